Context: an optimization exercise on an open-source flow, tuned for small area and a short achievable clock period. The choices shown serve that exercise and are no tape-out recipe.
RTL that was checked went through simulation tests only; none was proved equivalent to the original.
Order is by start time. A run may have started before the one above it ended, and the first run may already hold edits.
Some runs may be left out. An edit can pass the tests and still lose a function that they never use.
Only the layout flow was run in runs 2 to 10, 16, 24, 30, 31, 34, 35 and 43 to 49; the RTL was not checked for function there.

### design/flow/run.sh
#!/bin/bash
# synth_recipe.tcl (not shown) runs the flow's synth.tcl, then flattens the netlist and writes it again
# the make line also repeats each setting of config.mk as NAME=value (left out here)
make -C /OpenROAD-flow-scripts/flow DESIGN_CONFIG=/design/flow/config.mk WORK_HOME=/design/flow/orfs CLKGATE_MAP_FILE= SYNTH_SCRIPT=/design/flow/synth_recipe.tcl finish
### design/flow/config.mk
export PLATFORM = sky130hd
export DESIGN_NAME = iir
export DESIGN_NICKNAME = iir
export VERILOG_FILES = /design/flow/design.v
export SDC_FILE = /design/flow/constraint.sdc
export NUM_CORES = 4
export LEC_CHECK = 0
export CAP_MARGIN = 20
export CORE_MARGIN = 2
export CORE_UTILIZATION = 40
export SETUP_SLACK_MARGIN = 0.5
export SLEW_MARGIN = 20
### design/flow/constraint.sdc
create_clock -name core_clock -period 11.0 [get_ports {clk}]
set_input_delay 2.2000 -clock core_clock [delete_from_list [all_inputs] [get_ports {clk}]]
set_output_delay 2.2000 -clock core_clock [all_outputs]
set_load 0.01 [all_outputs]
### design/flow/design.v
`timescale 1ns / 1ps
module iir(
    input signed [31:0] x,
    input clk,
    input reset,
    output reg signed [31:0] y
    );
    reg signed [31:0] x1;
    reg signed [31:0] x2;
    reg signed [31:0] y1;
    reg signed [31:0] y2;
    always@* begin
        y = 32'sd6*x+32'sd1*x1+32'sd2*x2-32'sd4*y1-32'sd3*y2;
    end 
    always@(posedge clk or posedge reset)
        if(reset)
            x1 <= 32'sd0;
        else
            x1 <= x;
    always@(posedge clk or posedge reset)
        if(reset)
            x2 <= 32'sd0;
        else
            x2 <= x1;
    always@(posedge clk or posedge reset)
        if(reset)
            y1 <= 32'sd0;
        else
            y1 <= y;
    always@(posedge clk or posedge reset)
        if(reset)
            y2 <= 32'sd0;
        else
            y2 <= y1;
endmodule
==> results of run 1 <==
## registers in the layout, indices dropped and copies added, names as in the netlist
| signal | count |
|---|---|
| x1 | 32 |
| x2 | 31 |
| y2 | 32 |
| y1 | 32 |
## repair_timing
item	CTS	global route
setup endpoints to repair	16	15
buffers inserted	4	10
pin swaps	24	51
resized for setup	66	95
## placed cells by master, fill, tap and decap left out, types with 10 or more instances in the layout
master	n
clkbuf_2	11
a21oi_2	15
ha_4	16
o21a_1	13
o21ai_0	19
fa_1	116
ha_1	98
xor2_1	15
dfrtp_1	127
a21oi_1	33
clkbuf_16	17
nand2_1	26
dlygate4sd2_1	10
clkdlybuf4s50_1	34
inv_1	198
a21o_1	14
nor2_1	25
buf_4	81
xnor2_1	44
## worst min-delay path by stage
stage            from     end  slack [ps]  cells past startpoint
6_report       y1[31]  y2[31]         350                      0
5_1_grt        y1[31]  y2[31]         350                      0
4_1_cts        y1[31]  y2[31]         350                      0
3_5_place_dp   y1[30]  y2[30]         340                      0
3_3_place_gp   y1[30]  y2[30]         330                      0
2_1_floorplan  y1[30]  y2[30]         330                      0
## layout make-up
type,count,area (sq um),share of cell area
Timing Repair Buffer,148,1232,0.09761
Sequential cell,127,3178,0.2517
Clock inverter,10,112.6,0.008919
Multi-Input combinational cell,556,6470,0.5124
Clock buffer,22,464.2,0.03677
Tap cell,324,405.4,0.03211
Inverter,202,763.2,0.06045
## per-stage QoR
stage          cell area [sq um]  hold slack (ps)
2_1_floorplan               9913            331.2
3_3_place_gp               11480            333.6
3_5_place_dp               11480            336.2
4_1_cts                    12230            348.5
5_1_grt                    12630            352.5
6_report                   12630            345.5
## synthesized netlist by cell type (2+ instances only)
cell / count / share of area
inv_1: 202 / 0.076
dfrtp_1: 127 / 0.32
ha_1: 122 / 0.15
fa_1: 119 / 0.24
a21oi_1: 49 / 0.025
xnor2_1: 48 / 0.042
o21ai_0: 30 / 0.015
nand2_1: 27 / 0.010
nor2_1: 26 / 0.0098
xor2_1: 16 / 0.014
a21o_1: 14 / 0.011
o21a_1: 13 / 0.0098
nand2b_1: 8 / 0.0050
nor2b_1: 7 / 0.0044
nor3_1: 7 / 0.0035
o21bai_1: 6 / 0.0045
nand3_1: 5 / 0.0025
nand4_1: 5 / 0.0032
or3_1: 5 / 0.0032
a211oi_1: 4 / 0.0030
o31a_1: 4 / 0.0035
a31oi_1: 3 / 0.0019
o22a_1: 3 / 0.0027
and2_1: 2 / 0.0013
and3_1: 2 / 0.0013
clkbuf_1: 2 / 0.00076
o2111ai_1: 2 / 0.0018
o21ba_2: 2 / 0.0020
o22ai_1: 2 / 0.0013
or2_2: 2 / 0.0013
## critical path, stage by stage
cell and delay [ps]:
dlygate4sd2_1 290, ha_1 300, ha_2 280, o41ai_2 380
a21oi_2 90, o22ai_4 210, buf_6 140, o31ai_4 80
a211oi_2 180, buf_4 160, nor3_1 60, or3_4 380
a31oi_2 190, xor2_1 220, fa_1 470, fa_1 470
fa_1 550, inv_1 40, ha_1 310, buf_4 170
nor2b_1 140, a311oi_2 260, o21bai_1 100, xor2_1 210
buf_2 170
## kinds of logic after synthesis
family                     after synthesis
AOI/OAI and AO/OA                      147
xor gates and xnor gates                65
adders and majority gates              241
buffers and inverters                  204
DFF                                    127
muxes                                    1
and+or+nand+nor                        102
## routing by layer
| metal | wire length, um | global-route usage | share of wire | up-vias |
|---|---|---|---|---|
| met5 | 0 | 0 | 0 | - |
| met4 | 423 | 0.05885 | 0.021 | 0 |
| met3 | 593 | 0.03082 | 0.029 | 30 |
| met2 | 9698 | 0.2778 | 0.48 | 92 |
| met1 | 9606 | 0.2355 | 0.47 | 3256 |
| li1 | - | - | - | 3188 |
==> summary.txt, run 1 <==
Final HPWL DP 16.26 mm; fmax between 90 and 100 MHz; vias in the first global route around 7000; fillers about 2200; Synth Net Count 1162; CTS tree built; Critical Path End Type output port; remaining global-route overflow 0; cell count of the worst reg-to-reg path 18; top_reg_cell synth dfrtp_1; Synth Area in Adders 0.3943; IO Pins 66; Post-Route WL between 20 and 25 mm; CP startpoint kind primary input; flop and latch count out of synthesis about 130; Placer Congestion between 0.8 and 0.9; Arr. time, crit path 8070 ps; Vias/cell ~4.7; clk root buf clkbuf_16; total die area 26060 sq um; period utilization 0.9334; largest family of logic cells by synthesized area adder cells; Initial Utilization 0.4076; FF-to-FF setup slack approximately 6000 ps; area grow syn2layout 27.36%; post-synthesis compound-gate area fraction 0.09693; first-pass GRT wire length approximately 35 mm; R2R Path Start y2[2]; setup violators final 0; Worst Setup EP y[30]; initial antenna violation count 0; Post-synth ARST share 1.000; sequential area share after synthesis 0.3206; Slew headroom 0.6727; Inst Count DP roughly 1300; largest net degree at the start of global routing between 70 and 80; EDFF count, synth 0; CP max FO 5; Final Util 0.5192; Final Skew between 8 and 9 ps; fin. max-slew vios 0; worst-skew pair later-pin latency around 430 ps; Clock Tree Buf Depth 2; worst slack, placed -270.3 ps; Post-Syn Instances 887; critical path class in -> out; cell row count between 50 and 60; DRT iter0 DRCs ~200; Syn Area/Cell roughly 11 sq um; Worst Tran Pin Value around 500 ps; worst path required time a little under 9000 ps; core area about 24000 sq um; status finished clean; RSZ-0062 raised after global routing yes; Finished Layout Cells around 1400; Hold Vio Cnt, Final 0; die height between 150 and 200 um; Worst-path clk slew around 60 ps; share of cells above drive strength 1 0.2000; mapped cell area between 9000 and 10000 sq um; CTS buffer count 17; chip width 161.4 um; H-tree lvl count 4; cts hold-fix bufs 0; Reg-to-Reg End y1[22]; DR pass1 iterations 4; fin worst setup slack around 730 ps; crit path launch x[7]; Total Routing Usage GR 0.1722; min Tclk post-route 10270 ps; post-synthesis simple-gate area fraction 0.05112; vias 6566; Inserted Diodes 0; mux cell area share after synthesis 0.001010; Distinct cells, synth between 50 and 60; yosys warns 1; Max-cap violations 0; Detail Route Antenna Nets 0; clk sink count 127; layout net count around 1300; Synth Area in XOR/XNOR 0.05882; wire length per cell about 15 um; PortBufs 65; setup TNS 0 ps; drc violations 0; Worst Hold Class reg -> reg
Power of run 1 is left out: the tool's default activity adds up to more than one toggle a clock period on the data nets, which glitch-free logic cannot reach.
==> run 2: changes to the inputs <==
==> design/flow/design.v (replaced) <==
module iir(
    input signed [31:0] x,
    input clk,
    input reset,
    output reg signed [31:0] y
    );
    reg [31:0] s1;
    reg [31:0] s2;
    always @* begin
        y = (x << 2) + (x << 1) + s1;
    end
    always @(posedge clk or posedge reset)
        if (reset) begin
            s1 <= 32'd0;
            s2 <= 32'd0;
        end else begin
            s1 <= x - (y << 2) + s2;
            s2 <= (x << 1) - y - (y << 1);
        end
endmodule
==> run 2 against run 1 <==
Compared with the run above: still clean on timing, DRC and antenna; final cell count is 12% lower; area after synthesis is 15% lower; critical path depth is 4 lower; synthesized cell count is 0.23% lower; critical path type is now in -> reg; largest cell class unchanged; highest routed layer unchanged.
==> summary.txt, run 2 <==
Post-synth ARST share 1.000; min Tclk post-route ~9000 ps; Post-Syn Instances between 800 and 900; CTS buffer count 9; Final HPWL DP roughly 17 mm; setup TNS 0 ps; EDFF count, synth 0; Total Routing Usage GR 0.1932; commonest non-fill, non-tap cells in the layout ha_1 (119), a21oi_1 (76), xnor2_1 (75), inv_1 (74), clkdlybuf4s50_1 (65); hold depth 1; Resize count post-CTS 0; Vias/cell around 5.3; DR pass1 iterations 4; Post-CTS Setup Repair Bufs 0; die height 148.8 um; hold wc startpoint s2[0]; Post-Route WL between 20 and 25 mm; Initial Utilization 0.4105; cell count of the worst reg-to-reg path 20; worst-skew pair later-pin latency roughly 350 ps; Worst-path clk slew approximately 60 ps; chip width 148.8 um; synth top area cells dfrtp_1 (19%), ha_1 (18%), fa_1 (15%); cts hold-fix bufs 0; Slew headroom 0.3610; Syn Area/Cell roughly 9.5 sq um; top_reg_cell synth dfrtp_1; drc violations 0; total die area 22140 sq um; worst-path cell chain clkdlybuf4s50_1 > fa_1 > ha_1 > fa_1 > a211oi_1 > o21ai_1 > a21oi_2 > o211a_1 > o21ai_1 > xor2_1 > xnor2_1 > ha_1 > ha_1 > and3_1 > and3_1 > and3_1 > a32o_1 > a2111oi_1 > o21ai_0 > a31oi_1 > xnor2_1; clk sink count between 60 and 70; WP depth 21; CP max stage delay 860 ps; share of cells above drive strength 1 0.04289; delay-heaviest family, CP compound AO/OA/AOI/OAI gates; CP startpoint kind primary input; clk root buf clkbuf_16; fin. max-slew vios 0; Arr. time, crit path approximately 9200 ps; remaining global-route overflow 0; Synth Net Count 1100; worst path required time 11270 ps; largest net degree at the start of global routing 65; status finished clean; setup violators final 0; CTS tree built; Max-cap violations 0; mapped cell area around 8400 sq um; area grow syn2layout 14.73%; cell row count 52; cell taking the most area after synthesis dfrtp_1; Inserted Diodes 0; yosys warns 1; DRT iter0 DRCs 307; Distinct cells, synth 71; Final Skew 9.459 ps; IO Pins between 60 and 70; CP max stage cell a2111oi_1; flop and latch count out of synthesis 64; end of the worst hold path s1[0]; most common cell in the netlist ha_1; initial antenna violation count 0; period utilization 0.8157; H-tree lvl count 3; first-pass GRT wire length 33.51 mm; Worst Hold Class reg -> reg; Clock Tree Buf Depth 2; wire length per cell between 15 and 20 um; fmax 111.4 MHz; layout net count around 1200; critical path class in -> reg; Worst Path Buf+Inv 1; vias between 6000 and 7000; most common cell after layout, fill and taps aside ha_1; Detail Route Antenna Nets 0; Critical Path End Type flop; RSZ-0062 raised after global routing no; Placer Congestion approximately 0.89; sequential area share after synthesis 0.1910; PortBufs 65; Reg-to-Reg End s2[31]; Worst Tran Pin Value between 900 and 1000 ps; Hold Vio Cnt, Final 0; R2R Path Start s1[2]; CP max FO 8; Regs by FF count s1 x32, s2 x32; Yosys top cell area share 0.1910; FF-to-FF setup slack roughly 4200 ps; core area about 20000 sq um; vias in the first global route around 6600; most frequent cells after synthesis ha_1 (119), a21oi_1 (76), inv_1 (75), xnor2_1 (75), dfrtp_1 (64)
[run 2: cell types whose count changed after synthesis, moves of 12 or more]
cell      change
inv_1       -127
dfrtp_1      -63
fa_1         -57
a21oi_1      +27
xnor2_1      +27
o21bai_1     +26
a21o_1       +22
xor2_1       +16
nand3_1      +15
nor2_1       +13
nand2_1      +12
[run 2: worst max path at each step]
stage          from      to
6_report       x[0]  s2[31]
5_1_grt        x[0]  s2[31]
4_1_cts        x[0]  s2[31]
3_5_place_dp   x[0]  s2[31]
3_3_place_gp   x[0]  s2[31]
2_1_floorplan  x[0]  s2[31]
[run 2: kinds of logic (layout without fill, tap and decap cells)]
| group | Yosys count | in the layout | synth area share |
|---|---|---|---|
| adder cells (fa/ha/maj) | 181 | 181 | 0.3256 |
| flip-flops | 64 | 64 | 0.1910 |
| multiplexers | 1 | 1 | 0.001194 |
| AND/OR/NAND/NOR | 173 | 173 | 0.1046 |
| AO/OA/AOI/OAI | 267 | 267 | 0.2171 |
| buffers and inverters | 88 | 159 | 0.04029 |
| XOR/XNOR | 111 | 111 | 0.1203 |
[run 2: final cells by class]
| cell class | count | area, sq um |
|---|---|---|
| clock buffers | 13 | 240.2 |
| well taps | 270 | 337.8 |
| flip-flops and latches | 64 | 1602 |
| multi-input cells | 733 | 6447 |
| repair buffers | 67 | 665.6 |
| inverters | 76 | 285.3 |
| clock inverters | 3 | 42.54 |
| fillers | 2000 | 10810 |
[run 2: worst reg2reg max path, cell delays in order, from the launching register on]
cell and delay, ps:
dfrtp_1 380, fa_1 450, ha_1 260, fa_1 490, a211oi_1 360, o21ai_1 160
a21oi_2 300, o211a_1 240, o21ai_1 110, xor2_1 650, xnor2_1 170, ha_1 300
ha_1 400, and3_1 280, and3_1 230, and3_1 210, a32o_1 220, a2111oi_1 860
o21ai_0 280, a31oi_1 250, xnor2_1 130
[run 2: stage by stage]
stage	instance area [sq um]	instances	setup slack (ps)	hold slack, ps	utilization
floorplan	8386	885	3476	443.0	-
global placement	9336	1210	1649	471.9	0.4570
detailed placement	9338	1210	1746	481.2	0.4571
CTS	9620	1226	2061	492.8	0.4709
global route	9620	1226	1608	518.6	0.4709
finish	9620	1226	2027	494.4	0.4709
[run 2: layer usage]
layer,GRT usage,part of all wire,vias to the layer above
li1,-,-,3297
met1,0.2694,0.50,3125
met2,0.3204,0.46,104
met3,0.02141,0.030,15
met4,0.05238,0.013,0
met5,0,0,-
Power of run 2 is left out for the same reason.
==> run 3: changes to the inputs <==
--- a/design/flow/config.mk
+++ b/design/flow/config.mk
@@ -9,4 +9,4 @@
 export CORE_MARGIN = 2
 export CORE_UTILIZATION = 40
-export SETUP_SLACK_MARGIN = 0.5
+export SETUP_SLACK_MARGIN = 5
 export SLEW_MARGIN = 20
==> run 3 against run 2 <==
Compared with the run above: still clean; die area is the same; sequential cell count unchanged; area after synthesis unchanged; final cell count up 11%; critical path type is now in -> out; largest cell class unchanged.
==> summary.txt, run 3 <==
Final HPWL DP 17.05 mm; hold depth 1; IO Pins 66; Final Skew 9.412 ps; most common cell in the netlist ha_1; Worst Hold Class reg -> reg; Vias/cell 5.449; flop and latch count out of synthesis 64; Yosys top cell area share 0.1910; Critical Path End Type output port; Placer Congestion 0.8679; Worst-path clk slew about 60 ps; crit path launch x[1]; Clock Tree Buf Depth 2; top_reg_cell synth dfrtp_1; CP max FO 4; clk sink count between 60 and 70; Hold Vio Cnt, Final 0; CTS buffer count 9; initial antenna violation count 0; Syn Area/Cell ~9.5 sq um; critical path class in -> out; hold wc startpoint s2[0]; status finished clean; CTS tree built; Synth Net Count between 1000 and 1500; setup TNS 0 ps; drc violations 0; Worst Tran Pin Value slightly above 900 ps; Post-synth ARST share 1.000; sequential area share after synthesis 0.1910; area grow syn2layout 48.42%; fin. max-slew vios 0; die height 148.8 um; min Tclk post-route about 7500 ps; DRT iter0 DRCs roughly 260; Initial Utilization 0.4105; RSZ-0062 raised after global routing yes; worst-skew pair later-pin latency approximately 350 ps; cell count of the worst reg-to-reg path 25; mapped cell area around 8400 sq um; H-tree lvl count 3; cell taking the most area after synthesis dfrtp_1; most frequent cells after synthesis ha_1 (119), a21oi_1 (76), inv_1 (75), xnor2_1 (75), dfrtp_1 (64); Regs by FF count s1 x32, s2 x32; fillers approximately 1700; layout net count approximately 1300; R2R Path Start s1[3]; yosys warns 1; wire length per cell around 18 um; Inserted Diodes 0; first-pass GRT wire length 38.43 mm; core area 20430 sq um; most common cell after layout, fill and taps aside buf_4; Total Routing Usage GR 0.2213; setup violators final 0; share of cells above drive strength 1 0.3991; Post-Syn Instances around 900; EDFF count, synth 0; Detail Route Antenna Nets 0; Max-cap violations 0; largest net degree at the start of global routing 65; commonest non-fill, non-tap cells in the layout buf_4 (98), ha_1 (75), inv_1 (68), dfrtp_1 (64), xnor2_1 (59); CP startpoint kind primary input; remaining global-route overflow 0; period utilization 0.6824; total die area around 22000 sq um; chip width 148.8 um; worst path required time about 8800 ps; synth top area cells dfrtp_1 (19%), ha_1 (18%), fa_1 (15%); PortBufs between 60 and 70; vias around 7400; Distinct cells, synth just over 70; clk root buf clkbuf_16; vias in the first global route 7377; Slew headroom 0.3941; cell row count 52; fmax roughly 130 MHz; DR pass1 iterations 5; Arr. time, crit path around 5300 ps; Post-Route WL ~24 mm
==> run 3: logic make-up after synthesis <==
logic type               share of synthesized area
AO/OA/AOI/OAI                               0.2171
AND/OR/NAND/NOR                             0.1046
multiplexers                              0.001194
buffers and inverters                      0.04029
flip-flops                                  0.1910
XOR/XNOR                                    0.1203
adder cells (fa/ha/maj)                     0.3256
==> run 3: area by class of cell <==
cell class	count	area, sq um	share of cell area
Clock buffer	14	274.0	0.02202
Sequential cell	64	1602	0.1287
Timing Repair Buffer	198	1729	0.1389
Multi-Input combinational cell	733	8213	0.6599
Inverter	76	290.3	0.02332
Tap cell	270	337.8	0.02714
==> run 3: timing repair <==
item | 4_1_cts | 5_1_grt
pin swaps | 82 | 100
hold buffers | 0 | 0
setup endpoints to repair | 76 | 69
buffers inserted | 80 | 52
resized for setup | 421 | 111
==> run 3: worst paths after layout <==
kind,to,slack [ps]
setup reg to reg,s2[28],5110
max in group asynchronous,s2[23],7950
hold / removal,s1[0],490
min in group asynchronous,s1[31],2450
hold reg to reg,s1[0],490
setup / recovery,y[17],3490
==> run 3: worst max-delay path: stages <==
cell,delay (ps)
buf_12,110
fa_2,580
ha_4,210
a211oi_2,270
o211ai_2,180
a221oi_4,320
and2b_2,270
o21a_1,190
o21a_1,210
o21a_1,200
nor2_4,130
buf_4,130
xnor2_2,130
buf_2,170
==> run 3: per-layer routing <==
layer / vias up / wire length (um) / GRT usage
li1: 3551 / - / -
met1: 3685 / 11200 / 0.3065
met2: 125 / 12220 / 0.3701
met3: 23 / 714 / 0.02385
met4: 0 / 316 / 0.06095
met5: - / 0 / 0
==> run 3: metrics by stage <==
step                      cell area (sq um)  worst slack, ps  hold slack (ps)  cells  utilization
final                                 12450             3494            487.9   1355       0.6092
after global routing                  12450             3385            496.0   1355       0.6092
after CTS                             11560             3594            490.3   1303       0.5658
after detailed placement               9714             2511            477.7   1209       0.4755
after global placement                 9714             2521            471.6   1209       0.4755
after floorplan                        8803             3905            443.0    885            -
Power of run 3 is left out for the same reason.
==> run 4: changes to the inputs <==
--- a/design/flow/config.mk
+++ b/design/flow/config.mk
@@ -9,4 +9,4 @@
 export CORE_MARGIN = 2
 export CORE_UTILIZATION = 40
-export SETUP_SLACK_MARGIN = 5
+export SETUP_SLACK_MARGIN = 3
 export SLEW_MARGIN = 20
==> run 4 against run 3 <==
Compared with the run above: synthesized cell count did not move; area after synthesis unchanged; worst setup slack got worse by 350 ps; via count down 9.5%; clock skew is 0.52 ps lower; wire length shrank 15%; fmax fell by 4.5%; global-route usage decreased by 2.4 points.
==> summary.txt, run 4 <==
Distinct cells, synth a little over 70; worst path required time ~8800 ps; Worst Hold Class reg -> reg; most frequent cells after synthesis ha_1 (119), a21oi_1 (76), inv_1 (75), xnor2_1 (75), dfrtp_1 (64); Total Routing Usage GR 0.1973; Post-Route WL slightly above 20 mm; EDFF count, synth 0; fillers about 2000; Final HPWL DP 16.61 mm; wire length per cell 16.57 um; sequential area share after synthesis 0.1910; setup violators final 0; min Tclk post-route a little under 8000 ps; worst-skew pair later-pin latency roughly 350 ps; yosys warns 1; fmax 127.2 MHz; Clock Tree Buf Depth 2; initial antenna violation count 0; first-pass GRT wire length about 34 mm; cell row count between 50 and 60; Critical Path End Type output port; share of cells above drive strength 1 0.1009; Worst Tran Pin Value about 900 ps; remaining global-route overflow 0; Post-Syn Instances a little under 900; hold depth 1; Regs by FF count s1 x32, s2 x32; area of the multi-input gates between 6000 and 7000 sq um; H-tree lvl count 3; top_reg_cell synth dfrtp_1; largest family of logic cells by synthesized area adder cells; clk root buf clkbuf_16; chip width approximately 150 um; CTS tree built; setup TNS 0 ps; DRT iter0 DRCs approximately 340; post-synthesis compound-gate area fraction 0.2171; mux cell area share after synthesis 0.001194; Detail Route Antenna Nets 0; PortBufs 65; clk sink count 64; period utilization 0.7146; commonest non-fill, non-tap cells in the layout ha_1 (118), a21oi_1 (76), inv_1 (74), xnor2_1 (70), dfrtp_1 (64); total die area 22140 sq um; flop and latch count out of synthesis 64; vias between 6000 and 7000; vias in the first global route 6766; layout net count 1191; Hold Vio Cnt, Final 0; Initial Utilization 0.4105; Worst-path clk slew around 50 ps; Vias/cell approximately 5.3; Inserted Diodes 0; core area ~20000 sq um; Synth Area in XOR/XNOR 0.1203; Slew headroom 0.4126; cell taking the most area after synthesis dfrtp_1; synth top area cells dfrtp_1 (19%), ha_1 (18%), fa_1 (15%); Arr. time, crit path around 5700 ps; Max-cap violations 0; largest net degree at the start of global routing 65; RSZ-0062 raised after global routing yes; sequential cell area between 1500 and 2000 sq um; most common cell in the netlist ha_1; design area 9966 sq um; post-synthesis simple-gate area fraction 0.1046; CP startpoint kind primary input; DP Area 9338 sq um; Synth Net Count 1100; CTS buffer count 9; critical path class in -> out; most common cell after layout, fill and taps aside ha_1; cts hold-fix bufs 0; Final Skew 8.896 ps; Syn Area/Cell roughly 9.5 sq um; area grow syn2layout 18.85%; status finished clean; Placer Congestion approximately 0.9; cell count of the worst reg-to-reg path 22; DR pass1 iterations 5; fin. max-slew vios 0; Yosys top cell area share 0.1910; IO Pins 66; CP max FO 7; Synth Area in Adders 0.3256; drc violations 0; Post-synth ARST share 1.000; die height approximately 150 um; mapped cell area about 8400 sq um
run 4: cell counts after synthesis:
Identical to the previous run, type by type.
run 4: layout make-up:
| type | instances | area share |
|---|---|---|
| sequential | 64 | 0.1607 |
| inverter | 76 | 0.02863 |
| clock inverter | 3 | 0.004269 |
| timing repair buffer | 92 | 0.08098 |
| tap | 270 | 0.03390 |
| clock buffer | 13 | 0.02411 |
| multi-input combinational | 733 | 0.6674 |
run 4: per-stage QoR:
stage,worst slack [ps],hold slack [ps],utilization,instances
CTS,2932,492.8,0.4812,1241
finish,3139,488.2,0.4878,1251
detailed placement,1746,481.2,0.4571,1210
global route,2976,518.6,0.4878,1251
global placement,1649,471.9,0.4570,1210
floorplan,3476,443.0,-,885
run 4: cell families after synthesis:
group / Yosys count
AOI/OAI and AO/OA: 267
adders and majority gates: 181
and+or+nand+nor: 173
xor gates and xnor gates: 111
buffers and inverters: 88
DFF: 64
muxes: 1
run 4: path summary, 6_finish.rpt:
kind                       start      to  slack, ps
max reg2reg                s1[3]  s2[30]       5040
min in group asynchronous  reset  s1[31]       2440
min                        s2[0]   s1[0]        490
max in group asynchronous  reset  s2[14]       7980
max                         x[0]   y[26]       3140
min reg2reg                s2[0]   s1[0]        490
run 4: what timing repair did:
action	in CTS	in global routing
endpoints found under the hold margin	0	0
gates resized for setup	48	30
pin swaps	6	12
endpoints found under the setup margin	28	20
setup buffers	15	10
run 4: critical path, stage by stage:
cell,delay [ps]
clkdlybuf4s15_2,270
fa_2,490
ha_1,260
fa_2,440
a211oi_2,270
o21ai_1,140
a21oi_2,220
buf_4,140
nand3_1,70
a31oi_1,190
o21bai_1,150
a2111oi_2,420
nor2_2,90
dlygate4sd2_1,310
run 4: per-layer routing:
layer / vias to the layer above / track usage / wire length, um
met4: 0 / 0.05381 / 260
met3: 18 / 0.02171 / 621
met2: 120 / 0.3306 / 9803
met1: 3205 / 0.2724 / 10050
met5: - / 0 / 0
li1: 3338 / - / -
Power of run 4 is left out for the same reason.
## Run 5: large edit since run 4, in outline
design/flow/design.v: 20 -> 833 lines; modules unchanged: 0
  iir: edited, 20 -> 833 lines, not shown
--- a/design/flow/config.mk
+++ b/design/flow/config.mk
@@ -6,4 +6,5 @@
 export NUM_CORES = 4
 export LEC_CHECK = 0
+export ABC_AREA = 1
 export CAP_MARGIN = 20
 export CORE_MARGIN = 2
==> run 5 against run 4 <==
Compared with the run above: sequential share of layout area up 2.3 points; critical path type unchanged; clock-buffer cell count unchanged; die area down 10%; highest routed layer is now met5; utilization down 1.6 points; largest cell class unchanged; sequential cell count unchanged; critical path depth down 1; wire length down 29%; area after synthesis down 11%; clock skew down 2.1 ps; first-iteration DRC count down 68%.
==> summary.txt, run 5 <==
flop and latch count out of synthesis 64; layout net count around 1100; wire length per cell around 14 um; Post-Route WL 14.74 mm; Post-Syn Instances 730; Yosys top cell area share 0.3422; FF-to-FF setup slack approximately 5400 ps; setup violators final 0; core area 18520 sq um; clk sink count 64; cts hold-fix bufs 0; worst-skew pair later-pin latency around 340 ps; sequential area share after synthesis 0.2139; top_reg_cell synth dfrtp_1; Post-synth ARST share 1.000; Worst Path Buf+Inv 3; fin. max-slew vios 0; setup TNS 0 ps; Clock Tree Buf Depth 2; Critical Path End Type output port; synth top area cells fa_1 (34%), dfrtp_1 (21%), ha_1 (15%); fillers 1774; post-synthesis simple-gate area fraction 0.09442; commonest non-fill, non-tap cells in the layout inv_1 (165), fa_1 (126), nand2_1 (92), ha_1 (88), dfrtp_1 (64); Hold Vio Cnt, Final 0; CP max stage delay about 640 ps; mux cell area share after synthesis 0; Vias/cell ~4.6; yosys warns 1; Detail Route Antenna Nets 0; period utilization 0.7037; Placer Congestion 0.7922; cell taking the most area after synthesis fa_1; area grow syn2layout 16.66%; largest family of logic cells by synthesized area adder cells; DR pass1 iterations 4; Initial Utilization 0.4043; most frequent cells after synthesis inv_1 (167), fa_1 (128), nand2_1 (92); IO Pins 66; Synth Area in Adders 0.4893; Final HPWL DP 12.54 mm; total die area roughly 20000 sq um; Slew headroom 0.3924; mapped cell area 7487 sq um; Max-cap violations 0; sequential cell area approximately 1600 sq um; Synth Area in XOR/XNOR 0.06668; EDFF count, synth 0; post-synthesis compound-gate area fraction 0.04796; Regs by FF count s1 x32, s2 x32; Worst-path clk slew roughly 60 ps; status finished clean; Worst Hold Class reg -> reg; CTS buffer count 9; fmax 129.2 MHz; share of cells above drive strength 1 0.08015; CP startpoint kind primary input; Inserted Diodes 0; chip width about 140 um; first-pass GRT wire length roughly 26 mm; cell row count 50; H-tree lvl count 3; Final Skew ~6.8 ps; CP max stage cell clkdlybuf4s50_1; Synth Net Count 980; Total Routing Usage GR 0.1684; CTS tree built; Distinct cells, synth 30; critical path class in -> out; Syn Area/Cell a little over 10 sq um; min Tclk post-route between 7000 and 8000 ps; vias ~4800; worst path required time 8800 ps; worst-path cell chain dlygate4sd2_1 > fa_1 > ha_1 > nand2_1 > nor2_1 > inv_1 > nor2_1 > nand2_1 > nand2_2 > a31oi_1 > fa_1 > xnor2_1 > clkdlybuf4s50_1; Worst Tran Pin Value between 900 and 1000 ps; largest net degree at the start of global routing 65; DRT iter0 DRCs approximately 110; RSZ-0062 raised after global routing yes; CP max FO 4; most common cell after layout, fill and taps aside inv_1; PortBufs 65; Arr. time, crit path around 5500 ps; die height around 140 um; clk root buf clkbuf_16; remaining global-route overflow 0; delay-heaviest family, CP adder cells; area of the multi-input gates around 5300 sq um; most common cell in the netlist inv_1; drc violations 0; initial antenna violation count 1; vias in the first global route around 5300
-- run 5: changes by cell type after synthesis, moves of 29 or more --
cell / previous run / this run
a21o_1: 36 / 7
ha_1: 119 / 88
fa_1: 62 / 128
nand2_1: 39 / 92
a21oi_1: 76 / 31
xnor2_1: 75 / 19
inv_1: 75 / 167
-- run 5: layout make-up --
class	instances	area share
clock buffers	13	0.03209
clock inverters	2	0.001432
inverters	171	0.07349
multi-input cells	493	0.6051
flip-flops and latches	64	0.1834
well taps	234	0.03352
repair buffers	68	0.07105
-- run 5: logic make-up after synthesis --
kind of cell,after synthesis
buf+inv,173
flops,64
fa+ha+maj,216
xor+xnor,57
compound gates,58
simple gates,162
-- run 5: timing repair --
| action | 4_1_cts | 5_1_grt |
|---|---|---|
| gates resized for setup | 33 | 24 |
| pin swaps | 1 | 4 |
| setup endpoints to repair | 18 | 11 |
| buffers inserted | 1 | 1 |
| hold endpoints to repair | 0 | 0 |
-- run 5: path summary, 6_finish.rpt --
| check | from | to | cells after the start |
|---|---|---|---|
| worst max-delay path | x[12] | y[19] | 13 |
| worst max register to register | s1[3] | s2[31] | 29 |
| max in group asynchronous | reset | s2[6] | 3 |
| worst min register to register | s2[0] | s1[0] | 1 |
| worst min-delay path | s2[0] | s1[0] | 1 |
| min in group asynchronous | reset | s2[31] | 3 |
-- run 5: worst reg2reg max path, delay by kind of cell, from the launching register on --
family / cells / cell delay (ps)
buf+inv: 2 / 240
simple gates: 14 / 1150
compound gates: 3 / 420
fa+ha+maj: 6 / 2380
flops: 1 / 380
xor+xnor: 4 / 950
-- run 5: through the flow --
step | setup slack (ps) | hold WS (ps) | utilization | instance area (sq um) | std cells
final | 3259 | 466.3 | 0.4717 | 8735 | 1045
after global routing | 2997 | 499.5 | 0.4717 | 8735 | 1045
after CTS | 3002 | 470.6 | 0.4702 | 8707 | 1044
after detailed placement | 2599 | 457.4 | 0.4549 | 8423 | 1028
after global placement | 2632 | 445.8 | 0.4549 | 8423 | 1028
after floorplan | 3945 | 443.0 | - | 7487 | 730
-- run 5: routing by layer --
layer	global-route usage	wire length, um
met4	0.03789	151
met3	0.03397	418
met2	0.2942	7601
met1	0.2174	6558
met5	0	13
Power of run 5 is left out for the same reason.
## Run 6: large edit since run 5, in outline
design/flow/design.v: 833 -> 971 lines; modules unchanged: 0
  iir: edited, 833 -> 971 lines, not shown
==> run 6 against run 5 <==
Compared with the run above: non-clock buffer count up 1; clock-buffer cell count shrank 3; utilization down 0.11 points; final cell count up 33%; still clean; critical path type unchanged; synthesized cell count grew 42%; area after synthesis rose by 13%.
==> summary.txt, run 6 <==
setup TNS 0 ps; Post-Syn Instances ~1000; worst-skew pair later-pin latency between 300 and 400 ps; met3 WL 507 um; DR pass1 iterations 4; RSZ-0062 raised after global routing yes; area grow syn2layout 16.52%; total die area about 22000 sq um; die height between 100 and 150 um; Critical Path End Type output port; PortBufs between 60 and 70; worst-path cell chain clkdlybuf4s50_1 > fa_1 > ha_1 > inv_1 > nor3_2 > a21oi_4 > nand2_8 > inv_1 > fa_1 > xor2_4 > inv_1 > clkdlybuf4s50_1; cell taking the most area after synthesis fa_1; DRT iter0 DRCs roughly 220; mapped cell area between 8000 and 9000 sq um; Syn Area/Cell a little over 8 sq um; top_reg_cell synth dfrtp_1; IO Pins 66; vias in the first global route around 6800; share of cells above drive strength 1 0.08625; clk root buf clkbuf_16; Hold Vio Cnt, Final 0; commonest non-fill, non-tap cells in the layout nand2_1 (207), inv_1 (201), ha_1 (98), fa_1 (81); CTS tree built; Worst Tran Pin Value 917.8 ps; cts hold-fix bufs 0; initial antenna violation count 0; critical path class in -> out; wire length per cell approximately 13 um; Total Routing Usage GR 0.1773; CP max FO 14; Regs by FF count s1 x32, s2 x32; status finished clean; CP max stage delay between 500 and 600 ps; Slew headroom 0.3881; fillers roughly 2100; Initial Utilization 0.4039; yosys warns 1; Clock Tree Buf Depth 2; worst slack, placed about 2800 ps; period utilization 0.7134; Final Skew roughly 8.6 ps; setup violators final 0; core area about 21000 sq um; delay-heaviest family, CP adder cells; CTS buffer count 9; met2 WL ~8.6 mm; clk sink count 64; EDFF count, synth 0; remaining global-route overflow 0; Inserted Diodes 0; Max-cap violations 0; Post-Route WL about 18 mm; Vias/cell between 4 and 5; H-tree lvl count 3; flop and latch count out of synthesis between 60 and 70; fin. max-slew vios 0; Yosys top cell area share 0.1922; cell row count 53; Final HPWL DP between 10 and 15 mm; Worst Path Buf+Inv 5; drc violations 0; max layer used met4; most common cell after layout, fill and taps aside nand2_1; largest net degree at the start of global routing 65; most common cell in the netlist nand2_1; CP max stage cell clkdlybuf4s50_1; fin worst setup slack 3153 ps; most frequent cells after synthesis nand2_1 (209), inv_1 (202), ha_1 (98); Synth Net Count ~1200; sequential area share after synthesis 0.1898; Worst path most repeated cell inv_1; Detail Route Antenna Nets 0; Distinct cells, synth 37; Arr. time, crit path between 5000 and 6000 ps; vias 6488; fmax approximately 130 MHz; Worst Hold Class reg -> reg; synth top area cells fa_1 (19%), dfrtp_1 (19%), ha_1 (15%); worst path required time about 8800 ps; first-pass GRT wire length 31.50 mm; Met1 Routed Length 8.415 mm; layout net count about 1300; chip width between 100 and 150 um; min Tclk post-route a little under 8000 ps; Worst-path clk slew roughly 60 ps; Placer Congestion between 0.8 and 0.9; Post-synth ARST share 1.000; CP startpoint kind primary input
-- run 6: repair_timing --
action	in CTS	in global routing
endpoints found under the setup margin	5	9
gates resized for setup	8	18
cloned	0	0
setup buffers	0	3
pin swaps	0	1
-- run 6: final cells by class --
class	instances	area [sq um]	share of cell area
Clock buffer	10	239.0	0.02431
Sequential cell	64	1602	0.1629
Clock inverter	6	82.58	0.008400
Inverter	215	807.0	0.08209
Multi-Input combinational cell	749	6041	0.6145
Tap cell	275	344.1	0.03500
Timing Repair Buffer	69	715.7	0.07280
-- run 6: kinds of logic after synthesis --
group	after synthesis	synth area share
AO/OA/AOI/OAI	117	0.08572
XOR/XNOR	80	0.08394
adder cells (fa/ha/maj)	179	0.3375
buffers and inverters	220	0.1016
flip-flops	64	0.1898
AND/OR/NAND/NOR	373	0.2014
-- run 6: per-layer routing --
metal / track usage / vias to the layer above
met2: 0.3051 / 83
met1: 0.2318 / 3025
met4: 0.05190 / 0
met5: 0 / -
li1: - / 3357
met3: 0.02599 / 23
-- run 6: stage by stage --
stage | utilization | std cells | cell area [sq um] | hold WS [ps]
after floorplan | - | 1033 | 8437 | 443.0
after global placement | 0.4495 | 1369 | 9389 | 446.7
after detailed placement | 0.4495 | 1369 | 9389 | 457.4
after CTS | 0.4670 | 1385 | 9754 | 471.6
after global routing | 0.4706 | 1388 | 9831 | 482.9
final | 0.4706 | 1388 | 9831 | 463.4
-- run 6: worst paths after layout --
| path | start | cells after the start | slack, ps | to |
|---|---|---|---|---|
| worst max-delay path | x[11] | 12 | 3150 | y[17] |
| worst min-delay path | s2[0] | 1 | 460 | s1[0] |
| worst max register to register | s1[3] | 23 | 6020 | s2[16] |
| worst min register to register | s2[0] | 1 | 460 | s1[0] |
| max in group asynchronous | reset | 3 | 7930 | s2[28] |
| min in group asynchronous | reset | 3 | 2420 | s2[31] |
Power of run 6 is left out for the same reason.
==> run 7: changes to the inputs <==
==> design/flow/design.v: back to that of run 5 <==
==> design/flow/flow/run.sh (new file) <==
#!/bin/bash
# The standard ORFS layout with extra make settings:
#   BUFFER_PORTS_ARGS="-buffer_cell sky130_fd_sc_hd__buf_2"
# Each ORFS step keeps its full log under orfs/logs; make's own output goes to flow.log.
set -o pipefail
bash standard.sh BUFFER_PORTS_ARGS="-buffer_cell sky130_fd_sc_hd__buf_2" finish > flow.log 2>&1
==> design/flow/standard.sh (new file) <==
#!/bin/bash
# synth_recipe.tcl (not shown) runs the flow's synth.tcl, then flattens the netlist and writes it again
# the make line also repeats each setting of config.mk as NAME=value (left out here)
make -C /OpenROAD-flow-scripts/flow DESIGN_CONFIG=/design/flow/config.mk WORK_HOME=/design/flow/orfs CLKGATE_MAP_FILE= SYNTH_SCRIPT=/design/flow/synth_recipe.tcl "${@:-finish}"
removed: design/flow/run.sh
==> run 7 against run 6 <==
Compared with the run above: still clean; worst hold slack improved by 5.0 ps; final area fell by 15%; synthesized cell count down 29%; sequential cell count is the same; via count shrank 25%; worst setup slack improved by 330 ps; largest cell class unchanged.
==> summary.txt, run 7 <==
status finished clean; RSZ-0062 raised after global routing no; Synth Net Count 980; CTS buffer count 9; area of the multi-input gates 5229 sq um; setup TNS 0 ps; largest net degree at the start of global routing 65; GR Layer Usage met3 0.03668; worst-skew pair later-pin latency 340 ps; Post-Route WL ~15 mm; synth top area cells fa_1 (34%), dfrtp_1 (21%), ha_1 (15%); Critical Path End Type output port; yosys warns 1; met2 Track Usage GR 0.2896; chip width 140.8 um; clk sink count 64; Yosys top cell area share 0.3422; Max-cap violations 0; mux cell area share after synthesis 0; first-pass GRT wire length between 20 and 30 mm; Inserted Diodes 0; initial antenna violation count 1; Hold Vio Cnt, Final 0; met1 Use GR 0.2123; EDFF count, synth 0; CP max FO 4; Post-CTS Setup Repair Bufs 0; die height roughly 140 um; DR pass1 iterations 4; Final Util 0.4529; wire length per cell 14.13 um; Post-synth ARST share 1.000; post-synthesis compound-gate area fraction 0.04796; CP startpoint kind primary input; area grow syn2layout 12.02%; Worst Tran Pin Value approximately 880 ps; vias in the first global route around 5300; IO Pins 66; worst path required time 8800 ps; mapped cell area about 7500 sq um; fin. max-slew vios 0; min Tclk post-route roughly 7500 ps; critical path class in -> out; flop and latch count out of synthesis 64; Worst-path clk slew 60 ps; period utilization 0.6836; remaining global-route overflow 0; sequential cell area between 1500 and 2000 sq um; Vias/cell between 4 and 5; Synth Area in XOR/XNOR 0.06668; cts hold-fix bufs 0; Slew headroom 0.4103; most frequent cells after synthesis inv_1 (167), fa_1 (128), nand2_1 (92); Distinct cells, synth 30; vias 4842; PortBufs 65; Post-Syn Instances 730; core area about 19000 sq um; cell row count 50; share of cells above drive strength 1 0.1358; Clock Tree Buf Depth 2; clk root buf clkbuf_16; sequential area share after synthesis 0.2139; most common cell in the netlist inv_1; Final Skew approximately 6.6 ps; Worst Hold Class reg -> reg; drc violations 0; CTS tree built; setup violators final 0; GRT Max-Usage Layer met2; Regs by FF count s1 x32, s2 x32; Initial Utilization 0.4043; Synth Area in Adders 0.4893; post-synthesis simple-gate area fraction 0.09442; cell taking the most area after synthesis fa_1; Syn Area/Cell between 10 and 15 sq um; Total Routing Usage GR 0.1673; DRT iter0 DRCs between 150 and 200; top_reg_cell synth dfrtp_1; largest family of logic cells by synthesized area adder cells; fillers 1781; Placer Congestion around 0.8; Detail Route Antenna Nets 0; total die area 19830 sq um; most common cell after layout, fill and taps aside inv_1; fmax approximately 130 MHz; Resize count post-CTS 0; layout net count roughly 1100; H-tree lvl count 3; commonest non-fill, non-tap cells in the layout inv_1 (166), fa_1 (128), nand2_1 (92), ha_1 (88), buf_2 (65); Final HPWL DP ~13 mm; Arr. time, crit path around 5300 ps
[run 7: changes by cell type after synthesis, moves of 7 or more]
cell,change
nand2_2,-20
nor3_1,-7
nor2_1,-13
a21oi_1,-30
a21o_1,-8
fa_1,+47
ha_1,-10
nand3_1,-44
inv_1,-35
xor2_1,-18
nand2_1,-117
o21bai_1,-11
inv_2,-9
[run 7: metal layers]
metal / up-vias / wire [um]
li1: 2385 / -
met1: 2369 / 6484
met2: 66 / 7462
met3: 20 / 524
met4: 2 / 265
met5: - / 13
[run 7: worst paths after layout]
path	from	endpoint	slack [ps]	cells after the start
min	s2[0]	s1[0]	470	1
max in group asynchronous	reset	s2[7]	8310	3
min reg2reg	s2[0]	s1[0]	470	1
max	x[3]	y[31]	3480	22
min in group asynchronous	reset	s2[12]	2130	3
max reg2reg	s1[5]	s1[31]	5430	29
[run 7: per-stage QoR]
step                      instance area (sq um)  hold WS (ps)  instances  setup slack [ps]
after floorplan                            7487         443.0        730              3945
after global placement                     8098         446.4       1028              3305
after detailed placement                   8098         452.9       1028              3269
after CTS                                  8387         467.2       1044              3428
after global routing                       8387         502.9       1044              3172
final                                      8387         468.4       1044              3480
[run 7: critical path: stages]
cell and delay, ps:
buf_2 150, inv_1 80, fa_1 530, inv_1 40, ha_1 320, nand2_1 90, nor2_1 90, nand2_1 70
nand3_2 110, nand2_1 80, nand2_2 100, nand2_2 60, nand2_2 70, nand2_1 50, nand2_1 90, a21oi_2 70
fa_1 370, xnor2_1 150, xnor2_1 250, xor2_1 170, inv_1 50, buf_2 130
[run 7: kinds of logic (layout without fill, tap and decap cells)]
logic type,after synthesis,in the layout
AO/OA/AOI/OAI,58,58
adder cells (fa/ha/maj),216,216
flip-flops,64,64
buffers and inverters,173,253
XOR/XNOR,57,57
AND/OR/NAND/NOR,162,162
[run 7: final cells by class]
cell class / count / share of cell area
clock inverters: 6 / 0.007161
well taps: 234 / 0.03491
flip-flops and latches: 64 / 0.1910
inverters: 171 / 0.07653
multi-input cells: 493 / 0.6235
clock buffers: 10 / 0.02730
repair buffers: 66 / 0.03968
Power of run 7 is left out for the same reason.
==> run 8: changes to the inputs <==
==> design/flow/design.v: back to that of run 6 <==
==> run 8 against run 7 <==
Compared with the run above: critical path type unchanged; area after synthesis up 13%; synthesized cell count up 42%; non-clock buffer count unchanged; utilization down 0.62 points; via count up 33%; wire length up 17%; sequential cell count unchanged; highest routed layer is now met4; clock-buffer cell count up 5; register-to-register slack better by 590 ps; critical endpoint is now y[17].
==> summary.txt, run 8 <==
total die area roughly 22000 sq um; Distinct cells, synth 37; mapped cell area about 8400 sq um; Slew headroom 0.4039; initial antenna violation count 0; Placer Congestion 0.8271; DR pass1 iterations 4; Worst Hold Class reg -> reg; Post-synth ARST share 1.000; die height around 150 um; core area approximately 21000 sq um; RSZ-0062 raised after global routing no; most frequent cells after synthesis nand2_1 (209), inv_1 (202), ha_1 (98); DRT iter0 DRCs 194; Total Routing Usage GR 0.1708; IO Pins 66; drc violations 0; Synth Area in XOR/XNOR 0.08394; share of cells above drive strength 1 0.1326; largest family of logic cells by synthesized area adder cells; fin. max-slew vios 0; most common cell in the netlist nand2_1; synth top area cells fa_1 (19%), dfrtp_1 (19%), ha_1 (15%); PortBufs 65; Synth Area in Adders 0.3375; vias 6440; Worst Tran Pin Value around 900 ps; cell taking the most area after synthesis fa_1; cell row count 53; CP max FO 14; Final Skew around 8.3 ps; CTS buffer count 9; Initial Utilization 0.4039; sequential area share after synthesis 0.1898; Synth Net Count about 1200; fmax roughly 140 MHz; wire length per cell approximately 12 um; Critical Path End Type output port; cts hold-fix bufs 0; CP startpoint kind primary input; Vias/cell about 4.7; EDFF count, synth 0; min Tclk post-route about 7400 ps; H-tree lvl count 3; commonest non-fill, non-tap cells in the layout nand2_1 (209), inv_1 (201), ha_1 (98), fa_1 (81), buf_2 (65); critical path class in -> out; mux cell area share after synthesis 0; Hold Vio Cnt, Final 0; status finished clean; yosys warns 1; worst path required time slightly below 9000 ps; post-synthesis compound-gate area fraction 0.08572; worst-skew pair later-pin latency between 300 and 400 ps; Yosys top cell area share 0.1922; most common cell after layout, fill and taps aside nand2_1; remaining global-route overflow 0; Regs by FF count s1 x32, s2 x32; period utilization 0.6691; chip width between 100 and 150 um; vias in the first global route 6541; CTS tree built; Max-cap violations 0; clk root buf clkbuf_16; Inserted Diodes 0; Arr. time, crit path slightly above 5000 ps; Syn Area/Cell slightly above 8 sq um; Clock Tree Buf Depth 2; post-synthesis simple-gate area fraction 0.2014; setup violators final 0; largest net degree at the start of global routing between 60 and 70; flop and latch count out of synthesis 64; area grow syn2layout 10.60%; Post-CTS Setup Repair Bufs 0; Detail Route Antenna Nets 0; Min Hold Slack 459.0 ps; first-pass GRT wire length ~30 mm; Worst-path clk slew around 50 ps; setup TNS 0 ps; fillers 2119; top_reg_cell synth dfrtp_1; Post-Route WL 17.29 mm; Final HPWL DP roughly 15 mm; Resize count post-CTS 0; clk sink count between 60 and 70; layout net count roughly 1300; Post-Syn Instances between 1000 and 1500
==> run 8: cell types whose count changed after synthesis, sizes merged, moves of 19 or more <==
cell / change
fa: -47
nand3: +48
nand2: +141
a21oi: +34
inv: +44
xor2: +19
==> run 8: layout make-up <==
class,count,area (sq um),area share
clock buffers,15,267.8,0.02869
repair buffers,66,332.8,0.03567
multi-input cells,749,5978,0.6407
inverters,215,807.0,0.08648
well taps,275,344.1,0.03687
flip-flops and latches,64,1602,0.1716
==> run 8: path summary, 6_finish.rpt <==
kind | from | endpoint | slack (ps) | depth (start not counted)
max | x[1] | y[17] | 3640 | 16
min | s2[0] | s1[0] | 460 | 1
max reg2reg | s1[3] | s2[16] | 6020 | 23
min reg2reg | s2[0] | s1[0] | 460 | 1
max in group asynchronous | reset | s1[14] | 8300 | 3
min in group asynchronous | reset | s2[31] | 2140 | 3
==> run 8: per-stage QoR <==
stage                 util  setup WS [ps]  instance area, sq um  cells
finish              0.4467           3640                  9331   1384
CTS                 0.4467           3586                  9331   1384
global route        0.4467           3411                  9331   1384
global placement    0.4339           3633                  9064   1369
floorplan                -           4185                  8437   1033
detailed placement  0.4339           3587                  9064   1369
==> run 8: routing by layer <==
layer | GRT usage | share of wire | vias up
met3 | 0.02171 | 0.032 | 13
met2 | 0.2959 | 0.48 | 73
met4 | 0.05810 | 0.015 | 0
met1 | 0.2204 | 0.47 | 2994
li1 | - | - | 3360
met5 | 0 | 0 | -
==> run 8: worst max-delay path, stage by stage <==
cell and delay [ps]:
buf_2 130, inv_1 100, fa_1 540, inv_1 40, ha_1 300, nand3_1 80, nand2_1 120, nand2_1 80
nand3_2 130, nand2_2 80, nand2_4 190, inv_1 80, fa_1 370, xor2_1 400, inv_1 150, buf_2 170
==> run 8: logic make-up after synthesis <==
kind of cell	count (synthesis)
AO/OA/AOI/OAI	117
adder cells (fa/ha/maj)	179
buffers and inverters	220
XOR/XNOR	80
AND/OR/NAND/NOR	373
flip-flops	64
Power of run 8 is left out for the same reason.
==> run 9: too many edits to list; what changed since run 8 <==
design/flow/design.v: 971 -> 1547 lines; modules unchanged: 0
  iir: edited, 971 -> 807 lines, shown in part
  iir_fa: new, 4 lines
  iir_ha: new, 4 lines
  iir_pfx_y: new, 266 lines, not shown
  iir_pfx_r: new, 197 lines, not shown
  iir_pfx_s: new, 269 lines, not shown
==> module iir as of run 9, first 38 of 807 lines <==
module iir(
    input signed [31:0] x,
    input clk,
    input reset,
    output signed [31:0] y
    );
    reg [31:0] s1;
    reg [31:0] r2;
    wire [31:0] yv;
    wire [31:0] s1n;
    wire [31:0] r2n;
    wire ys_1;
    wire yc_2;
    wire ys_3;
    wire yc_4;
    wire ys_5;
    wire yc_6;
    wire ys_7;
    wire yc_8;
    wire ys_9;
    wire yc_10;
    wire ys_11;
    wire yc_12;
    wire ys_13;
    wire yc_14;
    wire ys_15;
    wire yc_16;
    wire ys_17;
    wire yc_18;
    wire ys_19;
    wire yc_20;
    wire ys_21;
    wire yc_22;
    wire ys_23;
    wire yc_24;
    wire ys_25;
    wire yc_26;
    wire ys_27;
==> module iir_fa as of run 9 <==
module iir_fa(input a, input b, input c, output s, output co);
    assign s = a ^ b ^ c;
    assign co = (a & b) | (a & c) | (b & c);
endmodule
==> module iir_ha as of run 9 <==
module iir_ha(input a, input b, output s, output co);
    assign s = a ^ b;
    assign co = a & b;
endmodule
--- a/design/flow/config.mk
+++ b/design/flow/config.mk
@@ -6,5 +6,4 @@
 export NUM_CORES = 4
 export LEC_CHECK = 0
-export ABC_AREA = 1
 export CAP_MARGIN = 20
 export CORE_MARGIN = 2
@@ -12,2 +11,3 @@
 export SETUP_SLACK_MARGIN = 3
 export SLEW_MARGIN = 20
+export SYNTH_HIERARCHICAL = 1
==> run 9 against run 8 <==
Compared with the run above: critical path depth down 5; utilization up 1.6 points; still clean on timing, DRC and antenna; clock skew down 3.6 ps; worst setup slack worse by 44 ps; sequential share of layout area up 2.8 points; area after synthesis down 15%; register-to-register slack worse by 400 ps.
==> summary.txt, run 9 <==
status finished clean; cell taking the most area after synthesis fa_1; drc violations 0; sequential area share after synthesis 0.2243; Worst Tran Pin Value 865.0 ps; Final HPWL DP between 10 and 15 mm; Distinct cells, synth just under 60; CP startpoint kind primary input; Post-Route WL approximately 16 mm; cts hold-fix bufs 0; synth top area cells fa_1 (25%), dfrtp_1 (22%), ha_1 (16%); critical path class in -> out; Final Skew ~4.7 ps; Vias/cell approximately 5.4; total die area about 19000 sq um; period utilization 0.6731; Detail Route Antenna Nets 0; CP max FO 5; Max-cap violations 0; min Tclk post-route roughly 7400 ps; commonest non-fill, non-tap cells in the layout ha_1 (91), fa_1 (88), buf_2 (65), dfrtp_1 (64), xor2_1 (60); vias 5058; worst slack, placed 3584 ps; Inserted Diodes 0; fillers ~1600; mapped cell area roughly 7100 sq um; Resize count post-CTS 0; RSZ-0062 raised after global routing no; CTS tree built; most common cell in the netlist ha_1; most common cell after layout, fill and taps aside ha_1; wire length per cell 17.34 um; cell row count 48; Slew headroom 0.4234; Worst Hold Class reg -> reg; Yosys top cell area share 0.2467; Worst-path clk slew about 60 ps; DR pass1 iterations 4; layout net count 926; remaining global-route overflow 0; first-pass GRT wire length about 27 mm; Post-CTS Setup Repair Bufs 0; vias in the first global route roughly 5400; EDFF count, synth 0; Regs by FF count r2 x32, s1 x32; Initial Utilization 0.4114; Post-Syn Instances 638; share of cells above drive strength 1 0.1518; most frequent cells after synthesis ha_1 (91), fa_1 (88), dfrtp_1 (64); clk sink count 64; fin. max-slew vios 0; core area around 17000 sq um; Hold Vio Cnt, Final 0; worst-skew pair later-pin latency ~340 ps; chip width around 140 um; PortBufs 65; Post-synth ARST share 1.000; fin worst setup slack 3596 ps; yosys warns 7; Clock Tree Buf Depth 2; IO Pins 66; initial antenna violation count 0; Synth Net Count about 850; clk root buf clkbuf_16; top_reg_cell synth dfrtp_1; Arr. time, crit path 5200 ps; area grow syn2layout 12.37%; worst path required time about 8800 ps; Total Routing Usage GR 0.1869; H-tree lvl count 3; Placer Congestion a little under 0.9; flop and latch count out of synthesis 64; setup TNS 0 ps; Syn Area/Cell roughly 11 sq um; Critical Path End Type output port; setup violators final 0; die height 137.6 um; DRT iter0 DRCs roughly 210; CTS buffer count 9; Final Util 0.4623; fmax 135.1 MHz; largest net degree at the start of global routing 65
[run 9: Yosys stat by module (local to each module, per instance)]
module	cell area [sq um]	flip-flops and latches	times used
iir_ha	12.51	0	89
iir	2566	64	1
iir_fa	20.02	0	88
iir_pfx_s	679.4	0	1
iir_pfx_r	481.7	0	1
iir_pfx_y	538.0	0	1
[run 9: logic make-up (layout without fill, tap and decap cells)]
group           count (synthesis)  count (layout)  synth area share
buf+inv                        52             132           0.02839
flops                          64              64            0.2243
fa+ha+maj                     179             179            0.4062
simple gates                  107             107           0.08148
xor+xnor                       91              91            0.1116
compound gates                145             145            0.1481
[run 9: worst paths after layout]
kind,end,slack (ps),start,depth (start not counted)
min,r2[0],470,s1[0],0
min in group asynchronous,r2[2],2120,reset,3
max,y[28],3600,x[12],11
max in group asynchronous,r2[18],8320,reset,3
max reg2reg,s1[31],5620,s1[9],17
min reg2reg,r2[0],470,s1[0],0
[run 9: through the flow]
step | instances | hold WS (ps) | area, sq um
detailed placement | 927 | 453.5 | 7740
global placement | 927 | 442.7 | 7740
floorplan | 638 | 417.6 | 7141
finish | 943 | 469.0 | 8024
global route | 943 | 493.0 | 8024
CTS | 943 | 468.4 | 8024
[run 9: final cells by class]
class | instances | area [sq um] | area share
Timing Repair Buffer | 66 | 332.8 | 0.04148
Tap cell | 225 | 281.5 | 0.03508
Clock inverter | 6 | 45.04 | 0.005614
Sequential cell | 64 | 1602 | 0.1996
Inverter | 50 | 187.7 | 0.02339
Clock buffer | 10 | 239.0 | 0.02978
Multi-Input combinational cell | 522 | 5336 | 0.6651
[run 9: worst max-delay path, stage by stage]
cell and delay [ps]:
buf_2 140, fa_1 470, ha_1 380, and4_1 280, nand4_1 110, o21bai_2 220
a211oi_1 560, o2111ai_1 220, a21oi_1 210, xor2_1 240, buf_2 180
[run 9: metal layers]
metal  vias to the layer above  GRT usage  wire length, um
met5                         -          0                0
met4                         0    0.05498              287
met3                        23    0.03458              518
met2                        85     0.3170             7986
met1                      2553     0.2435             7558
li1                       2397          -                -
Power of run 9 is left out for the same reason.
==> run 10: changes to the inputs <==
--- a/design/flow/config.mk
+++ b/design/flow/config.mk
@@ -9,5 +9,5 @@
 export CORE_MARGIN = 2
 export CORE_UTILIZATION = 40
-export SETUP_SLACK_MARGIN = 3
+export SETUP_SLACK_MARGIN = 2
 export SLEW_MARGIN = 20
 export SYNTH_HIERARCHICAL = 1
==> run 10 against run 9 <==
Compared with the run above: fmax is the same; non-clock buffer count is the same; sequential share of layout area is the same; die area is the same; worst setup slack is the same; critical path depth is the same; register-to-register slack is essentially flat; area after synthesis is the same; critical path type unchanged; critical endpoint unchanged; largest cell class unchanged; highest routed layer unchanged.
==> summary.txt, run 10 <==
status finished clean; Post-CTS Setup Repair Bufs 0; Detail Route Antenna Nets 0; H-tree lvl count 3; Initial Utilization 0.4114; vias 5058; yosys warns 7; Arr. time, crit path about 5200 ps; Final Util 0.4623; Regs by FF count r2 x32, s1 x32; clk root buf clkbuf_16; core area about 17000 sq um; CP max FO 5; chip width roughly 140 um; Resize count post-CTS 0; CP startpoint kind primary input; synth top area cells fa_1 (25%), dfrtp_1 (22%), ha_1 (16%); worst path required time around 9000 ps; PortBufs 65; Yosys top cell area share 0.2467; cell row count 48; GRT Max-Usage Layer met2; mapped cell area roughly 7100 sq um; CP max stage cell a211oi_1; drc violations 0; DR pass1 iterations 4; Total Routing Usage GR 0.1869; EDFF count, synth 0; met1 Use GR 0.2435; worst-path cell chain buf_2 > fa_1 > ha_1 > and4_1 > nand4_1 > o21bai_2 > a211oi_1 > o2111ai_1 > a21oi_1 > xor2_1 > buf_2; Post-synth ARST share 1.000; Post-Route WL 16.35 mm; setup TNS 0 ps; min Tclk post-route approximately 7400 ps; die height around 140 um; Slew headroom 0.4234; Worst Hold Class reg -> reg; met2 Track Usage GR 0.3170; Vias/cell 5.364; Critical Path End Type output port; worst-skew pair later-pin latency 340 ps; RSZ-0062 raised after global routing no; period utilization 0.6731; commonest non-fill, non-tap cells in the layout ha_1 (91), fa_1 (88), buf_2 (65), dfrtp_1 (64), xor2_1 (60); most frequent cells after synthesis ha_1 (91), fa_1 (88), dfrtp_1 (64); area grow syn2layout 12.37%; top_reg_cell synth dfrtp_1; Distinct cells, synth between 50 and 60; fmax ~140 MHz; vias in the first global route 5415; CTS tree built; largest net degree at the start of global routing between 60 and 70; Syn Area/Cell about 11 sq um; initial antenna violation count 0; IO Pins between 60 and 70; cell taking the most area after synthesis fa_1; Placer Congestion around 0.87; sequential area share after synthesis 0.2243; cts hold-fix bufs 0; Post-Syn Instances between 600 and 700; CTS buffer count 9; Clock Tree Buf Depth 2; Synth Net Count roughly 850; Worst path most repeated cell buf_2; flop and latch count out of synthesis 64; layout net count around 900; first-pass GRT wire length about 27 mm; Max-cap violations 0; Worst-path clk slew ~60 ps; Final HPWL DP approximately 14 mm; most common cell after layout, fill and taps aside ha_1; remaining global-route overflow 0; Final Skew ~4.7 ps; total die area about 19000 sq um; critical path class in -> out; fin. max-slew vios 0; most common cell in the netlist ha_1; setup violators final 0; share of cells above drive strength 1 0.1518; Inserted Diodes 0; CP max stage delay roughly 560 ps; Worst Tran Pin Value about 860 ps; DRT iter0 DRCs roughly 200; wire length per cell roughly 17 um; Hold Vio Cnt, Final 0; GR Layer Usage met3 0.03458; clk sink count 64
-- run 10: cell counts in the layout (fill, tap and decap cells not counted) --
No cell type changed its count.
-- run 10: worst paths after layout --
kind | cells after the start | slack (ps) | start | end
max | 11 | 3600 | x[12] | y[28]
min | 0 | 470 | s1[0] | r2[0]
max reg2reg | 17 | 5620 | s1[9] | s1[31]
min reg2reg | 0 | 470 | s1[0] | r2[0]
max in group asynchronous | 3 | 8320 | reset | r2[18]
min in group asynchronous | 3 | 2120 | reset | r2[2]
-- run 10: per-module statistics from Yosys, one instance, submodules excluded --
module	copies in the design	cell area (sq um)	cells	flip-flops and latches
iir	1	2566	193	64
iir_fa	88	20.02	1	0
iir_ha	89	12.51	1	0
iir_pfx_r	1	481.7	71	0
iir_pfx_s	1	679.4	111	0
iir_pfx_y	1	538.0	86	0
-- run 10: final cells by class --
type | count | area, sq um
clock inverter | 6 | 45.04
clock buffer | 10 | 239.0
tap | 225 | 281.5
timing repair buffer | 66 | 332.8
multi-input combinational | 522 | 5336
fill | 1627 | 9333
sequential | 64 | 1602
inverter | 50 | 187.7
-- run 10: metrics by stage --
step,hold slack (ps),worst slack (ps),cells,area (sq um)
floorplan,417.6,4279,638,7141
global placement,442.7,3592,927,7740
detailed placement,453.5,3584,927,7740
CTS,468.4,3578,943,8024
global route,493.0,3388,943,8024
finish,469.0,3596,943,8024
-- run 10: cells by family (layout without fill, tap and decap cells) --
kind of cell               after synthesis  in the layout  share of synthesized area
AOI/OAI and AO/OA                      145            145                     0.1481
xor gates and xnor gates                91             91                     0.1116
adders and majority gates              179            179                     0.4062
buffers and inverters                   52            132                    0.02839
DFF                                     64             64                     0.2243
and+or+nand+nor                        107            107                    0.08148
-- run 10: critical path: cells and delay by family --
family | cells | cell delay, ps
compound gates | 4 | 1210
simple gates | 2 | 390
buf+inv | 2 | 320
fa+ha+maj | 2 | 850
xor+xnor | 1 | 240
-- run 10: metal layers --
metal	up-vias	part of all wire
li1	2397	-
met1	2553	0.46
met2	85	0.49
met3	23	0.032
met4	0	0.018
met5	-	0
Power of run 10 is left out for the same reason.
==> run 11: changes to the inputs <==
--- a/design/flow/design.v
+++ b/design/flow/design.v
@@ -1324,224 +1324,155 @@
     wire n45 = i30 | n44;
     wire n46 = i62 & i61;
-    wire n47 = i33 & n2;
-    wire n48 = i33 & n3;
-    wire n49 = n4 & n2;
-    wire n50 = i2 | n49;
-    wire n51 = n4 & n3;
-    wire n52 = i37 & n6;
-    wire n53 = i5 | n52;
-    wire n54 = i37 & n7;
-    wire n55 = n10 & n6;
-    wire n56 = n9 | n55;
-    wire n57 = n10 & n7;
-    wire n58 = i41 & n12;
-    wire n59 = i9 | n58;
-    wire n60 = i41 & n13;
-    wire n61 = n16 & n12;
-    wire n62 = n15 | n61;
-    wire n63 = n16 & n13;
-    wire n64 = i45 & n18;
-    wire n65 = i13 | n64;
-    wire n66 = i45 & n19;
-    wire n67 = n22 & n18;
-    wire n68 = n21 | n67;
-    wire n69 = n22 & n19;
-    wire n70 = i49 & n24;
-    wire n71 = i17 | n70;
-    wire n72 = i49 & n25;
-    wire n73 = n28 & n24;
-    wire n74 = n27 | n73;
-    wire n75 = n28 & n25;
-    wire n76 = i53 & n30;
-    wire n77 = i21 | n76;
-    wire n78 = i53 & n31;
-    wire n79 = n34 & n30;
-    wire n80 = n33 | n79;
-    wire n81 = n34 & n31;
-    wire n82 = i57 & n36;
-    wire n83 = i25 | n82;
-    wire n84 = i57 & n37;
-    wire n85 = n40 & n36;
-    wire n86 = n39 | n85;
-    wire n87 = n40 & n37;
-    wire n88 = i61 & n42;
-    wire n89 = i29 | n88;
-    wire n90 = i61 & n43;
-    wire n91 = n46 & n42;
-    wire n92 = n45 | n91;
-    wire n93 = n46 & n43;
-    wire n94 = i35 & n50;
-    wire n95 = i3 | n94;
-    wire n96 = i35 & n51;
-    wire n97 = n7 & n50;
-    wire n98 = n6 | n97;
-    wire n99 = n7 & n51;
-    wire n100 = n54 & n50;
-    wire n101 = n53 | n100;
-    wire n102 = n54 & n51;
-    wire n103 = n57 & n50;
-    wire n104 = n56 | n103;
-    wire n105 = n57 & n51;
-    wire n106 = i43 & n62;
-    wire n107 = i11 | n106;
-    wire n108 = i43 & n63;
-    wire n109 = n19 & n62;
-    wire n110 = n18 | n109;
-    wire n111 = n19 & n63;
-    wire n112 = n66 & n62;
-    wire n113 = n65 | n112;
-    wire n114 = n66 & n63;
-    wire n115 = n69 & n62;
-    wire n116 = n68 | n115;
-    wire n117 = n69 & n63;
-    wire n118 = i51 & n74;
-    wire n119 = i19 | n118;
-    wire n120 = i51 & n75;
-    wire n121 = n31 & n74;
-    wire n122 = n30 | n121;
-    wire n123 = n31 & n75;
-    wire n124 = n78 & n74;
-    wire n125 = n77 | n124;
-    wire n126 = n78 & n75;
-    wire n127 = n81 & n74;
-    wire n128 = n80 | n127;
-    wire n129 = n81 & n75;
-    wire n130 = i59 & n86;
-    wire n131 = i27 | n130;
-    wire n132 = i59 & n87;
-    wire n133 = n43 & n86;
-    wire n134 = n42 | n133;
-    wire n135 = n43 & n87;
-    wire n136 = n90 & n86;
-    wire n137 = n89 | n136;
-    wire n138 = n90 & n87;
-    wire n139 = n93 & n86;
-    wire n140 = n92 | n139;
-    wire n141 = n93 & n87;
-    wire n142 = i39 & n104;
-    wire n143 = i7 | n142;
-    wire n144 = i39 & n105;
-    wire n145 = n13 & n104;
-    wire n146 = n12 | n145;
-    wire n147 = n13 & n105;
-    wire n148 = n60 & n104;
-    wire n149 = n59 | n148;
-    wire n150 = n60 & n105;
-    wire n151 = n63 & n104;
-    wire n152 = n62 | n151;
-    wire n153 = n63 & n105;
-    wire n154 = n108 & n104;
-    wire n155 = n107 | n154;
-    wire n156 = n108 & n105;
-    wire n157 = n111 & n104;
-    wire n158 = n110 | n157;
-    wire n159 = n111 & n105;
-    wire n160 = n114 & n104;
-    wire n161 = n113 | n160;
-    wire n162 = n114 & n105;
-    wire n163 = n117 & n104;
-    wire n164 = n116 | n163;
-    wire n165 = n117 & n105;
-    wire n166 = i55 & n128;
-    wire n167 = i23 | n166;
-    wire n168 = i55 & n129;
-    wire n169 = n37 & n128;
-    wire n170 = n36 | n169;
-    wire n171 = n37 & n129;
-    wire n172 = n84 & n128;
-    wire n173 = n83 | n172;
-    wire n174 = n84 & n129;
-    wire n175 = n87 & n128;
-    wire n176 = n86 | n175;
-    wire n177 = n87 & n129;
-    wire n178 = n132 & n128;
-    wire n179 = n131 | n178;
-    wire n180 = n132 & n129;
-    wire n181 = n135 & n128;
-    wire n182 = n134 | n181;
-    wire n183 = n135 & n129;
-    wire n184 = n138 & n128;
-    wire n185 = n137 | n184;
-    wire n186 = n138 & n129;
-    wire n187 = n141 & n128;
-    wire n188 = n140 | n187;
-    wire n189 = n141 & n129;
-    wire n190 = i47 & n164;
-    wire n191 = i15 | n190;
-    wire n192 = i47 & n165;
-    wire n193 = n25 & n164;
-    wire n194 = n24 | n193;
-    wire n195 = n25 & n165;
-    wire n196 = n72 & n164;
-    wire n197 = n71 | n196;
-    wire n198 = n72 & n165;
-    wire n199 = n75 & n164;
-    wire n200 = n74 | n199;
-    wire n201 = n75 & n165;
-    wire n202 = n120 & n164;
-    wire n203 = n119 | n202;
-    wire n204 = n120 & n165;
-    wire n205 = n123 & n164;
-    wire n206 = n122 | n205;
-    wire n207 = n123 & n165;
-    wire n208 = n126 & n164;
-    wire n209 = n125 | n208;
-    wire n210 = n126 & n165;
-    wire n211 = n129 & n164;
-    wire n212 = n128 | n211;
-    wire n213 = n129 & n165;
-    wire n214 = n168 & n164;
-    wire n215 = n167 | n214;
-    wire n216 = n168 & n165;
-    wire n217 = n171 & n164;
-    wire n218 = n170 | n217;
-    wire n219 = n171 & n165;
-    wire n220 = n174 & n164;
-    wire n221 = n173 | n220;
-    wire n222 = n174 & n165;
-    wire n223 = n177 & n164;
-    wire n224 = n176 | n223;
-    wire n225 = n177 & n165;
-    wire n226 = n180 & n164;
-    wire n227 = n179 | n226;
-    wire n228 = n180 & n165;
-    wire n229 = n183 & n164;
-    wire n230 = n182 | n229;
-    wire n231 = n183 & n165;
-    wire n232 = n186 & n164;
-    wire n233 = n185 | n232;
-    wire n234 = n186 & n165;
-    wire n235 = n189 & n164;
-    wire n236 = n188 | n235;
-    wire n237 = n189 & n165;
+    wire n47 = n4 & n2;
+    wire n48 = i2 | n47;
+    wire n49 = n4 & n3;
+    wire n50 = n10 & n6;
+    wire n51 = n9 | n50;
+    wire n52 = n10 & n7;
+    wire n53 = n16 & n12;
+    wire n54 = n15 | n53;
+    wire n55 = n16 & n13;
+    wire n56 = n22 & n18;
+    wire n57 = n21 | n56;
+    wire n58 = n22 & n19;
+    wire n59 = n28 & n24;
+    wire n60 = n27 | n59;
+    wire n61 = n28 & n25;
+    wire n62 = n34 & n30;
+    wire n63 = n33 | n62;
+    wire n64 = n34 & n31;
+    wire n65 = n40 & n36;
+    wire n66 = n39 | n65;
+    wire n67 = n40 & n37;
+    wire n68 = n46 & n42;
+    wire n69 = n45 | n68;
+    wire n70 = n46 & n43;
+    wire n71 = n52 & n48;
+    wire n72 = n51 | n71;
+    wire n73 = n52 & n49;
+    wire n74 = n58 & n54;
+    wire n75 = n57 | n74;
+    wire n76 = n58 & n55;
+    wire n77 = n64 & n60;
+    wire n78 = n63 | n77;
+    wire n79 = n64 & n61;
+    wire n80 = n70 & n66;
+    wire n81 = n69 | n80;
+    wire n82 = n70 & n67;
+    wire n83 = n76 & n72;
+    wire n84 = n75 | n83;
+    wire n85 = n76 & n73;
+    wire n86 = n82 & n78;
+    wire n87 = n81 | n86;
+    wire n88 = n82 & n79;
+    wire n89 = n88 & n84;
+    wire n90 = n87 | n89;
+    wire n91 = n88 & n85;
+    wire n92 = n79 & n84;
+    wire n93 = n78 | n92;
+    wire n94 = n79 & n85;
+    wire n95 = n55 & n72;
+    wire n96 = n54 | n95;
+    wire n97 = n55 & n73;
+    wire n98 = n61 & n84;
+    wire n99 = n60 | n98;
+    wire n100 = n61 & n85;
+    wire n101 = n67 & n93;
+    wire n102 = n66 | n101;
+    wire n103 = n67 & n94;
+    wire n104 = n7 & n48;
+    wire n105 = n6 | n104;
+    wire n106 = n7 & n49;
+    wire n107 = n13 & n72;
+    wire n108 = n12 | n107;
+    wire n109 = n13 & n73;
+    wire n110 = n19 & n96;
+    wire n111 = n18 | n110;
+    wire n112 = n19 & n97;
+    wire n113 = n25 & n84;
+    wire n114 = n24 | n113;
+    wire n115 = n25 & n85;
+    wire n116 = n31 & n99;
+    wire n117 = n30 | n116;
+    wire n118 = n31 & n100;
+    wire n119 = n37 & n93;
+    wire n120 = n36 | n119;
+    wire n121 = n37 & n94;
+    wire n122 = n43 & n102;
+    wire n123 = n42 | n122;
+    wire n124 = n43 & n103;
+    wire n125 = i33 & n2;
+    wire n126 = i33 & n3;
+    wire n127 = i35 & n48;
+    wire n128 = i3 | n127;
+    wire n129 = i35 & n49;
+    wire n130 = i37 & n105;
+    wire n131 = i5 | n130;
+    wire n132 = i37 & n106;
+    wire n133 = i39 & n72;
+    wire n134 = i7 | n133;
+    wire n135 = i39 & n73;
+    wire n136 = i41 & n108;
+    wire n137 = i9 | n136;
+    wire n138 = i41 & n109;
+    wire n139 = i43 & n96;
+    wire n140 = i11 | n139;
+    wire n141 = i43 & n97;
+    wire n142 = i45 & n111;
+    wire n143 = i13 | n142;
+    wire n144 = i45 & n112;
+    wire n145 = i47 & n84;
+    wire n146 = i15 | n145;
+    wire n147 = i47 & n85;
+    wire n148 = i49 & n114;
+    wire n149 = i17 | n148;
+    wire n150 = i49 & n115;
+    wire n151 = i51 & n99;
+    wire n152 = i19 | n151;
+    wire n153 = i51 & n100;
+    wire n154 = i53 & n117;
+    wire n155 = i21 | n154;
+    wire n156 = i53 & n118;
+    wire n157 = i55 & n93;
+    wire n158 = i23 | n157;
+    wire n159 = i55 & n94;
+    wire n160 = i57 & n120;
+    wire n161 = i25 | n160;
+    wire n162 = i57 & n121;
+    wire n163 = i59 & n102;
+    wire n164 = i27 | n163;
+    wire n165 = i59 & n103;
+    wire n166 = i61 & n123;
+    wire n167 = i29 | n166;
+    wire n168 = i61 & n124;
     assign o0 = n2;
-    assign o1 = n47;
-    assign o2 = n50;
-    assign o3 = n95;
-    assign o4 = n98;
-    assign o5 = n101;
-    assign o6 = n104;
-    assign o7 = n143;
-    assign o8 = n146;
-    assign o9 = n149;
-    assign o10 = n152;
-    assign o11 = n155;
-    assign o12 = n158;
-    assign o13 = n161;
-    assign o14 = n164;
-    assign o15 = n191;
-    assign o16 = n194;
-    assign o17 = n197;
-    assign o18 = n200;
-    assign o19 = n203;
-    assign o20 = n206;
-    assign o21 = n209;
-    assign o22 = n212;
-    assign o23 = n215;
-    assign o24 = n218;
-    assign o25 = n221;
-    assign o26 = n224;
-    assign o27 = n227;
-    assign o28 = n230;
-    assign o29 = n233;
+    assign o1 = n125;
+    assign o2 = n48;
+    assign o3 = n128;
+    assign o4 = n105;
+    assign o5 = n131;
+    assign o6 = n72;
+    assign o7 = n134;
+    assign o8 = n108;
+    assign o9 = n137;
+    assign o10 = n96;
+    assign o11 = n140;
+    assign o12 = n111;
+    assign o13 = n143;
+    assign o14 = n84;
+    assign o15 = n146;
+    assign o16 = n114;
+    assign o17 = n149;
+    assign o18 = n99;
+    assign o19 = n152;
+    assign o20 = n117;
+    assign o21 = n155;
+    assign o22 = n93;
+    assign o23 = n158;
+    assign o24 = n120;
+    assign o25 = n161;
+    assign o26 = n102;
+    assign o27 = n164;
+    assign o28 = n123;
+    assign o29 = n167;
 endmodule
--- a/design/flow/config.mk
+++ b/design/flow/config.mk
@@ -9,5 +9,5 @@
 export CORE_MARGIN = 2
 export CORE_UTILIZATION = 40
-export SETUP_SLACK_MARGIN = 2
+export SETUP_SLACK_MARGIN = 4
 export SLEW_MARGIN = 20
 export SYNTH_HIERARCHICAL = 1
==> run 11 against run 10 <==
Compared with the run above: still clean on timing, DRC and antenna; fmax up 4.5%; wire length is 0.23% higher; utilization is 3.1 points higher; first-iteration DRC count shrank 22%; critical path depth stayed put; die area shrank 2.6%; worst hold slack worse by 12 ps; clock skew is 1.5 ps higher; final cell count fell by 0.85%; register-to-register slack barely moved; area after synthesis fell by 2.6%; critical endpoint is now y[23]; largest cell class unchanged.
==> summary.txt, run 11 <==
CP max stage cell fa_1; Worst path most repeated cell buf_2; CTS tree built; fin. max-slew vios 0; largest family of logic cells by synthesized area adder cells; post-synthesis compound-gate area fraction 0.1474; area of the multi-input gates 5487 sq um; cell row count between 40 and 50; fmax 141.2 MHz; min Tclk post-route ~7100 ps; die height 135.8 um; sequential cell area 1602 sq um; Final Util 0.4930; cell taking the most area after synthesis fa_1; share of cells above drive strength 1 0.2380; worst path required time between 8000 and 9000 ps; H-tree lvl count 3; Post-synth ARST share 1.000; worst slack, placed around 3600 ps; Inst Count DP between 800 and 900; DR pass1 iterations 4; Arr. time, crit path about 5000 ps; CTS buffer count 9; top_reg_cell synth dfrtp_1; Synth Area in Adders 0.4172; initial antenna violation count 0; drc violations 0; worst-path cell chain buf_2 > fa_1 > ha_4 > a21oi_1 > o22ai_2 > o21bai_4 > nand2_4 > a221o_2 > a31o_1 > xor2_2 > buf_2; Worst Hold Class reg -> reg; most common cell after layout, fill and taps aside fa_1; most frequent cells after synthesis ha_1 (91), fa_1 (88), dfrtp_1 (64); setup violators final 0; IO Pins 66; synth top area cells fa_1 (25%), dfrtp_1 (23%), ha_1 (16%); Worst-path clk slew about 50 ps; setup TNS 0 ps; layout net count approximately 920; DRT iter0 DRCs 159; total die area about 18000 sq um; vias in the first global route ~5400; cts hold-fix bufs 0; CP max FO 4; delay-heaviest family, CP compound AO/OA/AOI/OAI gates; fillers between 1500 and 2000; Vias/cell roughly 5.2; Slew headroom 0.4113; commonest non-fill, non-tap cells in the layout fa_1 (88), ha_1 (78), dfrtp_1 (64), buf_2 (56), xor2_1 (50); yosys warns 7; Initial Utilization 0.4061; Final HPWL DP ~13 mm; sequential area share after synthesis 0.2304; Clock Tree Buf Depth 2; most common cell in the netlist ha_1; Syn Area/Cell between 10 and 15 sq um; largest net degree at the start of global routing 65; CP startpoint kind primary input; Worst Path Buf+Inv 2; Max-cap violations 0; vias between 4000 and 5000; fin worst setup slack 3917 ps; Total Routing Usage GR 0.1926; wire length per cell ~18 um; chip width 135.8 um; Synth Net Count 819; area grow syn2layout 21.38%; Critical Path End Type output port; Post-Route WL about 16 mm; status finished clean; Synth Area in XOR/XNOR 0.1147; EDFF count, synth 0; post-synthesis simple-gate area fraction 0.06281; Inserted Diodes 0; CP max stage delay about 570 ps; period utilization 0.6439; Detail Route Antenna Nets 0; RSZ-0062 raised after global routing yes; Hold Vio Cnt, Final 0; worst-skew pair later-pin latency ~340 ps; Post-Syn Instances roughly 600; mux cell area share after synthesis 0; PortBufs between 60 and 70; Yosys top cell area share 0.2534; FF-to-FF setup slack 5630 ps; Finished Layout Cells just over 900; Worst Tran Pin Value roughly 880 ps; critical path class in -> out; Final Skew slightly above 6 ps; mapped cell area 6952 sq um; clk root buf clkbuf_16; flop and latch count out of synthesis between 60 and 70; first-pass GRT wire length around 27 mm; Distinct cells, synth 50; remaining global-route overflow 0; Placer Congestion a little under 0.9; core area ~17000 sq um; Regs by FF count r2 x32, s1 x32; clk sink count 64
-- run 11: cell count changes after synthesis, moves of 3 or more --
cell	delta
a21o_2	+3
a21o_1	+8
o21ai_0	-5
inv_1	-3
and3_1	-3
nor2_1	-8
nand2_1	+6
and4_1	-3
nor3_1	-6
-- run 11: modules after synthesis (local to each module, per instance) --
module     cell area (sq um)  cells  times used  flops+latches
iir_fa                 20.02      1          88              0
iir_pfx_r              481.7     71           1              0
iir_ha                 12.51      1          89              0
iir                     2566    193           1             64
iir_pfx_s              490.5     79           1              0
iir_pfx_y              538.0     86           1              0
-- run 11: stage by stage --
stage | cell area [sq um] | hold WS, ps
after global placement | 7551 | 458.1
after global routing | 8438 | 495.4
after floorplan | 6952 | 417.6
final | 8438 | 457.0
after detailed placement | 7551 | 458.7
after CTS | 8155 | 466.8
-- run 11: kinds of logic after synthesis --
kind of cell,count (synthesis)
AOI/OAI and AO/OA,140
xor gates and xnor gates,91
adders and majority gates,179
buffers and inverters,49
DFF,64
and+or+nand+nor,83
-- run 11: per-layer routing --
| metal | track usage | part of all wire |
|---|---|---|
| met2 | 0.3272 | 0.50 |
| met5 | 0 | 0 |
| met4 | 0.05556 | 0.018 |
| met1 | 0.2499 | 0.45 |
| met3 | 0.03878 | 0.032 |
-- run 11: cell type report --
cell class,count,share of cell area
Clock buffer,12,0.03158
Clock inverter,3,0.004745
Inverter,47,0.02091
Multi-Input combinational cell,493,0.6502
Sequential cell,64,0.1898
Tap cell,225,0.03336
Timing Repair Buffer,91,0.06940
-- run 11: timing repair --
item / 4_1_cts / 5_1_grt
setup buffers: 11 / 14
gates resized for setup: 31 / 42
pin swaps: 18 / 38
setup endpoints to repair: 18 / 19
-- run 11: final timing paths --
kind,end,start,depth (start not counted)
setup / recovery,y[23],x[3],11
hold / removal,r2[0],s1[0],0
setup reg to reg,s1[31],s1[9],21
hold reg to reg,r2[0],s1[0],0
max in group asynchronous,r2[10],reset,3
min in group asynchronous,s1[0],reset,3
Power of run 11 is left out for the same reason.
==> run 12: changes to the inputs <==
--- a/design/flow/config.mk
+++ b/design/flow/config.mk
@@ -9,5 +9,5 @@
 export CORE_MARGIN = 2
 export CORE_UTILIZATION = 40
-export SETUP_SLACK_MARGIN = 4
+export SETUP_SLACK_MARGIN = 4.5
 export SLEW_MARGIN = 20
 export SYNTH_HIERARCHICAL = 1
==> run 12 against run 11 <==
Compared with the run above: still clean; area after synthesis is the same; die area is the same; sequential cell count is the same; fmax grew 0.55%; critical path depth grew 1.
==> summary.txt, run 12 <==
flop and latch count out of synthesis between 60 and 70; critical path class in -> out; mapped cell area between 6000 and 7000 sq um; Worst Hold Class reg -> reg; Post-synth ARST share 1.000; fmax 142.0 MHz; FF-to-FF setup slack a little under 6000 ps; Final HPWL DP 13.10 mm; drc violations 0; worst path required time ~9000 ps; wire length per cell ~17 um; status finished clean; CP startpoint kind primary input; hold wc startpoint s1[0]; Final Skew roughly 8.0 ps; EDFF count, synth 0; first-pass GRT wire length around 28 mm; setup violators final 0; share of cells above drive strength 1 0.3289; min Tclk post-route about 7000 ps; remaining global-route overflow 0; cell taking the most area after synthesis fa_1; worst-path cell chain buf_12 > fa_2 > ha_4 > a21oi_4 > o21ai_4 > a221oi_2 > buf_4 > nand2_4 > a221o_2 > a31o_1 > xor2_2 > buf_2; vias about 5000; Inserted Diodes 0; initial antenna violation count 0; Critical Path End Type output port; Hold Vio Cnt, Final 0; fin. max-slew vios 0; delay-heaviest family, CP compound AO/OA/AOI/OAI gates; CP max FO 4; CP max stage cell fa_2; Clock Tree Buf Depth 2; Vias/cell just over 5; most common cell after layout, fill and taps aside fa_1; cell row count 48; worst-skew pair later-pin latency approximately 340 ps; area grow syn2layout 34.29%; sequential area share after synthesis 0.2304; Worst Tran Pin Value around 870 ps; Distinct cells, synth 50; clk root buf clkbuf_16; cts hold-fix bufs 0; Syn Area/Cell about 11 sq um; layout net count 963; Yosys top cell area share 0.2534; met3 WL 613 um; Initial Utilization 0.4061; hold depth 0; Detail Route Antenna Nets 0; die height 135.8 um; Synth Net Count between 800 and 900; Regs by FF count r2 x32, s1 x32; yosys warns 7; Met1 Routed Length about 7.6 mm; most frequent cells after synthesis ha_1 (91), fa_1 (88), dfrtp_1 (64); Placer Congestion just under 0.9; DR pass1 iterations 4; cell count of the worst reg-to-reg path 20; most common cell in the netlist ha_1; synth top area cells fa_1 (25%), dfrtp_1 (23%), ha_1 (16%); Reg-to-Reg End s1[27]; chip width 135.8 um; RSZ-0062 raised after global routing yes; clk sink count 64; Max-cap violations 0; top_reg_cell synth dfrtp_1; CTS tree built; DRT iter0 DRCs between 150 and 200; IO Pins 66; Post-Route WL around 17 mm; Worst-path clk slew approximately 50 ps; CTS buffer count 9; Post-Syn Instances 606; R2R Path Start s1[3]; largest net degree at the start of global routing 65; H-tree lvl count 3; vias in the first global route 5495; fillers approximately 1400; Arr. time, crit path roughly 4800 ps; setup TNS 0 ps; PortBufs 65; core area 17120 sq um; Worst Path Buf+Inv 3; Total Routing Usage GR 0.1984; period utilization 0.6404; Slew headroom 0.4217; CP max stage delay between 500 and 600 ps; total die area 18450 sq um; end of the worst hold path r2[0]; commonest non-fill, non-tap cells in the layout fa_1 (85), ha_1 (73), dfrtp_1 (64), buf_4 (56), a21o_1 (46); max layer used met4; met2 WL approximately 8.6 mm
run 12: changes by cell type in the layout (fill, tap and decap cells not counted), sizes merged:
cell    change
buf        +44
clkbuf      +1
bufinv      +1
clkinv      -2
run 12: area by class of cell:
class,instances,area (sq um),area share
multi-input combinational,493,5863,0.6281
inverter,47,178.9,0.01917
tap,225,281.5,0.03016
sequential,64,1602,0.1716
clock buffer,13,280.3,0.03002
timing repair buffer,135,1070,0.1146
clock inverter,2,60.06,0.006433
run 12: worst max-delay path by stage:
stage	depth (start not counted)	end	slack (ps)	start
2_1_floorplan	9	y[22]	4420	x[12]
3_3_place_gp	11	y[22]	3720	x[10]
3_5_place_dp	11	y[22]	3720	x[10]
4_1_cts	12	y[23]	3950	x[13]
5_1_grt	12	y[23]	3870	x[10]
6_report	12	y[23]	3960	x[10]
run 12: logic make-up (layout without fill, tap and decap cells):
logic type                 Yosys count  in the layout  share of synthesized area
AOI/OAI and AO/OA                  140            140                     0.1474
DFF                                 64             64                     0.2304
buffers and inverters               49            197                    0.02754
adders and majority gates          179            179                     0.4172
xor gates and xnor gates            91             91                     0.1147
and+or+nand+nor                     83             83                    0.06281
run 12: metrics by stage:
stage	util	worst slack [ps]	cells	instance area, sq um	hold slack (ps)
after floorplan	-	4424	606	7122	417.6
after global placement	0.4511	3717	895	7721	443.1
after detailed placement	0.4511	3715	895	7721	445.7
after CTS	0.5221	3955	961	8937	468.5
after global routing	0.5454	3867	979	9335	476.7
final	0.5454	3956	979	9335	452.9
run 12: what timing repair did:
| action | CTS | global route |
|---|---|---|
| setup buffers | 51 | 18 |
| setup endpoints to repair | 35 | 38 |
| resized for setup | 92 | 50 |
| pin swaps | 66 | 49 |
run 12: routing by layer:
metal  vias to the layer above  GRT usage
met5                         -          0
met4                         0    0.05150
met3                        23    0.04027
met2                        94     0.3361
met1                      2524     0.2607
li1                       2371          -
run 12: worst reg2reg max path, stage by stage, from the launching register on:
cell and delay (ps):
dfrtp_1 450, fa_2 630, ha_4 210, a31o_4 240, and3_4 190, or3_4 400
a21o_4 230, a21o_1 200, xor2_2 150, buf_4 130, fa_1 510, ha_4 220
nand4_1 130, nor3_2 80, a31oi_2 200, nand3_2 140, a21oi_4 220, inv_2 80
a21o_4 220, a41o_1 220, xnor2_1 120
run 12: modules after synthesis, one instance, submodules excluded:
| module | cells | flip-flops and latches | area (sq um) | times used |
|---|---|---|---|---|
| iir_pfx_s | 79 | 0 | 490.5 | 1 |
| iir_fa | 1 | 0 | 20.02 | 88 |
| iir_pfx_r | 71 | 0 | 481.7 | 1 |
| iir_pfx_y | 86 | 0 | 538.0 | 1 |
| iir_ha | 1 | 0 | 12.51 | 89 |
| iir | 193 | 64 | 2566 | 1 |
Power of run 12 is left out for the same reason.
==> run 13: changes to the inputs <==
==> design/flow/flow/run.sh (replaced) <==
#!/bin/bash
# The standard ORFS layout, with the port buffers made from buf_2 cells
# instead of the delay cells buffer_ports picks by default.  Each ORFS step
# keeps its full log under orfs/logs; make's own output goes to flow.log.
set -o pipefail
bash standard.sh BUFFER_PORTS_ARGS="-buffer_cell sky130_fd_sc_hd__buf_2" finish > flow.log 2>&1
--- a/design/flow/config.mk
+++ b/design/flow/config.mk
@@ -9,5 +9,5 @@
 export CORE_MARGIN = 2
 export CORE_UTILIZATION = 40
-export SETUP_SLACK_MARGIN = 4.5
+export SETUP_SLACK_MARGIN = 3
 export SLEW_MARGIN = 20
 export SYNTH_HIERARCHICAL = 1
==> run 13 against run 12 <==
Compared with the run above: final area decreased by 16%; register-to-register slack got worse by 450 ps; non-clock buffer count decreased by 69; critical path type unchanged.
==> summary.txt, run 13 <==
die height between 100 and 150 um; Initial Utilization 0.4061; Arr. time, crit path 5200 ps; mux cell area share after synthesis 0; chip width roughly 140 um; Worst Path Buf+Inv 2; Post-synth ARST share 1.000; critical path class in -> out; CTS buffer count 9; Synth Area in Adders 0.4172; RSZ-0062 raised after global routing no; flop and latch count out of synthesis between 60 and 70; largest net degree at the start of global routing 65; Placer Congestion about 0.87; most common cell after layout, fill and taps aside ha_1; total die area 18450 sq um; Critical Path End Type output port; vias in the first global route between 5000 and 6000; CP max FO 5; Yosys top cell area share 0.2534; initial antenna violation count 0; DP Area 7551 sq um; Worst Hold Class reg -> reg; min Tclk post-route about 7400 ps; Min Hold Slack 457.4 ps; DRT iter0 DRCs approximately 160; Final Util 0.4591; yosys warns 7; Vias/cell around 5.2; design area ~8000 sq um; area grow syn2layout 13.03%; setup TNS 0 ps; cell row count 48; wire length per cell between 15 and 20 um; EDFF count, synth 0; Synth Area in XOR/XNOR 0.1147; first-pass GRT wire length about 27 mm; drc violations 0; DR pass1 iterations 4; Post-Route WL between 15 and 20 mm; clk sink count 64; sequential area share after synthesis 0.2304; largest family of logic cells by synthesized area adder cells; cell taking the most area after synthesis fa_1; Worst path most repeated cell buf_2; layout net count between 800 and 900; Total Routing Usage GR 0.1891; H-tree lvl count 3; Inserted Diodes 0; post-synthesis simple-gate area fraction 0.06281; clk root buf clkbuf_16; worst path required time about 8800 ps; Final Skew approximately 6.8 ps; most common cell in the netlist ha_1; Final HPWL DP ~13 mm; period utilization 0.6729; synth top area cells fa_1 (25%), dfrtp_1 (23%), ha_1 (16%); Worst Tran Pin Value 867.2 ps; Post-Syn Instances around 610; fillers ~1600; Clock Tree Buf Depth 2; Resize count post-CTS 0; Detail Route Antenna Nets 0; Syn Area/Cell about 11 sq um; setup violators final 0; IO Pins 66; CP max stage delay approximately 460 ps; CTS tree built; commonest non-fill, non-tap cells in the layout ha_1 (91), fa_1 (88), buf_2 (65), dfrtp_1 (64), xor2_1 (60); worst-skew pair later-pin latency 350 ps; remaining global-route overflow 0; Worst-path clk slew roughly 50 ps; post-synthesis compound-gate area fraction 0.1474; CP startpoint kind primary input; top_reg_cell synth dfrtp_1; PortBufs 65; Synth Net Count around 800; CP max stage cell fa_1; status finished clean; fmax around 140 MHz; share of cells above drive strength 1 0.1577; core area between 15000 and 20000 sq um; delay-heaviest family, CP compound AO/OA/AOI/OAI gates; fin. max-slew vios 0; Post-CTS Setup Repair Bufs 0; Max-cap violations 0; vias 4743; most frequent cells after synthesis ha_1 (91), fa_1 (88), dfrtp_1 (64); mapped cell area 6952 sq um; cts hold-fix bufs 0; Hold Vio Cnt, Final 0; Slew headroom 0.4218; worst-path cell chain buf_2 > fa_1 > ha_1 > a21oi_1 > o21ai_1 > a221oi_2 > nand2_2 > a221o_2 > a31o_1 > xor2_1 > buf_2; Regs by FF count r2 x32, s1 x32; Distinct cells, synth 50
==> run 13: worst paths after layout <==
path,slack (ps),endpoint,cells past startpoint,start
max,3600,y[23],11,x[8]
min,460,r2[0],0,s1[0]
max reg2reg,5460,s1[31],19,s1[9]
min reg2reg,460,r2[0],0,s1[0]
max in group asynchronous,8310,r2[10],3,reset
min in group asynchronous,2090,s1[0],3,reset
==> run 13: metal layers <==
metal / global-route usage / part of all wire / wire length [um] / vias to the layer above
li1: - / - / - / 2253
met1: 0.2459 / 0.46 / 7282 / 2386
met2: 0.3201 / 0.49 / 7796 / 86
met3: 0.03915 / 0.030 / 478 / 18
met4: 0.05382 / 0.018 / 291 / 0
met5: 0 / 0 / 0 / -
==> run 13: final cells by class <==
| class | count | area [sq um] | area share |
|---|---|---|---|
| Inverter | 47 | 176.4 | 0.02245 |
| Multi-Input combinational cell | 493 | 5159 | 0.6565 |
| Clock buffer | 12 | 266.5 | 0.03392 |
| Clock inverter | 3 | 40.04 | 0.005096 |
| Timing Repair Buffer | 66 | 332.8 | 0.04236 |
| Sequential cell | 64 | 1602 | 0.2038 |
| Tap cell | 225 | 281.5 | 0.03583 |
==> run 13: stage by stage <==
step	setup WS (ps)	instances
after floorplan	4279	606
after global placement	3560	895
after detailed placement	3584	895
after CTS	3569	910
after global routing	3464	910
final	3598	910
==> run 13: kinds of logic (layout without fill, tap and decap cells) <==
family          Yosys count  in the layout
buf+inv                  49            128
flops                    64             64
xor+xnor                 91             91
compound gates          140            140
simple gates             83             83
fa+ha+maj               179            179
==> run 13: per-module statistics from Yosys (local to each module, per instance) <==
module | flops+latches | cell area [sq um]
iir | 64 | 2566
iir_pfx_y | 0 | 538.0
iir_pfx_s | 0 | 490.5
iir_pfx_r | 0 | 481.7
iir_fa | 0 | 20.02
iir_ha | 0 | 12.51
Power of run 13 is left out for the same reason.
==> run 14: changes to the inputs <==
==> design/flow/flow/run.sh (replaced) <==
#!/bin/bash
# The standard ORFS layout with extra make settings:
#   BUFFER_PORTS_ARGS="-buffer_cell sky130_fd_sc_hd__buf_2"
# Each ORFS step keeps its full log under orfs/logs; make's own output goes to flow.log.
set -o pipefail
bash standard.sh BUFFER_PORTS_ARGS="-buffer_cell sky130_fd_sc_hd__buf_2" finish > flow.log 2>&1
--- a/design/flow/config.mk
+++ b/design/flow/config.mk
@@ -8,5 +8,5 @@
 export CAP_MARGIN = 20
 export CORE_MARGIN = 2
-export CORE_UTILIZATION = 40
+export CORE_UTILIZATION = 65
 export SETUP_SLACK_MARGIN = 3
 export SLEW_MARGIN = 20
==> run 14 against run 13 <==
Compared with the run above: still clean on timing, DRC and antenna; non-clock buffer count is the same; area after synthesis unchanged; final cell count fell by 9.7%; utilization up 28 points; wire length down 2.3%; sequential cell count stayed put; critical path depth unchanged; worst hold slack got worse by 4.1 ps; synthesized cell count did not move; worst setup slack improved by 100 ps; critical endpoint is now y[25]; highest routed layer unchanged.
==> summary.txt, run 14 <==
status finished clean; Placer Congestion roughly 0.89; Arr. time, crit path around 5100 ps; Detail Route Antenna Nets 0; CP max FO 5; Slew headroom 0.4422; sequential cell area 1602 sq um; clk sink count 64; Resize count post-CTS 0; Post-Route WL 15.48 mm; Total Routing Usage GR 0.2992; Post-synth ARST share 1.000; most frequent cells after synthesis ha_1 (91), fa_1 (88), dfrtp_1 (64); Synth Net Count ~800; setup TNS 0 ps; Post-Syn Instances between 600 and 700; EDFF count, synth 0; mapped cell area between 6000 and 7000 sq um; RSZ-0062 raised after global routing no; min Tclk post-route between 7000 and 8000 ps; PortBufs 65; area grow syn2layout 10.48%; cell row count 37; R2R Path Start s1[6]; area of the multi-input gates between 5000 and 6000 sq um; top_reg_cell synth dfrtp_1; drc violations 0; H-tree lvl count 3; Worst-path clk slew 70 ps; vias in the first global route approximately 5300; Inserted Diodes 0; fillers 749; fin. max-slew vios 0; total die area 11540 sq um; wire length per cell around 19 um; initial antenna violation count 0; Worst Tran Pin Value roughly 840 ps; Yosys top cell area share 0.2534; CP startpoint kind primary input; CTS tree built; period utilization 0.6635; share of cells above drive strength 1 0.1589; cell count of the worst reg-to-reg path 19; Distinct cells, synth 50; core area ~10000 sq um; critical path class in -> out; Critical Path End Type output port; Final HPWL DP 12.99 mm; largest net degree at the start of global routing 65; clk root buf clkbuf_8; cell taking the most area after synthesis fa_1; Clock Tree Buf Depth 2; Max-cap violations 0; hold wc startpoint s1[0]; DR pass1 iterations 4; remaining global-route overflow 0; worst path required time just under 9000 ps; end of the worst hold path r2[0]; Finished Layout Cells 822; chip width between 100 and 150 um; fin worst setup slack between 3000 and 4000 ps; Initial Utilization 0.6704; worst-skew pair later-pin latency 370 ps; die height around 110 um; Vias/cell 5.915; Hold Vio Cnt, Final 0; Reg-to-Reg End s1[28]; flop and latch count out of synthesis 64; most common cell in the netlist ha_1; Syn Area/Cell about 11 sq um; Final Skew between 7 and 8 ps; CTS buffer count 9; worst slack, placed ~3700 ps; hold depth 0; fmax about 140 MHz; Worst Hold Class reg -> reg; layout net count a little under 900; first-pass GRT wire length about 26 mm; most common cell after layout, fill and taps aside ha_1; yosys warns 7; DRT iter0 DRCs around 250; Inst Count DP 806; synth top area cells fa_1 (25%), dfrtp_1 (23%), ha_1 (16%); IO Pins 66; Post-CTS Setup Repair Bufs 0; vias 4862; setup violators final 0; commonest non-fill, non-tap cells in the layout ha_1 (91), fa_1 (88), buf_2 (65), dfrtp_1 (64), xor2_1 (60); FF-to-FF setup slack between 5000 and 6000 ps; sequential area share after synthesis 0.2304; cts hold-fix bufs 0; crit path launch x[12]; Regs by FF count r2 x32, s1 x32
[run 14: cell counts after synthesis]
Identical to the previous run, type by type.
[run 14: final cells by class]
| type | count | area share |
|---|---|---|
| flip-flops and latches | 64 | 0.2085 |
| clock inverters | 4 | 0.009775 |
| multi-input cells | 493 | 0.6717 |
| inverters | 47 | 0.02297 |
| repair buffers | 66 | 0.04334 |
| well taps | 136 | 0.02216 |
| clock buffers | 12 | 0.02151 |
[run 14: metal layers]
metal  share of wire  wire (um)  vias up  GRT usage
met3           0.039        599       38    0.05751
met1            0.41       6341     2451     0.3616
met4           0.025        385        0    0.09615
met5               0          0        -          0
met2            0.53       8157      119     0.5389
li1                -          -     2254          -
[run 14: kinds of logic after synthesis]
group                      count (synthesis)  synth area share
AOI/OAI and AO/OA                        140            0.1474
xor gates and xnor gates                  91            0.1147
adders and majority gates                179            0.4172
buffers and inverters                     49           0.02754
DFF                                       64            0.2304
and+or+nand+nor                           83           0.06281
[run 14: modules after synthesis (local to each module, per instance)]
module | copies in the design | cells inside | cell area [sq um] | flops+latches
iir | 1 | 193 | 2566 | 64
iir_fa | 88 | 1 | 20.02 | 0
iir_pfx_y | 1 | 86 | 538.0 | 0
iir_pfx_s | 1 | 79 | 490.5 | 0
iir_pfx_r | 1 | 71 | 481.7 | 0
iir_ha | 89 | 1 | 12.51 | 0
[run 14: worst max-delay path, cell delays in order]
cell,delay (ps)
buf_2,150
fa_1,480
ha_1,390
and4_1,270
nand4_1,100
o21bai_2,230
a211oi_1,410
nor2_1,140
o21bai_1,210
xor2_1,330
buf_2,200
[run 14: worst max path at each step]
stage | endpoint | slack, ps
2_1_floorplan | y[23] | 4280
3_3_place_gp | y[23] | 3750
3_5_place_dp | y[25] | 3720
4_1_cts | y[25] | 3730
5_1_grt | y[26] | 3500
6_report | y[25] | 3700
[run 14: metrics by stage]
step                utilization  cell area, sq um  hold slack (ps)
finish                   0.7406              7680            453.4
global route             0.7406              7680            491.7
CTS                      0.7406              7680            457.0
detailed placement       0.7174              7440            434.6
global placement         0.7174              7440            436.8
floorplan                     -              6952            417.6
Power of run 14 is left out for the same reason.
==> run 15: changes to the inputs <==
--- a/design/flow/config.mk
+++ b/design/flow/config.mk
@@ -8,5 +8,5 @@
 export CAP_MARGIN = 20
 export CORE_MARGIN = 2
-export CORE_UTILIZATION = 65
+export CORE_UTILIZATION = 80
 export SETUP_SLACK_MARGIN = 3
 export SLEW_MARGIN = 20
==> run 15 against run 14 <==
Compared with the run above: still clean on timing, DRC and antenna; final cell count down 3.4%; area after synthesis is the same; global-route usage is 8.4 points higher; worst setup slack got worse by 21 ps; clock-buffer cell count fell by 2; final area decreased by 0.91%; worst hold slack improved by 10 ps; non-clock buffer count is the same; sequential cell count unchanged; largest cell class unchanged; highest routed layer unchanged.
==> summary.txt, run 15 <==
Final HPWL DP 13.22 mm; post-synthesis simple-gate area fraction 0.06281; Inst Count DP 778; met2 WL 8.870 mm; yosys warns 7; cell taking the most area after synthesis fa_1; CP max FO 5; first-pass GRT wire length 28.15 mm; cts hold-fix bufs 0; hold wc startpoint s1[0]; Post-Route WL 17.01 mm; Inserted Diodes 0; Arr. time, crit path 5120 ps; setup TNS 0 ps; Post-Syn Instances 606; mux cell area share after synthesis 0; most frequent cells after synthesis ha_1 (91), fa_1 (88), dfrtp_1 (64); H-tree lvl count 3; Max-cap violations 0; mapped cell area approximately 7000 sq um; Worst path most repeated cell buf_2; share of cells above drive strength 1 0.1589; Placer Congestion about 0.91; CP max stage delay around 470 ps; Worst Hold Class reg -> reg; worst slack, placed 3758 ps; CP startpoint kind primary input; clk root buf clkbuf_8; max layer used met4; die height a little under 100 um; initial antenna violation count 0; worst-path cell chain buf_2 > fa_1 > ha_1 > a21oi_1 > o21ai_1 > a221oi_2 > nand2_2 > a221o_2 > a31o_1 > xor2_1 > buf_2; Critical Path End Type output port; Detail Route Antenna Nets 0; delay-heaviest family, CP compound AO/OA/AOI/OAI gates; sequential cell area ~1600 sq um; critical path class in -> out; vias in the first global route around 5700; fmax roughly 140 MHz; top_reg_cell synth dfrtp_1; remaining global-route overflow 0; DP Area 7405 sq um; largest net degree at the start of global routing 65; wire length per cell 21.42 um; RSZ-0062 raised after global routing no; status finished clean; largest family of logic cells by synthesized area adder cells; worst path required time roughly 8800 ps; Vias/cell ~6.5; post-synthesis compound-gate area fraction 0.1474; cell row count 34; sequential area share after synthesis 0.2304; Post-CTS Setup Repair Bufs 0; cell count of the worst reg-to-reg path 19; vias between 5000 and 6000; min Tclk post-route approximately 7300 ps; Resize count post-CTS 0; Worst Tran Pin Value around 860 ps; design area ~7600 sq um; met3 WL ~930 um; Synth Area in XOR/XNOR 0.1147; area grow syn2layout 9.467%; FF-to-FF setup slack about 5500 ps; DRT iter0 DRCs 257; hold depth 0; Yosys top cell area share 0.2534; total die area about 9500 sq um; R2R Path Start s1[3]; chip width about 100 um; Distinct cells, synth 50; layout net count 894; period utilization 0.6653; Final Skew roughly 14 ps; Worst Path Buf+Inv 2; WP depth 11; commonest non-fill, non-tap cells in the layout ha_1 (91), fa_1 (88), buf_2 (65), dfrtp_1 (64), xor2_1 (60); Syn Area/Cell about 11 sq um; fin. max-slew vios 0; Met1 Routed Length 6.532 mm; most common cell after layout, fill and taps aside ha_1; clk sink count between 60 and 70; DR pass1 iterations 7; setup violators final 0; Worst-path clk slew 80 ps; Synth Net Count 819; synth top area cells fa_1 (25%), dfrtp_1 (23%), ha_1 (16%); end of the worst hold path r2[0]; Reg-to-Reg End s1[27]; Initial Utilization 0.8130; Regs by FF count r2 x32, s1 x32; fillers around 400; area of the multi-input gates a little over 5000 sq um; CP max stage cell fa_1; Synth Area in Adders 0.4172; Hold Vio Cnt, Final 0; Post-synth ARST share 1.000; drc violations 0; CTS buffer count 9; Clock Tree Buf Depth 2; Total Routing Usage GR 0.3829; flop and latch count out of synthesis 64; most common cell in the netlist ha_1; EDFF count, synth 0; core area roughly 8600 sq um; fin worst setup slack between 3000 and 4000 ps; worst-skew pair later-pin latency between 300 and 400 ps; Finished Layout Cells 794; IO Pins 66; Slew headroom 0.4256; CTS tree built; PortBufs 65
==> run 15: metrics by stage <==
step | util | hold WS [ps]
after global routing | 0.8900 | 485.0
after detailed placement | 0.8660 | 450.9
after floorplan | - | 417.6
final | 0.8900 | 463.5
after CTS | 0.8900 | 468.6
after global placement | 0.8660 | 439.6
==> run 15: routing by layer <==
layer | track usage | vias up
met5 | 0 | -
met4 | 0.1624 | 0
met3 | 0.06259 | 64
met2 | 0.6811 | 225
met1 | 0.4648 | 2612
li1 | - | 2263
==> run 15: cell families (layout without fill, tap and decap cells) <==
kind of cell / count (synthesis) / count (layout)
adders and majority gates: 179 / 179
AOI/OAI and AO/OA: 140 / 140
DFF: 64 / 64
buffers and inverters: 49 / 129
and+or+nand+nor: 83 / 83
xor gates and xnor gates: 91 / 91
==> run 15: worst max path at each step <==
| stage | start | slack [ps] | end |
|---|---|---|---|
| finish | x[8] | 3680 | y[23] |
| global route | x[13] | 3490 | y[28] |
| CTS | x[8] | 3720 | y[23] |
| detailed placement | x[13] | 3760 | y[28] |
| global placement | x[8] | 3780 | y[23] |
| floorplan | x[8] | 4280 | y[23] |
==> run 15: modules after synthesis (local to each module, per instance) <==
module,area (sq um),flip-flops and latches
iir_ha,12.51,0
iir,2566,64
iir_pfx_r,481.7,0
iir_pfx_y,538.0,0
iir_pfx_s,490.5,0
iir_fa,20.02,0
==> run 15: cell type report <==
class | count | area share
Clock buffer | 10 | 0.01809
Inverter | 47 | 0.02318
Timing Repair Buffer | 66 | 0.04374
Multi-Input combinational cell | 493 | 0.6779
Clock inverter | 6 | 0.008879
Tap cell | 108 | 0.01776
Sequential cell | 64 | 0.2105
==> run 15: worst reg2reg max path: cells and delay by family (launching register included) <==
kind                     cells  cell delay (ps)
flip-flops                   1              460
adder cells (fa/ha/maj)      4             1680
AO/OA/AOI/OAI                9             2040
AND/OR/NAND/NOR              3              770
XOR/XNOR                     2              350
buffers and inverters        1               90
Power of run 15 is left out for the same reason.
==> run 16: too many edits to list; what changed since run 15 <==
design/flow/design.v: 1478 -> 1697 lines; modules unchanged: 4
  iir: edited, 807 -> 1277 lines, shown in part
  iir_aoi21: new, 3 lines
  iir_oai21: new, 3 lines
  iir_nand2: new, 3 lines
  iir_nor2: new, 3 lines
  iir_inv: new, 3 lines
  removed: iir_pfx_y
==> module iir as of run 16, first 29 of 1277 lines <==
module iir(
    input signed [31:0] x,
    input clk,
    input reset,
    output signed [31:0] y
    );
    reg [31:0] s1;
    reg [31:0] r2;
    wire [31:0] yv;
    wire [31:0] s1n;
    wire [31:0] r2n;
    wire ys_1;
    wire yc_2;
    wire ys_3;
    wire yc_4;
    wire ys_5;
    wire yc_6;
    wire ys_7;
    wire yc_8;
    wire ys_9;
    wire yc_10;
    wire ys_11;
    wire yc_12;
    wire ys_13;
    wire yc_14;
    wire ys_15;
    wire yc_16;
    wire ys_17;
    wire yc_18;
==> module iir_aoi21 as of run 16 <==
module iir_aoi21(input a, input b, input c, output y);
    assign y = ~((a & b) | c);
endmodule
==> module iir_oai21 as of run 16 <==
module iir_oai21(input a, input b, input c, output y);
    assign y = ~((a | b) & c);
endmodule
==> module iir_nand2 as of run 16 <==
module iir_nand2(input a, input b, output y);
    assign y = ~(a & b);
endmodule
==> module iir_nor2 as of run 16 <==
module iir_nor2(input a, input b, output y);
    assign y = ~(a | b);
endmodule
==> module iir_inv as of run 16 <==
module iir_inv(input a, output y);
    assign y = ~a;
endmodule
--- a/design/flow/config.mk
+++ b/design/flow/config.mk
@@ -8,5 +8,5 @@
 export CAP_MARGIN = 20
 export CORE_MARGIN = 2
-export CORE_UTILIZATION = 80
+export CORE_UTILIZATION = 65
 export SETUP_SLACK_MARGIN = 3
 export SLEW_MARGIN = 20
==> run 16 against run 15 <==
Compared with the run above: final area rose by 11%; still clean on timing, DRC and antenna; fmax rose by 5.4%; critical path depth fell by 1; final cell count rose by 21%; wire length rose by 9.0%; utilization fell by 15 points; synthesized cell count rose by 22%; worst hold slack improved by 17 ps; via count rose by 12%; die area rose by 34%.
==> summary.txt, run 16 <==
status finished clean; H-tree lvl count 3; CP startpoint kind primary input; Slew headroom 0.4255; fin. max-slew vios 0; layout net count around 1000; setup TNS 0 ps; CTS buffer count 9; Finished Layout Cells about 960; sequential cell area 1602 sq um; clk root buf clkbuf_16; Resize count post-CTS 0; Worst-path clk slew 60 ps; Yosys top cell area share 0.2308; Detail Route Antenna Nets 0; Post-Route WL roughly 19 mm; chip width approximately 110 um; cell taking the most area after synthesis fa_1; Hold Vio Cnt, Final 0; DRT iter0 DRCs 381; cts hold-fix bufs 0; CTS tree built; hold wc startpoint s1[0]; Final HPWL DP approximately 15 mm; yosys warns 7; worst path required time about 8800 ps; Min Hold Slack 480.7 ps; drc violations 0; Syn Area/Cell between 10 and 15 sq um; share of cells above drive strength 1 0.2017; die height between 100 and 150 um; Synth Net Count between 900 and 1000; initial antenna violation count 0; Worst Hold Class reg -> reg; mapped cell area 7634 sq um; Distinct cells, synth 43; synth top area cells fa_1 (23%), dfrtp_1 (21%), ha_1 (15%); Clock Tree Buf Depth 2; IO Pins 66; Regs by FF count r2 x32, s1 x32; largest net degree at the start of global routing between 60 and 70; critical path class in -> out; Worst Tran Pin Value about 860 ps; clk sink count 64; Inst Count DP roughly 950; most frequent cells after synthesis ha_1 (91), fa_1 (88), nand2_1 (72); Total Routing Usage GR 0.3166; sequential area share after synthesis 0.2098; top_reg_cell synth dfrtp_1; min Tclk post-route ~6900 ps; crit path launch x[3]; Vias/cell between 6 and 7; fmax 144.0 MHz; area grow syn2layout 10.29%; vias in the first global route 6086; fillers around 900; core area 11420 sq um; RSZ-0062 raised after global routing no; DR pass1 iterations 6; Max-cap violations 0; Inserted Diodes 0; total die area roughly 13000 sq um; wire length per cell slightly below 20 um; most common cell in the netlist ha_1; CP max FO 4; vias around 5800; worst-skew pair later-pin latency approximately 350 ps; remaining global-route overflow 0; cell row count 39; flop and latch count out of synthesis between 60 and 70; Arr. time, crit path between 4000 and 5000 ps; Post-CTS Setup Repair Bufs 0; setup violators final 0; first-pass GRT wire length 31.08 mm; most common cell after layout, fill and taps aside ha_1; Final Skew slightly below 5 ps; Post-Syn Instances ~740; commonest non-fill, non-tap cells in the layout ha_1 (91), fa_1 (88), nand2_1 (72), a21oi_2 (68), buf_2 (65); EDFF count, synth 0; Initial Utilization 0.6685; Critical Path End Type output port; R2R Path Start s1[4]; period utilization 0.6313; Post-synth ARST share 1.000; Placer Congestion a little under 1; area of the multi-input gates about 6000 sq um; PortBufs 65
## run 16: cell count changes after synthesis, sizes merged, moves of 11 or more
cell,previous run,this run
nand2,30,72
xnor2,31,51
a21oi,32,89
o21ai,15,60
xor2,60,40
a21o,53,42
nor2,9,42
## run 16: stage by stage
stage               cell area (sq um)  worst slack (ps)    util
finish                           8419              4056  0.7373
global route                     8419              3913  0.7373
CTS                              8419              4058  0.7373
detailed placement               8130              3983  0.7120
global placement                 8130              4020  0.7120
floorplan                        7634              4754       -
## run 16: worst paths after layout
kind,to,slack [ps],depth (start not counted)
max in group asynchronous,r2[17],8330,3
worst max-delay path,y[29],4060,10
worst max register to register,s1[27],5730,18
min in group asynchronous,r2[31],2120,3
worst min register to register,r2[0],480,0
worst min-delay path,r2[0],480,0
## run 16: area by class of cell
type / instances / share of cell area
multi-input combinational: 621 / 0.6919
clock inverter: 6 / 0.007133
inverter: 51 / 0.02274
clock buffer: 10 / 0.02720
tap: 143 / 0.02125
timing repair buffer: 66 / 0.03953
sequential: 64 / 0.1902
## run 16: cells by family (layout without fill, tap and decap cells)
logic type | count (synthesis) | in the layout | synth area share
adders and majority gates | 179 | 179 | 0.3799
and+or+nand+nor | 138 | 138 | 0.07638
DFF | 64 | 64 | 0.2098
xor gates and xnor gates | 91 | 91 | 0.1044
AOI/OAI and AO/OA | 213 | 213 | 0.2024
buffers and inverters | 53 | 133 | 0.02704
## run 16: layer usage
layer / up-vias / part of all wire / track usage
li1: 2695 / - / -
met1: 2881 / 0.46 / 0.4479
met2: 172 / 0.47 / 0.5124
met3: 31 / 0.045 / 0.04320
met4: 0 / 0.022 / 0.1016
met5: - / 0 / 0
## run 16: critical path, cell delays in order
cell     delay, ps
buf_2          140
fa_1           470
ha_1           380
nand2_1        110
o21ai_1        360
inv_1           70
o21ai_1        400
a21oi_2        110
xnor2_1        310
buf_2          190
## run 16: per-module statistics from Yosys, one instance, submodules excluded
module,times used,flip-flops and latches,cells inside,area (sq um)
iir_nor2,40,0,1,3.754
iir_fa,88,0,1,20.02
iir_oai21,49,0,1,5.005
iir_aoi21,68,0,1,8.758
iir_nand2,51,0,1,3.754
iir_pfx_r,1,0,71,481.7
iir,1,64,193,2566
iir_pfx_s,1,0,79,490.5
iir_ha,89,0,1,12.51
iir_inv,10,0,1,3.754
Power of run 16 is left out for the same reason.
==> run 17: changes to the inputs <==
==> design/flow/design.v: back to that of run 11 <==
--- a/design/flow/config.mk
+++ b/design/flow/config.mk
@@ -9,5 +9,5 @@
 export CORE_MARGIN = 2
 export CORE_UTILIZATION = 65
-export SETUP_SLACK_MARGIN = 3
+export SETUP_SLACK_MARGIN = 3.8
 export SLEW_MARGIN = 20
 export SYNTH_HIERARCHICAL = 1
==> run 17 against run 16 <==
Compared with the run above: die area decreased by 8.6%; fmax decreased by 2.6%; register-to-register slack got worse by 90 ps; area after synthesis decreased by 8.9%; clock skew increased by 1.8 ps; largest cell class unchanged.
==> summary.txt, run 17 <==
IO Pins 66; CP max FO 5; post-synthesis compound-gate area fraction 0.1474; min Tclk post-route just over 7000 ps; Critical Path End Type output port; DR pass1 iterations 4; yosys warns 7; fin. max-slew vios 0; Worst Hold Class reg -> reg; Synth Net Count between 800 and 900; Reg-to-Reg End s1[23]; CP startpoint kind primary input; largest net degree at the start of global routing 65; most common cell after layout, fill and taps aside fa_1; Synth Area in Adders 0.4172; end of the worst hold path r2[0]; first-pass GRT wire length around 26 mm; flop and latch count out of synthesis between 60 and 70; synth top area cells fa_1 (25%), dfrtp_1 (23%), ha_1 (16%); cell taking the most area after synthesis fa_1; Arr. time, crit path between 4000 and 5000 ps; vias in the first global route 5333; layout net count 901; clk sink count between 60 and 70; Regs by FF count r2 x32, s1 x32; initial antenna violation count 0; mux cell area share after synthesis 0; share of cells above drive strength 1 0.1847; RSZ-0062 raised after global routing yes; most common cell in the netlist ha_1; hold wc startpoint s1[0]; DRT iter0 DRCs around 260; clk root buf clkbuf_8; drc violations 0; fmax between 100 and 150 MHz; Distinct cells, synth 50; R2R Path Start s1[5]; Final Skew slightly below 7 ps; remaining global-route overflow 0; FF-to-FF setup slack about 5600 ps; PortBufs 65; die height about 110 um; mapped cell area between 6000 and 7000 sq um; post-synthesis simple-gate area fraction 0.06281; Inserted Diodes 0; wire length per cell 19.02 um; Worst Tran Pin Value around 840 ps; CTS tree built; Synth Area in XOR/XNOR 0.1147; total die area roughly 12000 sq um; worst-skew pair later-pin latency 370 ps; chip width 107.4 um; Hold Vio Cnt, Final 0; Slew headroom 0.4392; setup violators final 0; most frequent cells after synthesis ha_1 (91), fa_1 (88), dfrtp_1 (64); H-tree lvl count 3; area grow syn2layout 12.65%; critical path class in -> out; sequential area share after synthesis 0.2304; CTS buffer count 9; largest family of logic cells by synthesized area adder cells; status finished clean; Clock Tree Buf Depth 2; vias approximately 5000; Max-cap violations 0; Post-Route WL ~16 mm; commonest non-fill, non-tap cells in the layout fa_1 (88), ha_1 (86), buf_2 (65), dfrtp_1 (64), xor2_1 (57); hold depth 0; cell count of the worst reg-to-reg path 19; top_reg_cell synth dfrtp_1; core area approximately 10000 sq um; Vias/cell 5.891; Placer Congestion between 0.8 and 0.9; Final HPWL DP ~13 mm; Worst-path clk slew approximately 70 ps; cts hold-fix bufs 0; Syn Area/Cell between 10 and 15 sq um; EDFF count, synth 0; period utilization 0.6482; Post-Syn Instances 606; Post-synth ARST share 1.000; Yosys top cell area share 0.2534; worst path required time 8800 ps; cell row count 37; setup TNS 0 ps; Total Routing Usage GR 0.2998; Detail Route Antenna Nets 0; Initial Utilization 0.6704
run 17: changes by cell type after synthesis, moves of 20 or more:
cell,previous run,this run
xor2_1,40,60
nand2_1,72,29
nor2_1,42,9
xnor2_1,51,31
a21oi_2,68,0
o21ai_1,51,3
run 17: kinds of logic after synthesis:
kind of cell,Yosys count
adder cells (fa/ha/maj),179
flip-flops,64
AND/OR/NAND/NOR,83
buffers and inverters,49
XOR/XNOR,91
AO/OA/AOI/OAI,140
run 17: cell type report:
type,instances,area [sq um]
multi-input cells,493,5258
inverters,47,176.4
fillers,727,2539
repair buffers,73,385.4
flip-flops and latches,64,1602
well taps,136,170.2
clock buffers,12,165.2
clock inverters,4,75.07
run 17: how the worst max path moves through the flow:
stage | from | end | slack (ps) | depth (start not counted)
floorplan | x[8] | y[23] | 4280 | 9
global placement | x[8] | y[23] | 3750 | 11
detailed placement | x[12] | y[25] | 3720 | 11
CTS | x[8] | y[29] | 3800 | 12
global route | x[12] | y[25] | 3780 | 11
finish | x[4] | y[22] | 3870 | 11
run 17: Yosys stat by module, one instance, submodules excluded:
module	copies in the design	flip-flops and latches	area, sq um	cells inside
iir	1	64	2566	193
iir_pfx_s	1	0	490.5	79
iir_pfx_r	1	0	481.7	71
iir_ha	89	0	12.51	1
iir_fa	88	0	20.02	1
iir_pfx_y	1	0	538.0	86
run 17: routing by layer:
metal / vias up / routed length (um) / GRT usage
met5: - / 0 / 0
li1: 2266 / - / -
met2: 106 / 8282 / 0.5402
met3: 37 / 582 / 0.05024
met1: 2475 / 6534 / 0.3637
met4: 0 / 371 / 0.1044
run 17: through the flow:
| step | instance area [sq um] | hold WS, ps | worst slack [ps] | std cells | utilization |
|---|---|---|---|---|---|
| 4_1_cts | 7707 | 457.0 | 3802 | 823 | 0.7432 |
| 5_1_grt | 7831 | 491.7 | 3780 | 829 | 0.7552 |
| 6_report | 7831 | 455.6 | 3870 | 829 | 0.7552 |
| 3_3_place_gp | 7440 | 436.8 | 3751 | 806 | 0.7174 |
| 3_5_place_dp | 7440 | 434.6 | 3725 | 806 | 0.7174 |
| 2_1_floorplan | 6952 | 417.6 | 4279 | 606 | - |
run 17: what timing repair did:
action,CTS,global route
endpoints found under the hold margin,0,0
pin swaps,0,7
setup buffers,1,6
setup endpoints to repair,7,13
gates resized for setup,3,13
run 17: worst max-delay path: stages:
cell and delay (ps):
buf_2 140, fa_1 460, ha_1 400, and4_1 260, and3_4 200, o21bai_4 170
nand2_2 100, a221o_2 410, a21o_2 240, xor2_2 200, buf_2 170
Power of run 17 is left out for the same reason.
## Run 18: large edit since run 17, in outline
design/flow/design.v: 1478 -> 1515 lines; modules unchanged: 4
  iir: edited, 807 -> 1095 lines, shown in part
  iir_aoi21: new, 3 lines
  iir_oai21: new, 3 lines
  iir_nand2: new, 3 lines
  iir_nor2: new, 3 lines
  iir_inv: new, 3 lines
  removed: iir_pfx_y
==> module iir as of run 18, first 25 of 1095 lines <==
module iir(
    input signed [31:0] x,
    input clk,
    input reset,
    output signed [31:0] y
    );
    reg [31:0] s1;
    reg [31:0] r2;
    wire [31:0] yv;
    wire [31:0] s1n;
    wire [31:0] r2n;
    wire ys_1;
    wire yc_2;
    wire ys_3;
    wire yc_4;
    wire ys_5;
    wire yc_6;
    wire ys_7;
    wire yc_8;
    wire ys_9;
    wire yc_10;
    wire ys_11;
    wire yc_12;
    wire ys_13;
    wire yc_14;
==> module iir_aoi21 as of run 18 <==
module iir_aoi21(input a, input b, input c, output y);
    assign y = ~((a & b) | c);
endmodule
==> module iir_oai21 as of run 18 <==
module iir_oai21(input a, input b, input c, output y);
    assign y = ~((a | b) & c);
endmodule
==> module iir_nand2 as of run 18 <==
module iir_nand2(input a, input b, output y);
    assign y = ~(a & b);
endmodule
==> module iir_nor2 as of run 18 <==
module iir_nor2(input a, input b, output y);
    assign y = ~(a | b);
endmodule
==> module iir_inv as of run 18 <==
module iir_inv(input a, output y);
    assign y = ~a;
endmodule
--- a/design/flow/config.mk
+++ b/design/flow/config.mk
@@ -8,6 +8,6 @@
 export CAP_MARGIN = 20
 export CORE_MARGIN = 2
-export CORE_UTILIZATION = 65
-export SETUP_SLACK_MARGIN = 3.8
+export CORE_UTILIZATION = 80
+export SETUP_SLACK_MARGIN = 3
 export SLEW_MARGIN = 20
 export SYNTH_HIERARCHICAL = 1
==> run 18 against run 17 <==
Compared with the run above: clock skew is 2.2 ps higher; wire length is 9.1% higher; largest cell class unchanged; final area is 0.24% higher; still clean on timing, DRC and antenna; worst setup slack better by 140 ps; critical path depth is 1 higher; sequential share of layout area hardly changed.
==> summary.txt, run 18 <==
drc violations 0; status finished clean; fmax 143.0 MHz; CP max stage cell fa_1; Inserted Diodes 0; vias between 5000 and 6000; delay-heaviest family, CP adder cells; flop and latch count out of synthesis 64; CTS tree built; most common cell in the netlist ha_1; Arr. time, crit path roughly 4800 ps; CP max stage delay about 480 ps; EDFF count, synth 0; PortBufs 65; most common cell after layout, fill and taps aside ha_1; share of cells above drive strength 1 0.1984; area of the multi-input gates about 5400 sq um; largest net degree at the start of global routing 65; vias in the first global route roughly 5900; remaining global-route overflow 0; IO Pins 66; DRT iter0 DRCs ~200; critical path class in -> out; RSZ-0062 raised after global routing no; most frequent cells after synthesis ha_1 (91), fa_1 (88), dfrtp_1 (64); fin. max-slew vios 0; top_reg_cell synth dfrtp_1; sequential cell area approximately 1600 sq um; worst-skew pair later-pin latency 350 ps; Vias/cell 6.356; H-tree lvl count 3; setup TNS 0 ps; die height ~99 um; clk sink count 64; Placer Congestion between 0.9 and 1; Initial Utilization 0.8228; cts hold-fix bufs 0; Post-Route WL ~17 mm; clk root buf clkbuf_8; Max-cap violations 0; DR pass1 iterations 4; Final Skew between 8 and 9 ps; Final HPWL DP roughly 14 mm; Regs by FF count r2 x32, s1 x32; Critical Path End Type output port; Worst Hold Class reg -> reg; fillers between 400 and 500; Post-CTS Setup Repair Bufs 0; yosys warns 7; synth top area cells fa_1 (25%), dfrtp_1 (22%), ha_1 (16%); CP startpoint kind primary input; layout net count between 900 and 1000; CP max FO 4; setup violators final 0; Yosys top cell area share 0.2455; Worst Tran Pin Value about 840 ps; Hold Vio Cnt, Final 0; Detail Route Antenna Nets 0; Syn Area/Cell 11.02 sq um; worst-path cell chain buf_2 > fa_1 > ha_1 > nand2_1 > nor2_1 > nand2_1 > o21ai_1 > a21oi_2 > inv_1 > a21oi_2 > xnor2_1 > buf_2; cell row count 34; Worst Path Buf+Inv 3; first-pass GRT wire length roughly 29 mm; Synth Net Count roughly 860; sequential area share after synthesis 0.2232; chip width a little under 100 um; Worst-path clk slew about 80 ps; total die area 9743 sq um; worst path required time approximately 9000 ps; Post-synth ARST share 1.000; Distinct cells, synth 43; wire length per cell around 20 um; Slew headroom 0.4373; area grow syn2layout 9.398%; core area a little under 9000 sq um; min Tclk post-route roughly 7000 ps; Clock Tree Buf Depth 2; Post-Syn Instances approximately 650; Resize count post-CTS 0; initial antenna violation count 0; mapped cell area roughly 7200 sq um; cell taking the most area after synthesis fa_1; CTS buffer count 9; commonest non-fill, non-tap cells in the layout ha_1 (91), fa_1 (88), buf_2 (65), dfrtp_1 (64), xnor2_1 (56); Total Routing Usage GR 0.3788; period utilization 0.6358
==> run 18: final cells by class <==
cell class | count | area share
flip-flops and latches | 64 | 0.2040
repair buffers | 66 | 0.04240
clock inverters | 5 | 0.01020
clock buffers | 11 | 0.01801
multi-input cells | 531 | 0.6823
inverters | 54 | 0.02582
well taps | 108 | 0.01721
==> run 18: worst paths after layout <==
kind | startpoint | endpoint | slack (ps) | cells past startpoint
max reg2reg | s1[3] | s1[27] | 5740 | 21
max | x[7] | y[27] | 4010 | 12
min in group asynchronous | reset | s1[21] | 2100 | 3
max in group asynchronous | reset | s1[11] | 8340 | 3
min reg2reg | s1[0] | r2[0] | 480 | 0
min | s1[0] | r2[0] | 480 | 0
==> run 18: modules after synthesis (local to each module, per instance), excerpt <==
| module | times used | flip-flops and latches | cells inside |
|---|---|---|---|
| iir | 1 | 64 | 193 |
| iir_aoi21 | 48 | 0 | 1 |
| iir_fa | 88 | 0 | 1 |
| iir_ha | 89 | 0 | 1 |
| iir_inv | 13 | 0 | 1 |
| iir_nand2 | 26 | 0 | 1 |
| iir_oai21 | 24 | 0 | 1 |
| iir_pfx_s | 1 | 0 | 79 |
==> run 18: worst register-to-register path, cell delays in order, from the launching register on <==
cell,delay [ps]
dfrtp_1,460
fa_1,500
ha_1,310
nand2_1,110
inv_1,60
a21oi_2,200
inv_1,120
a21oi_2,210
inv_1,120
a21oi_2,150
xnor2_1,200
fa_1,480
ha_1,360
a21oi_1,280
o21ai_0,170
a21oi_1,190
nand3_1,160
a21oi_1,330
inv_2,90
a21o_1,240
a41o_1,280
xnor2_1,120
==> run 18: logic make-up (layout without fill, tap and decap cells) <==
logic type               after synthesis  count (layout)  share of synthesized area
XOR/XNOR                              91              91                     0.1111
AO/OA/AOI/OAI                        168             168                     0.1735
flip-flops                            64              64                     0.2232
adder cells (fa/ha/maj)              179             179                     0.4042
buffers and inverters                 56             136                    0.03034
AND/OR/NAND/NOR                       93              93                    0.05772
==> run 18: through the flow <==
stage	util	cell area, sq um	setup slack, ps	hold WS, ps	instances
global placement	0.8747	7629	4164	450.7	823
floorplan	-	7176	4648	417.6	651
global route	0.9001	7850	3818	491.6	839
finish	0.9001	7850	4006	476.2	839
detailed placement	0.8747	7629	4062	456.8	823
CTS	0.9001	7850	4043	479.7	839
==> run 18: metal layers <==
| layer | wire length (um) | vias up | GRT usage |
|---|---|---|---|
| met5 | 0 | - | 0 |
| met4 | 427 | 0 | 0.1233 |
| met3 | 1011 | 41 | 0.07305 |
| met2 | 8745 | 196 | 0.6536 |
| met1 | 7013 | 2708 | 0.4875 |
| li1 | - | 2388 | - |
Power of run 18 is left out for the same reason.
==> run 19: changes to the inputs <==
--- a/design/flow/config.mk
+++ b/design/flow/config.mk
@@ -9,5 +9,5 @@
 export CORE_MARGIN = 2
 export CORE_UTILIZATION = 80
-export SETUP_SLACK_MARGIN = 3
+export SETUP_SLACK_MARGIN = 4.3
 export SLEW_MARGIN = 20
 export SYNTH_HIERARCHICAL = 1
==> run 19 against run 18 <==
Compared with the run above: the flow now stops in 5_1_grt; area after synthesis is the same; synthesized cell count is the same.
==> summary.txt, run 19 <==
worst slack, placed ~4000 ps; Fail Step 5_1_grt; die height 98.71 um; cell taking the most area after synthesis fa_1; PortBufs 65; yosys warns 7; top_reg_cell synth dfrtp_1; synth top area cells fa_1 (25%), dfrtp_1 (22%), ha_1 (16%); Distinct cells, synth 43; Final HPWL DP roughly 14 mm; Post-Syn Instances roughly 650; Worst endpoint type primary output; Clock Tree Buf Depth 2; Placer Congestion 0.9885; clk root buf clkbuf_8; sequential area share after synthesis 0.2232; cell row count 34; Log Error [ERROR DPL-0038] Utilization greater than 100%, impossible to legalize; status aborted with a tool error; most common cell in the netlist ha_1; worst_ep grt y[23]; chip width just under 100 um; cts hold-fix bufs 0; most frequent cells after synthesis ha_1 (91), fa_1 (88), dfrtp_1 (64); flop and latch count out of synthesis 64; H-tree lvl count 3; Synth Net Count 864; Syn Area/Cell 11.02 sq um; mapped cell area ~7200 sq um; Initial Utilization 0.8228; clk sink count between 60 and 70; IO Pins 66; EDFF count, synth 0; CTS buffer count 9; Post-synth ARST share 1.000; Yosys top cell area share 0.2455; largest net degree at the start of global routing between 60 and 70
==> run 19: cell counts after synthesis <==
No cell type changed its count.
==> run 19: logic make-up after synthesis <==
logic type / after synthesis / share of synthesized area
buf+inv: 56 / 0.03034
flops: 64 / 0.2232
simple gates: 93 / 0.05772
compound gates: 168 / 0.1735
xor+xnor: 91 / 0.1111
fa+ha+maj: 179 / 0.4042
==> run 19: per-stage QoR <==
step / std cells / area (sq um)
floorplan: 651 / 7176
global placement: 823 / 7629
detailed placement: 823 / 7629
CTS: 843 / 8045
==> run 19: modules after synthesis (local to each module, per instance) <==
module | area (sq um) | cells
iir_oai21 | 5.005 | 1
iir_nor2 | 3.754 | 1
iir_ha | 12.51 | 1
iir_pfx_r | 481.7 | 71
iir_pfx_s | 490.5 | 79
iir_fa | 20.02 | 1
iir_aoi21 | 8.758 | 1
iir | 2566 | 193
iir_inv | 3.754 | 1
iir_nand2 | 3.754 | 1
==> run 19: how the worst min path moves through the flow <==
stage / endpoint / start / cells past startpoint / slack (ps)
after detailed placement: r2[0] / s1[0] / 0 / 460
after global placement: r2[0] / s1[0] / 0 / 450
after floorplan: r2[0] / s1[0] / 0 / 420
after CTS: r2[0] / s1[0] / 0 / 480
==> run 19: what timing repair did <==
item,in CTS
buffers inserted,4
setup endpoints to repair,16
cloned,0
gates resized for setup,23
pin swaps,7
==> run 20: changes to the inputs <==
--- a/design/flow/config.mk
+++ b/design/flow/config.mk
@@ -9,5 +9,5 @@
 export CORE_MARGIN = 2
 export CORE_UTILIZATION = 80
-export SETUP_SLACK_MARGIN = 4.3
+export SETUP_SLACK_MARGIN = 4
 export SLEW_MARGIN = 20
 export SYNTH_HIERARCHICAL = 1
==> run 20 against run 19 <==
Compared with the run above: the run now finishes clean; area after synthesis unchanged; synthesized cell count is the same.
==> summary.txt, run 20 <==
cell row count 34; min Tclk post-route 6903 ps; status finished clean; worst-skew pair later-pin latency about 350 ps; vias in the first global route around 5900; Post-CTS Setup Repair Bufs 0; vias around 5300; IO Pins 66; core area between 8000 and 9000 sq um; Arr. time, crit path roughly 4700 ps; remaining global-route overflow 0; worst path required time 8800 ps; total die area between 9000 and 10000 sq um; PortBufs 65; RSZ-0062 raised after global routing yes; Syn Area/Cell 11.02 sq um; commonest non-fill, non-tap cells in the layout ha_1 (91), fa_1 (88), buf_2 (65), dfrtp_1 (64), xnor2_1 (54); layout net count around 940; Inserted Diodes 0; top_reg_cell synth dfrtp_1; clk sink count between 60 and 70; fin. max-slew vios 0; Critical Path End Type output port; Initial Utilization 0.8228; cts hold-fix bufs 0; Worst Setup EP y[29]; Hold Vio Cnt, Final 0; CP startpoint kind primary input; Synth Net Count approximately 860; share of cells above drive strength 1 0.2066; synth top area cells fa_1 (25%), dfrtp_1 (22%), ha_1 (16%); R2R Path Start s1[3]; Post-Syn Instances ~650; most frequent cells after synthesis ha_1 (91), fa_1 (88), dfrtp_1 (64); cell taking the most area after synthesis fa_1; most common cell after layout, fill and taps aside ha_1; fmax around 140 MHz; flop and latch count out of synthesis 64; wire length per cell roughly 20 um; H-tree lvl count 3; first-pass GRT wire length roughly 29 mm; period utilization 0.6275; Distinct cells, synth between 40 and 50; initial antenna violation count 0; yosys warns 7; DR pass1 iterations 6; Max-cap violations 0; Final Skew between 8 and 9 ps; crit path launch x[3]; largest net degree at the start of global routing 65; CP max FO 4; Regs by FF count r2 x32, s1 x32; fillers ~400; most common cell in the netlist ha_1; Placer Congestion between 0.9 and 1; Worst Tran Pin Value approximately 850 ps; Worst Hold Class reg -> reg; Vias/cell 6.372; critical path class in -> out; area grow syn2layout 9.974%; cell count of the worst reg-to-reg path 21; die height roughly 99 um; EDFF count, synth 0; Yosys top cell area share 0.2455; Final HPWL DP 13.88 mm; Post-Route WL around 17 mm; drc violations 0; CTS tree built; mapped cell area ~7200 sq um; Slew headroom 0.4332; DRT iter0 DRCs about 230; Detail Route Antenna Nets 0; Reg-to-Reg End s1[22]; CTS buffer count 9; sequential area share after synthesis 0.2232; setup violators final 0; FF-to-FF setup slack roughly 5900 ps; Total Routing Usage GR 0.3788; chip width ~100 um; Worst-path clk slew around 80 ps; setup TNS 0 ps; Clock Tree Buf Depth 2; Post-synth ARST share 1.000; clk root buf clkbuf_8
run 20: cell counts after synthesis:
Identical to the previous run, type by type.
run 20: cell families (layout without fill, tap and decap cells):
kind of cell	after synthesis	count (layout)	synth area share
adders and majority gates	179	179	0.4042
DFF	64	64	0.2232
xor gates and xnor gates	91	91	0.1111
and+or+nand+nor	93	93	0.05772
AOI/OAI and AO/OA	168	168	0.1735
buffers and inverters	56	136	0.03034
run 20: cell type report:
type | count | area, sq um | share of cell area
inverters | 54 | 202.7 | 0.02569
well taps | 108 | 135.1 | 0.01712
multi-input cells | 531 | 5398 | 0.6840
clock inverters | 5 | 80.08 | 0.01015
clock buffers | 11 | 141.4 | 0.01792
repair buffers | 66 | 332.8 | 0.04218
flip-flops and latches | 64 | 1602 | 0.2029
run 20: worst max-delay path, stage by stage:
cell and delay [ps]:
buf_2 140, fa_1 460, ha_1 360, nand2_1 120
nor2_1 260, nand2_1 110, o21ai_1 310, a21oi_2 130
inv_1 90, a21oi_2 50, xnor2_1 270, buf_2 190
run 20: worst min-delay path by stage:
stage,endpoint,start,slack [ps],cells after the start
after floorplan,r2[0],s1[0],420,0
after global placement,r2[0],s1[0],450,0
after detailed placement,r2[0],s1[0],460,0
after CTS,r2[0],s1[0],480,0
after global routing,r2[0],s1[0],490,0
final,r2[0],s1[0],470,0
run 20: per-stage QoR:
stage | hold WS, ps | instances | worst slack, ps | instance area, sq um | util
2_1_floorplan | 417.6 | 651 | 4648 | 7176 | -
3_3_place_gp | 450.7 | 823 | 4164 | 7629 | 0.8747
3_5_place_dp | 456.8 | 823 | 4062 | 7629 | 0.8747
4_1_cts | 479.7 | 839 | 4043 | 7850 | 0.9001
5_1_grt | 491.6 | 839 | 3932 | 7891 | 0.9049
6_report | 474.7 | 839 | 4097 | 7891 | 0.9049
run 20: per-module statistics from Yosys, one instance, submodules excluded, a selection:
module	copies in the design	area (sq um)	flops+latches	cells
iir_oai21	24	5.005	0	1
iir	1	2566	64	193
iir_nor2	20	3.754	0	1
iir_pfx_r	1	481.7	0	71
iir_fa	88	20.02	0	1
iir_ha	89	12.51	0	1
iir_pfx_s	1	490.5	0	79
run 20: what timing repair did:
item                                   4_1_cts  5_1_grt
endpoints found under the hold margin        0        0
gates resized for setup                      0        8
setup endpoints to repair                    0       14
run 20: routing by layer:
metal	vias to the layer above	part of all wire	GRT usage
li1	2383	-	-
met1	2689	0.40	0.4875
met2	225	0.51	0.6536
met3	49	0.063	0.07305
met4	0	0.027	0.1233
met5	-	0	0
Power of run 20 is left out for the same reason.
==> run 21: changes to the inputs <==
==> design/flow/flow/run.sh (replaced) <==
#!/bin/bash
# The standard ORFS layout with extra make settings:
#   BUFFER_PORTS_ARGS="-buffer_cell sky130_fd_sc_hd__buf_2" ABC_LOAD_IN_FF=1
# Each ORFS step keeps its full log under orfs/logs; make's own output goes to flow.log.
set -o pipefail
bash standard.sh BUFFER_PORTS_ARGS="-buffer_cell sky130_fd_sc_hd__buf_2" ABC_LOAD_IN_FF=1 finish > flow.log 2>&1
--- a/design/flow/config.mk
+++ b/design/flow/config.mk
@@ -8,6 +8,6 @@
 export CAP_MARGIN = 20
 export CORE_MARGIN = 2
-export CORE_UTILIZATION = 80
-export SETUP_SLACK_MARGIN = 4
+export CORE_UTILIZATION = 70
+export SETUP_SLACK_MARGIN = 3.5
 export SLEW_MARGIN = 20
 export SYNTH_HIERARCHICAL = 1
==> run 21 against run 20 <==
Compared with the run above: critical path depth rose by 2; worst hold slack got worse by 13 ps; highest routed layer unchanged; sequential share of layout area rose by 0.56 points.
==> summary.txt, run 21 <==
initial antenna violation count 0; die height between 100 and 150 um; fillers between 600 and 700; Detail Route Antenna Nets 0; Syn Area/Cell between 10 and 15 sq um; Yosys top cell area share 0.2524; cell row count 36; worst-skew pair later-pin latency 370 ps; top_reg_cell synth dfrtp_1; Post-synth ARST share 1.000; area grow syn2layout 10.00%; first-pass GRT wire length ~28 mm; Resize count post-CTS 0; total die area 10790 sq um; Inserted Diodes 0; share of cells above drive strength 1 0.1231; CP max stage delay ~470 ps; clk root buf clkbuf_8; fmax around 140 MHz; vias in the first global route 5561; Post-CTS Setup Repair Bufs 0; period utilization 0.6544; layout net count about 940; Placer Congestion ~0.95; CP startpoint kind primary input; fin. max-slew vios 0; Worst-path clk slew ~70 ps; most common cell in the netlist ha_1; Vias/cell 5.903; most frequent cells after synthesis ha_1 (91), fa_1 (88), a21oi_1 (69); critical path class in -> out; clk sink count 64; Post-Route WL around 17 mm; Clock Tree Buf Depth 2; PortBufs 65; DRT iter0 DRCs approximately 230; most common cell after layout, fill and taps aside ha_1; synth top area cells fa_1 (25%), dfrtp_1 (23%), ha_1 (16%); Regs by FF count r2 x32, s1 x32; wire length per cell approximately 19 um; Worst Tran Pin Value 873.6 ps; yosys warns 7; core area 9729 sq um; Synth Net Count 864; Final HPWL DP roughly 14 mm; Final Skew roughly 7.8 ps; setup TNS 0 ps; DR pass1 iterations 4; CP max stage cell fa_1; Worst Path Buf+Inv 6; CP max FO 4; Post-Syn Instances between 600 and 700; sequential area share after synthesis 0.2294; EDFF count, synth 0; RSZ-0062 raised after global routing no; remaining global-route overflow 0; mapped cell area 6980 sq um; largest net degree at the start of global routing 65; status finished clean; Initial Utilization 0.7175; chip width between 100 and 150 um; CTS buffer count 9; setup violators final 0; drc violations 0; commonest non-fill, non-tap cells in the layout ha_1 (91), fa_1 (88), a21oi_1 (69), buf_2 (65), dfrtp_1 (64); Critical Path End Type output port; Distinct cells, synth 37; Worst Hold Class reg -> reg; worst path required time approximately 9000 ps; worst-path cell chain buf_2 > fa_1 > ha_1 > nand2_1 > inv_1 > a21oi_1 > inv_1 > a21oi_1 > inv_1 > a21oi_1 > inv_1 > a21oi_1 > xnor2_1 > buf_2; min Tclk post-route between 7000 and 8000 ps; delay-heaviest family, CP compound AO/OA/AOI/OAI gates; IO Pins 66; Total Routing Usage GR 0.3295; Slew headroom 0.4176; cell taking the most area after synthesis fa_1; Max-cap violations 0; vias just over 5000; H-tree lvl count 3; Arr. time, crit path ~5000 ps; Hold Vio Cnt, Final 0; CTS tree built; flop and latch count out of synthesis 64; cts hold-fix bufs 0
[run 21: cell families after synthesis]
| kind of cell | count (synthesis) | share of synthesized area |
|---|---|---|
| fa+ha+maj | 179 | 0.4155 |
| compound gates | 168 | 0.1515 |
| simple gates | 93 | 0.05826 |
| xor+xnor | 91 | 0.1142 |
| flops | 64 | 0.2294 |
| buf+inv | 56 | 0.03119 |
[run 21: modules after synthesis (local to each module, per instance)]
module     flops+latches  times used  cells
iir_nand2              0          26      1
iir_ha                 0          89      1
iir_pfx_s              0           1     79
iir_pfx_r              0           1     71
iir_nor2               0          20      1
iir_inv                0          13      1
iir_oai21              0          24      1
iir_fa                 0          88      1
iir                   64           1    193
iir_aoi21              0          48      1
[run 21: path summary, 6_finish.rpt]
path                            start     end  slack (ps)  cells past startpoint
worst max-delay path             x[2]   y[25]        3800                     14
worst max register to register  s1[3]  s1[27]        5350                     21
max in group asynchronous       reset  s1[31]        8350                      3
min in group asynchronous       reset   s1[0]        2090                      3
worst min register to register  s1[0]   r2[0]         460                      0
worst min-delay path            s1[0]   r2[0]         460                      0
[run 21: worst register-to-register path, cell delays in order (launching register included)]
cell and delay, ps:
dfrtp_1 440, fa_1 500, ha_1 330, nand2_1 100
inv_1 40, a21oi_1 280, inv_1 120, a21oi_1 310
inv_1 150, a21oi_1 180, xnor2_1 220, fa_1 480
ha_1 370, a21oi_1 300, o21ai_0 150, a21oi_1 240
nand3_1 180, a21oi_1 290, inv_1 140, a21o_1 250
a41o_1 270, xnor2_1 200
[run 21: per-layer routing]
layer  GRT usage  vias up  wire (um)
li1            -     2375          -
met1      0.4126     2559       6952
met2      0.5851      143       8620
met3     0.06579       23        644
met4     0.08977        0        302
met5           0        -          0
[run 21: cell type report]
cell class	count	area [sq um]	share of cell area
timing repair buffer	66	332.8	0.04334
clock inverter	3	65.06	0.008473
tap	133	166.4	0.02167
clock buffer	13	148.9	0.01939
sequential	64	1602	0.2086
inverter	54	202.7	0.02640
multi-input combinational	531	5161	0.6722
[run 21: through the flow]
step	cells	hold WS, ps	util	cell area, sq um	setup WS (ps)
after floorplan	651	417.6	-	6980	4514
after global placement	848	436.4	0.7672	7465	3675
after detailed placement	848	447.4	0.7672	7465	3604
after CTS	864	464.3	0.7892	7679	3852
after global routing	864	473.8	0.7892	7679	3602
final	864	461.9	0.7892	7679	3802
Power of run 21 is left out for the same reason.
==> run 22: changes to the inputs <==
--- a/design/flow/config.mk
+++ b/design/flow/config.mk
@@ -9,5 +9,5 @@
 export CORE_MARGIN = 2
 export CORE_UTILIZATION = 70
-export SETUP_SLACK_MARGIN = 3.5
+export SETUP_SLACK_MARGIN = 4
 export SLEW_MARGIN = 20
 export SYNTH_HIERARCHICAL = 1
==> run 22 against run 21 <==
Compared with the run above: via count decreased by 0.24%; global-route usage unchanged; utilization increased by 1.1 points; highest routed layer unchanged; critical endpoint is now y[15]; clock skew decreased by 0.86 ps; area after synthesis unchanged.
==> summary.txt, run 22 <==
status finished clean; cell taking the most area after synthesis fa_1; initial antenna violation count 0; Yosys top cell area share 0.2524; Final Skew around 6.9 ps; largest net degree at the start of global routing between 60 and 70; Worst Path Buf+Inv 2; Inserted Diodes 0; fin. max-slew vios 0; Synth Area in Adders 0.4155; DRT iter0 DRCs around 250; EDFF count, synth 0; post-synthesis simple-gate area fraction 0.05825; Post-Route WL 16.69 mm; Critical Path End Type output port; Arr. time, crit path about 4700 ps; yosys warns 7; Final HPWL DP between 10 and 15 mm; fmax 144.5 MHz; period utilization 0.6293; CP startpoint kind primary input; area grow syn2layout 11.51%; Placer Congestion 0.9482; Worst Hold Class reg -> reg; Total Routing Usage GR 0.3295; mapped cell area ~7000 sq um; worst-path cell chain buf_2 > fa_1 > ha_1 > nand2_1 > o21ai_1 > a21oi_2 > o21ai_1 > a21oi_1 > xnor2_1 > buf_2; DR pass1 iterations 4; Worst Tran Pin Value 873.6 ps; most frequent cells after synthesis ha_1 (91), fa_1 (88), a21oi_1 (69); area of the multi-input gates between 5000 and 6000 sq um; Vias/cell around 6; CP max stage delay 510 ps; IO Pins 66; largest family of logic cells by synthesized area adder cells; cell row count 36; layout net count 940; Clock Tree Buf Depth 2; PortBufs between 60 and 70; flop and latch count out of synthesis 64; drc violations 0; min Tclk post-route 6922 ps; post-synthesis compound-gate area fraction 0.1515; vias in the first global route between 5000 and 6000; Max-cap violations 0; Worst-path clk slew about 70 ps; die height approximately 100 um; CP max FO 4; synth top area cells fa_1 (25%), dfrtp_1 (23%), ha_1 (16%); worst-skew pair later-pin latency around 370 ps; setup TNS 0 ps; Distinct cells, synth 37; sequential cell area around 1600 sq um; clk sink count 64; worst path required time around 8800 ps; most common cell in the netlist ha_1; CTS buffer count 9; vias a little over 5000; wire length per cell slightly below 20 um; Slew headroom 0.4176; Syn Area/Cell 10.72 sq um; delay-heaviest family, CP compound AO/OA/AOI/OAI gates; critical path class in -> out; Initial Utilization 0.7175; Post-Syn Instances between 600 and 700; CP max stage cell fa_1; total die area roughly 11000 sq um; sequential area share after synthesis 0.2294; Regs by FF count r2 x32, s1 x32; CTS tree built; core area 9729 sq um; clk root buf clkbuf_8; commonest non-fill, non-tap cells in the layout ha_1 (91), fa_1 (88), buf_2 (65), dfrtp_1 (64), xnor2_1 (54); most common cell after layout, fill and taps aside ha_1; top_reg_cell synth dfrtp_1; share of cells above drive strength 1 0.1516; Post-synth ARST share 1.000; remaining global-route overflow 0; Synth Area in XOR/XNOR 0.1142; Synth Net Count between 800 and 900; setup violators final 0; RSZ-0062 raised after global routing yes; fillers around 660; Detail Route Antenna Nets 0; H-tree lvl count 3; mux cell area share after synthesis 0; Hold Vio Cnt, Final 0; first-pass GRT wire length 27.51 mm; chip width 103.9 um
[run 22: cell counts after synthesis]
No cell type changed its count.
[run 22: kinds of logic after synthesis]
family          count (synthesis)
compound gates                168
xor+xnor                       91
fa+ha+maj                     179
buf+inv                        56
flops                          64
simple gates                   93
[run 22: final cells by class]
| cell class | instances | share of cell area |
|---|---|---|
| Sequential cell | 64 | 0.2058 |
| Clock buffer | 13 | 0.01913 |
| Multi-Input combinational cell | 531 | 0.6756 |
| Inverter | 54 | 0.02604 |
| Timing Repair Buffer | 67 | 0.04372 |
| Clock inverter | 3 | 0.008359 |
| Tap cell | 133 | 0.02138 |
[run 22: final timing paths]
kind,from,endpoint,slack (ps),depth (start not counted)
setup / recovery,x[3],y[15],4080,10
hold / removal,s1[0],r2[0],460,0
setup reg to reg,s1[3],s1[26],5660,21
hold reg to reg,s1[0],r2[0],460,0
max in group asynchronous,reset,r2[29],8350,3
min in group asynchronous,reset,s1[0],2090,3
[run 22: routing by layer]
layer	vias to the layer above	global-route usage	part of all wire
li1	2385	-	-
met1	2546	0.4126	0.42
met2	134	0.5851	0.52
met3	23	0.06579	0.037
met4	0	0.08977	0.017
met5	-	0	0
[run 22: repair_timing]
| action | 4_1_cts | 5_1_grt |
|---|---|---|
| pin swaps | 0 | 1 |
| resized for setup | 3 | 19 |
| hold buffers | 0 | 0 |
| endpoints found under the setup margin | 5 | 18 |
| buffers inserted | 0 | 1 |
[run 22: worst register-to-register path, stage by stage, from the launching register on]
cell     delay, ps
dfrtp_1        440
fa_1           500
ha_1           330
nand2_1        110
inv_1           80
a21oi_4        190
inv_1          120
a21oi_4        180
inv_1          110
a21oi_1        170
xnor2_1        220
fa_1           480
ha_1           370
a21oi_1        280
o21ai_0        150
a21oi_1        240
nand3_1        200
a21oi_2        240
inv_1          120
a21o_1         240
a31o_2         270
xnor2_1        200
[run 22: metrics by stage]
| stage | hold slack (ps) | area, sq um | std cells | worst slack (ps) | util |
|---|---|---|---|---|---|
| 6_report | 461.7 | 7784 | 865 | 4078 | 0.8000 |
| 2_1_floorplan | 417.6 | 6980 | 651 | 4514 | - |
| 5_1_grt | 473.8 | 7784 | 865 | 3936 | 0.8000 |
| 4_1_cts | 464.3 | 7690 | 864 | 3935 | 0.7904 |
| 3_3_place_gp | 436.4 | 7465 | 848 | 3675 | 0.7672 |
| 3_5_place_dp | 447.4 | 7465 | 848 | 3604 | 0.7672 |
[run 22: Yosys stat by module (local to each module, per instance)]
module | cells | times used
iir_fa | 1 | 88
iir_ha | 1 | 89
iir_aoi21 | 1 | 48
iir | 193 | 1
iir_oai21 | 1 | 24
iir_inv | 1 | 13
iir_nand2 | 1 | 26
iir_nor2 | 1 | 20
iir_pfx_r | 71 | 1
iir_pfx_s | 79 | 1
Power of run 22 is left out for the same reason.
==> run 23: changes to the inputs <==
==> design/flow/flow/run.sh (replaced) <==
#!/bin/bash
# The standard ORFS layout with extra make settings:
#   BUFFER_PORTS_ARGS="-buffer_cell sky130_fd_sc_hd__buf_2" CTS_ARGS="-sink_clustering_enable -repair_clock_nets -dont_use_dummy_load"
# Each ORFS step keeps its full log under orfs/logs; make's own output goes to flow.log.
set -o pipefail
bash standard.sh BUFFER_PORTS_ARGS="-buffer_cell sky130_fd_sc_hd__buf_2" CTS_ARGS="-sink_clustering_enable -repair_clock_nets -dont_use_dummy_load" finish > flow.log 2>&1
--- a/design/flow/config.mk
+++ b/design/flow/config.mk
@@ -8,5 +8,5 @@
 export CAP_MARGIN = 20
 export CORE_MARGIN = 2
-export CORE_UTILIZATION = 70
+export CORE_UTILIZATION = 75
 export SETUP_SLACK_MARGIN = 4
 export SLEW_MARGIN = 20
==> run 23 against run 22 <==
Compared with the run above: area after synthesis is 2.8% higher; largest cell class unchanged; worst setup slack better by 16 ps; fmax grew 0.23%; utilization up 4.7 points; final area is 0.51% higher.
==> summary.txt, run 23 <==
status finished clean; RSZ-0062 raised after global routing no; commonest non-fill, non-tap cells in the layout ha_1 (91), fa_1 (88), buf_2 (65), dfrtp_1 (64), xnor2_1 (55); drc violations 0; wire length per cell roughly 20 um; Clock Tree Buf Depth 2; Distinct cells, synth 43; flop and latch count out of synthesis 64; setup violators final 0; post-synthesis compound-gate area fraction 0.1735; sequential cell area between 1500 and 2000 sq um; Syn Area/Cell around 11 sq um; largest net degree at the start of global routing 65; clk sink count 64; vias about 5300; area grow syn2layout 9.032%; layout net count 940; PortBufs 65; worst path required time 8800 ps; fin. max-slew vios 0; most frequent cells after synthesis ha_1 (91), fa_1 (88), dfrtp_1 (64); Slew headroom 0.4272; worst-skew pair later-pin latency between 300 and 400 ps; most common cell in the netlist ha_1; yosys warns 7; Worst-path clk slew 70 ps; Vias/cell 6.184; share of cells above drive strength 1 0.2041; CTS buffer count 9; EDFF count, synth 0; Regs by FF count r2 x32, s1 x32; cell taking the most area after synthesis fa_1; Initial Utilization 0.7766; Critical Path End Type output port; Worst Tran Pin Value ~860 ps; Post-synth ARST share 1.000; Max-cap violations 0; Total Routing Usage GR 0.3519; Arr. time, crit path 4710 ps; min Tclk post-route approximately 6900 ps; R2R Path Start s1[3]; chip width just over 100 um; Synth Area in Adders 0.4042; fillers ~560; DRT iter0 DRCs 320; CTS tree built; most common cell after layout, fill and taps aside ha_1; hold wc startpoint s1[0]; Final Skew a little under 20 ps; die height approximately 100 um; cts hold-fix bufs 0; remaining global-route overflow 0; initial antenna violation count 0; top_reg_cell synth dfrtp_1; Reg-to-Reg End s1[28]; first-pass GRT wire length ~27 mm; Post-Syn Instances 651; clk root buf clkbuf_8; fmax 144.8 MHz; IO Pins 66; vias in the first global route 5530; FF-to-FF setup slack roughly 5800 ps; cell row count 35; Detail Route Antenna Nets 0; mux cell area share after synthesis 0; Synth Area in XOR/XNOR 0.1111; Final HPWL DP between 10 and 15 mm; Inserted Diodes 0; post-synthesis simple-gate area fraction 0.05772; mapped cell area approximately 7000 sq um; cell count of the worst reg-to-reg path 21; sequential area share after synthesis 0.2232; critical path class in -> out; synth top area cells fa_1 (25%), dfrtp_1 (22%), ha_1 (16%); Hold Vio Cnt, Final 0; CP startpoint kind primary input; Worst Hold Class reg -> reg; Yosys top cell area share 0.2455; total die area slightly above 10000 sq um; end of the worst hold path r2[0]; hold depth 0; largest family of logic cells by synthesized area adder cells; DR pass1 iterations 5; Synth Net Count ~860; H-tree lvl count 3; period utilization 0.6278; CP max FO 4; area of the multi-input gates ~5400 sq um; setup TNS 0 ps; Post-Route WL between 15 and 20 mm; core area 9240 sq um; Placer Congestion just over 0.9
==> run 23: cell count changes after synthesis, moves of 2 or more <==
cell	delta
a21oi_2	+48
and3_1	-2
a21o_1	-3
a21o_2	+3
a21oi_1	-48
==> run 23: modules after synthesis, one instance, submodules excluded <==
module	cell area, sq um	cells inside	flops+latches
iir	2566	193	64
iir_pfx_s	490.5	79	0
iir_pfx_r	481.7	71	0
iir_fa	20.02	1	0
iir_ha	12.51	1	0
iir_aoi21	8.758	1	0
iir_oai21	5.005	1	0
iir_inv	3.754	1	0
iir_nand2	3.754	1	0
iir_nor2	3.754	1	0
==> run 23: per-stage QoR <==
stage | cell area (sq um) | setup slack (ps) | instances | util | hold WS [ps]
finish | 7824 | 4094 | 854 | 0.8467 | 464.9
global route | 7824 | 3998 | 854 | 0.8467 | 490.8
CTS | 7779 | 4067 | 853 | 0.8418 | 465.0
detailed placement | 7655 | 3811 | 844 | 0.8284 | 455.1
global placement | 7655 | 3903 | 844 | 0.8284 | 446.3
floorplan | 7176 | 4648 | 651 | - | 417.6
==> run 23: cells by family (layout without fill, tap and decap cells) <==
family,Yosys count,after routing
compound gates,168,168
xor+xnor,91,91
fa+ha+maj,179,179
buf+inv,56,130
flops,64,64
simple gates,93,93
==> run 23: cell type report <==
| class | instances | share of cell area |
|---|---|---|
| Clock buffer | 9 | 0.01583 |
| Inverter | 54 | 0.02591 |
| Multi-Input combinational cell | 531 | 0.6894 |
| Sequential cell | 64 | 0.2047 |
| Tap cell | 129 | 0.02063 |
| Timing Repair Buffer | 67 | 0.04350 |
==> run 23: how the worst max path moves through the flow <==
stage / start / slack, ps / cells after the start / endpoint
4_1_cts: x[8] / 4070 / 12 / y[27]
2_1_floorplan: x[6] / 4650 / 10 / y[27]
3_3_place_gp: x[2] / 3900 / 22 / s1[27]
5_1_grt: x[6] / 4000 / 12 / y[27]
6_report: x[11] / 4090 / 10 / y[17]
3_5_place_dp: x[2] / 3810 / 22 / s1[28]
==> run 23: worst max-delay path, stage by stage <==
cell,delay [ps]
buf_2,150
fa_1,520
ha_1,380
nand2_1,110
nor2_1,250
nand2_1,130
o21ai_1,320
a21oi_2,100
xnor2_1,350
buf_2,200
==> run 23: repair_timing <==
action / CTS / global route
setup buffers: 0 / 1
endpoints found under the hold margin: 0 / 0
resized for setup: 0 / 9
endpoints found under the setup margin: 0 / 16
==> run 23: layer usage <==
metal | GRT usage | share of wire | vias to the layer above
met4 | 0.09949 | 0.021 | 0
li1 | - | - | 2373
met1 | 0.4998 | 0.43 | 2643
met5 | 0 | 0 | -
met3 | 0.06361 | 0.065 | 47
met2 | 0.5643 | 0.48 | 218
Power of run 23 is left out for the same reason.
==> run 24: changes to the inputs <==
--- a/design/flow/design.v
+++ b/design/flow/design.v
@@ -586,34 +586,164 @@
     wire sp_575;
     wire sg_576;
-    wire scy_577;
-    wire scy_578;
-    wire scy_579;
-    wire scy_580;
-    wire scy_581;
-    wire scy_582;
-    wire scy_583;
-    wire scy_584;
-    wire scy_585;
-    wire scy_586;
-    wire scy_587;
-    wire scy_588;
-    wire scy_589;
-    wire scy_590;
-    wire scy_591;
-    wire scy_592;
-    wire scy_593;
-    wire scy_594;
-    wire scy_595;
-    wire scy_596;
-    wire scy_597;
-    wire scy_598;
-    wire scy_599;
-    wire scy_600;
-    wire scy_601;
-    wire scy_602;
-    wire scy_603;
-    wire scy_604;
-    wire scy_605;
-    wire scy_606;
+    wire saoi21_577;
+    wire snand2_578;
+    wire snand2_579;
+    wire saoi21_580;
+    wire snand2_581;
+    wire saoi21_582;
+    wire snand2_583;
+    wire saoi21_584;
+    wire snand2_585;
+    wire saoi21_586;
+    wire snand2_587;
+    wire saoi21_588;
+    wire snand2_589;
+    wire saoi21_590;
+    wire snand2_591;
+    wire saoi21_592;
+    wire snand2_593;
+    wire saoi21_594;
+    wire snand2_595;
+    wire saoi21_596;
+    wire snand2_597;
+    wire saoi21_598;
+    wire snand2_599;
+    wire saoi21_600;
+    wire snand2_601;
+    wire saoi21_602;
+    wire snand2_603;
+    wire saoi21_604;
+    wire snand2_605;
+    wire saoi21_606;
+    wire snand2_607;
+    wire sinv_608;
+    wire sinv_609;
+    wire sinv_610;
+    wire saoi21_611;
+    wire snand2_612;
+    wire sinv_613;
+    wire soai21_614;
+    wire snor2_615;
+    wire soai21_616;
+    wire snor2_617;
+    wire soai21_618;
+    wire snor2_619;
+    wire soai21_620;
+    wire snor2_621;
+    wire soai21_622;
+    wire snor2_623;
+    wire soai21_624;
+    wire snor2_625;
+    wire soai21_626;
+    wire snor2_627;
+    wire soai21_628;
+    wire snor2_629;
+    wire soai21_630;
+    wire snor2_631;
+    wire soai21_632;
+    wire snor2_633;
+    wire soai21_634;
+    wire snor2_635;
+    wire soai21_636;
+    wire snor2_637;
+    wire soai21_638;
+    wire snor2_639;
+    wire soai21_640;
+    wire snor2_641;
+    wire saoi21_642;
+    wire snand2_643;
+    wire sinv_644;
+    wire sinv_645;
+    wire saoi21_646;
+    wire snand2_647;
+    wire saoi21_648;
+    wire snand2_649;
+    wire saoi21_650;
+    wire snand2_651;
+    wire saoi21_652;
+    wire snand2_653;
+    wire saoi21_654;
+    wire snand2_655;
+    wire saoi21_656;
+    wire snand2_657;
+    wire saoi21_658;
+    wire snand2_659;
+    wire saoi21_660;
+    wire snand2_661;
+    wire saoi21_662;
+    wire snand2_663;
+    wire saoi21_664;
+    wire snand2_665;
+    wire saoi21_666;
+    wire snand2_667;
+    wire saoi21_668;
+    wire snand2_669;
+    wire saoi21_670;
+    wire snand2_671;
+    wire soai21_672;
+    wire snor2_673;
+    wire soai21_674;
+    wire snor2_675;
+    wire soai21_676;
+    wire snor2_677;
+    wire soai21_678;
+    wire snor2_679;
+    wire soai21_680;
+    wire snor2_681;
+    wire soai21_682;
+    wire snor2_683;
+    wire soai21_684;
+    wire snor2_685;
+    wire soai21_686;
+    wire snor2_687;
+    wire soai21_688;
+    wire snor2_689;
+    wire soai21_690;
+    wire snor2_691;
+    wire soai21_692;
+    wire snor2_693;
+    wire soai21_694;
+    wire snor2_695;
+    wire saoi21_696;
+    wire snand2_697;
+    wire saoi21_698;
+    wire snand2_699;
+    wire sinv_700;
+    wire sinv_701;
+    wire saoi21_702;
+    wire snand2_703;
+    wire sinv_704;
+    wire sinv_705;
+    wire saoi21_706;
+    wire snand2_707;
+    wire saoi21_708;
+    wire snand2_709;
+    wire saoi21_710;
+    wire snand2_711;
+    wire saoi21_712;
+    wire snand2_713;
+    wire saoi21_714;
+    wire snand2_715;
+    wire saoi21_716;
+    wire saoi21_717;
+    wire saoi21_718;
+    wire saoi21_719;
+    wire saoi21_720;
+    wire saoi21_721;
+    wire saoi21_722;
+    wire sinv_723;
+    wire saoi21_724;
+    wire sinv_725;
+    wire saoi21_726;
+    wire sinv_727;
+    wire saoi21_728;
+    wire sinv_729;
+    wire saoi21_730;
+    wire sinv_731;
+    wire saoi21_732;
+    wire sinv_733;
+    wire saoi21_734;
+    wire sinv_735;
+    wire saoi21_736;
     iir_fa yfa_2 (.a(s1[2]), .b(x[1]), .c(x[0]), .s(ys_1), .co(yc_2));
     iir_fa yfa_4 (.a(s1[3]), .b(x[2]), .c(x[1]), .s(ys_3), .co(yc_4));
@@ -1051,37 +1181,196 @@
     iir_ha spg_574 (.a(sc_508), .b(ss_510), .s(sp_573), .co(sg_574));
     iir_ha spg_576 (.a(sc_511), .b(ss_513), .s(sp_575), .co(sg_576));
-    iir_pfx_s s_pfx (.i0(sg_515), .i1(sg_517), .i2(sg_520), .i3(sg_522), .i4(sg_524), .i5(sg_526), .i6(sg_528), .i7(sg_530), .i8(sg_532), .i9(sg_534), .i10(sg_536), .i11(sg_538), .i12(sg_540), .i13(sg_542), .i14(sg_544), .i15(sg_546), .i16(sg_548), .i17(sg_550), .i18(sg_552), .i19(sg_554), .i20(sg_556), .i21(sg_558), .i22(sg_560), .i23(sg_562), .i24(sg_564), .i25(sg_566), .i26(sg_568), .i27(sg_570), .i28(sg_572), .i29(sg_574), .i30(sg_576), .i31(sp_516), .i32(sp_518), .i33(ss_426), .i34(sp_519), .i35(sp_521), .i36(sp_523), .i37(sp_525), .i38(sp_527), .i39(sp_529), .i40(sp_531), .i41(sp_533), .i42(sp_535), .i43(sp_537), .i44(sp_539), .i45(sp_541), .i46(sp_543), .i47(sp_545), .i48(sp_547), .i49(sp_549), .i50(sp_551), .i51(sp_553), .i52(sp_555), .i53(sp_557), .i54(sp_559), .i55(sp_561), .i56(sp_563), .i57(sp_565), .i58(sp_567), .i59(sp_569), .i60(sp_571), .i61(sp_573), .i62(sp_575), .o0(scy_577), .o1(scy_578), .o2(scy_579), .o3(scy_580), .o4(scy_581), .o5(scy_582), .o6(scy_583), .o7(scy_584), .o8(scy_585), .o9(scy_586), .o10(scy_587), .o11(scy_588), .o12(scy_589), .o13(scy_590), .o14(scy_591), .o15(scy_592), .o16(scy_593), .o17(scy_594), .o18(scy_595), .o19(scy_596), .o20(scy_597), .o21(scy_598), .o22(scy_599), .o23(scy_600), .o24(scy_601), .o25(scy_602), .o26(scy_603), .o27(scy_604), .o28(scy_605), .o29(scy_606));
+    iir_aoi21 saoi21_577_i (.a(sp_518), .b(sg_515), .c(sg_517), .y(saoi21_577));
+    iir_nand2 snand2_578_i (.a(sp_518), .b(sp_516), .y(snand2_578));
+    iir_nand2 snand2_579_i (.a(sp_519), .b(ss_426), .y(snand2_579));
+    iir_aoi21 saoi21_580_i (.a(sp_523), .b(sg_522), .c(sg_524), .y(saoi21_580));
+    iir_nand2 snand2_581_i (.a(sp_523), .b(sp_521), .y(snand2_581));
+    iir_aoi21 saoi21_582_i (.a(sp_527), .b(sg_526), .c(sg_528), .y(saoi21_582));
+    iir_nand2 snand2_583_i (.a(sp_527), .b(sp_525), .y(snand2_583));
+    iir_aoi21 saoi21_584_i (.a(sp_531), .b(sg_530), .c(sg_532), .y(saoi21_584));
+    iir_nand2 snand2_585_i (.a(sp_531), .b(sp_529), .y(snand2_585));
+    iir_aoi21 saoi21_586_i (.a(sp_535), .b(sg_534), .c(sg_536), .y(saoi21_586));
+    iir_nand2 snand2_587_i (.a(sp_535), .b(sp_533), .y(snand2_587));
+    iir_aoi21 saoi21_588_i (.a(sp_539), .b(sg_538), .c(sg_540), .y(saoi21_588));
+    iir_nand2 snand2_589_i (.a(sp_539), .b(sp_537), .y(snand2_589));
+    iir_aoi21 saoi21_590_i (.a(sp_543), .b(sg_542), .c(sg_544), .y(saoi21_590));
+    iir_nand2 snand2_591_i (.a(sp_543), .b(sp_541), .y(snand2_591));
+    iir_aoi21 saoi21_592_i (.a(sp_547), .b(sg_546), .c(sg_548), .y(saoi21_592));
+    iir_nand2 snand2_593_i (.a(sp_547), .b(sp_545), .y(snand2_593));
+    iir_aoi21 saoi21_594_i (.a(sp_551), .b(sg_550), .c(sg_552), .y(saoi21_594));
+    iir_nand2 snand2_595_i (.a(sp_551), .b(sp_549), .y(snand2_595));
+    iir_aoi21 saoi21_596_i (.a(sp_555), .b(sg_554), .c(sg_556), .y(saoi21_596));
+    iir_nand2 snand2_597_i (.a(sp_555), .b(sp_553), .y(snand2_597));
+    iir_aoi21 saoi21_598_i (.a(sp_559), .b(sg_558), .c(sg_560), .y(saoi21_598));
+    iir_nand2 snand2_599_i (.a(sp_559), .b(sp_557), .y(snand2_599));
+    iir_aoi21 saoi21_600_i (.a(sp_563), .b(sg_562), .c(sg_564), .y(saoi21_600));
+    iir_nand2 snand2_601_i (.a(sp_563), .b(sp_561), .y(snand2_601));
+    iir_aoi21 saoi21_602_i (.a(sp_567), .b(sg_566), .c(sg_568), .y(saoi21_602));
+    iir_nand2 snand2_603_i (.a(sp_567), .b(sp_565), .y(snand2_603));
+    iir_aoi21 saoi21_604_i (.a(sp_571), .b(sg_570), .c(sg_572), .y(saoi21_604));
+    iir_nand2 snand2_605_i (.a(sp_571), .b(sp_569), .y(snand2_605));
+    iir_aoi21 saoi21_606_i (.a(sp_575), .b(sg_574), .c(sg_576), .y(saoi21_606));
+    iir_nand2 snand2_607_i (.a(sp_575), .b(sp_573), .y(snand2_607));
+    iir_inv sinv_608_i (.a(snand2_579), .y(sinv_608));
+    iir_inv sinv_609_i (.a(saoi21_577), .y(sinv_609));
+    iir_inv sinv_610_i (.a(snand2_578), .y(sinv_610));
+    iir_aoi21 saoi21_611_i (.a(sinv_608), .b(sinv_609), .c(sg_520), .y(saoi21_611));
+    iir_nand2 snand2_612_i (.a(sinv_608), .b(sinv_610), .y(snand2_612));
+    iir_inv sinv_613_i (.a(sg_520), .y(sinv_613));
+    iir_oai21 soai21_614_i (.a(snand2_581), .b(sinv_613), .c(saoi21_580), .y(soai21_614));
+    iir_nor2 snor2_615_i (.a(snand2_581), .b(snand2_579), .y(snor2_615));
+    iir_oai21 soai21_616_i (.a(snand2_583), .b(saoi21_580), .c(saoi21_582), .y(soai21_616));
+    iir_nor2 snor2_617_i (.a(snand2_583), .b(snand2_581), .y(snor2_617));
+    iir_oai21 soai21_618_i (.a(snand2_585), .b(saoi21_582), .c(saoi21_584), .y(soai21_618));
+    iir_nor2 snor2_619_i (.a(snand2_585), .b(snand2_583), .y(snor2_619));
+    iir_oai21 soai21_620_i (.a(snand2_587), .b(saoi21_584), .c(saoi21_586), .y(soai21_620));
+    iir_nor2 snor2_621_i (.a(snand2_587), .b(snand2_585), .y(snor2_621));
+    iir_oai21 soai21_622_i (.a(snand2_589), .b(saoi21_586), .c(saoi21_588), .y(soai21_622));
+    iir_nor2 snor2_623_i (.a(snand2_589), .b(snand2_587), .y(snor2_623));
+    iir_oai21 soai21_624_i (.a(snand2_591), .b(saoi21_588), .c(saoi21_590), .y(soai21_624));
+    iir_nor2 snor2_625_i (.a(snand2_591), .b(snand2_589), .y(snor2_625));
+    iir_oai21 soai21_626_i (.a(snand2_593), .b(saoi21_590), .c(saoi21_592), .y(soai21_626));
+    iir_nor2 snor2_627_i (.a(snand2_593), .b(snand2_591), .y(snor2_627));
+    iir_oai21 soai21_628_i (.a(snand2_595), .b(saoi21_592), .c(saoi21_594), .y(soai21_628));
+    iir_nor2 snor2_629_i (.a(snand2_595), .b(snand2_593), .y(snor2_629));
+    iir_oai21 soai21_630_i (.a(snand2_597), .b(saoi21_594), .c(saoi21_596), .y(soai21_630));
+    iir_nor2 snor2_631_i (.a(snand2_597), .b(snand2_595), .y(snor2_631));
+    iir_oai21 soai21_632_i (.a(snand2_599), .b(saoi21_596), .c(saoi21_598), .y(soai21_632));
+    iir_nor2 snor2_633_i (.a(snand2_599), .b(snand2_597), .y(snor2_633));
+    iir_oai21 soai21_634_i (.a(snand2_601), .b(saoi21_598), .c(saoi21_600), .y(soai21_634));
+    iir_nor2 snor2_635_i (.a(snand2_601), .b(snand2_599), .y(snor2_635));
+    iir_oai21 soai21_636_i (.a(snand2_603), .b(saoi21_600), .c(saoi21_602), .y(soai21_636));
+    iir_nor2 snor2_637_i (.a(snand2_603), .b(snand2_601), .y(snor2_637));
+    iir_oai21 soai21_638_i (.a(snand2_605), .b(saoi21_602), .c(saoi21_604), .y(soai21_638));
+    iir_nor2 snor2_639_i (.a(snand2_605), .b(snand2_603), .y(snor2_639));
+    iir_oai21 soai21_640_i (.a(snand2_607), .b(saoi21_604), .c(saoi21_606), .y(soai21_640));
+    iir_nor2 snor2_641_i (.a(snand2_607), .b(snand2_605), .y(snor2_641));
+    iir_aoi21 saoi21_642_i (.a(snor2_615), .b(sinv_609), .c(soai21_614), .y(saoi21_642));
+    iir_nand2 snand2_643_i (.a(snor2_615), .b(sinv_610), .y(snand2_643));
+    iir_inv sinv_644_i (.a(saoi21_611), .y(sinv_644));
+    iir_inv sinv_645_i (.a(snand2_612), .y(sinv_645));
+    iir_aoi21 saoi21_646_i (.a(snor2_617), .b(sinv_644), .c(soai21_616), .y(saoi21_646));
+    iir_nand2 snand2_647_i (.a(snor2_617), .b(sinv_645), .y(snand2_647));
+    iir_aoi21 saoi21_648_i (.a(snor2_619), .b(soai21_614), .c(soai21_618), .y(saoi21_648));
+    iir_nand2 snand2_649_i (.a(snor2_619), .b(snor2_615), .y(snand2_649));
+    iir_aoi21 saoi21_650_i (.a(snor2_621), .b(soai21_616), .c(soai21_620), .y(saoi21_650));
+    iir_nand2 snand2_651_i (.a(snor2_621), .b(snor2_617), .y(snand2_651));
+    iir_aoi21 saoi21_652_i (.a(snor2_623), .b(soai21_618), .c(soai21_622), .y(saoi21_652));
+    iir_nand2 snand2_653_i (.a(snor2_623), .b(snor2_619), .y(snand2_653));
+    iir_aoi21 saoi21_654_i (.a(snor2_625), .b(soai21_620), .c(soai21_624), .y(saoi21_654));
+    iir_nand2 snand2_655_i (.a(snor2_625), .b(snor2_621), .y(snand2_655));
+    iir_aoi21 saoi21_656_i (.a(snor2_627), .b(soai21_622), .c(soai21_626), .y(saoi21_656));
+    iir_nand2 snand2_657_i (.a(snor2_627), .b(snor2_623), .y(snand2_657));
+    iir_aoi21 saoi21_658_i (.a(snor2_629), .b(soai21_624), .c(soai21_628), .y(saoi21_658));
+    iir_nand2 snand2_659_i (.a(snor2_629), .b(snor2_625), .y(snand2_659));
+    iir_aoi21 saoi21_660_i (.a(snor2_631), .b(soai21_626), .c(soai21_630), .y(saoi21_660));
+    iir_nand2 snand2_661_i (.a(snor2_631), .b(snor2_627), .y(snand2_661));
+    iir_aoi21 saoi21_662_i (.a(snor2_633), .b(soai21_628), .c(soai21_632), .y(saoi21_662));
+    iir_nand2 snand2_663_i (.a(snor2_633), .b(snor2_629), .y(snand2_663));
+    iir_aoi21 saoi21_664_i (.a(snor2_635), .b(soai21_630), .c(soai21_634), .y(saoi21_664));
+    iir_nand2 snand2_665_i (.a(snor2_635), .b(snor2_631), .y(snand2_665));
+    iir_aoi21 saoi21_666_i (.a(snor2_637), .b(soai21_632), .c(soai21_636), .y(saoi21_666));
+    iir_nand2 snand2_667_i (.a(snor2_637), .b(snor2_633), .y(snand2_667));
+    iir_aoi21 saoi21_668_i (.a(snor2_639), .b(soai21_634), .c(soai21_638), .y(saoi21_668));
+    iir_nand2 snand2_669_i (.a(snor2_639), .b(snor2_635), .y(snand2_669));
+    iir_aoi21 saoi21_670_i (.a(snor2_641), .b(soai21_636), .c(soai21_640), .y(saoi21_670));
+    iir_nand2 snand2_671_i (.a(snor2_641), .b(snor2_637), .y(snand2_671));
+    iir_oai21 soai21_672_i (.a(snand2_649), .b(saoi21_577), .c(saoi21_648), .y(soai21_672));
+    iir_nor2 snor2_673_i (.a(snand2_649), .b(snand2_578), .y(snor2_673));
+    iir_oai21 soai21_674_i (.a(snand2_651), .b(saoi21_611), .c(saoi21_650), .y(soai21_674));
+    iir_nor2 snor2_675_i (.a(snand2_651), .b(snand2_612), .y(snor2_675));
+    iir_oai21 soai21_676_i (.a(snand2_653), .b(saoi21_642), .c(saoi21_652), .y(soai21_676));
+    iir_nor2 snor2_677_i (.a(snand2_653), .b(snand2_643), .y(snor2_677));
+    iir_oai21 soai21_678_i (.a(snand2_655), .b(saoi21_646), .c(saoi21_654), .y(soai21_678));
+    iir_nor2 snor2_679_i (.a(snand2_655), .b(snand2_647), .y(snor2_679));
+    iir_oai21 soai21_680_i (.a(snand2_657), .b(saoi21_648), .c(saoi21_656), .y(soai21_680));
+    iir_nor2 snor2_681_i (.a(snand2_657), .b(snand2_649), .y(snor2_681));
+    iir_oai21 soai21_682_i (.a(snand2_659), .b(saoi21_650), .c(saoi21_658), .y(soai21_682));
+    iir_nor2 snor2_683_i (.a(snand2_659), .b(snand2_651), .y(snor2_683));
+    iir_oai21 soai21_684_i (.a(snand2_661), .b(saoi21_652), .c(saoi21_660), .y(soai21_684));
+    iir_nor2 snor2_685_i (.a(snand2_661), .b(snand2_653), .y(snor2_685));
+    iir_oai21 soai21_686_i (.a(snand2_663), .b(saoi21_654), .c(saoi21_662), .y(soai21_686));
+    iir_nor2 snor2_687_i (.a(snand2_663), .b(snand2_655), .y(snor2_687));
+    iir_oai21 soai21_688_i (.a(snand2_665), .b(saoi21_656), .c(saoi21_664), .y(soai21_688));
+    iir_nor2 snor2_689_i (.a(snand2_665), .b(snand2_657), .y(snor2_689));
+    iir_oai21 soai21_690_i (.a(snand2_667), .b(saoi21_658), .c(saoi21_666), .y(soai21_690));
+    iir_nor2 snor2_691_i (.a(snand2_667), .b(snand2_659), .y(snor2_691));
+    iir_oai21 soai21_692_i (.a(snand2_669), .b(saoi21_660), .c(saoi21_668), .y(soai21_692));
+    iir_nor2 snor2_693_i (.a(snand2_669), .b(snand2_661), .y(snor2_693));
+    iir_oai21 soai21_694_i (.a(snand2_671), .b(saoi21_662), .c(saoi21_670), .y(soai21_694));
+    iir_nor2 snor2_695_i (.a(snand2_671), .b(snand2_663), .y(snor2_695));
+    iir_aoi21 saoi21_696_i (.a(snor2_681), .b(sinv_609), .c(soai21_680), .y(saoi21_696));
+    iir_nand2 snand2_697_i (.a(snor2_681), .b(sinv_610), .y(snand2_697));
+    iir_aoi21 saoi21_698_i (.a(snor2_683), .b(sinv_644), .c(soai21_682), .y(saoi21_698));
+    iir_nand2 snand2_699_i (.a(snor2_683), .b(sinv_645), .y(snand2_699));
+    iir_inv sinv_700_i (.a(saoi21_642), .y(sinv_700));
+    iir_inv sinv_701_i (.a(snand2_643), .y(sinv_701));
+    iir_aoi21 saoi21_702_i (.a(snor2_685), .b(sinv_700), .c(soai21_684), .y(saoi21_702));
+    iir_nand2 snand2_703_i (.a(snor2_685), .b(sinv_701), .y(snand2_703));
+    iir_inv sinv_704_i (.a(saoi21_646), .y(sinv_704));
+    iir_inv sinv_705_i (.a(snand2_647), .y(sinv_705));
+    iir_aoi21 saoi21_706_i (.a(snor2_687), .b(sinv_704), .c(soai21_686), .y(saoi21_706));
+    iir_nand2 snand2_707_i (.a(snor2_687), .b(sinv_705), .y(snand2_707));
+    iir_aoi21 saoi21_708_i (.a(snor2_689), .b(soai21_672), .c(soai21_688), .y(saoi21_708));
+    iir_nand2 snand2_709_i (.a(snor2_689), .b(snor2_673), .y(snand2_709));
+    iir_aoi21 saoi21_710_i (.a(snor2_691), .b(soai21_674), .c(soai21_690), .y(saoi21_710));
+    iir_nand2 snand2_711_i (.a(snor2_691), .b(snor2_675), .y(snand2_711));
+    iir_aoi21 saoi21_712_i (.a(snor2_693), .b(soai21_676), .c(soai21_692), .y(saoi21_712));
+    iir_nand2 snand2_713_i (.a(snor2_693), .b(snor2_677), .y(snand2_713));
+    iir_aoi21 saoi21_714_i (.a(snor2_695), .b(soai21_678), .c(soai21_694), .y(saoi21_714));
+    iir_nand2 snand2_715_i (.a(ss_426), .b(sinv_609), .y(snand2_715));
+    iir_aoi21 saoi21_716_i (.a(sp_521), .b(sinv_644), .c(sg_522), .y(saoi21_716));
+    iir_aoi21 saoi21_717_i (.a(sp_525), .b(sinv_700), .c(sg_526), .y(saoi21_717));
+    iir_aoi21 saoi21_718_i (.a(sp_529), .b(sinv_704), .c(sg_530), .y(saoi21_718));
+    iir_aoi21 saoi21_719_i (.a(sp_533), .b(soai21_672), .c(sg_534), .y(saoi21_719));
+    iir_aoi21 saoi21_720_i (.a(sp_537), .b(soai21_674), .c(sg_538), .y(saoi21_720));
+    iir_aoi21 saoi21_721_i (.a(sp_541), .b(soai21_676), .c(sg_542), .y(saoi21_721));
+    iir_aoi21 saoi21_722_i (.a(sp_545), .b(soai21_678), .c(sg_546), .y(saoi21_722));
+    iir_inv sinv_723_i (.a(saoi21_696), .y(sinv_723));
+    iir_aoi21 saoi21_724_i (.a(sp_549), .b(sinv_723), .c(sg_550), .y(saoi21_724));
+    iir_inv sinv_725_i (.a(saoi21_698), .y(sinv_725));
+    iir_aoi21 saoi21_726_i (.a(sp_553), .b(sinv_725), .c(sg_554), .y(saoi21_726));
+    iir_inv sinv_727_i (.a(saoi21_702), .y(sinv_727));
+    iir_aoi21 saoi21_728_i (.a(sp_557), .b(sinv_727), .c(sg_558), .y(saoi21_728));
+    iir_inv sinv_729_i (.a(saoi21_706), .y(sinv_729));
+    iir_aoi21 saoi21_730_i (.a(sp_561), .b(sinv_729), .c(sg_562), .y(saoi21_730));
+    iir_inv sinv_731_i (.a(saoi21_708), .y(sinv_731));
+    iir_aoi21 saoi21_732_i (.a(sp_565), .b(sinv_731), .c(sg_566), .y(saoi21_732));
+    iir_inv sinv_733_i (.a(saoi21_710), .y(sinv_733));
+    iir_aoi21 saoi21_734_i (.a(sp_569), .b(sinv_733), .c(sg_570), .y(saoi21_734));
+    iir_inv sinv_735_i (.a(saoi21_712), .y(sinv_735));
+    iir_aoi21 saoi21_736_i (.a(sp_573), .b(sinv_735), .c(sg_574), .y(saoi21_736));
     assign s1n[0] = ~sp_516;
     assign s1n[1] = ~(sp_518 ^ sg_515);
-    assign s1n[2] = ~(ss_426 ^ scy_577);
-    assign s1n[3] = ~(sp_519 ^ scy_578);
-    assign s1n[4] = ~(sp_521 ^ scy_579);
-    assign s1n[5] = ~(sp_523 ^ scy_580);
-    assign s1n[6] = ~(sp_525 ^ scy_581);
-    assign s1n[7] = ~(sp_527 ^ scy_582);
-    assign s1n[8] = ~(sp_529 ^ scy_583);
-    assign s1n[9] = ~(sp_531 ^ scy_584);
-    assign s1n[10] = ~(sp_533 ^ scy_585);
-    assign s1n[11] = ~(sp_535 ^ scy_586);
-    assign s1n[12] = ~(sp_537 ^ scy_587);
-    assign s1n[13] = ~(sp_539 ^ scy_588);
-    assign s1n[14] = ~(sp_541 ^ scy_589);
-    assign s1n[15] = ~(sp_543 ^ scy_590);
-    assign s1n[16] = ~(sp_545 ^ scy_591);
-    assign s1n[17] = ~(sp_547 ^ scy_592);
-    assign s1n[18] = ~(sp_549 ^ scy_593);
-    assign s1n[19] = ~(sp_551 ^ scy_594);
-    assign s1n[20] = ~(sp_553 ^ scy_595);
-    assign s1n[21] = ~(sp_555 ^ scy_596);
-    assign s1n[22] = ~(sp_557 ^ scy_597);
-    assign s1n[23] = ~(sp_559 ^ scy_598);
-    assign s1n[24] = ~(sp_561 ^ scy_599);
-    assign s1n[25] = ~(sp_563 ^ scy_600);
-    assign s1n[26] = ~(sp_565 ^ scy_601);
-    assign s1n[27] = ~(sp_567 ^ scy_602);
-    assign s1n[28] = ~(sp_569 ^ scy_603);
-    assign s1n[29] = ~(sp_571 ^ scy_604);
-    assign s1n[30] = ~(sp_573 ^ scy_605);
-    assign s1n[31] = ~(sp_575 ^ scy_606);
+    assign s1n[2] = ss_426 ^ saoi21_577;
+    assign s1n[3] = sp_519 ^ snand2_715;
+    assign s1n[4] = sp_521 ^ saoi21_611;
+    assign s1n[5] = sp_523 ^ saoi21_716;
+    assign s1n[6] = sp_525 ^ saoi21_642;
+    assign s1n[7] = sp_527 ^ saoi21_717;
+    assign s1n[8] = sp_529 ^ saoi21_646;
+    assign s1n[9] = sp_531 ^ saoi21_718;
+    assign s1n[10] = ~(sp_533 ^ soai21_672);
+    assign s1n[11] = sp_535 ^ saoi21_719;
+    assign s1n[12] = ~(sp_537 ^ soai21_674);
+    assign s1n[13] = sp_539 ^ saoi21_720;
+    assign s1n[14] = ~(sp_541 ^ soai21_676);
+    assign s1n[15] = sp_543 ^ saoi21_721;
+    assign s1n[16] = ~(sp_545 ^ soai21_678);
+    assign s1n[17] = sp_547 ^ saoi21_722;
+    assign s1n[18] = sp_549 ^ saoi21_696;
+    assign s1n[19] = sp_551 ^ saoi21_724;
+    assign s1n[20] = sp_553 ^ saoi21_698;
+    assign s1n[21] = sp_555 ^ saoi21_726;
+    assign s1n[22] = sp_557 ^ saoi21_702;
+    assign s1n[23] = sp_559 ^ saoi21_728;
+    assign s1n[24] = sp_561 ^ saoi21_706;
+    assign s1n[25] = sp_563 ^ saoi21_730;
+    assign s1n[26] = sp_565 ^ saoi21_708;
+    assign s1n[27] = sp_567 ^ saoi21_732;
+    assign s1n[28] = sp_569 ^ saoi21_710;
+    assign s1n[29] = sp_571 ^ saoi21_734;
+    assign s1n[30] = sp_573 ^ saoi21_712;
+    assign s1n[31] = sp_575 ^ saoi21_736;
     assign y = yv;
     always @(posedge clk or posedge reset)
@@ -1314,202 +1603,2 @@
     assign o28 = n165;
 endmodule
-module iir_pfx_s(input i0, input i1, input i2, input i3, input i4, input i5, input i6, input i7, input i8, input i9, input i10, input i11, input i12, input i13, input i14, input i15, input i16, input i17, input i18, input i19, input i20, input i21, input i22, input i23, input i24, input i25, input i26, input i27, input i28, input i29, input i30, input i31, input i32, input i33, input i34, input i35, input i36, input i37, input i38, input i39, input i40, input i41, input i42, input i43, input i44, input i45, input i46, input i47, input i48, input i49, input i50, input i51, input i52, input i53, input i54, input i55, input i56, input i57, input i58, input i59, input i60, input i61, input i62, output o0, output o1, output o2, output o3, output o4, output o5, output o6, output o7, output o8, output o9, output o10, output o11, output o12, output o13, output o14, output o15, output o16, output o17, output o18, output o19, output o20, output o21, output o22, output o23, output o24, output o25, output o26, output o27, output o28, output o29);
-    wire n1 = i32 & i0;
-    wire n2 = i1 | n1;
-    wire n3 = i32 & i31;
-    wire n4 = i34 & i33;
-    wire n5 = i36 & i3;
-    wire n6 = i4 | n5;
-    wire n7 = i36 & i35;
-    wire n8 = i38 & i5;
-    wire n9 = i6 | n8;
-    wire n10 = i38 & i37;
-    wire n11 = i40 & i7;
-    wire n12 = i8 | n11;
-    wire n13 = i40 & i39;
-    wire n14 = i42 & i9;
-    wire n15 = i10 | n14;
-    wire n16 = i42 & i41;
-    wire n17 = i44 & i11;
-    wire n18 = i12 | n17;
-    wire n19 = i44 & i43;
-    wire n20 = i46 & i13;
-    wire n21 = i14 | n20;
-    wire n22 = i46 & i45;
-    wire n23 = i48 & i15;
-    wire n24 = i16 | n23;
-    wire n25 = i48 & i47;
-    wire n26 = i50 & i17;
-    wire n27 = i18 | n26;
-    wire n28 = i50 & i49;
-    wire n29 = i52 & i19;
-    wire n30 = i20 | n29;
-    wire n31 = i52 & i51;
-    wire n32 = i54 & i21;
-    wire n33 = i22 | n32;
-    wire n34 = i54 & i53;
-    wire n35 = i56 & i23;
-    wire n36 = i24 | n35;
-    wire n37 = i56 & i55;
-    wire n38 = i58 & i25;
-    wire n39 = i26 | n38;
-    wire n40 = i58 & i57;
-    wire n41 = i60 & i27;
-    wire n42 = i28 | n41;
-    wire n43 = i60 & i59;
-    wire n44 = i62 & i29;
-    wire n45 = i30 | n44;
-    wire n46 = i62 & i61;
-    wire n47 = n4 & n2;
-    wire n48 = i2 | n47;
-    wire n49 = n4 & n3;
-    wire n50 = n10 & n6;
-    wire n51 = n9 | n50;
-    wire n52 = n10 & n7;
-    wire n53 = n16 & n12;
-    wire n54 = n15 | n53;
-    wire n55 = n16 & n13;
-    wire n56 = n22 & n18;
-    wire n57 = n21 | n56;
-    wire n58 = n22 & n19;
-    wire n59 = n28 & n24;
-    wire n60 = n27 | n59;
-    wire n61 = n28 & n25;
-    wire n62 = n34 & n30;
-    wire n63 = n33 | n62;
-    wire n64 = n34 & n31;
-    wire n65 = n40 & n36;
-    wire n66 = n39 | n65;
-    wire n67 = n40 & n37;
-    wire n68 = n46 & n42;
-    wire n69 = n45 | n68;
-    wire n70 = n46 & n43;
-    wire n71 = n52 & n48;
-    wire n72 = n51 | n71;
-    wire n73 = n52 & n49;
-    wire n74 = n58 & n54;
-    wire n75 = n57 | n74;
-    wire n76 = n58 & n55;
-    wire n77 = n64 & n60;
-    wire n78 = n63 | n77;
-    wire n79 = n64 & n61;
-    wire n80 = n70 & n66;
-    wire n81 = n69 | n80;
-    wire n82 = n70 & n67;
-    wire n83 = n76 & n72;
-    wire n84 = n75 | n83;
-    wire n85 = n76 & n73;
-    wire n86 = n82 & n78;
-    wire n87 = n81 | n86;
-    wire n88 = n82 & n79;
-    wire n89 = n88 & n84;
-    wire n90 = n87 | n89;
-    wire n91 = n88 & n85;
-    wire n92 = n79 & n84;
-    wire n93 = n78 | n92;
-    wire n94 = n79 & n85;
-    wire n95 = n55 & n72;
-    wire n96 = n54 | n95;
-    wire n97 = n55 & n73;
-    wire n98 = n61 & n84;
-    wire n99 = n60 | n98;
-    wire n100 = n61 & n85;
-    wire n101 = n67 & n93;
-    wire n102 = n66 | n101;
-    wire n103 = n67 & n94;
-    wire n104 = n7 & n48;
-    wire n105 = n6 | n104;
-    wire n106 = n7 & n49;
-    wire n107 = n13 & n72;
-    wire n108 = n12 | n107;
-    wire n109 = n13 & n73;
-    wire n110 = n19 & n96;
-    wire n111 = n18 | n110;
-    wire n112 = n19 & n97;
-    wire n113 = n25 & n84;
-    wire n114 = n24 | n113;
-    wire n115 = n25 & n85;
-    wire n116 = n31 & n99;
-    wire n117 = n30 | n116;
-    wire n118 = n31 & n100;
-    wire n119 = n37 & n93;
-    wire n120 = n36 | n119;
-    wire n121 = n37 & n94;
-    wire n122 = n43 & n102;
-    wire n123 = n42 | n122;
-    wire n124 = n43 & n103;
-    wire n125 = i33 & n2;
-    wire n126 = i33 & n3;
-    wire n127 = i35 & n48;
-    wire n128 = i3 | n127;
-    wire n129 = i35 & n49;
-    wire n130 = i37 & n105;
-    wire n131 = i5 | n130;
-    wire n132 = i37 & n106;
-    wire n133 = i39 & n72;
-    wire n134 = i7 | n133;
-    wire n135 = i39 & n73;
-    wire n136 = i41 & n108;
-    wire n137 = i9 | n136;
-    wire n138 = i41 & n109;
-    wire n139 = i43 & n96;
-    wire n140 = i11 | n139;
-    wire n141 = i43 & n97;
-    wire n142 = i45 & n111;
-    wire n143 = i13 | n142;
-    wire n144 = i45 & n112;
-    wire n145 = i47 & n84;
-    wire n146 = i15 | n145;
-    wire n147 = i47 & n85;
-    wire n148 = i49 & n114;
-    wire n149 = i17 | n148;
-    wire n150 = i49 & n115;
-    wire n151 = i51 & n99;
-    wire n152 = i19 | n151;
-    wire n153 = i51 & n100;
-    wire n154 = i53 & n117;
-    wire n155 = i21 | n154;
-    wire n156 = i53 & n118;
-    wire n157 = i55 & n93;
-    wire n158 = i23 | n157;
-    wire n159 = i55 & n94;
-    wire n160 = i57 & n120;
-    wire n161 = i25 | n160;
-    wire n162 = i57 & n121;
-    wire n163 = i59 & n102;
-    wire n164 = i27 | n163;
-    wire n165 = i59 & n103;
-    wire n166 = i61 & n123;
-    wire n167 = i29 | n166;
-    wire n168 = i61 & n124;
-    assign o0 = n2;
-    assign o1 = n125;
-    assign o2 = n48;
-    assign o3 = n128;
-    assign o4 = n105;
-    assign o5 = n131;
-    assign o6 = n72;
-    assign o7 = n134;
-    assign o8 = n108;
-    assign o9 = n137;
-    assign o10 = n96;
-    assign o11 = n140;
-    assign o12 = n111;
-    assign o13 = n143;
-    assign o14 = n84;
-    assign o15 = n146;
-    assign o16 = n114;
-    assign o17 = n149;
-    assign o18 = n99;
-    assign o19 = n152;
-    assign o20 = n117;
-    assign o21 = n155;
-    assign o22 = n93;
-    assign o23 = n158;
-    assign o24 = n120;
-    assign o25 = n161;
-    assign o26 = n102;
-    assign o27 = n164;
-    assign o28 = n123;
-    assign o29 = n167;
-endmodule
==> design/flow/flow/run.sh (replaced) <==
#!/bin/bash
# The standard ORFS layout with extra make settings:
#   BUFFER_PORTS_ARGS="-buffer_cell sky130_fd_sc_hd__buf_2" ABC_LOAD_IN_FF=1
# Each ORFS step keeps its full log under orfs/logs; make's own output goes to flow.log.
set -o pipefail
bash standard.sh BUFFER_PORTS_ARGS="-buffer_cell sky130_fd_sc_hd__buf_2" ABC_LOAD_IN_FF=1 finish > flow.log 2>&1
--- a/design/flow/config.mk
+++ b/design/flow/config.mk
@@ -8,6 +8,6 @@
 export CAP_MARGIN = 20
 export CORE_MARGIN = 2
-export CORE_UTILIZATION = 75
-export SETUP_SLACK_MARGIN = 4
+export CORE_UTILIZATION = 70
+export SETUP_SLACK_MARGIN = 4.3
 export SLEW_MARGIN = 20
 export SYNTH_HIERARCHICAL = 1
==> run 24 against run 23 <==
Compared with the run above: worst hold slack better by 15 ps; area after synthesis is 1.1% lower; final area is 13% higher; register-to-register slack better by 30 ps.
==> summary.txt, run 24 <==
most frequent cells after synthesis a21oi_1 (105), ha_1 (91), fa_1 (88); clk sink count 64; hold depth 0; vias in the first global route ~6000; initial antenna violation count 0; Synth Area in XOR/XNOR 0.1123; largest family of logic cells by synthesized area adder cells; Reg-to-Reg End s1[25]; Yosys top cell area share 0.2482; CTS buffer count 9; DRT iter0 DRCs ~600; core area slightly below 10000 sq um; cell row count 36; post-synthesis simple-gate area fraction 0.06435; setup violators final 0; worst path required time slightly below 9000 ps; wire length per cell ~23 um; fin worst setup slack roughly 4200 ps; mux cell area share after synthesis 0; Final Skew between 10 and 15 ps; Syn Area/Cell between 10 and 15 sq um; Vias/cell ~6.4; fillers 440; H-tree lvl count 3; Max-cap violations 0; vias 6027; Post-Route WL 21.52 mm; PortBufs 65; setup TNS 0 ps; status finished clean; Post-Syn Instances ~700; chip width about 100 um; Hold Vio Cnt, Final 0; period utilization 0.6169; DR pass1 iterations 6; cts hold-fix bufs 0; area grow syn2layout 24.26%; layout net count 1015; Worst Hold Class reg -> reg; end of the worst hold path r2[0]; cell count of the worst reg-to-reg path 23; CTS tree built; CP max FO 4; Detail Route Antenna Nets 0; clk root buf clkbuf_8; largest net degree at the start of global routing 65; Worst-path clk slew ~70 ps; Initial Utilization 0.7227; Slew headroom 0.4125; Synth Net Count between 900 and 1000; first-pass GRT wire length around 31 mm; Critical Path End Type output port; Regs by FF count r2 x32, s1 x32; Synth Area in Adders 0.4087; Min Hold Slack around 480 ps; Distinct cells, synth 31; synth top area cells fa_1 (25%), dfrtp_1 (23%), ha_1 (16%); drc violations 0; Worst Tran Pin Value about 900 ps; Post-synth ARST share 1.000; critical path class in -> out; most common cell after layout, fill and taps aside fa_1; share of cells above drive strength 1 0.2776; die height approximately 100 um; Placer Congestion ~0.98; yosys warns 7; worst-skew pair later-pin latency approximately 380 ps; cell taking the most area after synthesis fa_1; Arr. time, crit path 4590 ps; RSZ-0062 raised after global routing yes; Final HPWL DP ~15 mm; most common cell in the netlist a21oi_1; Total Routing Usage GR 0.3722; top_reg_cell synth dfrtp_1; IO Pins 66; R2R Path Start s1[7]; CP startpoint kind primary input; FF-to-FF setup slack between 5000 and 6000 ps; worst slack, placed slightly below 4000 ps; total die area ~11000 sq um; remaining global-route overflow 0; hold wc startpoint s1[0]; Clock Tree Buf Depth 2; Final Util 0.8981; post-synthesis compound-gate area fraction 0.1536; EDFF count, synth 0; min Tclk post-route between 6000 and 7000 ps; flop and latch count out of synthesis 64; commonest non-fill, non-tap cells in the layout fa_1 (85), ha_1 (75), a21oi_1 (68), dfrtp_1 (64), xor2_1 (60); fin. max-slew vios 0; fmax between 100 and 150 MHz; Inserted Diodes 0; sequential area share after synthesis 0.2257; mapped cell area between 7000 and 8000 sq um
run 24: changes by cell type in the layout (fill, tap and decap cells not counted), moves of 18 or more:
| cell | previous run | this run |
|---|---|---|
| a21oi_1 | 18 | 68 |
| xnor2_1 | 55 | 19 |
| a21oi_2 | 50 | 19 |
| xor2_1 | 35 | 60 |
| buf_4 | 2 | 25 |
| a21o_1 | 39 | 21 |
run 24: critical path: stages:
cell     delay, ps
buf_2          140
fa_1           520
ha_1           380
nand2_2        130
nor2_4         180
nand2_1        160
nor2_1         180
a21oi_2        110
buf_4          140
xnor2_1        250
buf_2          190
run 24: worst max-delay path by stage:
| stage | from | endpoint | depth (start not counted) |
|---|---|---|---|
| 5_1_grt | x[15] | y[19] | 12 |
| 3_5_place_dp | x[2] | y[25] | 14 |
| 4_1_cts | x[6] | y[17] | 10 |
| 6_report | x[15] | y[20] | 11 |
| 2_1_floorplan | x[2] | y[25] | 12 |
| 3_3_place_gp | x[6] | y[27] | 12 |
run 24: area by class of cell:
class / count / area, sq um / share of cell area
Clock buffer: 13 / 168.9 / 0.01915
Clock inverter: 3 / 15.01 / 0.001703
Inverter: 63 / 236.5 / 0.02682
Multi-Input combinational cell: 575 / 6053 / 0.6864
Sequential cell: 64 / 1602 / 0.1816
Tap cell: 133 / 166.4 / 0.01887
Timing Repair Buffer: 89 / 576.8 / 0.06541
run 24: metrics by stage:
stage	instance area, sq um	std cells
2_1_floorplan	7097	704
3_3_place_gp	7581	901
3_5_place_dp	7581	901
4_1_cts	8105	928
5_1_grt	8818	940
6_report	8818	940
run 24: modules after synthesis, one instance, submodules excluded:
| module | times used | cells inside | area, sq um |
|---|---|---|---|
| iir_inv | 26 | 1 | 3.754 |
| iir_fa | 88 | 1 | 20.02 |
| iir | 1 | 193 | 2566 |
| iir_aoi21 | 97 | 1 | 5.005 |
| iir_nor2 | 40 | 1 | 3.754 |
| iir_oai21 | 48 | 1 | 5.005 |
| iir_pfx_r | 1 | 71 | 486.7 |
| iir_nand2 | 52 | 1 | 3.754 |
| iir_ha | 89 | 1 | 12.51 |
run 24: metal layers:
layer | wire length (um) | part of all wire | vias to the layer above | GRT usage
li1 | - | - | 2577 | -
met1 | 8183 | 0.38 | 2966 | 0.4859
met2 | 10790 | 0.50 | 365 | 0.6349
met3 | 1518 | 0.071 | 119 | 0.07985
met4 | 1023 | 0.048 | 0 | 0.09905
met5 | 0 | 0 | - | 0
run 24: timing repair:
action	4_1_cts	5_1_grt
pin swaps	14	58
endpoints found under the setup margin	21	25
setup buffers	11	12
gates resized for setup	48	138
Power of run 24 is left out for the same reason.
==> run 25: changes to the inputs <==
==> design/flow/design.v: back to that of run 18 <==
==> design/flow/flow/run.sh (replaced) <==
#!/bin/bash
# The standard ORFS layout with two extra make settings:
#  - the port buffers are buf_2 cells instead of the delay cells that
#    buffer_ports picks by default;
#  - ABC maps the small leaf modules for a 1 fF load, so they start at the
#    smallest drive strength and the resizer upsizes only what timing needs.
# Each ORFS step keeps its full log under orfs/logs; make's own output goes
# to flow.log.
set -o pipefail
bash standard.sh BUFFER_PORTS_ARGS="-buffer_cell sky130_fd_sc_hd__buf_2" ABC_LOAD_IN_FF=1 finish > flow.log 2>&1
--- a/design/flow/config.mk
+++ b/design/flow/config.mk
@@ -9,5 +9,5 @@
 export CORE_MARGIN = 2
 export CORE_UTILIZATION = 70
-export SETUP_SLACK_MARGIN = 4.3
+export SETUP_SLACK_MARGIN = 4
 export SLEW_MARGIN = 20
 export SYNTH_HIERARCHICAL = 1
==> run 25 against run 24 <==
Compared with the run above: synthesized cell count shrank 7.5%; worst setup slack lost 140 ps; clock-buffer cell count is the same; clock skew shrank 7.1 ps; first-iteration DRC count shrank 60%; non-clock buffer count shrank 22; still clean on timing, DRC and antenna; final cell count shrank 8.0%; fmax shrank 2.0%; via count shrank 16%; die area shrank 1.6%; largest cell class unchanged; sequential share of layout area grew 2.4 points.
==> summary.txt, run 25 <==
Final HPWL DP ~14 mm; Post-Route WL about 17 mm; Hold Vio Cnt, Final 0; flop and latch count out of synthesis 64; H-tree lvl count 3; Syn Area/Cell between 10 and 15 sq um; Synth Net Count between 800 and 900; share of cells above drive strength 1 0.1516; IO Pins 66; Arr. time, crit path 4720 ps; Worst-path clk slew about 70 ps; commonest non-fill, non-tap cells in the layout ha_1 (91), fa_1 (88), buf_2 (65), dfrtp_1 (64), xnor2_1 (54); Critical Path End Type output port; Clock Tree Buf Depth 2; remaining global-route overflow 0; PortBufs 65; RSZ-0062 raised after global routing yes; Initial Utilization 0.7175; vias in the first global route about 5600; largest net degree at the start of global routing 65; most common cell after layout, fill and taps aside ha_1; top_reg_cell synth dfrtp_1; fin. max-slew vios 0; CP max stage cell fa_1; Worst Path Buf+Inv 2; Post-synth ARST share 1.000; chip width slightly above 100 um; WP depth 10; CP max stage delay about 510 ps; CP max FO 4; worst-path cell chain buf_2 > fa_1 > ha_1 > nand2_1 > o21ai_1 > a21oi_2 > o21ai_1 > a21oi_1 > xnor2_1 > buf_2; Worst Tran Pin Value about 870 ps; Final Skew approximately 6.9 ps; most common cell in the netlist ha_1; Detail Route Antenna Nets 0; initial antenna violation count 0; first-pass GRT wire length between 20 and 30 mm; Placer Congestion about 0.95; Slew headroom 0.4176; Distinct cells, synth 37; cts hold-fix bufs 0; Worst Hold Class reg -> reg; min Tclk post-route approximately 7000 ps; Yosys top cell area share 0.2524; most frequent cells after synthesis ha_1 (91), fa_1 (88), a21oi_1 (69); Worst Setup EP y[15]; worst slack, placed around 3600 ps; mapped cell area between 6000 and 7000 sq um; fmax between 100 and 150 MHz; DR pass1 iterations 4; crit path launch x[3]; DRT iter0 DRCs 245; Vias/cell just under 6; drc violations 0; clk root buf clkbuf_8; cell taking the most area after synthesis fa_1; wire length per cell 19.29 um; area grow syn2layout 11.51%; total die area around 11000 sq um; core area a little under 10000 sq um; die height 103.9 um; worst-skew pair later-pin latency ~370 ps; worst path required time between 8000 and 9000 ps; fin worst setup slack a little over 4000 ps; synth top area cells fa_1 (25%), dfrtp_1 (23%), ha_1 (16%); cell count of the worst reg-to-reg path 21; R2R Path Start s1[3]; period utilization 0.6293; CTS buffer count 9; Post-Syn Instances between 600 and 700; Inserted Diodes 0; EDFF count, synth 0; yosys warns 7; clk sink count between 60 and 70; cell row count 36; sequential area share after synthesis 0.2294; Total Routing Usage GR 0.3295; delay-heaviest family, CP compound AO/OA/AOI/OAI gates; layout net count 940; Regs by FF count r2 x32, s1 x32; setup TNS 0 ps; vias 5088; setup violators final 0; Max-cap violations 0; CP startpoint kind primary input; Reg-to-Reg End s1[26]; status finished clean; FF-to-FF setup slack ~5700 ps; CTS tree built; critical path class in -> out
## run 25: cells by family (layout without fill, tap and decap cells)
logic type / count (synthesis) / after routing / share of synthesized area
AO/OA/AOI/OAI: 168 / 168 / 0.1515
flip-flops: 64 / 64 / 0.2294
buffers and inverters: 56 / 137 / 0.03119
XOR/XNOR: 91 / 91 / 0.1142
adder cells (fa/ha/maj): 179 / 179 / 0.4155
AND/OR/NAND/NOR: 93 / 93 / 0.05826
## run 25: timing repair
item / in CTS / in global routing
endpoints found under the setup margin: 5 / 18
pin swaps: 0 / 1
resized for setup: 3 / 19
setup buffers: 0 / 1
## run 25: area by class of cell
| cell class | instances | area (sq um) |
|---|---|---|
| Tap cell | 133 | 166.4 |
| Clock buffer | 13 | 148.9 |
| Multi-Input combinational cell | 531 | 5259 |
| Fill cell | 655 | 1946 |
| Clock inverter | 3 | 65.06 |
| Timing Repair Buffer | 67 | 340.3 |
| Inverter | 54 | 202.7 |
| Sequential cell | 64 | 1602 |
## run 25: modules after synthesis (local to each module, per instance)
module | cells | area [sq um] | copies in the design | flip-flops and latches
iir_nand2 | 1 | 3.754 | 26 | 0
iir_pfx_r | 71 | 486.7 | 1 | 0
iir_nor2 | 1 | 3.754 | 20 | 0
iir_inv | 1 | 3.754 | 13 | 0
iir_pfx_s | 79 | 470.5 | 1 | 0
iir_aoi21 | 1 | 5.005 | 48 | 0
iir_oai21 | 1 | 5.005 | 24 | 0
iir_fa | 1 | 20.02 | 88 | 0
iir | 193 | 2566 | 1 | 64
iir_ha | 1 | 12.51 | 89 | 0
## run 25: through the flow
| stage | util | hold WS, ps | cell area (sq um) | instances |
|---|---|---|---|---|
| 2_1_floorplan | - | 417.6 | 6980 | 651 |
| 3_3_place_gp | 0.7672 | 436.4 | 7465 | 848 |
| 3_5_place_dp | 0.7672 | 447.4 | 7465 | 848 |
| 4_1_cts | 0.7904 | 464.3 | 7690 | 864 |
| 5_1_grt | 0.8000 | 473.8 | 7784 | 865 |
| 6_report | 0.8000 | 461.7 | 7784 | 865 |
## run 25: worst min path at each step
stage / startpoint / to / slack [ps] / cells after the start
CTS: s1[0] / r2[0] / 460 / 0
global route: s1[0] / r2[0] / 470 / 0
global placement: s1[0] / r2[0] / 440 / 0
detailed placement: s1[0] / r2[0] / 450 / 0
floorplan: s1[0] / r2[0] / 420 / 0
finish: s1[0] / r2[0] / 460 / 0
## run 25: per-layer routing
metal	vias up	wire [um]	track usage
met3	23	612	0.06579
met5	-	0	0
li1	2385	-	-
met1	2546	7037	0.4126
met2	134	8757	0.5851
met4	0	279	0.08977
Power of run 25 is left out for the same reason.
==> run 26: changes to the inputs <==
==> design/flow/flow/run.sh (replaced) <==
#!/bin/bash
# The standard ORFS layout with extra make settings:
#   BUFFER_PORTS_ARGS="-buffer_cell sky130_fd_sc_hd__buf_2" ABC_LOAD_IN_FF=1 CTS_ARGS="-sink_clustering_enable -repair_clock_nets -dont_use_dummy_load"
# Each ORFS step keeps its full log under orfs/logs; make's own output goes to flow.log.
set -o pipefail
bash standard.sh BUFFER_PORTS_ARGS="-buffer_cell sky130_fd_sc_hd__buf_2" ABC_LOAD_IN_FF=1 CTS_ARGS="-sink_clustering_enable -repair_clock_nets -dont_use_dummy_load" finish > flow.log 2>&1
==> run 26 against run 25 <==
Compared with the run above: first-iteration DRC count decreased by 7.3%; sequential share of layout area increased by 0.29 points; clock skew increased by 11 ps; die area unchanged; synthesized cell count unchanged; wire length decreased by 1.3%; global-route usage decreased by 0.096 points; clock-buffer cell count decreased by 4; critical path depth increased by 2; fmax decreased by 0.18%.
==> summary.txt, run 26 <==
Max-cap violations 0; Post-Syn Instances roughly 650; Initial Utilization 0.7175; Final HPWL DP 13.60 mm; CTS buffer count 9; synth top area cells fa_1 (25%), dfrtp_1 (23%), ha_1 (16%); top_reg_cell synth dfrtp_1; Post-Route WL approximately 16 mm; Synth Area in Adders 0.4155; total die area about 11000 sq um; area grow syn2layout 9.948%; H-tree lvl count 3; most common cell in the netlist ha_1; clk root buf clkbuf_8; fin. max-slew vios 0; mux cell area share after synthesis 0; setup TNS 0 ps; design area 7675 sq um; PortBufs 65; hold wc startpoint s1[0]; cts hold-fix bufs 0; worst path required time slightly below 9000 ps; min Tclk post-route ~6900 ps; first-pass GRT wire length ~27 mm; most common cell after layout, fill and taps aside ha_1; Hold Vio Cnt, Final 0; RSZ-0062 raised after global routing yes; CTS tree built; CP max stage delay around 480 ps; crit path launch x[4]; Worst Hold Class reg -> reg; mapped cell area between 6000 and 7000 sq um; Detail Route Antenna Nets 0; IO Pins 66; post-synthesis simple-gate area fraction 0.05825; sequential area share after synthesis 0.2294; status finished clean; period utilization 0.6304; CP max stage cell fa_1; Regs by FF count r2 x32, s1 x32; die height slightly above 100 um; CP startpoint kind primary input; critical path class in -> out; flop and latch count out of synthesis between 60 and 70; cell row count 36; largest family of logic cells by synthesized area adder cells; DR pass1 iterations 4; layout net count 939; Placer Congestion between 0.9 and 1; most frequent cells after synthesis ha_1 (91), fa_1 (88), a21oi_1 (69); drc violations 0; Inserted Diodes 0; clk sink count 64; chip width ~100 um; core area around 10000 sq um; yosys warns 7; cell taking the most area after synthesis fa_1; share of cells above drive strength 1 0.1450; DRT iter0 DRCs around 230; setup violators final 0; worst-skew pair later-pin latency 370 ps; Yosys top cell area share 0.2524; post-synthesis compound-gate area fraction 0.1515; vias in the first global route between 5000 and 6000; remaining global-route overflow 0; Final Skew between 15 and 20 ps; largest net degree at the start of global routing 65; Slew headroom 0.4014; Post-synth ARST share 1.000; Distinct cells, synth 37; Worst Tran Pin Value 897.9 ps; Worst-path clk slew around 70 ps; CP max FO 4; EDFF count, synth 0; initial antenna violation count 0; Total Routing Usage GR 0.3285; Arr. time, crit path 4730 ps; Clock Tree Buf Depth 2; wire length per cell 19.21 um; fmax around 140 MHz; Critical Path End Type output port; vias ~5000; worst-path cell chain buf_2 > fa_1 > ha_1 > a21oi_1 > o21ai_1 > a21oi_2 > inv_1 > a21oi_2 > inv_1 > a21oi_1 > xnor2_1 > buf_2; Synth Area in XOR/XNOR 0.1142; DP Area 7465 sq um; commonest non-fill, non-tap cells in the layout ha_1 (91), fa_1 (88), buf_2 (65), dfrtp_1 (64), xnor2_1 (55); Synth Net Count 864; R2R Path Start s1[3]; Vias/cell 5.874; Syn Area/Cell between 10 and 15 sq um
run 26: path summary, 6_finish.rpt:
path                               end  slack [ps]  cells after the start
worst min-delay path             r2[0]         460                      0
worst max register to register  s1[27]        5710                     21
worst max-delay path             y[23]        4070                     12
worst min register to register   r2[0]         460                      0
min in group asynchronous       r2[17]        2050                      3
max in group asynchronous       s1[10]        8300                      3
run 26: cell type report:
class	instances	area (sq um)
flip-flops and latches	64	1602
clock buffers	9	123.9
inverters	54	202.7
fillers	678	2054
multi-input cells	531	5248
well taps	133	166.4
repair buffers	66	332.8
run 26: repair_timing:
action / CTS / global route
gates resized for setup: 2 / 19
setup buffers: 0 / 0
pin swaps: 0 / 2
setup endpoints to repair: 3 / 15
run 26: logic make-up after synthesis:
group | count (synthesis)
buffers and inverters | 56
DFF | 64
adders and majority gates | 179
and+or+nand+nor | 93
xor gates and xnor gates | 91
AOI/OAI and AO/OA | 168
run 26: layer usage:
| metal | up-vias | GRT usage | part of all wire | wire length, um |
|---|---|---|---|---|
| li1 | 2368 | - | - | - |
| met1 | 2497 | 0.4173 | 0.42 | 6932 |
| met2 | 137 | 0.5724 | 0.52 | 8518 |
| met3 | 32 | 0.06328 | 0.039 | 645 |
| met4 | 0 | 0.1023 | 0.022 | 369 |
| met5 | - | 0 | 0 | 0 |
run 26: Yosys stat by module (local to each module, per instance):
module     cells inside  cell area (sq um)  flops+latches  copies in the design
iir_oai21             1              5.005              0                    24
iir_pfx_r            71              486.7              0                     1
iir_inv               1              3.754              0                    13
iir_pfx_s            79              470.5              0                     1
iir_ha                1              12.51              0                    89
iir                 193               2566             64                     1
iir_fa                1              20.02              0                    88
iir_nand2             1              3.754              0                    26
iir_aoi21             1              5.005              0                    48
iir_nor2              1              3.754              0                    20
run 26: critical path: cells and delay by family:
| kind | cells | cell delay [ps] |
|---|---|---|
| AO/OA/AOI/OAI | 5 | 970 |
| adder cells (fa/ha/maj) | 2 | 810 |
| buffers and inverters | 4 | 550 |
| XOR/XNOR | 1 | 210 |
run 26: metrics by stage:
| stage | setup WS [ps] | util | hold WS [ps] | cells |
|---|---|---|---|---|
| 3_5_place_dp | 3604 | 0.7672 | 447.4 | 848 |
| 4_1_cts | 4002 | 0.7807 | 464.3 | 857 |
| 6_report | 4065 | 0.7888 | 462.3 | 857 |
| 2_1_floorplan | 4514 | - | 417.6 | 651 |
| 5_1_grt | 3965 | 0.7888 | 473.8 | 857 |
| 3_3_place_gp | 3675 | 0.7672 | 436.4 | 848 |
Power of run 26 is left out for the same reason.
==> run 27: changes to the inputs <==
--- a/design/flow/config.mk
+++ b/design/flow/config.mk
@@ -6,4 +6,5 @@
 export NUM_CORES = 4
 export LEC_CHECK = 0
+export ABC_AREA = 1
 export CAP_MARGIN = 20
 export CORE_MARGIN = 2
==> run 27 against run 26 <==
Compared with the run above: via count grew 30%; sequential share of layout area is 2.8 points lower; clock-buffer cell count unchanged; worst setup slack improved by 52 ps; final area grew 15%; critical path depth up 2; critical path type unchanged; critical endpoint is now y[21]; highest routed layer unchanged.
==> summary.txt, run 27 <==
status finished clean; clk root buf clkbuf_16; initial antenna violation count 0; fmax approximately 150 MHz; WP depth 14; Arr. time, crit path 4680 ps; CP max FO 4; vias between 6000 and 7000; period utilization 0.6257; min Tclk post-route 6883 ps; first-pass GRT wire length roughly 30 mm; chip width approximately 110 um; Regs by FF count r2 x32, s1 x32; worst path required time about 9000 ps; setup TNS 0 ps; mux cell area share after synthesis 0; area grow syn2layout 9.949%; Worst-path clk slew roughly 50 ps; flop and latch count out of synthesis 64; die height approximately 110 um; vias in the first global route 6739; Min Hold Slack 465.5 ps; Final Util 0.7817; synth top area cells fa_1 (22%), dfrtp_1 (20%), nand2_1 (17%); Post-synth ARST share 1.000; post-synthesis simple-gate area fraction 0.2209; CP max stage cell fa_1; core area between 10000 and 15000 sq um; hold depth 0; share of cells above drive strength 1 0.1139; Post-CTS Setup Repair Bufs 0; commonest non-fill, non-tap cells in the layout nand2_1 (368), inv_1 (258), ha_1 (91), fa_1 (88), buf_2 (65); Slew headroom 0.4480; Hold Vio Cnt, Final 0; Syn Area/Cell approximately 7.5 sq um; cell taking the most area after synthesis fa_1; Final HPWL DP approximately 14 mm; PortBufs 65; Synth Area in XOR/XNOR 0; Worst Hold Class reg -> reg; Post-Syn Instances about 1100; RSZ-0062 raised after global routing yes; worst-path cell chain buf_2 > fa_1 > ha_1 > a21oi_1 > o21ai_1 > a21oi_2 > o21ai_1 > a21oi_1 > inv_1 > a21oi_1 > inv_1 > nand2_1 > nand2_1 > buf_2; delay-heaviest family, CP compound AO/OA/AOI/OAI gates; CP startpoint kind primary input; drc violations 0; Final Skew 9.227 ps; largest net degree at the start of global routing 65; top_reg_cell synth dfrtp_1; worst-skew pair later-pin latency approximately 340 ps; Max-cap violations 0; CP max stage delay ~460 ps; cts hold-fix bufs 0; Synth Net Count approximately 1300; layout net count approximately 1400; yosys warns 7; setup violators final 0; most frequent cells after synthesis nand2_1 (368), inv_1 (259), ha_1 (91); Yosys top cell area share 0.2189; critical path class in -> out; Worst Tran Pin Value roughly 830 ps; DRT iter0 DRCs 373; wire length per cell ~13 um; IO Pins 66; cell row count 39; sequential area share after synthesis 0.1990; Vias/cell ~5; Inserted Diodes 0; Synth Area in Adders 0.3603; Worst Path Buf+Inv 4; clk sink count 64; post-synthesis compound-gate area fraction 0.09529; total die area between 10000 and 15000 sq um; most common cell after layout, fill and taps aside nand2_1; EDFF count, synth 0; Post-Route WL 17.18 mm; most common cell in the netlist nand2_1; largest family of logic cells by synthesized area adder cells; Initial Utilization 0.7110; fin. max-slew vios 0; Total Routing Usage GR 0.3054; Placer Congestion ~0.87; Clock Tree Buf Depth 2; DR pass1 iterations 5; cell count of the worst reg-to-reg path 26; Distinct cells, synth 26; CTS tree built; mapped cell area between 8000 and 9000 sq um; CTS buffer count 9; Critical Path End Type output port; Detail Route Antenna Nets 0; remaining global-route overflow 0; H-tree lvl count 3; Worst path most repeated cell a21oi_1
run 27: changes by cell type after synthesis, sizes merged, moves of 3 or more:
cell   delta
and4      -3
o21ai    -10
a21oi     -5
and3      -4
xnor2    -56
nand3     +6
a21o     -16
nor2     +16
nand2   +339
xor2     -35
inv     +209
run 27: final timing paths:
path	endpoint	from	slack, ps
min in group asynchronous	s1[27]	reset	2100
hold reg to reg	r2[0]	s1[0]	470
hold / removal	r2[0]	s1[0]	470
max in group asynchronous	s1[9]	reset	8360
setup reg to reg	s1[31]	s1[5]	6220
setup / recovery	y[21]	x[4]	4120
run 27: through the flow:
step | cell area, sq um | cells | setup slack (ps)
after floorplan | 8049 | 1077 | 4527
after global placement | 8546 | 1284 | 3949
after detailed placement | 8546 | 1284 | 3858
after CTS | 8778 | 1293 | 4017
after global routing | 8850 | 1293 | 3901
final | 8850 | 1293 | 4117
run 27: modules after synthesis (local to each module, per instance), excerpt:
module	cells	copies in the design
iir_pfx_s	105	1
iir	557	1
iir_inv	1	13
iir_oai21	1	24
iir_aoi21	1	48
iir_ha	1	89
iir_fa	1	88
iir_nor2	1	20
run 27: cells by family (layout without fill, tap and decap cells):
kind of cell,after synthesis,after routing
simple gates,442,442
buf+inv,265,338
fa+ha+maj,179,179
compound gates,127,127
flops,64,64
run 27: worst register-to-register path, stage by stage, from the launching register on:
cell and delay (ps):
dfrtp_1 470, fa_1 510, ha_1 330, a21oi_1 220
o21ai_1 170, a21oi_2 200, o21ai_1 90, a21oi_1 250
inv_1 70, a21oi_1 180, inv_1 70, nand2_1 60
nand2_1 90, fa_1 460, ha_1 370, a21oi_1 200
nand2_1 70, nor2_1 180, nand2_4 110, nand2_2 70
nand2_2 60, nand2_1 80, nand2_1 80, nand2_1 70
nand2_1 80, nand2_1 70, nand2_1 50
run 27: what timing repair did:
action	4_1_cts	5_1_grt
endpoints found under the setup margin	1	9
resized for setup	2	16
endpoints found under the hold margin	0	0
run 27: area by class of cell:
cell class / instances / area, sq um
Tap cell: 143 / 178.9
Sequential cell: 64 / 1602
Timing Repair Buffer: 66 / 332.8
Multi-Input combinational cell: 748 / 5524
Inverter: 263 / 987.2
Fill cell: 858 / 2471
Clock buffer: 9 / 225.2
run 27: per-layer routing:
metal,GRT usage,share of wire,up-vias
met5,0,0,-
met4,0.1012,0.021,0
met3,0.05194,0.038,30
met2,0.5187,0.48,135
met1,0.4002,0.46,3013
li1,-,-,3379
Power of run 27 is left out for the same reason.
## Run 28: large edit since run 27, in outline
design/flow/design.v: 1515 -> 1497 lines; modules unchanged: 7
  iir: edited, 1095 -> 1474 lines, shown in part
  removed: iir_pfx_r, iir_pfx_s
==> module iir as of run 28, first 70 of 1474 lines <==
module iir(
    input signed [31:0] x,
    input clk,
    input reset,
    output signed [31:0] y
    );
    reg [31:0] s1;
    reg [31:0] r2;
    wire [31:0] yv;
    wire [31:0] s1n;
    wire [31:0] r2n;
    wire ys_1;
    wire yc_2;
    wire ys_3;
    wire yc_4;
    wire ys_5;
    wire yc_6;
    wire ys_7;
    wire yc_8;
    wire ys_9;
    wire yc_10;
    wire ys_11;
    wire yc_12;
    wire ys_13;
    wire yc_14;
    wire ys_15;
    wire yc_16;
    wire ys_17;
    wire yc_18;
    wire ys_19;
    wire yc_20;
    wire ys_21;
    wire yc_22;
    wire ys_23;
    wire yc_24;
    wire ys_25;
    wire yc_26;
    wire ys_27;
    wire yc_28;
    wire ys_29;
    wire yc_30;
    wire ys_31;
    wire yc_32;
    wire ys_33;
    wire yc_34;
    wire ys_35;
    wire yc_36;
    wire ys_37;
    wire yc_38;
    wire ys_39;
    wire yc_40;
    wire ys_41;
    wire yc_42;
    wire ys_43;
    wire yc_44;
    wire ys_45;
    wire yc_46;
    wire ys_47;
    wire yc_48;
    wire ys_49;
    wire yc_50;
    wire ys_51;
    wire yc_52;
    wire ys_53;
    wire yc_54;
    wire ys_55;
    wire yc_56;
    wire ys_57;
    wire yc_58;
    wire ys_59;
--- a/design/flow/config.mk
+++ b/design/flow/config.mk
@@ -6,5 +6,4 @@
 export NUM_CORES = 4
 export LEC_CHECK = 0
-export ABC_AREA = 1
 export CAP_MARGIN = 20
 export CORE_MARGIN = 2
==> run 28 against run 27 <==
Compared with the run above: worst hold slack improved by 5.4 ps; non-clock buffer count grew 4; still clean on timing, DRC and antenna; highest routed layer unchanged; fmax decreased by 0.33%; critical endpoint is now y[25].
==> summary.txt, run 28 <==
status finished clean; Total Routing Usage GR 0.3293; Hold Vio Cnt, Final 0; IO Pins 66; Post-Route WL ~16 mm; worst-path cell chain buf_2 > fa_1 > ha_1 > nand2_1 > inv_1 > a21oi_4 > inv_1 > a21oi_4 > inv_1 > a21oi_2 > inv_1 > a21oi_1 > xnor2_1 > buf_2; CP max FO 4; vias just over 5000; period utilization 0.6278; most frequent cells after synthesis a21oi_1 (117), ha_1 (91), fa_1 (88); synth top area cells fa_1 (26%), dfrtp_1 (24%), ha_1 (17%); Distinct cells, synth 11; delay-heaviest family, CP adder cells; Yosys top cell area share 0.2605; clk root buf clkbuf_8; Worst Path Buf+Inv 6; cell row count 35; wire length per cell 18.36 um; Worst-path clk slew 60 ps; area grow syn2layout 10.97%; Regs by FF count r2 x32, s1 x32; Final HPWL DP 13.12 mm; Final Skew 9.067 ps; Synth Net Count 878; Worst Hold Class reg -> reg; mapped cell area ~6800 sq um; Worst Tran Pin Value 854.5 ps; chip width around 100 um; CP max stage cell fa_1; layout net count between 900 and 1000; Critical Path End Type output port; Placer Congestion 0.9476; CTS buffer count 9; Post-Syn Instances approximately 670; fmax roughly 140 MHz; yosys warns 7; Vias/cell about 5.8; vias in the first global route 5339; flop and latch count out of synthesis between 60 and 70; cts hold-fix bufs 0; RSZ-0062 raised after global routing yes; Clock Tree Buf Depth 2; DR pass1 iterations 5; Detail Route Antenna Nets 0; die height ~100 um; Inserted Diodes 0; worst path required time a little under 9000 ps; setup TNS 0 ps; Arr. time, crit path between 4000 and 5000 ps; min Tclk post-route around 6900 ps; CTS tree built; CP max stage delay around 460 ps; initial antenna violation count 0; Slew headroom 0.4303; DRT iter0 DRCs around 180; Initial Utilization 0.7250; PortBufs 65; Max-cap violations 0; fin. max-slew vios 0; core area a little over 9000 sq um; critical path class in -> out; top_reg_cell synth dfrtp_1; total die area 10460 sq um; drc violations 0; remaining global-route overflow 0; most common cell after layout, fill and taps aside a21oi_1; first-pass GRT wire length 25.79 mm; commonest non-fill, non-tap cells in the layout a21oi_1 (100), ha_1 (91), fa_1 (88), inv_1 (65), buf_2 (65); H-tree lvl count 3; EDFF count, synth 0; clk sink count between 60 and 70; CP startpoint kind primary input; largest net degree at the start of global routing 65; Post-synth ARST share 1.000; cell taking the most area after synthesis fa_1; share of cells above drive strength 1 0.1388; Worst path most repeated cell inv_1; Syn Area/Cell roughly 10 sq um; setup violators final 0; sequential area share after synthesis 0.2368; worst-skew pair later-pin latency 350 ps; most common cell in the netlist a21oi_1
## run 28: cell count changes in the layout (fill, tap and decap cells not counted), sizes merged, moves of 4 or more
cell,previous run,this run
nand2,386,60
inv,263,66
xnor2,0,55
a21oi,64,117
xor2,0,36
o21ai,25,54
a21o,26,0
nand3,13,0
a31o,7,0
nor2,38,32
buf,66,70
## run 28: area by class of cell
| cell class | instances | area [sq um] |
|---|---|---|
| Clock buffer | 9 | 123.9 |
| Tap cell | 129 | 161.4 |
| Multi-Input combinational cell | 533 | 5007 |
| Inverter | 66 | 247.7 |
| Timing Repair Buffer | 70 | 362.8 |
| Fill cell | 620 | 1823 |
| Sequential cell | 64 | 1602 |
## run 28: timing repair
item	in CTS	in global routing
endpoints found under the setup margin	3	10
gates resized for setup	5	20
pin swaps	0	5
buffers inserted	0	4
## run 28: kinds of logic after synthesis
group                    count (synthesis)  synth area share
AND/OR/NAND/NOR                         92           0.05107
adder cells (fa/ha/maj)                179            0.4289
buffers and inverters                   68           0.03885
AO/OA/AOI/OAI                          171            0.1265
flip-flops                              64            0.2368
XOR/XNOR                                91            0.1179
## run 28: path summary, 6_finish.rpt
| kind | depth (start not counted) | to | slack [ps] | start |
|---|---|---|---|---|
| setup reg to reg | 20 | s1[31] | 5820 | s1[5] |
| min in group asynchronous | 3 | s1[17] | 2110 | reset |
| max in group asynchronous | 3 | s1[12] | 8330 | reset |
| hold / removal | 0 | r2[0] | 470 | s1[0] |
| hold reg to reg | 0 | r2[0] | 470 | s1[0] |
| setup / recovery | 14 | y[25] | 4090 | x[2] |
## run 28: Yosys stat by module (local to each module, per instance)
module | flops+latches | copies in the design
iir_aoi21 | 0 | 117
iir_nor2 | 0 | 32
iir_oai21 | 0 | 54
iir_nand2 | 0 | 60
iir_ha | 0 | 89
iir_inv | 0 | 32
iir_fa | 0 | 88
iir | 64 | 1
## run 28: per-layer routing
| layer | track usage | vias to the layer above | wire length, um | part of all wire |
|---|---|---|---|---|
| li1 | - | 2364 | - | - |
| met1 | 0.4111 | 2511 | 6569 | 0.41 |
| met2 | 0.5774 | 169 | 8289 | 0.52 |
| met3 | 0.05609 | 31 | 693 | 0.043 |
| met4 | 0.1221 | 0 | 434 | 0.027 |
| met5 | 0 | - | 0 | 0 |
## run 28: through the flow
stage / cell area (sq um) / utilization / hold WS [ps] / cells / setup slack (ps)
floorplan: 6763 / - / 417.6 / 665 / 4514
global placement: 7242 / 0.7764 / 453.2 / 858 / 3857
detailed placement: 7242 / 0.7764 / 456.0 / 858 / 3708
CTS: 7385 / 0.7917 / 477.9 / 867 / 4024
global route: 7505 / 0.8046 / 486.5 / 871 / 3912
finish: 7505 / 0.8046 / 470.9 / 871 / 4094
Power of run 28 is left out for the same reason.
==> run 29: changes to the inputs <==
==> design/flow/design.v: back to that of run 18 <==
--- a/design/flow/config.mk
+++ b/design/flow/config.mk
@@ -9,5 +9,5 @@
 export CORE_MARGIN = 2
 export CORE_UTILIZATION = 70
-export SETUP_SLACK_MARGIN = 4
+export SETUP_SLACK_MARGIN = 4.2
 export SLEW_MARGIN = 20
 export SYNTH_HIERARCHICAL = 1
==> run 29 against run 28 <==
Compared with the run above: still clean; sequential cell count unchanged; first-iteration DRC count increased by 31%; global-route usage increased by 0.069 points; register-to-register slack improved by 20 ps; sequential share of layout area decreased by 1.3 points; wire length increased by 5.9%; clock skew increased by 8.9 ps; critical endpoint is now y[17].
==> summary.txt, run 29 <==
status finished clean; clk root buf clkbuf_8; mapped cell area 6980 sq um; Vias/cell 5.943; Max-cap violations 0; IO Pins 66; Synth Area in XOR/XNOR 0.1142; Yosys top cell area share 0.2524; die height 103.9 um; min Tclk post-route 6773 ps; core area 9729 sq um; DR pass1 iterations 5; post-synthesis simple-gate area fraction 0.05825; most frequent cells after synthesis ha_1 (91), fa_1 (88), a21oi_1 (69); Worst Tran Pin Value a little over 900 ps; clk sink count 64; worst-path cell chain buf_2 > fa_1 > ha_1 > nand2_1 > o21ai_1 > a21oi_2 > buf_4 > o21ai_1 > a21oi_2 > xnor2_2 > buf_2; largest family of logic cells by synthesized area adder cells; Clock Tree Buf Depth 2; Regs by FF count r2 x32, s1 x32; sequential area share after synthesis 0.2294; Final HPWL DP between 10 and 15 mm; Arr. time, crit path 4570 ps; Placer Congestion about 0.95; chip width between 100 and 150 um; first-pass GRT wire length between 20 and 30 mm; Final Skew 17.93 ps; share of cells above drive strength 1 0.2169; fin. max-slew vios 0; Post-synth ARST share 1.000; vias 5147; post-synthesis compound-gate area fraction 0.1515; critical path class in -> out; RSZ-0062 raised after global routing yes; flop and latch count out of synthesis 64; layout net count about 950; Distinct cells, synth 37; worst path required time approximately 8800 ps; yosys warns 7; Worst Path Buf+Inv 3; fmax ~150 MHz; CTS tree built; top_reg_cell synth dfrtp_1; Synth Area in Adders 0.4155; synth top area cells fa_1 (25%), dfrtp_1 (23%), ha_1 (16%); CP max stage delay between 400 and 500 ps; Worst-path clk slew roughly 70 ps; Worst Hold Class reg -> reg; CTS buffer count 9; EDFF count, synth 0; setup violators final 0; Critical Path End Type output port; cell row count 36; H-tree lvl count 3; CP max stage cell fa_1; most common cell after layout, fill and taps aside fa_1; Post-Route WL about 17 mm; worst-skew pair later-pin latency 380 ps; Post-Syn Instances 651; cell taking the most area after synthesis fa_1; CP startpoint kind primary input; initial antenna violation count 1; remaining global-route overflow 0; CP max FO 4; vias in the first global route approximately 5600; area grow syn2layout 14.70%; period utilization 0.6157; Initial Utilization 0.7175; PortBufs 65; wire length per cell ~20 um; Inserted Diodes 0; Syn Area/Cell between 10 and 15 sq um; most common cell in the netlist ha_1; cts hold-fix bufs 0; Detail Route Antenna Nets 0; delay-heaviest family, CP adder cells; mux cell area share after synthesis 0; drc violations 0; largest net degree at the start of global routing 65; Hold Vio Cnt, Final 0; setup TNS 0 ps; total die area roughly 11000 sq um; DRT iter0 DRCs 230; commonest non-fill, non-tap cells in the layout fa_1 (88), ha_1 (82), buf_2 (65), dfrtp_1 (64); Synth Net Count between 800 and 900; Slew headroom 0.3956; Total Routing Usage GR 0.3300
[run 29: changes by cell type after synthesis, sizes merged, moves of 4 or more]
cell | previous run | this run
nand3 | 0 | 7
o21ai | 54 | 35
and3 | 0 | 4
nand2 | 60 | 47
a21o | 0 | 42
a21oi | 117 | 69
a31o | 0 | 7
inv | 66 | 54
nor2 | 32 | 22
[run 29: worst reg2reg max path, stage by stage, from the launching register on]
cell and delay, ps:
dfrtp_1 440, fa_1 600, ha_4 220, nand2_1 110, inv_1 90, a21oi_4 160, inv_2 80, a21oi_2 180
inv_2 80, a21oi_1 160, xnor2_1 230, fa_1 480, ha_1 380, a21oi_2 230, o21ai_0 120, a21oi_1 240
nand3_1 200, a21oi_2 240, inv_1 110, a21o_1 240, a41o_1 280, xnor2_1 210
[run 29: metrics by stage]
step / worst slack [ps] / instance area, sq um / hold slack, ps / instances / utilization
after floorplan: 4514 / 6980 / 417.6 / 651 / -
after global placement: 3675 / 7465 / 436.4 / 848 / 0.7672
after detailed placement: 3604 / 7465 / 447.4 / 848 / 0.7672
after CTS: 4152 / 7679 / 464.3 / 859 / 0.7892
after global routing: 4089 / 8006 / 472.9 / 866 / 0.8229
final: 4227 / 8006 / 461.3 / 866 / 0.8229
[run 29: cell type report]
type,count,area [sq um]
Clock buffer,9,123.9
Fill cell,619,1723
Inverter,54,202.7
Multi-Input combinational cell,531,5512
Sequential cell,64,1602
Tap cell,133,166.4
Timing Repair Buffer,75,400.4
[run 29: routing by layer]
metal	track usage	vias to the layer above	wire length, um
met1	0.4073	2544	6938
met4	0.1100	2	483
met3	0.07080	46	781
met2	0.5789	163	8710
met5	0	-	13
li1	-	2392	-
[run 29: repair_timing]
item                       in CTS  in global routing
pin swaps                       4                 16
setup endpoints to repair      19                 29
gates resized for setup        18                 50
setup buffers                   2                  7
cloned                          0                  0
[run 29: worst paths after layout]
path	startpoint	end	slack, ps	cells after the start
setup / recovery	x[5]	y[17]	4230	11
hold / removal	s1[0]	r2[0]	460	0
setup reg to reg	s1[3]	s1[27]	5840	21
hold reg to reg	s1[0]	r2[0]	460	0
max in group asynchronous	reset	s1[10]	8300	3
min in group asynchronous	reset	r2[17]	2040	3
[run 29: cell families (layout without fill, tap and decap cells)]
kind of cell,after synthesis,after routing
compound gates,168,168
simple gates,93,93
fa+ha+maj,179,179
flops,64,64
xor+xnor,91,91
buf+inv,56,138
Power of run 29 is left out for the same reason.
==> run 30: too many edits to list; what changed since run 29 <==
design/flow/design.v: 1515 -> 1531 lines; modules unchanged: 7
  iir: edited, 1095 -> 1508 lines, shown in part
  removed: iir_pfx_r, iir_pfx_s
==> module iir, changes in run 30, first 50 of 1761 lines <==
@@ -197,6 +197,6 @@
     wire yinv_186;
     wire yinv_187;
-    wire yaoi21_188;
-    wire ynand2_189;
+    wire yoai21_188;
+    wire ynor2_189;
     wire yaoi21_190;
     wire ynand2_191;
@@ -230,8 +230,8 @@
     wire yoai21_219;
     wire ynor2_220;
-    wire yoai21_221;
-    wire ynor2_222;
-    wire yoai21_223;
-    wire ynor2_224;
+    wire yinv_221;
+    wire yinv_222;
+    wire yaoi21_223;
+    wire ynand2_224;
     wire yoai21_225;
     wire ynor2_226;
@@ -248,6 +248,6 @@
     wire yoai21_237;
     wire ynor2_238;
-    wire yaoi21_239;
-    wire ynand2_240;
+    wire yoai21_239;
+    wire ynor2_240;
     wire yaoi21_241;
     wire ynand2_242;
@@ -268,352 +268,530 @@
     wire yaoi21_257;
     wire ynand2_258;
-    wire yaoi21_259;
-    wire yaoi21_260;
-    wire yaoi21_261;
-    wire yaoi21_262;
-    wire yaoi21_263;
-    wire yaoi21_264;
-    wire yaoi21_265;
+    wire yinv_259;
+    wire yinv_260;
+    wire yoai21_261;
+    wire ynand2_262;
+    wire yinv_263;
+    wire yinv_264;
+    wire yoai21_265;
     wire yinv_266;
-    wire yaoi21_267;
--- a/design/flow/config.mk
+++ b/design/flow/config.mk
@@ -9,5 +9,5 @@
 export CORE_MARGIN = 2
 export CORE_UTILIZATION = 70
-export SETUP_SLACK_MARGIN = 4.2
+export SETUP_SLACK_MARGIN = 3.8
 export SLEW_MARGIN = 20
 export SYNTH_HIERARCHICAL = 1
==> run 30 against run 29 <==
Compared with the run above: area after synthesis is 2.3% lower; still clean; critical endpoint is now y[23]; synthesized cell count is 4.6% higher; clock-buffer cell count stayed put; utilization is 4.8 points lower; highest routed layer is now met4; sequential share of layout area is 1.5 points higher; wire length is 9.0% lower; first-iteration DRC count is 22% higher; worst hold slack better by 8.6 ps; worst setup slack worse by 250 ps; clock skew is 6.7 ps lower.
==> summary.txt, run 30 <==
CTS buffer count 9; IO Pins between 60 and 70; status finished clean; most common cell in the netlist a21oi_1; vias in the first global route 5391; DR pass1 iterations 6; Clock Tree Buf Depth 2; PortBufs 65; Detail Route Antenna Nets 0; synth top area cells fa_1 (26%), dfrtp_1 (23%), ha_1 (17%); most common cell after layout, fill and taps aside a21oi_1; total die area approximately 11000 sq um; Total Routing Usage GR 0.3247; DRT iter0 DRCs 280; setup violators final 0; fmax 142.3 MHz; first-pass GRT wire length about 26 mm; Worst Hold Class reg -> reg; CP max stage delay around 470 ps; Worst Tran Pin Value slightly below 900 ps; Distinct cells, synth 11; design area 7438 sq um; CP max FO 4; worst path required time just under 9000 ps; worst-path cell chain buf_2 > fa_1 > ha_1 > a21oi_1 > o21ai_1 > a21oi_1 > inv_1 > a21oi_1 > o21ai_1 > xor2_1 > buf_2; Regs by FF count r2 x32, s1 x32; commonest non-fill, non-tap cells in the layout a21oi_1 (106), ha_1 (91), fa_1 (88), inv_1 (81), buf_2 (65); Vias/cell ~5.7; Slew headroom 0.4237; most frequent cells after synthesis a21oi_1 (107), ha_1 (91), fa_1 (88); CTS tree built; share of cells above drive strength 1 0.1034; vias about 5000; core area 9594 sq um; clk root buf clkbuf_8; Final HPWL DP roughly 13 mm; DP Area between 7000 and 8000 sq um; period utilization 0.6388; Arr. time, crit path a little under 5000 ps; worst slack, placed between 3000 and 4000 ps; min Tclk post-route between 7000 and 8000 ps; worst-skew pair later-pin latency roughly 350 ps; clk sink count 64; top_reg_cell synth dfrtp_1; layout net count between 900 and 1000; flop and latch count out of synthesis 64; Hold Vio Cnt, Final 0; remaining global-route overflow 0; drc violations 0; Worst-path clk slew approximately 60 ps; Initial Utilization 0.7111; H-tree lvl count 3; mapped cell area about 6800 sq um; sequential area share after synthesis 0.2347; Placer Congestion roughly 1.1; Critical Path End Type output port; cts hold-fix bufs 0; cell taking the most area after synthesis fa_1; delay-heaviest family, CP compound AO/OA/AOI/OAI gates; Post-Syn Instances between 600 and 700; Yosys top cell area share 0.2582; wire length per cell roughly 17 um; RSZ-0062 raised after global routing no; Inserted Diodes 0; chip width 102.7 um; EDFF count, synth 0; Worst path most repeated cell a21oi_1; setup TNS 0 ps; Max-cap violations 0; Post-Route WL 15.40 mm; area grow syn2layout 9.022%; critical path class in -> out; Worst Path Buf+Inv 3; largest net degree at the start of global routing 65; fin. max-slew vios 0; Synth Net Count just under 900; Syn Area/Cell around 10 sq um; fin worst setup slack between 3000 and 4000 ps; yosys warns 7; initial antenna violation count 0; CP max stage cell fa_1; CP startpoint kind primary input; Final Skew 11.28 ps; die height around 100 um; Post-synth ARST share 1.000; cell row count 36
-- run 30: cell types whose count changed in the layout (fill, tap and decap cells not counted), sizes merged, moves of 10 or more --
cell and change:
a21o -42, a21oi +38, inv +28, nand2 +13
nor2 +10, o21ai +29, xnor2 -11, xor2 +11
-- run 30: path summary, 6_finish.rpt --
check / start / endpoint / slack [ps] / cells after the start
min in group asynchronous: reset / r2[4] / 2080 / 3
max: x[4] / y[23] / 3970 / 11
max reg2reg: s1[5] / s1[31] / 5740 / 20
max in group asynchronous: reset / s1[25] / 8310 / 3
min: s1[0] / r2[0] / 470 / 0
min reg2reg: s1[0] / r2[0] / 470 / 0
-- run 30: what timing repair did --
action | in CTS | in global routing
endpoints found under the setup margin | 0 | 2
buffers inserted | 0 | 0
resized for setup | 0 | 2
-- run 30: cell families (layout without fill, tap and decap cells) --
kind of cell,Yosys count,count (layout),synth area share
compound gates,171,171,0.1254
xor+xnor,91,91,0.1168
fa+ha+maj,179,179,0.4251
buf+inv,84,157,0.04731
flops,64,64,0.2347
simple gates,92,92,0.05062
-- run 30: layer usage --
metal / part of all wire / routed length [um] / track usage
met2: 0.52 / 7991 / 0.5641
met5: 0 / 0 / 0
met3: 0.039 / 599 / 0.04339
met4: 0.033 / 513 / 0.1436
met1: 0.41 / 6297 / 0.4077
-- run 30: stage by stage --
| stage | util | hold WS [ps] | std cells |
|---|---|---|---|
| finish | 0.7753 | 469.9 | 887 |
| global route | 0.7753 | 491.6 | 887 |
| CTS | 0.7745 | 472.9 | 887 |
| detailed placement | 0.7616 | 457.1 | 878 |
| global placement | 0.7616 | 456.1 | 878 |
| floorplan | - | 417.6 | 681 |
-- run 30: area by class of cell --
class,count,area (sq um)
Tap cell,133,166.4
Timing Repair Buffer,66,332.8
Fill cell,660,2156
Sequential cell,64,1602
Multi-Input combinational cell,533,4906
Inverter,82,307.8
Clock buffer,9,123.9
-- run 30: Yosys stat by module, one instance, submodules excluded --
module,cells,flip-flops and latches,copies in the design
iir_nor2,1,0,32
iir_fa,1,0,88
iir_oai21,1,0,64
iir_ha,1,0,89
iir,193,64,1
iir_inv,1,0,48
iir_nand2,1,0,60
iir_aoi21,1,0,107
Power of run 30 is left out for the same reason.
==> run 31: changes to the inputs <==
--- a/design/flow/config.mk
+++ b/design/flow/config.mk
@@ -9,5 +9,5 @@
 export CORE_MARGIN = 2
 export CORE_UTILIZATION = 70
-export SETUP_SLACK_MARGIN = 3.8
+export SETUP_SLACK_MARGIN = 4
 export SLEW_MARGIN = 20
 export SYNTH_HIERARCHICAL = 1
==> run 31 against run 30 <==
Compared with the run above: final cell count grew 0.11%; die area unchanged; global-route usage stayed put; sequential cell count is the same; wire length is 1.1% higher; register-to-register slack improved by 160 ps.
==> summary.txt, run 31 <==
most frequent cells after synthesis a21oi_1 (107), ha_1 (91), fa_1 (88); Met1 Routed Length ~6.3 mm; Worst Tran Pin Value approximately 860 ps; remaining global-route overflow 0; met2 WL approximately 8.1 mm; status finished clean; clk sink count 64; max layer used met4; Clock Tree Buf Depth 2; cell taking the most area after synthesis fa_1; Synth Net Count 894; wire length per cell 17.53 um; Yosys top cell area share 0.2582; chip width ~100 um; Vias/cell between 5 and 6; Detail Route Antenna Nets 0; hold depth 0; initial antenna violation count 0; largest net degree at the start of global routing 65; Post-Route WL ~16 mm; Worst Hold Class reg -> reg; Hold Vio Cnt, Final 0; most common cell in the netlist a21oi_1; DR pass1 iterations 4; met3 WL between 600 and 700 um; layout net count between 900 and 1000; cell count of the worst reg-to-reg path 20; area grow syn2layout 10.01%; Arr. time, crit path 4790 ps; Final HPWL DP 13.11 mm; DRT iter0 DRCs 287; worst path required time between 8000 and 9000 ps; setup violators final 0; Critical Path End Type output port; die height just over 100 um; Placer Congestion about 1.1; Initial Utilization 0.7111; synth top area cells fa_1 (26%), dfrtp_1 (23%), ha_1 (17%); EDFF count, synth 0; Final Util 0.7823; Finished Layout Cells approximately 900; first-pass GRT wire length between 20 and 30 mm; period utilization 0.6350; Distinct cells, synth 11; Post-Syn Instances between 600 and 700; Slew headroom 0.4248; Final Skew about 13 ps; Regs by FF count r2 x32, s1 x32; share of cells above drive strength 1 0.1205; drc violations 0; CTS tree built; RSZ-0062 raised after global routing yes; most common cell after layout, fill and taps aside a21oi_1; yosys warns 7; Total Routing Usage GR 0.3247; worst-skew pair later-pin latency between 300 and 400 ps; vias approximately 5100; sequential area share after synthesis 0.2347; vias in the first global route 5397; flop and latch count out of synthesis 64; cts hold-fix bufs 0; setup TNS 0 ps; Worst-path clk slew approximately 70 ps; min Tclk post-route 6985 ps; H-tree lvl count 3; fin. max-slew vios 0; cell row count 36; Inst Count DP ~880; core area 9594 sq um; Syn Area/Cell between 10 and 15 sq um; mapped cell area between 6000 and 7000 sq um; commonest non-fill, non-tap cells in the layout a21oi_1 (100), ha_1 (91), fa_1 (88), inv_1 (81), buf_2 (65); Max-cap violations 0; clk root buf clkbuf_8; CP max FO 4; fmax approximately 140 MHz; critical path class in -> out; PortBufs 65; Post-synth ARST share 1.000; worst slack, placed 3843 ps; CTS buffer count 9; total die area 10550 sq um; CP startpoint kind primary input; top_reg_cell synth dfrtp_1; fin worst setup slack 4015 ps; IO Pins 66; Inserted Diodes 0
-- run 31: cell count changes in the layout (fill, tap and decap cells not counted) --
cell,change
xor2_1,-3
xnor2_2,+1
buf_4,+1
o21ai_1,-2
xor2_2,+3
a21oi_1,-6
a21oi_2,+6
xnor2_1,-1
o21ai_2,+2
-- run 31: cell families (layout without fill, tap and decap cells) --
group | count (synthesis) | after routing | synth area share
flops | 64 | 64 | 0.2347
simple gates | 92 | 92 | 0.05062
compound gates | 171 | 171 | 0.1254
buf+inv | 84 | 158 | 0.04731
xor+xnor | 91 | 91 | 0.1168
fa+ha+maj | 179 | 179 | 0.4251
-- run 31: path summary, 6_finish.rpt --
check / from / slack (ps) / end
max: x[12] / 4010 / y[21]
max reg2reg: s1[11] / 5900 / s1[31]
min in group asynchronous: reset / 2070 / r2[4]
max in group asynchronous: reset / 8320 / s1[25]
min reg2reg: s1[0] / 470 / r2[0]
min: s1[0] / 470 / r2[0]
-- run 31: per-layer routing --
| metal | track usage | vias up |
|---|---|---|
| li1 | - | 2391 |
| met1 | 0.4073 | 2467 |
| met2 | 0.5646 | 162 |
| met3 | 0.04339 | 43 |
| met4 | 0.1436 | 0 |
| met5 | 0 | - |
-- run 31: what timing repair did --
item | CTS | global route
setup endpoints to repair | 1 | 13
cloned | 0 | 0
gates resized for setup | 1 | 13
setup buffers | 0 | 1
pin swaps | 0 | 5
-- run 31: area by class of cell --
cell class / instances / area, sq um
multi-input cells: 533 / 4966
fillers: 656 / 2088
flip-flops and latches: 64 / 1602
repair buffers: 67 / 340.3
inverters: 82 / 307.8
well taps: 133 / 166.4
clock buffers: 9 / 123.9
-- run 31: metrics by stage --
step                      hold WS [ps]  cell area, sq um
after floorplan                  417.6              6823
after CTS                        472.9              7435
after detailed placement         457.1              7307
final                            471.0              7506
after global routing             491.6              7506
after global placement           456.1              7307
-- run 31: worst max-delay path, stage by stage --
cell and delay, ps:
buf_2 140, fa_1 460, ha_1 350, a21oi_1 230, o21ai_1 140, a21oi_1 280, o21ai_1 150, a21oi_2 240
o21ai_1 130, xor2_1 280, buf_2 190
-- run 31: Yosys stat by module, one instance, submodules excluded --
module / cells inside / cell area (sq um)
iir_nand2: 1 / 3.754
iir_inv: 1 / 3.754
iir_nor2: 1 / 3.754
iir_ha: 1 / 12.51
iir_oai21: 1 / 5.005
iir_fa: 1 / 20.02
iir: 193 / 2566
iir_aoi21: 1 / 5.005
Power of run 31 is left out for the same reason.
==> run 32: changes to the inputs <==
==> design/flow/design.v: back to that of run 28 <==
==> design/flow/flow/run.sh (replaced) <==
#!/bin/bash
# The standard ORFS layout with three extra make settings:
#  - the port buffers are buf_2 cells instead of the delay cells that
#    buffer_ports picks by default;
#  - ABC maps the small leaf modules for a 1 fF load, so they start at the
#    smallest drive strength and the resizer upsizes only what timing needs;
#  - clock tree synthesis adds no dummy loads (its default arguments
#    otherwise).
# Each ORFS step keeps its full log under orfs/logs; make's own output goes
# to flow.log.
set -o pipefail
bash standard.sh BUFFER_PORTS_ARGS="-buffer_cell sky130_fd_sc_hd__buf_2" ABC_LOAD_IN_FF=1 \
  CTS_ARGS="-sink_clustering_enable -repair_clock_nets -dont_use_dummy_load" finish > flow.log 2>&1
==> run 32 against run 31 <==
Compared with the run above: final area barely moved; area after synthesis fell by 0.88%; first-iteration DRC count fell by 39%; synthesized cell count fell by 2.3%; worst setup slack improved by 80 ps; global-route usage rose by 0.46 points; final cell count fell by 1.9%; utilization rose by 2.2 points; fmax rose by 1.2%; die area fell by 0.85%; critical path type unchanged.
==> summary.txt, run 32 <==
status finished clean; CTS tree built; Clock Tree Buf Depth 2; vias 5075; largest net degree at the start of global routing 65; Hold Vio Cnt, Final 0; layout net count around 960; clk root buf clkbuf_8; Yosys top cell area share 0.2605; initial antenna violation count 0; Post-synth ARST share 1.000; FF-to-FF setup slack slightly below 6000 ps; cell taking the most area after synthesis fa_1; share of cells above drive strength 1 0.1388; worst-skew pair later-pin latency between 300 and 400 ps; period utilization 0.6278; fmax about 140 MHz; flop and latch count out of synthesis 64; CTS buffer count 9; setup TNS 0 ps; fin. max-slew vios 0; Max-cap violations 0; critical path class in -> out; clk sink count between 60 and 70; cell row count 35; remaining global-route overflow 0; Regs by FF count r2 x32, s1 x32; Worst Setup EP y[25]; Placer Congestion around 0.95; Final Skew about 9 ps; H-tree lvl count 3; crit path launch x[2]; die height between 100 and 150 um; wire length per cell 18.36 um; chip width ~100 um; DRT iter0 DRCs ~180; core area around 9300 sq um; top_reg_cell synth dfrtp_1; Detail Route Antenna Nets 0; Inserted Diodes 0; Distinct cells, synth 11; min Tclk post-route between 6000 and 7000 ps; RSZ-0062 raised after global routing yes; EDFF count, synth 0; PortBufs 65; Total Routing Usage GR 0.3293; synth top area cells fa_1 (26%), dfrtp_1 (24%), ha_1 (17%); Post-Route WL 15.99 mm; Reg-to-Reg End s1[31]; most common cell after layout, fill and taps aside a21oi_1; Final HPWL DP 13.12 mm; mapped cell area approximately 6800 sq um; IO Pins 66; total die area about 10000 sq um; Post-Syn Instances approximately 670; CP max FO 4; most frequent cells after synthesis a21oi_1 (117), ha_1 (91), fa_1 (88); R2R Path Start s1[5]; yosys warns 7; CP startpoint kind primary input; sequential area share after synthesis 0.2368; cell count of the worst reg-to-reg path 20; Syn Area/Cell around 10 sq um; Worst-path clk slew 60 ps; Slew headroom 0.4303; Vias/cell around 6; Synth Net Count between 800 and 900; Critical Path End Type output port; worst path required time just under 9000 ps; DR pass1 iterations 5; drc violations 0; commonest non-fill, non-tap cells in the layout a21oi_1 (100), ha_1 (91), fa_1 (88), inv_1 (65), buf_2 (65); area grow syn2layout 10.97%; most common cell in the netlist a21oi_1; Initial Utilization 0.7250; Worst Tran Pin Value 854.5 ps; first-pass GRT wire length between 20 and 30 mm; Arr. time, crit path ~4700 ps; vias in the first global route about 5300; Worst Hold Class reg -> reg; setup violators final 0
run 32: repair_timing:
item                                   CTS  global route
setup endpoints to repair                3            10
setup buffers                            0             4
endpoints found under the hold margin    0             0
gates resized for setup                  5            20
pin swaps                                0             5
hold buffers                             0             0
run 32: worst min-delay path by stage:
stage | from | end | depth (start not counted)
floorplan | s1[0] | r2[0] | 0
global placement | s1[0] | r2[0] | 0
detailed placement | s1[0] | r2[0] | 0
CTS | s1[0] | r2[0] | 0
global route | s1[0] | r2[0] | 0
finish | s1[0] | r2[0] | 0
run 32: area by class of cell:
cell class | instances | area [sq um]
Sequential cell | 64 | 1602
Fill cell | 620 | 1823
Multi-Input combinational cell | 533 | 5007
Clock buffer | 9 | 123.9
Timing Repair Buffer | 70 | 362.8
Inverter | 66 | 247.7
Tap cell | 129 | 161.4
run 32: metrics by stage:
step	util	cells	setup slack [ps]	hold slack (ps)	cell area, sq um
3_5_place_dp	0.7764	858	3708	456.0	7242
5_1_grt	0.8046	871	3912	486.5	7505
4_1_cts	0.7917	867	4024	477.9	7385
3_3_place_gp	0.7764	858	3857	453.2	7242
2_1_floorplan	-	665	4514	417.6	6763
6_report	0.8046	871	4094	470.9	7505
run 32: critical path, stage by stage:
cell and delay (ps):
buf_2 150, fa_1 460, ha_1 310, nand2_1 110
inv_1 80, a21oi_4 190, inv_1 130, a21oi_4 180
inv_1 110, a21oi_2 210, inv_1 70, a21oi_1 150
xnor2_1 180, buf_2 180
run 32: logic make-up (layout without fill, tap and decap cells):
group | Yosys count | after routing | synth area share
adder cells (fa/ha/maj) | 179 | 179 | 0.4289
AO/OA/AOI/OAI | 171 | 171 | 0.1265
AND/OR/NAND/NOR | 92 | 92 | 0.05107
XOR/XNOR | 91 | 91 | 0.1179
buffers and inverters | 68 | 145 | 0.03885
flip-flops | 64 | 64 | 0.2368
run 32: layer usage:
metal / wire length (um) / vias up / global-route usage
li1: - / 2364 / -
met2: 8289 / 169 / 0.5774
met4: 434 / 0 / 0.1221
met1: 6569 / 2511 / 0.4111
met5: 0 / - / 0
met3: 693 / 31 / 0.05609
run 32: modules after synthesis, one instance, submodules excluded:
module	copies in the design	flops+latches	area, sq um
iir_ha	89	0	12.51
iir_nand2	60	0	3.754
iir_oai21	54	0	5.005
iir_nor2	32	0	3.754
iir_inv	32	0	3.754
iir	1	64	2566
iir_fa	88	0	20.02
iir_aoi21	117	0	5.005
Power of run 32 is left out for the same reason.
==> run 33: changes to the inputs <==
==> design/flow/flow/run.sh (replaced) <==
#!/bin/bash
# The standard ORFS layout with extra make settings:
#   BUFFER_PORTS_ARGS="-buffer_cell sky130_fd_sc_hd__buf_2" ABC_LOAD_IN_FF=1 CTS_ARGS="-sink_clustering_enable -repair_clock_nets -dont_use_dummy_load -buf_list sky130_fd_sc_hd__clkbuf_4"
# Each ORFS step keeps its full log under orfs/logs; make's own output goes to flow.log.
set -o pipefail
bash standard.sh BUFFER_PORTS_ARGS="-buffer_cell sky130_fd_sc_hd__buf_2" ABC_LOAD_IN_FF=1 CTS_ARGS="-sink_clustering_enable -repair_clock_nets -dont_use_dummy_load -buf_list sky130_fd_sc_hd__clkbuf_4" finish > flow.log 2>&1
==> run 33 against run 32 <==
Compared with the run above: global-route usage shrank 0.26 points; fmax shrank 0.76%; wire length shrank 1.9%; synthesized cell count is the same; critical endpoint is now y[17]; final area shrank 1.0%; area after synthesis is the same; via count shrank 1.3%; clock skew grew 8.1 ps; die area is the same; worst hold slack gained 6.2 ps; critical path depth shrank 1.
==> summary.txt, run 33 <==
DRT iter0 DRCs roughly 170; top_reg_cell synth dfrtp_1; Regs by FF count r2 x32, s1 x32; wire length per cell ~18 um; Clock Tree Buf Depth 2; worst path required time between 8000 and 9000 ps; Initial Utilization 0.7250; Worst Tran Pin Value ~860 ps; most common cell in the netlist a21oi_1; GRT Max-Usage Layer met2; Post-synth ARST share 1.000; Inserted Diodes 0; flop and latch count out of synthesis 64; total die area roughly 10000 sq um; vias between 5000 and 6000; area grow syn2layout 9.861%; core area about 9300 sq um; most frequent cells after synthesis a21oi_1 (117), ha_1 (91), fa_1 (88); yosys warns 7; CTS tree built; Placer Congestion roughly 0.95; critical path class in -> out; min Tclk post-route roughly 7000 ps; first-pass GRT wire length 25.53 mm; setup TNS 0 ps; Max-cap violations 0; met2 Track Usage GR 0.5693; met1 Use GR 0.4025; largest net degree at the start of global routing 65; clk root buf clkbuf_4; Post-Syn Instances about 670; Syn Area/Cell between 10 and 15 sq um; status finished clean; Arr. time, crit path approximately 4800 ps; fin. max-slew vios 0; vias in the first global route around 5300; clk sink count between 60 and 70; drc violations 0; CTS buffer count 9; Worst Hold Class reg -> reg; Distinct cells, synth 11; most common cell after layout, fill and taps aside a21oi_1; mapped cell area approximately 6800 sq um; remaining global-route overflow 0; CP startpoint kind primary input; Post-Route WL 15.68 mm; GR Layer Usage met3 0.06361; layout net count 956; R2R Path Start s1[3]; Detail Route Antenna Nets 0; setup violators final 0; sequential area share after synthesis 0.2368; die height 102.3 um; cell row count 35; Final Skew about 17 ps; Total Routing Usage GR 0.3266; initial antenna violation count 0; IO Pins 66; CP max FO 4; cell taking the most area after synthesis fa_1; period utilization 0.6326; Worst-path clk slew 90 ps; DR pass1 iterations 5; hold wc startpoint s1[0]; H-tree lvl count 3; fmax about 140 MHz; Hold Vio Cnt, Final 0; RSZ-0062 raised after global routing yes; synth top area cells fa_1 (26%), dfrtp_1 (24%), ha_1 (17%); Critical Path End Type output port; Slew headroom 0.4295; worst-skew pair later-pin latency 430 ps; commonest non-fill, non-tap cells in the layout a21oi_1 (100), ha_1 (91), fa_1 (88), inv_1 (65), buf_2 (65); EDFF count, synth 0; share of cells above drive strength 1 0.1363; Yosys top cell area share 0.2605; Vias/cell 5.760; chip width between 100 and 150 um; Synth Net Count just under 900; Final HPWL DP about 13 mm; PortBufs 65; crit path launch x[2]
[run 33: cell counts after synthesis]
Identical to the previous run, type by type.
[run 33: modules after synthesis (local to each module, per instance)]
module | flip-flops and latches | area [sq um] | cells | times used
iir | 64 | 2566 | 193 | 1
iir_aoi21 | 0 | 5.005 | 1 | 117
iir_fa | 0 | 20.02 | 1 | 88
iir_ha | 0 | 12.51 | 1 | 89
iir_inv | 0 | 3.754 | 1 | 32
iir_nand2 | 0 | 3.754 | 1 | 60
iir_nor2 | 0 | 3.754 | 1 | 32
iir_oai21 | 0 | 5.005 | 1 | 54
[run 33: layout make-up]
class | count | area (sq um)
clock buffer | 9 | 67.56
inverter | 66 | 247.7
sequential | 64 | 1602
tap | 129 | 161.4
multi-input combinational | 533 | 4996
timing repair buffer | 69 | 355.3
fill | 636 | 1898
[run 33: repair_timing]
item,4_1_cts,5_1_grt
cloned,0,0
resized for setup,5,18
pin swaps,0,5
setup buffers,0,3
hold buffers,0,0
setup endpoints to repair,3,8
[run 33: cells by family after synthesis]
kind of cell               after synthesis  synth area share
AOI/OAI and AO/OA                      171            0.1265
xor gates and xnor gates                91            0.1179
adders and majority gates              179            0.4289
buffers and inverters                   68           0.03885
DFF                                     64            0.2368
and+or+nand+nor                         92           0.05107
[run 33: path summary, 6_finish.rpt]
check | end | slack (ps) | cells past startpoint
setup / recovery | y[17] | 4040 | 13
hold / removal | r2[0] | 480 | 0
setup reg to reg | s1[31] | 5810 | 20
hold reg to reg | r2[0] | 480 | 0
max in group asynchronous | s1[12] | 8420 | 3
min in group asynchronous | s1[17] | 2010 | 3
[run 33: per-stage QoR]
step / cell area (sq um) / util / hold WS, ps / worst slack, ps / instances
global route: 7430 / 0.7965 / 495.9 / 3901 / 870
CTS: 7328 / 0.7856 / 485.8 / 4024 / 867
global placement: 7242 / 0.7764 / 453.2 / 3857 / 858
detailed placement: 7242 / 0.7764 / 456.0 / 3708 / 858
finish: 7430 / 0.7965 / 477.1 / 4041 / 870
floorplan: 6763 / - / 417.6 / 4514 / 665
[run 33: worst max-delay path, cell delays in order]
cell,delay (ps)
buf_2,140
fa_1,460
ha_1,320
nand2_1,80
inv_1,110
a21oi_4,80
inv_1,140
a21oi_2,90
buf_4,140
o21ai_1,280
a21oi_1,150
xnor2_1,350
buf_2,200
[run 33: per-layer routing]
layer / part of all wire / wire length, um
met4: 0.029 / 459
met3: 0.045 / 704
met5: 0 / 0
met2: 0.51 / 8072
met1: 0.41 / 6448
Power of run 33 is left out for the same reason.
==> run 34: changes to the inputs <==
==> design/flow/design.v: back to that of run 30 <==
==> run 34 against run 33 <==
Compared with the run above: critical path depth shrank 2; final cell count grew 2.1%; clock-buffer cell count is the same; sequential share of layout area is essentially flat; first-iteration DRC count grew 68%; clock skew grew 5.2 ps; die area grew 0.85%; still clean on timing, DRC and antenna.
==> summary.txt, run 34 <==
Total Routing Usage GR 0.3208; Clock Tree Buf Depth 2; Placer Congestion 1.110; Syn Area/Cell around 10 sq um; drc violations 0; min Tclk post-route 6962 ps; RSZ-0062 raised after global routing yes; Initial Utilization 0.7111; setup TNS 0 ps; Regs by FF count r2 x32, s1 x32; WP depth 11; Worst Hold Class reg -> reg; top_reg_cell synth dfrtp_1; mapped cell area 6823 sq um; flop and latch count out of synthesis 64; DR pass1 iterations 5; cell taking the most area after synthesis fa_1; Post-synth ARST share 1.000; sequential area share after synthesis 0.2347; cell row count 36; hold depth 0; critical path class in -> out; area grow syn2layout 9.022%; PortBufs between 60 and 70; chip width between 100 and 150 um; Vias/cell between 5 and 6; share of cells above drive strength 1 0.1179; most common cell in the netlist a21oi_1; DP Area between 7000 and 8000 sq um; IO Pins 66; initial antenna violation count 0; Post-Syn Instances 681; commonest non-fill, non-tap cells in the layout a21oi_1 (101), ha_1 (91), fa_1 (88), inv_1 (81), buf_2 (65); Final Util 0.7753; most common cell after layout, fill and taps aside a21oi_1; first-pass GRT wire length between 20 and 30 mm; CP max stage delay 460 ps; status finished clean; synth top area cells fa_1 (26%), dfrtp_1 (23%), ha_1 (17%); DRT iter0 DRCs 278; CP max stage cell fa_1; Yosys top cell area share 0.2582; Hold Vio Cnt, Final 0; Max-cap violations 0; remaining global-route overflow 0; vias in the first global route ~5300; vias between 5000 and 6000; Reg-to-Reg End s1[31]; Critical Path End Type output port; EDFF count, synth 0; Distinct cells, synth 11; largest net degree at the start of global routing 65; fin. max-slew vios 0; most frequent cells after synthesis a21oi_1 (107), ha_1 (91), fa_1 (88); CTS buffer count 9; cell count of the worst reg-to-reg path 20; setup violators final 0; delay-heaviest family, CP compound AO/OA/AOI/OAI gates; Inserted Diodes 0; Worst-path clk slew 100 ps; fmax roughly 140 MHz; worst-path cell chain buf_2 > fa_1 > ha_1 > a21oi_1 > o21ai_1 > a21oi_1 > o21ai_1 > a21oi_1 > o21ai_1 > xor2_1 > buf_2; clk sink count 64; Synth Net Count around 890; period utilization 0.6329; Final HPWL DP 13.11 mm; Final Skew about 22 ps; crit path launch x[15]; Worst Setup EP y[23]; core area 9594 sq um; Detail Route Antenna Nets 0; die height slightly above 100 um; worst-skew pair later-pin latency around 420 ps; Worst Path Buf+Inv 2; Arr. time, crit path 4760 ps; Worst Tran Pin Value 860.1 ps; Slew headroom 0.4266; R2R Path Start s1[10]; total die area around 11000 sq um; CP max FO 4; yosys warns 7; H-tree lvl count 3; CP startpoint kind primary input; worst path required time 8800 ps; fillers 665; clk root buf clkbuf_4; wire length per cell around 17 um; FF-to-FF setup slack ~6000 ps; CTS tree built; layout net count 970; Post-Route WL roughly 15 mm; design area ~7400 sq um
## run 34: cell count changes after synthesis
cell / before / now
o21ai_1: 54 / 64
a21oi_1: 117 / 107
xor2_1: 36 / 46
xnor2_1: 55 / 45
inv_1: 66 / 82
## run 34: area by class of cell
cell class	instances	area, sq um	share of cell area
Multi-Input combinational cell	533	4955	0.6661
Sequential cell	64	1602	0.2153
Timing Repair Buffer	67	340.3	0.04575
Inverter	82	307.8	0.04138
Tap cell	133	166.4	0.02237
Clock buffer	9	67.56	0.009083
## run 34: per-stage QoR
stage	hold slack, ps	std cells	setup slack (ps)
2_1_floorplan	417.6	681	4619
3_3_place_gp	456.1	878	3972
3_5_place_dp	457.1	878	3843
4_1_cts	481.6	887	4007
5_1_grt	501.4	888	3943
6_report	482.3	888	4038
## run 34: layer usage
metal,vias to the layer above,GRT usage,routed length (um)
met5,-,0,0
met3,37,0.04068,631
met2,155,0.5566,7919
met1,2471,0.4075,6260
li1,2395,-,-
met4,0,0.1364,548
## run 34: cells by family (layout without fill, tap and decap cells)
family / count (synthesis) / in the layout / synth area share
flops: 64 / 64 / 0.2347
buf+inv: 84 / 158 / 0.04731
fa+ha+maj: 179 / 179 / 0.4251
xor+xnor: 91 / 91 / 0.1168
simple gates: 92 / 92 / 0.05062
compound gates: 171 / 171 / 0.1254
## run 34: Yosys stat by module, one instance, submodules excluded, excerpt
module,area [sq um],flip-flops and latches,cells inside
iir,2566,64,193
iir_fa,20.02,0,1
iir_ha,12.51,0,1
iir_oai21,5.005,0,1
iir_aoi21,5.005,0,1
iir_nand2,3.754,0,1
iir_inv,3.754,0,1
## run 34: worst min path at each step
| stage | to | from | slack, ps |
|---|---|---|---|
| 2_1_floorplan | r2[0] | s1[0] | 420 |
| 3_3_place_gp | r2[0] | s1[0] | 460 |
| 3_5_place_dp | r2[0] | s1[0] | 460 |
| 4_1_cts | r2[0] | s1[0] | 480 |
| 5_1_grt | r2[0] | s1[0] | 500 |
| 6_report | r2[0] | s1[0] | 480 |
## run 34: timing repair
action                                  in CTS  in global routing
hold buffers                                 0                  0
buffers inserted                             0                  1
endpoints found under the setup margin       1                 11
cloned                                       0                  0
gates resized for setup                      1                 11
pin swaps                                    0                  6
Power of run 34 is left out for the same reason.
--- run 35: outline of the changes from run 34 ---
design/flow/design.v: 1531 -> 1534 lines; modules unchanged: 7
  iir: edited, 1508 -> 1508 lines, shown in part
  iir_xnor2: new, 3 lines
==> module iir as of run 35, first 73 of 1508 lines <==
module iir(
    input signed [31:0] x,
    input clk,
    input reset,
    output signed [31:0] y
    );
    reg [31:0] s1;
    reg [31:0] r2;
    wire [31:0] yv;
    wire [31:0] s1n;
    wire [31:0] r2n;
    wire ys_1;
    wire yc_2;
    wire ys_3;
    wire yc_4;
    wire ys_5;
    wire yc_6;
    wire ys_7;
    wire yc_8;
    wire ys_9;
    wire yc_10;
    wire ys_11;
    wire yc_12;
    wire ys_13;
    wire yc_14;
    wire ys_15;
    wire yc_16;
    wire ys_17;
    wire yc_18;
    wire ys_19;
    wire yc_20;
    wire ys_21;
    wire yc_22;
    wire ys_23;
    wire yc_24;
    wire ys_25;
    wire yc_26;
    wire ys_27;
    wire yc_28;
    wire ys_29;
    wire yc_30;
    wire ys_31;
    wire yc_32;
    wire ys_33;
    wire yc_34;
    wire ys_35;
    wire yc_36;
    wire ys_37;
    wire yc_38;
    wire ys_39;
    wire yc_40;
    wire ys_41;
    wire yc_42;
    wire ys_43;
    wire yc_44;
    wire ys_45;
    wire yc_46;
    wire ys_47;
    wire yc_48;
    wire ys_49;
    wire yc_50;
    wire ys_51;
    wire yc_52;
    wire ys_53;
    wire yc_54;
    wire ys_55;
    wire yc_56;
    wire ys_57;
    wire yc_58;
    wire ys_59;
    wire yc_60;
    wire ygn_61;
    wire ypn_62;
==> module iir_xnor2 as of run 35 <==
module iir_xnor2(input a, input b, output y);
    assign y = ~(a ^ b);
endmodule
==> run 35 against run 34 <==
Compared with the run above: highest routed layer unchanged; worst setup slack better by 13 ps; first-iteration DRC count is 56% higher; clock-buffer cell count stayed put; clock skew is 17 ps higher; non-clock buffer count is 1 higher; global-route usage is 1.6 points higher; final cell count is 1.4% higher; fmax is 0.19% higher.
==> summary.txt, run 35 <==
status finished clean; Syn Area/Cell a little under 10 sq um; DRT iter0 DRCs 434; CTS tree built; clk sink count between 60 and 70; fillers 650; period utilization 0.6317; mapped cell area around 6800 sq um; cts hold-fix bufs 0; FF-to-FF setup slack 5680 ps; commonest non-fill, non-tap cells in the layout a21oi_1 (91), fa_1 (88), nand2_1 (84), xnor2_1 (76), o21ai_1 (73); setup TNS 0 ps; die height ~100 um; min Tclk post-route between 6000 and 7000 ps; Post-synth ARST share 1.000; clk root buf clkbuf_4; Worst Tran Pin Value between 800 and 900 ps; largest net degree at the start of global routing between 60 and 70; sequential area share after synthesis 0.2369; EDFF count, synth 0; Final HPWL DP between 10 and 15 mm; worst path required time between 8000 and 9000 ps; area grow syn2layout 9.848%; Initial Utilization 0.7280; Clock Tree Buf Depth 2; chip width 102.3 um; H-tree lvl count 3; layout net count 956; flop and latch count out of synthesis 64; CP max FO 4; Vias/cell approximately 5.8; Total Routing Usage GR 0.3364; met1 Use GR 0.4629; yosys warns 7; CTS buffer count 9; Arr. time, crit path approximately 4800 ps; most common cell in the netlist a21oi_1; GR Layer Usage met3 0.07524; top_reg_cell synth dfrtp_1; Max-cap violations 0; Worst-path clk slew 120 ps; first-pass GRT wire length 26.22 mm; remaining global-route overflow 0; RSZ-0062 raised after global routing yes; Synth Net Count a little under 900; fmax between 100 and 150 MHz; synth top area cells fa_1 (26%), dfrtp_1 (24%), ha_1 (11%); fin. max-slew vios 0; worst-skew pair later-pin latency 440 ps; CP startpoint kind primary input; Worst Hold Class reg -> reg; DR pass1 iterations 7; setup violators final 0; cell row count 35; Inserted Diodes 0; cell taking the most area after synthesis fa_1; wire length per cell around 18 um; Placer Congestion roughly 0.95; GRT Max-Usage Layer met2; Slew headroom 0.4343; share of cells above drive strength 1 0.1232; Critical Path End Type output port; PortBufs 65; Distinct cells, synth 11; total die area between 10000 and 15000 sq um; Regs by FF count r2 x32, s1 x32; vias about 5200; most common cell after layout, fill and taps aside a21oi_1; IO Pins 66; most frequent cells after synthesis a21oi_1 (93), fa_1 (88), xnor2_1 (85); Post-Route WL 16.13 mm; Final Skew 39.49 ps; critical path class in -> out; vias in the first global route roughly 5400; core area around 9300 sq um; Yosys top cell area share 0.2606; drc violations 0; met2 Track Usage GR 0.5461; initial antenna violation count 0; Hold Vio Cnt, Final 0; Detail Route Antenna Nets 0; Post-Syn Instances 695
[run 35: worst paths after layout]
kind                            cells past startpoint  startpoint     end
worst min register to register                      0       s1[0]   r2[0]
worst max-delay path                               12       x[15]   y[19]
worst max register to register                     20       s1[5]  s1[31]
max in group asynchronous                           3       reset  s1[31]
min in group asynchronous                           3       reset   r2[0]
worst min-delay path                                0       s1[0]   r2[0]
[run 35: cell families after synthesis]
group,after synthesis,share of synthesized area
buffers and inverters,69,0.03887
DFF,64,0.2369
AOI/OAI and AO/OA,171,0.1266
adders and majority gates,149,0.3736
and+or+nand+nor,121,0.06720
xor gates and xnor gates,121,0.1568
[run 35: per-module statistics from Yosys (local to each module, per instance), a selection]
module	area [sq um]	flops+latches
iir	2562	64
iir_ha	12.51	0
iir_xnor2	8.758	0
iir_aoi21	5.005	0
iir_oai21	5.005	0
iir_nor2	3.754	0
[run 35: final cells by class]
cell class	instances	area, sq um	area share
Timing Repair Buffer	68	347.8	0.04685
Multi-Input combinational cell	562	4991	0.6722
Tap cell	129	161.4	0.02174
Inverter	68	255.2	0.03438
Sequential cell	64	1602	0.2157
Clock buffer	9	67.56	0.009100
[run 35: worst max-delay path: stages]
cell and delay, ps:
buf_2 180, fa_1 470, xnor2_1 370, nor2_1 140, a21oi_1 250, o21ai_1 140, a21oi_1 190, o21ai_2 120
inv_1 70, o21ai_1 90, xnor2_1 310, buf_2 200
[run 35: repair_timing]
item,4_1_cts,5_1_grt
setup buffers,0,2
endpoints found under the setup margin,1,14
gates resized for setup,1,16
pin swaps,0,1
gates cloned,0,0
[run 35: per-stage QoR]
| stage | instances | cell area (sq um) | setup WS, ps | hold slack [ps] | utilization |
|---|---|---|---|---|---|
| detailed placement | 889 | 7246 | 3816 | 471.4 | 0.7805 |
| floorplan | 695 | 6759 | 4617 | 417.6 | - |
| global placement | 889 | 7246 | 3922 | 458.7 | 0.7805 |
| finish | 900 | 7425 | 4051 | 497.5 | 0.7997 |
| global route | 900 | 7425 | 3966 | 523.8 | 0.7997 |
| CTS | 898 | 7317 | 4006 | 498.0 | 0.7881 |
[run 35: layer usage]
| layer | part of all wire | up-vias |
|---|---|---|
| li1 | - | 2424 |
| met1 | 0.43 | 2549 |
| met2 | 0.48 | 205 |
| met3 | 0.070 | 29 |
| met4 | 0.018 | 0 |
| met5 | 0 | - |
Power of run 35 is left out for the same reason.
--- run 36: outline of the changes from run 35 ---
design/flow/design.v: 1534 -> 1568 lines; modules unchanged: 8
  iir: edited, 1508 -> 1542 lines, shown in part
==> module iir, changes in run 36, first 61 of 2100 lines <==
@@ -199,6 +199,6 @@
     wire yinv_188;
     wire yinv_189;
-    wire yoai21_190;
-    wire ynor2_191;
+    wire yaoi21_190;
+    wire ynand2_191;
     wire yoai21_192;
     wire ynor2_193;
@@ -232,8 +232,8 @@
     wire yaoi21_221;
     wire ynand2_222;
-    wire yaoi21_223;
-    wire ynand2_224;
-    wire yaoi21_225;
-    wire ynand2_226;
+    wire yinv_223;
+    wire yinv_224;
+    wire yoai21_225;
+    wire ynor2_226;
     wire yaoi21_227;
     wire ynand2_228;
@@ -250,6 +250,6 @@
     wire yaoi21_239;
     wire ynand2_240;
-    wire yoai21_241;
-    wire ynor2_242;
+    wire yaoi21_241;
+    wire ynand2_242;
     wire yoai21_243;
     wire ynor2_244;
@@ -269,209 +269,209 @@
     wire ynor2_258;
     wire yoai21_259;
-    wire ynand2_260;
-    wire yoai21_261;
-    wire yoai21_262;
-    wire yoai21_263;
-    wire yoai21_264;
-    wire yoai21_265;
-    wire yoai21_266;
-    wire yoai21_267;
+    wire ynor2_260;
+    wire yinv_261;
+    wire yinv_262;
+    wire yaoi21_263;
+    wire ynand2_264;
+    wire yinv_265;
+    wire yinv_266;
+    wire yaoi21_267;
     wire yinv_268;
-    wire yoai21_269;
-    wire yinv_270;
+    wire yinv_269;
+    wire yaoi21_270;
     wire yoai21_271;
-    wire yinv_272;
+    wire yoai21_272;
     wire yoai21_273;
-    wire yinv_274;
-    wire yoai21_275;
==> run 36 against run 35 <==
Compared with the run above: still clean on timing, DRC and antenna; sequential cell count did not move; final cell count rose by 2.1%; worst setup slack improved by 97 ps; sequential share of layout area fell by 0.17 points; critical endpoint is now y[23]; largest cell class unchanged.
==> summary.txt, run 36 <==
remaining global-route overflow 0; cell row count 36; flop and latch count out of synthesis 64; setup TNS 0 ps; IO Pins 66; R2R Path Start s1[4]; Post-synth ARST share 1.000; Regs by FF count r2 x32, s1 x32; vias in the first global route 5565; drc violations 0; area grow syn2layout 9.743%; Clock Tree Buf Depth 2; Inserted Diodes 0; Worst Hold Class reg -> reg; worst-skew pair later-pin latency between 400 and 500 ps; FF-to-FF setup slack 5880 ps; Hold Vio Cnt, Final 0; Total Routing Usage GR 0.3305; worst slack, placed 3833 ps; Slew headroom 0.4216; RSZ-0062 raised after global routing no; Placer Congestion 0.9724; vias about 5200; clk sink count 64; Worst Setup EP y[23]; initial antenna violation count 0; Worst-path clk slew approximately 110 ps; DRT iter0 DRCs 267; Arr. time, crit path about 4700 ps; top_reg_cell synth dfrtp_1; wire length per cell 17.22 um; Vias/cell approximately 5.7; critical path class in -> out; Post-Route WL about 16 mm; Final Skew 20.14 ps; DP Area around 7300 sq um; most common cell in the netlist a21oi_1; cell taking the most area after synthesis fa_1; Distinct cells, synth 11; Detail Route Antenna Nets 0; fin. max-slew vios 0; die height slightly above 100 um; Critical Path End Type output port; Worst Tran Pin Value about 870 ps; Final HPWL DP approximately 13 mm; DR pass1 iterations 5; CTS tree built; mapped cell area 6819 sq um; PortBufs 65; min Tclk post-route approximately 6900 ps; Syn Area/Cell between 9 and 10 sq um; share of cells above drive strength 1 0.1183; Post-Syn Instances 711; largest net degree at the start of global routing 65; yosys warns 7; cell count of the worst reg-to-reg path 20; cts hold-fix bufs 0; Synth Net Count about 890; chip width 102.7 um; Yosys top cell area share 0.2583; sequential area share after synthesis 0.2349; Reg-to-Reg End s1[31]; commonest non-fill, non-tap cells in the layout a21oi_1 (100), fa_1 (88), nand2_1 (84), inv_1 (83); Max-cap violations 0; CP startpoint kind primary input; most common cell after layout, fill and taps aside a21oi_1; crit path launch x[15]; status finished clean; clk root buf clkbuf_4; layout net count between 900 and 1000; total die area approximately 11000 sq um; synth top area cells fa_1 (26%), dfrtp_1 (23%), ha_1 (11%); fmax ~150 MHz; H-tree lvl count 3; setup violators final 0; CP max FO 4; design area 7483 sq um; worst path required time ~8800 ps; CTS buffer count 9; period utilization 0.6229; EDFF count, synth 0; Initial Utilization 0.7107; fin worst setup slack ~4100 ps; most frequent cells after synthesis a21oi_1 (103), fa_1 (88), inv_1 (84), nand2_1 (84), xnor2_1 (75); first-pass GRT wire length ~26 mm; core area between 9000 and 10000 sq um; Final Util 0.7800
## run 36: area by class of cell
cell class,count,area [sq um]
well taps,133,166.4
repair buffers,67,340.3
clock buffers,9,67.56
multi-input cells,562,4992
inverters,84,315.3
flip-flops and latches,64,1602
fillers,693,2111
## run 36: layer usage
| metal | track usage | vias to the layer above | part of all wire |
|---|---|---|---|
| met5 | 0 | - | 0 |
| met3 | 0.08068 | 50 | 0.049 |
| met2 | 0.5812 | 152 | 0.52 |
| met1 | 0.3973 | 2575 | 0.40 |
| met4 | 0.1169 | 0 | 0.033 |
| li1 | - | 2454 | - |
## run 36: Yosys stat by module (local to each module, per instance)
module	area, sq um	times used
iir_nor2	3.754	37
iir_xnor2	8.758	30
iir_oai21	5.005	68
iir	2562	1
iir_aoi21	5.005	103
iir_ha	12.51	59
iir_nand2	3.754	84
iir_fa	20.02	88
iir_inv	3.754	49
## run 36: worst min-delay path by stage
stage               startpoint    end  slack, ps  cells after the start
global route             s1[0]  r2[0]        520                      0
floorplan                s1[0]  r2[0]        420                      0
CTS                      s1[0]  r2[0]        500                      0
finish                   s1[0]  r2[0]        510                      0
detailed placement       s1[0]  r2[0]        470                      0
global placement         s1[0]  r2[0]        460                      0
## run 36: cell families (layout without fill, tap and decap cells)
group                    count (synthesis)  after routing  share of synthesized area
AO/OA/AOI/OAI                          171            171                     0.1255
buffers and inverters                   85            160                    0.04734
AND/OR/NAND/NOR                        121            121                    0.06660
XOR/XNOR                               121            121                     0.1554
adder cells (fa/ha/maj)                149            149                     0.3703
flip-flops                              64             64                     0.2349
## run 36: timing repair
item | in CTS | in global routing
pin swaps | 0 | 1
setup buffers | 0 | 1
resized for setup | 3 | 13
endpoints found under the setup margin | 4 | 10
## run 36: through the flow
step                      hold slack, ps  cells
after global routing               515.8    919
final                              506.8    919
after CTS                          498.4    918
after floorplan                    417.6    711
after global placement             462.2    909
after detailed placement           469.8    909
## run 36: critical path: stages
cell     delay (ps)
buf_2           150
fa_1            510
xnor2_1         330
nor2_1          140
a21oi_1         230
o21ai_1         120
a21oi_1         130
o21ai_1         150
a21oi_1         200
xor2_1          290
buf_2           190
Power of run 36 is left out for the same reason.
==> run 37: changes to the inputs <==
--- a/design/flow/config.mk
+++ b/design/flow/config.mk
@@ -9,5 +9,5 @@
 export CORE_MARGIN = 2
 export CORE_UTILIZATION = 70
-export SETUP_SLACK_MARGIN = 4
+export SETUP_SLACK_MARGIN = 4.2
 export SLEW_MARGIN = 20
 export SYNTH_HIERARCHICAL = 1
==> run 37 against run 36 <==
Compared with the run above: still clean; critical path type unchanged; clock skew shrank 3.0 ps; final cell count grew 1.6%; via count increased by 2.7%; critical path depth did not move; clock-buffer cell count did not move; non-clock buffer count grew 15; register-to-register slack improved by 100 ps; critical endpoint is now y[19].
==> summary.txt, run 37 <==
CP max stage delay between 500 and 600 ps; Critical Path End Type output port; share of cells above drive strength 1 0.1798; CP max stage cell fa_1; DR pass1 iterations 6; Placer Congestion between 0.9 and 1; remaining global-route overflow 0; cell row count 36; Final HPWL DP between 10 and 15 mm; Post-Route WL roughly 16 mm; worst path required time roughly 9000 ps; Initial Utilization 0.7107; most frequent cells after synthesis a21oi_1 (103), fa_1 (88), inv_1 (84), nand2_1 (84), xnor2_1 (75); IO Pins 66; Final Util 0.8108; CTS buffer count 9; setup TNS 0 ps; area grow syn2layout 14.07%; Final Skew around 17 ps; Syn Area/Cell roughly 9.6 sq um; Worst Tran Pin Value ~860 ps; initial antenna violation count 0; delay-heaviest family, CP compound AO/OA/AOI/OAI gates; clk root buf clkbuf_4; most common cell after layout, fill and taps aside a21oi_1; worst-skew pair later-pin latency 460 ps; layout net count 986; period utilization 0.6173; Worst path most repeated cell a21oi_1; Yosys top cell area share 0.2583; clk sink count 64; yosys warns 7; vias between 5000 and 6000; Slew headroom 0.4277; Worst Hold Class reg -> reg; cts hold-fix bufs 0; RSZ-0062 raised after global routing yes; mapped cell area slightly below 7000 sq um; GR Layer Usage met3 0.08068; worst-path cell chain buf_2 > fa_1 > xnor2_2 > o21ai_1 > a21oi_1 > o21ai_1 > a21oi_1 > o21ai_2 > a21oi_1 > xor2_1 > buf_2; setup violators final 0; Synth Net Count around 890; CTS tree built; Regs by FF count r2 x32, s1 x32; Worst-path clk slew 110 ps; EDFF count, synth 0; vias in the first global route roughly 5600; Arr. time, crit path about 4600 ps; Inserted Diodes 0; chip width about 100 um; Distinct cells, synth 11; DRT iter0 DRCs 289; commonest non-fill, non-tap cells in the layout a21oi_1 (92), fa_1 (86), nand2_1 (84), inv_1 (83), buf_2 (65); flop and latch count out of synthesis 64; fillers 630; total die area ~11000 sq um; PortBufs 65; Post-synth ARST share 1.000; met1 Use GR 0.4015; synth top area cells fa_1 (26%), dfrtp_1 (23%), ha_1 (11%); Clock Tree Buf Depth 2; sequential area share after synthesis 0.2349; core area around 9600 sq um; fin. max-slew vios 0; top_reg_cell synth dfrtp_1; Hold Vio Cnt, Final 0; Max-cap violations 0; first-pass GRT wire length between 20 and 30 mm; Post-Syn Instances a little over 700; CP startpoint kind primary input; critical path class in -> out; Vias/cell about 5.8; Min Hold Slack 501.4 ps; Inst Count DP 909; status finished clean; drc violations 0; CP max FO 4; wire length per cell 17.59 um; met2 Track Usage GR 0.5852; H-tree lvl count 3; largest net degree at the start of global routing 65; cell taking the most area after synthesis fa_1; fmax 147.3 MHz; GRT Max-Usage Layer met2; min Tclk post-route between 6000 and 7000 ps; Total Routing Usage GR 0.3330; Detail Route Antenna Nets 0; Finished Layout Cells 934; die height just over 100 um; Worst Path Buf+Inv 2; most common cell in the netlist a21oi_1
-- run 37: modules after synthesis (local to each module, per instance) --
module,cells,copies in the design,cell area (sq um)
iir,193,1,2562
iir_fa,1,88,20.02
iir_ha,1,59,12.51
iir_xnor2,1,30,8.758
iir_aoi21,1,103,5.005
iir_oai21,1,68,5.005
iir_inv,1,49,3.754
iir_nand2,1,84,3.754
iir_nor2,1,37,3.754
-- run 37: worst paths after layout --
path | depth (start not counted) | end | start | slack [ps]
max in group asynchronous | 3 | s1[13] | reset | 8440
min | 0 | r2[0] | s1[0] | 500
max | 11 | y[19] | x[14] | 4210
min reg2reg | 0 | r2[0] | s1[0] | 500
max reg2reg | 20 | s1[31] | s1[4] | 5980
min in group asynchronous | 3 | r2[17] | reset | 1970
-- run 37: metal layers --
| metal | up-vias | routed length [um] | share of wire |
|---|---|---|---|
| li1 | 2490 | - | - |
| met2 | 174 | 8668 | 0.53 |
| met3 | 45 | 910 | 0.055 |
| met4 | 0 | 479 | 0.029 |
| met1 | 2662 | 6372 | 0.39 |
| met5 | - | 0 | 0 |
-- run 37: through the flow --
stage	area [sq um]	setup slack [ps]
2_1_floorplan	6819	4665
3_3_place_gp	7311	3825
3_5_place_dp	7311	3833
4_1_cts	7472	4159
5_1_grt	7779	4142
6_report	7779	4210
-- run 37: cell families (layout without fill, tap and decap cells) --
| kind of cell | after synthesis | after routing | synth area share |
|---|---|---|---|
| compound gates | 171 | 171 | 0.1255 |
| fa+ha+maj | 149 | 149 | 0.3703 |
| xor+xnor | 121 | 121 | 0.1554 |
| simple gates | 121 | 121 | 0.06660 |
| buf+inv | 85 | 175 | 0.04734 |
| flops | 64 | 64 | 0.2349 |
-- run 37: area by class of cell --
class,instances,area [sq um],share of cell area
Tap cell,133,166.4,0.02139
Multi-Input combinational cell,562,5175,0.6653
Timing Repair Buffer,82,452.9,0.05823
Sequential cell,64,1602,0.2059
Inverter,84,315.3,0.04053
Clock buffer,9,67.56,0.008686
-- run 37: repair_timing --
action                                  4_1_cts  5_1_grt
endpoints found under the setup margin       13       21
pin swaps                                     0       17
hold endpoints to repair                      0        0
gates resized for setup                      12       42
setup buffers                                 3       13
-- run 37: worst register-to-register path: cells and delay by family, from the launching register on --
family,cells,cell delay (ps)
AOI/OAI and AO/OA,9,1750
adders and majority gates,3,1480
xor gates and xnor gates,3,630
DFF,1,490
and+or+nand+nor,4,430
buffers and inverters,1,100
Power of run 37 is left out for the same reason.
==> run 38: changes to the inputs <==
--- a/design/flow/config.mk
+++ b/design/flow/config.mk
@@ -8,6 +8,6 @@
 export CAP_MARGIN = 20
 export CORE_MARGIN = 2
-export CORE_UTILIZATION = 70
-export SETUP_SLACK_MARGIN = 4.2
+export CORE_UTILIZATION = 60
+export SETUP_SLACK_MARGIN = 4
 export SLEW_MARGIN = 20
 export SYNTH_HIERARCHICAL = 1
==> run 38 against run 37 <==
Compared with the run above: wire length is 4.2% lower; die area rose by 16%; global-route usage shrank 5.9 points; synthesized cell count did not move; first-iteration DRC count down 17%; area after synthesis stayed put; final area shrank 3.3%; critical endpoint is now y[27]; via count decreased by 4.4%; clock-buffer cell count unchanged; highest routed layer unchanged.
==> summary.txt, run 38 <==
Arr. time, crit path between 4000 and 5000 ps; yosys warns 7; drc violations 0; setup TNS 0 ps; flop and latch count out of synthesis 64; remaining global-route overflow 0; vias between 5000 and 6000; CTS buffer count 9; cell taking the most area after synthesis fa_1; worst-path cell chain buf_2 > fa_1 > xnor2_2 > nor2_1 > a21oi_1 > o21ai_1 > a21oi_2 > o21ai_1 > a21oi_1 > xor2_1 > buf_2; Worst Hold Class reg -> reg; period utilization 0.6278; Post-Route WL ~16 mm; Total Routing Usage GR 0.2740; Regs by FF count r2 x32, s1 x32; Max-cap violations 0; most frequent cells after synthesis a21oi_1 (103), fa_1 (88), inv_1 (84), nand2_1 (84), xnor2_1 (75); commonest non-fill, non-tap cells in the layout a21oi_1 (99), fa_1 (88), nand2_1 (84), inv_1 (83), buf_2 (65); Clock Tree Buf Depth 2; clk sink count 64; Critical Path End Type output port; chip width 110.6 um; layout net count ~1000; area grow syn2layout 10.31%; fin. max-slew vios 0; Yosys top cell area share 0.2583; core area roughly 11000 sq um; CTS tree built; PortBufs between 60 and 70; Worst Path Buf+Inv 2; critical path class in -> out; die height approximately 110 um; cell count of the worst reg-to-reg path 20; fmax 144.8 MHz; IO Pins 66; Initial Utilization 0.6209; Placer Congestion 0.9724; Inserted Diodes 0; status finished clean; DR pass1 iterations 4; cell row count 38; Post-synth ARST share 1.000; clk root buf clkbuf_4; EDFF count, synth 0; Final Skew around 32 ps; vias in the first global route around 5500; Hold Vio Cnt, Final 0; Distinct cells, synth 11; first-pass GRT wire length roughly 27 mm; initial antenna violation count 0; setup violators final 0; hold depth 0; most common cell in the netlist a21oi_1; Final HPWL DP 13.23 mm; largest net degree at the start of global routing 65; top_reg_cell synth dfrtp_1; share of cells above drive strength 1 0.1244; Worst-path clk slew between 100 and 150 ps; synth top area cells fa_1 (26%), dfrtp_1 (23%), ha_1 (11%); Syn Area/Cell 9.591 sq um; CP max stage cell fa_1; worst-skew pair later-pin latency about 440 ps; most common cell after layout, fill and taps aside a21oi_1; total die area approximately 12000 sq um; sequential area share after synthesis 0.2349; CP max stage delay about 550 ps; Detail Route Antenna Nets 0; Slew headroom 0.4115; DRT iter0 DRCs between 200 and 250; wire length per cell 16.96 um; Synth Net Count between 800 and 900; RSZ-0062 raised after global routing yes; Worst Tran Pin Value around 900 ps; worst path required time 8800 ps; min Tclk post-route between 6000 and 7000 ps; WP depth 11; delay-heaviest family, CP compound AO/OA/AOI/OAI gates; mapped cell area 6819 sq um; CP max FO 4; Vias/cell 5.532; CP startpoint kind primary input; Post-Syn Instances 711; H-tree lvl count 3
## run 38: metal layers
layer / GRT usage / share of wire
met5: 0 / 0
met1: 0.3541 / 0.43
met2: 0.4703 / 0.51
met3: 0.03897 / 0.035
met4: 0.1025 / 0.021
## run 38: logic make-up (layout without fill, tap and decap cells)
group | after synthesis | in the layout | share of synthesized area
xor+xnor | 121 | 121 | 0.1554
compound gates | 171 | 171 | 0.1255
simple gates | 121 | 121 | 0.06660
fa+ha+maj | 149 | 149 | 0.3703
buf+inv | 85 | 162 | 0.04734
flops | 64 | 64 | 0.2349
## run 38: path summary, 6_finish.rpt
| kind | start | end | slack, ps |
|---|---|---|---|
| setup / recovery | x[3] | y[27] | 4090 |
| hold / removal | s1[0] | r2[0] | 490 |
| setup reg to reg | s1[4] | s1[31] | 5830 |
| hold reg to reg | s1[0] | r2[0] | 490 |
| max in group asynchronous | reset | r2[24] | 8380 |
| min in group asynchronous | reset | r2[21] | 1970 |
## run 38: metrics by stage
| stage | utilization | std cells | setup slack [ps] | hold WS [ps] | cell area (sq um) |
|---|---|---|---|---|---|
| after floorplan | - | 711 | 4665 | 417.6 | 6819 |
| after global placement | 0.6664 | 916 | 3707 | 456.0 | 7320 |
| after detailed placement | 0.6664 | 916 | 3627 | 473.9 | 7320 |
| after CTS | 0.6729 | 925 | 4001 | 502.1 | 7391 |
| after global routing | 0.6849 | 928 | 3938 | 522.6 | 7522 |
| final | 0.6849 | 928 | 4094 | 491.0 | 7522 |
## run 38: layout make-up
cell class,count,area (sq um)
clock buffers,9,67.56
fillers,879,3461
inverters,84,315.3
multi-input cells,562,5007
flip-flops and latches,64,1602
well taps,140,175.2
repair buffers,69,355.3
## run 38: what timing repair did
| item | 4_1_cts | 5_1_grt |
|---|---|---|
| setup endpoints to repair | 1 | 18 |
| gates resized for setup | 1 | 18 |
| buffers inserted | 0 | 3 |
| hold buffers | 0 | 0 |
| gates cloned | 0 | 0 |
## run 38: worst reg2reg max path: stages (launching register included)
cell and delay (ps):
dfrtp_1 470, fa_1 580, xnor2_2 250, nor2_1 110, a21oi_1 260, o21ai_1 150
a21oi_2 220, o21ai_1 120, xnor2_1 310, fa_1 490, ha_1 340, nand2_1 80
nor2_1 150, nand2_1 80, o21ai_2 310, inv_1 130, o21ai_2 300, a21oi_1 170
o21ai_1 240, a21oi_1 110, xor2_1 160
Power of run 38 is left out for the same reason.
==> run 39: changes to the inputs <==
--- a/design/flow/config.mk
+++ b/design/flow/config.mk
@@ -8,6 +8,7 @@
 export CAP_MARGIN = 20
 export CORE_MARGIN = 2
-export CORE_UTILIZATION = 60
-export SETUP_SLACK_MARGIN = 4
+export CORE_UTILIZATION = 70
+export SETUP_SLACK_MARGIN = 4.3
 export SLEW_MARGIN = 20
 export SYNTH_HIERARCHICAL = 1
+export TNS_END_PERCENT = 0
==> run 39 against run 38 <==
Compared with the run above: register-to-register slack improved by 40 ps; sequential cell count unchanged; non-clock buffer count increased by 20; still clean on timing, DRC and antenna; final cell count increased by 1.4%; utilization increased by 15 points; clock skew decreased by 17 ps; critical path depth increased by 1; worst setup slack improved by 200 ps.
==> summary.txt, run 39 <==
Placer Congestion between 0.9 and 1; most frequent cells after synthesis a21oi_1 (103), fa_1 (88), inv_1 (84), nand2_1 (84), xnor2_1 (75); vias in the first global route around 5700; Post-synth ARST share 1.000; Arr. time, crit path 4500 ps; flop and latch count out of synthesis 64; Yosys top cell area share 0.2583; setup TNS 0 ps; clk root buf clkbuf_4; worst path required time just under 9000 ps; total die area 10550 sq um; Post-Route WL between 15 and 20 mm; Synth Net Count 894; Final Skew ~15 ps; commonest non-fill, non-tap cells in the layout inv_1 (83), a21oi_1 (83), nand2_1 (83), fa_1 (82), buf_2 (65); Clock Tree Buf Depth 2; setup violators final 0; Regs by FF count r2 x32, s1 x32; critical path class in -> out; vias 5502; Worst Path Buf+Inv 3; synth top area cells fa_1 (26%), dfrtp_1 (23%), ha_1 (11%); Distinct cells, synth 11; mapped cell area 6819 sq um; area grow syn2layout 17.14%; Final Util 0.8326; Post-Syn Instances between 700 and 800; Syn Area/Cell ~9.6 sq um; Hold Vio Cnt, Final 0; CP max stage delay between 500 and 600 ps; drc violations 0; CP startpoint kind primary input; IO Pins between 60 and 70; H-tree lvl count 3; Initial Utilization 0.7107; die height roughly 100 um; remaining global-route overflow 0; Slew headroom 0.4306; CTS tree built; Max-cap violations 0; Worst Tran Pin Value approximately 850 ps; yosys warns 7; delay-heaviest family, CP compound AO/OA/AOI/OAI gates; Detail Route Antenna Nets 0; worst-path cell chain buf_2 > fa_1 > xnor2_2 > buf_4 > nor2_4 > a21oi_2 > o21ai_1 > a21oi_2 > o21ai_2 > a21oi_1 > xor2_1 > buf_2; Finished Layout Cells approximately 940; RSZ-0062 raised after global routing yes; chip width slightly above 100 um; fmax between 100 and 150 MHz; most common cell in the netlist a21oi_1; fin worst setup slack between 4000 and 5000 ps; core area between 9000 and 10000 sq um; share of cells above drive strength 1 0.2252; Worst Hold Class reg -> reg; min Tclk post-route between 6000 and 7000 ps; largest net degree at the start of global routing 65; Worst-path clk slew 100 ps; CTS buffer count 9; layout net count 993; DRT iter0 DRCs 325; Inst Count DP around 910; status finished clean; top_reg_cell synth dfrtp_1; wire length per cell roughly 18 um; cts hold-fix bufs 0; initial antenna violation count 0; Critical Path End Type output port; cell taking the most area after synthesis fa_1; fin. max-slew vios 0; worst slack, placed between 3000 and 4000 ps; CP max stage cell fa_1; worst-skew pair later-pin latency between 400 and 500 ps; Total Routing Usage GR 0.3393; Inserted Diodes 0; CP max FO 4; period utilization 0.6094; PortBufs 65; Final HPWL DP between 10 and 15 mm; clk sink count 64; DR pass1 iterations 5; EDFF count, synth 0; Vias/cell 5.847; first-pass GRT wire length 26.84 mm; fillers between 500 and 600; cell row count 36; sequential area share after synthesis 0.2349
run 39: cell counts after synthesis:
Identical to the previous run, type by type.
run 39: kinds of logic after synthesis:
kind of cell | synth area share
buf+inv | 0.04734
flops | 0.2349
simple gates | 0.06660
xor+xnor | 0.1554
fa+ha+maj | 0.3703
compound gates | 0.1255
run 39: final timing paths:
path	from	endpoint	slack, ps	depth (start not counted)
max	x[14]	y[21]	4300	12
min	s1[0]	r2[0]	500	0
max reg2reg	s1[4]	s1[31]	5870	20
min reg2reg	s1[0]	r2[0]	500	0
max in group asynchronous	reset	s1[30]	8440	3
min in group asynchronous	reset	r2[16]	1980	3
run 39: what timing repair did:
action | 4_1_cts | 5_1_grt
endpoints found under the hold margin | 0 | 0
gates resized for setup | 29 | 62
pin swaps | 6 | 27
buffers inserted | 9 | 14
endpoints found under the setup margin | 19 | 21
run 39: final cells by class:
| type | instances | area (sq um) | share of cell area |
|---|---|---|---|
| timing repair buffer | 89 | 505.5 | 0.06328 |
| inverter | 84 | 315.3 | 0.03947 |
| clock buffer | 9 | 67.56 | 0.008459 |
| multi-input combinational | 562 | 5331 | 0.6674 |
| sequential | 64 | 1602 | 0.2005 |
| tap | 133 | 166.4 | 0.02083 |
run 39: modules after synthesis, one instance, submodules excluded, excerpt:
module	cells	cell area, sq um	flops+latches	copies in the design
iir	193	2562	64	1
iir_ha	1	12.51	0	59
iir_oai21	1	5.005	0	68
iir_nor2	1	3.754	0	37
iir_nand2	1	3.754	0	84
iir_inv	1	3.754	0	49
iir_xnor2	1	8.758	0	30
iir_fa	1	20.02	0	88
run 39: worst register-to-register path, cell delays in order (launching register included):
cell and delay [ps]:
dfrtp_1 480, fa_2 690, xnor2_4 160, nor2_2 90, a21oi_2 230, o21ai_4 110
buf_4 160, a21oi_1 200, xor2_1 300, fa_1 470, ha_1 330, nand2_1 90
nor2_1 180, nand2_1 100, o21ai_2 250, inv_1 100, o21ai_1 340, a21oi_1 200
o21ai_1 240, a21oi_1 110, xor2_1 170
run 39: per-stage QoR:
step	hold WS, ps	cell area [sq um]
2_1_floorplan	417.6	6819
3_3_place_gp	462.2	7311
3_5_place_dp	469.8	7311
4_1_cts	498.4	7629
5_1_grt	514.6	7988
6_report	503.0	7988
run 39: routing by layer:
metal  GRT usage  wire length (um)  vias up  share of wire
li1            -                 -     2495              -
met1      0.4129              6574     2707           0.38
met2      0.5892              8875      229           0.52
met3     0.06576               959       71          0.056
met4      0.1497               803        0          0.047
met5           0                 0        -              0
Power of run 39 is left out for the same reason.
==> run 40: changes to the inputs <==
--- a/design/flow/config.mk
+++ b/design/flow/config.mk
@@ -9,6 +9,6 @@
 export CORE_MARGIN = 2
 export CORE_UTILIZATION = 70
-export SETUP_SLACK_MARGIN = 4.3
+export GPL_ROUTABILITY_DRIVEN = 0
+export SETUP_SLACK_MARGIN = 4
 export SLEW_MARGIN = 20
 export SYNTH_HIERARCHICAL = 1
-export TNS_END_PERCENT = 0
==> run 40 against run 39 <==
Compared with the run above: largest cell class unchanged; non-clock buffer count fell by 21; still clean; via count fell by 6.5%; die area stayed put; first-iteration DRC count fell by 31%; sequential cell count stayed put; area after synthesis is the same; global-route usage down 2.6 points; critical path depth fell by 1; critical endpoint is now y[29]; final cell count down 2.2%; critical path type unchanged; utilization shrank 5.1 points; register-to-register slack worse by 220 ps; final area down 6.2%.
==> summary.txt, run 40 <==
core area ~9600 sq um; Detail Route Antenna Nets 0; vias 5143; Synth Net Count approximately 890; Distinct cells, synth 11; Clock Tree Buf Depth 2; DRT iter0 DRCs ~220; CTS tree built; Initial Utilization 0.7107; DP Area ~7300 sq um; Worst Hold Class reg -> reg; fillers slightly below 700; hold wc startpoint s1[0]; Regs by FF count r2 x32, s1 x32; DR pass1 iterations 4; cell count of the worst reg-to-reg path 20; first-pass GRT wire length roughly 25 mm; Syn Area/Cell between 9 and 10 sq um; drc violations 0; H-tree lvl count 3; CTS buffer count 9; design area 7495 sq um; Slew headroom 0.4403; layout net count just under 1000; Arr. time, crit path 4690 ps; setup TNS 0 ps; yosys warns 7; clk sink count 64; mapped cell area a little under 7000 sq um; share of cells above drive strength 1 0.1194; largest net degree at the start of global routing 65; Hold Vio Cnt, Final 0; die height slightly above 100 um; most frequent cells after synthesis a21oi_1 (103), fa_1 (88), inv_1 (84), nand2_1 (84), xnor2_1 (75); fmax approximately 150 MHz; setup violators final 0; initial antenna violation count 0; worst path required time a little under 9000 ps; FF-to-FF setup slack ~5700 ps; total die area approximately 11000 sq um; Yosys top cell area share 0.2583; IO Pins 66; Post-Route WL between 15 and 20 mm; Total Routing Usage GR 0.3137; Worst Tran Pin Value ~840 ps; cts hold-fix bufs 0; commonest non-fill, non-tap cells in the layout a21oi_1 (100), fa_1 (88), nand2_1 (84), inv_1 (83), o21ai_1 (66); Worst-path clk slew 110 ps; clk root buf clkbuf_4; status finished clean; top_reg_cell synth dfrtp_1; Max-cap violations 0; sequential area share after synthesis 0.2349; Post-synth ARST share 1.000; hold depth 0; Post-Syn Instances approximately 700; remaining global-route overflow 0; Inst Count DP between 900 and 1000; critical path class in -> out; period utilization 0.6262; vias in the first global route 5347; chip width between 100 and 150 um; Reg-to-Reg End s1[31]; Finished Layout Cells 920; synth top area cells fa_1 (26%), dfrtp_1 (23%), ha_1 (11%); cell taking the most area after synthesis fa_1; CP startpoint kind primary input; Vias/cell approximately 5.6; CP max FO 4; PortBufs 65; Final Skew between 20 and 25 ps; worst-skew pair later-pin latency roughly 440 ps; min Tclk post-route 6888 ps; cell row count 36; flop and latch count out of synthesis 64; wire length per cell approximately 17 um; most common cell after layout, fill and taps aside a21oi_1; RSZ-0062 raised after global routing no; fin. max-slew vios 0; Final HPWL DP ~13 mm; EDFF count, synth 0; area grow syn2layout 9.908%; Critical Path End Type output port; Inserted Diodes 0; R2R Path Start s1[5]; most common cell in the netlist a21oi_1; end of the worst hold path r2[0]
-- run 40: worst max-delay path, cell delays in order --
cell	delay, ps
buf_2	140
fa_1	530
xnor2_2	260
nor2_1	120
a21oi_1	250
o21ai_1	140
a21oi_2	240
o21ai_1	180
a21oi_1	180
xor2_1	260
buf_2	180
-- run 40: stage by stage --
| stage | util | hold WS (ps) | setup slack [ps] |
|---|---|---|---|
| 6_report | 0.7812 | 478.8 | 4112 |
| 2_1_floorplan | - | 417.6 | 4665 |
| 4_1_cts | 0.7698 | 481.2 | 4040 |
| 5_1_grt | 0.7812 | 504.3 | 3931 |
| 3_5_place_dp | 0.7620 | 448.9 | 3835 |
| 3_3_place_gp | 0.7620 | 454.8 | 3880 |
-- run 40: cell families (layout without fill, tap and decap cells) --
kind of cell / after synthesis / after routing / synth area share
and+or+nand+nor: 121 / 121 / 0.06660
buffers and inverters: 85 / 161 / 0.04734
adders and majority gates: 149 / 149 / 0.3703
AOI/OAI and AO/OA: 171 / 171 / 0.1255
DFF: 64 / 64 / 0.2349
xor gates and xnor gates: 121 / 121 / 0.1554
-- run 40: how the worst max path moves through the flow --
stage                     startpoint  endpoint  slack, ps  cells after the start
after floorplan                 x[5]     y[29]       4660                      9
after global placement          x[9]    s1[31]       3880                     21
after detailed placement        x[7]    s1[31]       3840                     21
after CTS                       x[7]     y[27]       4040                     11
after global routing            x[4]     y[27]       3930                     12
final                           x[9]     y[29]       4110                     11
-- run 40: per-module statistics from Yosys, one instance, submodules excluded --
module	copies in the design	cells	flip-flops and latches	area (sq um)
iir_oai21	68	1	0	5.005
iir_inv	49	1	0	3.754
iir_aoi21	103	1	0	5.005
iir_nor2	37	1	0	3.754
iir	1	193	64	2562
iir_ha	59	1	0	12.51
iir_xnor2	30	1	0	8.758
iir_nand2	84	1	0	3.754
iir_fa	88	1	0	20.02
-- run 40: per-layer routing --
metal  part of all wire  up-vias  GRT usage
li1                   -     2456          -
met1               0.41     2498     0.3826
met2               0.50      142     0.5289
met3              0.046       47    0.08000
met4              0.040        0     0.1395
met5                  0        -          0
-- run 40: what timing repair did --
action / in CTS / in global routing
pin swaps: 0 / 0
setup endpoints to repair: 2 / 10
resized for setup: 2 / 14
buffers inserted: 0 / 2
-- run 40: final cells by class --
cell class	count	area [sq um]	area share
multi-input cells	562	4996	0.6666
well taps	133	166.4	0.02220
clock buffers	9	67.56	0.009015
repair buffers	68	347.8	0.04641
flip-flops and latches	64	1602	0.2137
inverters	84	315.3	0.04207
Power of run 40 is left out for the same reason.
==> run 41: changes to the inputs <==
==> design/flow/flow/run.sh (replaced) <==
#!/bin/bash
# The standard ORFS layout with three extra make settings:
#  - the port buffers are buf_2 cells instead of the delay cells that
#    buffer_ports picks by default;
#  - ABC maps the small leaf modules for a 1 fF load, so they start at the
#    smallest drive strength and the resizer upsizes only what timing needs;
#  - clock tree synthesis uses clkbuf_4 buffers and adds no dummy loads
#    (its default arguments otherwise).
# Each ORFS step keeps its full log under orfs/logs; make's own output goes
# to flow.log.
set -o pipefail
bash standard.sh BUFFER_PORTS_ARGS="-buffer_cell sky130_fd_sc_hd__buf_2" ABC_LOAD_IN_FF=1 \
  CTS_ARGS="-sink_clustering_enable -repair_clock_nets -dont_use_dummy_load -buf_list sky130_fd_sc_hd__clkbuf_4" \
  finish > flow.log 2>&1
--- a/design/flow/config.mk
+++ b/design/flow/config.mk
@@ -9,5 +9,4 @@
 export CORE_MARGIN = 2
 export CORE_UTILIZATION = 70
-export GPL_ROUTABILITY_DRIVEN = 0
 export SETUP_SLACK_MARGIN = 4
 export SLEW_MARGIN = 20
==> run 41 against run 40 <==
Compared with the run above: still clean on timing, DRC and antenna; non-clock buffer count fell by 1; final area is 0.15% lower; critical path depth stayed put; wire length grew 3.8%; clock skew is 2.2 ps lower; sequential cell count is the same; sequential share of layout area barely moved; utilization shrank 0.12 points; worst setup slack better by 36 ps; clock-buffer cell count did not move; critical path type unchanged.
==> summary.txt, run 41 <==
status finished clean; most common cell after layout, fill and taps aside a21oi_1; core area ~9600 sq um; Total Routing Usage GR 0.3305; Synth Net Count between 800 and 900; IO Pins 66; CP startpoint kind primary input; setup violators final 0; DR pass1 iterations 5; remaining global-route overflow 0; critical path class in -> out; PortBufs 65; setup TNS 0 ps; Hold Vio Cnt, Final 0; die height slightly above 100 um; vias in the first global route between 5000 and 6000; Post-Route WL about 16 mm; Detail Route Antenna Nets 0; flop and latch count out of synthesis 64; fmax 145.9 MHz; Critical Path End Type output port; H-tree lvl count 3; vias 5231; clk sink count 64; CP max FO 4; Final HPWL DP approximately 13 mm; Worst Hold Class reg -> reg; most common cell in the netlist a21oi_1; clk root buf clkbuf_4; fin. max-slew vios 0; area grow syn2layout 9.743%; period utilization 0.6229; most frequent cells after synthesis a21oi_1 (103), fa_1 (88), inv_1 (84), nand2_1 (84), xnor2_1 (75); Post-Syn Instances ~710; synth top area cells fa_1 (26%), dfrtp_1 (23%), ha_1 (11%); cell taking the most area after synthesis fa_1; Arr. time, crit path 4650 ps; Max-cap violations 0; Placer Congestion 0.9724; drc violations 0; layout net count 971; Syn Area/Cell between 9 and 10 sq um; Final Skew just over 20 ps; Vias/cell about 5.7; first-pass GRT wire length around 26 mm; chip width between 100 and 150 um; Clock Tree Buf Depth 2; Regs by FF count r2 x32, s1 x32; DRT iter0 DRCs about 270; CTS buffer count 9; cell row count 36; Slew headroom 0.4216; min Tclk post-route between 6000 and 7000 ps; RSZ-0062 raised after global routing no; hold depth 0; worst-skew pair later-pin latency 460 ps; wire length per cell 17.22 um; worst path required time ~8800 ps; share of cells above drive strength 1 0.1183; top_reg_cell synth dfrtp_1; total die area approximately 11000 sq um; CTS tree built; Inserted Diodes 0; cell count of the worst reg-to-reg path 20; Worst-path clk slew 110 ps; EDFF count, synth 0; Distinct cells, synth 11; Min Hold Slack 506.8 ps; Yosys top cell area share 0.2583; Post-synth ARST share 1.000; yosys warns 7; cts hold-fix bufs 0; sequential area share after synthesis 0.2349; largest net degree at the start of global routing 65; mapped cell area between 6000 and 7000 sq um; initial antenna violation count 0; commonest non-fill, non-tap cells in the layout a21oi_1 (100), fa_1 (88), nand2_1 (84), inv_1 (83); Initial Utilization 0.7107; Worst Tran Pin Value just under 900 ps
[run 41: path summary, 6_finish.rpt]
| path | from | endpoint | slack, ps |
|---|---|---|---|
| min in group asynchronous | reset | r2[16] | 1960 |
| hold / removal | s1[0] | r2[0] | 510 |
| setup reg to reg | s1[4] | s1[31] | 5880 |
| hold reg to reg | s1[0] | r2[0] | 510 |
| setup / recovery | x[15] | y[23] | 4150 |
| max in group asynchronous | reset | s1[20] | 8420 |
[run 41: critical path, cell delays in order]
cell,delay (ps)
buf_2,150
fa_1,510
xnor2_1,330
nor2_1,140
a21oi_1,230
o21ai_1,120
a21oi_1,130
o21ai_1,150
a21oi_1,200
xor2_1,290
buf_2,190
[run 41: kinds of logic (layout without fill, tap and decap cells)]
| kind of cell | after synthesis | after routing | synth area share |
|---|---|---|---|
| buffers and inverters | 85 | 160 | 0.04734 |
| and+or+nand+nor | 121 | 121 | 0.06660 |
| DFF | 64 | 64 | 0.2349 |
| adders and majority gates | 149 | 149 | 0.3703 |
| AOI/OAI and AO/OA | 171 | 171 | 0.1255 |
| xor gates and xnor gates | 121 | 121 | 0.1554 |
[run 41: timing repair]
item / in CTS / in global routing
pin swaps: 0 / 1
buffers inserted: 0 / 1
resized for setup: 3 / 13
setup endpoints to repair: 4 / 10
[run 41: Yosys stat by module, one instance, submodules excluded]
module	cells	flip-flops and latches	area, sq um	times used
iir	193	64	2562	1
iir_aoi21	1	0	5.005	103
iir_fa	1	0	20.02	88
iir_ha	1	0	12.51	59
iir_inv	1	0	3.754	49
iir_nand2	1	0	3.754	84
iir_nor2	1	0	3.754	37
iir_oai21	1	0	5.005	68
iir_xnor2	1	0	8.758	30
[run 41: per-layer routing]
layer	global-route usage	wire length [um]
met1	0.3973	6276
met3	0.08068	768
met4	0.1169	524
met2	0.5812	8252
met5	0	0
[run 41: layout make-up]
cell class | count | area, sq um
multi-input cells | 562 | 4992
fillers | 693 | 2111
flip-flops and latches | 64 | 1602
repair buffers | 67 | 340.3
inverters | 84 | 315.3
well taps | 133 | 166.4
clock buffers | 9 | 67.56
[run 41: metrics by stage]
stage | cells | utilization | area [sq um] | worst slack [ps]
after floorplan | 711 | - | 6819 | 4665
after global placement | 909 | 0.7620 | 7311 | 3825
after detailed placement | 909 | 0.7620 | 7311 | 3833
after CTS | 918 | 0.7706 | 7393 | 4010
after global routing | 919 | 0.7800 | 7483 | 3991
final | 919 | 0.7800 | 7483 | 4148
Power of run 41 is left out for the same reason.
==> run 42: changes to the inputs <==
==> design/flow/flow/run.sh (replaced) <==
#!/bin/bash
# The standard ORFS layout with extra make settings:
#   BUFFER_PORTS_ARGS="-buffer_cell sky130_fd_sc_hd__buf_2" ABC_LOAD_IN_FF=1 RECOVER_POWER=100 CTS_ARGS="-sink_clustering_enable -repair_clock_nets -dont_use_dummy_load -buf_list sky130_fd_sc_hd__clkbuf_4"
# Each ORFS step keeps its full log under orfs/logs; make's own output goes to flow.log.
set -o pipefail
bash standard.sh BUFFER_PORTS_ARGS="-buffer_cell sky130_fd_sc_hd__buf_2" ABC_LOAD_IN_FF=1 RECOVER_POWER=100 CTS_ARGS="-sink_clustering_enable -repair_clock_nets -dont_use_dummy_load -buf_list sky130_fd_sc_hd__clkbuf_4" finish > flow.log 2>&1
==> run 42 against run 41 <==
Compared with the run above: the layout now fails its checks (capacitance limit, slew limit); wire length up 0.33%; register-to-register slack worse by 850 ps; fmax down 8.1%; global-route usage unchanged; sequential cell count unchanged; area after synthesis unchanged; via count down 0.38%; die area unchanged; critical endpoint is now s1[31]; largest cell class unchanged.
==> summary.txt, run 42 <==
IO Pins 66; Placer Congestion a little under 1; commonest non-fill, non-tap cells in the layout a21oi_1 (103), fa_1 (88), inv_1 (84), nand2_1 (84), xnor2_1 (66); DRT iter0 DRCs approximately 270; FF-to-FF setup slack just over 5000 ps; wire length per cell approximately 17 um; Layout Check Failures capacitance limit, slew limit; CP startpoint kind primary input; critical path class in -> reg; hold depth 0; design area roughly 7400 sq um; sequential area share after synthesis 0.2349; fin. max-slew vios 65; CP max FO 5; remaining global-route overflow 0; Distinct cells, synth 11; setup violators final 0; Total Routing Usage GR 0.3305; Vias/cell about 5.7; Reg-to-Reg End s1[31]; Syn Area/Cell around 9.6 sq um; core area about 9600 sq um; CTS tree built; Final HPWL DP 13.28 mm; synth top area cells fa_1 (26%), dfrtp_1 (23%), ha_1 (11%); mapped cell area 6819 sq um; clk sink count 64; Synth Net Count approximately 890; Final Skew approximately 18 ps; cell row count 36; setup TNS 0 ps; Clock Tree Buf Depth 2; Post-Route WL around 16 mm; Worst Tran Pin Value about 3600 ps; min Tclk post-route approximately 7500 ps; end of the worst hold path r2[0]; area grow syn2layout 8.826%; layout net count around 970; status failed layout checks; first-pass GRT wire length 26.18 mm; area of the multi-input gates about 5000 sq um; fmax ~130 MHz; clk root buf clkbuf_4; RSZ-0062 raised after global routing no; CTS buffer count 9; largest net degree at the start of global routing 65; most common cell after layout, fill and taps aside a21oi_1; Detail Route Antenna Nets 0; Worst Hold Class reg -> reg; worst path required time roughly 11000 ps; Post-synth ARST share 1.000; vias in the first global route roughly 5600; vias around 5200; sequential cell area about 1600 sq um; chip width 102.7 um; Arr. time, crit path approximately 7800 ps; Inserted Diodes 0; total die area 10550 sq um; Hold Vio Cnt, Final 0; yosys warns 7; Regs by FF count r2 x32, s1 x32; H-tree lvl count 3; most frequent cells after synthesis a21oi_1 (103), fa_1 (88), inv_1 (84), nand2_1 (84), xnor2_1 (75); Initial Utilization 0.7107; Critical Path End Type flop; DP Area roughly 7300 sq um; Max-cap violations 1; die height 102.7 um; period utilization 0.6778; fillers around 720; PortBufs between 60 and 70; most common cell in the netlist a21oi_1; DR pass1 iterations 6; EDFF count, synth 0; drc violations 0; Worst-path clk slew roughly 100 ps; cell taking the most area after synthesis fa_1; Yosys top cell area share 0.2583; initial antenna violation count 0; top_reg_cell synth dfrtp_1; Post-Syn Instances 711; cell count of the worst reg-to-reg path 20; worst-skew pair later-pin latency between 400 and 500 ps; hold wc startpoint s1[0]; share of cells above drive strength 1 0.07761; flop and latch count out of synthesis 64; R2R Path Start s1[3]; Min Hold Slack roughly 500 ps; Slew headroom -1.395
==> run 42: worst max-delay path, stage by stage <==
cell and delay, ps:
clkbuf_1 240, fa_1 500, xnor2_1 190, nor2_1 140, inv_1 50, o21ai_0 530
a21oi_1 310, o21ai_0 290, xnor2_1 210, fa_1 490, ha_1 350, nand2_1 90
nor2_1 130, nand2_1 60, o21ai_0 550, inv_1 130, o21ai_0 490, a21oi_1 230
o21ai_0 320, a21oi_1 130, xor2_1 170
==> run 42: cell families after synthesis <==
kind of cell	share of synthesized area
compound gates	0.1255
xor+xnor	0.1554
buf+inv	0.04734
fa+ha+maj	0.3703
simple gates	0.06660
flops	0.2349
==> run 42: metrics by stage <==
stage | util | worst slack [ps] | cells
after floorplan | - | 4665 | 711
after global placement | 0.7620 | 3825 | 909
after detailed placement | 0.7620 | 3833 | 909
after CTS | 0.7706 | 4010 | 918
after global routing | 0.7735 | 3119 | 919
final | 0.7735 | 3544 | 919
==> run 42: Yosys stat by module (local to each module, per instance) <==
module | copies in the design | area (sq um) | flops+latches | cells inside
iir_inv | 49 | 3.754 | 0 | 1
iir_ha | 59 | 12.51 | 0 | 1
iir_nand2 | 84 | 3.754 | 0 | 1
iir | 1 | 2562 | 64 | 193
iir_nor2 | 37 | 3.754 | 0 | 1
iir_fa | 88 | 20.02 | 0 | 1
iir_aoi21 | 103 | 5.005 | 0 | 1
iir_xnor2 | 30 | 8.758 | 0 | 1
iir_oai21 | 68 | 5.005 | 0 | 1
==> run 42: what timing repair did <==
| item | CTS | global route |
|---|---|---|
| setup endpoints to repair | 4 | 10 |
| resized for setup | 3 | 13 |
| buffers inserted | 0 | 1 |
| hold buffers | 0 | 0 |
| pin swaps | 0 | 1 |
==> run 42: layout make-up <==
type                            count  share of cell area
Multi-Input combinational cell    562              0.6687
Sequential cell                    64              0.2158
Inverter                           84             0.04249
Timing Repair Buffer               67             0.04148
Tap cell                          133             0.02242
Clock buffer                        9            0.009105
==> run 42: how the worst max path moves through the flow <==
stage,from,cells past startpoint,endpoint,slack [ps]
6_report,x[2],21,s1[31],3540
3_5_place_dp,x[5],21,s1[31],3830
3_3_place_gp,x[10],21,s1[31],3830
4_1_cts,x[8],11,y[27],4010
5_1_grt,x[2],21,s1[31],3120
2_1_floorplan,x[5],9,y[29],4660
==> run 42: routing by layer <==
layer / track usage / up-vias / wire (um)
li1: - / 2447 / -
met1: 0.3973 / 2560 / 6241
met2: 0.5812 / 163 / 8311
met3: 0.08068 / 41 / 838
met4: 0.1169 / 0 / 483
met5: 0 / - / 0
Power of run 42 is left out for the same reason.
==> run 43: too many edits to list; what changed since run 42 <==
design/flow/design.v: 1568 -> 1562 lines; modules unchanged: 8
  iir: edited, 1542 -> 1536 lines, shown in part
==> module iir as of run 43, first 47 of 1536 lines <==
module iir(
    input signed [31:0] x,
    input clk,
    input reset,
    output signed [31:0] y
    );
    reg [31:0] s1;
    reg [31:0] r2;
    wire [31:0] yv;
    wire [31:0] s1n;
    wire [31:0] r2n;
    wire ys_1;
    wire yc_2;
    wire ys_3;
    wire yc_4;
    wire ys_5;
    wire yc_6;
    wire ys_7;
    wire yc_8;
    wire ys_9;
    wire yc_10;
    wire ys_11;
    wire yc_12;
    wire ys_13;
    wire yc_14;
    wire ys_15;
    wire yc_16;
    wire ys_17;
    wire yc_18;
    wire ys_19;
    wire yc_20;
    wire ys_21;
    wire yc_22;
    wire ys_23;
    wire yc_24;
    wire ys_25;
    wire yc_26;
    wire ys_27;
    wire yc_28;
    wire ys_29;
    wire yc_30;
    wire ys_31;
    wire yc_32;
    wire ys_33;
    wire yc_34;
    wire ys_35;
    wire yc_36;
==> design/flow/flow/run.sh (replaced) <==
#!/bin/bash
# The standard ORFS layout with extra make settings:
#   BUFFER_PORTS_ARGS="-buffer_cell sky130_fd_sc_hd__buf_2" ABC_LOAD_IN_FF=1 CTS_ARGS="-sink_clustering_enable -repair_clock_nets -dont_use_dummy_load -buf_list sky130_fd_sc_hd__clkbuf_4"
# Each ORFS step keeps its full log under orfs/logs; make's own output goes to flow.log.
set -o pipefail
bash standard.sh BUFFER_PORTS_ARGS="-buffer_cell sky130_fd_sc_hd__buf_2" ABC_LOAD_IN_FF=1 CTS_ARGS="-sink_clustering_enable -repair_clock_nets -dont_use_dummy_load -buf_list sky130_fd_sc_hd__clkbuf_4" finish > flow.log 2>&1
==> run 43 against run 42 <==
Compared with the run above: the run now finishes clean; via count shrank 0.73%; fmax grew 8.1%; critical path type is now in -> out; die area is the same; clock-buffer cell count is the same; clock skew up 6.0 ps; critical path depth shrank 10; sequential share of layout area shrank 0.080 points; worst setup slack gained 560 ps.
==> summary.txt, run 43 <==
min Tclk post-route slightly below 7000 ps; cell row count 36; fin. max-slew vios 0; Clock Tree Buf Depth 2; worst path required time about 8800 ps; fillers around 700; CTS buffer count 9; period utilization 0.6270; layout net count roughly 970; top_reg_cell synth dfrtp_1; total die area around 11000 sq um; Final Skew between 20 and 25 ps; Post-Route WL 15.98 mm; commonest non-fill, non-tap cells in the layout fa_1 (88), inv_1 (81), o21ai_1 (80), a21oi_1 (79), nand2_1 (78); design area about 7400 sq um; initial antenna violation count 0; CTS tree built; yosys warns 7; status finished clean; Arr. time, crit path 4700 ps; Vias/cell between 5 and 6; clk sink count 64; flop and latch count out of synthesis 64; most frequent cells after synthesis a21oi_1 (89), fa_1 (88), inv_1 (82), o21ai_1 (82), nand2_1 (78); Worst Tran Pin Value between 800 and 900 ps; synth top area cells fa_1 (26%), dfrtp_1 (23%), ha_1 (12%); area grow syn2layout 9.229%; Synth Net Count roughly 890; Distinct cells, synth 11; remaining global-route overflow 0; most common cell in the netlist a21oi_1; DR pass1 iterations 5; setup violators final 0; Hold Vio Cnt, Final 0; Final HPWL DP about 14 mm; IO Pins 66; Max-cap violations 0; first-pass GRT wire length 25.94 mm; PortBufs 65; fmax ~140 MHz; Total Routing Usage GR 0.3311; core area roughly 9600 sq um; cts hold-fix bufs 0; Detail Route Antenna Nets 0; Post-CTS Setup Repair Bufs 0; CP max FO 4; Worst Hold Class reg -> reg; Critical Path End Type output port; wire length per cell 17.46 um; drc violations 0; most common cell after layout, fill and taps aside fa_1; Min Hold Slack around 490 ps; Slew headroom 0.4312; vias in the first global route about 5500; chip width between 100 and 150 um; Inserted Diodes 0; Resize count post-CTS 2; Placer Congestion slightly below 1; Regs by FF count r2 x32, s1 x32; vias 5173; worst-skew pair later-pin latency just over 400 ps; mapped cell area slightly below 7000 sq um; DP Area around 7300 sq um; share of cells above drive strength 1 0.1176; Initial Utilization 0.7107; RSZ-0062 raised after global routing yes; Post-Syn Instances 708; H-tree lvl count 3; setup TNS 0 ps; clk root buf clkbuf_4; critical path class in -> out; cell taking the most area after synthesis fa_1; DRT iter0 DRCs between 200 and 300; CP startpoint kind primary input; Worst-path clk slew 100 ps; Yosys top cell area share 0.2583; sequential area share after synthesis 0.2349; Syn Area/Cell 9.631 sq um; hold depth 0; EDFF count, synth 0; largest net degree at the start of global routing between 60 and 70; Post-synth ARST share 1.000; die height approximately 100 um; cell count of the worst reg-to-reg path 20
-- run 43: changes by cell type after synthesis --
| cell | previous run | this run |
|---|---|---|
| ha_1 | 61 | 63 |
| buf_4 | 1 | 2 |
| o21ai_1 | 68 | 82 |
| inv_1 | 84 | 82 |
| xnor2_1 | 75 | 74 |
| nand2_1 | 84 | 78 |
| nor2_1 | 37 | 41 |
| xor2_1 | 46 | 45 |
| a21oi_1 | 103 | 89 |
-- run 43: final timing paths --
| path | slack [ps] | from | to |
|---|---|---|---|
| min reg2reg | 490 | s1[0] | r2[0] |
| max in group asynchronous | 8380 | reset | r2[26] |
| min in group asynchronous | 2030 | reset | s1[2] |
| max reg2reg | 5690 | s1[4] | s1[31] |
| min | 490 | s1[0] | r2[0] |
| max | 4100 | x[14] | y[19] |
-- run 43: through the flow --
step,utilization,worst slack [ps],std cells
after floorplan,-,4619,708
after global placement,0.7612,3730,905
after detailed placement,0.7612,3669,905
after CTS,0.7690,4021,914
after global routing,0.7763,3967,915
final,0.7763,4103,915
-- run 43: layer usage --
layer	routed length (um)	part of all wire	vias to the layer above	track usage
li1	-	-	2453	-
met1	6540	0.41	2546	0.4099
met2	8214	0.51	140	0.5797
met3	677	0.042	34	0.04678
met4	546	0.034	0	0.1467
met5	0	0	-	0
-- run 43: cell type report --
cell class / count / area (sq um) / share of cell area
timing repair buffer: 67 / 340.3 / 0.04569
inverter: 82 / 307.8 / 0.04132
tap: 133 / 166.4 / 0.02234
multi-input combinational: 560 / 4965 / 0.6666
clock buffer: 9 / 67.56 / 0.009071
sequential: 64 / 1602 / 0.2150
-- run 43: modules after synthesis, one instance, submodules excluded --
module / cell area, sq um / times used / flops+latches / cells inside
iir_fa: 20.02 / 88 / 0 / 1
iir_aoi21: 5.005 / 89 / 0 / 1
iir_nand2: 3.754 / 78 / 0 / 1
iir_oai21: 5.005 / 82 / 0 / 1
iir_inv: 3.754 / 48 / 0 / 1
iir_nor2: 3.754 / 41 / 0 / 1
iir_ha: 12.51 / 61 / 0 / 1
iir_xnor2: 8.758 / 28 / 0 / 1
iir: 2566 / 1 / 64 / 193
-- run 43: critical path, cell delays in order --
cell and delay [ps]:
buf_2 160, fa_1 530, ha_1 350, a21oi_1 210
o21ai_1 140, a21oi_1 210, o21ai_1 110, a21oi_2 200
o21ai_1 130, xor2_1 260, buf_2 190
-- run 43: logic make-up after synthesis --
family / count (synthesis) / share of synthesized area
compound gates: 171 / 0.1255
buf+inv: 84 / 0.04734
fa+ha+maj: 151 / 0.3739
flops: 64 / 0.2349
xor+xnor: 119 / 0.1528
simple gates: 119 / 0.06550
Power of run 43 is left out for the same reason.
==> run 44: changes to the inputs <==
--- a/design/flow/config.mk
+++ b/design/flow/config.mk
@@ -9,5 +9,6 @@
 export CORE_MARGIN = 2
 export CORE_UTILIZATION = 70
-export SETUP_SLACK_MARGIN = 4
+export SETUP_SLACK_MARGIN = 4.1
 export SLEW_MARGIN = 20
 export SYNTH_HIERARCHICAL = 1
+export TNS_END_PERCENT = 0
==> run 44 against run 43 <==
Compared with the run above: final cell count is 0.33% higher; via count decreased by 0.19%; sequential cell count did not move; worst setup slack improved by 9.9 ps; clock skew rose by 1.6 ps; worst hold slack about the same; highest routed layer unchanged.
==> summary.txt, run 44 <==
core area roughly 9600 sq um; fillers approximately 710; min Tclk post-route about 6900 ps; critical path class in -> out; largest net degree at the start of global routing 65; Worst Tran Pin Value roughly 850 ps; commonest non-fill, non-tap cells in the layout fa_1 (88), inv_1 (81), o21ai_1 (80), a21oi_1 (78), nand2_1 (78); vias 5163; Worst Hold Class reg -> reg; Worst Path Buf+Inv 2; period utilization 0.6261; wire length per cell between 15 and 20 um; most frequent cells after synthesis a21oi_1 (89), fa_1 (88), inv_1 (82), o21ai_1 (82), nand2_1 (78); Post-Syn Instances approximately 710; area grow syn2layout 9.541%; Yosys top cell area share 0.2583; Reg-to-Reg End s1[31]; Final Skew approximately 26 ps; worst path required time 8800 ps; IO Pins 66; setup TNS 0 ps; cell taking the most area after synthesis fa_1; largest family of logic cells by synthesized area adder cells; Clock Tree Buf Depth 2; chip width about 100 um; drc violations 0; EDFF count, synth 0; delay-heaviest family, CP compound AO/OA/AOI/OAI gates; R2R Path Start s1[4]; CP max FO 4; end of the worst hold path r2[0]; CP max stage delay 470 ps; Synth Area in XOR/XNOR 0.1528; worst-skew pair later-pin latency ~420 ps; Distinct cells, synth 11; fmax between 100 and 150 MHz; Slew headroom 0.4366; H-tree lvl count 3; worst-path cell chain buf_2 > fa_1 > ha_1 > a21oi_1 > o21ai_1 > a21oi_2 > o21ai_1 > a21oi_1 > o21ai_1 > xor2_1 > buf_2; initial antenna violation count 0; Worst path most repeated cell o21ai_1; fin. max-slew vios 0; Hold Vio Cnt, Final 0; remaining global-route overflow 0; post-synthesis simple-gate area fraction 0.06550; cell count of the worst reg-to-reg path 20; Post-Route WL around 16 mm; CTS tree built; layout net count between 900 and 1000; clk root buf clkbuf_4; total die area 10550 sq um; Vias/cell between 5 and 6; share of cells above drive strength 1 0.1236; Worst-path clk slew around 100 ps; vias in the first global route 5479; post-synthesis compound-gate area fraction 0.1255; sequential area share after synthesis 0.2349; Total Routing Usage GR 0.3312; Regs by FF count r2 x32, s1 x32; CTS buffer count 9; Placer Congestion slightly below 1; cell row count 36; Final HPWL DP around 14 mm; CP startpoint kind primary input; hold depth 0; PortBufs 65; Critical Path End Type output port; mux cell area share after synthesis 0; Arr. time, crit path around 4700 ps; Inserted Diodes 0; status finished clean; hold wc startpoint s1[0]; top_reg_cell synth dfrtp_1; die height between 100 and 150 um; RSZ-0062 raised after global routing yes; DR pass1 iterations 5; setup violators final 0; yosys warns 7; FF-to-FF setup slack 5680 ps; Synth Net Count a little under 900; most common cell in the netlist a21oi_1; first-pass GRT wire length ~26 mm; Max-cap violations 0; mapped cell area approximately 7000 sq um; Syn Area/Cell slightly below 10 sq um; Synth Area in Adders 0.3739; most common cell after layout, fill and taps aside fa_1; CP max stage cell fa_1; clk sink count 64; DRT iter0 DRCs 217; cts hold-fix bufs 0; Post-synth ARST share 1.000; Initial Utilization 0.7107; Detail Route Antenna Nets 0; synth top area cells fa_1 (26%), dfrtp_1 (23%), ha_1 (12%); flop and latch count out of synthesis 64
-- run 44: kinds of logic after synthesis --
family          count (synthesis)
compound gates                171
xor+xnor                      119
fa+ha+maj                     151
buf+inv                        84
flops                          64
simple gates                  119
-- run 44: worst max path at each step --
stage,from,to,slack [ps],cells past startpoint
after floorplan,x[4],y[31],4620,9
after global placement,x[2],s1[31],3730,21
after detailed placement,x[2],s1[31],3670,21
after CTS,x[14],y[27],4020,11
after global routing,x[12],y[31],4020,11
final,x[4],y[31],4110,11
-- run 44: cell type report --
| class | instances | area, sq um | area share |
|---|---|---|---|
| sequential | 64 | 1602 | 0.2144 |
| timing repair buffer | 70 | 362.8 | 0.04858 |
| inverter | 82 | 307.8 | 0.04121 |
| clock buffer | 9 | 67.56 | 0.009045 |
| multi-input combinational | 560 | 4964 | 0.6645 |
| tap | 133 | 166.4 | 0.02228 |
-- run 44: repair_timing --
item,in CTS,in global routing
pin swaps,1,5
setup endpoints to repair,9,19
endpoints found under the hold margin,0,0
gates resized for setup,3,14
setup buffers,0,4
-- run 44: stage by stage --
step / util / instance area, sq um / worst slack, ps / hold WS [ps] / cells
5_1_grt: 0.7786 / 7470 / 4019 / 514.4 / 918
3_3_place_gp: 0.7612 / 7303 / 3730 / 458.7 / 905
2_1_floorplan: - / 6819 / 4619 / 417.6 / 708
3_5_place_dp: 0.7612 / 7303 / 3669 / 487.3 / 905
6_report: 0.7786 / 7470 / 4113 / 493.0 / 918
4_1_cts: 0.7694 / 7382 / 4024 / 502.5 / 914
-- run 44: routing by layer --
layer / wire length, um / GRT usage / up-vias
li1: - / - / 2460
met1: 6579 / 0.4099 / 2517
met2: 8220 / 0.5802 / 147
met3: 632 / 0.04678 / 39
met4: 601 / 0.1467 / 0
met5: 0 / 0 / -
-- run 44: Yosys stat by module, one instance, submodules excluded --
module / cell area [sq um] / cells / times used / flops+latches
iir: 2566 / 193 / 1 / 64
iir_aoi21: 5.005 / 1 / 89 / 0
iir_fa: 20.02 / 1 / 88 / 0
iir_ha: 12.51 / 1 / 61 / 0
iir_inv: 3.754 / 1 / 48 / 0
iir_nand2: 3.754 / 1 / 78 / 0
iir_nor2: 3.754 / 1 / 41 / 0
iir_oai21: 5.005 / 1 / 82 / 0
iir_xnor2: 8.758 / 1 / 28 / 0
Power of run 44 is left out for the same reason.
==> run 45: changes to the inputs <==
--- a/design/flow/config.mk
+++ b/design/flow/config.mk
@@ -9,5 +9,5 @@
 export CORE_MARGIN = 2
 export CORE_UTILIZATION = 70
-export SETUP_SLACK_MARGIN = 4.1
+export SETUP_SLACK_MARGIN = 4.0
 export SLEW_MARGIN = 20
 export SYNTH_HIERARCHICAL = 1
==> run 45 against run 44 <==
Compared with the run above: via count about the same; clock-buffer cell count unchanged; non-clock buffer count is 4 lower; first-iteration DRC count is 1.4% higher; wire length fell by 0.49%; fmax decreased by 0.67%; synthesized cell count is the same; critical path depth unchanged; global-route usage decreased by 0.058 points; sequential cell count stayed put; worst hold slack better by 4.9 ps; area after synthesis unchanged; highest routed layer unchanged.
==> summary.txt, run 45 <==
wire length per cell between 15 and 20 um; Placer Congestion slightly below 1; end of the worst hold path r2[0]; Vias/cell ~5.6; hold wc startpoint s1[0]; Initial Utilization 0.7107; sequential area share after synthesis 0.2349; core area 9594 sq um; Hold Vio Cnt, Final 0; Synth Net Count 893; Regs by FF count r2 x32, s1 x32; status finished clean; Final HPWL DP ~14 mm; CP max stage delay 460 ps; period utilization 0.6303; Clock Tree Buf Depth 2; fmax about 140 MHz; Slew headroom 0.4307; cell row count 36; Worst-path clk slew 100 ps; commonest non-fill, non-tap cells in the layout fa_1 (88), a21oi_1 (82), inv_1 (81), o21ai_1 (81), nand2_1 (78); Yosys top cell area share 0.2583; IO Pins 66; Worst Path Buf+Inv 2; Inserted Diodes 0; GRT Max-Usage Layer met2; most common cell after layout, fill and taps aside fa_1; RSZ-0062 raised after global routing yes; Post-Route WL 15.95 mm; worst path required time a little under 9000 ps; top_reg_cell synth dfrtp_1; Reg-to-Reg End s1[31]; GR Layer Usage met3 0.04678; design area approximately 7400 sq um; H-tree lvl count 3; vias in the first global route between 5000 and 6000; critical path class in -> out; Worst Hold Class reg -> reg; yosys warns 7; worst-skew pair later-pin latency 420 ps; Max-cap violations 0; clk sink count 64; initial antenna violation count 0; clk root buf clkbuf_4; cts hold-fix bufs 0; hold depth 0; PortBufs between 60 and 70; largest net degree at the start of global routing 65; layout net count between 900 and 1000; remaining global-route overflow 0; first-pass GRT wire length between 20 and 30 mm; Min Hold Slack approximately 500 ps; Detail Route Antenna Nets 0; Critical Path End Type output port; FF-to-FF setup slack 5700 ps; min Tclk post-route roughly 7000 ps; Total Routing Usage GR 0.3307; met1 Use GR 0.4099; Worst Tran Pin Value roughly 850 ps; share of cells above drive strength 1 0.1101; CTS tree built; most common cell in the netlist a21oi_1; cell taking the most area after synthesis fa_1; chip width between 100 and 150 um; drc violations 0; DR pass1 iterations 4; setup violators final 0; Post-CTS Setup Repair Bufs 0; R2R Path Start s1[4]; CP startpoint kind primary input; EDFF count, synth 0; area grow syn2layout 8.752%; setup TNS 0 ps; CP max FO 4; DRT iter0 DRCs 220; DP Area between 7000 and 8000 sq um; mapped cell area between 6000 and 7000 sq um; fin. max-slew vios 0; synth top area cells fa_1 (26%), dfrtp_1 (23%), ha_1 (12%); cell count of the worst reg-to-reg path 20; Final Skew 23.64 ps; worst-path cell chain buf_2 > fa_1 > ha_1 > a21oi_1 > o21ai_1 > a21oi_1 > o21ai_1 > a21oi_1 > o21ai_1 > xor2_1 > buf_2; vias slightly above 5000; Distinct cells, synth 11; CTS buffer count 9; CP max stage cell fa_1; Post-Syn Instances between 700 and 800; most frequent cells after synthesis a21oi_1 (89), fa_1 (88), inv_1 (82), o21ai_1 (82), nand2_1 (78); delay-heaviest family, CP compound AO/OA/AOI/OAI gates; Syn Area/Cell 9.631 sq um; total die area between 10000 and 15000 sq um; Arr. time, crit path 4730 ps; met2 Track Usage GR 0.5782; Post-synth ARST share 1.000; flop and latch count out of synthesis 64; die height about 100 um
==> run 45: changes by cell type in the layout (fill, tap and decap cells not counted), moves of 2 or more <==
| cell | before | now |
|---|---|---|
| a21oi_2 | 11 | 7 |
| buf_4 | 5 | 1 |
| a21oi_1 | 78 | 82 |
| nor2_1 | 39 | 41 |
| nor2_2 | 2 | 0 |
==> run 45: metrics by stage <==
| step | util | cells | setup slack [ps] |
|---|---|---|---|
| final | 0.7730 | 914 | 4066 |
| after global routing | 0.7730 | 914 | 3905 |
| after CTS | 0.7686 | 914 | 3974 |
| after detailed placement | 0.7612 | 905 | 3669 |
| after global placement | 0.7612 | 905 | 3730 |
| after floorplan | - | 708 | 4619 |
==> run 45: layout make-up <==
class	instances	area, sq um
multi-input combinational	560	4940
fill	713	2178
sequential	64	1602
timing repair buffer	66	332.8
inverter	82	307.8
tap	133	166.4
clock buffer	9	67.56
==> run 45: metal layers <==
layer / part of all wire / vias to the layer above / wire [um]
li1: - / 2447 / -
met1: 0.41 / 2541 / 6532
met2: 0.51 / 137 / 8192
met3: 0.042 / 36 / 674
met4: 0.035 / 0 / 554
met5: 0 / - / 0
==> run 45: kinds of logic after synthesis <==
group                    after synthesis  share of synthesized area
flip-flops                            64                     0.2349
XOR/XNOR                             119                     0.1528
buffers and inverters                 84                    0.04734
AND/OR/NAND/NOR                      119                    0.06550
AO/OA/AOI/OAI                        171                     0.1255
adder cells (fa/ha/maj)              151                     0.3739
==> run 45: how the worst max path moves through the flow <==
stage	slack, ps	cells after the start	endpoint	from
finish	4070	11	y[25]	x[22]
global route	3910	11	y[25]	x[14]
CTS	3970	11	y[23]	x[4]
detailed placement	3670	21	s1[31]	x[2]
floorplan	4620	9	y[31]	x[4]
global placement	3730	21	s1[31]	x[2]
==> run 45: modules after synthesis (local to each module, per instance), a selection <==
module,cells inside,flip-flops and latches,copies in the design
iir,193,64,1
iir_fa,1,0,88
iir_inv,1,0,48
iir_nand2,1,0,78
iir_oai21,1,0,82
iir_xnor2,1,0,28
==> run 45: what timing repair did <==
item,4_1_cts,5_1_grt
gates resized for setup,1,9
pin swaps,0,2
hold endpoints to repair,0,0
endpoints found under the setup margin,4,14
Power of run 45 is left out for the same reason.
--- run 46: outline of the changes from run 45 ---
design/flow/design.v: 1562 -> 1651 lines; modules unchanged: 8
  iir: edited, 1536 -> 1625 lines, shown in part
==> module iir, changes in run 46, first 55 of 801 lines <==
@@ -625,139 +625,139 @@
     wire sg_614;
     wire sp_615;
-    wire sp_616;
-    wire sg_617;
-    wire sgn_618;
-    wire spn_619;
-    wire sgn_620;
-    wire spn_621;
-    wire sgn_622;
-    wire spn_623;
-    wire sgn_624;
-    wire spn_625;
-    wire sgn_626;
-    wire spn_627;
-    wire sgn_628;
-    wire spn_629;
-    wire sgn_630;
-    wire spn_631;
-    wire sgn_632;
-    wire spn_633;
-    wire sgn_634;
-    wire spn_635;
-    wire sgn_636;
-    wire spn_637;
-    wire sgn_638;
-    wire spn_639;
-    wire sgn_640;
-    wire spn_641;
-    wire sgn_642;
-    wire spn_643;
-    wire sgn_644;
-    wire spn_645;
-    wire sgn_646;
-    wire spn_647;
-    wire sgn_648;
-    wire spn_649;
-    wire sgn_650;
-    wire spn_651;
-    wire sgn_652;
-    wire spn_653;
-    wire sgn_654;
-    wire spn_655;
-    wire sgn_656;
-    wire spn_657;
-    wire sgn_658;
-    wire spn_659;
-    wire sgn_660;
-    wire spn_661;
-    wire sgn_662;
-    wire spn_663;
-    wire sgn_664;
-    wire spn_665;
-    wire sgn_666;
-    wire spn_667;
--- a/design/flow/config.mk
+++ b/design/flow/config.mk
@@ -9,6 +9,5 @@
 export CORE_MARGIN = 2
 export CORE_UTILIZATION = 70
-export SETUP_SLACK_MARGIN = 4.0
+export SETUP_SLACK_MARGIN = 4.2
 export SLEW_MARGIN = 20
 export SYNTH_HIERARCHICAL = 1
-export TNS_END_PERCENT = 0
==> run 46 against run 45 <==
Compared with the run above: clock skew grew 11 ps; synthesized cell count is 5.1% higher; register-to-register slack improved by 200 ps; worst setup slack improved by 120 ps; clock-buffer cell count unchanged; sequential share of layout area shrank 1.8 points; non-clock buffer count grew 9; critical path depth unchanged; utilization increased by 4.9 points; highest routed layer unchanged.
==> summary.txt, run 46 <==
status finished clean; worst-skew pair later-pin latency 460 ps; largest net degree at the start of global routing 65; area grow syn2layout 13.99%; CP max FO 4; wire length per cell ~19 um; Final HPWL DP between 10 and 15 mm; WP depth 11; vias in the first global route approximately 6100; RSZ-0062 raised after global routing yes; Post-Route WL between 15 and 20 mm; clk sink count between 60 and 70; DRT iter0 DRCs roughly 380; Finished Layout Cells roughly 960; met3 WL 1.193 mm; die height around 100 um; cell taking the most area after synthesis fa_1; Critical Path End Type output port; Hold Vio Cnt, Final 0; period utilization 0.6190; IO Pins 66; Worst Setup EP y[27]; post-synthesis simple-gate area fraction 0.06146; Inst Count DP 941; Met1 Routed Length 7.529 mm; Worst Tran Pin Value ~840 ps; mux cell area share after synthesis 0; layout net count between 1000 and 1500; design area just over 8000 sq um; Post-synth ARST share 1.000; commonest non-fill, non-tap cells in the layout inv_1 (97), a21oi_1 (88), fa_1 (87), ha_1 (82), o21ai_1 (69); flop and latch count out of synthesis 64; sequential area share after synthesis 0.2261; met2 WL 9.171 mm; DR pass1 iterations 5; vias ~5800; fillers approximately 640; critical path class in -> out; Post-Syn Instances approximately 740; total die area between 10000 and 15000 sq um; Inserted Diodes 0; fmax roughly 150 MHz; share of cells above drive strength 1 0.1804; post-synthesis compound-gate area fraction 0.1371; cts hold-fix bufs 0; Syn Area/Cell roughly 9.5 sq um; largest family of logic cells by synthesized area adder cells; yosys warns 7; worst-path cell chain buf_2 > fa_1 > ha_4 > a21oi_2 > o21ai_2 > a21oi_2 > o21ai_4 > a21oi_4 > o21ai_1 > xor2_1 > buf_2; most common cell in the netlist a21oi_1; cell count of the worst reg-to-reg path 18; H-tree lvl count 3; setup violators final 0; DP Area about 7600 sq um; Clock Tree Buf Depth 2; mapped cell area between 7000 and 8000 sq um; Max-cap violations 0; delay-heaviest family, CP compound AO/OA/AOI/OAI gates; EDFF count, synth 0; remaining global-route overflow 0; top_reg_cell synth dfrtp_1; synth top area cells fa_1 (25%), dfrtp_1 (23%), ha_1 (16%); first-pass GRT wire length approximately 29 mm; core area between 9000 and 10000 sq um; cell row count 36; worst path required time 8800 ps; Initial Utilization 0.7215; most common cell after layout, fill and taps aside inv_1; Worst Path Buf+Inv 2; CTS tree built; Final Skew between 30 and 40 ps; setup TNS 0 ps; max layer used met4; CP max stage delay 580 ps; Vias/cell roughly 6; CP startpoint kind primary input; PortBufs 65; Worst-path clk slew roughly 80 ps; CP max stage cell fa_1; Detail Route Antenna Nets 0; sequential cell area about 1600 sq um; Reg-to-Reg End s1[29]; min Tclk post-route slightly below 7000 ps; chip width about 100 um; Regs by FF count r2 x32, s1 x32; Worst Hold Class reg -> reg; Arr. time, crit path roughly 4600 ps; Distinct cells, synth 11; CTS buffer count 9; R2R Path Start s1[4]; Placer Congestion around 0.99; area of the multi-input gates ~5500 sq um; Yosys top cell area share 0.2487; fin. max-slew vios 0; Synth Area in XOR/XNOR 0.1137; FF-to-FF setup slack roughly 5900 ps; Synth Net Count roughly 960; clk root buf clkbuf_4; Total Routing Usage GR 0.3468; initial antenna violation count 0; crit path launch x[6]; Slew headroom 0.4417; most frequent cells after synthesis a21oi_1 (111), inv_1 (98), ha_1 (90); drc violations 0; Synth Area in Adders 0.4076
## run 46: cell count changes after synthesis
cell	change
a21oi_1	+22
ha_1	+27
inv_1	+16
nand2_1	-9
nor2_1	+6
o21ai_1	+1
xnor2_1	-22
xor2_1	-5
## run 46: area by class of cell
class,instances,share of cell area
multi-input cells,580,0.6776
clock buffers,9,0.008367
flip-flops and latches,64,0.1983
well taps,133,0.02061
inverters,98,0.04555
repair buffers,75,0.04958
## run 46: worst min-delay path by stage
stage | slack (ps) | start | to | cells after the start
2_1_floorplan | 420 | s1[0] | r2[0] | 0
3_3_place_gp | 450 | s1[0] | r2[0] | 0
3_5_place_dp | 450 | s1[0] | r2[0] | 0
4_1_cts | 470 | s1[0] | r2[0] | 0
5_1_grt | 510 | s1[0] | r2[0] | 0
6_report | 470 | s1[0] | r2[0] | 0
## run 46: modules after synthesis (local to each module, per instance), a selection
module	cells inside	flip-flops and latches
iir_oai21	1	0
iir_nand2	1	0
iir_xnor2	1	0
iir_ha	1	0
iir	193	64
iir_aoi21	1	0
## run 46: metal layers
metal  vias to the layer above  GRT usage
met2                       247     0.5901
met1                      2845     0.4514
met5                         -          0
met4                         0     0.1019
li1                       2620          -
met3                        52    0.07299
## run 46: logic make-up after synthesis
group / count (synthesis)
AOI/OAI and AO/OA: 194
xor gates and xnor gates: 92
adders and majority gates: 178
buffers and inverters: 100
DFF: 64
and+or+nand+nor: 116
## run 46: through the flow
| stage | hold WS [ps] | setup WS, ps | utilization |
|---|---|---|---|
| after global routing | 511.8 | 4122 | 0.8224 |
| final | 466.6 | 4191 | 0.8224 |
| after floorplan | 417.6 | 4619 | - |
| after global placement | 450.1 | 3888 | 0.7708 |
| after detailed placement | 450.1 | 3922 | 0.7708 |
| after CTS | 471.7 | 4129 | 0.7870 |
## run 46: timing repair
item	in CTS	in global routing
gates resized for setup	19	61
endpoints found under the hold margin	0	0
pin swaps	5	15
buffers inserted	2	7
endpoints found under the setup margin	15	17
Power of run 46 is left out for the same reason.
==> run 47: too many edits to list; what changed since run 46 <==
design/flow/design.v: 1651 -> 1742 lines; modules unchanged: 8
  iir: edited, 1625 -> 1716 lines, shown in part
==> module iir, changes in run 47, first 75 of 3067 lines <==
@@ -74,712 +74,712 @@
     wire yp_63;
     wire yg_64;
-    wire yp_65;
-    wire yg_66;
-    wire yp_67;
-    wire yg_68;
-    wire yp_69;
-    wire yg_70;
-    wire yp_71;
-    wire yg_72;
-    wire yp_73;
-    wire yg_74;
-    wire yp_75;
-    wire yg_76;
-    wire yp_77;
-    wire yg_78;
-    wire yp_79;
-    wire yg_80;
-    wire yp_81;
-    wire yg_82;
-    wire yp_83;
-    wire yg_84;
-    wire yp_85;
-    wire yg_86;
-    wire yp_87;
-    wire yg_88;
-    wire yp_89;
-    wire yg_90;
-    wire yp_91;
-    wire yg_92;
-    wire yp_93;
-    wire yg_94;
-    wire yp_95;
-    wire yg_96;
-    wire yp_97;
-    wire yg_98;
-    wire yp_99;
-    wire yg_100;
-    wire yp_101;
-    wire yg_102;
-    wire yp_103;
-    wire yg_104;
-    wire yp_105;
-    wire yg_106;
-    wire yp_107;
-    wire yg_108;
-    wire yp_109;
-    wire yg_110;
-    wire yp_111;
-    wire yg_112;
-    wire yp_113;
-    wire yg_114;
-    wire yp_115;
-    wire yg_116;
-    wire yp_117;
-    wire yg_118;
-    wire yp_119;
-    wire yg_120;
+    wire ygn_65;
+    wire ypn_66;
+    wire ygn_67;
+    wire ypn_68;
+    wire ygn_69;
+    wire ypn_70;
+    wire ygn_71;
+    wire ypn_72;
+    wire ygn_73;
+    wire ypn_74;
+    wire ygn_75;
+    wire ypn_76;
+    wire ygn_77;
+    wire ypn_78;
+    wire ygn_79;
+    wire ypn_80;
==> run 47 against run 46 <==
Compared with the run above: worst setup slack improved by 48 ps; utilization fell by 0.87 points; clock skew down 13 ps; wire length rose by 2.7%; fmax rose by 0.71%; sequential cell count unchanged; clock-buffer cell count unchanged; area after synthesis up 0.81%; final area down 1.1%; via count rose by 6.7%; sequential share of layout area rose by 0.21 points.
==> summary.txt, run 47 <==
status finished clean; IO Pins between 60 and 70; Worst Hold Class reg -> reg; PortBufs 65; Arr. time, crit path ~4600 ps; wire length per cell roughly 18 um; most common cell in the netlist nand2_1; DRT iter0 DRCs ~560; period utilization 0.6146; top_reg_cell synth dfrtp_1; synth top area cells fa_1 (25%), dfrtp_1 (22%), xnor2_1 (13%); EDFF count, synth 0; mapped cell area 7142 sq um; layout net count roughly 1000; most frequent cells after synthesis nand2_1 (121), o21ai_1 (115), xnor2_1 (106); worst-skew pair later-pin latency between 400 and 500 ps; Final Skew 21.60 ps; cell taking the most area after synthesis fa_1; area grow syn2layout 11.88%; largest net degree at the start of global routing 65; Max-cap violations 0; area of the multi-input gates approximately 5500 sq um; sequential cell area 1602 sq um; clk root buf clkbuf_4; setup TNS 0 ps; Post-Syn Instances between 800 and 900; vias in the first global route about 6500; Hold Vio Cnt, Final 0; setup violators final 0; Worst-path clk slew approximately 100 ps; worst-path cell chain buf_2 > fa_1 > xnor2_2 > o21ai_1 > a21oi_1 > o21ai_1 > a21oi_1 > xor2_1 > buf_2; die height 105.0 um; CTS tree built; Detail Route Antenna Nets 0; clk sink count 64; Distinct cells, synth 11; Slew headroom 0.4286; Syn Area/Cell between 8 and 9 sq um; yosys warns 7; Synth Net Count 964; Yosys top cell area share 0.2467; Placer Congestion 1.049; critical path class in -> out; core area around 9800 sq um; H-tree lvl count 3; Final HPWL DP around 15 mm; CP max FO 4; chip width ~110 um; remaining global-route overflow 0; sequential area share after synthesis 0.2242; cts hold-fix bufs 0; total die area around 11000 sq um; DR pass1 iterations 5; CP startpoint kind primary input; Post-synth ARST share 1.000; Initial Utilization 0.7273; fin. max-slew vios 0; min Tclk post-route 6761 ps; CP max stage cell fa_1; fmax around 150 MHz; share of cells above drive strength 1 0.1401; RSZ-0062 raised after global routing no; Regs by FF count r2 x32, s1 x32; initial antenna violation count 0; Vias/cell between 6 and 7; worst path required time 8800 ps; CTS buffer count 9; Total Routing Usage GR 0.3599; CP max stage delay around 520 ps; Post-Route WL about 19 mm; cell row count 36; drc violations 0; flop and latch count out of synthesis 64; most common cell after layout, fill and taps aside nand2_1; vias 6151; Clock Tree Buf Depth 2; fillers 644; Inserted Diodes 0; Worst Tran Pin Value approximately 860 ps; first-pass GRT wire length just over 30 mm; Critical Path End Type output port; commonest non-fill, non-tap cells in the layout nand2_1 (121), o21ai_1 (108), a21oi_1 (91), fa_1 (88), xnor2_1 (80)
## run 47: cell type report
cell class,count,share of cell area
inverter,64,0.03007
timing repair buffer,71,0.04635
tap,133,0.02083
sequential,64,0.2004
clock buffer,9,0.008456
multi-input combinational,677,0.6939
## run 47: what timing repair did
action,in CTS,in global routing
buffers inserted,1,4
pin swaps,1,5
resized for setup,7,36
endpoints found under the setup margin,6,26
## run 47: Yosys stat by module, one instance, submodules excluded
module / times used / cells inside / flops+latches / cell area [sq um]
iir: 1 / 193 / 64 / 2566
iir_aoi21: 101 / 1 / 0 / 5.005
iir_fa: 88 / 1 / 0 / 20.02
iir_ha: 33 / 1 / 0 / 12.51
iir_inv: 30 / 1 / 0 / 3.754
iir_nand2: 121 / 1 / 0 / 3.754
iir_nor2: 70 / 1 / 0 / 3.754
iir_oai21: 115 / 1 / 0 / 5.005
iir_xnor2: 56 / 1 / 0 / 8.758
## run 47: per-stage QoR
step	area, sq um	utilization	instances	hold WS [ps]	setup WS (ps)
2_1_floorplan	7142	-	807	417.6	4708
3_3_place_gp	7626	0.7766	1004	451.7	3862
3_5_place_dp	7626	0.7766	1004	462.0	3724
4_1_cts	7750	0.7892	1014	489.0	4185
5_1_grt	7990	0.8137	1018	500.5	4181
6_report	7990	0.8137	1018	489.2	4239
## run 47: final timing paths
path	from	to	slack [ps]	cells past startpoint
worst max-delay path	x[7]	y[15]	4240	9
worst min-delay path	s1[0]	r2[0]	490	0
worst max register to register	s1[8]	s1[31]	5920	19
worst min register to register	s1[0]	r2[0]	490	0
max in group asynchronous	reset	s1[16]	8440	3
min in group asynchronous	reset	r2[1]	2010	3
## run 47: layer usage
layer	wire length, um	global-route usage
met1	7961	0.4712
met2	9218	0.5886
met3	1086	0.07735
met4	560	0.1410
met5	0	0
## run 47: cell families after synthesis
kind of cell | share of synthesized area
compound gates | 0.1514
xor+xnor | 0.1803
fa+ha+maj | 0.3080
buf+inv | 0.03574
flops | 0.2242
simple gates | 0.1004
## run 47: critical path: cells and delay by family
kind            cells  cell delay, ps
compound gates      4             880
xor+xnor            2             620
buf+inv             2             330
fa+ha+maj           1             520
Power of run 47 is left out for the same reason.
==> run 48: changes to the inputs <==
==> design/flow/design.v: back to that of run 43 <==
==> design/flow/flow/run.sh (replaced) <==
#!/bin/bash
# The standard ORFS layout with extra make settings:
#   BUFFER_PORTS_ARGS="-buffer_cell sky130_fd_sc_hd__buf_2" ABC_LOAD_IN_FF=1 SETUP_MOVE_SEQUENCE=sizeup,swap CTS_ARGS="-sink_clustering_enable -repair_clock_nets -dont_use_dummy_load -buf_list sky130_fd_sc_hd__clkbuf_4"
# Each ORFS step keeps its full log under orfs/logs; make's own output goes to flow.log.
set -o pipefail
bash standard.sh BUFFER_PORTS_ARGS="-buffer_cell sky130_fd_sc_hd__buf_2" ABC_LOAD_IN_FF=1 SETUP_MOVE_SEQUENCE=sizeup,swap CTS_ARGS="-sink_clustering_enable -repair_clock_nets -dont_use_dummy_load -buf_list sky130_fd_sc_hd__clkbuf_4" finish > flow.log 2>&1
--- a/design/flow/config.mk
+++ b/design/flow/config.mk
@@ -9,5 +9,5 @@
 export CORE_MARGIN = 2
 export CORE_UTILIZATION = 70
-export SETUP_SLACK_MARGIN = 4.2
+export SETUP_SLACK_MARGIN = 4.0
 export SLEW_MARGIN = 20
 export SYNTH_HIERARCHICAL = 1
==> run 48 against run 47 <==
Compared with the run above: final cell count is 10% lower; first-iteration DRC count fell by 67%; wire length is 15% lower; sequential share of layout area grew 1.5 points; fmax fell by 2.2%; clock-buffer cell count unchanged; utilization shrank 3.7 points; final area shrank 6.8%; clock skew increased by 4.4 ps.
==> summary.txt, run 48 <==
core area approximately 9600 sq um; drc violations 0; vias in the first global route 5473; cell row count 36; setup violators final 0; fillers between 700 and 800; fin. max-slew vios 0; min Tclk post-route around 7000 ps; DP Area between 7000 and 8000 sq um; clk root buf clkbuf_4; Critical Path End Type output port; Hold Vio Cnt, Final 0; most common cell after layout, fill and taps aside fa_1; flop and latch count out of synthesis 64; H-tree lvl count 3; Final Skew 26.05 ps; DR pass1 iterations 5; remaining global-route overflow 0; sequential area share after synthesis 0.2349; RSZ-0062 raised after global routing yes; CP startpoint kind primary input; Regs by FF count r2 x32, s1 x32; critical path class in -> out; Inserted Diodes 0; Post-CTS Setup Repair Bufs 0; die height 102.7 um; Syn Area/Cell around 9.6 sq um; Initial Utilization 0.7107; Yosys top cell area share 0.2583; commonest non-fill, non-tap cells in the layout fa_1 (88), inv_1 (81), o21ai_1 (79), a21oi_1 (78), nand2_1 (78); Placer Congestion 0.9627; Distinct cells, synth 11; IO Pins 66; top_reg_cell synth dfrtp_1; vias 5147; CP max stage delay roughly 530 ps; Total Routing Usage GR 0.3311; synth top area cells fa_1 (26%), dfrtp_1 (23%), ha_1 (12%); Worst path most repeated cell o21ai_1; setup TNS 0 ps; Vias/cell around 5.6; EDFF count, synth 0; worst-path cell chain buf_2 > fa_1 > ha_1 > a21oi_1 > o21ai_1 > a21oi_1 > o21ai_1 > a21oi_2 > o21ai_1 > xor2_1 > buf_2; chip width 102.7 um; worst-skew pair later-pin latency ~410 ps; Final HPWL DP about 14 mm; CP max stage cell fa_1; Max-cap violations 0; layout net count just under 1000; design area ~7400 sq um; Detail Route Antenna Nets 0; PortBufs 65; first-pass GRT wire length between 20 and 30 mm; Slew headroom 0.4405; Worst Tran Pin Value ~840 ps; CP max FO 4; mapped cell area approximately 6800 sq um; worst path required time 8800 ps; area grow syn2layout 9.229%; initial antenna violation count 0; Worst Hold Class reg -> reg; Post-synth ARST share 1.000; share of cells above drive strength 1 0.1191; yosys warns 7; Worst-path clk slew around 100 ps; CTS tree built; cts hold-fix bufs 0; DRT iter0 DRCs roughly 180; Post-Route WL 15.95 mm; most frequent cells after synthesis a21oi_1 (89), fa_1 (88), inv_1 (82), o21ai_1 (82), nand2_1 (78); largest net degree at the start of global routing 65; clk sink count 64; fmax about 140 MHz; total die area 10550 sq um; cell taking the most area after synthesis fa_1; Clock Tree Buf Depth 2; CTS buffer count 9; Synth Net Count approximately 890; wire length per cell approximately 17 um; Post-Syn Instances between 700 and 800; status finished clean; most common cell in the netlist a21oi_1; cell count of the worst reg-to-reg path 20; period utilization 0.6282; hold depth 0; Arr. time, crit path 4710 ps
## run 48: changes by cell type after synthesis
cell,change
a21oi_1,-12
ha_1,+28
inv_1,+18
nand2_1,-43
nor2_1,-29
o21ai_1,-33
xnor2_1,-32
xor2_1,+4
## run 48: worst max-delay path, delay by kind of cell
family	cells	cell delay (ps)
adders and majority gates	2	880
xor gates and xnor gates	1	270
AOI/OAI and AO/OA	6	1020
buffers and inverters	2	350
## run 48: per-layer routing
layer / share of wire / vias up / global-route usage
li1: - / 2452 / -
met2: 0.52 / 149 / 0.5797
met1: 0.40 / 2511 / 0.4099
met3: 0.049 / 35 / 0.04678
met5: 0 / - / 0
met4: 0.034 / 0 / 0.1467
## run 48: per-module statistics from Yosys, one instance, submodules excluded
| module | cells | flip-flops and latches | area (sq um) |
|---|---|---|---|
| iir_inv | 1 | 0 | 3.754 |
| iir_fa | 1 | 0 | 20.02 |
| iir_oai21 | 1 | 0 | 5.005 |
| iir_aoi21 | 1 | 0 | 5.005 |
| iir_nand2 | 1 | 0 | 3.754 |
| iir_ha | 1 | 0 | 12.51 |
| iir_xnor2 | 1 | 0 | 8.758 |
| iir_nor2 | 1 | 0 | 3.754 |
| iir | 193 | 64 | 2566 |
## run 48: layout make-up
type                    count  area, sq um  share of cell area
clock buffers               9        67.56            0.009071
inverters                  82        307.8             0.04132
well taps                 133        166.4             0.02234
multi-input cells         560         4972              0.6676
flip-flops and latches     64         1602              0.2150
repair buffers             66        332.8             0.04468
## run 48: logic make-up after synthesis
logic type,count (synthesis),synth area share
AND/OR/NAND/NOR,119,0.06550
buffers and inverters,84,0.04734
AO/OA/AOI/OAI,171,0.1255
adder cells (fa/ha/maj),151,0.3739
XOR/XNOR,119,0.1528
flip-flops,64,0.2349
## run 48: path summary, 6_finish.rpt
check | from | end | slack, ps
setup / recovery | x[14] | y[19] | 4090
hold / removal | s1[0] | r2[0] | 500
setup reg to reg | s1[4] | s1[31] | 5690
hold reg to reg | s1[0] | r2[0] | 500
max in group asynchronous | reset | s1[13] | 8400
min in group asynchronous | reset | r2[2] | 2030
## run 48: what timing repair did
action | CTS | global route
pin swaps | 0 | 7
gates cloned | 0 | 0
endpoints found under the setup margin | 4 | 11
resized for setup | 2 | 16
## run 48: per-stage QoR
stage | hold slack, ps | setup slack, ps | util | std cells
after detailed placement | 487.3 | 3669 | 0.7612 | 905
final | 497.8 | 4089 | 0.7763 | 914
after global placement | 458.7 | 3730 | 0.7612 | 905
after CTS | 502.5 | 4021 | 0.7690 | 914
after floorplan | 417.6 | 4619 | - | 708
after global routing | 514.4 | 3967 | 0.7763 | 914
Power of run 48 is left out for the same reason.
==> run 49: changes to the inputs <==
--- a/design/flow/config.mk
+++ b/design/flow/config.mk
@@ -9,5 +9,5 @@
 export CORE_MARGIN = 2
 export CORE_UTILIZATION = 70
-export SETUP_SLACK_MARGIN = 4.0
+export SETUP_SLACK_MARGIN = 4.2
 export SLEW_MARGIN = 20
 export SYNTH_HIERARCHICAL = 1
==> run 49 against run 48 <==
Compared with the run above: sequential cell count unchanged; die area unchanged; wire length increased by 7.9%; highest routed layer unchanged.
==> summary.txt, run 49 <==
die height slightly above 100 um; RSZ-0062 raised after global routing yes; vias in the first global route 5544; cell row count 36; share of cells above drive strength 1 0.2138; fillers 627; drc violations 0; Hold Vio Cnt, Final 0; post-synthesis simple-gate area fraction 0.06550; status finished clean; top_reg_cell synth dfrtp_1; Total Routing Usage GR 0.3341; CP max FO 4; R2R Path Start s1[4]; Synth Area in Adders 0.3739; Yosys top cell area share 0.2583; post-synthesis compound-gate area fraction 0.1255; wire length per cell around 19 um; core area approximately 9600 sq um; Post-CTS Setup Repair Bufs 0; Worst-path clk slew 100 ps; Final Skew around 25 ps; cell taking the most area after synthesis fa_1; clk root buf clkbuf_4; DR pass1 iterations 5; clk sink count between 60 and 70; worst-skew pair later-pin latency around 420 ps; Arr. time, crit path 4660 ps; Regs by FF count r2 x32, s1 x32; Worst Tran Pin Value roughly 850 ps; Synth Net Count 893; Post-Route WL between 15 and 20 mm; first-pass GRT wire length ~26 mm; largest family of logic cells by synthesized area adder cells; Syn Area/Cell roughly 9.6 sq um; Post-synth ARST share 1.000; chip width between 100 and 150 um; min Tclk post-route 6857 ps; yosys warns 7; EDFF count, synth 0; CTS buffer count 9; worst path required time approximately 8800 ps; cts hold-fix bufs 0; Critical Path End Type output port; Worst Setup EP y[25]; Inserted Diodes 0; layout net count a little under 1000; area grow syn2layout 16.02%; critical path class in -> out; FF-to-FF setup slack 5820 ps; Final HPWL DP between 10 and 15 mm; Synth Area in XOR/XNOR 0.1528; remaining global-route overflow 0; largest net degree at the start of global routing 65; CTS tree built; period utilization 0.6234; fmax 145.8 MHz; Placer Congestion 0.9627; synth top area cells fa_1 (26%), dfrtp_1 (23%), ha_1 (12%); Worst Hold Class reg -> reg; Vias/cell 5.795; DRT iter0 DRCs approximately 240; vias between 5000 and 6000; sequential area share after synthesis 0.2349; initial antenna violation count 0; Reg-to-Reg End s1[31]; crit path launch x[9]; CP startpoint kind primary input; PortBufs 65; fin. max-slew vios 0; Distinct cells, synth 11; most common cell in the netlist a21oi_1; total die area 10550 sq um; setup violators final 0; most common cell after layout, fill and taps aside fa_1; Initial Utilization 0.7107; commonest non-fill, non-tap cells in the layout fa_1 (87), inv_1 (81), xnor2_1 (73), nand2_1 (68); cell count of the worst reg-to-reg path 20; H-tree lvl count 3; flop and latch count out of synthesis 64; mux cell area share after synthesis 0; Detail Route Antenna Nets 0; Max-cap violations 0; Min Hold Slack approximately 500 ps; Slew headroom 0.4360; IO Pins between 60 and 70; Post-Syn Instances about 700; mapped cell area 6819 sq um; most frequent cells after synthesis a21oi_1 (89), fa_1 (88), inv_1 (82), o21ai_1 (82), nand2_1 (78); Clock Tree Buf Depth 2; setup TNS 0 ps
## run 49: cell counts after synthesis
No cell type changed its count.
## run 49: through the flow
stage               instance area, sq um  worst slack [ps]  cells  utilization
detailed placement                  7303              3669    905       0.7612
global route                        7911              4100    914       0.8246
finish                              7911              4143    914       0.8246
floorplan                           6819              4619    708            -
global placement                    7303              3730    905       0.7612
CTS                                 7498              4192    914       0.7816
## run 49: per-module statistics from Yosys, one instance, submodules excluded
module | times used | area, sq um | flip-flops and latches
iir_fa | 88 | 20.02 | 0
iir_aoi21 | 89 | 5.005 | 0
iir_xnor2 | 28 | 8.758 | 0
iir | 1 | 2566 | 64
iir_nor2 | 41 | 3.754 | 0
iir_ha | 61 | 12.51 | 0
iir_inv | 48 | 3.754 | 0
iir_oai21 | 82 | 5.005 | 0
iir_nand2 | 78 | 3.754 | 0
## run 49: worst min path at each step
stage                      from    end  slack, ps  cells after the start
after floorplan           s1[0]  r2[0]        420                      0
after global placement    s1[0]  r2[0]        460                      0
after global routing      s1[0]  r2[0]        510                      0
after detailed placement  s1[0]  r2[0]        490                      0
after CTS                 s1[0]  r2[0]        500                      0
final                     s1[0]  r2[0]        500                      0
## run 49: cell families (layout without fill, tap and decap cells)
group	count (synthesis)	after routing
adder cells (fa/ha/maj)	151	151
AO/OA/AOI/OAI	171	171
XOR/XNOR	119	119
AND/OR/NAND/NOR	119	119
buffers and inverters	84	157
flip-flops	64	64
## run 49: timing repair
action | 4_1_cts | 5_1_grt
cloned | 0 | 0
pin swaps | 8 | 25
endpoints found under the setup margin | 16 | 21
resized for setup | 29 | 82
## run 49: final cells by class
cell class,instances,area (sq um),share of cell area
sequential,64,1602,0.2024
multi-input combinational,560,5435,0.6870
clock buffer,9,67.56,0.008540
timing repair buffer,66,332.8,0.04207
inverter,82,307.8,0.03891
tap,133,166.4,0.02103
## run 49: routing by layer
metal | vias up | routed length (um) | GRT usage
li1 | 2451 | - | -
met1 | 2634 | 6778 | 0.4105
met2 | 160 | 8923 | 0.5787
met3 | 52 | 702 | 0.04881
met4 | 0 | 813 | 0.1651
met5 | - | 0 | 0
## run 49: worst max-delay path, stage by stage
cell and delay (ps):
buf_2 150, fa_1 490, ha_1 370, nand2_2 140, o21ai_2 210, a21oi_2 90, o21ai_1 240, a21oi_4 70
o21ai_1 170, xor2_1 320, buf_2 210
Power of run 49 is left out for the same reason.

-- afterwards: timing with drivers on the ports --
In the flow no input, the clock included, has a driving cell. The finished layouts below were timed again as built, in two steps. Step 1, drivers: a clkbuf_16 drives clk and a buf_2 each remaining input, both assumed. Step 2 times the ports against the registers' clock, not the clock port: input delays grow and output delays shrink by t, the midpoint of the rising clock arrivals with the driver on. Three values: ideal ports, drivers, drivers and shift; two values: the first two.
| run | shift t [ns] | setup slack, ns | hold slack, ns | latest minus earliest clock arrival (ns) | worst data-port slew with drivers (ns) |
|---|---|---|---|---|---|
| run 1 | 0.471 | 0.733 / 0.715 / 0.715 | 0.345 / 0.345 / 0.345 | 0.009 / 0.009 | 0.06 |
| run 2 | 0.386 | 2.027 / 2.046 / 1.661 | 0.494 / 0.494 / 0.494 | 0.009 / 0.009 | 0.04 |
| run 3 | 0.392 | 3.494 / 3.446 / 3.196 | 0.488 / 0.488 / 0.488 | 0.010 / 0.009 | 0.06 |
| run 4 | 0.386 | 3.139 / 3.117 / 2.900 | 0.488 / 0.488 / 0.488 | 0.009 / 0.009 | 0.03 |
| run 5 | 0.379 | 3.259 / 3.240 / 3.175 | 0.466 / 0.466 / 0.466 | 0.007 / 0.007 | 0.05 |
| run 6 | 0.383 | 3.153 / 3.130 / 3.130 | 0.463 / 0.463 / 0.463 | 0.009 / 0.009 | 0.03 |
| run 7 | 0.378 | 3.480 / 3.458 / 3.282 | 0.468 / 0.468 / 0.468 | 0.006 / 0.007 | 0.05 |
| run 8 | 0.383 | 3.640 / 3.618 / 3.618 | 0.459 / 0.459 / 0.459 | 0.009 / 0.008 | 0.03 |
| run 9 | 0.381 | 3.596 / 3.576 / 3.576 | 0.469 / 0.469 / 0.469 | 0.005 / 0.005 | 0.03 |
| run 10 | 0.381 | 3.596 / 3.576 / 3.576 | 0.469 / 0.469 / 0.469 | 0.005 / 0.005 | 0.03 |
| run 11 | 0.381 | 3.917 / 3.897 / 3.815 | 0.457 / 0.457 / 0.457 | 0.006 / 0.006 | 0.06 |
| run 12 | 0.377 | 3.956 / 3.907 / 3.907 | 0.453 / 0.453 / 0.453 | 0.008 / 0.008 | 0.06 |
| run 13 | 0.382 | 3.598 / 3.577 / 3.577 | 0.457 / 0.457 / 0.457 | 0.007 / 0.007 | 0.03 |
| run 14 | 0.403 | 3.702 / 3.683 / 3.683 | 0.453 / 0.453 / 0.453 | 0.007 / 0.007 | 0.03 |
| run 15 | 0.385 | 3.681 / 3.662 / 3.658 | 0.463 / 0.463 / 0.463 | 0.014 / 0.013 | 0.03 |
| run 16 | 0.388 | 4.056 / 4.037 / 3.876 | 0.481 / 0.481 / 0.481 | 0.005 / 0.005 | 0.03 |
| run 17 | 0.405 | 3.870 / 3.852 / 3.780 | 0.456 / 0.456 / 0.456 | 0.007 / 0.006 | 0.03 |
| run 18 | 0.379 | 4.006 / 3.980 / 3.876 | 0.476 / 0.476 / 0.476 | 0.009 / 0.009 | 0.04 |
| run 20 | 0.380 | 4.097 / 4.077 / 4.021 | 0.475 / 0.475 / 0.475 | 0.009 / 0.008 | 0.04 |
| run 21 | 0.399 | 3.802 / 3.775 / 3.463 | 0.462 / 0.462 / 0.462 | 0.008 / 0.008 | 0.03 |
| run 22 | 0.396 | 4.078 / 4.058 / 3.774 | 0.462 / 0.462 / 0.462 | 0.007 / 0.007 | 0.03 |
| run 23 | 0.375 | 4.094 / 4.073 / 3.929 | 0.465 / 0.465 / 0.465 | 0.019 / 0.020 | 0.03 |
| run 24 | 0.412 | 4.214 / 4.188 / 4.003 | 0.480 / 0.480 / 0.480 | 0.014 / 0.014 | 0.06 |
| run 25 | 0.396 | 4.078 / 4.058 / 3.774 | 0.462 / 0.462 / 0.462 | 0.007 / 0.007 | 0.03 |
| run 26 | 0.398 | 4.065 / 4.045 / 3.813 | 0.462 / 0.462 / 0.462 | 0.017 / 0.018 | 0.03 |
| run 27 | 0.379 | 4.117 / 4.100 / 4.100 | 0.465 / 0.465 / 0.465 | 0.009 / 0.009 | 0.03 |
| run 28 | 0.377 | 4.094 / 4.075 / 3.965 | 0.471 / 0.471 / 0.471 | 0.009 / 0.009 | 0.04 |
| run 29 | 0.403 | 4.227 / 4.208 / 3.967 | 0.461 / 0.461 / 0.461 | 0.018 / 0.018 | 0.03 |
| run 30 | 0.373 | 3.973 / 3.953 / 3.875 | 0.470 / 0.470 / 0.470 | 0.011 / 0.011 | 0.03 |
| run 31 | 0.376 | 4.015 / 3.996 / 3.996 | 0.471 / 0.471 / 0.471 | 0.013 / 0.013 | 0.04 |
| run 32 | 0.377 | 4.094 / 4.075 / 3.965 | 0.471 / 0.471 / 0.471 | 0.009 / 0.009 | 0.04 |
| run 33 | 0.458 | 4.041 / 4.022 / 3.965 | 0.477 / 0.477 / 0.477 | 0.017 / 0.018 | 0.04 |
| run 34 | 0.438 | 4.038 / 4.017 / 3.997 | 0.482 / 0.482 / 0.482 | 0.023 / 0.022 | 0.03 |
| run 35 | 0.458 | 4.051 / 4.030 / 3.849 | 0.498 / 0.498 / 0.498 | 0.039 / 0.039 | 0.03 |
| run 36 | 0.483 | 4.148 / 4.126 / 4.060 | 0.507 / 0.507 / 0.507 | 0.020 / 0.020 | 0.03 |
| run 37 | 0.482 | 4.210 / 4.189 / 4.149 | 0.501 / 0.501 / 0.501 | 0.017 / 0.017 | 0.03 |
| run 38 | 0.460 | 4.094 / 4.075 / 3.977 | 0.491 / 0.491 / 0.491 | 0.031 / 0.031 | 0.04 |
| run 39 | 0.481 | 4.297 / 4.276 / 4.049 | 0.503 / 0.503 / 0.503 | 0.015 / 0.015 | 0.03 |
| run 40 | 0.469 | 4.112 / 4.094 / 3.829 | 0.479 / 0.479 / 0.479 | 0.023 / 0.023 | 0.03 |
| run 41 | 0.483 | 4.148 / 4.126 / 4.060 | 0.507 / 0.507 / 0.507 | 0.020 / 0.020 | 0.03 |
| run 42 | 0.487 | 3.544 / 3.553 / 3.066 | 0.498 / 0.498 / 0.498 | 0.018 / 0.018 | 0.03 |
| run 43 | 0.429 | 4.103 / 4.078 / 3.889 | 0.493 / 0.493 / 0.493 | 0.024 / 0.024 | 0.04 |
| run 44 | 0.441 | 4.113 / 4.091 / 3.871 | 0.493 / 0.493 / 0.493 | 0.026 / 0.026 | 0.04 |
| run 45 | 0.436 | 4.066 / 4.044 / 3.893 | 0.498 / 0.498 / 0.498 | 0.023 / 0.023 | 0.04 |
| run 46 | 0.479 | 4.191 / 4.169 / 4.049 | 0.467 / 0.467 / 0.467 | 0.035 / 0.034 | 0.03 |
| run 47 | 0.478 | 4.239 / 4.220 / 4.064 | 0.489 / 0.489 / 0.489 | 0.022 / 0.022 | 0.04 |
| run 48 | 0.432 | 4.089 / 4.064 / 3.891 | 0.498 / 0.498 / 0.498 | 0.026 / 0.027 | 0.04 |
| run 49 | 0.436 | 4.143 / 4.121 / 3.988 | 0.497 / 0.497 / 0.497 | 0.025 / 0.024 | 0.04 |
The setup slack of run 42, which loses most, moves by +0.009 ns with the drivers and by -0.478 ns with both steps.
